What follows belongs to an exercise in optimizing a design on an open flow for small area; a production flow would make more cautious choices.
Where RTL was checked, it was by simulation tests only, not by an equivalence proof against the original.
Order is by start time. A run may have started before the one above it ended, and the first run may already hold edits.
The series may have gaps, and a smaller design here may also do less where the tests do not look.
For runs 2 to 6, 8 to 11, 13 to 18 and 20 to 22, only the layout was checked, not whether the RTL still works.
Power is estimated from default activity; no workload was simulated.

===== flow/design.v =====
module add_32(
    input  [31:0] a,
    input  [31:0] b,
    output [31:0] c
);
    assign c = a + b;
endmodule
module REG32(
    input             clk,
    input             rst,
    input             CE,
    input      [31:0] D,
    output reg [31:0] Q
);
    always @(posedge clk or posedge rst) begin
        if (rst) Q <= 32'b0;
        else if (CE) Q <= D;
    end
endmodule
module Pipeline_IF(
    input wire clk_IF,
    input wire rst_IF,
    input wire en_IF,
    input wire [31:0] PC_in_IF,
    input wire PCSrc,
    output wire[31:0] PC_out_IF
);
    wire [31:0] Four_dout;
    assign Four_dout = 32'd4;
    wire [31:0] add_32_c;
    wire [31:0] MUX_o;
    wire [31:0] PC_out_Q; 
    add_32 add_32_0(
        .a(Four_dout),
        .b(PC_out_Q),
        .c(add_32_c)
    );
    REG32 PC(
        .clk(clk_IF),
        .rst(rst_IF),
        .CE(en_IF),
        .D(MUX_o),
        .Q(PC_out_Q)
    );
    assign MUX_o = (PCSrc == 1'b0) ? add_32_c : PC_in_IF;
    assign PC_out_IF = PC_out_Q;
endmodule
module IF_reg_ID(
    input wire clk_IFID,
    input wire rst_IFID,
    input wire en_IFID,
    input wire[31:0] PC_in_IFID,
    input wire[31:0] inst_in_IFID,
    output reg [31:0] PC_out_IFID,
    output reg [31:0] inst_out_IFID
);
always @(posedge clk_IFID or posedge rst_IFID) begin
    if (rst_IFID == 1'b1) begin 
        PC_out_IFID <= 32'b0;
        inst_out_IFID <= 32'b0;
    end
    else if (en_IFID == 1'b1) begin
        PC_out_IFID <= PC_in_IFID;
        inst_out_IFID <= inst_in_IFID;
    end
end
endmodule
module Regs(    input clk,
				input rst,
				input [4:0] Rs1_addr, 
				input [4:0] Rs2_addr, 
				input [4:0] Wt_addr, 
				input [31:0]Wt_data, 
				input RegWrite, 
				output [31:0] Rs1_data, 
				output [31:0] Rs2_data
    );
    reg [31:0] register [1:31];
        integer i;
    assign Rs1_data = (Rs1_addr == 0 )? 0 : register[Rs1_addr];
    assign Rs2_data = (Rs2_addr == 0 )? 0 : register[Rs2_addr];
    always @(posedge  clk or posedge rst)begin
        if(rst == 1) for(i = 1; i < 32; i=i+1) register[i] <= 0;
        else if ((Wt_addr != 0) && (RegWrite == 1)) register[Wt_addr] <= Wt_data;
    end 
endmodule
module ImmGen(
  input [2:0]   ImmSel,
  input [31:0]  inst_field,
  output reg [31:0] Imm_out
);
    always @(*) begin
        case(ImmSel) 
        3'b001: Imm_out <= {{20{inst_field[31]}}, inst_field[31:20]};
        3'b010: Imm_out <= {{20{inst_field[31]}}, inst_field[31:25] , inst_field[11:7]};
        3'b011: Imm_out <= {{20{inst_field[31]}}, inst_field[7],inst_field[30:25],inst_field[11:8],1'b0};
        3'b100: Imm_out <= {{12{inst_field[31]}}, inst_field[19:12],inst_field[20],inst_field[30:21],1'b0};
        3'b000: Imm_out <= {inst_field[31:12], 12'h000};
        default: Imm_out <= 32'b0;
        endcase
    end
endmodule
module SCPU_ctrl(
  input [4:0]       OPcode, 
  input [2:0]       Fun3,
  input             Fun7,
  input             MIO_ready,
  output reg [2:0]  ImmSel,
  output reg        ALUSrc_B,
  output reg [1:0]  MemtoReg,
  output reg [1:0]  Jump,
  output reg        Branch,
  output reg        BranchN,
  output reg        RegWrite,
  output reg        MemRW,
  output reg [3:0]  ALU_Control,
  output reg        CPU_MIO
);
  wire [3:0] Fun;
  assign Fun = {Fun3, Fun7};
  always @* begin
    {ALUSrc_B, MemtoReg, RegWrite, MemRW, Branch, BranchN, Jump, ALU_Control, ImmSel} = 16'b0;
    case(OPcode)
    5'b01100:  
        case(Fun)
            4'b0000: begin {ALUSrc_B, MemtoReg, RegWrite, MemRW, Branch, BranchN, Jump, ALU_Control, ImmSel} = {1'b0, 2'b0, 1'b1, 1'b0, 1'b0, 1'b0, 2'b0, 4'b0010, 3'b0}; end  
            4'b0001: begin {ALUSrc_B, MemtoReg, RegWrite, MemRW, Branch, BranchN, Jump, ALU_Control, ImmSel} = {1'b0, 2'b0, 1'b1, 1'b0, 1'b0, 1'b0, 2'b0, 4'b0110, 3'b0}; end  
            4'b0010: begin {ALUSrc_B, MemtoReg, RegWrite, MemRW, Branch, BranchN, Jump, ALU_Control, ImmSel} = {1'b0, 2'b0, 1'b1, 1'b0, 1'b0, 1'b0, 2'b0, 4'b1110, 3'b0}; end  
            4'b0100: begin {ALUSrc_B, MemtoReg, RegWrite, MemRW, Branch, BranchN, Jump, ALU_Control, ImmSel} = {1'b0, 2'b0, 1'b1, 1'b0, 1'b0, 1'b0, 2'b0, 4'b0111, 3'b0}; end  
            4'b0110: begin {ALUSrc_B, MemtoReg, RegWrite, MemRW, Branch, BranchN, Jump, ALU_Control, ImmSel} = {1'b0, 2'b0, 1'b1, 1'b0, 1'b0, 1'b0, 2'b0, 4'b1001, 3'b0}; end  
            4'b1000: begin {ALUSrc_B, MemtoReg, RegWrite, MemRW, Branch, BranchN, Jump, ALU_Control, ImmSel} = {1'b0, 2'b0, 1'b1, 1'b0, 1'b0, 1'b0, 2'b0, 4'b1100, 3'b0}; end  
            4'b1010: begin {ALUSrc_B, MemtoReg, RegWrite, MemRW, Branch, BranchN, Jump, ALU_Control, ImmSel} = {1'b0, 2'b0, 1'b1, 1'b0, 1'b0, 1'b0, 2'b0, 4'b1101, 3'b0}; end  
            4'b1011: begin {ALUSrc_B, MemtoReg, RegWrite, MemRW, Branch, BranchN, Jump, ALU_Control, ImmSel} = {1'b0, 2'b0, 1'b1, 1'b0, 1'b0, 1'b0, 2'b0, 4'b1111, 3'b0}; end  
            4'b1100: begin {ALUSrc_B, MemtoReg, RegWrite, MemRW, Branch, BranchN, Jump, ALU_Control, ImmSel} = {1'b0, 2'b0, 1'b1, 1'b0, 1'b0, 1'b0, 2'b0, 4'b0001, 3'b0}; end  
            4'b1110: begin {ALUSrc_B, MemtoReg, RegWrite, MemRW, Branch, BranchN, Jump, ALU_Control, ImmSel} = {1'b0, 2'b0, 1'b1, 1'b0, 1'b0, 1'b0, 2'b0, 4'b0000, 3'b0}; end  
        endcase
    5'b00000: begin {ALUSrc_B, MemtoReg, RegWrite, MemRW, Branch, BranchN, Jump, ALU_Control, ImmSel} = {1'b1, 2'b1, 1'b1, 1'b0, 1'b0, 1'b0, 2'b0, 4'b0010, 3'b001}; end  
    5'b01000: begin {ALUSrc_B, MemtoReg, RegWrite, MemRW, Branch, BranchN, Jump, ALU_Control, ImmSel} = {1'b1, 2'b0, 1'b0, 1'b1, 1'b0, 1'b0, 2'b0, 4'b0010, 3'b010}; end  
    5'b00100:   
        case(Fun3)
            3'b000: begin {ALUSrc_B, MemtoReg, RegWrite, MemRW, Branch, BranchN, Jump, ALU_Control, ImmSel} = {1'b1, 2'b0, 1'b1, 1'b0, 1'b0, 1'b0, 2'b0, 4'b0010, 3'b001}; end  
            3'b010: begin {ALUSrc_B, MemtoReg, RegWrite, MemRW, Branch, BranchN, Jump, ALU_Control, ImmSel} = {1'b1, 2'b0, 1'b1, 1'b0, 1'b0, 1'b0, 2'b0, 4'b0111, 3'b001}; end  
            3'b011: begin {ALUSrc_B, MemtoReg, RegWrite, MemRW, Branch, BranchN, Jump, ALU_Control, ImmSel} = {1'b1, 2'b0, 1'b1, 1'b0, 1'b0, 1'b0, 2'b0, 4'b1001, 3'b001}; end  
            3'b100: begin {ALUSrc_B, MemtoReg, RegWrite, MemRW, Branch, BranchN, Jump, ALU_Control, ImmSel} = {1'b1, 2'b0, 1'b1, 1'b0, 1'b0, 1'b0, 2'b0, 4'b1100, 3'b001}; end  
            3'b110: begin {ALUSrc_B, MemtoReg, RegWrite, MemRW, Branch, BranchN, Jump, ALU_Control, ImmSel} = {1'b1, 2'b0, 1'b1, 1'b0, 1'b0, 1'b0, 2'b0, 4'b0001, 3'b001}; end  
            3'b111: begin {ALUSrc_B, MemtoReg, RegWrite, MemRW, Branch, BranchN, Jump, ALU_Control, ImmSel} = {1'b1, 2'b0, 1'b1, 1'b0, 1'b0, 1'b0, 2'b0, 4'b0000, 3'b001}; end  
            3'b001: begin {ALUSrc_B, MemtoReg, RegWrite, MemRW, Branch, BranchN, Jump, ALU_Control, ImmSel} = {1'b1, 2'b0, 1'b1, 1'b0, 1'b0, 1'b0, 2'b0, 4'b1110, 3'b001}; end  
            3'b101: 
            begin 
                if (Fun7 == 1'b0) begin {ALUSrc_B, MemtoReg, RegWrite, MemRW, Branch, BranchN, Jump, ALU_Control, ImmSel} = {1'b1, 2'b0, 1'b1, 1'b0, 1'b0, 1'b0, 2'b0, 4'b1101, 3'b001}; end  
                else if (Fun7 == 1'b1) begin {ALUSrc_B, MemtoReg, RegWrite, MemRW, Branch, BranchN, Jump, ALU_Control, ImmSel} = {1'b1, 2'b0, 1'b1, 1'b0, 1'b0, 1'b0, 2'b0, 4'b1111, 3'b001}; end  
            end
        endcase
    5'b11000:  
        case(Fun3) 
        3'b000: begin {ALUSrc_B, MemtoReg, RegWrite, MemRW, Branch, BranchN, Jump, ALU_Control, ImmSel} = {1'b0, 2'b0, 1'b0, 1'b0, 1'b1, 1'b0, 2'b0, 4'b0110, 3'b011}; end  
        3'b001: begin {ALUSrc_B, MemtoReg, RegWrite, MemRW, Branch, BranchN, Jump, ALU_Control, ImmSel} = {1'b0, 2'b0, 1'b0, 1'b0, 1'b0, 1'b1, 2'b0, 4'b0110, 3'b011}; end  
        endcase
    5'b11011: begin {ALUSrc_B, MemtoReg, RegWrite, MemRW, Branch, BranchN, Jump, ALU_Control, ImmSel} = {1'b0, 2'b10, 1'b1, 1'b0, 1'b0, 1'b0, 2'b1, 4'b0, 3'b100}; end  
    5'b11001: begin {ALUSrc_B, MemtoReg, RegWrite, MemRW, Branch, BranchN, Jump, ALU_Control, ImmSel} = {1'b1, 2'b10, 1'b1, 1'b0, 1'b0, 1'b0, 2'b10, 4'b0010, 3'b001}; end  
    5'b01101: begin {ALUSrc_B, MemtoReg, RegWrite, MemRW, Branch, BranchN, Jump, ALU_Control, ImmSel} = {1'b0, 2'b11, 1'b1, 1'b0, 1'b0, 1'b0, 2'b0, 4'b0, 3'b000}; end  
    default: begin {ALUSrc_B, MemtoReg, RegWrite, MemRW, Branch, BranchN, Jump, ALU_Control, ImmSel} = {1'b0, 2'b00, 1'b0, 1'b0, 1'b0, 1'b0, 2'b0, 4'b0, 3'b000}; end 
        endcase 
        CPU_MIO = MIO_ready;
  end
endmodule
module Pipeline_ID (
    clk_ID, rst_ID, RegWrite_in_ID, Rd_addr_ID, 
  Wt_data_ID, Inst_in_ID, Rd_addr_out_ID, Rs1_out_ID, Rs2_out_ID, Imm_out_ID, ALUSrc_B_ID, 
  ALU_control_ID, Branch_ID, BranchN_ID, MemRW_ID, Jump_ID, MemtoReg_ID, RegWrite_out_ID)
 ;
  input clk_ID;
  input rst_ID;
  input RegWrite_in_ID;
  input [4:0]Rd_addr_ID;
  input [31:0]Wt_data_ID;
  input [31:0]Inst_in_ID;
  output [4:0]Rd_addr_out_ID;
  output [31:0]Rs1_out_ID;
  output [31:0]Rs2_out_ID;
  output [31:0]Imm_out_ID;
  output ALUSrc_B_ID;
  output [3:0]ALU_control_ID;
  output Branch_ID;
  output BranchN_ID;
  output MemRW_ID;
  output [1:0] Jump_ID;
  output [1:0]MemtoReg_ID;
  output RegWrite_out_ID;
    wire [2:0] SCPU_ctrl_ImmSel;
    Regs Regs_0(
        .clk(clk_ID),
        .rst(rst_ID),
        .RegWrite(RegWrite_in_ID),
        .Wt_data(Wt_data_ID),
        .Wt_addr(Rd_addr_ID),
        .Rs1_addr(Inst_in_ID[19:15]),
        .Rs2_addr(Inst_in_ID[24:20]),
        .Rs1_data(Rs1_out_ID),
        .Rs2_data(Rs2_out_ID)
    );
    ImmGen ImmGen_0(
        .ImmSel(SCPU_ctrl_ImmSel),
        .inst_field(Inst_in_ID),
        .Imm_out(Imm_out_ID)
    );
    SCPU_ctrl SCPU_ctrl_0(
        .OPcode(Inst_in_ID[6:2]),
        .Fun3(Inst_in_ID[14:12]),
        .Fun7(Inst_in_ID[30]),
        .MIO_ready(1'b0),
        .ImmSel(SCPU_ctrl_ImmSel),
        .ALUSrc_B(ALUSrc_B_ID),
        .ALU_Control(ALU_control_ID),
        .Branch(Branch_ID),
        .BranchN(BranchN_ID),
        .MemRW(MemRW_ID),
        .Jump(Jump_ID),
        .MemtoReg(MemtoReg_ID),
        .RegWrite(RegWrite_out_ID)
    );
    assign Rd_addr_out_ID = Inst_in_ID[11:7];
endmodule
module ID_reg_Ex(
    input clk_IDEX,
    input rst_IDEX,
    input en_IDEX,
    input [31:0] PC_in_IDEX,
    input [4:0] Rd_addr_IDEX,
    input [31:0] Rs1_in_IDEX,
    input [31:0] Rs2_in_IDEX,
    input [31:0] Imm_in_IDEX,
    input ALUSrc_B_in_IDEX,
    input [3:0] ALU_control_in_IDEX,
    input Branch_in_IDEX,
    input BranchN_in_IDEX,
    input MemRW_in_IDEX,
    input [1:0] Jump_in_IDEX,
    input [1:0] MemtoReg_in_IDEX,
    input RegWrite_in_IDEX,
    output reg [31:0] PC_out_IDEX,
    output reg [4:0] Rd_addr_out_IDEX,
    output reg [31:0] Rs1_out_IDEX,
    output reg [31:0] Rs2_out_IDEX,
    output reg [31:0] Imm_out_IDEX,
    output reg ALUSrc_B_out_IDEX,
    output reg [3:0] ALU_control_out_IDEX,
    output reg Branch_out_IDEX,
    output reg BranchN_out_IDEX,
    output reg MemRW_out_IDEX,
    output reg [1:0] Jump_out_IDEX,
    output reg [1:0] MemtoReg_out_IDEX,
    output reg RegWrite_out_IDEX
);  
    always @ (posedge clk_IDEX or posedge rst_IDEX) begin
        if (rst_IDEX) begin
            PC_out_IDEX <= 32'b0;
            Rd_addr_out_IDEX <= 5'b0;
            Rs1_out_IDEX <= 32'b0;
            Rs2_out_IDEX <= 32'b0;
            Imm_out_IDEX <= 32'b0;
            ALUSrc_B_out_IDEX <= 1'b0;
            ALU_control_out_IDEX <= 4'b0;
            Branch_out_IDEX <= 1'b0;
            BranchN_out_IDEX <= 1'b0;
            MemRW_out_IDEX <= 1'b0;
            Jump_out_IDEX <= 2'b0;
            MemtoReg_out_IDEX <= 2'b0;
            RegWrite_out_IDEX <= 1'b0;
        end
        else if (en_IDEX == 1'b1) begin
            PC_out_IDEX <= PC_in_IDEX;
            Rd_addr_out_IDEX <= Rd_addr_IDEX;
            Rs1_out_IDEX <= Rs1_in_IDEX;
            Rs2_out_IDEX <= Rs2_in_IDEX;
            Imm_out_IDEX <= Imm_in_IDEX;
            ALUSrc_B_out_IDEX <= ALUSrc_B_in_IDEX;
            ALU_control_out_IDEX <= ALU_control_in_IDEX;
            Branch_out_IDEX <= Branch_in_IDEX;
            BranchN_out_IDEX <= BranchN_in_IDEX;
            MemRW_out_IDEX <= MemRW_in_IDEX;
            Jump_out_IDEX <= Jump_in_IDEX;
            MemtoReg_out_IDEX <= MemtoReg_in_IDEX;
            RegWrite_out_IDEX <= RegWrite_in_IDEX;
        end
    end
endmodule
module ALU (
  input [31:0]  A,
  input [31:0]  B,
  input [3:0]   ALU_operation,
  output [31:0]  res,
  output        zero
);
reg [31:0] temp;
always @(*) begin
case (ALU_operation)
            4'b0000: temp <= A&B;  
            4'b0001: temp <= A|B;  
            4'b0010: temp <= A+B;  
            4'b1100: temp <= A^B;  
            4'b0110: temp <= A-B;  
            4'b1101: temp <= A >> B[4:0];  
            4'b0111: temp <= $signed(A) < $signed(B) ? 1:0;  
            4'b1110: temp <= A << B[4:0];  
            4'b1111: temp <= A >>> B[4:0];  
            4'b1001: temp <= $unsigned(A) < $unsigned(B) ? 1:0;  
  default : temp <= 0;
endcase
end
assign zero = temp == 0 ? 1 : 0 ;
assign res = temp;
endmodule
module Pipeline_Ex(
    input [31:0] PC_in_EX,
    input [31:0] Rs1_in_EX,
    input [31:0] Rs2_in_EX,
    input [31:0] Imm_in_EX,
    input ALUSrc_B_in_EX,
    input [3:0] ALU_control_in_EX,
    output [31:0] PC_out_EX,
    output [31:0] PC4_out_EX,
    output zero_out_EX,
    output [31:0] ALU_out_EX,
    output [31:0] Rs2_out_EX
);
assign PC_out_EX = PC_in_EX + Imm_in_EX;
assign PC4_out_EX = PC_in_EX + 4;
assign Rs2_out_EX = Rs2_in_EX;
wire [31:0] B;
assign B = ALUSrc_B_in_EX ? Imm_in_EX : Rs2_in_EX;
ALU alu_inst(
    .A(Rs1_in_EX),
    .B(B),
    .ALU_operation(ALU_control_in_EX),
    .res(ALU_out_EX),
    .zero(zero_out_EX)
);
endmodule
module Ex_reg_Mem(clk_EXMem, rst_EXMem, en_EXMem, PC_in_EXMem, 
  PC4_in_EXMem, Rd_addr_EXMem, zero_in_EXMem, ALU_in_EXMem, Rs2_in_EXMem, Branch_in_EXMem, 
  BranchN_in_EXMem, MemRW_in_EXMem, Junp_in_EXMem, MemtoReg_in_EXMem, RegWrite_in_EXMem, 
  PC_out_EXMem, PC4_out_EXMem, Rd_addr_out_EXMem, zero_out_EXMem, ALU_out_EXMem, 
  Rs2_out_EXMem, Branch_out_EXMem, BranchN_out_EXMem, MemRW_out_EXMem, Jump_out_EXMem, 
  MemtoReg_out_EXMem, RegWrite_out_EXMem)
 ;
  input clk_EXMem;
  input rst_EXMem;
  input en_EXMem;
  input [31:0]PC_in_EXMem;
  input [31:0]PC4_in_EXMem;
  input [4:0]Rd_addr_EXMem;
  input zero_in_EXMem;
  input [31:0]ALU_in_EXMem;
  input [31:0]Rs2_in_EXMem;
  input Branch_in_EXMem;
  input BranchN_in_EXMem;
  input MemRW_in_EXMem;
  input [1:0] Junp_in_EXMem;
  input [1:0]MemtoReg_in_EXMem;
  input RegWrite_in_EXMem;
  output reg [31:0]PC_out_EXMem;
  output reg [31:0]PC4_out_EXMem;
  output reg [4:0]Rd_addr_out_EXMem;
  output reg zero_out_EXMem;
  output reg [31:0]ALU_out_EXMem;
  output reg [31:0]Rs2_out_EXMem;
  output reg Branch_out_EXMem;
  output reg BranchN_out_EXMem;
  output reg MemRW_out_EXMem;
  output reg [1:0] Jump_out_EXMem;
  output reg [1:0]MemtoReg_out_EXMem;
  output reg RegWrite_out_EXMem;
  always @(posedge clk_EXMem or posedge rst_EXMem) begin
    if(rst_EXMem) begin 
        PC_out_EXMem <= 32'b0;
        PC4_out_EXMem <= 32'b0;
        Rd_addr_out_EXMem <= 5'b0;
        zero_out_EXMem <= 1'b0;
        ALU_out_EXMem <= 32'b0;
        Rs2_out_EXMem <= 32'b0;
        Branch_out_EXMem <= 1'b0;
        BranchN_out_EXMem <= 1'b0;
        MemRW_out_EXMem <= 1'b0;
        Jump_out_EXMem <= 2'b0;
        MemtoReg_out_EXMem <= 2'b0;
        RegWrite_out_EXMem <= 1'b0;
        end
        else if(en_EXMem == 1'b1) begin
        PC_out_EXMem <= PC_in_EXMem;
        PC4_out_EXMem <= PC4_in_EXMem;
        Rd_addr_out_EXMem <= Rd_addr_EXMem;
        zero_out_EXMem <= zero_in_EXMem;
        ALU_out_EXMem <= ALU_in_EXMem;
        Rs2_out_EXMem <= Rs2_in_EXMem;
        Branch_out_EXMem <= Branch_in_EXMem;
        BranchN_out_EXMem <= BranchN_in_EXMem;
        MemRW_out_EXMem <= MemRW_in_EXMem;
        Jump_out_EXMem <= Junp_in_EXMem;
        MemtoReg_out_EXMem <= MemtoReg_in_EXMem;
        RegWrite_out_EXMem <= RegWrite_in_EXMem;
    end
  end
endmodule
module Pipeline_Mem(
    input Branch_in_Mem,
    input zero_in_Mem,
    input BranchN_in_Mem,
    input [1:0] Jump_in_Mem,
    output PCSrc
);
assign PCSrc = (Branch_in_Mem & zero_in_Mem) | (BranchN_in_Mem & ~zero_in_Mem) | Jump_in_Mem[0] | Jump_in_Mem[1];
endmodule
module Mem_reg_WB(clk_MemWB, rst_MemWB, en_MemWB, PC4_in_MemWB, 
  Rd_addr_MemWB, ALU_in_MemWB, DMem_data_MemWB, MemtoReg_in_MemWB, RegWrite_in_MemWB, 
  PC4_out_MemWB, Rd_addr_out_MemWB, ALU_out_MemWB, DMem_data_out_MemWB, MemtoReg_out_MemWB, 
  RegWrite_out_MemWB)
 ;
  input clk_MemWB;
  input rst_MemWB;
  input en_MemWB;
  input [31:0]PC4_in_MemWB;
  input [4:0]Rd_addr_MemWB;
  input [31:0]ALU_in_MemWB;
  input [31:0]DMem_data_MemWB;
  input [1:0]MemtoReg_in_MemWB;
  input RegWrite_in_MemWB;
  output reg [31:0]PC4_out_MemWB;
  output reg [4:0]Rd_addr_out_MemWB;
  output reg [31:0]ALU_out_MemWB;
  output reg [31:0]DMem_data_out_MemWB;
  output reg [1:0]MemtoReg_out_MemWB;
  output reg RegWrite_out_MemWB;
always @(posedge clk_MemWB or posedge rst_MemWB) begin
    if(rst_MemWB) begin 
        PC4_out_MemWB <= 32'b0;
        Rd_addr_out_MemWB <= 5'b0;
        ALU_out_MemWB <= 32'b0;
        DMem_data_out_MemWB <= 32'b0;
        MemtoReg_out_MemWB <= 2'b0;
        RegWrite_out_MemWB <= 1'b0;
    end
    else if(en_MemWB == 1'b1) begin
        PC4_out_MemWB <= PC4_in_MemWB;
        Rd_addr_out_MemWB <= Rd_addr_MemWB;
        ALU_out_MemWB <= ALU_in_MemWB;
        DMem_data_out_MemWB <= DMem_data_MemWB;
        MemtoReg_out_MemWB <= MemtoReg_in_MemWB;
        RegWrite_out_MemWB <= RegWrite_in_MemWB;
    end
end
endmodule
module Pipeline_WB(
    input [1:0] MemtoReg_in_WB,
    input [31:0] ALU_in_WB,
    input [31:0] DMem_data_WB,
    input [31:0] PC4_in_WB,
    output reg [31:0] Data_out_WB   
);
always @(*) begin
    case(MemtoReg_in_WB)
        2'b00: Data_out_WB <= ALU_in_WB;
        2'b01: Data_out_WB <= DMem_data_WB;
        2'b10: Data_out_WB <= PC4_in_WB;
        2'b11: Data_out_WB <= PC4_in_WB;
    endcase
end
endmodule
module Pipeline_CPU(
    input clk,
    input rst,
    input[31:0] Data_in,
    input[31:0] inst_IF,
    output[31:0] PC_out_IF,
    output[31:0] PC_out_ID,
    output[31:0] inst_ID,
    output[31:0] PC_out_EX,
    output       MemRW_Ex,
    output       MemRW_Mem,
    output[31:0] Addr_out,
    output[31:0] Data_out,
    output[31:0] Data_out_WB
);
    wire b1_dout;
    assign b1_dout = 1'b1;
    wire [31:0] Instruction_Fetch_PC_out_IF;
    wire [31:0] IF_reg_ID_PC_out_IFID;
    wire [31:0] IF_reg_ID_inst_out_IFID;
    wire [4:0] Instruction_Decoder_Rd_addr_out_ID;
    wire [31:0] Instruction_Decoder_Rs1_out_ID;
    wire [31:0] Instruction_Decoder_Rs2_out_ID;
    wire [31:0] Instruction_Decoder_Imm_out_ID;
    wire Instruction_Decoder_ALUSrc_B_ID;
    wire [3:0] Instruction_Decoder_ALU_control_ID;
    wire  Instruction_Decoder_Branch_ID;
    wire  Instruction_Decoder_BranchN_ID;
    wire  Instruction_Decoder_MemRW_ID;
    wire  [1:0] Instruction_Decoder_Jump_ID;
    wire [1:0] Instruction_Decoder_MemtoReg_ID;
    wire  Instruction_Decoder_RegWrite_out_ID;
    wire [31:0] ID_reg_EX_PC_out_IDEX;
    wire [4:0] ID_reg_EX_Rd_addr_out_IDEX;
    wire [31:0] ID_reg_EX_Rs1_out_IDEX;
    wire [31:0] ID_reg_EX_Rs2_out_IDEX;
    wire [31:0] ID_reg_EX_Imm_out_IDEX;
    wire ID_reg_EX_ALUSrc_B_out_IDEX;
    wire [3:0] ID_reg_EX_ALU_control_out_IDEX;
    wire ID_reg_EX_Branch_out_IDEX;
    wire ID_reg_EX_BranchN_out_IDEX;
    wire ID_reg_EX_MemRW_out_IDEX;
    wire [1:0] ID_reg_EX_Jump_out_IDEX;
    wire [1:0] ID_reg_EX_MemtoReg_out_IDEX;
    wire ID_reg_EX_RegWrite_out_IDEX;
    wire [31:0] Execute_PC_out_EX;
    wire [31:0] Execute_PC4_out_EX;
    wire Execute_zero_out_EX;
    wire [31:0] Execute_ALU_out_EX;
    wire [31:0] Execute_Rs2_out_EX;
    wire [31:0] Ex_reg_Mem_PC_out_EXMem;
    wire [31:0] Ex_reg_Mem_PC4_out_EXMem;
    wire [4:0] Ex_reg_Mem_Rd_addr_out_EXMem;
    wire Ex_reg_Mem_zero_out_EXMem;
    wire [31:0] Ex_reg_Mem_ALU_out_EXMem;
    wire [31:0] Ex_reg_Mem_Rs2_out_EXMem;
    wire Ex_reg_Mem_Branch_out_EXMem;
    wire Ex_reg_Mem_BranchN_out_EXMem;
    wire Ex_reg_Mem_MemRW_out_EXMem;
    wire [1:0] Ex_reg_Mem_Jump_out_EXMem;
    wire [1:0] Ex_reg_Mem_MemtoReg_out_EXMem;
    wire Ex_reg_Mem_RegWrite_out_EXMem;
    wire Memory_Access_PCSrc;
    wire [31:0] Mem_reg_WB_PC4_out_MemWB;
    wire [4:0] Mem_reg_WB_Rd_addr_out_MemWB;
    wire [31:0] Mem_reg_WB_ALU_out_MemWB;
    wire [31:0] Mem_reg_WB_DMem_data_out_MemWB;
    wire [1:0] Mem_reg_WB_MemtoReg_out_MemWB;
    wire Mem_reg_WB_RegWrite_out_MemWB;
    wire [31:0] Write_Back_Data_out_WB;
    Pipeline_IF Instruction_Fetch (
        .clk_IF(clk),
        .rst_IF(rst),
        .en_IF(b1_dout),
        .PC_in_IF(Ex_reg_Mem_PC_out_EXMem),
        .PCSrc(Memory_Access_PCSrc),
        .PC_out_IF(Instruction_Fetch_PC_out_IF)
    );
    IF_reg_ID IF_reg_ID (
        .clk_IFID(clk),
        .rst_IFID(rst),
        .en_IFID(b1_dout),
        .PC_in_IFID(Instruction_Fetch_PC_out_IF),
        .inst_in_IFID(inst_IF),
        .PC_out_IFID(IF_reg_ID_PC_out_IFID),
        .inst_out_IFID(IF_reg_ID_inst_out_IFID)  
    );
    Pipeline_ID Instruction_Decoder (
        .clk_ID(clk),
        .rst_ID(rst),
        .RegWrite_in_ID(Mem_reg_WB_RegWrite_out_MemWB),
        .Rd_addr_ID(Mem_reg_WB_Rd_addr_out_MemWB),
        .Wt_data_ID(Write_Back_Data_out_WB),
        .Inst_in_ID(IF_reg_ID_inst_out_IFID),
        .Rd_addr_out_ID(Instruction_Decoder_Rd_addr_out_ID),
        .Rs1_out_ID(Instruction_Decoder_Rs1_out_ID),
        .Rs2_out_ID(Instruction_Decoder_Rs2_out_ID),
        .Imm_out_ID(Instruction_Decoder_Imm_out_ID),
        .ALUSrc_B_ID(Instruction_Decoder_ALUSrc_B_ID),
        .ALU_control_ID(Instruction_Decoder_ALU_control_ID),
        .Branch_ID(Instruction_Decoder_Branch_ID),
        .BranchN_ID(Instruction_Decoder_BranchN_ID),
        .MemRW_ID(Instruction_Decoder_MemRW_ID),
        .Jump_ID(Instruction_Decoder_Jump_ID),
        .MemtoReg_ID(Instruction_Decoder_MemtoReg_ID),
        .RegWrite_out_ID(Instruction_Decoder_RegWrite_out_ID)
    );
    ID_reg_Ex ID_reg_Ex(
        .clk_IDEX(clk),
        .rst_IDEX(rst),
        .en_IDEX(b1_dout),
        .PC_in_IDEX(IF_reg_ID_PC_out_IFID),
        .Rd_addr_IDEX(Instruction_Decoder_Rd_addr_out_ID),
        .Rs1_in_IDEX(Instruction_Decoder_Rs1_out_ID),
        .Rs2_in_IDEX(Instruction_Decoder_Rs2_out_ID),
        .Imm_in_IDEX(Instruction_Decoder_Imm_out_ID),
        .ALUSrc_B_in_IDEX(Instruction_Decoder_ALUSrc_B_ID),
        .ALU_control_in_IDEX(Instruction_Decoder_ALU_control_ID),
        .Branch_in_IDEX(Instruction_Decoder_Branch_ID),
        .BranchN_in_IDEX(Instruction_Decoder_BranchN_ID),
        .MemRW_in_IDEX(Instruction_Decoder_MemRW_ID),
        .Jump_in_IDEX(Instruction_Decoder_Jump_ID),
        .MemtoReg_in_IDEX(Instruction_Decoder_MemtoReg_ID),
        .RegWrite_in_IDEX(Instruction_Decoder_RegWrite_out_ID),
        .PC_out_IDEX(ID_reg_EX_PC_out_IDEX),
        .Rd_addr_out_IDEX(ID_reg_EX_Rd_addr_out_IDEX),
        .Rs1_out_IDEX(ID_reg_EX_Rs1_out_IDEX),
        .Rs2_out_IDEX(ID_reg_EX_Rs2_out_IDEX),
        .Imm_out_IDEX(ID_reg_EX_Imm_out_IDEX),
        .ALUSrc_B_out_IDEX(ID_reg_EX_ALUSrc_B_out_IDEX),
        .ALU_control_out_IDEX(ID_reg_EX_ALU_control_out_IDEX),
        .Branch_out_IDEX(ID_reg_EX_Branch_out_IDEX),
        .BranchN_out_IDEX(ID_reg_EX_BranchN_out_IDEX),
        .MemRW_out_IDEX(ID_reg_EX_MemRW_out_IDEX),
        .Jump_out_IDEX(ID_reg_EX_Jump_out_IDEX),
        .MemtoReg_out_IDEX(ID_reg_EX_MemtoReg_out_IDEX),
        .RegWrite_out_IDEX(ID_reg_EX_RegWrite_out_IDEX)
    );
    Pipeline_Ex Execute (
        .PC_in_EX(ID_reg_EX_PC_out_IDEX),
        .Rs1_in_EX(ID_reg_EX_Rs1_out_IDEX),
        .Rs2_in_EX(ID_reg_EX_Rs2_out_IDEX),
        .Imm_in_EX(ID_reg_EX_Imm_out_IDEX),
        .ALUSrc_B_in_EX(ID_reg_EX_ALUSrc_B_out_IDEX),
        .ALU_control_in_EX(ID_reg_EX_ALU_control_out_IDEX),
        .PC_out_EX(Execute_PC_out_EX),
        .PC4_out_EX(Execute_PC4_out_EX),
        .zero_out_EX(Execute_zero_out_EX),
        .ALU_out_EX(Execute_ALU_out_EX),
        .Rs2_out_EX(Execute_Rs2_out_EX)
    );
    Ex_reg_Mem Ex_reg_Mem(
        .clk_EXMem(clk),
        .rst_EXMem(rst),
        .en_EXMem(b1_dout),
        .Rd_addr_EXMem(ID_reg_EX_Rd_addr_out_IDEX),
        .PC_in_EXMem(Execute_PC_out_EX),
        .PC4_in_EXMem(Execute_PC4_out_EX),
        .zero_in_EXMem(Execute_zero_out_EX),
        .ALU_in_EXMem(Execute_ALU_out_EX),
        .Rs2_in_EXMem(Execute_Rs2_out_EX),
        .Branch_in_EXMem(ID_reg_EX_Branch_out_IDEX),
        .BranchN_in_EXMem(ID_reg_EX_BranchN_out_IDEX),
        .MemRW_in_EXMem(ID_reg_EX_MemRW_out_IDEX),
        .Junp_in_EXMem(ID_reg_EX_Jump_out_IDEX),
        .MemtoReg_in_EXMem(ID_reg_EX_MemtoReg_out_IDEX),
        .RegWrite_in_EXMem(ID_reg_EX_RegWrite_out_IDEX),
        .PC_out_EXMem(Ex_reg_Mem_PC_out_EXMem),
        .PC4_out_EXMem(Ex_reg_Mem_PC4_out_EXMem),
        .Rd_addr_out_EXMem(Ex_reg_Mem_Rd_addr_out_EXMem),
        .zero_out_EXMem(Ex_reg_Mem_zero_out_EXMem),
        .ALU_out_EXMem(Ex_reg_Mem_ALU_out_EXMem),
        .Rs2_out_EXMem(Ex_reg_Mem_Rs2_out_EXMem),
        .Branch_out_EXMem(Ex_reg_Mem_Branch_out_EXMem),
        .BranchN_out_EXMem(Ex_reg_Mem_BranchN_out_EXMem),
        .MemRW_out_EXMem(Ex_reg_Mem_MemRW_out_EXMem),
        .Jump_out_EXMem(Ex_reg_Mem_Jump_out_EXMem),
        .MemtoReg_out_EXMem(Ex_reg_Mem_MemtoReg_out_EXMem),
        .RegWrite_out_EXMem(Ex_reg_Mem_RegWrite_out_EXMem)
    );
    Pipeline_Mem Memory_Access (
        .zero_in_Mem(Ex_reg_Mem_zero_out_EXMem),
        .Branch_in_Mem(Ex_reg_Mem_Branch_out_EXMem),
        .BranchN_in_Mem(Ex_reg_Mem_BranchN_out_EXMem),
        .Jump_in_Mem(Ex_reg_Mem_Jump_out_EXMem),
        .PCSrc(Memory_Access_PCSrc)
    );
    Mem_reg_WB Mem_reg_WB(
        .clk_MemWB(clk),
        .rst_MemWB(rst),
        .en_MemWB(b1_dout),
        .DMem_data_MemWB(Data_in),
        .PC4_in_MemWB(Ex_reg_Mem_PC4_out_EXMem), 
        .Rd_addr_MemWB(Ex_reg_Mem_Rd_addr_out_EXMem),
        .ALU_in_MemWB(Ex_reg_Mem_ALU_out_EXMem),
        .MemtoReg_in_MemWB(Ex_reg_Mem_MemtoReg_out_EXMem),
        .RegWrite_in_MemWB(Ex_reg_Mem_RegWrite_out_EXMem),
        .PC4_out_MemWB(Mem_reg_WB_PC4_out_MemWB),
        .Rd_addr_out_MemWB(Mem_reg_WB_Rd_addr_out_MemWB),
        .ALU_out_MemWB(Mem_reg_WB_ALU_out_MemWB),
        .DMem_data_out_MemWB(Mem_reg_WB_DMem_data_out_MemWB),
        .MemtoReg_out_MemWB(Mem_reg_WB_MemtoReg_out_MemWB),
        .RegWrite_out_MemWB(Mem_reg_WB_RegWrite_out_MemWB)
    );
    Pipeline_WB Write_Back(
        .PC4_in_WB(Mem_reg_WB_PC4_out_MemWB),
        .ALU_in_WB(Mem_reg_WB_ALU_out_MemWB),
        .DMem_data_WB(Mem_reg_WB_DMem_data_out_MemWB),
        .MemtoReg_in_WB(Mem_reg_WB_MemtoReg_out_MemWB),
        .Data_out_WB(Write_Back_Data_out_WB)
    );
    assign Data_out_WB = Write_Back_Data_out_WB;
    assign MemRW_Mem = Ex_reg_Mem_MemRW_out_EXMem;
    assign MemRW_Ex = ID_reg_EX_MemRW_out_IDEX;
    assign Data_out = Ex_reg_Mem_Rs2_out_EXMem;
    assign Addr_out = Ex_reg_Mem_ALU_out_EXMem;
    assign PC_out_IF = Instruction_Fetch_PC_out_IF;
    assign PC_out_ID = IF_reg_ID_PC_out_IFID;
    assign PC_out_EX = Execute_PC_out_EX;
    assign inst_ID = IF_reg_ID_inst_out_IFID;
endmodule

===== flow/run.sh =====
#!/bin/bash
# synth_recipe.tcl (not shown) runs the flow's synth.tcl, then flattens the netlist and writes it again
# the make line also repeats each setting of config.mk as NAME=value (left out here)
make -C /OpenROAD-flow-scripts/flow DESIGN_CONFIG=/design/flow/config.mk WORK_HOME=/design/flow/orfs CLKGATE_MAP_FILE= SYNTH_SCRIPT=/design/flow/synth_recipe.tcl finish

===== flow/config.mk =====
export PLATFORM = sky130hd
export DESIGN_NAME = Pipeline_CPU
export DESIGN_NICKNAME = Pipeline_CPU
export VERILOG_FILES = /design/flow/design.v
export SDC_FILE = /design/flow/constraint.sdc
export NUM_CORES = 8
export LEC_CHECK = 0
export CAP_MARGIN = 20
export CORE_MARGIN = 2
export CORE_UTILIZATION = 30
export SLEW_MARGIN = 20

===== flow/constraint.sdc =====
create_clock -name core_clock -period 6.3 [get_ports {clk}]
set_input_delay 1.2600 -clock core_clock [delete_from_list [all_inputs] [get_ports {clk}]]
set_output_delay 1.2600 -clock core_clock [all_outputs]
set_load 0.01 [all_outputs]

==> flow_summary_export.csv, run 1 <==
group,metric,value,unit
pwr,p_sw_share,31.8,%
flow_run,maxCapViolCount,0,
detailed_routing,postRouteAntennaNets,0,
synth,syn-cell-area,72000,um2
setup_path,cpPeakStageDelay,0.44,ns
pwr,leakage,35.8,nW
detailed_routing,vias,69000,
grt,grt-ovfl-total,0,
floorplanning,fp.dieW,494,um
setup_path,worstSetupStartpoint,"ID_reg_Ex.Imm_out_IDEX[1]",
synth,synthCells,7502,
pwr,seqPwrFrac,44.3,%
floorplanning,die_h,494,um
grt,grt_pass1_wl,524,mm
cts,clk_latency,0.88,ns
setup_path,end_kind,"output port",
floorplanning,num_rows,179,
layout,drive_gt1_share,9.80,%
place,dp_hpwl,241,mm
setup_path,r2r_slack,0.49,ns
synth,synthArstFlopShare,100,%
sta,slew_headroom,2.37,%
floorplanning,dieArea,244000,um2
grt,grt_pass1_vias,65800,
pwr,power.internal,17.8,mW
grt,grt_max_degree,175,
pwr,p_comb_share,18.6,%
sta,grt_setup_unrepaired,"no",
grt,grt_use_total,30.1,%
cts,cts_buffers,157,
synth,synth_cell_types,98,
setup_path,arrival,4.85,ns
detailed_routing,drt_iter0_markers,12300,
pwr,p_per_area,307,nW/um2
sta,period_share,97.1,%
setup_path,critPathKind,"reg2out",
pwr,clkPwrFrac,37.1,%
cts,cts-hold-fix-buffers,0,
layout,instances_no_fill,10900,
detailed_routing,dr.pass1.iters,12,
floorplanning,io-pin-count,292,
setup_path,worstPathCellList,"ha_1 > a21o_1 > a21oi_2 > o211ai_1 > a221o_1 > a211oi_4 > o21ai_2 > a221o_1 > a311o_1 > o31ai_2 > o21ai_1 > a21oi_1 > xnor2_1 > dlygate4sd2_1",
detailed_routing,drcViolationCount,0,
cts,htreeDepth,4,
detailed_routing,via_per_inst,6.32,
place,gp_congestion,1.01,
cts,clock_sink_count,1480,
synth,synth-seq-cells,1480,
cts,clk_path_buf_depth,3,
sta,worst_slew_pin_slew,1.45,ns
setup_path,r2r_start,"ID_reg_Ex.ALUSrc_B_out_IDEX",
sta,setup_tns,0,ns
synth,synth_warnings,11,
floorplanning,core,238000,um2
grt,grt_antenna_before_repair,19,
detailed_routing,drt_wl_total,377,mm
pwr,peakVddDrop,323,uV
setup_path,crit_top_cell,"a221o_1",
sta,fmax,164,MHz
layout,fillers,23900,
outcome,outcome,"complete, no violations",
place,dp.cells,10600,
synth,ys.flop_type,"dfrtp_1",
worst_hold_path,hp-start,"Ex_reg_Mem.PC4_out_EXMem[10]",
setup_path,path_max_fanout,3,
detailed_routing,wl_per_cell,34.6,um
synth,avgSynthCellArea,9.60,um2
sta,period_minus_slack,6.11,ns
sta,hold_viol,0,
synth,synth_edf_count,0,
setup_path,worstSetupStartpointType,"register",
cts,cts_root_buffer,"clkbuf_16",
pwr,p_switching,8.31,mW
setup_path,slowest_stage,"a221o_1",
layout,area_growth,18.1,%
layout,layout.nets,7818,
sta,drv_slew,0,
floorplanning,initial_utilization,30.2,%
cts,clkSlewWorstSetupHoldPaths,0.06,ns
place,io_buffers,291,
sta,skew,0.0779,ns
setup_path,crit_required,5.04,ns
synth,synth_seq_area_share,51.4,%
sta,setup_viol,0,
cts,tritoncts,"yes",
worst_hold_path,worstHoldPathType,"reg2reg",
-- per-stage QoR --
| step | cell area [um2] | hold WS (ns) | power [mW] | util [%] | worst slack (ns) |
|---|---|---|---|---|---|
| 6_report | 85000 | 0.317 | 26.1 | 35.7 | 0.186 |
| 3_5_place_dp | 79600 | 0.335 | 16.4 | 33.4 | 0.314 |
| 3_3_place_gp | 79600 | 0.331 | 16.4 | 33.4 | 0.261 |
| 5_1_grt | 85000 | 0.319 | 26.9 | 35.7 | 0.00577 |
| 2_1_floorplan | 72000 | 0.331 | 13.7 | - | -15.45 |
| 4_1_cts | 84900 | 0.318 | 26.1 | 35.6 | 0.0418 |
-- cell families (layout without fill, tap and decap cells) --
kind of cell	Yosys count	after routing	share of synthesized area [%]
flops	1480	1480	51.4
simple gates	2144	2144	12.9
compound gates	2660	2660	24.2
mux	177	177	3.31
xor+xnor	100	100	1.22
fa+ha+maj	150	150	2.64
other cells	0	21	0
buf+inv	791	1020	4.26
-- power groups by stage --
stage,combinational (mW),sequential [mW],clock [mW]
6_report,4.86,11.6,9.68
2_1_floorplan,2.33,11.4,0
5_1_grt,5.15,11.7,10.1
4_1_cts,4.77,11.5,9.75
3_5_place_dp,4.75,11.7,0
3_3_place_gp,4.74,11.7,0
-- metal layers --
layer  part of all wire, %  global-route usage (%)  wire length, um  vias to the layer above
met5                 0.037                   0.294              138                        -
met2                    40                    41.8           153000                     5602
met4                   8.5                    20.6            32000                       15
met1                    38                    39.0           144000                    34000
li1                      -                       -                -                    27700
met3                    13                    10.5            48900                     1723
-- placed cells by master (no fill, tap or decap), types with 22 or more instances in the layout --
master           Yosys  layout
a211oi_1            25      24
a21o_1              49      49
a21oi_1            282     247
a21oi_2              0      33
a221oi_1           266     266
a222oi_1            65      65
a22o_1             259     259
a22oi_1            347     347
a31oi_1             25      25
and3_1              26      25
buf_12               0      24
buf_4                5     252
clkbuf_1           558      34
clkbuf_16            0     159
clkbuf_8             0      22
clkdlybuf4s50_1      0     288
clkinv_2             0      36
dfrtp_1           1480    1475
ha_1               147     147
inv_1              158     157
mux2i_1            122     122
mux4_2              39      39
nand2_1           1280    1261
nand2b_1            23      23
nand3_1            147     137
nand4_1            154     154
nor2_1             266     206
nor2_4               0      60
nor2b_1             29      29
nor3_1             119     114
o21ai_0           1108    1104
o22ai_1             42      42
xnor2_1             63      63
xor2_1              37      37
-- state kept, by name (all words and copies together), names as in the netlist, 32 cells and up --
| register | cells |
|---|---|
| IF_reg_ID.inst_out_IFID | 32 |
| Ex_reg_Mem.PC4_out_EXMem | 32 |
| ID_reg_Ex.Imm_out_IDEX | 32 |
| Ex_reg_Mem.ALU_out_EXMem | 32 |
| Mem_reg_WB.PC4_out_MemWB | 32 |
| Instruction_Fetch.PC.Q | 32 |
| Mem_reg_WB.DMem_data_out_MemWB | 32 |
| Mem_reg_WB.ALU_out_MemWB | 32 |
| Instruction_Decoder.Regs_0.register | 992 |
| ID_reg_Ex.Rs1_out_IDEX | 32 |
| ID_reg_Ex.Rs2_out_IDEX | 32 |
| Ex_reg_Mem.PC_out_EXMem | 32 |
| IF_reg_ID.PC_out_IFID | 32 |
| ID_reg_Ex.PC_out_IDEX | 32 |
| Ex_reg_Mem.Rs2_out_EXMem | 32 |
-- layout make-up --
class | count | area [um2] | share of cell area, %
antenna | 21 | 52.6 | 0.0618
clock buffer | 215 | 4410 | 5.18
clock inverter | 73 | 908 | 1.07
inverter | 164 | 622 | 0.731
multi-input combinational | 5231 | 32800 | 38.5
sequential | 1480 | 37000 | 43.6
tap | 3167 | 3960 | 4.66
timing repair buffer | 568 | 5290 | 6.21
-- timing repair --
action	CTS	global route
setup endpoints to repair	5	4
resized for setup	13	7
pin swaps	1	2
setup buffers	0	1
-- cell usage after synthesis (11+ instances only) --
library cell	count	area, um2
a211oi_1	25	188
mux4_2	39	878
o21a_1	11	82.6
inv_1	158	593
buf_2	18	90.1
xor2_1	37	324
nor2b_1	29	181
nand2b_1	23	144
o211ai_1	20	150
nand3_1	147	736
nand4_1	154	963
nor3_1	119	596
o221ai_1	15	131
o22ai_1	42	263
nor2_1	266	998
dfrtp_1	1480	37000
and2_1	13	81.3
buf_1	39	146
a22o_1	259	2270
a21oi_1	282	1410
o21ai_0	1108	5550
nor4_1	20	125
and3_1	26	163
a22oi_1	347	2610
xnor2_1	63	552
a31oi_1	25	156
or3_1	14	87.6
a21o_1	49	368
o21bai_1	18	135
a32oi_1	11	96.3
a222oi_1	65	651
a221oi_1	266	2330
clkbuf_1	558	2090
nand2_1	1280	4800
ha_1	147	1840
mux2i_1	122	1220
-- path summary, 6_finish.rpt --
path                                                                    end  cells after the start
worst min register to register                 Mem_reg_WB.PC4_out_MemWB[10]                      0
worst min-delay path                           Mem_reg_WB.PC4_out_MemWB[10]                      0
min in group asynchronous       Instruction_Decoder.Regs_0.register[18][20]                      2
max in group asynchronous                          IF_reg_ID.PC_out_IFID[7]                      4
worst max-delay path                                          PC_out_EX[31]                     14
worst max register to register                    Ex_reg_Mem.zero_out_EXMem                     15
-- worst max-delay path, delay by kind of cell (launching register included) --
family,cells,cell delay (ns)
fa+ha+maj,1,0.31
compound gates,11,2.79
xor+xnor,1,0.16
flops,1,0.42
buf+inv,1,0.31
==> run 2: changes to the inputs <==
==> flow/design.v (replaced) <==
module add_32(
    input  [31:0] a,
    input  [31:0] b,
    output [31:0] c
);
    assign c = a + b;
endmodule
module REG32(
    input             clk,
    input             rst,
    input             CE,
    input      [31:0] D,
    output reg [31:0] Q
);
    always @(posedge clk or posedge rst) begin
        if (rst) Q <= 32'b0;
        else if (CE) Q <= D;
    end
endmodule
module Pipeline_IF(
    input wire clk_IF,
    input wire rst_IF,
    input wire [31:0] PC_in_IF,
    input wire PCSrc,
    output wire [31:0] PC_out_IF
);
    wire [31:0] PC_q;
    wire [31:0] PC_next = PCSrc ? PC_in_IF : {PC_q[31:2] + 30'd1, PC_q[1:0]};
    REG32 PC(
        .clk(clk_IF),
        .rst(rst_IF),
        .CE(1'b1),
        .D(PC_next),
        .Q(PC_q)
    );
    assign PC_out_IF = PC_q;
endmodule
module IF_reg_ID(
    input wire clk_IFID,
    input wire rst_IFID,
    input wire[31:0] PC_in_IFID,
    input wire[31:0] inst_in_IFID,
    output reg [31:0] PC_out_IFID,
    output reg [31:0] inst_out_IFID
);
always @(posedge clk_IFID or posedge rst_IFID) begin
    if (rst_IFID) begin
        PC_out_IFID <= 32'b0;
        inst_out_IFID <= 32'b0;
    end
    else begin
        PC_out_IFID <= PC_in_IFID;
        inst_out_IFID <= inst_in_IFID;
    end
end
endmodule
module Regs(
    input clk,
    input rst,
    input [4:0] Rs1_addr,
    input [4:0] Rs2_addr,
    input [4:0] Wt_addr,
    input [31:0] Wt_data,
    input RegWrite,
    output reg [31:0] Rs1_data,
    output reg [31:0] Rs2_data
);
    reg [32*32-1:32] register;
    reg [31:1] valid;
    wire [31:1] we;
    wire [31:1] sel1, sel2;
    genvar i;
    generate
        for (i = 1; i < 32; i = i + 1) begin : dec
            assign we[i] = RegWrite && (Wt_addr == i);
            assign sel1[i] = valid[i] && (Rs1_addr == i);
            assign sel2[i] = valid[i] && (Rs2_addr == i);
        end
    endgenerate
    integer k;
    always @(posedge clk) begin
        for (k = 1; k < 32; k = k + 1)
            if (we[k]) register[k*32 +: 32] <= Wt_data;
    end
    always @(posedge clk or posedge rst) begin
        if (rst) valid <= 31'b0;
        else valid <= valid | we;
    end
    always @(*) begin
        Rs1_data = 32'b0;
        Rs2_data = 32'b0;
        for (k = 1; k < 32; k = k + 1) begin
            Rs1_data = Rs1_data | ({32{sel1[k]}} & register[k*32 +: 32]);
            Rs2_data = Rs2_data | ({32{sel2[k]}} & register[k*32 +: 32]);
        end
    end
endmodule
module ImmGen(
  input [2:0]   ImmSel,
  input [31:2]  inst_field,
  output reg [31:0] Imm_out
);
    always @(*) begin
        case(ImmSel)
        3'b001: Imm_out = {{20{inst_field[31]}}, inst_field[31:20]};
        3'b010: Imm_out = {{20{inst_field[31]}}, inst_field[31:25], inst_field[11:7]};
        3'b011: Imm_out = {{20{inst_field[31]}}, inst_field[7], inst_field[30:25], inst_field[11:8], 1'b0};
        3'b100: Imm_out = {{12{inst_field[31]}}, inst_field[19:12], inst_field[20], inst_field[30:21], 1'b0};
        default: Imm_out = {inst_field[31:12], 12'h000};
        endcase
    end
endmodule
module SCPU_ctrl(
  input [4:0]       OPcode,
  input [2:0]       Fun3,
  input             Fun7,
  output reg [2:0]  ImmSel,
  output reg        ALUSrc_B,
  output reg        MemtoReg,    
  output reg        PCtoReg,     
  output reg [1:0]  Br,
  output reg        RegWrite,
  output reg        MemRW,
  output reg [3:0]  ALU_Control
);
  localparam AND = 4'b0000, OR = 4'b0001, XOR = 4'b0010,
             ADD = 4'b0100, SUB = 4'b0101,
             SLL = 4'b1000, SRL = 4'b1001,
             SLT = 4'b1100, SLTU = 4'b1101;
  always @* begin
    ImmSel = 3'b000; ALUSrc_B = 1'b0; MemtoReg = 1'b0; PCtoReg = 1'b0;
    Br = 2'b00; RegWrite = 1'b0; MemRW = 1'b0; ALU_Control = AND;
    case (OPcode)
    5'b01100: begin  
        RegWrite = 1'b1;
        case ({Fun3, Fun7})
            4'b0000: ALU_Control = ADD;
            4'b0001: ALU_Control = SUB;
            4'b0010: ALU_Control = SLL;
            4'b0100: ALU_Control = SLT;
            4'b0110: ALU_Control = SLTU;
            4'b1000: ALU_Control = XOR;
            4'b1010: ALU_Control = SRL;
            4'b1011: ALU_Control = SRL;    
            4'b1100: ALU_Control = OR;
            4'b1110: ALU_Control = AND;
            default: RegWrite = 1'b0;
        endcase
    end
    5'b00000: begin  
        ALUSrc_B = 1'b1; MemtoReg = 1'b1; RegWrite = 1'b1; ALU_Control = ADD; ImmSel = 3'b001;
    end
    5'b01000: begin  
        ALUSrc_B = 1'b1; MemRW = 1'b1; ALU_Control = ADD; ImmSel = 3'b010;
    end
    5'b00100: begin  
        ALUSrc_B = 1'b1; RegWrite = 1'b1; ImmSel = 3'b001;
        case (Fun3)
            3'b000: ALU_Control = ADD;
            3'b010: ALU_Control = SLT;
            3'b011: ALU_Control = SLTU;
            3'b100: ALU_Control = XOR;
            3'b110: ALU_Control = OR;
            3'b111: ALU_Control = AND;
            3'b001: ALU_Control = SLL;
            3'b101: ALU_Control = SRL;
        endcase
    end
    5'b11000: begin  
        case (Fun3)
            3'b000: begin Br = 2'b01; ALU_Control = SUB; ImmSel = 3'b011; end
            3'b001: begin Br = 2'b10; ALU_Control = SUB; ImmSel = 3'b011; end
            default: ;
        endcase
    end
    5'b11011: begin  
        PCtoReg = 1'b1; RegWrite = 1'b1; Br = 2'b11; ImmSel = 3'b100;
    end
    5'b11001: begin  
        ALUSrc_B = 1'b1; PCtoReg = 1'b1; RegWrite = 1'b1; Br = 2'b11; ALU_Control = ADD; ImmSel = 3'b001;
    end
    5'b01101: begin  
        PCtoReg = 1'b1; RegWrite = 1'b1;
    end
    default: ;
    endcase
  end
endmodule
module Pipeline_ID (
    input clk_ID,
    input rst_ID,
    input RegWrite_in_ID,
    input [4:0] Rd_addr_ID,
    input [31:0] Wt_data_ID,
    input [31:2] Inst_in_ID,
    output [4:0] Rd_addr_out_ID,
    output [31:0] Rs1_out_ID,
    output [31:0] Rs2_out_ID,
    output [31:0] Imm_out_ID,
    output ALUSrc_B_ID,
    output [3:0] ALU_control_ID,
    output [1:0] Br_ID,
    output MemRW_ID,
    output MemtoReg_ID,
    output PCtoReg_ID,
    output RegWrite_out_ID
);
    wire [2:0] ImmSel;
    Regs Regs_0(
        .clk(clk_ID),
        .rst(rst_ID),
        .RegWrite(RegWrite_in_ID),
        .Wt_data(Wt_data_ID),
        .Wt_addr(Rd_addr_ID),
        .Rs1_addr(Inst_in_ID[19:15]),
        .Rs2_addr(Inst_in_ID[24:20]),
        .Rs1_data(Rs1_out_ID),
        .Rs2_data(Rs2_out_ID)
    );
    ImmGen ImmGen_0(
        .ImmSel(ImmSel),
        .inst_field(Inst_in_ID),
        .Imm_out(Imm_out_ID)
    );
    SCPU_ctrl SCPU_ctrl_0(
        .OPcode(Inst_in_ID[6:2]),
        .Fun3(Inst_in_ID[14:12]),
        .Fun7(Inst_in_ID[30]),
        .ImmSel(ImmSel),
        .ALUSrc_B(ALUSrc_B_ID),
        .MemtoReg(MemtoReg_ID),
        .PCtoReg(PCtoReg_ID),
        .Br(Br_ID),
        .RegWrite(RegWrite_out_ID),
        .MemRW(MemRW_ID),
        .ALU_Control(ALU_control_ID)
    );
    assign Rd_addr_out_ID = Inst_in_ID[11:7];
endmodule
module ID_reg_Ex(
    input clk_IDEX,
    input rst_IDEX,
    input [31:0] PC_in_IDEX,
    input [31:0] inst_in_IDEX,
    output reg [31:0] PC_out_IDEX,
    output [31:2] inst_out_IDEX
);
    reg [31:2] ir;
    always @ (posedge clk_IDEX or posedge rst_IDEX) begin
        if (rst_IDEX) begin
            PC_out_IDEX <= 32'b0;
            ir <= 30'b0;
        end
        else begin
            PC_out_IDEX <= PC_in_IDEX;
            ir <= {inst_in_IDEX[31:3], ~inst_in_IDEX[2]};
        end
    end
    assign inst_out_IDEX = {ir[31:3], ~ir[2]};
endmodule
module ALU (
  input [31:0]  A,
  input [31:0]  B,
  input [3:0]   ALU_operation,
  output reg [31:0] res
);
  wire sub = ALU_operation[3] | ALU_operation[0];
  wire [31:0] Bx = B ^ {32{sub}};
  wire [32:0] sum = {1'b0, A} + {1'b0, Bx} + {32'b0, sub};
  wire ltu = ~sum[32];
  wire lt = (A[31] ^ B[31]) ? A[31] : sum[31];
  wire left = ~ALU_operation[0];
  function [31:0] rev(input [31:0] x);
    integer j;
    for (j = 0; j < 32; j = j + 1) rev[j] = x[31-j];
  endfunction
  wire [31:0] sh_in = left ? rev(A) : A;
  wire [31:0] sh = sh_in >> B[4:0];
  wire [31:0] sh_out = left ? rev(sh) : sh;
  always @(*) begin
    case (ALU_operation[3:2])
      2'b00: case (ALU_operation[1:0])
               2'b00: res = A & B;
               2'b01: res = A | B;
               default: res = A ^ B;
             endcase
      2'b01: res = sum[31:0];
      2'b10: res = sh_out;
      default: res = {31'b0, ALU_operation[0] ? ltu : lt};
    endcase
  end
endmodule
module Pipeline_Ex(
    input [31:0] PC_in_EX,
    input [31:0] Rs1_in_EX,
    input [31:0] Rs2_in_EX,
    input [31:0] Imm_in_EX,
    input ALUSrc_B_in_EX,
    input [3:0] ALU_control_in_EX,
    output [31:0] PC_out_EX,
    output [31:0] PC4_out_EX,
    output [31:0] ALU_out_EX
);
add_32 target(
    .a(PC_in_EX),
    .b(Imm_in_EX),
    .c(PC_out_EX)
);
assign PC4_out_EX = {PC_in_EX[31:2] + 30'd1, PC_in_EX[1:0]};
ALU alu_inst(
    .A(Rs1_in_EX),
    .B(ALUSrc_B_in_EX ? Imm_in_EX : Rs2_in_EX),
    .ALU_operation(ALU_control_in_EX),
    .res(ALU_out_EX)
);
endmodule
module Ex_reg_Mem(
  input clk_EXMem,
  input rst_EXMem,
  input [31:0] PC_in_EXMem,
  input [31:0] PC4_in_EXMem,
  input [4:0] Rd_addr_EXMem,
  input [31:0] ALU_in_EXMem,
  input [31:0] Rs2_in_EXMem,
  input [1:0] Br_in_EXMem,
  input MemRW_in_EXMem,
  input MemtoReg_in_EXMem,
  input PCtoReg_in_EXMem,
  input RegWrite_in_EXMem,
  output reg [31:0] PC_out_EXMem,
  output reg [31:0] PC4_out_EXMem,
  output reg [4:0] Rd_addr_out_EXMem,
  output reg [31:0] ALU_out_EXMem,
  output reg [31:0] Rs2_out_EXMem,
  output reg [1:0] Br_out_EXMem,
  output reg MemRW_out_EXMem,
  output reg MemtoReg_out_EXMem,
  output reg PCtoReg_out_EXMem,
  output reg RegWrite_out_EXMem
);
  always @(posedge clk_EXMem) begin
    PC_out_EXMem <= PC_in_EXMem;
    PC4_out_EXMem <= PC4_in_EXMem;
    Rd_addr_out_EXMem <= Rd_addr_EXMem;
  end
  always @(posedge clk_EXMem or posedge rst_EXMem) begin
    if (rst_EXMem) begin
      ALU_out_EXMem <= 32'b0;
      Rs2_out_EXMem <= 32'b0;
      Br_out_EXMem <= 2'b0;
      MemRW_out_EXMem <= 1'b0;
      MemtoReg_out_EXMem <= 1'b0;
      PCtoReg_out_EXMem <= 1'b0;
      RegWrite_out_EXMem <= 1'b0;
    end
    else begin
      ALU_out_EXMem <= ALU_in_EXMem;
      Rs2_out_EXMem <= Rs2_in_EXMem;
      Br_out_EXMem <= Br_in_EXMem;
      MemRW_out_EXMem <= MemRW_in_EXMem;
      MemtoReg_out_EXMem <= MemtoReg_in_EXMem;
      PCtoReg_out_EXMem <= PCtoReg_in_EXMem;
      RegWrite_out_EXMem <= RegWrite_in_EXMem;
    end
  end
endmodule
module Pipeline_Mem(
    input [1:0] Br_in_Mem,
    input [31:0] ALU_in_Mem,
    output PCSrc
);
wire zero = ~|ALU_in_Mem;
assign PCSrc = (Br_in_Mem == 2'b11) | (Br_in_Mem == 2'b01 & zero) | (Br_in_Mem == 2'b10 & ~zero);
endmodule
module Mem_reg_WB(
  input clk_MemWB,
  input rst_MemWB,
  input [31:0] Data_in_MemWB,
  input [4:0] Rd_addr_MemWB,
  input RegWrite_in_MemWB,
  output reg [31:0] Data_out_MemWB,
  output reg [31:0] Wt_data_MemWB,
  output reg [4:0] Wt_addr_MemWB,
  output reg RegWrite_out_MemWB
);
  reg [4:0] Rd_addr_q;
  reg RegWrite_q;
  always @(posedge clk_MemWB) begin
    Rd_addr_q <= Rd_addr_MemWB;
    Wt_data_MemWB <= Data_out_MemWB;
    Wt_addr_MemWB <= Rd_addr_q;
  end
  always @(posedge clk_MemWB or posedge rst_MemWB) begin
    if (rst_MemWB) begin
      Data_out_MemWB <= 32'b0;
      RegWrite_q <= 1'b0;
      RegWrite_out_MemWB <= 1'b0;
    end
    else begin
      Data_out_MemWB <= Data_in_MemWB;
      RegWrite_q <= RegWrite_in_MemWB;
      RegWrite_out_MemWB <= RegWrite_q;
    end
  end
endmodule
module Pipeline_WB(
    input MemtoReg_in_WB,
    input PCtoReg_in_WB,
    input [31:0] ALU_in_WB,
    input [31:0] DMem_data_WB,
    input [31:0] PC4_in_WB,
    output [31:0] Data_out_WB
);
assign Data_out_WB = MemtoReg_in_WB ? DMem_data_WB : PCtoReg_in_WB ? PC4_in_WB : ALU_in_WB;
endmodule
module Pipeline_CPU(
    input clk,
    input rst,
    input[31:0] Data_in,
    input[31:0] inst_IF,
    output[31:0] PC_out_IF,
    output[31:0] PC_out_ID,
    output[31:0] inst_ID,
    output[31:0] PC_out_EX,
    output       MemRW_Ex,
    output       MemRW_Mem,
    output[31:0] Addr_out,
    output[31:0] Data_out,
    output[31:0] Data_out_WB
);
    wire [31:0] pc_if;
    wire [31:0] pc_id, inst_id;
    wire [31:0] pc_ex;
    wire [31:2] ir_ex;
    wire [4:0]  rd_ex;
    wire [31:0] rs1_ex, rs2_ex, imm_ex;
    wire        alusrc_ex, memrw_ex, memtoreg_ex, pctoreg_ex, regwrite_ex;
    wire [3:0]  aluctl_ex;
    wire [1:0]  br_ex;
    wire [31:0] target_ex, pc4_ex, alu_ex;
    wire [31:0] target_mem, pc4_mem, alu_mem, rs2_mem;
    wire [4:0]  rd_mem;
    wire [1:0]  br_mem;
    wire        memrw_mem, memtoreg_mem, pctoreg_mem, regwrite_mem;
    wire        pcsrc;
    wire [31:0] wb_next, wb_data, wt_data;
    wire [4:0]  wt_addr;
    wire        wt_en;
    Pipeline_IF Instruction_Fetch (
        .clk_IF(clk),
        .rst_IF(rst),
        .PC_in_IF(target_mem),
        .PCSrc(pcsrc),
        .PC_out_IF(pc_if)
    );
    IF_reg_ID IF_reg_ID (
        .clk_IFID(clk),
        .rst_IFID(rst),
        .PC_in_IFID(pc_if),
        .inst_in_IFID(inst_IF),
        .PC_out_IFID(pc_id),
        .inst_out_IFID(inst_id)
    );
    ID_reg_Ex ID_reg_Ex (
        .clk_IDEX(clk),
        .rst_IDEX(rst),
        .PC_in_IDEX(pc_id),
        .inst_in_IDEX(inst_id),
        .PC_out_IDEX(pc_ex),
        .inst_out_IDEX(ir_ex)
    );
    Pipeline_ID Instruction_Decoder (
        .clk_ID(clk),
        .rst_ID(rst),
        .RegWrite_in_ID(wt_en),
        .Rd_addr_ID(wt_addr),
        .Wt_data_ID(wt_data),
        .Inst_in_ID(ir_ex),
        .Rd_addr_out_ID(rd_ex),
        .Rs1_out_ID(rs1_ex),
        .Rs2_out_ID(rs2_ex),
        .Imm_out_ID(imm_ex),
        .ALUSrc_B_ID(alusrc_ex),
        .ALU_control_ID(aluctl_ex),
        .Br_ID(br_ex),
        .MemRW_ID(memrw_ex),
        .MemtoReg_ID(memtoreg_ex),
        .PCtoReg_ID(pctoreg_ex),
        .RegWrite_out_ID(regwrite_ex)
    );
    Pipeline_Ex Execute (
        .PC_in_EX(pc_ex),
        .Rs1_in_EX(rs1_ex),
        .Rs2_in_EX(rs2_ex),
        .Imm_in_EX(imm_ex),
        .ALUSrc_B_in_EX(alusrc_ex),
        .ALU_control_in_EX(aluctl_ex),
        .PC_out_EX(target_ex),
        .PC4_out_EX(pc4_ex),
        .ALU_out_EX(alu_ex)
    );
    Ex_reg_Mem Ex_reg_Mem (
        .clk_EXMem(clk),
        .rst_EXMem(rst),
        .PC_in_EXMem(target_ex),
        .PC4_in_EXMem(pc4_ex),
        .Rd_addr_EXMem(rd_ex),
        .ALU_in_EXMem(alu_ex),
        .Rs2_in_EXMem(rs2_ex),
        .Br_in_EXMem(br_ex),
        .MemRW_in_EXMem(memrw_ex),
        .MemtoReg_in_EXMem(memtoreg_ex),
        .PCtoReg_in_EXMem(pctoreg_ex),
        .RegWrite_in_EXMem(regwrite_ex),
        .PC_out_EXMem(target_mem),
        .PC4_out_EXMem(pc4_mem),
        .Rd_addr_out_EXMem(rd_mem),
        .ALU_out_EXMem(alu_mem),
        .Rs2_out_EXMem(rs2_mem),
        .Br_out_EXMem(br_mem),
        .MemRW_out_EXMem(memrw_mem),
        .MemtoReg_out_EXMem(memtoreg_mem),
        .PCtoReg_out_EXMem(pctoreg_mem),
        .RegWrite_out_EXMem(regwrite_mem)
    );
    Pipeline_Mem Memory_Access (
        .Br_in_Mem(br_mem),
        .ALU_in_Mem(alu_mem),
        .PCSrc(pcsrc)
    );
    Pipeline_WB Write_Back (
        .MemtoReg_in_WB(memtoreg_mem),
        .PCtoReg_in_WB(pctoreg_mem),
        .ALU_in_WB(alu_mem),
        .DMem_data_WB(Data_in),
        .PC4_in_WB(pc4_mem),
        .Data_out_WB(wb_next)
    );
    Mem_reg_WB Mem_reg_WB (
        .clk_MemWB(clk),
        .rst_MemWB(rst),
        .Data_in_MemWB(wb_next),
        .Rd_addr_MemWB(rd_mem),
        .RegWrite_in_MemWB(regwrite_mem),
        .Data_out_MemWB(wb_data),
        .Wt_data_MemWB(wt_data),
        .Wt_addr_MemWB(wt_addr),
        .RegWrite_out_MemWB(wt_en)
    );
    assign PC_out_IF = pc_if;
    assign PC_out_ID = pc_id;
    assign inst_ID = inst_id;
    assign PC_out_EX = target_ex;
    assign MemRW_Ex = memrw_ex;
    assign MemRW_Mem = memrw_mem;
    assign Addr_out = alu_mem;
    assign Data_out = rs2_mem;
    assign Data_out_WB = wb_data;
endmodule
==> flow_summary_export.csv, run 2 <==
group,metric,value,unit
pwr,leakage,29.8,nW
floorplanning,die_h,468,um
synth,synthArstFlopShare,21.0,%
cts,cts_buffers,149,
setup_path,worstSetupStartpointType,"register",
setup_path,arrival,5.41,ns
cts,clock_sink_count,1396,
pwr,p_per_area,327,nW/um2
place,io_buffers,291,
flow_run,maxCapViolCount,0,
place,dp_hpwl,221,mm
floorplanning,fp.dieW,468,um
synth,synth_common_cells,"992 x edfxtp_1, 693 x nand3_1, 423 x a22oi_1",
cts,clkSlewWorstSetupHoldPaths,0.06,ns
floorplanning,io-pin-count,292,
grt,grt_max_degree,151,
detailed_routing,met1_length,126,mm
detailed_routing,dr.pass1.iters,12,
sta,period_minus_slack,6.67,ns
layout,instances_no_fill,9009,
setup_path,critPathKind,"reg2out",
detailed_routing,highest-signal-layer,"met5",
detailed_routing,postRouteAntennaNets,0,
cts,htreeDepth,4,
sta,hold_viol,0,
floorplanning,num_rows,170,
layout,largest_register_ffs,992,
detailed_routing,dr_wl_met2,135,mm
sta,setup_viol,3,
sta,layout_setup_ws,-0.372,ns
detailed_routing,wl_met3,56.6,mm
synth,syn-cell-area,64500,um2
synth,synth_seq_area_share,61.0,%
grt,grt_antenna_before_repair,21,
cts,cts_root_buffer,"clkbuf_16",
synth,avgSynthCellArea,12.0,um2
place,gp_congestion,1.00,
pwr,peakVddDrop,291,uV
layout,area_growth,24.2,%
detailed_routing,vias,58700,
grt,grt-ovfl-total,0,
outcome,check.faults,"negative setup slack",
synth,synth_cell_types,91,
synth,netlist_top_cells_area,"edfxtp_1 46%, dfrtp_1 11%, nand3_1 5.4%",
synth,ys.flop_type,"edfxtp_1",
worst_hold_path,hp-start,"Mem_reg_WB.Rd_addr_q[2]",
layout,mostFrequentLayoutCells,"992 x edfxtp_1, 693 x nand3_1, 528 x buf_4, 421 x a22oi_1, 287 x dfrtp_1",
place,dp.cells,8643,
detailed_routing,via_per_inst,6.51,
layout,layout_commonest_cell,"edfxtp_1",
setup_path,end_kind,"output port",
cts,tritoncts,"yes",
grt,grt_use_total,30.4,%
grt,grt_pass1_wl,461,mm
synth,synth_top_cell_area_share,46.2,%
synth,synth-seq-cells,1396,
layout,drive_gt1_share,17.6,%
synth,synth_warnings,9,
setup_path,r2r_slack,0.13,ns
setup_path,crit_required,5.04,ns
sta,grt_setup_unrepaired,"yes",
layout,fin_util,37.4,%
detailed_routing,drcViolationCount,0,
sta,worst_slew_pin_slew,1.38,ns
outcome,outcome,"failed layout checks",
sta,setup_tns,-0.740,ns
floorplanning,dieArea,219000,um2
worst_hold_path,hold_depth,0,
layout,layout.nets,6182,
layout,top_register,"Instruction_Decoder.Regs_0.register",
sta,slew_headroom,7.60,%
setup_path,reg2reg_depth,18,
synth,synthCells,5361,
synth,yosysMostFrequentCell,"edfxtp_1",
detailed_routing,drt_iter0_markers,11400,
worst_hold_path,holdPathEnd,"Mem_reg_WB.Wt_addr_MemWB[2]",
synth,synth_edf_count,992,
cts,clk_path_buf_depth,3,
cts,clk_latency,0.83,ns
layout,fillers,20600,
sta,drv_slew,0,
sta,fmax,150,MHz
floorplanning,initial_utilization,30.1,%
floorplanning,core,214000,um2
setup_path,r2r-end,"Ex_reg_Mem.ALU_out_EXMem[0]",
synth,synth_area_leader_cell,"edfxtp_1",
sta,period_share,106,%
grt,grt_pass1_vias,55300,
detailed_routing,wl_per_cell,38.2,um
setup_path,r2r_start,"ID_reg_Ex.ir[17]",
worst_hold_path,worstHoldPathType,"reg2reg",
detailed_routing,drt_wl_total,344,mm
sta,skew,0.0427,ns
setup_path,path_max_fanout,2,
run 2: cell types whose count changed after synthesis, sizes merged, moves of 338 or more:
cell	before	now
clkbuf	558	220
dfrtp	1480	293
edfxtp	0	992
nand2	1280	274
nand3	147	693
o21ai	1115	115
run 2: final cells by class:
cell class	count	area (um2)	share of cell area, %
antenna	62	155	0.194
clock buffer	200	4250	5.31
clock inverter	77	736	0.919
inverter	96	364	0.455
multi-input combinational	3478	24000	30.0
sequential	1396	39400	49.1
tap	2838	3550	4.43
timing repair buffer	862	7680	9.59
run 2: where the power goes:
part / internal (mW) / leakage, nW / switching (mW)
Combinational: 2.24 / 13.8 / 2.98
Sequential: 10.8 / 13.6 / 1.06
Clock: 5.12 / 2.44 / 4.01
run 2: worst max path at each step:
stage,from,end
after floorplan,ID_reg_Ex.ir[3],PC_out_EX[31]
after global placement,ID_reg_Ex.ir[4],PC_out_EX[31]
after detailed placement,ID_reg_Ex.ir[4],PC_out_EX[31]
after CTS,ID_reg_Ex.ir[4],PC_out_EX[31]
after global routing,ID_reg_Ex.ir[4],PC_out_EX[31]
final,ID_reg_Ex.ir[4],PC_out_EX[31]
run 2: logic make-up after synthesis:
kind of cell / count (synthesis) / share of synthesized area [%]
adders and majority gates: 133 / 2.60
DFF: 1396 / 61.0
and+or+nand+nor: 1864 / 15.3
AOI/OAI and AO/OA: 1133 / 12.8
buffers and inverters: 487 / 3.08
xor gates and xnor gates: 137 / 1.86
muxes: 211 / 3.36
run 2: worst max-delay path, stage by stage, from the launching register on:
cell and delay, ns:
dfrtp_1 0.37, nand3b_1 0.20, nor4b_2 0.23, buf_4 0.15, o21a_1 0.13, or2_1 0.13, a22o_1 0.19, ha_1 0.24
a21o_1 0.18, a21oi_2 0.18, o21ai_2 0.10, a2111oi_4 0.31, buf_4 0.18, o21ai_4 0.07, a21oi_2 0.21, a311oi_2 0.17
o31ai_2 0.33, o21ai_2 0.10, or4_4 0.42, a31o_2 0.25, a21oi_2 0.17, xnor2_2 0.14, buf_2 0.16
run 2: layer usage:
layer | vias to the layer above | track usage, %
met2 | 5874 | 41.0
met5 | - | 0.395
met1 | 28900 | 39.6
li1 | 22300 | -
met3 | 1547 | 13.7
met4 | 32 | 18.2
run 2: timing repair:
item / in CTS / in global routing
buffers inserted: 20 / 5
endpoints found under the setup margin: 25 / 27
hold buffers: 0 / 0
pin swaps: 30 / 26
resized for setup: 85 / 53
hold endpoints to repair: 0 / 0
run 2: metrics by stage:
step                      total power [mW]  setup WS, ns  area [um2]  hold WS, ns
after global routing                  26.9        -0.591       80000        0.325
after global placement                16.9        -0.850       74200        0.311
after floorplan                       13.7        0.0298       64500        0.310
after detailed placement              16.9        -0.610       74300        0.312
final                                 26.2        -0.372       80100        0.313
after CTS                             26.0        -0.309       79600        0.319
==> run 3: changes to the inputs <==
--- a/flow/design.v
+++ b/flow/design.v
@@ -1,20 +1,53 @@
 module add_32(
     input  [31:0] a,
     input  [31:0] b,
-    output [31:0] c
+    input         ci,
+    output [31:0] c,
+    output        co
+);
+    reg [31:0] p, g;
+    integer i, j;
+    always @* begin
+        p = a ^ b;
+        g = a & b;
+        g[0] = g[0] | (p[0] & ci);
+        for (i = 1; i <= 5; i = i + 1)
+            for (j = 2**i - 1; j < 32; j = j + 2**i) begin
+                g[j] = g[j] | (p[j] & g[j - 2**(i-1)]);
+                p[j] = p[j] & p[j - 2**(i-1)];
+            end
+        for (i = 5; i > 0; i = i - 1)
+            for (j = 2**i + 2**(i-1) - 1; j < 32; j = j + 2**i) begin
+                g[j] = g[j] | (p[j] & g[j - 2**(i-1)]);
+                p[j] = p[j] & p[j - 2**(i-1)];
+            end
+    end
+    assign c = a ^ b ^ {g[30:0], ci};
+    assign co = g[31];
+endmodule
+module inc30(
+    input  [31:0] a,
+    output [31:0] y
 );
-    assign c = a + b;
+    wire [32:2] cy;
+    assign cy[2] = 1'b1;
+    genvar i;
+    generate
+        for (i = 2; i < 32; i = i + 1) begin : carry
+            assign cy[i+1] = cy[i] & a[i];
+        end
+    endgenerate
+    assign y = {a[31:2] ^ cy[31:2], a[1:0]};
 endmodule
 module REG32(
     input             clk,
     input             rst,
-    input             CE,
     input      [31:0] D,
     output reg [31:0] Q
 );
     always @(posedge clk or posedge rst) begin
         if (rst) Q <= 32'b0;
-        else if (CE) Q <= D;
+        else Q <= D;
     end
 endmodule
 module Pipeline_IF(
@@ -25,11 +58,12 @@
     output wire [31:0] PC_out_IF
 );
     wire [31:0] PC_q;
-    wire [31:0] PC_next = PCSrc ? PC_in_IF : {PC_q[31:2] + 30'd1, PC_q[1:0]};
+    wire [31:0] PC_4;
+    inc30 pc4(.a(PC_q), .y(PC_4));
+    wire [31:0] PC_next = PCSrc ? PC_in_IF : PC_4;
     REG32 PC(
         .clk(clk_IF),
         .rst(rst_IF),
-        .CE(1'b1),
         .D(PC_next),
         .Q(PC_q)
     );
@@ -57,24 +91,26 @@
 module Regs(
     input clk,
     input rst,
-    input [4:0] Rs1_addr,
-    input [4:0] Rs2_addr,
+    input [3:0] Rs1_lo,      
+    input [7:0] Rs1_hi,      
+    input [3:0] Rs2_lo,
+    input [7:0] Rs2_hi,
     input [4:0] Wt_addr,
     input [31:0] Wt_data,
     input RegWrite,
-    output reg [31:0] Rs1_data,
-    output reg [31:0] Rs2_data
+    output [31:0] Rs1_data,
+    output [31:0] Rs2_data
 );
     reg [32*32-1:32] register;
     reg [31:1] valid;
     wire [31:1] we;
     wire [31:1] sel1, sel2;
-    genvar i;
+    genvar i, b;
     generate
         for (i = 1; i < 32; i = i + 1) begin : dec
             assign we[i] = RegWrite && (Wt_addr == i);
-            assign sel1[i] = valid[i] && (Rs1_addr == i);
-            assign sel2[i] = valid[i] && (Rs2_addr == i);
+            assign sel1[i] = valid[i] & Rs1_lo[i % 4] & Rs1_hi[i / 4];
+            assign sel2[i] = valid[i] & Rs2_lo[i % 4] & Rs2_hi[i / 4];
         end
     endgenerate
     integer k;
@@ -86,35 +122,39 @@
         if (rst) valid <= 31'b0;
         else valid <= valid | we;
     end
-    always @(*) begin
-        Rs1_data = 32'b0;
-        Rs2_data = 32'b0;
-        for (k = 1; k < 32; k = k + 1) begin
-            Rs1_data = Rs1_data | ({32{sel1[k]}} & register[k*32 +: 32]);
-            Rs2_data = Rs2_data | ({32{sel2[k]}} & register[k*32 +: 32]);
+    generate
+        for (b = 0; b < 32; b = b + 1) begin : rd
+            wire [31:1] col;
+            for (i = 1; i < 32; i = i + 1) begin : c
+                assign col[i] = register[i*32 + b];
+            end
+            rf_rbit r1(.d(col), .s(sel1), .y(Rs1_data[b]));
+            rf_rbit r2(.d(col), .s(sel2), .y(Rs2_data[b]));
         end
-    end
+    endgenerate
+endmodule
+module rf_rbit(input [31:1] d, input [31:1] s, output y);
+    assign y = |(d & s);
 endmodule
 module ImmGen(
-  input [2:0]   ImmSel,
+  input [3:0]   ImmType,      
   input [31:2]  inst_field,
-  output reg [31:0] Imm_out
+  output [31:0] Imm_out
 );
-    always @(*) begin
-        case(ImmSel)
-        3'b001: Imm_out = {{20{inst_field[31]}}, inst_field[31:20]};
-        3'b010: Imm_out = {{20{inst_field[31]}}, inst_field[31:25], inst_field[11:7]};
-        3'b011: Imm_out = {{20{inst_field[31]}}, inst_field[7], inst_field[30:25], inst_field[11:8], 1'b0};
-        3'b100: Imm_out = {{12{inst_field[31]}}, inst_field[19:12], inst_field[20], inst_field[30:21], 1'b0};
-        default: Imm_out = {inst_field[31:12], 12'h000};
-        endcase
-    end
+    wire [31:0] i_imm = {{20{inst_field[31]}}, inst_field[31:20]};
+    wire [31:0] s_imm = {{20{inst_field[31]}}, inst_field[31:25], inst_field[11:7]};
+    wire [31:0] b_imm = {{20{inst_field[31]}}, inst_field[7], inst_field[30:25], inst_field[11:8], 1'b0};
+    wire [31:0] j_imm = {{12{inst_field[31]}}, inst_field[19:12], inst_field[20], inst_field[30:21], 1'b0};
+    wire [31:0] u_imm = {inst_field[31:12], 12'h000};
+    wire u = ~|ImmType;
+    assign Imm_out = ({32{ImmType[0]}} & i_imm) | ({32{ImmType[1]}} & s_imm)
+                   | ({32{ImmType[2]}} & b_imm) | ({32{ImmType[3]}} & j_imm)
+                   | ({32{u}} & u_imm);
 endmodule
 module SCPU_ctrl(
   input [4:0]       OPcode,
   input [2:0]       Fun3,
   input             Fun7,
-  output reg [2:0]  ImmSel,
   output reg        ALUSrc_B,
   output reg        MemtoReg,    
   output reg        PCtoReg,     
@@ -128,7 +168,7 @@
              SLL = 4'b1000, SRL = 4'b1001,
              SLT = 4'b1100, SLTU = 4'b1101;
   always @* begin
-    ImmSel = 3'b000; ALUSrc_B = 1'b0; MemtoReg = 1'b0; PCtoReg = 1'b0;
+    ALUSrc_B = 1'b0; MemtoReg = 1'b0; PCtoReg = 1'b0;
     Br = 2'b00; RegWrite = 1'b0; MemRW = 1'b0; ALU_Control = AND;
     case (OPcode)
     5'b01100: begin  
@@ -148,13 +188,13 @@
         endcase
     end
     5'b00000: begin  
-        ALUSrc_B = 1'b1; MemtoReg = 1'b1; RegWrite = 1'b1; ALU_Control = ADD; ImmSel = 3'b001;
+        ALUSrc_B = 1'b1; MemtoReg = 1'b1; RegWrite = 1'b1; ALU_Control = ADD;
     end
     5'b01000: begin  
-        ALUSrc_B = 1'b1; MemRW = 1'b1; ALU_Control = ADD; ImmSel = 3'b010;
+        ALUSrc_B = 1'b1; MemRW = 1'b1; ALU_Control = ADD;
     end
     5'b00100: begin  
-        ALUSrc_B = 1'b1; RegWrite = 1'b1; ImmSel = 3'b001;
+        ALUSrc_B = 1'b1; RegWrite = 1'b1;
         case (Fun3)
             3'b000: ALU_Control = ADD;
             3'b010: ALU_Control = SLT;
@@ -168,16 +208,16 @@
     end
     5'b11000: begin  
         case (Fun3)
-            3'b000: begin Br = 2'b01; ALU_Control = SUB; ImmSel = 3'b011; end
-            3'b001: begin Br = 2'b10; ALU_Control = SUB; ImmSel = 3'b011; end
+            3'b000: begin Br = 2'b01; ALU_Control = SUB; end
+            3'b001: begin Br = 2'b10; ALU_Control = SUB; end
             default: ;
         endcase
     end
     5'b11011: begin  
-        PCtoReg = 1'b1; RegWrite = 1'b1; Br = 2'b11; ImmSel = 3'b100;
+        PCtoReg = 1'b1; RegWrite = 1'b1; Br = 2'b11;
     end
     5'b11001: begin  
-        ALUSrc_B = 1'b1; PCtoReg = 1'b1; RegWrite = 1'b1; Br = 2'b11; ALU_Control = ADD; ImmSel = 3'b001;
+        ALUSrc_B = 1'b1; PCtoReg = 1'b1; RegWrite = 1'b1; Br = 2'b11; ALU_Control = ADD;
     end
     5'b01101: begin  
         PCtoReg = 1'b1; RegWrite = 1'b1;
@@ -193,6 +233,11 @@
     input [4:0] Rd_addr_ID,
     input [31:0] Wt_data_ID,
     input [31:2] Inst_in_ID,
+    input [3:0] ImmType_ID,
+    input [3:0] Rs1_lo_ID,
+    input [7:0] Rs1_hi_ID,
+    input [3:0] Rs2_lo_ID,
+    input [7:0] Rs2_hi_ID,
     output [4:0] Rd_addr_out_ID,
     output [31:0] Rs1_out_ID,
     output [31:0] Rs2_out_ID,
@@ -205,20 +250,21 @@
     output PCtoReg_ID,
     output RegWrite_out_ID
 );
-    wire [2:0] ImmSel;
     Regs Regs_0(
         .clk(clk_ID),
         .rst(rst_ID),
         .RegWrite(RegWrite_in_ID),
         .Wt_data(Wt_data_ID),
         .Wt_addr(Rd_addr_ID),
-        .Rs1_addr(Inst_in_ID[19:15]),
-        .Rs2_addr(Inst_in_ID[24:20]),
+        .Rs1_lo(Rs1_lo_ID),
+        .Rs1_hi(Rs1_hi_ID),
+        .Rs2_lo(Rs2_lo_ID),
+        .Rs2_hi(Rs2_hi_ID),
         .Rs1_data(Rs1_out_ID),
         .Rs2_data(Rs2_out_ID)
     );
     ImmGen ImmGen_0(
-        .ImmSel(ImmSel),
+        .ImmType(ImmType_ID),
         .inst_field(Inst_in_ID),
         .Imm_out(Imm_out_ID)
     );
@@ -226,7 +272,6 @@
         .OPcode(Inst_in_ID[6:2]),
         .Fun3(Inst_in_ID[14:12]),
         .Fun7(Inst_in_ID[30]),
-        .ImmSel(ImmSel),
         .ALUSrc_B(ALUSrc_B_ID),
         .MemtoReg(MemtoReg_ID),
         .PCtoReg(PCtoReg_ID),
@@ -243,17 +288,38 @@
     input [31:0] PC_in_IDEX,
     input [31:0] inst_in_IDEX,
     output reg [31:0] PC_out_IDEX,
-    output [31:2] inst_out_IDEX
+    output [31:2] inst_out_IDEX,
+    output reg [3:0] ImmType_out_IDEX,   
+    output reg [3:0] Rs1_lo_IDEX,
+    output reg [7:0] Rs1_hi_IDEX,
+    output reg [3:0] Rs2_lo_IDEX,
+    output reg [7:0] Rs2_hi_IDEX
 );
     reg [31:2] ir;
+    wire [4:0] op = inst_in_IDEX[6:2];
+    wire [3:0] imm_type;
+    assign imm_type[0] = op == 5'b00000 || op == 5'b00100 || op == 5'b11001;
+    assign imm_type[1] = op == 5'b01000;
+    assign imm_type[2] = op == 5'b11000 && inst_in_IDEX[14:13] == 2'b00;
+    assign imm_type[3] = op == 5'b11011;
     always @ (posedge clk_IDEX or posedge rst_IDEX) begin
         if (rst_IDEX) begin
             PC_out_IDEX <= 32'b0;
             ir <= 30'b0;
+            ImmType_out_IDEX <= 4'b0;
+            Rs1_lo_IDEX <= 4'b0;
+            Rs1_hi_IDEX <= 8'b0;
+            Rs2_lo_IDEX <= 4'b0;
+            Rs2_hi_IDEX <= 8'b0;
         end
         else begin
             PC_out_IDEX <= PC_in_IDEX;
             ir <= {inst_in_IDEX[31:3], ~inst_in_IDEX[2]};
+            ImmType_out_IDEX <= imm_type;
+            Rs1_lo_IDEX <= 4'b1 << inst_in_IDEX[16:15];
+            Rs1_hi_IDEX <= 8'b1 << inst_in_IDEX[19:17];
+            Rs2_lo_IDEX <= 4'b1 << inst_in_IDEX[21:20];
+            Rs2_hi_IDEX <= 8'b1 << inst_in_IDEX[24:22];
         end
     end
     assign inst_out_IDEX = {ir[31:3], ~ir[2]};
@@ -266,8 +332,10 @@
 );
   wire sub = ALU_operation[3] | ALU_operation[0];
   wire [31:0] Bx = B ^ {32{sub}};
-  wire [32:0] sum = {1'b0, A} + {1'b0, Bx} + {32'b0, sub};
-  wire ltu = ~sum[32];
+  wire [31:0] sum;
+  wire co;
+  add_32 adder(.a(A), .b(Bx), .ci(sub), .c(sum), .co(co));
+  wire ltu = ~co;
   wire lt = (A[31] ^ B[31]) ? A[31] : sum[31];
   wire left = ~ALU_operation[0];
   function [31:0] rev(input [31:0] x);
@@ -284,7 +352,7 @@
                2'b01: res = A | B;
                default: res = A ^ B;
              endcase
-      2'b01: res = sum[31:0];
+      2'b01: res = sum;
       2'b10: res = sh_out;
       default: res = {31'b0, ALU_operation[0] ? ltu : lt};
     endcase
@@ -304,9 +372,11 @@
 add_32 target(
     .a(PC_in_EX),
     .b(Imm_in_EX),
+    .ci(1'b0),
+    .co(),
     .c(PC_out_EX)
 );
-assign PC4_out_EX = {PC_in_EX[31:2] + 30'd1, PC_in_EX[1:0]};
+inc30 pc4(.a(PC_in_EX), .y(PC4_out_EX));
 ALU alu_inst(
     .A(Rs1_in_EX),
     .B(ALUSrc_B_in_EX ? Imm_in_EX : Rs2_in_EX),
@@ -432,6 +502,9 @@
     wire [31:0] pc_id, inst_id;
     wire [31:0] pc_ex;
     wire [31:2] ir_ex;
+    wire [3:0]  immtype_ex;
+    wire [3:0]  rs1lo_ex, rs2lo_ex;
+    wire [7:0]  rs1hi_ex, rs2hi_ex;
     wire [4:0]  rd_ex;
     wire [31:0] rs1_ex, rs2_ex, imm_ex;
     wire        alusrc_ex, memrw_ex, memtoreg_ex, pctoreg_ex, regwrite_ex;
@@ -467,7 +540,12 @@
         .PC_in_IDEX(pc_id),
         .inst_in_IDEX(inst_id),
         .PC_out_IDEX(pc_ex),
-        .inst_out_IDEX(ir_ex)
+        .inst_out_IDEX(ir_ex),
+        .ImmType_out_IDEX(immtype_ex),
+        .Rs1_lo_IDEX(rs1lo_ex),
+        .Rs1_hi_IDEX(rs1hi_ex),
+        .Rs2_lo_IDEX(rs2lo_ex),
+        .Rs2_hi_IDEX(rs2hi_ex)
     );
     Pipeline_ID Instruction_Decoder (
         .clk_ID(clk),
@@ -476,6 +554,11 @@
         .Rd_addr_ID(wt_addr),
         .Wt_data_ID(wt_data),
         .Inst_in_ID(ir_ex),
+        .ImmType_ID(immtype_ex),
+        .Rs1_lo_ID(rs1lo_ex),
+        .Rs1_hi_ID(rs1hi_ex),
+        .Rs2_lo_ID(rs2lo_ex),
+        .Rs2_hi_ID(rs2hi_ex),
         .Rd_addr_out_ID(rd_ex),
         .Rs1_out_ID(rs1_ex),
         .Rs2_out_ID(rs2_ex),
==> flow/flow/run.sh (new file) <==
#!/bin/bash
# Layout flow: the standard flow (standard.sh), with the port buffers
# made from the smallest buffer cell and the clock tree built without
# dummy loads.  Each step's full log is under orfs/logs; the output of
# standard.sh itself goes to standard.log.
set -e
export BUFFER_PORTS_ARGS="-buffer_cell sky130_fd_sc_hd__buf_1"
export CTS_ARGS="-sink_clustering_enable -repair_clock_nets -buf_list "sky130_fd_sc_hd__clkbuf_8" -sink_clustering_size 16 -sink_clustering_max_diameter 50 -dont_use_dummy_load"
bash standard.sh > standard.log 2>&1
==> flow/standard.sh (new file) <==
#!/bin/bash
# synth_recipe.tcl (not shown) runs the flow's synth.tcl, then flattens the netlist and writes it again
# the make line also repeats each setting of config.mk as NAME=value (left out here)
make -C /OpenROAD-flow-scripts/flow DESIGN_CONFIG=/design/flow/config.mk WORK_HOME=/design/flow/orfs CLKGATE_MAP_FILE= SYNTH_SCRIPT=/design/flow/synth_recipe.tcl "${@:-finish}"
--- a/flow/config.mk
+++ b/flow/config.mk
@@ -7,5 +7,10 @@
 export LEC_CHECK = 0
 export CAP_MARGIN = 20
 export CORE_MARGIN = 2
-export CORE_UTILIZATION = 30
+export CORE_UTILIZATION = 60
+export CTS_BUF_LIST = sky130_fd_sc_hd__clkbuf_8
+export CTS_CLUSTER_DIAMETER = 100
+export CTS_CLUSTER_SIZE = 30
+export GPL_TIMING_DRIVEN = 0
 export SLEW_MARGIN = 20
+export SYNTH_HIERARCHICAL = 1
removed: flow/run.sh
==> flow_summary_export.csv, run 3 <==
group,metric,value,unit
sta,grt_setup_unrepaired,"yes",
floorplanning,initial_utilization,60.7,%
layout,mostFrequentLayoutCells,"992 x edfxtp_1, 783 x a22oi_1, 317 x dfrtp_1, 291 x buf_1, 163 x ha_1",
cts,clock_sink_count,1424,
setup_path,crit_required,5.04,ns
detailed_routing,vias,47300,
sta,worst_slew_pin_slew,1.19,ns
detailed_routing,via_per_inst,7.53,
pwr,p_per_area,283,nW/um2
cts,cts_buffers,119,
sta,fmax,159,MHz
cts,htreeDepth,3,
synth,synth_warnings,15,
setup_path,worstSetupStartpointType,"register",
setup_path,path_max_fanout,10,
worst_hold_path,worstHoldPathType,"reg2reg",
synth,avgSynthCellArea,14.4,um2
setup_path,cpPeakStageDelay,0.47,ns
setup_path,crit_buf_inv,4,
setup_path,cp.depth,13,
layout,largest_register_ffs,992,
cts,cts_root_buffer,"clkbuf_8",
sta,holdWs,0.331,ns
floorplanning,die_h,328,um
outcome,outcome,"failed layout checks",
sta,hold_viol,0,
setup_path,end_kind,"output port",
sta,period_share,100,%
layout,drive_gt1_share,15.2,%
layout,fillers,7246,
worst_hold_path,hold_depth,0,
detailed_routing,wl_per_cell,37.8,um
detailed_routing,drt_wl_total,237,mm
detailed_routing,dr.pass1.iters,8,
floorplanning,fp.dieW,328,um
sta,drv_slew,0,
synth,synthCells,4360,
grt,grt_pass1_vias,44500,
sta,slew_headroom,20.9,%
pwr,total_power,20.0,mW
pwr,peakVddDrop,317,uV
detailed_routing,postRouteAntennaNets,0,
layout,fin_util,68.1,%
detailed_routing,drt_iter0_markers,8133,
layout,layout_commonest_cell,"edfxtp_1",
floorplanning,num_rows,118,
cts,clkSlewWorstSetupHoldPaths,0.09,ns
place,io_buffers,291,
pwr,leakage,25.4,nW
synth,syn-cell-area,63000,um2
layout,area_growth,12.3,%
sta,skew,0.125,ns
grt,grt_antenna_before_repair,21,
setup_path,worstPathCellList,"buf_2 > o31ai_4 > buf_12 > nand3_1 > ha_1 > a21oi_1 > o21ai_0 > a221oi_2 > nor2b_2 > inv_1 > fa_1 > xor2_1 > buf_1",
setup_path,path_delay_family,"compound AO/OA/AOI/OAI gates",
cts,tritoncts,"yes",
layout,top_register,"Instruction_Decoder.Regs_0.register",
floorplanning,dieArea,108000,um2
outcome,check.faults,"negative setup slack",
cts,clk_path_buf_depth,3,
floorplanning,io-pin-count,292,
detailed_routing,drcViolationCount,0,
grt,grt_max_degree,67,
flow_run,maxCapViolCount,0,
sta,setup_viol,1,
layout,layout.nets,5174,
place,gp_congestion,1.08,
grt,grt_use_total,43.4,%
cts,cts-hold-fix-buffers,0,
sta,layout_setup_ws,-0.00877,ns
sta,period_minus_slack,6.31,ns
grt,grt_pass1_wl,329,mm
setup_path,critPathKind,"reg2out",
place,dp_hpwl,174,mm
cts,clk_latency,0.87,ns
setup_path,slowest_stage,"dfrtp_1",
setup_path,arrival,5.05,ns
floorplanning,core,104000,um2
setup_path,reg2reg_depth,23,
grt,grt-ovfl-total,0,
==> run 3: worst reg2reg max path, cell delays in order (launching register included) <==
cell and delay (ns):
dfrtp_2 0.52, and3_4 0.25, buf_4 0.17, clkbuf_16 0.19, a22o_1 0.23, a221oi_2 0.19, nand3_1 0.26, or4_1 0.76
mux2_4 0.40, xnor2_1 0.18, ha_1 0.30, nand2_1 0.06, a21oi_1 0.31, nand4b_4 0.18, a2111oi_4 0.45, nor2_2 0.09
nor2_2 0.12, fa_2 0.21, xor2_1 0.09, mux2_4 0.30, o2111ai_4 0.25, o21ai_2 0.11, a211oi_2 0.20, o211ai_1 0.21
==> run 3: final timing paths <==
path / start / endpoint / slack [ns]
worst max-delay path: ID_reg_Ex.ImmType_out_IDEX[2] / PC_out_EX[25] / -0.009
worst min-delay path: Mem_reg_WB.Rd_addr_q[4] / Mem_reg_WB.Wt_addr_MemWB[4] / 0.33
worst max register to register: ID_reg_Ex.Rs2_lo_IDEX[1] / Ex_reg_Mem.ALU_out_EXMem[0] / 0
worst min register to register: Mem_reg_WB.Rd_addr_q[4] / Mem_reg_WB.Wt_addr_MemWB[4] / 0.33
max in group asynchronous: rst / ID_reg_Ex.PC_out_IDEX[7] / 4.69
min in group asynchronous: rst / Instruction_Fetch.PC.Q[26] / 0.70
==> run 3: cell type report <==
| class | instances | area, um2 | share of cell area [%] |
|---|---|---|---|
| antenna | 10 | 25.0 | 0.0354 |
| buffer | 123 | 947 | 1.34 |
| clock buffer | 119 | 1640 | 2.32 |
| inverter | 137 | 524 | 0.741 |
| multi-input combinational | 2662 | 22200 | 31.4 |
| sequential | 1424 | 40100 | 56.7 |
| tap | 1380 | 1730 | 2.44 |
| timing repair buffer | 424 | 3610 | 5.10 |
==> run 3: power by group <==
group / internal, mW / switching, mW / total (mW)
Combinational: 1.32 / 2.33 / 3.65
Clock: 1.67 / 2.90 / 4.57
Sequential: 10.9 / 0.854 / 11.8
==> run 3: repair_timing <==
action                                  CTS  global route
gates resized for setup                  57            68
pin swaps                                16            29
endpoints found under the hold margin     0             0
setup buffers                             9            22
endpoints found under the setup margin   47            26
gates cloned                              2             3
==> run 3: metal layers <==
metal  GRT usage [%]  up-vias  share of wire (%)
li1                -    18900                  -
met1            60.9    23500                 37
met2            60.7     4106                 42
met3            13.0      733                 14
met4            24.0       16                7.1
met5           0.577        -              0.069
==> run 3: stage by stage <==
stage                     instances  TNS [ns]  setup slack [ns]  cell area [um2]
after global placement         6031    -57.40             -2.62            65800
after CTS                      6248         0           0.00268            70200
after global routing           6271   -0.0570           -0.0509            70700
after floorplan                4360         0             0.259            63000
final                          6279  -0.00877          -0.00877            70700
after detailed placement       6130    -25.05             -1.56            68300
==> run 4: changes to the inputs <==
--- a/flow/config.mk
+++ b/flow/config.mk
@@ -8,9 +8,7 @@
 export CAP_MARGIN = 20
 export CORE_MARGIN = 2
 export CORE_UTILIZATION = 60
-export CTS_BUF_LIST = sky130_fd_sc_hd__clkbuf_8
-export CTS_CLUSTER_DIAMETER = 100
-export CTS_CLUSTER_SIZE = 30
 export GPL_TIMING_DRIVEN = 0
+export SETUP_SLACK_MARGIN = 0.15
 export SLEW_MARGIN = 20
 export SYNTH_HIERARCHICAL = 1
==> flow_summary_export.csv, run 4 <==
group,metric,value,unit
sta,fmax,155,MHz
setup_path,cpPeakStageDelay,0.56,ns
grt,grt_use_total,43.9,%
place,io_buffers,291,
sta,drv_slew,0,
detailed_routing,via_per_inst,7.52,
grt,grt_antenna_before_repair,27,
cts,htreeDepth,3,
worst_hold_path,hp-start,"Mem_reg_WB.Rd_addr_q[4]",
floorplanning,initial_utilization,60.7,%
setup_path,worstSetupStartpoint,"ID_reg_Ex.Rs2_lo_IDEX[1]",
pwr,power.internal,14.0,mW
setup_path,r2r_start,"ID_reg_Ex.Rs2_lo_IDEX[1]",
sta,period_share,102,%
sta,worst_slew_pin_slew,1.19,ns
pwr,p_switching,6.12,mW
setup_path,r2r_slack,-0.15,ns
pwr,p_sw_share,30.5,%
pwr,p_per_area,282,nW/um2
floorplanning,dieArea,108000,um2
pwr,seqPwrFrac,58.8,%
setup_path,end_kind,"register",
outcome,outcome,"failed layout checks",
sta,setup_tns,-0.260,ns
setup_path,crit_required,6.90,ns
grt,grt_pass1_vias,44800,
worst_hold_path,worstHoldPathType,"reg2reg",
pwr,p_comb_share,18.5,%
setup_path,path_max_fanout,9,
worst_hold_path,holdPathEnd,"Mem_reg_WB.Wt_addr_MemWB[4]",
detailed_routing,drt_iter0_markers,8564,
cts,tritoncts,"yes",
synth,syn-cell-area,63000,um2
sta,holdWs,0.332,ns
cts,clock_sink_count,1424,
floorplanning,core,104000,um2
detailed_routing,vias,47500,
floorplanning,io-pin-count,292,
cts,clkSlewWorstSetupHoldPaths,0.09,ns
synth,synthCells,4360,
cts,cts_buffers,119,
detailed_routing,postRouteAntennaNets,0,
worst_hold_path,hold_depth,0,
layout,mostFrequentLayoutCells,"992 x edfxtp_1, 779 x a22oi_1, 315 x dfrtp_1, 289 x buf_1, 151 x ha_1",
place,dp_hpwl,174,mm
detailed_routing,drt_wl_total,240,mm
pwr,leakage,25.7,nW
layout,fin_util,68.7,%
setup_path,cp.depth,28,
place,gp_congestion,1.08,
setup_path,worstSetupStartpointType,"register",
cts,cts_root_buffer,"clkbuf_8",
grt,grt-ovfl-total,0,
cts,clk_latency,0.87,ns
floorplanning,fp.dieW,328,um
flow_run,maxCapViolCount,0,
sta,hold_viol,0,
floorplanning,num_rows,118,
layout,layout.nets,5209,
grt,grt_max_degree,67,
setup_path,r2r-end,"Ex_reg_Mem.ALU_out_EXMem[0]",
sta,period_minus_slack,6.45,ns
detailed_routing,drcViolationCount,0,
place,place_worst_setup_slack,-1.56,ns
setup_path,path_delay_family,"compound AO/OA/AOI/OAI gates",
setup_path,arrival,7.05,ns
setup_path,slowest_stage,"or4_4",
setup_path,crit_buf_inv,6,
layout,largest_register_ffs,992,
grt,grt_pass1_wl,332,mm
pwr,peakVddDrop,320,uV
sta,slew_headroom,20.7,%
synth,avgSynthCellArea,14.4,um2
sta,layout_setup_ws,-0.152,ns
sta,skew,0.124,ns
layout,drive_gt1_share,16.3,%
setup_path,crit_top_cell,"fa_2",
cts,cts-hold-fix-buffers,0,
cts,clk_path_buf_depth,3,
layout,top_register,"Instruction_Decoder.Regs_0.register",
synth,synth_warnings,15,
detailed_routing,dr.pass1.iters,10,
pwr,clkPwrFrac,22.8,%
setup_path,critPathKind,"reg2reg",
outcome,check.faults,"negative setup slack",
floorplanning,die_h,328,um
sta,setup_viol,4,
pwr,total_power,20.1,mW
layout,area_growth,13.2,%
sta,grt_setup_unrepaired,"yes",
setup_path,reg2reg_depth,28,
layout,layout_commonest_cell,"edfxtp_1",
detailed_routing,wl_per_cell,38.0,um
## run 4: how the worst max path moves through the flow
stage | end | slack [ns]
2_1_floorplan | Ex_reg_Mem.ALU_out_EXMem[0] | 0.26
3_5_place_dp | Ex_reg_Mem.ALU_out_EXMem[0] | -1.56
4_1_cts | Ex_reg_Mem.ALU_out_EXMem[0] | 0.02
5_1_grt | Ex_reg_Mem.ALU_out_EXMem[0] | -0.23
6_report | Ex_reg_Mem.ALU_out_EXMem[0] | -0.15
3_3_place_gp | Ex_reg_Mem.ALU_out_EXMem[0] | -2.62
## run 4: final cells by class
cell class,instances,area [um2]
plain buffers,135,1100
flip-flops and latches,1424,40100
fillers,7182,32500
diodes,11,27.5
inverters,137,524
multi-input cells,2661,22400
well taps,1380,1730
clock buffers,119,1640
repair buffers,448,3840
## run 4: power groups by stage
stage                     logic, mW  clock network [mW]  registers [mW]
after CTS                      3.53                4.53            11.8
after global routing           3.91                4.84            11.9
final                          3.71                4.57            11.8
after global placement         3.36                   0            11.9
after detailed placement       3.43                   0            11.9
after floorplan                1.90                   0            11.7
## run 4: metrics by stage
stage	cells	instance area [um2]
3_5_place_dp	6130	68300
2_1_floorplan	4360	63000
4_1_cts	6279	70700
5_1_grt	6308	71300
6_report	6315	71300
3_3_place_gp	6031	65800
## run 4: routing by layer
layer / vias to the layer above / wire length (um) / track usage (%)
met3: 741 / 36300 / 14.2
met5: - / 205 / 0.577
met1: 23600 / 87200 / 60.9
met4: 20 / 16700 / 24.8
li1: 19000 / - / -
met2: 4128 / 99800 / 61.0
## run 4: worst register-to-register path, delay by kind of cell (launching register included)
kind | cells | cell delay [ns]
multiplexers | 2 | 0.61
flip-flops | 1 | 0.52
adder cells (fa/ha/maj) | 3 | 0.82
XOR/XNOR | 2 | 0.18
buffers and inverters | 6 | 0.66
AO/OA/AOI/OAI | 9 | 2.01
AND/OR/NAND/NOR | 6 | 1.36
## run 4: repair_timing
item	4_1_cts	5_1_grt
cloned	2	3
setup buffers	32	22
endpoints found under the setup margin	53	35
resized for setup	117	84
pin swaps	32	36
endpoints found under the hold margin	0	0
==> run 5: changes to the inputs <==
--- a/flow/config.mk
+++ b/flow/config.mk
@@ -5,10 +5,10 @@
 export SDC_FILE = /design/flow/constraint.sdc
 export NUM_CORES = 8
 export LEC_CHECK = 0
-export CAP_MARGIN = 20
+export CAP_MARGIN = 0
 export CORE_MARGIN = 2
 export CORE_UTILIZATION = 60
 export GPL_TIMING_DRIVEN = 0
 export SETUP_SLACK_MARGIN = 0.15
-export SLEW_MARGIN = 20
+export SLEW_MARGIN = 0
 export SYNTH_HIERARCHICAL = 1
==> flow_summary_export.csv, run 5 <==
group,metric,value,unit
pwr,p_per_area,284,nW/um2
setup_path,worstSetupStartpointType,"register",
sta,slew_headroom,7.29,%
pwr,leakage,25.4,nW
detailed_routing,drt_iter0_markers,8235,
floorplanning,die_h,328,um
layout,top_register,"Instruction_Decoder.Regs_0.register",
layout,mostFrequentLayoutCells,"992 x edfxtp_1, 781 x a22oi_1, 314 x dfrtp_1, 290 x buf_1, 154 x ha_1",
place,io_buffers,291,
pwr,total_power,20.1,mW
floorplanning,initial_utilization,60.7,%
place,place_worst_setup_slack,-1.58,ns
grt,grt-ovfl-total,0,
setup_path,arrival,7.00,ns
sta,setup_viol,2,
detailed_routing,dr.pass1.iters,7,
sta,layout_setup_ws,-0.108,ns
setup_path,slowest_stage,"or4_1",
sta,period_minus_slack,6.41,ns
detailed_routing,drt_wl_total,239,mm
sta,grt_setup_unrepaired,"yes",
place,gp_congestion,1.08,
layout,largest_register_ffs,992,
grt,gr-max-usage-layer,"met2",
grt,met3_usage,14.9,%
sta,fmax,156,MHz
sta,hold_viol,0,
outcome,check.faults,"negative setup slack",
cts,clk_path_buf_depth,3,
pwr,peakVddDrop,324,uV
synth,synth_warnings,15,
floorplanning,dieArea,108000,um2
grt,grtUsageMet2,60.6,%
sta,worst_slew_pin_slew,1.38,ns
grt,grt_antenna_before_repair,28,
detailed_routing,vias,47100,
worst_hold_path,worstHoldPathType,"reg2reg",
floorplanning,num_rows,118,
cts,cts_buffers,119,
synth,synthCells,4360,
floorplanning,core,104000,um2
worst_hold_path,hold_depth,0,
layout,multi_input_area,22300,um2
layout,drive_gt1_share,15.5,%
detailed_routing,via_per_inst,7.48,
sta,skew,0.109,ns
floorplanning,io-pin-count,292,
synth,avgSynthCellArea,14.4,um2
cts,cts_root_buffer,"clkbuf_8",
sta,period_share,102,%
layout,area_growth,12.1,%
grt,grt_use_total,43.6,%
cts,clock_sink_count,1424,
synth,syn-cell-area,63000,um2
layout,seq_area,40100,um2
grt,grt_pass1_vias,44400,
grt,grt_max_degree,65,
layout,layout.nets,5183,
cts,tritoncts,"yes",
setup_path,r2r_slack,-0.11,ns
detailed_routing,wl_per_cell,37.9,um
setup_path,path_max_fanout,16,
setup_path,cpPeakStageDelay,0.77,ns
setup_path,crit_required,6.89,ns
cts,cts-hold-fix-buffers,0,
setup_path,worstPathCellList,"buf_6 > buf_4 > and3_4 > a22o_1 > a221oi_2 > nand3_1 > or4_1 > mux2_4 > xnor2_1 > ha_1 > nand2_1 > a21oi_1 > nand4b_4 > a2111oi_4 > nor2_2 > nor2_2 > fa_2 > xor2_2 > mux2_4 > o2111ai_4 > o21ai_2 > a211oi_2 > o211ai_1",
place,dp_hpwl,168,mm
sta,drv_slew,0,
cts,clkSlewWorstSetupHoldPaths,0.09,ns
outcome,outcome,"failed layout checks",
flow_run,maxCapViolCount,0,
grt,grt_pass1_wl,330,mm
grt,grtUsageMet1,60.1,%
floorplanning,fp.dieW,328,um
setup_path,end_kind,"register",
detailed_routing,drcViolationCount,0,
layout,layout_commonest_cell,"edfxtp_1",
cts,clk_latency,0.86,ns
layout,fillers,7233,
detailed_routing,postRouteAntennaNets,0,
cts,htreeDepth,3,
setup_path,critPathKind,"reg2reg",
setup_path,reg2reg_depth,23,
run 5: path summary, 6_finish.rpt:
kind                                                 end                startpoint
max                          Ex_reg_Mem.ALU_out_EXMem[0]  ID_reg_Ex.Rs2_lo_IDEX[1]
min                          Mem_reg_WB.Wt_addr_MemWB[4]   Mem_reg_WB.Rd_addr_q[4]
max reg2reg                  Ex_reg_Mem.ALU_out_EXMem[0]  ID_reg_Ex.Rs2_lo_IDEX[1]
min reg2reg                  Mem_reg_WB.Wt_addr_MemWB[4]   Mem_reg_WB.Rd_addr_q[4]
max in group asynchronous  Mem_reg_WB.Data_out_MemWB[10]                       rst
min in group asynchronous   Ex_reg_Mem.Rs2_out_EXMem[22]                       rst
run 5: cell type report:
| class | count | area share [%] |
|---|---|---|
| Antenna cell | 15 | 0.0532 |
| Tap cell | 1380 | 2.45 |
| Buffer | 134 | 1.60 |
| Inverter | 137 | 0.739 |
| Multi-Input combinational cell | 2663 | 31.6 |
| Sequential cell | 1424 | 56.7 |
| Timing Repair Buffer | 421 | 4.46 |
| Clock buffer | 119 | 2.32 |
run 5: through the flow:
stage                     TNS (ns)  std cells  hold slack [ns]  util [%]  area, um2
after floorplan                  0       4360            0.310         -      63000
after global placement      -57.40       6031            0.311      63.4      65800
after detailed placement    -25.88       6104            0.312      65.2      67600
after CTS                 -0.00311       6257            0.330      67.6      70100
after global routing        -0.250       6279            0.335      68.0      70600
final                       -0.188       6293            0.331      68.0      70600
run 5: routing by layer:
layer  routed length, um  up-vias
li1                    -    18900
met4               17100       30
met3               34500      749
met5                 181        -
met1               87600    23300
met2               99200     4062
run 5: critical path, delay by kind of cell, from the launching register on:
family	cells	cell delay (ns)
AOI/OAI and AO/OA	8	1.95
xor gates and xnor gates	2	0.25
adders and majority gates	2	0.52
buffers and inverters	2	0.37
DFF	1	0.55
muxes	2	0.70
and+or+nand+nor	7	1.79
run 5: where the power goes:
part           internal (mW)  leakage, nW  switching [mW]
clock                   1.67        0.856            2.89
sequential              10.9         14.1           0.858
combinational           1.34         10.4            2.36
total                   14.0         25.4            6.11
run 5: what timing repair did:
| action | CTS | global route |
|---|---|---|
| setup buffers | 35 | 20 |
| hold endpoints to repair | 0 | 0 |
| endpoints found under the setup margin | 52 | 35 |
| resized for setup | 134 | 76 |
| pin swaps | 31 | 27 |
| gates cloned | 3 | 2 |
==> run 6: changes to the inputs <==
--- a/flow/design.v
+++ b/flow/design.v
@@ -91,10 +91,8 @@
 module Regs(
     input clk,
     input rst,
-    input [3:0] Rs1_lo,      
-    input [7:0] Rs1_hi,      
-    input [3:0] Rs2_lo,
-    input [7:0] Rs2_hi,
+    input [4:0] Rs1_addr,
+    input [4:0] Rs2_addr,
     input [4:0] Wt_addr,
     input [31:0] Wt_data,
     input RegWrite,
@@ -109,8 +107,8 @@
     generate
         for (i = 1; i < 32; i = i + 1) begin : dec
             assign we[i] = RegWrite && (Wt_addr == i);
-            assign sel1[i] = valid[i] & Rs1_lo[i % 4] & Rs1_hi[i / 4];
-            assign sel2[i] = valid[i] & Rs2_lo[i % 4] & Rs2_hi[i / 4];
+            assign sel1[i] = valid[i] & (Rs1_addr == i);
+            assign sel2[i] = valid[i] & (Rs2_addr == i);
         end
     endgenerate
     integer k;
@@ -134,7 +132,54 @@
     endgenerate
 endmodule
 module rf_rbit(input [31:1] d, input [31:1] s, output y);
-    assign y = |(d & s);
+    wire [10:0] t;
+    genvar i;
+    generate
+        for (i = 0; i < 10; i = i + 1) begin : g
+            cell_aoi222 u(.a1(d[3*i+1]), .a2(s[3*i+1]), .b1(d[3*i+2]), .b2(s[3*i+2]),
+                          .c1(d[3*i+3]), .c2(s[3*i+3]), .y(t[i]));
+        end
+    endgenerate
+    cell_nand2 u10(.a(d[31]), .b(s[31]), .y(t[10]));
+    wire u0, u1, u2;
+    cell_nand4 n0(.a(t[0]), .b(t[1]), .c(t[2]), .d(t[3]), .y(u0));
+    cell_nand4 n1(.a(t[4]), .b(t[5]), .c(t[6]), .d(t[7]), .y(u1));
+    cell_nand3 n2(.a(t[8]), .b(t[9]), .c(t[10]), .y(u2));
+    cell_or3 o(.a(u0), .b(u1), .c(u2), .y(y));
+endmodule
+module cell_aoi222(input a1, a2, b1, b2, c1, c2, output y);
+    assign y = ~((a1 & a2) | (b1 & b2) | (c1 & c2));
+endmodule
+module cell_nand2(input a, b, output y);
+    assign y = ~(a & b);
+endmodule
+module cell_nand3(input a, b, c, output y);
+    assign y = ~(a & b & c);
+endmodule
+module cell_nand4(input a, b, c, d, output y);
+    assign y = ~(a & b & c & d);
+endmodule
+module cell_or3(input a, b, c, output y);
+    assign y = a | b | c;
+endmodule
+module cell_inv(input a, output y);
+    assign y = ~a;
+endmodule
+module cell_nor2(input a, b, output y);
+    assign y = ~(a | b);
+endmodule
+module cell_xor2(input a, b, output y);
+    assign y = a ^ b;
+endmodule
+module cell_aoi22(input a1, a2, b1, b2, output y);
+    assign y = ~((a1 & a2) | (b1 & b2));
+endmodule
+module cell_mux2i(input a0, a1, s, output y);
+    assign y = ~(s ? a1 : a0);
+endmodule
+module cell_ha(input a, b, output c, output s);
+    assign c = a & b;
+    assign s = a ^ b;
 endmodule
 module ImmGen(
   input [3:0]   ImmType,      
@@ -232,23 +277,10 @@
     input RegWrite_in_ID,
     input [4:0] Rd_addr_ID,
     input [31:0] Wt_data_ID,
-    input [31:2] Inst_in_ID,
-    input [3:0] ImmType_ID,
-    input [3:0] Rs1_lo_ID,
-    input [7:0] Rs1_hi_ID,
-    input [3:0] Rs2_lo_ID,
-    input [7:0] Rs2_hi_ID,
-    output [4:0] Rd_addr_out_ID,
+    input [31:0] Inst_in_ID,
     output [31:0] Rs1_out_ID,
     output [31:0] Rs2_out_ID,
-    output [31:0] Imm_out_ID,
-    output ALUSrc_B_ID,
-    output [3:0] ALU_control_ID,
-    output [1:0] Br_ID,
-    output MemRW_ID,
-    output MemtoReg_ID,
-    output PCtoReg_ID,
-    output RegWrite_out_ID
+    output [3:0] ImmType_ID     
 );
     Regs Regs_0(
         .clk(clk_ID),
@@ -256,122 +288,187 @@
         .RegWrite(RegWrite_in_ID),
         .Wt_data(Wt_data_ID),
         .Wt_addr(Rd_addr_ID),
-        .Rs1_lo(Rs1_lo_ID),
-        .Rs1_hi(Rs1_hi_ID),
-        .Rs2_lo(Rs2_lo_ID),
-        .Rs2_hi(Rs2_hi_ID),
+        .Rs1_addr(Inst_in_ID[19:15]),
+        .Rs2_addr(Inst_in_ID[24:20]),
         .Rs1_data(Rs1_out_ID),
         .Rs2_data(Rs2_out_ID)
     );
-    ImmGen ImmGen_0(
-        .ImmType(ImmType_ID),
-        .inst_field(Inst_in_ID),
-        .Imm_out(Imm_out_ID)
-    );
-    SCPU_ctrl SCPU_ctrl_0(
-        .OPcode(Inst_in_ID[6:2]),
-        .Fun3(Inst_in_ID[14:12]),
-        .Fun7(Inst_in_ID[30]),
-        .ALUSrc_B(ALUSrc_B_ID),
-        .MemtoReg(MemtoReg_ID),
-        .PCtoReg(PCtoReg_ID),
-        .Br(Br_ID),
-        .RegWrite(RegWrite_out_ID),
-        .MemRW(MemRW_ID),
-        .ALU_Control(ALU_control_ID)
-    );
-    assign Rd_addr_out_ID = Inst_in_ID[11:7];
+    wire [4:0] op = Inst_in_ID[6:2];
+    assign ImmType_ID[0] = op == 5'b00000 || op == 5'b00100 || op == 5'b11001;
+    assign ImmType_ID[1] = op == 5'b01000;
+    assign ImmType_ID[2] = op == 5'b11000 && Inst_in_ID[14:13] == 2'b00;
+    assign ImmType_ID[3] = op == 5'b11011;
 endmodule
 module ID_reg_Ex(
     input clk_IDEX,
     input rst_IDEX,
     input [31:0] PC_in_IDEX,
     input [31:0] inst_in_IDEX,
+    input [3:0] ImmType_in_IDEX,
+    input [31:0] Rs1_in_IDEX,
+    input [31:0] Rs2_in_IDEX,
     output reg [31:0] PC_out_IDEX,
     output [31:2] inst_out_IDEX,
-    output reg [3:0] ImmType_out_IDEX,   
-    output reg [3:0] Rs1_lo_IDEX,
-    output reg [7:0] Rs1_hi_IDEX,
-    output reg [3:0] Rs2_lo_IDEX,
-    output reg [7:0] Rs2_hi_IDEX
+    output [3:0] ImmType_out_IDEX,     
+    output reg [31:0] Rs1_out_IDEX,
+    output reg [31:0] Rs2_out_IDEX
 );
+    localparam [31:2] INV = 30'b0 | (30'b1 << (4 - 2)) | (30'b111 << (12 - 2));
     reg [31:2] ir;
-    wire [4:0] op = inst_in_IDEX[6:2];
-    wire [3:0] imm_type;
-    assign imm_type[0] = op == 5'b00000 || op == 5'b00100 || op == 5'b11001;
-    assign imm_type[1] = op == 5'b01000;
-    assign imm_type[2] = op == 5'b11000 && inst_in_IDEX[14:13] == 2'b00;
-    assign imm_type[3] = op == 5'b11011;
+    reg [3:0] it;    
+    always @ (posedge clk_IDEX) begin
+        Rs1_out_IDEX <= Rs1_in_IDEX;
+    end
     always @ (posedge clk_IDEX or posedge rst_IDEX) begin
         if (rst_IDEX) begin
             PC_out_IDEX <= 32'b0;
             ir <= 30'b0;
-            ImmType_out_IDEX <= 4'b0;
-            Rs1_lo_IDEX <= 4'b0;
-            Rs1_hi_IDEX <= 8'b0;
-            Rs2_lo_IDEX <= 4'b0;
-            Rs2_hi_IDEX <= 8'b0;
+            it <= 4'b0;
+            Rs2_out_IDEX <= 32'b0;
         end
         else begin
             PC_out_IDEX <= PC_in_IDEX;
-            ir <= {inst_in_IDEX[31:3], ~inst_in_IDEX[2]};
-            ImmType_out_IDEX <= imm_type;
-            Rs1_lo_IDEX <= 4'b1 << inst_in_IDEX[16:15];
-            Rs1_hi_IDEX <= 8'b1 << inst_in_IDEX[19:17];
-            Rs2_lo_IDEX <= 4'b1 << inst_in_IDEX[21:20];
-            Rs2_hi_IDEX <= 8'b1 << inst_in_IDEX[24:22];
+            ir <= inst_in_IDEX[31:2] ^ INV;
+            it <= ImmType_in_IDEX ^ 4'b0001;
+            Rs2_out_IDEX <= Rs2_in_IDEX;
         end
     end
-    assign inst_out_IDEX = {ir[31:3], ~ir[2]};
+    assign inst_out_IDEX = ir ^ INV;
+    assign ImmType_out_IDEX = it ^ 4'b0001;
 endmodule
 module ALU (
   input [31:0]  A,
   input [31:0]  B,
   input [3:0]   ALU_operation,
-  output reg [31:0] res
+  output [31:0] res
 );
-  wire sub = ALU_operation[3] | ALU_operation[0];
-  wire [31:0] Bx = B ^ {32{sub}};
-  wire [31:0] sum;
+  wire [3:0] op = ALU_operation;
+  wire sub = op[2] & (op[3] | op[0]);
+  wire c_and = op[3:1] == 3'b000;                    
+  wire c_xor = op[3:2] == 2'b00 & (op[1] | op[0]);   
+  wire s_sum = op[3:2] == 2'b01;
+  wire s_sr  = op[3:2] == 2'b10 & op[0];
+  wire s_sl  = op[3:2] == 2'b10 & ~op[0];
+  wire s_lt  = op[3:2] == 2'b11;
+  wire [31:0] g, p, sum;
   wire co;
-  add_32 adder(.a(A), .b(Bx), .ci(sub), .c(sum), .co(co));
-  wire ltu = ~co;
-  wire lt = (A[31] ^ B[31]) ? A[31] : sum[31];
-  wire left = ~ALU_operation[0];
-  function [31:0] rev(input [31:0] x);
-    integer j;
-    for (j = 0; j < 32; j = j + 1) rev[j] = x[31-j];
-  endfunction
-  wire [31:0] sh_in = left ? rev(A) : A;
-  wire [31:0] sh = sh_in >> B[4:0];
-  wire [31:0] sh_out = left ? rev(sh) : sh;
-  always @(*) begin
-    case (ALU_operation[3:2])
-      2'b00: case (ALU_operation[1:0])
-               2'b00: res = A & B;
-               2'b01: res = A | B;
-               default: res = A ^ B;
-             endcase
-      2'b01: res = sum;
-      2'b10: res = sh_out;
-      default: res = {31'b0, ALU_operation[0] ? ltu : lt};
-    endcase
+  genvar i;
+  generate
+    for (i = 0; i < 32; i = i + 1) begin : pg
+      wire bx;
+      cell_xor2 x(.a(B[i]), .b(sub), .y(bx));
+      cell_ha h(.a(A[i]), .b(bx), .c(g[i]), .s(p[i]));
+    end
+  endgenerate
+  alu_carry carry(.p(p), .g(g), .ci(sub), .s(sum), .co(co));
+  wire lt = op[0] ? ~co : (p[31] ? sum[31] : A[31]);
+  wire lt_n;
+  cell_nand2 ltn(.a(s_lt), .b(lt), .y(lt_n));
+  wire [31:0] sr;
+  alu_shift shifter(.A(A), .s(B[4:0]), .left(~op[0]), .sr(sr));
+  generate
+    for (i = 0; i < 32; i = i + 1) begin : rb
+      wire n1, n2;
+      cell_aoi22 l(.a1(c_and), .a2(g[i]), .b1(c_xor), .b2(p[i]), .y(n1));
+      cell_aoi222 m(.a1(s_sum), .a2(sum[i]), .b1(s_sr), .b2(sr[i]), .c1(s_sl), .c2(sr[31-i]), .y(n2));
+      if (i == 0) begin : b0
+        cell_nand3 o(.a(n1), .b(n2), .c(lt_n), .y(res[i]));
+      end else begin : bn
+        cell_nand2 o(.a(n1), .b(n2), .y(res[i]));
+      end
+    end
+  endgenerate
+endmodule
+module alu_carry(
+  input  [31:0] p,
+  input  [31:0] g,
+  input         ci,
+  output [31:0] s,
+  output        co
+);
+  reg [31:0] pp, gg;
+  integer i, j;
+  always @* begin
+    pp = p;
+    gg = g;
+    gg[0] = gg[0] | (pp[0] & ci);
+    for (i = 1; i <= 5; i = i + 1)
+      for (j = 2**i - 1; j < 32; j = j + 2**i) begin
+        gg[j] = gg[j] | (pp[j] & gg[j - 2**(i-1)]);
+        pp[j] = pp[j] & pp[j - 2**(i-1)];
+      end
+    for (i = 5; i > 0; i = i - 1)
+      for (j = 2**i + 2**(i-1) - 1; j < 32; j = j + 2**i) begin
+        gg[j] = gg[j] | (pp[j] & gg[j - 2**(i-1)]);
+        pp[j] = pp[j] & pp[j - 2**(i-1)];
+      end
   end
+  assign s = p ^ {gg[30:0], ci};
+  assign co = gg[31];
+endmodule
+module alu_shift(input [31:0] A, input [4:0] s, input left, output [31:0] sr);
+  wire [31:0] v [0:5];
+  wire [4:0] sn;
+  genvar i, k;
+  generate
+    for (i = 0; i < 32; i = i + 1) begin : r
+      cell_mux2i m(.a0(A[i]), .a1(A[31-i]), .s(left), .y(v[0][i]));   
+    end
+    for (k = 0; k < 5; k = k + 1) begin : st
+      cell_inv si(.a(s[k]), .y(sn[k]));
+      for (i = 0; i < 32; i = i + 1) begin : b
+        if (i + 2**k < 32) begin : m
+          cell_mux2i m(.a0(v[k][i]), .a1(v[k][i + 2**k]), .s(s[k]), .y(v[k+1][i]));
+        end else if (k % 2 == 0) begin : z
+          cell_nor2 z(.a(s[k]), .b(v[k][i]), .y(v[k+1][i]));
+        end else begin : z
+          cell_nand2 z(.a(sn[k]), .b(v[k][i]), .y(v[k+1][i]));
+        end
+      end
+    end
+  endgenerate
+  assign sr = v[5];
 endmodule
 module Pipeline_Ex(
     input [31:0] PC_in_EX,
+    input [31:2] Inst_in_EX,
+    input [3:0] ImmType_in_EX,
     input [31:0] Rs1_in_EX,
     input [31:0] Rs2_in_EX,
-    input [31:0] Imm_in_EX,
-    input ALUSrc_B_in_EX,
-    input [3:0] ALU_control_in_EX,
     output [31:0] PC_out_EX,
     output [31:0] PC4_out_EX,
-    output [31:0] ALU_out_EX
+    output [31:0] ALU_out_EX,
+    output [4:0] Rd_addr_EX,
+    output [1:0] Br_EX,
+    output MemRW_EX,
+    output MemtoReg_EX,
+    output PCtoReg_EX,
+    output RegWrite_EX
+);
+wire [31:0] imm;
+wire alusrc;
+wire [3:0] aluctl;
+ImmGen ImmGen_0(
+    .ImmType(ImmType_in_EX),
+    .inst_field(Inst_in_EX),
+    .Imm_out(imm)
+);
+SCPU_ctrl SCPU_ctrl_0(
+    .OPcode(Inst_in_EX[6:2]),
+    .Fun3(Inst_in_EX[14:12]),
+    .Fun7(Inst_in_EX[30]),
+    .ALUSrc_B(alusrc),
+    .MemtoReg(MemtoReg_EX),
+    .PCtoReg(PCtoReg_EX),
+    .Br(Br_EX),
+    .RegWrite(RegWrite_EX),
+    .MemRW(MemRW_EX),
+    .ALU_Control(aluctl)
 );
+assign Rd_addr_EX = Inst_in_EX[11:7];
 add_32 target(
     .a(PC_in_EX),
-    .b(Imm_in_EX),
+    .b(imm),
     .ci(1'b0),
     .co(),
     .c(PC_out_EX)
@@ -379,8 +476,8 @@
 inc30 pc4(.a(PC_in_EX), .y(PC4_out_EX));
 ALU alu_inst(
     .A(Rs1_in_EX),
-    .B(ALUSrc_B_in_EX ? Imm_in_EX : Rs2_in_EX),
-    .ALU_operation(ALU_control_in_EX),
+    .B(alusrc ? imm : Rs2_in_EX),
+    .ALU_operation(aluctl),
     .res(ALU_out_EX)
 );
 endmodule
@@ -449,27 +546,20 @@
   input [4:0] Rd_addr_MemWB,
   input RegWrite_in_MemWB,
   output reg [31:0] Data_out_MemWB,
-  output reg [31:0] Wt_data_MemWB,
-  output reg [4:0] Wt_addr_MemWB,
+  output reg [4:0] Rd_addr_out_MemWB,
   output reg RegWrite_out_MemWB
 );
-  reg [4:0] Rd_addr_q;
-  reg RegWrite_q;
   always @(posedge clk_MemWB) begin
-    Rd_addr_q <= Rd_addr_MemWB;
-    Wt_data_MemWB <= Data_out_MemWB;
-    Wt_addr_MemWB <= Rd_addr_q;
+    Rd_addr_out_MemWB <= Rd_addr_MemWB;
   end
   always @(posedge clk_MemWB or posedge rst_MemWB) begin
     if (rst_MemWB) begin
       Data_out_MemWB <= 32'b0;
-      RegWrite_q <= 1'b0;
       RegWrite_out_MemWB <= 1'b0;
     end
     else begin
       Data_out_MemWB <= Data_in_MemWB;
-      RegWrite_q <= RegWrite_in_MemWB;
-      RegWrite_out_MemWB <= RegWrite_q;
+      RegWrite_out_MemWB <= RegWrite_in_MemWB;
     end
   end
 endmodule
@@ -481,7 +571,18 @@
     input [31:0] PC4_in_WB,
     output [31:0] Data_out_WB
 );
-assign Data_out_WB = MemtoReg_in_WB ? DMem_data_WB : PCtoReg_in_WB ? PC4_in_WB : ALU_in_WB;
+wire s_mem = MemtoReg_in_WB;
+wire s_pc = ~MemtoReg_in_WB & PCtoReg_in_WB;
+wire s_alu = ~MemtoReg_in_WB & ~PCtoReg_in_WB;
+genvar i;
+generate
+    for (i = 0; i < 32; i = i + 1) begin : m
+        wire n;
+        cell_aoi222 u(.a1(s_mem), .a2(DMem_data_WB[i]), .b1(s_pc), .b2(PC4_in_WB[i]),
+                      .c1(s_alu), .c2(ALU_in_WB[i]), .y(n));
+        cell_inv v(.a(n), .y(Data_out_WB[i]));
+    end
+endgenerate
 endmodule
 module Pipeline_CPU(
     input clk,
@@ -499,16 +600,13 @@
     output[31:0] Data_out_WB
 );
     wire [31:0] pc_if;
-    wire [31:0] pc_id, inst_id;
-    wire [31:0] pc_ex;
+    wire [31:0] pc_id, inst_id, rs1_id, rs2_id;
+    wire [3:0]  immtype_id;
+    wire [31:0] pc_ex, rs1_ex, rs2_ex;
     wire [31:2] ir_ex;
     wire [3:0]  immtype_ex;
-    wire [3:0]  rs1lo_ex, rs2lo_ex;
-    wire [7:0]  rs1hi_ex, rs2hi_ex;
     wire [4:0]  rd_ex;
-    wire [31:0] rs1_ex, rs2_ex, imm_ex;
-    wire        alusrc_ex, memrw_ex, memtoreg_ex, pctoreg_ex, regwrite_ex;
-    wire [3:0]  aluctl_ex;
+    wire        memrw_ex, memtoreg_ex, pctoreg_ex, regwrite_ex;
     wire [1:0]  br_ex;
     wire [31:0] target_ex, pc4_ex, alu_ex;
     wire [31:0] target_mem, pc4_mem, alu_mem, rs2_mem;
@@ -516,9 +614,9 @@
     wire [1:0]  br_mem;
     wire        memrw_mem, memtoreg_mem, pctoreg_mem, regwrite_mem;
     wire        pcsrc;
-    wire [31:0] wb_next, wb_data, wt_data;
-    wire [4:0]  wt_addr;
-    wire        wt_en;
+    wire [31:0] wb_next, wb_data;
+    wire [4:0]  rd_wb;
+    wire        regwrite_wb;
     Pipeline_IF Instruction_Fetch (
         .clk_IF(clk),
         .rst_IF(rst),
@@ -534,53 +632,46 @@
         .PC_out_IFID(pc_id),
         .inst_out_IFID(inst_id)
     );
+    Pipeline_ID Instruction_Decoder (
+        .clk_ID(clk),
+        .rst_ID(rst),
+        .RegWrite_in_ID(regwrite_wb),
+        .Rd_addr_ID(rd_wb),
+        .Wt_data_ID(wb_data),
+        .Inst_in_ID(inst_id),
+        .Rs1_out_ID(rs1_id),
+        .Rs2_out_ID(rs2_id),
+        .ImmType_ID(immtype_id)
+    );
     ID_reg_Ex ID_reg_Ex (
         .clk_IDEX(clk),
         .rst_IDEX(rst),
         .PC_in_IDEX(pc_id),
         .inst_in_IDEX(inst_id),
+        .ImmType_in_IDEX(immtype_id),
+        .Rs1_in_IDEX(rs1_id),
+        .Rs2_in_IDEX(rs2_id),
         .PC_out_IDEX(pc_ex),
         .inst_out_IDEX(ir_ex),
         .ImmType_out_IDEX(immtype_ex),
-        .Rs1_lo_IDEX(rs1lo_ex),
-        .Rs1_hi_IDEX(rs1hi_ex),
-        .Rs2_lo_IDEX(rs2lo_ex),
-        .Rs2_hi_IDEX(rs2hi_ex)
-    );
-    Pipeline_ID Instruction_Decoder (
-        .clk_ID(clk),
-        .rst_ID(rst),
-        .RegWrite_in_ID(wt_en),
-        .Rd_addr_ID(wt_addr),
-        .Wt_data_ID(wt_data),
-        .Inst_in_ID(ir_ex),
-        .ImmType_ID(immtype_ex),
-        .Rs1_lo_ID(rs1lo_ex),
-        .Rs1_hi_ID(rs1hi_ex),
-        .Rs2_lo_ID(rs2lo_ex),
-        .Rs2_hi_ID(rs2hi_ex),
-        .Rd_addr_out_ID(rd_ex),
-        .Rs1_out_ID(rs1_ex),
-        .Rs2_out_ID(rs2_ex),
-        .Imm_out_ID(imm_ex),
-        .ALUSrc_B_ID(alusrc_ex),
-        .ALU_control_ID(aluctl_ex),
-        .Br_ID(br_ex),
-        .MemRW_ID(memrw_ex),
-        .MemtoReg_ID(memtoreg_ex),
-        .PCtoReg_ID(pctoreg_ex),
-        .RegWrite_out_ID(regwrite_ex)
+        .Rs1_out_IDEX(rs1_ex),
+        .Rs2_out_IDEX(rs2_ex)
     );
     Pipeline_Ex Execute (
         .PC_in_EX(pc_ex),
+        .Inst_in_EX(ir_ex),
+        .ImmType_in_EX(immtype_ex),
         .Rs1_in_EX(rs1_ex),
         .Rs2_in_EX(rs2_ex),
-        .Imm_in_EX(imm_ex),
-        .ALUSrc_B_in_EX(alusrc_ex),
-        .ALU_control_in_EX(aluctl_ex),
         .PC_out_EX(target_ex),
         .PC4_out_EX(pc4_ex),
-        .ALU_out_EX(alu_ex)
+        .ALU_out_EX(alu_ex),
+        .Rd_addr_EX(rd_ex),
+        .Br_EX(br_ex),
+        .MemRW_EX(memrw_ex),
+        .MemtoReg_EX(memtoreg_ex),
+        .PCtoReg_EX(pctoreg_ex),
+        .RegWrite_EX(regwrite_ex)
     );
     Ex_reg_Mem Ex_reg_Mem (
         .clk_EXMem(clk),
@@ -626,9 +717,8 @@
         .Rd_addr_MemWB(rd_mem),
         .RegWrite_in_MemWB(regwrite_mem),
         .Data_out_MemWB(wb_data),
-        .Wt_data_MemWB(wt_data),
-        .Wt_addr_MemWB(wt_addr),
-        .RegWrite_out_MemWB(wt_en)
+        .Rd_addr_out_MemWB(rd_wb),
+        .RegWrite_out_MemWB(regwrite_wb)
     );
     assign PC_out_IF = pc_if;
     assign PC_out_ID = pc_id;
==> flow/config.mk (replaced) <==
export PLATFORM = sky130hd
export DESIGN_NAME = Pipeline_CPU
export DESIGN_NICKNAME = Pipeline_CPU
export VERILOG_FILES = /design/flow/design.v
export SDC_FILE = /design/flow/constraint.sdc
export NUM_CORES = 8
export LEC_CHECK = 0
export CAP_MARGIN = 20
export CORE_MARGIN = 2
export CORE_UTILIZATION = 60
export GPL_TIMING_DRIVEN = 0
export SLEW_MARGIN = 20
export SYNTH_HIERARCHICAL = 1
==> flow_summary_export.csv, run 6 <==
group,metric,value,unit
setup_path,r2r_slack,0.22,ns
sta,hold_viol,0,
layout,fillers,6507,
floorplanning,io-pin-count,292,
layout,drive_gt1_share,14.9,%
layout,largest_register_ffs,992,
sta,worst_slew_pin_slew,1.21,ns
grt,grt-ovfl-total,0,
pwr,total_power,20.0,mW
cts,clkSlewWorstSetupHoldPaths,0.10,ns
floorplanning,dieArea,100000,um2
layout,layout_commonest_cell,"edfxtp_1",
floorplanning,die_h,316,um
cts,cts_buffers,133,
layout,mostFrequentLayoutCells,"992 x edfxtp_1, 704 x a222oi_1, 298 x dfrtp_1, 291 x buf_1, 164 x mux2i_1",
layout,top_register,"Instruction_Decoder.Regs_0.register",
grt,grt_max_degree,63,
setup_path,end_kind,"output port",
setup_path,critPathKind,"reg2out",
grt,grt_use_total,43.7,%
detailed_routing,dr.pass1.iters,14,
detailed_routing,via_per_inst,7.96,
layout,multi_input_area,17900,um2
pwr,peakVddDrop,221,uV
place,io_buffers,291,
grt,grt_antenna_before_repair,20,
detailed_routing,drcViolationCount,0,
synth,syn-cell-area,58500,um2
worst_hold_path,hp-start,"Ex_reg_Mem.RegWrite_out_EXMem",
sta,setup_viol,0,
place,gp_congestion,1.02,
pwr,leakage,24.7,nW
setup_path,worstSetupStartpointType,"register",
sta,skew,0.107,ns
floorplanning,core,96700,um2
setup_path,r2r-end,"Instruction_Fetch.PC.Q[31]",
cts,cts_root_buffer,"clkbuf_8",
worst_hold_path,hold_depth,0,
grt,grt_pass1_vias,41800,
detailed_routing,drt_iter0_markers,11000,
sta,period_share,98.2,%
layout,layout.nets,4363,
worst_hold_path,worstHoldPathType,"reg2reg",
sta,period_minus_slack,6.19,ns
outcome,outcome,"complete, no violations",
setup_path,reg2reg_depth,30,
flow_run,maxCapViolCount,0,
floorplanning,num_rows,114,
place,dp_hpwl,154,mm
layout,seq_area,40200,um2
worst_hold_path,holdPathEnd,"Mem_reg_WB.RegWrite_out_MemWB",
sta,drv_slew,0,
setup_path,r2r_start,"Instruction_Fetch.PC.Q[3]",
floorplanning,initial_utilization,60.5,%
sta,fmax,162,MHz
detailed_routing,vias,43200,
cts,tritoncts,"yes",
cts,htreeDepth,4,
cts,clk_latency,0.88,ns
detailed_routing,drt_wl_total,222,mm
grt,grt_pass1_wl,305,mm
detailed_routing,postRouteAntennaNets,0,
cts,clk_path_buf_depth,3,
floorplanning,fp.dieW,316,um
setup_path,path_max_fanout,10,
setup_path,arrival,4.93,ns
cts,clock_sink_count,1426,
sta,setup_tns,0,ns
cts,cts-hold-fix-buffers,0,
synth,synth_warnings,16,
setup_path,crit_required,5.04,ns
layout,area_growth,13.4,%
detailed_routing,wl_per_cell,41.0,um
synth,synthCells,3573,
sta,slew_headroom,19.3,%
pwr,p_per_area,302,nW/um2
synth,avgSynthCellArea,16.4,um2
==> run 6: how the worst max path moves through the flow <==
| stage | slack, ns | from | depth (start not counted) | endpoint |
|---|---|---|---|---|
| finish | 0.11 | ID_reg_Ex.it[2] | 13 | PC_out_EX[23] |
| global route | -0.006 | Instruction_Fetch.PC.Q[2] | 30 | Instruction_Fetch.PC.Q[31] |
| CTS | 0.004 | Instruction_Fetch.PC.Q[2] | 30 | Instruction_Fetch.PC.Q[31] |
| detailed placement | -0.09 | ID_reg_Ex.ir[2] | 23 | Ex_reg_Mem.ALU_out_EXMem[21] |
| global placement | -1.97 | IF_reg_ID.inst_out_IFID[15] | 6 | ID_reg_Ex.Rs1_out_IDEX[14] |
| floorplan | 0.35 | ID_reg_Ex.ir[2] | 23 | Ex_reg_Mem.ALU_out_EXMem[21] |
==> run 6: worst max-delay path: stages (launching register included) <==
cell,delay (ns)
dfrtp_1,0.39
buf_4,0.16
buf_2,0.18
o31ai_4,0.33
nand3_1,0.48
ha_1,0.54
nand4_1,0.15
or3_1,0.36
o22a_4,0.26
and3_1,0.22
o31ai_2,0.25
fa_1,0.24
xor2_1,0.31
buf_1,0.20
==> run 6: timing repair <==
item	in CTS	in global routing
gates cloned	0	1
pin swaps	0	3
buffers inserted	1	5
resized for setup	3	14
setup endpoints to repair	15	16
==> run 6: stage by stage <==
stage	util (%)	setup slack, ns	hold slack (ns)	cells	instance area, um2
after floorplan	-	0.355	0.310	3573	58500
after global placement	63.3	-1.97	0.320	5140	61200
after detailed placement	66.5	-0.0944	0.312	5276	64300
after CTS	68.4	0.00377	0.343	5410	66100
after global routing	68.6	-0.00565	0.347	5417	66300
final	68.6	0.112	0.333	5427	66300
==> run 6: power breakdown <==
| group | total, mW | internal (mW) | leakage (nW) | switching, mW |
|---|---|---|---|---|
| clock | 4.82 | 1.88 | 0.956 | 2.94 |
| sequential | 12.0 | 11.0 | 14.2 | 0.987 |
| combinational | 3.24 | 1.25 | 9.58 | 2.00 |
| total | 20.0 | 14.1 | 24.7 | 5.93 |
==> run 6: layer usage <==
layer	vias up	track usage [%]	part of all wire, %
li1	16800	-	-
met1	21100	53.7	32
met2	4248	65.0	43
met3	982	14.8	15
met4	14	31.8	9.2
met5	-	0.900	0.083
==> run 6: area by class of cell <==
| cell class | instances | area share [%] |
|---|---|---|
| Sequential cell | 1426 | 60.5 |
| Multi-Input combinational cell | 1986 | 27.0 |
| Timing Repair Buffer | 433 | 5.83 |
| Clock buffer | 133 | 2.76 |
| Tap cell | 1276 | 2.41 |
| Buffer | 76 | 0.902 |
| Inverter | 86 | 0.502 |
| Antenna cell | 11 | 0.0415 |
==> run 7: changes to the inputs <==
--- a/flow/design.v
+++ b/flow/design.v
@@ -91,8 +91,10 @@
 module Regs(
     input clk,
     input rst,
-    input [4:0] Rs1_addr,
-    input [4:0] Rs2_addr,
+    input [3:0] Rs1_lo,      
+    input [7:0] Rs1_hi,      
+    input [3:0] Rs2_lo,
+    input [7:0] Rs2_hi,
     input [4:0] Wt_addr,
     input [31:0] Wt_data,
     input RegWrite,
@@ -107,8 +109,8 @@
     generate
         for (i = 1; i < 32; i = i + 1) begin : dec
             assign we[i] = RegWrite && (Wt_addr == i);
-            assign sel1[i] = valid[i] & (Rs1_addr == i);
-            assign sel2[i] = valid[i] & (Rs2_addr == i);
+            assign sel1[i] = valid[i] & Rs1_lo[i % 4] & Rs1_hi[i / 4];
+            assign sel2[i] = valid[i] & Rs2_lo[i % 4] & Rs2_hi[i / 4];
         end
     endgenerate
     integer k;
@@ -277,10 +279,23 @@
     input RegWrite_in_ID,
     input [4:0] Rd_addr_ID,
     input [31:0] Wt_data_ID,
-    input [31:0] Inst_in_ID,
+    input [31:2] Inst_in_ID,
+    input [3:0] ImmType_ID,
+    input [3:0] Rs1_lo_ID,
+    input [7:0] Rs1_hi_ID,
+    input [3:0] Rs2_lo_ID,
+    input [7:0] Rs2_hi_ID,
+    output [4:0] Rd_addr_out_ID,
     output [31:0] Rs1_out_ID,
     output [31:0] Rs2_out_ID,
-    output [3:0] ImmType_ID     
+    output [31:0] Imm_out_ID,
+    output ALUSrc_B_ID,
+    output [3:0] ALU_control_ID,
+    output [1:0] Br_ID,
+    output MemRW_ID,
+    output MemtoReg_ID,
+    output PCtoReg_ID,
+    output RegWrite_out_ID
 );
     Regs Regs_0(
         .clk(clk_ID),
@@ -288,53 +303,73 @@
         .RegWrite(RegWrite_in_ID),
         .Wt_data(Wt_data_ID),
         .Wt_addr(Rd_addr_ID),
-        .Rs1_addr(Inst_in_ID[19:15]),
-        .Rs2_addr(Inst_in_ID[24:20]),
+        .Rs1_lo(Rs1_lo_ID),
+        .Rs1_hi(Rs1_hi_ID),
+        .Rs2_lo(Rs2_lo_ID),
+        .Rs2_hi(Rs2_hi_ID),
         .Rs1_data(Rs1_out_ID),
         .Rs2_data(Rs2_out_ID)
     );
-    wire [4:0] op = Inst_in_ID[6:2];
-    assign ImmType_ID[0] = op == 5'b00000 || op == 5'b00100 || op == 5'b11001;
-    assign ImmType_ID[1] = op == 5'b01000;
-    assign ImmType_ID[2] = op == 5'b11000 && Inst_in_ID[14:13] == 2'b00;
-    assign ImmType_ID[3] = op == 5'b11011;
+    ImmGen ImmGen_0(
+        .ImmType(ImmType_ID),
+        .inst_field(Inst_in_ID),
+        .Imm_out(Imm_out_ID)
+    );
+    SCPU_ctrl SCPU_ctrl_0(
+        .OPcode(Inst_in_ID[6:2]),
+        .Fun3(Inst_in_ID[14:12]),
+        .Fun7(Inst_in_ID[30]),
+        .ALUSrc_B(ALUSrc_B_ID),
+        .MemtoReg(MemtoReg_ID),
+        .PCtoReg(PCtoReg_ID),
+        .Br(Br_ID),
+        .RegWrite(RegWrite_out_ID),
+        .MemRW(MemRW_ID),
+        .ALU_Control(ALU_control_ID)
+    );
+    assign Rd_addr_out_ID = Inst_in_ID[11:7];
 endmodule
 module ID_reg_Ex(
     input clk_IDEX,
     input rst_IDEX,
     input [31:0] PC_in_IDEX,
     input [31:0] inst_in_IDEX,
-    input [3:0] ImmType_in_IDEX,
-    input [31:0] Rs1_in_IDEX,
-    input [31:0] Rs2_in_IDEX,
     output reg [31:0] PC_out_IDEX,
     output [31:2] inst_out_IDEX,
-    output [3:0] ImmType_out_IDEX,     
-    output reg [31:0] Rs1_out_IDEX,
-    output reg [31:0] Rs2_out_IDEX
+    output reg [3:0] ImmType_out_IDEX,   
+    output reg [3:0] Rs1_lo_IDEX,
+    output reg [7:0] Rs1_hi_IDEX,
+    output reg [3:0] Rs2_lo_IDEX,
+    output reg [7:0] Rs2_hi_IDEX
 );
-    localparam [31:2] INV = 30'b0 | (30'b1 << (4 - 2)) | (30'b111 << (12 - 2));
     reg [31:2] ir;
-    reg [3:0] it;    
-    always @ (posedge clk_IDEX) begin
-        Rs1_out_IDEX <= Rs1_in_IDEX;
-    end
+    wire [4:0] op = inst_in_IDEX[6:2];
+    wire [3:0] imm_type;
+    assign imm_type[0] = op == 5'b00000 || op == 5'b00100 || op == 5'b11001;
+    assign imm_type[1] = op == 5'b01000;
+    assign imm_type[2] = op == 5'b11000 && inst_in_IDEX[14:13] == 2'b00;
+    assign imm_type[3] = op == 5'b11011;
     always @ (posedge clk_IDEX or posedge rst_IDEX) begin
         if (rst_IDEX) begin
             PC_out_IDEX <= 32'b0;
             ir <= 30'b0;
-            it <= 4'b0;
-            Rs2_out_IDEX <= 32'b0;
+            ImmType_out_IDEX <= 4'b0;
+            Rs1_lo_IDEX <= 4'b0;
+            Rs1_hi_IDEX <= 8'b0;
+            Rs2_lo_IDEX <= 4'b0;
+            Rs2_hi_IDEX <= 8'b0;
         end
         else begin
             PC_out_IDEX <= PC_in_IDEX;
-            ir <= inst_in_IDEX[31:2] ^ INV;
-            it <= ImmType_in_IDEX ^ 4'b0001;
-            Rs2_out_IDEX <= Rs2_in_IDEX;
+            ir <= {inst_in_IDEX[31:3], ~inst_in_IDEX[2]};
+            ImmType_out_IDEX <= imm_type;
+            Rs1_lo_IDEX <= 4'b1 << inst_in_IDEX[16:15];
+            Rs1_hi_IDEX <= 8'b1 << inst_in_IDEX[19:17];
+            Rs2_lo_IDEX <= 4'b1 << inst_in_IDEX[21:20];
+            Rs2_hi_IDEX <= 8'b1 << inst_in_IDEX[24:22];
         end
     end
-    assign inst_out_IDEX = ir ^ INV;
-    assign ImmType_out_IDEX = it ^ 4'b0001;
+    assign inst_out_IDEX = {ir[31:3], ~ir[2]};
 endmodule
 module ALU (
   input [31:0]  A,
@@ -431,44 +466,18 @@
 endmodule
 module Pipeline_Ex(
     input [31:0] PC_in_EX,
-    input [31:2] Inst_in_EX,
-    input [3:0] ImmType_in_EX,
     input [31:0] Rs1_in_EX,
     input [31:0] Rs2_in_EX,
+    input [31:0] Imm_in_EX,
+    input ALUSrc_B_in_EX,
+    input [3:0] ALU_control_in_EX,
     output [31:0] PC_out_EX,
     output [31:0] PC4_out_EX,
-    output [31:0] ALU_out_EX,
-    output [4:0] Rd_addr_EX,
-    output [1:0] Br_EX,
-    output MemRW_EX,
-    output MemtoReg_EX,
-    output PCtoReg_EX,
-    output RegWrite_EX
-);
-wire [31:0] imm;
-wire alusrc;
-wire [3:0] aluctl;
-ImmGen ImmGen_0(
-    .ImmType(ImmType_in_EX),
-    .inst_field(Inst_in_EX),
-    .Imm_out(imm)
-);
-SCPU_ctrl SCPU_ctrl_0(
-    .OPcode(Inst_in_EX[6:2]),
-    .Fun3(Inst_in_EX[14:12]),
-    .Fun7(Inst_in_EX[30]),
-    .ALUSrc_B(alusrc),
-    .MemtoReg(MemtoReg_EX),
-    .PCtoReg(PCtoReg_EX),
-    .Br(Br_EX),
-    .RegWrite(RegWrite_EX),
-    .MemRW(MemRW_EX),
-    .ALU_Control(aluctl)
+    output [31:0] ALU_out_EX
 );
-assign Rd_addr_EX = Inst_in_EX[11:7];
 add_32 target(
     .a(PC_in_EX),
-    .b(imm),
+    .b(Imm_in_EX),
     .ci(1'b0),
     .co(),
     .c(PC_out_EX)
@@ -476,8 +485,8 @@
 inc30 pc4(.a(PC_in_EX), .y(PC4_out_EX));
 ALU alu_inst(
     .A(Rs1_in_EX),
-    .B(alusrc ? imm : Rs2_in_EX),
-    .ALU_operation(aluctl),
+    .B(ALUSrc_B_in_EX ? Imm_in_EX : Rs2_in_EX),
+    .ALU_operation(ALU_control_in_EX),
     .res(ALU_out_EX)
 );
 endmodule
@@ -546,20 +555,27 @@
   input [4:0] Rd_addr_MemWB,
   input RegWrite_in_MemWB,
   output reg [31:0] Data_out_MemWB,
-  output reg [4:0] Rd_addr_out_MemWB,
+  output reg [31:0] Wt_data_MemWB,
+  output reg [4:0] Wt_addr_MemWB,
   output reg RegWrite_out_MemWB
 );
+  reg [4:0] Rd_addr_q;
+  reg RegWrite_q;
   always @(posedge clk_MemWB) begin
-    Rd_addr_out_MemWB <= Rd_addr_MemWB;
+    Rd_addr_q <= Rd_addr_MemWB;
+    Wt_data_MemWB <= Data_out_MemWB;
+    Wt_addr_MemWB <= Rd_addr_q;
   end
   always @(posedge clk_MemWB or posedge rst_MemWB) begin
     if (rst_MemWB) begin
       Data_out_MemWB <= 32'b0;
+      RegWrite_q <= 1'b0;
       RegWrite_out_MemWB <= 1'b0;
     end
     else begin
       Data_out_MemWB <= Data_in_MemWB;
-      RegWrite_out_MemWB <= RegWrite_in_MemWB;
+      RegWrite_q <= RegWrite_in_MemWB;
+      RegWrite_out_MemWB <= RegWrite_q;
     end
   end
 endmodule
@@ -600,13 +616,16 @@
     output[31:0] Data_out_WB
 );
     wire [31:0] pc_if;
-    wire [31:0] pc_id, inst_id, rs1_id, rs2_id;
-    wire [3:0]  immtype_id;
-    wire [31:0] pc_ex, rs1_ex, rs2_ex;
+    wire [31:0] pc_id, inst_id;
+    wire [31:0] pc_ex;
     wire [31:2] ir_ex;
     wire [3:0]  immtype_ex;
+    wire [3:0]  rs1lo_ex, rs2lo_ex;
+    wire [7:0]  rs1hi_ex, rs2hi_ex;
     wire [4:0]  rd_ex;
-    wire        memrw_ex, memtoreg_ex, pctoreg_ex, regwrite_ex;
+    wire [31:0] rs1_ex, rs2_ex, imm_ex;
+    wire        alusrc_ex, memrw_ex, memtoreg_ex, pctoreg_ex, regwrite_ex;
+    wire [3:0]  aluctl_ex;
     wire [1:0]  br_ex;
     wire [31:0] target_ex, pc4_ex, alu_ex;
     wire [31:0] target_mem, pc4_mem, alu_mem, rs2_mem;
@@ -614,9 +633,9 @@
     wire [1:0]  br_mem;
     wire        memrw_mem, memtoreg_mem, pctoreg_mem, regwrite_mem;
     wire        pcsrc;
-    wire [31:0] wb_next, wb_data;
-    wire [4:0]  rd_wb;
-    wire        regwrite_wb;
+    wire [31:0] wb_next, wb_data, wt_data;
+    wire [4:0]  wt_addr;
+    wire        wt_en;
     Pipeline_IF Instruction_Fetch (
         .clk_IF(clk),
         .rst_IF(rst),
@@ -632,46 +651,53 @@
         .PC_out_IFID(pc_id),
         .inst_out_IFID(inst_id)
     );
-    Pipeline_ID Instruction_Decoder (
-        .clk_ID(clk),
-        .rst_ID(rst),
-        .RegWrite_in_ID(regwrite_wb),
-        .Rd_addr_ID(rd_wb),
-        .Wt_data_ID(wb_data),
-        .Inst_in_ID(inst_id),
-        .Rs1_out_ID(rs1_id),
-        .Rs2_out_ID(rs2_id),
-        .ImmType_ID(immtype_id)
-    );
     ID_reg_Ex ID_reg_Ex (
         .clk_IDEX(clk),
         .rst_IDEX(rst),
         .PC_in_IDEX(pc_id),
         .inst_in_IDEX(inst_id),
-        .ImmType_in_IDEX(immtype_id),
-        .Rs1_in_IDEX(rs1_id),
-        .Rs2_in_IDEX(rs2_id),
         .PC_out_IDEX(pc_ex),
         .inst_out_IDEX(ir_ex),
         .ImmType_out_IDEX(immtype_ex),
-        .Rs1_out_IDEX(rs1_ex),
-        .Rs2_out_IDEX(rs2_ex)
+        .Rs1_lo_IDEX(rs1lo_ex),
+        .Rs1_hi_IDEX(rs1hi_ex),
+        .Rs2_lo_IDEX(rs2lo_ex),
+        .Rs2_hi_IDEX(rs2hi_ex)
+    );
+    Pipeline_ID Instruction_Decoder (
+        .clk_ID(clk),
+        .rst_ID(rst),
+        .RegWrite_in_ID(wt_en),
+        .Rd_addr_ID(wt_addr),
+        .Wt_data_ID(wt_data),
+        .Inst_in_ID(ir_ex),
+        .ImmType_ID(immtype_ex),
+        .Rs1_lo_ID(rs1lo_ex),
+        .Rs1_hi_ID(rs1hi_ex),
+        .Rs2_lo_ID(rs2lo_ex),
+        .Rs2_hi_ID(rs2hi_ex),
+        .Rd_addr_out_ID(rd_ex),
+        .Rs1_out_ID(rs1_ex),
+        .Rs2_out_ID(rs2_ex),
+        .Imm_out_ID(imm_ex),
+        .ALUSrc_B_ID(alusrc_ex),
+        .ALU_control_ID(aluctl_ex),
+        .Br_ID(br_ex),
+        .MemRW_ID(memrw_ex),
+        .MemtoReg_ID(memtoreg_ex),
+        .PCtoReg_ID(pctoreg_ex),
+        .RegWrite_out_ID(regwrite_ex)
     );
     Pipeline_Ex Execute (
         .PC_in_EX(pc_ex),
-        .Inst_in_EX(ir_ex),
-        .ImmType_in_EX(immtype_ex),
         .Rs1_in_EX(rs1_ex),
         .Rs2_in_EX(rs2_ex),
+        .Imm_in_EX(imm_ex),
+        .ALUSrc_B_in_EX(alusrc_ex),
+        .ALU_control_in_EX(aluctl_ex),
         .PC_out_EX(target_ex),
         .PC4_out_EX(pc4_ex),
-        .ALU_out_EX(alu_ex),
-        .Rd_addr_EX(rd_ex),
-        .Br_EX(br_ex),
-        .MemRW_EX(memrw_ex),
-        .MemtoReg_EX(memtoreg_ex),
-        .PCtoReg_EX(pctoreg_ex),
-        .RegWrite_EX(regwrite_ex)
+        .ALU_out_EX(alu_ex)
     );
     Ex_reg_Mem Ex_reg_Mem (
         .clk_EXMem(clk),
@@ -717,8 +743,9 @@
         .Rd_addr_MemWB(rd_mem),
         .RegWrite_in_MemWB(regwrite_mem),
         .Data_out_MemWB(wb_data),
-        .Rd_addr_out_MemWB(rd_wb),
-        .RegWrite_out_MemWB(regwrite_wb)
+        .Wt_data_MemWB(wt_data),
+        .Wt_addr_MemWB(wt_addr),
+        .RegWrite_out_MemWB(wt_en)
     );
     assign PC_out_IF = pc_if;
     assign PC_out_ID = pc_id;
--- a/flow/config.mk
+++ b/flow/config.mk
@@ -9,5 +9,6 @@
 export CORE_MARGIN = 2
 export CORE_UTILIZATION = 60
 export GPL_TIMING_DRIVEN = 0
+export SETUP_SLACK_MARGIN = 0.1
 export SLEW_MARGIN = 20
 export SYNTH_HIERARCHICAL = 1
==> flow_summary_export.csv, run 7 <==
group,metric,value,unit
setup_path,path_delay_family,"simple AND/OR/NAND/NOR gates",
setup_path,end_kind,"register",
synth,avgSynthCellArea,16.4,um2
floorplanning,io-pin-count,292,
cts,cts-hold-fix-buffers,0,
layout,layout.nets,4354,
layout,area_growth,14.1,%
detailed_routing,drt_wl_total,221,mm
place,io_buffers,291,
layout,top_register,"Instruction_Decoder.Regs_0.register",
floorplanning,dieArea,99800,um2
worst_hold_path,holdPathEnd,"Mem_reg_WB.Rd_addr_q[3]",
sta,hold_viol,0,
setup_path,cpPeakStageDelay,0.52,ns
pwr,seqPwrFrac,59.7,%
worst_hold_path,worstHoldPathType,"reg2reg",
setup_path,critPathKind,"reg2reg",
cts,clk_path_buf_depth,3,
sta,period_share,97.5,%
cts,htreeDepth,4,
layout,final_area,66600,um2
cts,clk_latency,0.88,ns
outcome,outcome,"complete, no violations",
pwr,clkPwrFrac,24.2,%
setup_path,slowest_stage,"dfrtp_2",
pwr,leakage,24.7,nW
setup_path,crit_required,7.02,ns
detailed_routing,dr_wl_met2,95.8,mm
sta,drv_slew,0,
sta,grt_setup_unrepaired,"yes",
setup_path,reg2reg_depth,23,
synth,synthCells,3559,
setup_path,worstPathCellList,"and3_4 > a222oi_1 > nand4_1 > or3_4 > mux2_8 > xor2_1 > ha_1 > ha_2 > or2_4 > ha_4 > o211ai_1 > buf_4 > a211oi_2 > nor3_2 > o31ai_4 > a41oi_4 > o211a_1 > nor2_1 > ha_2 > nor2_4 > xnor2_2 > a222oi_1 > nand2_1",
layout,mostFrequentLayoutCells,"992 x edfxtp_1, 704 x a222oi_1, 314 x dfrtp_1, 291 x buf_1, 164 x mux2i_1",
place,post_dp_cell_area,64200,um2
setup_path,r2r_slack,0.16,ns
setup_path,crit_buf_inv,1,
cts,tritoncts,"yes",
pwr,power.internal,14.0,mW
setup_path,r2r-end,"Ex_reg_Mem.ALU_out_EXMem[31]",
pwr,p_sw_share,28.7,%
detailed_routing,postRouteAntennaNets,0,
grt,grt_pass1_wl,306,mm
pwr,p_comb_share,16.1,%
sta,slew_headroom,18.9,%
setup_path,r2r_start,"ID_reg_Ex.Rs2_lo_IDEX[3]",
cts,cts_root_buffer,"clkbuf_8",
setup_path,path_max_fanout,8,
detailed_routing,drcViolationCount,0,
layout,drive_gt1_share,15.5,%
detailed_routing,met1_length,70.5,mm
synth,syn-cell-area,58400,um2
floorplanning,initial_utilization,60.4,%
grt,grt_pass1_vias,42300,
setup_path,arrival,6.86,ns
detailed_routing,wl_met3,34.9,mm
sta,setup_viol,0,
place,dp_hpwl,154,mm
layout,layout_commonest_cell,"edfxtp_1",
pwr,total_power,19.6,mW
grt,grt-ovfl-total,0,
floorplanning,core,96600,um2
sta,setup_tns,0,ns
worst_hold_path,hp-start,"Ex_reg_Mem.Rd_addr_out_EXMem[3]",
setup_path,worstSetupStartpointType,"register",
cts,clkSlewWorstSetupHoldPaths,0.10,ns
floorplanning,num_rows,114,
pwr,p_per_area,295,nW/um2
grt,grt_use_total,44.0,%
sta,skew,0.0952,ns
place,gp_congestion,0.976,
pwr,peakVddDrop,354,uV
floorplanning,fp.dieW,316,um
sta,fmax,163,MHz
detailed_routing,highest-signal-layer,"met5",
grt,grt_antenna_before_repair,18,
worst_hold_path,hold_depth,0,
detailed_routing,drt_iter0_markers,10700,
flow_run,maxCapViolCount,0,
sta,worst_slew_pin_slew,1.22,ns
floorplanning,die_h,316,um
layout,largest_register_ffs,992,
pwr,p_switching,5.64,mW
synth,synth_warnings,16,
cts,clock_sink_count,1424,
detailed_routing,dr.pass1.iters,17,
grt,grt_max_degree,58,
detailed_routing,via_per_inst,7.94,
detailed_routing,wl_per_cell,40.7,um
detailed_routing,vias,43000,
sta,period_minus_slack,6.14,ns
cts,cts_buffers,131,
-- run 7: power by group through the flow --
stage                     registers (mW)  logic (mW)  clock network, mW
after floorplan                     11.7        1.70                  0
after global placement              11.8        2.90                  0
after detailed placement            11.9        3.00                  0
after CTS                           11.7        3.06               4.72
after global routing                11.8        3.37               5.07
final                               11.7        3.15               4.75
-- run 7: timing repair --
item / 4_1_cts / 5_1_grt
pin swaps: 9 / 26
gates cloned: 1 / 1
setup endpoints to repair: 31 / 19
gates resized for setup: 23 / 49
setup buffers: 5 / 19
-- run 7: worst reg2reg max path, cell delays in order (launching register included) --
cell and delay, ns:
dfrtp_2 0.52, and3_4 0.24, a222oi_1 0.50, nand4_1 0.38, or3_4 0.52, mux2_8 0.36
xor2_1 0.16, ha_1 0.32, ha_2 0.18, or2_4 0.24, ha_4 0.17, o211ai_1 0.17
buf_4 0.18, a211oi_2 0.07, nor3_2 0.29, o31ai_4 0.14, a41oi_4 0.34, o211a_1 0.24
nor2_1 0.06, ha_2 0.19, nor2_4 0.13, xnor2_2 0.09, a222oi_1 0.41, nand2_1 0.11
-- run 7: worst max-delay path by stage --
stage,startpoint,end,cells past startpoint
2_1_floorplan,ID_reg_Ex.ir[3],Ex_reg_Mem.ALU_out_EXMem[21],22
3_3_place_gp,ID_reg_Ex.Rs2_lo_IDEX[2],Ex_reg_Mem.ALU_out_EXMem[27],22
3_5_place_dp,ID_reg_Ex.Rs2_lo_IDEX[2],Ex_reg_Mem.ALU_out_EXMem[27],22
4_1_cts,ID_reg_Ex.Rs2_lo_IDEX[1],Ex_reg_Mem.ALU_out_EXMem[23],23
5_1_grt,ID_reg_Ex.Rs2_lo_IDEX[3],Ex_reg_Mem.ALU_out_EXMem[31],23
6_report,ID_reg_Ex.Rs2_lo_IDEX[3],Ex_reg_Mem.ALU_out_EXMem[31],23
-- run 7: stage by stage --
stage | hold slack (ns) | utilization, % | worst slack [ns] | cells
2_1_floorplan | 0.310 | - | 0.491 | 3559
3_3_place_gp | 0.314 | 63.2 | -1.31 | 5126
3_5_place_dp | 0.312 | 66.5 | -0.466 | 5250
4_1_cts | 0.330 | 68.5 | 0.100 | 5387
5_1_grt | 0.347 | 68.9 | 0.0231 | 5409
6_report | 0.323 | 68.9 | 0.157 | 5416
-- run 7: final cells by class --
cell class | count | area (um2)
Sequential cell | 1424 | 40100
Antenna cell | 9 | 22.5
Tap cell | 1276 | 1600
Timing Repair Buffer | 439 | 4100
Buffer | 70 | 558
Multi-Input combinational cell | 1987 | 18100
Clock buffer | 131 | 1800
Inverter | 80 | 308
Fill cell | 6360 | 30000
-- run 7: per-layer routing --
| layer | vias to the layer above | GRT usage, % |
|---|---|---|
| li1 | 16800 | - |
| met1 | 20900 | 53.5 |
| met2 | 4346 | 64.7 |
| met3 | 935 | 17.3 |
| met4 | 18 | 30.6 |
| met5 | - | 0.663 |
==> run 8: changes to the inputs <==
==> flow/design.v: back to that of run 6 <==
==> flow/flow/run.sh (replaced) <==
#!/bin/bash
# Layout flow: the standard flow (standard.sh) with three changes:
#  - the port buffers are the smallest buffer cell (buf_1);
#  - the clock tree is built from clkbuf_8 in clusters of at most 16
#    sinks, without dummy loads;
#  - the largest buffers (buf_8 and up) are not used, so that repair
#    buffers the high-fanout nets with small buffers.
# Each step's full log is under orfs/logs; standard.sh's own output goes
# to standard.log.
set -e
PLATFORM_DONT_USE="$(sed -n '/^export DONT_USE_CELLS += /,/^#/p' $FLOW_HOME/platforms/sky130hd/config.mk | grep -o 'sky130_fd_sc_hd__[a-z0-9_]*' | tr '\n' ' ')"
EXTRA_DONT_USE="sky130_fd_sc_hd__buf_8 sky130_fd_sc_hd__buf_12 sky130_fd_sc_hd__buf_16 sky130_fd_sc_hd__bufbuf_8 sky130_fd_sc_hd__bufbuf_16"
export BUFFER_PORTS_ARGS="-buffer_cell sky130_fd_sc_hd__buf_1"
export CTS_ARGS="-sink_clustering_enable -repair_clock_nets -buf_list sky130_fd_sc_hd__clkbuf_8 -sink_clustering_size 16 -sink_clustering_max_diameter 50 -dont_use_dummy_load"
bash standard.sh "DONT_USE_CELLS=$PLATFORM_DONT_USE $EXTRA_DONT_USE" finish > standard.log 2>&1
--- a/flow/config.mk
+++ b/flow/config.mk
@@ -9,6 +9,5 @@
 export CORE_MARGIN = 2
 export CORE_UTILIZATION = 60
 export GPL_TIMING_DRIVEN = 0
-export SETUP_SLACK_MARGIN = 0.1
 export SLEW_MARGIN = 20
 export SYNTH_HIERARCHICAL = 1
==> flow_summary_export.csv, run 8 <==
group,metric,value,unit
place,dp.cells,5276,
cts,clk_path_buf_depth,3,
cts,cts_root_buffer,"clkbuf_8",
place,dp_hpwl,155,mm
floorplanning,io-pin-count,292,
floorplanning,initial_utilization,60.5,%
setup_path,path_max_fanout,10,
pwr,peakVddDrop,245,uV
detailed_routing,drcViolationCount,0,
sta,layout_setup_ws,0.129,ns
synth,avgSynthCellArea,16.4,um2
pwr,p_sw_share,29.5,%
pwr,clkPwrFrac,23.8,%
pwr,seqPwrFrac,59.6,%
floorplanning,num_rows,114,
place,io_buffers,291,
layout,drive_gt1_share,15.0,%
setup_path,r2r_slack,0.22,ns
sta,drv_slew,0,
flow_run,maxCapViolCount,0,
pwr,p_switching,5.88,mW
pwr,power.internal,14.1,mW
grt,grt_pass1_wl,308,mm
sta,hold_viol,0,
layout,area_growth,11.3,%
layout,largest_register_ffs,992,
synth,syn-cell-area,58400,um2
sta,period_share,97.9,%
cts,cts_buffers,131,
floorplanning,core,96600,um2
setup_path,arrival,4.91,ns
cts,tritoncts,"yes",
layout,fillers,6645,
setup_path,critPathKind,"reg2out",
layout,mostFrequentLayoutCells,"992 x edfxtp_1, 704 x a222oi_1, 303 x dfrtp_1, 291 x buf_1, 164 x mux2i_1",
layout,top_register,"Instruction_Decoder.Regs_0.register",
cts,clkSlewWorstSetupHoldPaths,0.08,ns
pwr,leakage,24.4,nW
grt,grt_use_total,44.4,%
grt,grt_pass1_vias,41800,
sta,setup_tns,0,ns
detailed_routing,postRouteAntennaNets,0,
layout,multi_input_area,17900,um2
setup_path,r2r-end,"Instruction_Fetch.PC.Q[31]",
sta,fmax,162,MHz
layout,seq_area,40100,um2
detailed_routing,wl_per_cell,41.1,um
pwr,total_power,19.9,mW
floorplanning,fp.dieW,316,um
layout,fin_util,67.3,%
synth,synth_warnings,16,
pwr,p_comb_share,16.6,%
setup_path,worstPathCellList,"buf_4 > buf_6 > o31ai_4 > nand3_1 > ha_1 > a21oi_1 > o21ai_1 > a221oi_2 > o21a_1 > o31ai_4 > a31o_1 > fa_1 > xor2_1 > buf_1",
layout,layout_commonest_cell,"edfxtp_1",
detailed_routing,via_per_inst,7.93,
layout,final_area,65000,um2
setup_path,cp-endpoint,"PC_out_EX[31]",
setup_path,cpPeakStageDelay,0.52,ns
detailed_routing,drt_iter0_markers,10700,
detailed_routing,dr.pass1.iters,14,
floorplanning,die_h,316,um
sta,period_minus_slack,6.17,ns
sta,worst_slew_pin_slew,1.36,ns
sta,skew,0.101,ns
sta,holdWs,0.315,ns
detailed_routing,vias,43100,
synth,synthCells,3573,
place,place_worst_setup_slack,-0.358,ns
grt,grt-ovfl-total,0,
layout,instances_no_fill,5435,
setup_path,worstSetupStartpointType,"register",
layout,layout.nets,4367,
outcome,outcome,"complete, no violations",
setup_path,worstSetupStartpoint,"ID_reg_Ex.it[1]",
cts,htreeDepth,4,
setup_path,crit_top_cell,"o31ai_4",
pwr,p_per_area,307,nW/um2
setup_path,r2r_start,"Instruction_Fetch.PC.Q[2]",
setup_path,reg2reg_depth,30,
worst_hold_path,worstHoldPathType,"reg2reg",
floorplanning,dieArea,99900,um2
place,post_dp_cell_area,62900,um2
detailed_routing,drt_wl_total,223,mm
sta,slew_headroom,9.30,%
sta,setup_viol,0,
setup_path,crit_required,5.04,ns
grt,grt_max_degree,71,
cts,clock_sink_count,1426,
grt,grt_antenna_before_repair,18,
setup_path,slowest_stage,"nand3_1",
setup_path,end_kind,"output port",
place,gp_congestion,1.03,
cts,clk_latency,0.90,ns
==> run 8: what timing repair did <==
| item | CTS | global route |
|---|---|---|
| buffers inserted | 3 | 5 |
| cloned | 1 | 0 |
| setup endpoints to repair | 15 | 12 |
| hold buffers | 0 | 0 |
| pin swaps | 3 | 4 |
| gates resized for setup | 5 | 21 |
| hold endpoints to repair | 0 | 0 |
==> run 8: power groups by stage <==
stage	Clock [mW]	Combinational, mW	Sequential, mW
2_1_floorplan	0	1.74	11.7
3_3_place_gp	0	3.09	12.0
3_5_place_dp	0	3.19	12.1
4_1_cts	4.74	3.22	11.9
5_1_grt	5.09	3.48	11.9
6_report	4.75	3.30	11.9
==> run 8: critical path: cells and delay by family, from the launching register on <==
family	cells	cell delay, ns
AO/OA/AOI/OAI	7	1.65
AND/OR/NAND/NOR	1	0.52
adder cells (fa/ha/maj)	2	0.75
XOR/XNOR	1	0.26
flip-flops	1	0.38
buffers and inverters	3	0.49
==> run 8: worst min-delay path by stage <==
stage,start,to,slack [ns],cells past startpoint
floorplan,Ex_reg_Mem.Rd_addr_out_EXMem[0],Mem_reg_WB.Rd_addr_out_MemWB[0],0.31,0
global placement,Ex_reg_Mem.Rd_addr_out_EXMem[3],Mem_reg_WB.Rd_addr_out_MemWB[3],0.32,0
detailed placement,Ex_reg_Mem.Rd_addr_out_EXMem[0],Mem_reg_WB.Rd_addr_out_MemWB[0],0.32,0
CTS,Ex_reg_Mem.Rd_addr_out_EXMem[2],Mem_reg_WB.Rd_addr_out_MemWB[2],0.32,0
global route,Ex_reg_Mem.Rd_addr_out_EXMem[2],Mem_reg_WB.Rd_addr_out_MemWB[2],0.31,0
finish,Ex_reg_Mem.Rd_addr_out_EXMem[2],Mem_reg_WB.Rd_addr_out_MemWB[2],0.32,0
==> run 8: layout make-up <==
| cell class | count | area share, % |
|---|---|---|
| timing repair buffer | 439 | 3.98 |
| sequential | 1426 | 61.8 |
| tap | 1276 | 2.46 |
| buffer | 76 | 0.858 |
| multi-input combinational | 1986 | 27.6 |
| antenna | 15 | 0.0577 |
| clock buffer | 131 | 2.77 |
| inverter | 86 | 0.512 |
==> run 8: metal layers <==
metal / track usage (%) / wire [um]
met5: 0.284 / 54
met4: 32.7 / 21100
met3: 16.5 / 34600
met2: 65.8 / 96600
met1: 53.3 / 71100
==> run 9: changes to the inputs <==
--- a/flow/design.v
+++ b/flow/design.v
@@ -338,12 +338,12 @@
 endmodule
 module ALU (
   input [31:0]  A,
-  input [31:0]  B,
+  input [31:0]  B_n,          
   input [3:0]   ALU_operation,
   output [31:0] res
 );
   wire [3:0] op = ALU_operation;
-  wire sub = op[2] & (op[3] | op[0]);
+  wire sub_n = ~(op[2] & (op[3] | op[0]));
   wire c_and = op[3:1] == 3'b000;                    
   wire c_xor = op[3:2] == 2'b00 & (op[1] | op[0]);   
   wire s_sum = op[3:2] == 2'b01;
@@ -356,20 +356,20 @@
   generate
     for (i = 0; i < 32; i = i + 1) begin : pg
       wire bx;
-      cell_xor2 x(.a(B[i]), .b(sub), .y(bx));
+      cell_xor2 x(.a(B_n[i]), .b(sub_n), .y(bx));    
       cell_ha h(.a(A[i]), .b(bx), .c(g[i]), .s(p[i]));
     end
   endgenerate
-  alu_carry carry(.p(p), .g(g), .ci(sub), .s(sum), .co(co));
+  alu_carry carry(.p(p), .g(g), .ci(~sub_n), .s(sum), .co(co));
   wire lt = op[0] ? ~co : (p[31] ? sum[31] : A[31]);
   wire lt_n;
   cell_nand2 ltn(.a(s_lt), .b(lt), .y(lt_n));
   wire [31:0] sr;
-  alu_shift shifter(.A(A), .s(B[4:0]), .left(~op[0]), .sr(sr));
+  alu_shift shifter(.A(A), .s_n(B_n[4:0]), .left(~op[0]), .sr(sr));
   generate
     for (i = 0; i < 32; i = i + 1) begin : rb
       wire n1, n2;
-      cell_aoi22 l(.a1(c_and), .a2(g[i]), .b1(c_xor), .b2(p[i]), .y(n1));
+      cell_aoi222 l(.a1(c_and), .a2(g[i]), .b1(c_xor), .b2(p[i]), .c1(1'b0), .c2(1'b0), .y(n1));
       cell_aoi222 m(.a1(s_sum), .a2(sum[i]), .b1(s_sr), .b2(sr[i]), .c1(s_sl), .c2(sr[31-i]), .y(n2));
       if (i == 0) begin : b0
         cell_nand3 o(.a(n1), .b(n2), .c(lt_n), .y(res[i]));
@@ -406,23 +406,23 @@
   assign s = p ^ {gg[30:0], ci};
   assign co = gg[31];
 endmodule
-module alu_shift(input [31:0] A, input [4:0] s, input left, output [31:0] sr);
+module alu_shift(input [31:0] A, input [4:0] s_n, input left, output [31:0] sr);
   wire [31:0] v [0:5];
-  wire [4:0] sn;
+  wire [4:0] s;
   genvar i, k;
   generate
     for (i = 0; i < 32; i = i + 1) begin : r
       cell_mux2i m(.a0(A[i]), .a1(A[31-i]), .s(left), .y(v[0][i]));   
     end
     for (k = 0; k < 5; k = k + 1) begin : st
-      cell_inv si(.a(s[k]), .y(sn[k]));
+      cell_inv si(.a(s_n[k]), .y(s[k]));
       for (i = 0; i < 32; i = i + 1) begin : b
         if (i + 2**k < 32) begin : m
-          cell_mux2i m(.a0(v[k][i]), .a1(v[k][i + 2**k]), .s(s[k]), .y(v[k+1][i]));
+          cell_mux2i m(.a0(v[k][i + 2**k]), .a1(v[k][i]), .s(s_n[k]), .y(v[k+1][i]));
         end else if (k % 2 == 0) begin : z
           cell_nor2 z(.a(s[k]), .b(v[k][i]), .y(v[k+1][i]));
         end else begin : z
-          cell_nand2 z(.a(sn[k]), .b(v[k][i]), .y(v[k+1][i]));
+          cell_nand2 z(.a(s_n[k]), .b(v[k][i]), .y(v[k+1][i]));
         end
       end
     end
@@ -474,9 +474,16 @@
     .c(PC_out_EX)
 );
 inc30 pc4(.a(PC_in_EX), .y(PC4_out_EX));
+wire [31:0] b_n;
+genvar i;
+generate
+    for (i = 0; i < 32; i = i + 1) begin : bsel
+        cell_mux2i m(.a0(Rs2_in_EX[i]), .a1(imm[i]), .s(alusrc), .y(b_n[i]));
+    end
+endgenerate
 ALU alu_inst(
     .A(Rs1_in_EX),
-    .B(alusrc ? imm : Rs2_in_EX),
+    .B_n(b_n),
     .ALU_operation(aluctl),
     .res(ALU_out_EX)
 );
==> flow_summary_export.csv, run 9 <==
group,metric,value,unit
outcome,outcome,"complete, no violations",
layout,layout_commonest_cell,"edfxtp_1",
setup_path,cp-endpoint,"PC_out_EX[31]",
cts,cts_root_buffer,"clkbuf_8",
floorplanning,die_h,315,um
setup_path,r2r_slack,0.22,ns
detailed_routing,via_per_inst,7.91,
sta,drv_slew,0,
detailed_routing,dr.pass1.iters,15,
pwr,peakVddDrop,234,uV
synth,avgSynthCellArea,16.3,um2
grt,grt_pass1_wl,306,mm
detailed_routing,drt_wl_total,222,mm
sta,slew_headroom,23.4,%
place,dp_hpwl,155,mm
sta,layout_setup_ws,0.182,ns
cts,clk_path_buf_depth,3,
place,io_buffers,291,
detailed_routing,postRouteAntennaNets,0,
floorplanning,core,96400,um2
layout,fin_util,67.4,%
setup_path,arrival,4.86,ns
layout,top_register,"Instruction_Decoder.Regs_0.register",
cts,htreeDepth,3,
detailed_routing,drt_iter0_markers,10500,
detailed_routing,drcViolationCount,0,
setup_path,worstSetupStartpointType,"register",
floorplanning,initial_utilization,60.3,%
floorplanning,fp.dieW,315,um
cts,clock_sink_count,1426,
floorplanning,io-pin-count,292,
sta,period_minus_slack,6.12,ns
sta,worst_slew_pin_slew,1.15,ns
layout,largest_register_ffs,992,
setup_path,reg2reg_depth,25,
cts,cts-hold-fix-buffers,0,
sta,grt_setup_unrepaired,"yes",
layout,mostFrequentLayoutCells,"992 x edfxtp_1, 736 x a222oi_1, 307 x dfrtp_1, 291 x buf_1, 191 x mux2i_1",
setup_path,path_max_fanout,10,
cts,clk_latency,0.90,ns
layout,layout.nets,4428,
synth,synth_warnings,16,
sta,holdWs,0.345,ns
cts,cts_buffers,120,
setup_path,cpPeakStageDelay,0.43,ns
setup_path,end_kind,"output port",
grt,grt_use_total,44.0,%
sta,period_share,97.1,%
synth,syn-cell-area,58200,um2
sta,hold_viol,0,
setup_path,r2r-end,"Ex_reg_Mem.ALU_out_EXMem[27]",
pwr,p_per_area,303,nW/um2
layout,instances_no_fill,5494,
grt,grt-ovfl-total,0,
sta,fmax,163,MHz
setup_path,worstSetupStartpoint,"ID_reg_Ex.it[2]",
detailed_routing,vias,43400,
grt,grt_pass1_vias,42200,
flow_run,maxCapViolCount,0,
setup_path,crit_top_cell,"o21ai_1",
pwr,leakage,24.8,nW
layout,drive_gt1_share,13.1,%
place,gp_congestion,1.03,
setup_path,critPathKind,"reg2out",
detailed_routing,wl_per_cell,40.4,um
worst_hold_path,worstHoldPathType,"reg2reg",
place,dp.cells,5355,
grt,grt_max_degree,65,
sta,skew,0.122,ns
floorplanning,dieArea,99500,um2
setup_path,worstPathCellList,"buf_4 > buf_2 > o31ai_4 > nand3_1 > ha_1 > nand2_1 > o21ai_1 > a221oi_2 > o21ai_1 > a21o_2 > a31o_1 > fa_1 > xor2_2 > buf_1",
cts,tritoncts,"yes",
place,place_worst_setup_slack,-0.366,ns
layout,fillers,6641,
cts,clkSlewWorstSetupHoldPaths,0.08,ns
synth,synthCells,3579,
sta,setup_viol,0,
setup_path,crit_required,5.04,ns
setup_path,r2r_start,"ID_reg_Ex.ir[2]",
layout,area_growth,11.6,%
floorplanning,num_rows,114,
grt,grt_antenna_before_repair,33,
setup_path,slowest_stage,"nand3_1",
==> run 9: final cells by class <==
class	count	area (um2)	area share, %
repair buffers	443	2640	4.06
plain buffers	72	499	0.769
clock buffers	120	1650	2.54
multi-input cells	2053	18000	27.8
diodes	13	32.5	0.0501
flip-flops and latches	1426	40100	61.8
well taps	1276	1600	2.46
inverters	91	354	0.545
==> run 9: metrics by stage <==
| stage | TNS (ns) | power (mW) | area [um2] |
|---|---|---|---|
| 6_report | 0 | 19.6 | 64900 |
| 3_3_place_gp | -77.82 | 15.0 | 61200 |
| 3_5_place_dp | -2.33 | 15.2 | 63100 |
| 4_1_cts | 0 | 19.5 | 64800 |
| 5_1_grt | -0.0287 | 20.2 | 64900 |
| 2_1_floorplan | 0 | 13.4 | 58500 |
==> run 9: metal layers <==
metal / wire length [um] / share of wire, % / up-vias / global-route usage [%]
met5: 257 / 0.12 / - / 0
met4: 19200 / 8.6 / 34 / 28.9
met3: 34200 / 15 / 1065 / 16.4
met2: 97300 / 44 / 4234 / 66.8
met1: 70900 / 32 / 21100 / 53.0
li1: - / - / 17000 / -
==> run 9: timing repair <==
item / 4_1_cts / 5_1_grt
buffers inserted: 2 / 0
pin swaps: 0 / 0
resized for setup: 7 / 15
setup endpoints to repair: 17 / 9
==> run 9: report_power, final <==
part | total (mW) | switching (mW) | internal [mW]
logic | 3.23 | 2.04 | 1.19
registers | 11.9 | 0.926 | 11.0
clock network | 4.53 | 2.85 | 1.68
total | 19.6 | 5.81 | 13.8
==> run 9: worst min path at each step <==
stage	from	to	slack, ns	depth (start not counted)
6_report	Ex_reg_Mem.Rd_addr_out_EXMem[3]	Mem_reg_WB.Rd_addr_out_MemWB[3]	0.35	0
5_1_grt	Ex_reg_Mem.Rd_addr_out_EXMem[4]	Mem_reg_WB.Rd_addr_out_MemWB[4]	0.36	0
4_1_cts	Ex_reg_Mem.Rd_addr_out_EXMem[3]	Mem_reg_WB.Rd_addr_out_MemWB[3]	0.35	0
3_5_place_dp	Ex_reg_Mem.Rd_addr_out_EXMem[2]	Mem_reg_WB.Rd_addr_out_MemWB[2]	0.31	0
3_3_place_gp	Ex_reg_Mem.Rd_addr_out_EXMem[3]	Mem_reg_WB.Rd_addr_out_MemWB[3]	0.32	0
2_1_floorplan	Ex_reg_Mem.Rd_addr_out_EXMem[0]	Mem_reg_WB.Rd_addr_out_MemWB[0]	0.31	0
==> run 9: worst max-delay path: cells and delay by family (launching register included) <==
| kind | cells | cell delay [ns] |
|---|---|---|
| compound gates | 6 | 1.45 |
| fa+ha+maj | 2 | 0.85 |
| simple gates | 2 | 0.59 |
| buf+inv | 3 | 0.52 |
| flops | 1 | 0.38 |
| xor+xnor | 1 | 0.26 |
==> run 10: changes to the inputs <==
--- a/flow/flow/run.sh
+++ b/flow/flow/run.sh
@@ -3,6 +3,8 @@
 #  - the port buffers are the smallest buffer cell (buf_1);
 #  - the clock tree is built from clkbuf_8 in clusters of at most 16
 #    sinks, without dummy loads;
+#  - after global routing, gates off the critical paths are downsized
+#    (RECOVER_POWER);
 #  - the largest buffers (buf_8 and up) are not used, so that repair
 #    buffers the high-fanout nets with small buffers.
 # Each step's full log is under orfs/logs; standard.sh's own output goes
@@ -12,4 +14,4 @@
 EXTRA_DONT_USE="sky130_fd_sc_hd__buf_8 sky130_fd_sc_hd__buf_12 sky130_fd_sc_hd__buf_16 sky130_fd_sc_hd__bufbuf_8 sky130_fd_sc_hd__bufbuf_16"
 export BUFFER_PORTS_ARGS="-buffer_cell sky130_fd_sc_hd__buf_1"
 export CTS_ARGS="-sink_clustering_enable -repair_clock_nets -buf_list sky130_fd_sc_hd__clkbuf_8 -sink_clustering_size 16 -sink_clustering_max_diameter 50 -dont_use_dummy_load"
-bash standard.sh "DONT_USE_CELLS=$PLATFORM_DONT_USE $EXTRA_DONT_USE" finish > standard.log 2>&1
+bash standard.sh "DONT_USE_CELLS=$PLATFORM_DONT_USE $EXTRA_DONT_USE" RECOVER_POWER=100 finish > standard.log 2>&1
==> flow_summary_export.csv, run 10 <==
group,metric,value,unit
outcome,outcome,"failed layout checks",
outcome,check.faults,"max-capacitance violations, max-slew violations",
cts,clkSlewWorstSetupHoldPaths,0.09,ns
cts,clk_path_buf_depth,3,
pwr,p_sw_share,29.5,%
layout,top_register,"Instruction_Decoder.Regs_0.register",
cts,cts_root_buffer,"clkbuf_8",
floorplanning,io-pin-count,292,
worst_hold_path,worstHoldPathType,"reg2reg",
cts,htreeDepth,3,
synth,synth_warnings,16,
setup_path,end_kind,"output port",
detailed_routing,dr.pass1.iters,14,
grt,grt_pass1_wl,306,mm
floorplanning,num_rows,114,
cts,cts_buffers,120,
pwr,peakVddDrop,235,uV
layout,drive_gt1_share,12.2,%
place,post_dp_cell_area,63100,um2
floorplanning,initial_utilization,60.3,%
cts,clock_sink_count,1426,
setup_path,r2r-end,"Instruction_Fetch.PC.Q[31]",
layout,multi_input_area,18000,um2
detailed_routing,dr_wl_met2,97.7,mm
sta,slew_headroom,-113,%
detailed_routing,highest-signal-layer,"met5",
detailed_routing,via_per_inst,7.88,
layout,largest_register_ffs,992,
pwr,p_comb_share,16.4,%
layout,mostFrequentLayoutCells,"992 x edfxtp_1, 736 x a222oi_1, 327 x dfrtp_1, 290 x buf_1, 191 x mux2i_1",
pwr,total_power,19.6,mW
setup_path,path_max_fanout,10,
setup_path,slowest_stage,"ha_1",
sta,setup_viol,0,
grt,grt-ovfl-total,0,
setup_path,worstSetupStartpointType,"register",
worst_hold_path,hp-start,"Ex_reg_Mem.Rd_addr_out_EXMem[1]",
synth,syn-cell-area,58200,um2
worst_hold_path,holdPathEnd,"Mem_reg_WB.Rd_addr_out_MemWB[1]",
layout,fillers,6681,
pwr,clkPwrFrac,23.0,%
setup_path,worstPathCellList,"buf_4 > buf_2 > o31ai_4 > nand3_2 > ha_1 > a21oi_1 > o21ai_0 > a32oi_1 > o41ai_4 > a21o_2 > a31o_1 > fa_1 > xor2_2 > buf_1",
pwr,power.internal,13.8,mW
floorplanning,dieArea,99500,um2
setup_path,crit_required,5.04,ns
place,io_buffers,291,
synth,avgSynthCellArea,16.3,um2
layout,layout_commonest_cell,"edfxtp_1",
floorplanning,fp.dieW,315,um
setup_path,reg2reg_depth,30,
detailed_routing,met1_length,70.4,mm
detailed_routing,drcViolationCount,0,
sta,worst_slew_pin_slew,3.19,ns
layout,area_growth,11.4,%
sta,fmax,163,MHz
flow_run,maxCapViolCount,7,
pwr,leakage,24.7,nW
grt,grt_pass1_vias,42200,
detailed_routing,postRouteAntennaNets,0,
worst_hold_path,hold_depth,0,
layout,final_area,64900,um2
pwr,p_switching,5.79,mW
cts,clk_latency,0.90,ns
setup_path,r2r_slack,0.24,ns
grt,grt_use_total,44.0,%
detailed_routing,wl_per_cell,40.3,um
cts,tritoncts,"yes",
layout,layout.nets,4428,
pwr,seqPwrFrac,60.6,%
sta,drv_slew,268,
sta,hold_viol,0,
setup_path,r2r_start,"Instruction_Fetch.PC.Q[2]",
synth,synthCells,3579,
detailed_routing,wl_met3,34.3,mm
sta,period_minus_slack,6.14,ns
sta,period_share,97.5,%
detailed_routing,drt_iter0_markers,10300,
place,gp_congestion,1.03,
sta,skew,0.121,ns
place,dp_hpwl,155,mm
setup_path,arrival,4.88,ns
setup_path,critPathKind,"reg2out",
sta,holdWs,0.345,ns
grt,grt_max_degree,65,
detailed_routing,vias,43300,
sta,grt_setup_unrepaired,"yes",
floorplanning,die_h,315,um
layout,seq_area,40100,um2
pwr,p_per_area,303,nW/um2
setup_path,cpPeakStageDelay,0.43,ns
detailed_routing,drt_wl_total,221,mm
grt,grt_antenna_before_repair,33,
floorplanning,core,96400,um2
run 10: changes by cell type in the layout (fill, tap and decap cells not counted), sizes merged:
cell,previous run,this run
buf,498,482
clkbuf,137,153
clkinvlp,0,3
diode,13,15
inv,91,88
run 10: what timing repair did:
action	CTS	global route
hold buffers	0	0
resized for setup	7	15
setup endpoints to repair	17	9
setup buffers	2	0
run 10: how the worst max path moves through the flow:
stage               startpoint                      endpoint  slack, ns  cells after the start
6_report       ID_reg_Ex.it[2]                 PC_out_EX[31]       0.16                     14
5_1_grt        ID_reg_Ex.ir[2]  Ex_reg_Mem.ALU_out_EXMem[31]      -0.02                     25
4_1_cts        ID_reg_Ex.it[2]                 PC_out_EX[31]       0.02                     14
3_5_place_dp   ID_reg_Ex.ir[2]  Ex_reg_Mem.ALU_out_EXMem[31]      -0.37                     24
3_3_place_gp   ID_reg_Ex.ir[2]  Ex_reg_Mem.ALU_out_EXMem[31]      -1.75                     20
2_1_floorplan  ID_reg_Ex.ir[2]  Ex_reg_Mem.ALU_out_EXMem[21]      0.001                     23
run 10: per-stage QoR:
| step | cells | util, % | worst slack (ns) | TNS, ns |
|---|---|---|---|---|
| 2_1_floorplan | 3642 | - | 0.00140 | 0 |
| 3_3_place_gp | 5209 | 63.4 | -1.75 | -77.82 |
| 3_5_place_dp | 5355 | 65.4 | -0.366 | -2.33 |
| 4_1_cts | 5477 | 67.2 | 0.0152 | 0 |
| 5_1_grt | 5487 | 67.2 | -0.0248 | -0.0287 |
| 6_report | 5496 | 67.3 | 0.156 | 0 |
run 10: power by group through the flow:
| stage | sequential, mW | combinational, mW | clock (mW) |
|---|---|---|---|
| floorplan | 11.8 | 1.70 | 0 |
| global placement | 12.0 | 3.02 | 0 |
| detailed placement | 12.1 | 3.11 | 0 |
| CTS | 11.9 | 3.14 | 4.50 |
| global route | 11.9 | 3.42 | 4.82 |
| finish | 11.9 | 3.22 | 4.51 |
run 10: final cells by class:
cell class	instances	area share (%)
sequential	1426	61.9
multi-input combinational	2053	27.8
timing repair buffer	443	4.00
clock buffer	120	2.55
tap	1276	2.46
buffer	72	0.722
inverter	91	0.536
antenna	15	0.0579
run 10: worst max-delay path, delay by kind of cell, from the launching register on:
family | cells | cell delay, ns
compound gates | 7 | 1.77
xor+xnor | 1 | 0.26
fa+ha+maj | 2 | 0.84
buf+inv | 3 | 0.52
flops | 1 | 0.38
simple gates | 1 | 0.30
run 10: layer usage:
| metal | global-route usage [%] | up-vias |
|---|---|---|
| met3 | 16.4 | 1034 |
| met4 | 28.9 | 34 |
| li1 | - | 16900 |
| met5 | 0 | - |
| met2 | 66.8 | 4332 |
| met1 | 53.0 | 21000 |
==> run 11: changes to the inputs <==
==> flow/flow/run.sh (replaced) <==
#!/bin/bash
# Layout flow: the standard flow (standard.sh) with these changes:
#  - the port buffers are the smallest buffer cell (buf_1);
#  - the clock tree is built from clkbuf_8 in clusters of at most 16
#    sinks, without dummy loads;
#  - the larger buffers (buf_6 and up) are not used, so that repair
#    buffers the high-fanout nets with small buffers;
#  - the buffers synthesis made are removed before placement
#    (REMOVE_ABC_BUFFERS), as the standard flow's timing-driven
#    placement would.
# Each step's full log is under orfs/logs; standard.sh's own output goes
# to standard.log.
set -e
PLATFORM_DONT_USE="$(sed -n '/^export DONT_USE_CELLS += /,/^#/p' $FLOW_HOME/platforms/sky130hd/config.mk | grep -o 'sky130_fd_sc_hd__[a-z0-9_]*' | tr '\n' ' ')"
EXTRA_DONT_USE="sky130_fd_sc_hd__buf_6 sky130_fd_sc_hd__buf_8 sky130_fd_sc_hd__buf_12 sky130_fd_sc_hd__buf_16 sky130_fd_sc_hd__bufbuf_8 sky130_fd_sc_hd__bufbuf_16"
export BUFFER_PORTS_ARGS="-buffer_cell sky130_fd_sc_hd__buf_1"
export CTS_ARGS="-sink_clustering_enable -repair_clock_nets -buf_list sky130_fd_sc_hd__clkbuf_8 -sink_clustering_size 16 -sink_clustering_max_diameter 50 -dont_use_dummy_load"
bash standard.sh "DONT_USE_CELLS=$PLATFORM_DONT_USE $EXTRA_DONT_USE" REMOVE_ABC_BUFFERS=1 finish > standard.log 2>&1
==> flow_summary_export.csv, run 11 <==
group,metric,value,unit
floorplanning,core,96400,um2
setup_path,crit_top_cell,"buf_1",
sta,hold_viol,0,
detailed_routing,wl_met3,32.7,mm
detailed_routing,vias,42200,
setup_path,path_delay_family,"compound AO/OA/AOI/OAI gates",
setup_path,critPathKind,"reg2out",
floorplanning,die_h,315,um
sta,fmax,160,MHz
cts,cts_buffers,134,
outcome,outcome,"complete, no violations",
layout,drive_gt1_share,12.5,%
grt,grt_max_degree,58,
detailed_routing,postRouteAntennaNets,0,
layout,instances_no_fill,5436,
setup_path,path_max_fanout,14,
detailed_routing,drcViolationCount,0,
cts,tritoncts,"yes",
sta,worst_slew_pin_slew,1.09,ns
setup_path,end_kind,"output port",
sta,slew_headroom,27.4,%
detailed_routing,wl_per_cell,39.6,um
setup_path,slowest_stage,"dfrtp_1",
setup_path,crit_required,5.04,ns
floorplanning,num_rows,114,
detailed_routing,drt_wl_total,215,mm
layout,multi_input_area,18000,um2
sta,skew,0.0996,ns
detailed_routing,dr.pass1.iters,15,
cts,clkSlewWorstSetupHoldPaths,0.10,ns
cts,cts-hold-fix-buffers,0,
place,io_buffers,291,
pwr,p_per_area,310,nW/um2
detailed_routing,drt_iter0_markers,9879,
detailed_routing,dr_wl_met2,95.0,mm
grt,grt_pass1_wl,296,mm
layout,seq_area,40200,um2
cts,cts_root_buffer,"clkbuf_8",
place,gp_congestion,1.04,
layout,layout_commonest_cell,"edfxtp_1",
sta,setup_viol,0,
place,post_dp_cell_area,62000,um2
grt,grt_pass1_vias,40400,
detailed_routing,met1_length,71.3,mm
layout,largest_register_ffs,992,
cts,clk_latency,0.87,ns
layout,final_area,64100,um2
cts,htreeDepth,4,
place,dp_hpwl,150,mm
cts,clock_sink_count,1426,
floorplanning,dieArea,99500,um2
floorplanning,initial_utilization,60.3,%
floorplanning,io-pin-count,292,
layout,fillers,6825,
sta,holdWs,0.322,ns
synth,syn-cell-area,58200,um2
flow_run,maxCapViolCount,0,
setup_path,arrival,5.00,ns
layout,top_register,"Instruction_Decoder.Regs_0.register",
layout,area_growth,10.2,%
detailed_routing,highest-signal-layer,"met5",
sta,period_share,99.4,%
synth,synth_warnings,16,
layout,mostFrequentLayoutCells,"992 x edfxtp_1, 736 x a222oi_1, 302 x buf_1, 295 x dfrtp_1, 191 x mux2i_1",
layout,layout.nets,4371,
grt,grt-ovfl-total,0,
floorplanning,fp.dieW,315,um
place,dp.cells,5270,
detailed_routing,via_per_inst,7.77,
setup_path,worstSetupStartpointType,"register",
sta,period_minus_slack,6.26,ns
pwr,leakage,24.4,nW
setup_path,crit_buf_inv,3,
grt,grt_antenna_before_repair,21,
sta,drv_slew,0,
cts,clk_path_buf_depth,3,
synth,synthCells,3579,
pwr,peakVddDrop,231,uV
grt,grt_use_total,42.6,%
synth,avgSynthCellArea,16.3,um2
worst_hold_path,worstHoldPathType,"reg2reg",
setup_path,worstPathCellList,"o31ai_4 > buf_1 > buf_1 > nand3_1 > ha_1 > a21oi_2 > o21ai_1 > a221oi_2 > o21ai_1 > a21o_2 > a31o_1 > fa_1 > xor2_2 > buf_1",
setup_path,cpPeakStageDelay,0.58,ns
run 11: final timing paths:
check                                           startpoint                              end  slack [ns]  depth (start not counted)
setup / recovery                           ID_reg_Ex.it[1]                    PC_out_EX[31]        0.04                         14
hold / removal             Ex_reg_Mem.Rd_addr_out_EXMem[3]  Mem_reg_WB.Rd_addr_out_MemWB[3]        0.32                          0
setup reg to reg                 Instruction_Fetch.PC.Q[2]       Instruction_Fetch.PC.Q[31]        0.19                         30
hold reg to reg            Ex_reg_Mem.Rd_addr_out_EXMem[3]  Mem_reg_WB.Rd_addr_out_MemWB[3]        0.32                          0
max in group asynchronous                              rst         ID_reg_Ex.PC_out_IDEX[5]        4.34                          3
min in group asynchronous                              rst     Ex_reg_Mem.Rs2_out_EXMem[25]        0.65                          2
run 11: power breakdown:
group | internal [mW] | total (mW) | switching (mW)
registers | 11.0 | 11.9 | 0.983
clock network | 1.90 | 4.83 | 2.94
logic | 1.14 | 3.13 | 1.99
total | 14.0 | 19.9 | 5.91
run 11: worst reg2reg max path, delay by kind of cell (launching register included):
family	cells	cell delay (ns)
adder cells (fa/ha/maj)	28	5.18
flip-flops	1	0.40
multiplexers	1	0.26
XOR/XNOR	1	0.16
run 11: timing repair:
action                     4_1_cts  5_1_grt
gates resized for setup          4       26
cloned                           0        1
pin swaps                        2        2
buffers inserted                 8       11
setup endpoints to repair       27       29
run 11: metal layers:
metal  up-vias  global-route usage (%)
met5         -                   0.900
met4        14                    25.2
met3       673                    14.2
met2      3843                    64.3
met1     20900                    53.9
li1      16800                       -
run 11: layout make-up:
cell class              count  share of cell area, %
clock buffers             134                   2.88
multi-input cells        2053                   28.1
inverters                  91                  0.558
repair inverters            1                0.00781
diodes                     12                 0.0468
well taps                1276                   2.49
flip-flops and latches   1426                   62.6
repair buffers            443                   3.30
run 11: through the flow:
step	total power [mW]	setup WS [ns]	util (%)	TNS (ns)
floorplan	13.4	-4.26	-	-122.56
global placement	15.0	-8.06	62.9	-282.15
detailed placement	15.1	-0.630	64.3	-7.00
CTS	19.8	0.00683	66.3	0
global route	20.5	-0.0397	66.5	-0.0397
finish	19.9	0.0361	66.5	0
==> run 12: changes to the inputs <==
--- a/flow/design.v
+++ b/flow/design.v
@@ -366,18 +366,8 @@
   cell_nand2 ltn(.a(s_lt), .b(lt), .y(lt_n));
   wire [31:0] sr;
   alu_shift shifter(.A(A), .s_n(B_n[4:0]), .left(~op[0]), .sr(sr));
-  generate
-    for (i = 0; i < 32; i = i + 1) begin : rb
-      wire n1, n2;
-      cell_aoi222 l(.a1(c_and), .a2(g[i]), .b1(c_xor), .b2(p[i]), .c1(1'b0), .c2(1'b0), .y(n1));
-      cell_aoi222 m(.a1(s_sum), .a2(sum[i]), .b1(s_sr), .b2(sr[i]), .c1(s_sl), .c2(sr[31-i]), .y(n2));
-      if (i == 0) begin : b0
-        cell_nand3 o(.a(n1), .b(n2), .c(lt_n), .y(res[i]));
-      end else begin : bn
-        cell_nand2 o(.a(n1), .b(n2), .y(res[i]));
-      end
-    end
-  endgenerate
+  alu_result result(.g(g), .p(p), .sum(sum), .sr(sr), .lt_n(lt_n),
+                    .c_and(c_and), .c_xor(c_xor), .s_sum(s_sum), .s_sr(s_sr), .s_sl(s_sl), .res(res));
 endmodule
 module alu_carry(
   input  [31:0] p,
@@ -407,27 +397,61 @@
   assign co = gg[31];
 endmodule
 module alu_shift(input [31:0] A, input [4:0] s_n, input left, output [31:0] sr);
-  wire [31:0] v [0:5];
+  wire [31:0] v0, v1, v2, v3, v4, v5;
   wire [4:0] s;
-  genvar i, k;
+  genvar k;
+  generate
+    for (k = 0; k < 5; k = k + 1) begin : si
+      cell_inv i(.a(s_n[k]), .y(s[k]));
+    end
+  endgenerate
+  alu_shift_rev r(.a(A), .left(left), .left_n(~left), .y(v0));
+  alu_shift_stage #(.K(0), .INV(1)) s0(.v(v0), .s(s[0]), .s_n(s_n[0]), .y(v1));
+  alu_shift_stage #(.K(1), .INV(0)) s1(.v(v1), .s(s[1]), .s_n(s_n[1]), .y(v2));
+  alu_shift_stage #(.K(2), .INV(1)) s2(.v(v2), .s(s[2]), .s_n(s_n[2]), .y(v3));
+  alu_shift_stage #(.K(3), .INV(0)) s3(.v(v3), .s(s[3]), .s_n(s_n[3]), .y(v4));
+  alu_shift_stage #(.K(4), .INV(1)) s4(.v(v4), .s(s[4]), .s_n(s_n[4]), .y(v5));
+  assign sr = v5;
+endmodule
+module alu_shift_rev(input [31:0] a, input left, input left_n, output [31:0] y);
+  genvar i;
+  generate
+    for (i = 0; i < 32; i = i + 1) begin : b
+      assign y[i] = ~((left & a[31-i]) | (left_n & a[i]));
+    end
+  endgenerate
+endmodule
+module alu_shift_stage #(parameter K = 0, parameter INV = 0) (
+  input [31:0] v, input s, input s_n, output [31:0] y);    
+  genvar i;
   generate
-    for (i = 0; i < 32; i = i + 1) begin : r
-      cell_mux2i m(.a0(A[i]), .a1(A[31-i]), .s(left), .y(v[0][i]));   
+    for (i = 0; i < 32; i = i + 1) begin : b
+      if (i + 2**K < 32) begin : m
+        assign y[i] = ~((s & v[i + 2**K]) | (s_n & v[i]));
+      end else if (INV) begin : z
+        assign y[i] = ~(s | (s_n & v[i]));
+      end else begin : z
+        assign y[i] = ~(s_n & v[i]);
+      end
     end
-    for (k = 0; k < 5; k = k + 1) begin : st
-      cell_inv si(.a(s_n[k]), .y(s[k]));
-      for (i = 0; i < 32; i = i + 1) begin : b
-        if (i + 2**k < 32) begin : m
-          cell_mux2i m(.a0(v[k][i + 2**k]), .a1(v[k][i]), .s(s_n[k]), .y(v[k+1][i]));
-        end else if (k % 2 == 0) begin : z
-          cell_nor2 z(.a(s[k]), .b(v[k][i]), .y(v[k+1][i]));
-        end else begin : z
-          cell_nand2 z(.a(s_n[k]), .b(v[k][i]), .y(v[k+1][i]));
-        end
+  endgenerate
+endmodule
+module alu_result(
+  input [31:0] g, p, sum, sr, input lt_n,
+  input c_and, c_xor, s_sum, s_sr, s_sl,
+  output [31:0] res);
+  genvar i;
+  generate
+    for (i = 0; i < 32; i = i + 1) begin : b
+      wire n1 = ~((c_and & g[i]) | (c_xor & p[i]));
+      wire n2 = ~((s_sum & sum[i]) | (s_sr & sr[i]) | (s_sl & sr[31-i]));
+      if (i == 0) begin : b0
+        assign res[i] = ~(n1 & n2 & lt_n);
+      end else begin : bn
+        assign res[i] = ~(n1 & n2);
       end
     end
   endgenerate
-  assign sr = v[5];
 endmodule
 module Pipeline_Ex(
     input [31:0] PC_in_EX,
@@ -475,12 +499,7 @@
 );
 inc30 pc4(.a(PC_in_EX), .y(PC4_out_EX));
 wire [31:0] b_n;
-genvar i;
-generate
-    for (i = 0; i < 32; i = i + 1) begin : bsel
-        cell_mux2i m(.a0(Rs2_in_EX[i]), .a1(imm[i]), .s(alusrc), .y(b_n[i]));
-    end
-endgenerate
+bmux bsel(.rs2(Rs2_in_EX), .imm(imm), .s(alusrc), .s_n(~alusrc), .y_n(b_n));
 ALU alu_inst(
     .A(Rs1_in_EX),
     .B_n(b_n),
@@ -488,6 +507,9 @@
     .res(ALU_out_EX)
 );
 endmodule
+module bmux(input [31:0] rs2, imm, input s, input s_n, output [31:0] y_n);    
+    assign y_n = ~((imm & {32{s}}) | (rs2 & {32{s_n}}));
+endmodule
 module Ex_reg_Mem(
   input clk_EXMem,
   input rst_EXMem,
==> flow_summary_export.csv, run 12 <==
group,metric,value,unit
floorplanning,io-pin-count,292,
detailed_routing,drcViolationCount,0,
pwr,leakage,23.4,nW
setup_path,arrival,4.85,ns
detailed_routing,via_per_inst,8.00,
sta,layout_setup_ws,0.186,ns
setup_path,path_delay_family,"simple AND/OR/NAND/NOR gates",
pwr,clkPwrFrac,22.8,%
setup_path,worstPathCellList,"inv_1 > nor4_4 > buf_4 > nor2b_1 > ha_1 > a21o_2 > a211oi_4 > nor4_4 > o21ai_1 > a31oi_1 > fa_1 > xor2_1 > buf_1",
layout,drive_gt1_share,13.4,%
setup_path,worstSetupStartpointType,"register",
sta,setup_tns,0,ns
sta,setup_viol,0,
sta,worst_slew_pin_slew,1.28,ns
floorplanning,num_rows,114,
sta,hold_viol,0,
setup_path,path_max_fanout,14,
place,io_buffers,291,
setup_path,crit_required,5.04,ns
place,gp_congestion,0.987,
synth,syn-cell-area,58400,um2
floorplanning,fp.dieW,316,um
floorplanning,dieArea,99800,um2
synth,synthCells,3648,
grt,grt_antenna_before_repair,21,
floorplanning,initial_utilization,60.4,%
sta,fmax,164,MHz
place,post_dp_cell_area,61600,um2
setup_path,crit_top_cell,"nor4_4",
floorplanning,core,96600,um2
flow_run,maxCapViolCount,0,
pwr,seqPwrFrac,60.3,%
setup_path,crit_buf_inv,3,
sta,slew_headroom,14.4,%
cts,clk_latency,0.85,ns
setup_path,cpPeakStageDelay,0.71,ns
outcome,outcome,"complete, no violations",
layout,top_register,"Instruction_Decoder.Regs_0.register",
cts,clkSlewWorstSetupHoldPaths,0.10,ns
setup_path,end_kind,"output port",
sta,skew,0.128,ns
pwr,p_sw_share,30.2,%
pwr,p_per_area,313,nW/um2
detailed_routing,postRouteAntennaNets,0,
pwr,power.internal,13.9,mW
detailed_routing,vias,43100,
cts,tritoncts,"yes",
worst_hold_path,worstHoldPathType,"reg2reg",
layout,layout_commonest_cell,"edfxtp_1",
detailed_routing,drt_iter0_markers,10700,
setup_path,slowest_stage,"nor2b_1",
cts,cts_buffers,120,
layout,area_growth,8.85,%
pwr,p_comb_share,16.9,%
cts,htreeDepth,3,
cts,clock_sink_count,1426,
layout,mostFrequentLayoutCells,"992 x edfxtp_1, 703 x a222oi_1, 308 x dfrtp_1, 304 x buf_1, 177 x a22oi_1",
cts,clk_path_buf_depth,3,
pwr,peakVddDrop,246,uV
place,dp_hpwl,155,mm
pwr,p_switching,6.00,mW
layout,layout.nets,4328,
sta,drv_slew,0,
sta,period_share,97.0,%
floorplanning,die_h,316,um
grt,grt_use_total,43.3,%
layout,largest_register_ffs,992,
synth,avgSynthCellArea,16.0,um2
setup_path,critPathKind,"reg2out",
grt,grt_pass1_wl,303,mm
grt,grt_max_degree,57,
grt,grt_pass1_vias,41400,
grt,grt-ovfl-total,0,
cts,cts_root_buffer,"clkbuf_8",
detailed_routing,drt_wl_total,218,mm
place,place_worst_setup_slack,-0.513,ns
synth,synth_warnings,15,
sta,period_minus_slack,6.11,ns
layout,final_area,63500,um2
detailed_routing,wl_per_cell,40.4,um
detailed_routing,dr.pass1.iters,15,
pwr,total_power,19.9,mW
## run 12: cell count changes in the layout (fill, tap and decap cells not counted), moves of 8 or more
| cell | previous run | this run |
|---|---|---|
| a22oi_2 | 0 | 50 |
| clkbuf_8 | 134 | 120 |
| nand3_1 | 71 | 79 |
| buf_4 | 110 | 123 |
| mux2i_1 | 191 | 3 |
| dfrtp_2 | 33 | 20 |
| a22oi_1 | 1 | 177 |
| a21oi_1 | 22 | 45 |
| conb_1 | 65 | 1 |
| nor2_1 | 52 | 36 |
| a222oi_1 | 736 | 703 |
| dfrtp_1 | 295 | 308 |
## run 12: path summary, 6_finish.rpt
kind | start | endpoint | slack (ns) | cells after the start
max | ID_reg_Ex.it[0] | PC_out_EX[31] | 0.19 | 13
min | Ex_reg_Mem.Rd_addr_out_EXMem[4] | Mem_reg_WB.Rd_addr_out_MemWB[4] | 0.34 | 0
max reg2reg | ID_reg_Ex.ir[12] | Ex_reg_Mem.ALU_out_EXMem[0] | 0.26 | 27
min reg2reg | Ex_reg_Mem.Rd_addr_out_EXMem[4] | Mem_reg_WB.Rd_addr_out_MemWB[4] | 0.34 | 0
max in group asynchronous | rst | ID_reg_Ex.ir[25] | 4.28 | 3
min in group asynchronous | rst | Mem_reg_WB.Data_out_MemWB[1] | 0.64 | 2
## run 12: metal layers
metal,vias to the layer above,part of all wire (%),GRT usage [%]
li1,17000,-,-
met1,21100,32,53.5
met2,4139,44,64.6
met3,892,15,15.4
met4,22,8.5,28.9
met5,-,0.067,0
## run 12: per-stage QoR
stage | std cells | utilization, % | hold WS, ns
floorplan | 3520 | - | 0.310
global placement | 5087 | 62.3 | 0.320
global route | 5382 | 65.8 | 0.348
finish | 5390 | 65.8 | 0.342
CTS | 5365 | 65.6 | 0.341
detailed placement | 5238 | 63.8 | 0.314
## run 12: final cells by class
type,instances,area [um2]
fillers,6832,33000
diodes,9,22.5
inverters,92,368
clock buffers,120,1650
flip-flops and latches,1426,40100
well taps,1276,1600
multi-input cells,2002,17500
repair buffers,465,2270
## run 12: power groups by stage
stage | combinational (mW) | clock [mW] | sequential [mW]
after floorplan | 1.83 | 0 | 11.8
after global placement | 3.16 | 0 | 12.1
after detailed placement | 3.24 | 0 | 12.2
after CTS | 3.27 | 4.52 | 12.0
after global routing | 3.61 | 4.83 | 12.1
final | 3.37 | 4.53 | 12.0
## run 12: what timing repair did
action | CTS | global route
endpoints found under the setup margin | 32 | 24
buffers inserted | 7 | 11
hold buffers | 0 | 0
pin swaps | 1 | 3
resized for setup | 7 | 17
==> run 13: changes to the inputs <==
--- a/flow/design.v
+++ b/flow/design.v
@@ -55,12 +55,14 @@
     input wire rst_IF,
     input wire [31:0] PC_in_IF,
     input wire PCSrc,
+    input wire PCSrc_n,      
     output wire [31:0] PC_out_IF
 );
     wire [31:0] PC_q;
     wire [31:0] PC_4;
     inc30 pc4(.a(PC_q), .y(PC_4));
-    wire [31:0] PC_next = PCSrc ? PC_in_IF : PC_4;
+    wire [31:0] PC_next;
+    pc_mux m(.target(PC_in_IF), .pc4(PC_4), .s(PCSrc), .s_n(PCSrc_n), .y(PC_next));
     REG32 PC(
         .clk(clk_IF),
         .rst(rst_IF),
@@ -69,6 +71,9 @@
     );
     assign PC_out_IF = PC_q;
 endmodule
+module pc_mux(input [31:0] target, pc4, input s, input s_n, output [31:0] y);
+    assign y = (target & {32{s}}) | (pc4 & {32{s_n}});
+endmodule
 module IF_reg_ID(
     input wire clk_IFID,
     input wire rst_IFID,
@@ -200,7 +205,6 @@
   input [4:0]       OPcode,
   input [2:0]       Fun3,
   input             Fun7,
-  output reg        ALUSrc_B,
   output reg        MemtoReg,    
   output reg        PCtoReg,     
   output reg [1:0]  Br,
@@ -213,7 +217,7 @@
              SLL = 4'b1000, SRL = 4'b1001,
              SLT = 4'b1100, SLTU = 4'b1101;
   always @* begin
-    ALUSrc_B = 1'b0; MemtoReg = 1'b0; PCtoReg = 1'b0;
+    MemtoReg = 1'b0; PCtoReg = 1'b0;
     Br = 2'b00; RegWrite = 1'b0; MemRW = 1'b0; ALU_Control = AND;
     case (OPcode)
     5'b01100: begin  
@@ -233,13 +237,13 @@
         endcase
     end
     5'b00000: begin  
-        ALUSrc_B = 1'b1; MemtoReg = 1'b1; RegWrite = 1'b1; ALU_Control = ADD;
+        MemtoReg = 1'b1; RegWrite = 1'b1; ALU_Control = ADD;
     end
     5'b01000: begin  
-        ALUSrc_B = 1'b1; MemRW = 1'b1; ALU_Control = ADD;
+        MemRW = 1'b1; ALU_Control = ADD;
     end
     5'b00100: begin  
-        ALUSrc_B = 1'b1; RegWrite = 1'b1;
+        RegWrite = 1'b1;
         case (Fun3)
             3'b000: ALU_Control = ADD;
             3'b010: ALU_Control = SLT;
@@ -262,7 +266,7 @@
         PCtoReg = 1'b1; RegWrite = 1'b1; Br = 2'b11;
     end
     5'b11001: begin  
-        ALUSrc_B = 1'b1; PCtoReg = 1'b1; RegWrite = 1'b1; Br = 2'b11; ALU_Control = ADD;
+        PCtoReg = 1'b1; RegWrite = 1'b1; Br = 2'b11; ALU_Control = ADD;
     end
     5'b01101: begin  
         PCtoReg = 1'b1; RegWrite = 1'b1;
@@ -280,7 +284,9 @@
     input [31:0] Inst_in_ID,
     output [31:0] Rs1_out_ID,
     output [31:0] Rs2_out_ID,
-    output [3:0] ImmType_ID     
+    output [3:0] ImmType_ID,    
+    output ALUSrc_B_ID,         
+    output Sub_ID               
 );
     Regs Regs_0(
         .clk(clk_ID),
@@ -298,6 +304,11 @@
     assign ImmType_ID[1] = op == 5'b01000;
     assign ImmType_ID[2] = op == 5'b11000 && Inst_in_ID[14:13] == 2'b00;
     assign ImmType_ID[3] = op == 5'b11011;
+    wire [2:0] f3 = Inst_in_ID[14:12];
+    assign ALUSrc_B_ID = op == 5'b00000 || op == 5'b01000 || op == 5'b00100 || op == 5'b11001;
+    assign Sub_ID = (op == 5'b01100 && (f3 == 3'b000 && Inst_in_ID[30] || f3 == 3'b010 && !Inst_in_ID[30] || f3 == 3'b011 && !Inst_in_ID[30]))
+                 || (op == 5'b00100 && (f3 == 3'b010 || f3 == 3'b011))
+                 || (op == 5'b11000 && (f3 == 3'b000 || f3 == 3'b001));
 endmodule
 module ID_reg_Ex(
     input clk_IDEX,
@@ -307,11 +318,15 @@
     input [3:0] ImmType_in_IDEX,
     input [31:0] Rs1_in_IDEX,
     input [31:0] Rs2_in_IDEX,
+    input ALUSrc_B_in_IDEX,
+    input Sub_in_IDEX,
     output reg [31:0] PC_out_IDEX,
     output [31:2] inst_out_IDEX,
     output [3:0] ImmType_out_IDEX,     
     output reg [31:0] Rs1_out_IDEX,
-    output reg [31:0] Rs2_out_IDEX
+    output reg [31:0] Rs2_out_IDEX,
+    output reg ALUSrc_B_n_out_IDEX,      
+    output reg Sub_out_IDEX
 );
     localparam [31:2] INV = 30'b0 | (30'b1 << (4 - 2)) | (30'b111 << (12 - 2));
     reg [31:2] ir;
@@ -325,12 +340,16 @@
             ir <= 30'b0;
             it <= 4'b0;
             Rs2_out_IDEX <= 32'b0;
+            ALUSrc_B_n_out_IDEX <= 1'b0;
+            Sub_out_IDEX <= 1'b0;
         end
         else begin
             PC_out_IDEX <= PC_in_IDEX;
             ir <= inst_in_IDEX[31:2] ^ INV;
             it <= ImmType_in_IDEX ^ 4'b0001;
             Rs2_out_IDEX <= Rs2_in_IDEX;
+            ALUSrc_B_n_out_IDEX <= ~ALUSrc_B_in_IDEX;
+            Sub_out_IDEX <= Sub_in_IDEX;
         end
     end
     assign inst_out_IDEX = ir ^ INV;
@@ -340,10 +359,11 @@
   input [31:0]  A,
   input [31:0]  B_n,          
   input [3:0]   ALU_operation,
+  input         sub,           
   output [31:0] res
 );
   wire [3:0] op = ALU_operation;
-  wire sub_n = ~(op[2] & (op[3] | op[0]));
+  wire sub_n = ~sub;
   wire c_and = op[3:1] == 3'b000;                    
   wire c_xor = op[3:2] == 2'b00 & (op[1] | op[0]);   
   wire s_sum = op[3:2] == 2'b01;
@@ -459,6 +479,8 @@
     input [3:0] ImmType_in_EX,
     input [31:0] Rs1_in_EX,
     input [31:0] Rs2_in_EX,
+    input ALUSrc_B_n_in_EX,
+    input Sub_in_EX,
     output [31:0] PC_out_EX,
     output [31:0] PC4_out_EX,
     output [31:0] ALU_out_EX,
@@ -470,7 +492,6 @@
     output RegWrite_EX
 );
 wire [31:0] imm;
-wire alusrc;
 wire [3:0] aluctl;
 ImmGen ImmGen_0(
     .ImmType(ImmType_in_EX),
@@ -481,7 +502,6 @@
     .OPcode(Inst_in_EX[6:2]),
     .Fun3(Inst_in_EX[14:12]),
     .Fun7(Inst_in_EX[30]),
-    .ALUSrc_B(alusrc),
     .MemtoReg(MemtoReg_EX),
     .PCtoReg(PCtoReg_EX),
     .Br(Br_EX),
@@ -499,11 +519,12 @@
 );
 inc30 pc4(.a(PC_in_EX), .y(PC4_out_EX));
 wire [31:0] b_n;
-bmux bsel(.rs2(Rs2_in_EX), .imm(imm), .s(alusrc), .s_n(~alusrc), .y_n(b_n));
+bmux bsel(.rs2(Rs2_in_EX), .imm(imm), .s(~ALUSrc_B_n_in_EX), .s_n(ALUSrc_B_n_in_EX), .y_n(b_n));
 ALU alu_inst(
     .A(Rs1_in_EX),
     .B_n(b_n),
     .ALU_operation(aluctl),
+    .sub(Sub_in_EX),
     .res(ALU_out_EX)
 );
 endmodule
@@ -563,10 +584,12 @@
 module Pipeline_Mem(
     input [1:0] Br_in_Mem,
     input [31:0] ALU_in_Mem,
-    output PCSrc
+    output PCSrc,
+    output PCSrc_n
 );
 wire zero = ~|ALU_in_Mem;
 assign PCSrc = (Br_in_Mem == 2'b11) | (Br_in_Mem == 2'b01 & zero) | (Br_in_Mem == 2'b10 & ~zero);
+assign PCSrc_n = ~PCSrc;
 endmodule
 module Mem_reg_WB(
   input clk_MemWB,
@@ -631,6 +654,7 @@
     wire [31:0] pc_if;
     wire [31:0] pc_id, inst_id, rs1_id, rs2_id;
     wire [3:0]  immtype_id;
+    wire        alusrc_id, sub_id, alusrc_n_ex, sub_ex;
     wire [31:0] pc_ex, rs1_ex, rs2_ex;
     wire [31:2] ir_ex;
     wire [3:0]  immtype_ex;
@@ -642,7 +666,7 @@
     wire [4:0]  rd_mem;
     wire [1:0]  br_mem;
     wire        memrw_mem, memtoreg_mem, pctoreg_mem, regwrite_mem;
-    wire        pcsrc;
+    wire        pcsrc, pcsrc_n;
     wire [31:0] wb_next, wb_data;
     wire [4:0]  rd_wb;
     wire        regwrite_wb;
@@ -651,6 +675,7 @@
         .rst_IF(rst),
         .PC_in_IF(target_mem),
         .PCSrc(pcsrc),
+        .PCSrc_n(pcsrc_n),
         .PC_out_IF(pc_if)
     );
     IF_reg_ID IF_reg_ID (
@@ -670,7 +695,9 @@
         .Inst_in_ID(inst_id),
         .Rs1_out_ID(rs1_id),
         .Rs2_out_ID(rs2_id),
-        .ImmType_ID(immtype_id)
+        .ImmType_ID(immtype_id),
+        .ALUSrc_B_ID(alusrc_id),
+        .Sub_ID(sub_id)
     );
     ID_reg_Ex ID_reg_Ex (
         .clk_IDEX(clk),
@@ -680,11 +707,15 @@
         .ImmType_in_IDEX(immtype_id),
         .Rs1_in_IDEX(rs1_id),
         .Rs2_in_IDEX(rs2_id),
+        .ALUSrc_B_in_IDEX(alusrc_id),
+        .Sub_in_IDEX(sub_id),
         .PC_out_IDEX(pc_ex),
         .inst_out_IDEX(ir_ex),
         .ImmType_out_IDEX(immtype_ex),
         .Rs1_out_IDEX(rs1_ex),
-        .Rs2_out_IDEX(rs2_ex)
+        .Rs2_out_IDEX(rs2_ex),
+        .ALUSrc_B_n_out_IDEX(alusrc_n_ex),
+        .Sub_out_IDEX(sub_ex)
     );
     Pipeline_Ex Execute (
         .PC_in_EX(pc_ex),
@@ -692,6 +723,8 @@
         .ImmType_in_EX(immtype_ex),
         .Rs1_in_EX(rs1_ex),
         .Rs2_in_EX(rs2_ex),
+        .ALUSrc_B_n_in_EX(alusrc_n_ex),
+        .Sub_in_EX(sub_ex),
         .PC_out_EX(target_ex),
         .PC4_out_EX(pc4_ex),
         .ALU_out_EX(alu_ex),
@@ -729,7 +762,8 @@
     Pipeline_Mem Memory_Access (
         .Br_in_Mem(br_mem),
         .ALU_in_Mem(alu_mem),
-        .PCSrc(pcsrc)
+        .PCSrc(pcsrc),
+        .PCSrc_n(pcsrc_n)
     );
     Pipeline_WB Write_Back (
         .MemtoReg_in_WB(memtoreg_mem),
==> flow/flow/run.sh (replaced) <==
#!/bin/bash
# Layout flow: the standard flow (standard.sh) with these changes:
#  - the port buffers are the smallest buffer cell (buf_1);
#  - the clock tree is built from clkbuf_16 in clusters of at most 30
#    sinks, without dummy loads;
#  - the larger buffers (buf_6 and up) are not used, so that repair
#    buffers the high-fanout nets with small buffers;
#  - the buffers synthesis made are removed before placement
#    (REMOVE_ABC_BUFFERS), as the standard flow's timing-driven
#    placement would.
# Each step's full log is under orfs/logs; standard.sh's own output goes
# to standard.log.
set -e
PLATFORM_DONT_USE="$(sed -n '/^export DONT_USE_CELLS += /,/^#/p' $FLOW_HOME/platforms/sky130hd/config.mk | grep -o 'sky130_fd_sc_hd__[a-z0-9_]*' | tr '\n' ' ')"
EXTRA_DONT_USE="sky130_fd_sc_hd__buf_6 sky130_fd_sc_hd__buf_8 sky130_fd_sc_hd__buf_12 sky130_fd_sc_hd__buf_16 sky130_fd_sc_hd__bufbuf_8 sky130_fd_sc_hd__bufbuf_16"
export BUFFER_PORTS_ARGS="-buffer_cell sky130_fd_sc_hd__buf_1"
export CTS_ARGS="-sink_clustering_enable -repair_clock_nets -buf_list sky130_fd_sc_hd__clkbuf_16 -sink_clustering_size 30 -sink_clustering_max_diameter 60 -dont_use_dummy_load"
bash standard.sh "DONT_USE_CELLS=$PLATFORM_DONT_USE $EXTRA_DONT_USE" REMOVE_ABC_BUFFERS=1 finish > standard.log 2>&1
==> flow_summary_export.csv, run 13 <==
group,metric,value,unit
floorplanning,dieArea,99400,um2
grt,grt_pass1_wl,296,mm
setup_path,slowest_stage,"nor2b_1",
place,io_buffers,291,
floorplanning,num_rows,114,
sta,fmax,160,MHz
setup_path,worstPathCellList,"inv_1 > nor4_4 > buf_4 > nor2b_1 > ha_1 > a21oi_1 > o211ai_2 > nand4b_2 > a21o_1 > nand3_1 > and2_1 > fa_1 > xor2_1 > buf_1",
setup_path,reg2reg_depth,30,
detailed_routing,wl_per_cell,39.9,um
floorplanning,fp.dieW,315,um
synth,synthCells,3652,
outcome,outcome,"complete, no violations",
sta,grt_setup_unrepaired,"no",
layout,largest_register_ffs,992,
cts,htreeDepth,3,
sta,period_share,98.9,%
synth,avgSynthCellArea,15.9,um2
sta,setup_viol,0,
cts,clock_sink_count,1428,
sta,setup_tns,0,ns
floorplanning,die_h,315,um
setup_path,crit_buf_inv,3,
setup_path,worstSetupStartpoint,"ID_reg_Ex.it[0]",
layout,top_register,"Instruction_Decoder.Regs_0.register",
cts,cts_root_buffer,"clkbuf_16",
place,dp_hpwl,151,mm
sta,drv_slew,0,
detailed_routing,drt_iter0_markers,10600,
setup_path,crit_required,5.04,ns
layout,area_growth,9.96,%
layout,layout_commonest_cell,"edfxtp_1",
synth,syn-cell-area,58100,um2
floorplanning,core,96300,um2
setup_path,arrival,4.97,ns
detailed_routing,postRouteAntennaNets,0,
flow_run,maxCapViolCount,0,
sta,slew_headroom,27.0,%
layout,multi_input_area,17200,um2
place,post_dp_cell_area,61300,um2
setup_path,path_max_fanout,14,
setup_path,cp.depth,14,
layout,mostFrequentLayoutCells,"992 x edfxtp_1, 703 x a222oi_1, 296 x dfrtp_1, 295 x buf_1, 177 x a22oi_1",
detailed_routing,via_per_inst,7.99,
cts,clkSlewWorstSetupHoldPaths,0.09,ns
worst_hold_path,hp-start,"Ex_reg_Mem.Rd_addr_out_EXMem[3]",
detailed_routing,drcViolationCount,0,
layout,seq_area,40200,um2
setup_path,worstSetupStartpointType,"register",
grt,grt_max_degree,73,
floorplanning,io-pin-count,292,
layout,instances_no_fill,5341,
setup_path,path_delay_family,"simple AND/OR/NAND/NOR gates",
layout,layout.nets,4276,
detailed_routing,dr.pass1.iters,17,
grt,grt_antenna_before_repair,27,
cts,clk_path_buf_depth,3,
sta,period_minus_slack,6.23,ns
pwr,peakVddDrop,279,uV
setup_path,r2r_start,"Instruction_Fetch.PC.Q[2]",
layout,fillers,6784,
detailed_routing,drt_wl_total,213,mm
synth,synth_warnings,15,
cts,cts_buffers,99,
grt,grt-ovfl-total,0,
place,dp.cells,5222,
setup_path,cpPeakStageDelay,0.78,ns
worst_hold_path,hold_depth,0,
detailed_routing,vias,42700,
layout,final_area,63900,um2
cts,clk_latency,0.74,ns
sta,worst_slew_pin_slew,1.09,ns
grt,grt_pass1_vias,40600,
sta,skew,0.0753,ns
worst_hold_path,worstHoldPathType,"reg2reg",
place,gp_congestion,1.08,
sta,hold_viol,0,
setup_path,critPathKind,"reg2out",
floorplanning,initial_utilization,60.4,%
cts,tritoncts,"yes",
pwr,p_per_area,322,nW/um2
pwr,leakage,23.7,nW
grt,grt_use_total,42.4,%
layout,drive_gt1_share,11.7,%
setup_path,end_kind,"output port",
[run 13: area by class of cell]
class | count | area share (%)
diodes | 12 | 0.0470
inverters | 93 | 0.562
flip-flops and latches | 1428 | 62.9
repair buffers | 430 | 3.22
multi-input cells | 2003 | 26.9
clock buffers | 99 | 3.88
well taps | 1276 | 2.50
[run 13: path summary, 6_finish.rpt]
| kind | end | slack (ns) |
|---|---|---|
| setup / recovery | PC_out_EX[21] | 0.07 |
| hold / removal | Mem_reg_WB.Rd_addr_out_MemWB[3] | 0.34 |
| setup reg to reg | Instruction_Fetch.PC.Q[31] | 0.20 |
| hold reg to reg | Mem_reg_WB.Rd_addr_out_MemWB[3] | 0.34 |
| max in group asynchronous | ID_reg_Ex.ALUSrc_B_n_out_IDEX | 4.19 |
| min in group asynchronous | IF_reg_ID.inst_out_IFID[18] | 0.73 |
[run 13: per-stage QoR]
stage	setup WS [ns]	util (%)	total power, mW	hold slack (ns)
detailed placement	0.0635	63.7	14.9	0.313
global route	0.00420	66.4	21.2	0.341
floorplan	-0.374	-	13.3	0.310
global placement	-2.60	62.3	14.8	0.318
finish	0.0678	66.4	20.6	0.336
CTS	0.0467	66.3	20.5	0.341
[run 13: repair_timing]
item / CTS / global route
hold buffers: 0 / 0
pin swaps: 1 / 0
buffers inserted: 6 / 2
setup endpoints to repair: 5 / 6
resized for setup: 1 / 7
[run 13: routing by layer]
metal	part of all wire (%)	track usage, %	up-vias	wire (um)
met3	15	11.6	717	31300
met4	8.0	27.3	16	17100
li1	-	-	16900	-
met1	33	53.9	21100	70100
met2	44	64.8	3940	94600
met5	0.044	0	-	93
[run 13: where the power goes]
| group | switching [mW] | internal (mW) | total, mW |
|---|---|---|---|
| combinational | 1.97 | 1.03 | 3.00 |
| sequential | 0.914 | 10.9 | 11.8 |
| clock | 2.97 | 2.76 | 5.73 |
==> run 14: changes to the inputs <==
==> flow/flow/run.sh (replaced) <==
#!/bin/bash
# Layout flow: the standard flow (standard.sh) with these changes:
#  - the port buffers are the smallest buffer cell (buf_1);
#  - the clock tree is built from clkbuf_8 in clusters of at most 16
#    sinks, without dummy loads;
#  - the larger buffers (buf_6 and up) are not used, so that repair
#    buffers the high-fanout nets with small buffers;
#  - the buffers synthesis made are removed before placement
#    (REMOVE_ABC_BUFFERS), as the standard flow's timing-driven
#    placement would.
# Each step's full log is under orfs/logs; standard.sh's own output goes
# to standard.log.
set -e
PLATFORM_DONT_USE="$(sed -n '/^export DONT_USE_CELLS += /,/^#/p' $FLOW_HOME/platforms/sky130hd/config.mk | grep -o 'sky130_fd_sc_hd__[a-z0-9_]*' | tr '\n' ' ')"
EXTRA_DONT_USE="sky130_fd_sc_hd__buf_6 sky130_fd_sc_hd__buf_8 sky130_fd_sc_hd__buf_12 sky130_fd_sc_hd__buf_16 sky130_fd_sc_hd__bufbuf_8 sky130_fd_sc_hd__bufbuf_16"
export BUFFER_PORTS_ARGS="-buffer_cell sky130_fd_sc_hd__buf_1"
export CTS_ARGS="-sink_clustering_enable -repair_clock_nets -buf_list sky130_fd_sc_hd__clkbuf_8 -sink_clustering_size 16 -sink_clustering_max_diameter 50 -dont_use_dummy_load"
bash standard.sh "DONT_USE_CELLS=$PLATFORM_DONT_USE $EXTRA_DONT_USE" REMOVE_ABC_BUFFERS=1 finish > standard.log 2>&1
==> flow_summary_export.csv, run 14 <==
group,metric,value,unit
pwr,total_power,19.7,mW
synth,avgSynthCellArea,15.9,um2
setup_path,worstSetupStartpointType,"register",
floorplanning,fp.dieW,315,um
pwr,p_sw_share,29.5,%
cts,clkSlewWorstSetupHoldPaths,0.09,ns
floorplanning,dieArea,99400,um2
place,post_dp_cell_area,61300,um2
setup_path,crit_buf_inv,1,
sta,slew_headroom,24.1,%
layout,layout.nets,4313,
pwr,power.internal,13.9,mW
detailed_routing,vias,42800,
sta,fmax,164,MHz
layout,layout_commonest_cell,"edfxtp_1",
setup_path,slowest_stage,"dfrtp_1",
sta,setup_viol,0,
cts,clock_sink_count,1428,
detailed_routing,drt_wl_total,214,mm
pwr,peakVddDrop,205,uV
detailed_routing,drt_iter0_markers,10800,
setup_path,cp.depth,12,
grt,grt_antenna_before_repair,31,
floorplanning,die_h,315,um
sta,skew,0.0913,ns
setup_path,path_max_fanout,13,
cts,cts_root_buffer,"clkbuf_8",
setup_path,crit_top_cell,"fa_1",
cts,clk_path_buf_depth,3,
grt,grt_max_degree,73,
layout,final_area,63400,um2
sta,worst_slew_pin_slew,1.14,ns
detailed_routing,wl_per_cell,39.8,um
outcome,outcome,"complete, no violations",
grt,grt_pass1_vias,40700,
setup_path,r2r_slack,0.23,ns
setup_path,worstPathCellList,"or2_1 > a22o_1 > fa_1 > a211oi_1 > o211ai_2 > nand4b_2 > a21o_1 > nand3_1 > and2_1 > fa_1 > xor2_1 > buf_1",
detailed_routing,postRouteAntennaNets,0,
detailed_routing,via_per_inst,7.95,
worst_hold_path,hp-start,"Ex_reg_Mem.Rd_addr_out_EXMem[2]",
cts,clk_latency,0.88,ns
cts,htreeDepth,4,
grt,grt-ovfl-total,0,
setup_path,arrival,4.85,ns
setup_path,worstSetupStartpoint,"ID_reg_Ex.it[2]",
detailed_routing,drcViolationCount,0,
place,dp_hpwl,151,mm
pwr,leakage,23.5,nW
layout,top_register,"Instruction_Decoder.Regs_0.register",
layout,area_growth,9.03,%
sta,period_minus_slack,6.11,ns
pwr,clkPwrFrac,24.5,%
layout,drive_gt1_share,12.8,%
setup_path,r2r_start,"Instruction_Fetch.PC.Q[2]",
place,io_buffers,291,
sta,holdWs,0.340,ns
pwr,p_per_area,310,nW/um2
sta,hold_viol,0,
grt,grt_use_total,42.6,%
setup_path,cpPeakStageDelay,0.59,ns
setup_path,end_kind,"output port",
worst_hold_path,worstHoldPathType,"reg2reg",
synth,synth_warnings,15,
flow_run,maxCapViolCount,0,
setup_path,path_delay_family,"compound AO/OA/AOI/OAI gates",
detailed_routing,dr.pass1.iters,12,
sta,drv_slew,0,
setup_path,reg2reg_depth,30,
pwr,seqPwrFrac,60.2,%
setup_path,critPathKind,"reg2out",
place,gp_congestion,1.08,
worst_hold_path,hold_depth,0,
synth,synthCells,3652,
floorplanning,io-pin-count,292,
layout,mostFrequentLayoutCells,"992 x edfxtp_1, 703 x a222oi_1, 296 x dfrtp_1, 295 x buf_1, 177 x a22oi_1",
cts,cts_buffers,134,
synth,syn-cell-area,58100,um2
pwr,p_switching,5.80,mW
sta,period_share,96.9,%
cts,tritoncts,"yes",
grt,grt_pass1_wl,297,mm
floorplanning,initial_utilization,60.4,%
layout,largest_register_ffs,992,
floorplanning,num_rows,114,
pwr,p_comb_share,15.3,%
cts,cts-hold-fix-buffers,0,
setup_path,crit_required,5.04,ns
floorplanning,core,96300,um2
run 14: metal layers:
layer / wire [um] / part of all wire (%) / vias up / global-route usage [%]
met3: 31500 / 15 / 781 / 12.1
met1: 71100 / 33 / 21100 / 54.1
met4: 17800 / 8.3 / 20 / 28.2
met2: 93900 / 44 / 3982 / 64.4
li1: - / - / 17000 / -
met5: 124 / 0.058 / - / 0
run 14: per-stage QoR:
step	worst slack, ns	instances	TNS, ns	util, %
floorplan	-0.374	3524	-3.40	-
global placement	-2.60	5091	-113.44	62.3
detailed placement	0.0635	5222	0	63.7
CTS	-0.00977	5362	-0.00977	65.7
global route	-0.0201	5370	-0.0201	65.8
finish	0.194	5384	0	65.8
run 14: area by class of cell:
class | instances | area, um2
Sequential cell | 1428 | 40200
Fill cell | 6869 | 32900
Multi-Input combinational cell | 2003 | 17200
Timing Repair Buffer | 432 | 2070
Clock buffer | 134 | 1840
Tap cell | 1276 | 1600
Inverter | 93 | 359
Antenna cell | 18 | 45.0
run 14: final timing paths:
check | to
setup / recovery | PC_out_EX[21]
hold / removal | Mem_reg_WB.Rd_addr_out_MemWB[2]
setup reg to reg | Instruction_Fetch.PC.Q[31]
hold reg to reg | Mem_reg_WB.Rd_addr_out_MemWB[2]
max in group asynchronous | ID_reg_Ex.Rs2_out_IDEX[26]
min in group asynchronous | IF_reg_ID.inst_out_IFID[15]
run 14: timing repair:
item / CTS / global route
pin swaps: 1 / 1
gates resized for setup: 3 / 20
setup endpoints to repair: 13 / 15
buffers inserted: 6 / 4
run 14: power groups by stage:
stage / Sequential (mW) / Combinational (mW) / Clock, mW
after CTS: 11.8 / 2.92 / 4.81
after floorplan: 11.7 / 1.59 / 0
after global routing: 11.9 / 3.20 / 5.13
after global placement: 12.0 / 2.82 / 0
after detailed placement: 12.0 / 2.90 / 0
final: 11.8 / 3.00 / 4.82
run 14: worst register-to-register path: cells and delay by family (launching register included):
family,cells,cell delay [ns]
AO/OA/AOI/OAI,1,0.21
flip-flops,1,0.41
XOR/XNOR,1,0.17
adder cells (fa/ha/maj),28,5.18
==> run 15: changes to the inputs <==
--- a/flow/design.v
+++ b/flow/design.v
@@ -5,25 +5,13 @@
     output [31:0] c,
     output        co
 );
-    reg [31:0] p, g;
-    integer i, j;
-    always @* begin
-        p = a ^ b;
-        g = a & b;
-        g[0] = g[0] | (p[0] & ci);
-        for (i = 1; i <= 5; i = i + 1)
-            for (j = 2**i - 1; j < 32; j = j + 2**i) begin
-                g[j] = g[j] | (p[j] & g[j - 2**(i-1)]);
-                p[j] = p[j] & p[j - 2**(i-1)];
-            end
-        for (i = 5; i > 0; i = i - 1)
-            for (j = 2**i + 2**(i-1) - 1; j < 32; j = j + 2**i) begin
-                g[j] = g[j] | (p[j] & g[j - 2**(i-1)]);
-                p[j] = p[j] & p[j - 2**(i-1)];
-            end
-    end
-    assign c = a ^ b ^ {g[30:0], ci};
-    assign co = g[31];
+    wire [31:0] p, g;
+    add_pg pg(.a(a), .b(b), .p(p), .g(g));
+    alu_carry carry(.p(p), .g(g), .ci(ci), .s(c), .co(co));
+endmodule
+module add_pg(input [31:0] a, input [31:0] b, output [31:0] p, output [31:0] g);
+    assign p = a ^ b;
+    assign g = a & b;
 endmodule
 module inc30(
     input  [31:0] a,
@@ -106,20 +94,23 @@
 );
     reg [32*32-1:32] register;
     reg [31:1] valid;
-    wire [31:1] we;
+    wire [31:1] we, we_n;
     wire [31:1] sel1, sel2;
+    wire [32*32-1:32] next;
     genvar i, b;
     generate
         for (i = 1; i < 32; i = i + 1) begin : dec
             assign we[i] = RegWrite && (Wt_addr == i);
+            assign we_n[i] = ~we[i];
+            rf_wmux wm(.d(Wt_data), .q(register[i*32 +: 32]), .we(we[i]), .we_n(we_n[i]),
+                       .y(next[i*32 +: 32]));
             assign sel1[i] = valid[i] & (Rs1_addr == i);
             assign sel2[i] = valid[i] & (Rs2_addr == i);
         end
     endgenerate
     integer k;
     always @(posedge clk) begin
-        for (k = 1; k < 32; k = k + 1)
-            if (we[k]) register[k*32 +: 32] <= Wt_data;
+        register <= next;
     end
     always @(posedge clk or posedge rst) begin
         if (rst) valid <= 31'b0;
@@ -136,6 +127,9 @@
         end
     endgenerate
 endmodule
+module rf_wmux(input [31:0] d, input [31:0] q, input we, input we_n, output [31:0] y);
+    assign y = (d & {32{we}}) | (q & {32{we_n}});
+endmodule
 module rf_rbit(input [31:1] d, input [31:1] s, output y);
     wire [10:0] t;
     genvar i;
==> flow_summary_export.csv, run 15 <==
group,metric,value,unit
setup_path,crit_required,5.04,ns
outcome,outcome,"complete, no violations",
floorplanning,dieArea,100000,um2
sta,holdWs,0.327,ns
floorplanning,die_h,316,um
detailed_routing,postRouteAntennaNets,0,
cts,clkSlewWorstSetupHoldPaths,0.10,ns
setup_path,critPathKind,"reg2out",
setup_path,reg2reg_depth,30,
cts,clk_latency,0.89,ns
cts,htreeDepth,4,
sta,period_share,97.4,%
layout,drive_gt1_share,13.1,%
layout,fillers,7687,
layout,seq_area,30300,um2
floorplanning,io-pin-count,292,
grt,grt_pass1_vias,48700,
detailed_routing,vias,53300,
layout,largest_register_ffs,992,
sta,setup_viol,0,
sta,fmax,163,MHz
pwr,leakage,25.6,nW
pwr,peakVddDrop,198,uV
place,io_buffers,291,
detailed_routing,wl_per_cell,39.1,um
synth,avgSynthCellArea,12.0,um2
layout,top_register,"Instruction_Decoder.Regs_0.register",
place,post_dp_cell_area,60800,um2
layout,layout.nets,5405,
sta,hold_viol,0,
grt,grt_antenna_before_repair,27,
cts,cts_buffers,136,
sta,drv_slew,0,
place,gp_congestion,1.02,
sta,worst_slew_pin_slew,1.13,ns
grt,grt_use_total,48.7,%
layout,mostFrequentLayoutCells,"1098 x dfxtp_1, 964 x a22o_1, 703 x a222oi_1, 299 x buf_1, 294 x dfrtp_1",
worst_hold_path,worstHoldPathType,"reg2reg",
sta,period_minus_slack,6.14,ns
setup_path,arrival,4.88,ns
floorplanning,num_rows,114,
floorplanning,core,96700,um2
layout,multi_input_area,26300,um2
detailed_routing,drt_wl_total,253,mm
cts,clock_sink_count,1428,
synth,syn-cell-area,58600,um2
grt,grt_max_degree,60,
cts,cts-hold-fix-buffers,0,
grt,grt_pass1_wl,354,mm
grt,grt-ovfl-total,0,
cts,cts_root_buffer,"clkbuf_8",
detailed_routing,drcViolationCount,0,
synth,synth_warnings,14,
layout,area_growth,7.36,%
floorplanning,fp.dieW,316,um
detailed_routing,via_per_inst,8.24,
setup_path,path_max_fanout,11,
cts,tritoncts,"yes",
layout,final_area,62900,um2
flow_run,maxCapViolCount,0,
floorplanning,initial_utilization,60.6,%
setup_path,worstSetupStartpointType,"register",
synth,synthCells,4876,
sta,skew,0.120,ns
cts,clk_path_buf_depth,3,
layout,layout_commonest_cell,"dfxtp_1",
worst_hold_path,hold_depth,0,
detailed_routing,drt_iter0_markers,12700,
sta,slew_headroom,24.4,%
detailed_routing,dr.pass1.iters,14,
pwr,p_per_area,282,nW/um2
setup_path,end_kind,"output port",
place,dp_hpwl,172,mm
==> run 15: what timing repair did <==
action | in CTS | in global routing
pin swaps | 1 | 1
setup buffers | 5 | 10
gates resized for setup | 5 | 15
setup endpoints to repair | 17 | 7
==> run 15: cell type report <==
cell class	instances	area share [%]
clock buffer	136	2.98
timing repair buffer	488	3.93
tap	1276	2.54
multi-input combinational	3052	41.9
inverter	75	0.470
sequential	1428	48.2
antenna	14	0.0557
==> run 15: layer usage <==
layer	share of wire, %	GRT usage [%]	routed length [um]
met4	8.6	33.1	21700
met5	0.052	0	132
met3	16	18.3	40600
met1	35	62.8	89200
met2	40	67.6	101000
==> run 15: through the flow <==
step	total power, mW	setup slack [ns]	util, %	setup TNS (ns)	cells
6_report	17.8	0.165	65.0	0	6469
5_1_grt	18.2	-0.0200	65.0	-0.0241	6457
4_1_cts	17.6	0.0369	64.9	0	6445
3_5_place_dp	12.9	0.0797	62.9	0	6304
3_3_place_gp	12.8	-2.97	61.0	-155.64	6122
2_1_floorplan	11.7	-0.374	-	-3.40	4555
==> run 15: path summary, 6_finish.rpt <==
path	start	end	slack, ns
min in group asynchronous	rst	Instruction_Fetch.PC.Q[17]	0.68
setup reg to reg	Instruction_Fetch.PC.Q[2]	Instruction_Fetch.PC.Q[31]	0.26
hold reg to reg	Ex_reg_Mem.Rd_addr_out_EXMem[1]	Mem_reg_WB.Rd_addr_out_MemWB[1]	0.33
setup / recovery	ID_reg_Ex.it[0]	PC_out_EX[27]	0.16
max in group asynchronous	rst	ID_reg_Ex.Rs2_out_IDEX[5]	4.18
hold / removal	Ex_reg_Mem.Rd_addr_out_EXMem[1]	Mem_reg_WB.Rd_addr_out_MemWB[1]	0.33
==> run 15: worst max-delay path: stages (launching register included) <==
cell and delay [ns]:
dfrtp_1 0.38, clkinvlp_4 0.21, o41a_1 0.73, a21o_4 0.33, ha_1 0.34, a21o_1 0.21, a21o_1 0.17, a21oi_1 0.16
o21ai_0 0.18, a41oi_4 0.30, inv_1 0.10, a31o_1 0.23, ha_1 0.17, nor2_1 0.11, xnor2_1 0.21, buf_1 0.19
==> run 15: where the power goes <==
group / internal, mW / total, mW / switching [mW]
registers: 9.80 / 10.5 / 0.680
logic: 0.848 / 2.30 / 1.46
clock network: 1.93 / 4.98 / 3.05
==> run 16: changes to the inputs <==
==> flow/flow/run.sh (replaced) <==
#!/bin/bash
# Layout flow: the standard flow (standard.sh) with these changes:
#  - the port buffers are the smallest buffer cell (buf_1);
#  - the clock tree is built from clkbuf_8, with clkbuf_4 driving
#    clusters of at most 10
#    sinks, without dummy loads;
#  - the larger buffers (buf_6 and up) are not used, so that repair
#    buffers the high-fanout nets with small buffers;
#  - the buffers synthesis made are removed before placement
#    (REMOVE_ABC_BUFFERS), as the standard flow's timing-driven
#    placement would.
# Each step's full log is under orfs/logs; standard.sh's own output goes
# to standard.log.
set -e
PLATFORM_DONT_USE="$(sed -n '/^export DONT_USE_CELLS += /,/^#/p' $FLOW_HOME/platforms/sky130hd/config.mk | grep -o 'sky130_fd_sc_hd__[a-z0-9_]*' | tr '\n' ' ')"
EXTRA_DONT_USE="sky130_fd_sc_hd__buf_6 sky130_fd_sc_hd__buf_8 sky130_fd_sc_hd__buf_12 sky130_fd_sc_hd__buf_16 sky130_fd_sc_hd__bufbuf_8 sky130_fd_sc_hd__bufbuf_16"
export BUFFER_PORTS_ARGS="-buffer_cell sky130_fd_sc_hd__buf_1"
export CTS_ARGS="-sink_clustering_enable -repair_clock_nets -buf_list sky130_fd_sc_hd__clkbuf_8 -sink_clustering_buffer sky130_fd_sc_hd__clkbuf_4 -sink_clustering_size 10 -sink_clustering_max_diameter 40 -dont_use_dummy_load"
bash standard.sh "DONT_USE_CELLS=$PLATFORM_DONT_USE $EXTRA_DONT_USE" REMOVE_ABC_BUFFERS=1 finish > standard.log 2>&1
==> flow_summary_export.csv, run 16 <==
group,metric,value,unit
cts,clock_sink_count,1428,
floorplanning,fp.dieW,316,um
setup_path,cp.depth,15,
floorplanning,num_rows,114,
detailed_routing,drt_wl_total,254,mm
setup_path,path_delay_family,"compound AO/OA/AOI/OAI gates",
cts,htreeDepth,4,
pwr,peakVddDrop,202,uV
setup_path,cpPeakStageDelay,0.72,ns
outcome,outcome,"complete, no violations",
place,gp_congestion,1.02,
floorplanning,initial_utilization,60.6,%
floorplanning,core,96700,um2
synth,syn-cell-area,58600,um2
sta,hold_viol,0,
synth,avgSynthCellArea,12.0,um2
pwr,leakage,25.5,nW
grt,grt_pass1_vias,48900,
grt,grt_use_total,48.7,%
cts,clk_path_buf_depth,3,
layout,mostFrequentLayoutCells,"1098 x dfxtp_1, 964 x a22o_1, 703 x a222oi_1, 298 x buf_1, 294 x dfrtp_1",
sta,setup_viol,0,
layout,layout.nets,5451,
worst_hold_path,hp-start,"Ex_reg_Mem.Rd_addr_out_EXMem[3]",
layout,layout_commonest_cell,"dfxtp_1",
sta,drv_slew,0,
setup_path,crit_required,5.04,ns
sta,worst_slew_pin_slew,1.28,ns
grt,grt_max_degree,60,
setup_path,worstPathCellList,"clkinvlp_4 > o41a_2 > a21o_1 > ha_1 > a21o_1 > a21o_1 > a21oi_1 > o21ai_0 > a41oi_4 > inv_1 > a31o_1 > ha_1 > nor2_1 > xnor2_1 > buf_1",
worst_hold_path,hold_depth,0,
cts,cts_buffers,184,
detailed_routing,vias,53800,
setup_path,worstSetupStartpointType,"register",
detailed_routing,wl_per_cell,38.9,um
sta,slew_headroom,14.7,%
setup_path,r2r_start,"Instruction_Fetch.PC.Q[2]",
detailed_routing,via_per_inst,8.27,
floorplanning,dieArea,100000,um2
sta,period_minus_slack,6.17,ns
floorplanning,die_h,316,um
cts,clkSlewWorstSetupHoldPaths,0.11,ns
setup_path,reg2reg_depth,30,
layout,drive_gt1_share,13.9,%
setup_path,crit_buf_inv,3,
setup_path,crit_top_cell,"a21o_1",
layout,area_growth,6.67,%
cts,tritoncts,"yes",
setup_path,worstSetupStartpoint,"ID_reg_Ex.it[0]",
detailed_routing,drt_iter0_markers,12400,
sta,fmax,162,MHz
setup_path,slowest_stage,"o41a_2",
detailed_routing,postRouteAntennaNets,0,
pwr,p_per_area,277,nW/um2
detailed_routing,drcViolationCount,0,
grt,grt-ovfl-total,0,
cts,cts-hold-fix-buffers,0,
grt,grt_pass1_wl,354,mm
place,dp.cells,6304,
setup_path,arrival,4.91,ns
layout,largest_register_ffs,992,
synth,synthCells,4876,
flow_run,maxCapViolCount,0,
place,dp_hpwl,172,mm
worst_hold_path,worstHoldPathType,"reg2reg",
grt,grt_antenna_before_repair,25,
layout,instances_no_fill,6513,
setup_path,path_max_fanout,11,
sta,skew,0.107,ns
detailed_routing,dr.pass1.iters,14,
cts,cts_root_buffer,"clkbuf_8",
cts,clk_latency,0.90,ns
place,io_buffers,291,
synth,synth_warnings,14,
setup_path,critPathKind,"reg2out",
floorplanning,io-pin-count,292,
sta,setup_tns,0,ns
setup_path,end_kind,"output port",
sta,holdWs,0.326,ns
sta,period_share,98.0,%
layout,top_register,"Instruction_Decoder.Regs_0.register",
## run 16: what timing repair did
| action | 4_1_cts | 5_1_grt |
|---|---|---|
| gates cloned | 0 | 0 |
| setup buffers | 5 | 8 |
| gates resized for setup | 3 | 16 |
| pin swaps | 1 | 1 |
| setup endpoints to repair | 17 | 11 |
## run 16: final timing paths
kind / end / slack, ns
setup / recovery: PC_out_EX[27] / 0.13
hold / removal: Mem_reg_WB.Rd_addr_out_MemWB[3] / 0.33
setup reg to reg: Instruction_Fetch.PC.Q[31] / 0.25
hold reg to reg: Mem_reg_WB.Rd_addr_out_MemWB[3] / 0.33
max in group asynchronous: ID_reg_Ex.Rs2_out_IDEX[7] / 4.19
min in group asynchronous: Instruction_Fetch.PC.Q[18] / 0.71
## run 16: report_power, final
part	switching, mW	internal, mW
registers	0.682	9.80
clock network	3.02	1.47
logic	1.46	0.845
## run 16: layer usage
layer	GRT usage (%)	up-vias	routed length, um	part of all wire (%)
met2	67.9	5076	102000	40
met3	18.1	1149	41200	16
li1	-	21500	-	-
met4	32.8	24	21400	8.4
met1	63.0	26100	89000	35
met5	0	-	161	0.063
## run 16: through the flow
step | instance area, um2 | worst slack (ns) | power (mW) | utilization (%)
floorplan | 56300 | -0.374 | 11.7 | -
global placement | 59000 | -2.97 | 12.8 | 61.0
detailed placement | 60800 | 0.0797 | 12.9 | 62.9
CTS | 62400 | 0.0147 | 17.1 | 64.5
global route | 62500 | -0.0277 | 17.8 | 64.6
finish | 62500 | 0.128 | 17.3 | 64.6
## run 16: worst register-to-register path: cells and delay by family (launching register included)
kind | cells | cell delay [ns]
xor+xnor | 1 | 0.16
flops | 1 | 0.41
fa+ha+maj | 28 | 5.16
compound gates | 1 | 0.20
## run 16: final cells by class
cell class              count  area [um2]
flip-flops and latches   1428       30300
inverters                  75         295
fillers                  7751       34200
multi-input cells        3052       26300
well taps                1276        1600
diodes                     12        30.0
clock buffers             184        1490
repair buffers            486        2460
==> run 17: changes to the inputs <==
--- a/flow/design.v
+++ b/flow/design.v
@@ -183,17 +183,25 @@
 module ImmGen(
   input [3:0]   ImmType,      
   input [31:2]  inst_field,
-  output [31:0] Imm_out
+  output [30:0] Imm_out
 );
-    wire [31:0] i_imm = {{20{inst_field[31]}}, inst_field[31:20]};
-    wire [31:0] s_imm = {{20{inst_field[31]}}, inst_field[31:25], inst_field[11:7]};
-    wire [31:0] b_imm = {{20{inst_field[31]}}, inst_field[7], inst_field[30:25], inst_field[11:8], 1'b0};
-    wire [31:0] j_imm = {{12{inst_field[31]}}, inst_field[19:12], inst_field[20], inst_field[30:21], 1'b0};
-    wire [31:0] u_imm = {inst_field[31:12], 12'h000};
-    wire u = ~|ImmType;
-    assign Imm_out = ({32{ImmType[0]}} & i_imm) | ({32{ImmType[1]}} & s_imm)
-                   | ({32{ImmType[2]}} & b_imm) | ({32{ImmType[3]}} & j_imm)
-                   | ({32{u}} & u_imm);
+    wire I = ImmType[0], S = ImmType[1], B = ImmType[2], J = ImmType[3];
+    wire nU = I | S | B | J;
+    imm_bits m(.ir(inst_field), .I(I), .S(S), .B(B), .J(J),
+               .IJ(I | J), .SB(S | B), .IS(I | S), .ISB(I | S | B), .JU(~(I | S | B)),
+               .U(~nU), .nU(nU), .y(Imm_out));
+endmodule
+module imm_bits(
+  input [31:2] ir,
+  input I, S, B, J, IJ, SB, IS, ISB, JU, U, nU,
+  output [30:0] y
+);
+    assign y[0]     = (I & ir[20]) | (S & ir[7]);
+    assign y[4:1]   = ({4{IJ}} & ir[24:21]) | ({4{SB}} & ir[11:8]);
+    assign y[10:5]  = {6{nU}} & ir[30:25];
+    assign y[11]    = (IS & ir[31]) | (B & ir[7]) | (J & ir[20]);
+    assign y[19:12] = ({8{ISB}} & {8{ir[31]}}) | ({8{JU}} & ir[19:12]);
+    assign y[30:20] = ({11{nU}} & {11{ir[31]}}) | ({11{U}} & ir[30:20]);
 endmodule
 module SCPU_ctrl(
   input [4:0]       OPcode,
@@ -316,15 +324,15 @@
     input Sub_in_IDEX,
     output reg [31:0] PC_out_IDEX,
     output [31:2] inst_out_IDEX,
-    output [3:0] ImmType_out_IDEX,     
+    output reg [3:0] ImmType_out_IDEX,   
     output reg [31:0] Rs1_out_IDEX,
     output reg [31:0] Rs2_out_IDEX,
+    output reg ALUSrc_B_out_IDEX,
     output reg ALUSrc_B_n_out_IDEX,      
     output reg Sub_out_IDEX
 );
-    localparam [31:2] INV = 30'b0 | (30'b1 << (4 - 2)) | (30'b111 << (12 - 2));
+    localparam [31:2] INV = 30'b1;
     reg [31:2] ir;
-    reg [3:0] it;    
     always @ (posedge clk_IDEX) begin
         Rs1_out_IDEX <= Rs1_in_IDEX;
     end
@@ -332,22 +340,23 @@
         if (rst_IDEX) begin
             PC_out_IDEX <= 32'b0;
             ir <= 30'b0;
-            it <= 4'b0;
+            ImmType_out_IDEX <= 4'b0;
             Rs2_out_IDEX <= 32'b0;
-            ALUSrc_B_n_out_IDEX <= 1'b0;
+            ALUSrc_B_out_IDEX <= 1'b0;
+            ALUSrc_B_n_out_IDEX <= 1'b1;
             Sub_out_IDEX <= 1'b0;
         end
         else begin
             PC_out_IDEX <= PC_in_IDEX;
             ir <= inst_in_IDEX[31:2] ^ INV;
-            it <= ImmType_in_IDEX ^ 4'b0001;
+            ImmType_out_IDEX <= ImmType_in_IDEX;
             Rs2_out_IDEX <= Rs2_in_IDEX;
+            ALUSrc_B_out_IDEX <= ALUSrc_B_in_IDEX;
             ALUSrc_B_n_out_IDEX <= ~ALUSrc_B_in_IDEX;
             Sub_out_IDEX <= Sub_in_IDEX;
         end
     end
     assign inst_out_IDEX = ir ^ INV;
-    assign ImmType_out_IDEX = it ^ 4'b0001;
 endmodule
 module ALU (
   input [31:0]  A,
@@ -473,6 +482,7 @@
     input [3:0] ImmType_in_EX,
     input [31:0] Rs1_in_EX,
     input [31:0] Rs2_in_EX,
+    input ALUSrc_B_in_EX,
     input ALUSrc_B_n_in_EX,
     input Sub_in_EX,
     output [31:0] PC_out_EX,
@@ -486,11 +496,13 @@
     output RegWrite_EX
 );
 wire [31:0] imm;
+wire [30:0] imm30;
+assign imm = {Inst_in_EX[31], imm30};
 wire [3:0] aluctl;
 ImmGen ImmGen_0(
     .ImmType(ImmType_in_EX),
     .inst_field(Inst_in_EX),
-    .Imm_out(imm)
+    .Imm_out(imm30)
 );
 SCPU_ctrl SCPU_ctrl_0(
     .OPcode(Inst_in_EX[6:2]),
@@ -513,7 +525,7 @@
 );
 inc30 pc4(.a(PC_in_EX), .y(PC4_out_EX));
 wire [31:0] b_n;
-bmux bsel(.rs2(Rs2_in_EX), .imm(imm), .s(~ALUSrc_B_n_in_EX), .s_n(ALUSrc_B_n_in_EX), .y_n(b_n));
+bmux bsel(.rs2(Rs2_in_EX), .imm(imm), .s(ALUSrc_B_in_EX), .s_n(ALUSrc_B_n_in_EX), .y_n(b_n));
 ALU alu_inst(
     .A(Rs1_in_EX),
     .B_n(b_n),
@@ -648,7 +660,7 @@
     wire [31:0] pc_if;
     wire [31:0] pc_id, inst_id, rs1_id, rs2_id;
     wire [3:0]  immtype_id;
-    wire        alusrc_id, sub_id, alusrc_n_ex, sub_ex;
+    wire        alusrc_id, sub_id, alusrc_ex, alusrc_n_ex, sub_ex;
     wire [31:0] pc_ex, rs1_ex, rs2_ex;
     wire [31:2] ir_ex;
     wire [3:0]  immtype_ex;
@@ -708,6 +720,7 @@
         .ImmType_out_IDEX(immtype_ex),
         .Rs1_out_IDEX(rs1_ex),
         .Rs2_out_IDEX(rs2_ex),
+        .ALUSrc_B_out_IDEX(alusrc_ex),
         .ALUSrc_B_n_out_IDEX(alusrc_n_ex),
         .Sub_out_IDEX(sub_ex)
     );
@@ -717,6 +730,7 @@
         .ImmType_in_EX(immtype_ex),
         .Rs1_in_EX(rs1_ex),
         .Rs2_in_EX(rs2_ex),
+        .ALUSrc_B_in_EX(alusrc_ex),
         .ALUSrc_B_n_in_EX(alusrc_n_ex),
         .Sub_in_EX(sub_ex),
         .PC_out_EX(target_ex),
==> flow/flow/run.sh (replaced) <==
#!/bin/bash
# Layout flow: the standard flow (standard.sh) with these changes:
#  - the port buffers are the smallest buffer cell (buf_1);
#  - the clock tree is built from clkbuf_8, with clkbuf_4 driving
#    clusters of at most 8
#    sinks, without dummy loads;
#  - the larger buffers (buf_6 and up) are not used, so that repair
#    buffers the high-fanout nets with small buffers;
#  - the buffers synthesis made are removed before placement
#    (REMOVE_ABC_BUFFERS), as the standard flow's timing-driven
#    placement would.
# Each step's full log is under orfs/logs; standard.sh's own output goes
# to standard.log.
set -e
PLATFORM_DONT_USE="$(sed -n '/^export DONT_USE_CELLS += /,/^#/p' $FLOW_HOME/platforms/sky130hd/config.mk | grep -o 'sky130_fd_sc_hd__[a-z0-9_]*' | tr '\n' ' ')"
EXTRA_DONT_USE="sky130_fd_sc_hd__buf_6 sky130_fd_sc_hd__buf_8 sky130_fd_sc_hd__buf_12 sky130_fd_sc_hd__buf_16 sky130_fd_sc_hd__bufbuf_8 sky130_fd_sc_hd__bufbuf_16"
export BUFFER_PORTS_ARGS="-buffer_cell sky130_fd_sc_hd__buf_1"
export CTS_ARGS="-sink_clustering_enable -repair_clock_nets -buf_list sky130_fd_sc_hd__clkbuf_8 -sink_clustering_buffer sky130_fd_sc_hd__clkbuf_4 -sink_clustering_size 8 -sink_clustering_max_diameter 35 -dont_use_dummy_load"
bash standard.sh "DONT_USE_CELLS=$PLATFORM_DONT_USE $EXTRA_DONT_USE" REMOVE_ABC_BUFFERS=1 finish > standard.log 2>&1
--- a/flow/config.mk
+++ b/flow/config.mk
@@ -9,5 +9,6 @@
 export CORE_MARGIN = 2
 export CORE_UTILIZATION = 60
 export GPL_TIMING_DRIVEN = 0
+export SETUP_SLACK_MARGIN = 0.05
 export SLEW_MARGIN = 20
 export SYNTH_HIERARCHICAL = 1
==> flow_summary_export.csv, run 17 <==
group,metric,value,unit
outcome,outcome,"complete, no violations",
grt,grt_max_degree,73,
sta,period_minus_slack,6.05,ns
setup_path,crit_buf_inv,0,
cts,cts_buffers,221,
detailed_routing,drt_iter0_markers,11400,
cts,tritoncts,"yes",
grt,grtUsageMet2,67.7,%
setup_path,r2r_start,"Instruction_Fetch.PC.Q[2]",
detailed_routing,vias,53300,
sta,grt_setup_unrepaired,"no",
grt,grt_pass1_vias,48600,
floorplanning,io-pin-count,292,
setup_path,path_delay_family,"adder cells",
setup_path,reg2reg_depth,30,
cts,clock_sink_count,1429,
sta,fmax,165,MHz
pwr,p_per_area,279,nW/um2
synth,synthCells,4871,
pwr,peakVddDrop,204,uV
setup_path,cp.depth,30,
place,io_buffers,291,
detailed_routing,drt_wl_total,249,mm
grt,grt_use_total,48.2,%
synth,avgSynthCellArea,12.0,um2
place,gp_congestion,1.02,
synth,synth_warnings,14,
layout,drive_gt1_share,14.1,%
place,dp_hpwl,171,mm
floorplanning,num_rows,114,
setup_path,critPathKind,"reg2reg",
pwr,leakage,25.6,nW
detailed_routing,postRouteAntennaNets,0,
setup_path,arrival,6.82,ns
grt,grt_pass1_wl,350,mm
setup_path,path_max_fanout,3,
sta,hold_viol,0,
sta,setup_tns,0,ns
worst_hold_path,worstHoldPathType,"reg2reg",
layout,layout_commonest_cell,"dfxtp_1",
layout,layout.nets,5477,
detailed_routing,wl_per_cell,38.1,um
setup_path,worstSetupStartpointType,"register",
detailed_routing,dr.pass1.iters,13,
flow_run,maxCapViolCount,0,
grt,met3_usage,17.9,%
detailed_routing,drcViolationCount,0,
grt,grt_antenna_before_repair,43,
setup_path,slowest_stage,"dfrtp_2",
setup_path,r2r-end,"Instruction_Fetch.PC.Q[31]",
cts,clkSlewWorstSetupHoldPaths,0.09,ns
setup_path,crit_top_cell,"ha_1",
sta,setup_viol,0,
cts,htreeDepth,4,
floorplanning,core,96600,um2
sta,worst_slew_pin_slew,1.20,ns
setup_path,cpPeakStageDelay,0.42,ns
layout,largest_register_ffs,992,
worst_hold_path,hp-start,"Ex_reg_Mem.Rd_addr_out_EXMem[2]",
layout,mostFrequentLayoutCells,"1098 x dfxtp_1, 965 x a22o_1, 704 x a222oi_1, 295 x dfrtp_1, 294 x buf_1",
floorplanning,fp.dieW,316,um
cts,clk_path_buf_depth,3,
layout,area_growth,7.09,%
grt,gr-max-usage-layer,"met2",
worst_hold_path,hold_depth,0,
detailed_routing,via_per_inst,8.13,
floorplanning,die_h,316,um
setup_path,crit_required,7.07,ns
grt,grtUsageMet1,61.6,%
layout,final_area,62600,um2
floorplanning,initial_utilization,60.5,%
place,post_dp_cell_area,60700,um2
setup_path,r2r_slack,0.25,ns
sta,drv_slew,0,
synth,syn-cell-area,58400,um2
sta,period_share,96.0,%
cts,cts_root_buffer,"clkbuf_8",
layout,top_register,"Instruction_Decoder.Regs_0.register",
setup_path,end_kind,"register",
grt,grt-ovfl-total,0,
floorplanning,dieArea,99900,um2
sta,slew_headroom,19.9,%
sta,skew,0.116,ns
cts,clk_latency,0.91,ns
worst_hold_path,holdPathEnd,"Mem_reg_WB.Rd_addr_out_MemWB[2]",
-- run 17: final cells by class --
| type | instances | area, um2 |
|---|---|---|
| timing repair buffer | 475 | 2420 |
| fill | 7677 | 34000 |
| antenna | 21 | 52.6 |
| sequential | 1429 | 30300 |
| multi-input combinational | 3060 | 26200 |
| clock buffer | 221 | 1770 |
| inverter | 66 | 258 |
| tap | 1276 | 1600 |
-- run 17: repair_timing --
item / 4_1_cts / 5_1_grt
setup endpoints to repair: 1 / 3
setup buffers: 0 / 3
gates cloned: 0 / 0
gates resized for setup: 1 / 5
hold buffers: 0 / 0
-- run 17: how the worst max path moves through the flow --
stage                                           start                    endpoint  slack (ns)
after floorplan             Instruction_Fetch.PC.Q[2]  Instruction_Fetch.PC.Q[31]        0.57
after global placement    IF_reg_ID.inst_out_IFID[15]  ID_reg_Ex.Rs1_out_IDEX[11]       -1.96
after detailed placement    Instruction_Fetch.PC.Q[2]  Instruction_Fetch.PC.Q[31]        0.14
after CTS                   Instruction_Fetch.PC.Q[2]  Instruction_Fetch.PC.Q[31]        0.11
after global routing        Instruction_Fetch.PC.Q[2]  Instruction_Fetch.PC.Q[31]        0.06
final                       Instruction_Fetch.PC.Q[2]  Instruction_Fetch.PC.Q[31]        0.25
-- run 17: report_power, final --
group,internal (mW),leakage (nW),total (mW),switching (mW)
Combinational,0.817,11.4,2.20,1.38
Clock,1.73,1.06,4.81,3.08
Sequential,9.79,13.1,10.5,0.659
Total,12.3,25.6,17.5,5.12
-- run 17: per-layer routing --
layer	vias up	part of all wire, %
li1	21500	-
met1	25600	35
met2	5002	41
met3	1105	16
met4	28	8.2
met5	-	0.10
-- run 17: metrics by stage --
| step | worst slack, ns | util, % | power [mW] | hold WS (ns) | instances |
|---|---|---|---|---|---|
| finish | 0.250 | 64.8 | 17.5 | 0.333 | 6548 |
| global route | 0.0579 | 64.8 | 18.0 | 0.334 | 6530 |
| CTS | 0.106 | 64.7 | 17.4 | 0.330 | 6523 |
| detailed placement | 0.138 | 62.9 | 12.8 | 0.322 | 6302 |
| global placement | -1.96 | 61.0 | 12.7 | 0.317 | 6122 |
| floorplan | 0.569 | - | 11.7 | 0.310 | 4555 |
==> run 18: changes to the inputs <==
--- a/flow/config.mk
+++ b/flow/config.mk
@@ -9,6 +9,5 @@
 export CORE_MARGIN = 2
 export CORE_UTILIZATION = 60
 export GPL_TIMING_DRIVEN = 0
-export SETUP_SLACK_MARGIN = 0.05
 export SLEW_MARGIN = 20
 export SYNTH_HIERARCHICAL = 1
==> flow_summary_export.csv, run 18 <==
group,metric,value,unit
outcome,outcome,"complete, no violations",
layout,drive_gt1_share,14.1,%
cts,cts_root_buffer,"clkbuf_8",
worst_hold_path,worstHoldPathType,"reg2reg",
cts,clock_sink_count,1429,
pwr,clkPwrFrac,27.5,%
cts,clk_path_buf_depth,3,
pwr,p_sw_share,29.3,%
grt,grt_antenna_before_repair,43,
floorplanning,num_rows,114,
place,gp_congestion,1.02,
cts,clk_latency,0.91,ns
detailed_routing,drt_iter0_markers,11500,
floorplanning,initial_utilization,60.5,%
detailed_routing,via_per_inst,8.15,
pwr,power.internal,12.3,mW
flow_run,maxCapViolCount,0,
sta,grt_setup_unrepaired,"no",
floorplanning,dieArea,99900,um2
pwr,p_per_area,279,nW/um2
grt,grt_max_degree,73,
grt,grt-ovfl-total,0,
cts,tritoncts,"yes",
sta,fmax,164,MHz
floorplanning,io-pin-count,292,
detailed_routing,vias,53400,
place,dp_hpwl,171,mm
layout,area_growth,7.08,%
setup_path,r2r_start,"Instruction_Fetch.PC.Q[2]",
sta,period_minus_slack,6.10,ns
detailed_routing,wl_per_cell,38.1,um
setup_path,worstSetupStartpoint,"ID_reg_Ex.ImmType_out_IDEX[1]",
sta,skew,0.113,ns
layout,layout.nets,5477,
pwr,total_power,17.5,mW
cts,cts-hold-fix-buffers,0,
synth,synth_warnings,14,
cts,clkSlewWorstSetupHoldPaths,0.09,ns
pwr,peakVddDrop,204,uV
setup_path,end_kind,"output port",
worst_hold_path,hold_depth,0,
detailed_routing,drcViolationCount,0,
sta,period_share,96.8,%
setup_path,arrival,4.84,ns
grt,grt_pass1_vias,48600,
pwr,leakage,25.6,nW
pwr,seqPwrFrac,59.9,%
setup_path,worstSetupStartpointType,"register",
synth,avgSynthCellArea,12.0,um2
sta,slew_headroom,16.1,%
setup_path,reg2reg_depth,30,
setup_path,critPathKind,"reg2out",
sta,setup_viol,0,
cts,htreeDepth,4,
layout,seq_area,30300,um2
synth,synthCells,4871,
sta,holdWs,0.333,ns
sta,hold_viol,0,
floorplanning,die_h,316,um
pwr,p_comb_share,12.6,%
pwr,p_switching,5.11,mW
detailed_routing,drt_wl_total,249,mm
place,io_buffers,291,
layout,multi_input_area,26200,um2
floorplanning,fp.dieW,316,um
sta,drv_slew,0,
grt,grt_use_total,48.2,%
detailed_routing,postRouteAntennaNets,0,
sta,worst_slew_pin_slew,1.26,ns
layout,mostFrequentLayoutCells,"1098 x dfxtp_1, 965 x a22o_1, 704 x a222oi_1, 295 x dfrtp_1, 294 x buf_1",
detailed_routing,dr.pass1.iters,14,
floorplanning,core,96600,um2
grt,grt_pass1_wl,350,mm
worst_hold_path,hp-start,"Ex_reg_Mem.Rd_addr_out_EXMem[2]",
cts,cts_buffers,221,
layout,top_register,"Instruction_Decoder.Regs_0.register",
synth,syn-cell-area,58400,um2
layout,layout_commonest_cell,"dfxtp_1",
setup_path,path_max_fanout,11,
layout,largest_register_ffs,992,
setup_path,crit_required,5.04,ns
layout,fillers,7685,
run 18: worst paths after layout:
kind	slack, ns	endpoint
max	0.20	PC_out_EX[27]
min	0.33	Mem_reg_WB.Rd_addr_out_MemWB[2]
max reg2reg	0.21	Instruction_Fetch.PC.Q[31]
min reg2reg	0.33	Mem_reg_WB.Rd_addr_out_MemWB[2]
max in group asynchronous	4.49	ID_reg_Ex.PC_out_IDEX[5]
min in group asynchronous	0.63	Ex_reg_Mem.ALU_out_EXMem[9]
run 18: power by group through the flow:
| stage | clock, mW | combinational, mW | sequential, mW |
|---|---|---|---|
| finish | 4.81 | 2.19 | 10.5 |
| floorplan | 0 | 1.15 | 10.5 |
| global route | 5.16 | 2.35 | 10.5 |
| global placement | 0 | 1.98 | 10.7 |
| detailed placement | 0 | 2.14 | 10.6 |
| CTS | 4.80 | 2.15 | 10.4 |
run 18: area by class of cell:
cell class | count | share of cell area (%)
antenna | 21 | 0.0840
tap | 1276 | 2.55
clock buffer | 221 | 2.82
timing repair buffer | 475 | 3.86
sequential | 1429 | 48.4
inverter | 66 | 0.412
multi-input combinational | 3060 | 41.8
run 18: timing repair:
action                                  CTS  global route
hold endpoints to repair                  0             0
gates cloned                              0             0
pin swaps                                 0             0
resized for setup                         1             2
endpoints found under the setup margin    1             3
setup buffers                             0             3
run 18: critical path, stage by stage, from the launching register on:
cell	delay, ns
dfrtp_1	0.46
or4_1	0.69
nand2_2	0.31
nand2_2	0.22
ha_1	0.39
a21o_1	0.22
a21o_1	0.17
a21oi_1	0.14
o21ai_0	0.13
a41oi_2	0.27
inv_1	0.11
a31o_1	0.23
ha_1	0.18
nor2_1	0.11
xnor2_1	0.17
buf_1	0.19
run 18: per-layer routing:
metal	share of wire [%]	global-route usage, %	vias to the layer above
met3	16	17.9	1076
li1	-	-	21500
met1	35	61.6	25800
met2	41	67.7	4978
met5	0.10	1.18	-
met4	8.2	32.8	26
run 18: metrics by stage:
step | instances | area, um2 | setup slack, ns | util, % | setup TNS, ns
final | 6548 | 62600 | 0.204 | 64.8 | 0
after global routing | 6530 | 62500 | 0.00230 | 64.7 | 0
after CTS | 6523 | 62500 | 0.106 | 64.7 | 0
after detailed placement | 6302 | 60700 | 0.138 | 62.9 | 0
after global placement | 6122 | 58900 | -1.96 | 61.0 | -70.48
after floorplan | 4555 | 56200 | 0.569 | - | 0
==> run 19: changes to the inputs <==
--- a/flow/design.v
+++ b/flow/design.v
@@ -324,15 +324,15 @@
     input Sub_in_IDEX,
     output reg [31:0] PC_out_IDEX,
     output [31:2] inst_out_IDEX,
-    output reg [3:0] ImmType_out_IDEX,   
+    output [3:0] ImmType_out_IDEX,     
     output reg [31:0] Rs1_out_IDEX,
     output reg [31:0] Rs2_out_IDEX,
-    output reg ALUSrc_B_out_IDEX,
     output reg ALUSrc_B_n_out_IDEX,      
     output reg Sub_out_IDEX
 );
-    localparam [31:2] INV = 30'b1;
+    localparam [31:2] INV = 30'b0 | (30'b1 << (4 - 2)) | (30'b111 << (12 - 2));
     reg [31:2] ir;
+    reg [3:0] it;    
     always @ (posedge clk_IDEX) begin
         Rs1_out_IDEX <= Rs1_in_IDEX;
     end
@@ -340,23 +340,22 @@
         if (rst_IDEX) begin
             PC_out_IDEX <= 32'b0;
             ir <= 30'b0;
-            ImmType_out_IDEX <= 4'b0;
+            it <= 4'b0;
             Rs2_out_IDEX <= 32'b0;
-            ALUSrc_B_out_IDEX <= 1'b0;
-            ALUSrc_B_n_out_IDEX <= 1'b1;
+            ALUSrc_B_n_out_IDEX <= 1'b0;
             Sub_out_IDEX <= 1'b0;
         end
         else begin
             PC_out_IDEX <= PC_in_IDEX;
             ir <= inst_in_IDEX[31:2] ^ INV;
-            ImmType_out_IDEX <= ImmType_in_IDEX;
+            it <= ImmType_in_IDEX ^ 4'b0001;
             Rs2_out_IDEX <= Rs2_in_IDEX;
-            ALUSrc_B_out_IDEX <= ALUSrc_B_in_IDEX;
             ALUSrc_B_n_out_IDEX <= ~ALUSrc_B_in_IDEX;
             Sub_out_IDEX <= Sub_in_IDEX;
         end
     end
     assign inst_out_IDEX = ir ^ INV;
+    assign ImmType_out_IDEX = it ^ 4'b0001;
 endmodule
 module ALU (
   input [31:0]  A,
@@ -482,7 +481,6 @@
     input [3:0] ImmType_in_EX,
     input [31:0] Rs1_in_EX,
     input [31:0] Rs2_in_EX,
-    input ALUSrc_B_in_EX,
     input ALUSrc_B_n_in_EX,
     input Sub_in_EX,
     output [31:0] PC_out_EX,
@@ -525,7 +523,7 @@
 );
 inc30 pc4(.a(PC_in_EX), .y(PC4_out_EX));
 wire [31:0] b_n;
-bmux bsel(.rs2(Rs2_in_EX), .imm(imm), .s(ALUSrc_B_in_EX), .s_n(ALUSrc_B_n_in_EX), .y_n(b_n));
+bmux bsel(.rs2(Rs2_in_EX), .imm(imm), .s(~ALUSrc_B_n_in_EX), .s_n(ALUSrc_B_n_in_EX), .y_n(b_n));
 ALU alu_inst(
     .A(Rs1_in_EX),
     .B_n(b_n),
@@ -660,7 +658,7 @@
     wire [31:0] pc_if;
     wire [31:0] pc_id, inst_id, rs1_id, rs2_id;
     wire [3:0]  immtype_id;
-    wire        alusrc_id, sub_id, alusrc_ex, alusrc_n_ex, sub_ex;
+    wire        alusrc_id, sub_id, alusrc_n_ex, sub_ex;
     wire [31:0] pc_ex, rs1_ex, rs2_ex;
     wire [31:2] ir_ex;
     wire [3:0]  immtype_ex;
@@ -720,7 +718,6 @@
         .ImmType_out_IDEX(immtype_ex),
         .Rs1_out_IDEX(rs1_ex),
         .Rs2_out_IDEX(rs2_ex),
-        .ALUSrc_B_out_IDEX(alusrc_ex),
         .ALUSrc_B_n_out_IDEX(alusrc_n_ex),
         .Sub_out_IDEX(sub_ex)
     );
@@ -730,7 +727,6 @@
         .ImmType_in_EX(immtype_ex),
         .Rs1_in_EX(rs1_ex),
         .Rs2_in_EX(rs2_ex),
-        .ALUSrc_B_in_EX(alusrc_ex),
         .ALUSrc_B_n_in_EX(alusrc_n_ex),
         .Sub_in_EX(sub_ex),
         .PC_out_EX(target_ex),
==> flow_summary_export.csv, run 19 <==
group,metric,value,unit
cts,clock_sink_count,1428,
sta,grt_setup_unrepaired,"yes",
cts,cts-hold-fix-buffers,0,
layout,drive_gt1_share,14.0,%
place,post_dp_cell_area,60700,um2
layout,final_area,62500,um2
place,io_buffers,291,
cts,htreeDepth,4,
grt,grt-ovfl-total,0,
detailed_routing,drt_wl_total,257,mm
sta,slew_headroom,20.0,%
layout,multi_input_area,26200,um2
grt,grt_use_total,49.8,%
sta,fmax,161,MHz
pwr,power.internal,12.3,mW
layout,fin_util,64.7,%
synth,syn-cell-area,58400,um2
layout,fillers,7730,
sta,holdWs,0.325,ns
setup_path,critPathKind,"reg2reg",
layout,layout.nets,5480,
sta,period_minus_slack,6.19,ns
grt,met3_usage,22.3,%
pwr,p_comb_share,12.6,%
layout,mostFrequentLayoutCells,"1098 x dfxtp_1, 965 x a22o_1, 704 x a222oi_1, 296 x dfrtp_1, 292 x buf_1",
place,dp_hpwl,175,mm
sta,setup_viol,0,
worst_hold_path,worstHoldPathType,"reg2reg",
setup_path,path_max_fanout,26,
floorplanning,core,96600,um2
synth,synthCells,4879,
sta,skew,0.0912,ns
pwr,p_switching,5.20,mW
cts,tritoncts,"yes",
setup_path,crit_buf_inv,4,
floorplanning,initial_utilization,60.5,%
pwr,leakage,25.6,nW
grt,gr-max-usage-layer,"met2",
floorplanning,fp.dieW,316,um
cts,cts_root_buffer,"clkbuf_8",
setup_path,cpPeakStageDelay,0.62,ns
cts,clk_latency,0.93,ns
synth,synth_warnings,14,
setup_path,crit_required,7.10,ns
pwr,p_per_area,280,nW/um2
pwr,p_sw_share,29.7,%
setup_path,r2r_slack,0.11,ns
layout,top_register,"Instruction_Decoder.Regs_0.register",
sta,period_share,98.3,%
sta,setup_tns,0,ns
outcome,outcome,"complete, no violations",
setup_path,path_delay_family,"compound AO/OA/AOI/OAI gates",
grt,grt_antenna_before_repair,32,
grt,grtUsageMet1,61.2,%
floorplanning,num_rows,114,
layout,layout_commonest_cell,"dfxtp_1",
detailed_routing,drt_iter0_markers,11300,
sta,hold_viol,0,
detailed_routing,dr.pass1.iters,14,
grt,grtUsageMet2,68.9,%
detailed_routing,via_per_inst,8.18,
detailed_routing,postRouteAntennaNets,0,
pwr,seqPwrFrac,59.6,%
setup_path,end_kind,"register",
sta,worst_slew_pin_slew,1.20,ns
setup_path,worstSetupStartpointType,"register",
layout,seq_area,30300,um2
pwr,clkPwrFrac,27.8,%
pwr,total_power,17.5,mW
floorplanning,dieArea,99900,um2
cts,clkSlewWorstSetupHoldPaths,0.09,ns
flow_run,maxCapViolCount,0,
pwr,peakVddDrop,170,uV
sta,layout_setup_ws,0.108,ns
detailed_routing,vias,53600,
place,place_worst_setup_slack,0.0511,ns
floorplanning,die_h,316,um
cts,cts_buffers,219,
setup_path,worstPathCellList,"buf_4 > inv_2 > buf_4 > a22oi_2 > buf_4 > xor2_1 > ha_1 > ha_1 > o211ai_1 > a211oi_2 > nor3_2 > o31ai_4 > a41oi_2 > o211a_1 > nor2_1 > ha_1 > nor2_1 > xnor2_1 > mux2i_1 > mux2i_1 > nand2_1 > nand4_1",
detailed_routing,wl_per_cell,39.2,um
layout,instances_no_fill,6548,
floorplanning,io-pin-count,292,
place,dp.cells,6304,
place,gp_congestion,1.04,
detailed_routing,drcViolationCount,0,
layout,largest_register_ffs,992,
sta,drv_slew,0,
grt,grt_max_degree,57,
cts,clk_path_buf_depth,3,
grt,grt_pass1_wl,357,mm
synth,avgSynthCellArea,12.0,um2
setup_path,slowest_stage,"a22oi_2",
setup_path,arrival,6.99,ns
grt,grt_pass1_vias,49400,
layout,area_growth,6.99,%
## run 19: cell count changes in the layout (fill, tap and decap cells not counted), moves of 2 or more
cell and change:
buf_1 -2, buf_2 +11, buf_4 -11, clkbuf_4 -2
diode_2 -3, inv_1 +8, nand2_2 -3, nand2_4 +3
## run 19: area by class of cell
type / instances / area share (%)
antenna: 18 / 0.0720
multi-input combinational: 3060 / 41.9
clock buffer: 219 / 2.80
tap: 1276 / 2.55
inverter: 75 / 0.470
sequential: 1428 / 48.4
timing repair buffer: 472 / 3.79
## run 19: path summary, 6_finish.rpt
path                                              endpoint                             from  depth (start not counted)
min reg2reg                Mem_reg_WB.Rd_addr_out_MemWB[0]  Ex_reg_Mem.Rd_addr_out_EXMem[0]                          0
min in group asynchronous      IF_reg_ID.inst_out_IFID[24]                              rst                          2
max                            Ex_reg_Mem.ALU_out_EXMem[0]    ID_reg_Ex.ALUSrc_B_n_out_IDEX                         22
max in group asynchronous    ID_reg_Ex.ALUSrc_B_n_out_IDEX                              rst                          3
min                        Mem_reg_WB.Rd_addr_out_MemWB[0]  Ex_reg_Mem.Rd_addr_out_EXMem[0]                          0
max reg2reg                    Ex_reg_Mem.ALU_out_EXMem[0]    ID_reg_Ex.ALUSrc_B_n_out_IDEX                         22
## run 19: power groups by stage
| stage | logic, mW | clock network, mW | registers, mW |
|---|---|---|---|
| 2_1_floorplan | 1.16 | 0 | 10.5 |
| 4_1_cts | 2.18 | 4.81 | 10.4 |
| 3_3_place_gp | 2.01 | 0 | 10.6 |
| 5_1_grt | 2.37 | 5.19 | 10.5 |
| 6_report | 2.21 | 4.86 | 10.4 |
| 3_5_place_dp | 2.16 | 0 | 10.6 |
## run 19: repair_timing
action,in CTS,in global routing
endpoints found under the setup margin,1,7
pin swaps,0,2
gates resized for setup,1,5
gates cloned,0,0
setup buffers,0,3
## run 19: metal layers
layer | routed length, um | part of all wire, %
met5 | 671 | 0.26
met4 | 22700 | 8.8
met3 | 42100 | 16
met2 | 103000 | 40
met1 | 88800 | 35
==> run 20: changes to the inputs <==
--- a/flow/design.v
+++ b/flow/design.v
@@ -2,12 +2,11 @@
     input  [31:0] a,
     input  [31:0] b,
     input         ci,
-    output [31:0] c,
-    output        co
+    output [31:0] c
 );
     wire [31:0] p, g;
     add_pg pg(.a(a), .b(b), .p(p), .g(g));
-    alu_carry carry(.p(p), .g(g), .ci(ci), .s(c), .co(co));
+    alu_carry carry(.p(p), .g(g), .ci(ci), .s(c), .c31());
 endmodule
 module add_pg(input [31:0] a, input [31:0] b, output [31:0] p, output [31:0] g);
     assign p = a ^ b;
@@ -324,38 +323,43 @@
     input Sub_in_IDEX,
     output reg [31:0] PC_out_IDEX,
     output [31:2] inst_out_IDEX,
-    output [3:0] ImmType_out_IDEX,     
+    output reg [3:0] ImmType_out_IDEX,   
     output reg [31:0] Rs1_out_IDEX,
     output reg [31:0] Rs2_out_IDEX,
+    output reg ALUSrc_B_out_IDEX,
     output reg ALUSrc_B_n_out_IDEX,      
     output reg Sub_out_IDEX
 );
-    localparam [31:2] INV = 30'b0 | (30'b1 << (4 - 2)) | (30'b111 << (12 - 2));
-    reg [31:2] ir;
-    reg [3:0] it;    
+    reg [31:12] ir_hi;
+    reg [11:7] ir_rd;
+    reg [6:2] ir_op;
     always @ (posedge clk_IDEX) begin
         Rs1_out_IDEX <= Rs1_in_IDEX;
+        ir_rd <= inst_in_IDEX[11:7];
     end
     always @ (posedge clk_IDEX or posedge rst_IDEX) begin
         if (rst_IDEX) begin
             PC_out_IDEX <= 32'b0;
-            ir <= 30'b0;
-            it <= 4'b0;
+            ir_hi <= 20'b0;
+            ir_op <= 5'b0;
+            ImmType_out_IDEX <= 4'b0;
             Rs2_out_IDEX <= 32'b0;
-            ALUSrc_B_n_out_IDEX <= 1'b0;
+            ALUSrc_B_out_IDEX <= 1'b0;
+            ALUSrc_B_n_out_IDEX <= 1'b1;
             Sub_out_IDEX <= 1'b0;
         end
         else begin
             PC_out_IDEX <= PC_in_IDEX;
-            ir <= inst_in_IDEX[31:2] ^ INV;
-            it <= ImmType_in_IDEX ^ 4'b0001;
+            ir_hi <= inst_in_IDEX[31:12];
+            ir_op <= inst_in_IDEX[6:2] ^ 5'b00001;
+            ImmType_out_IDEX <= ImmType_in_IDEX;
             Rs2_out_IDEX <= Rs2_in_IDEX;
+            ALUSrc_B_out_IDEX <= ALUSrc_B_in_IDEX;
             ALUSrc_B_n_out_IDEX <= ~ALUSrc_B_in_IDEX;
             Sub_out_IDEX <= Sub_in_IDEX;
         end
     end
-    assign inst_out_IDEX = ir ^ INV;
-    assign ImmType_out_IDEX = it ^ 4'b0001;
+    assign inst_out_IDEX = {ir_hi, ir_rd, ir_op ^ 5'b00001};
 endmodule
 module ALU (
   input [31:0]  A,
@@ -373,7 +377,7 @@
   wire s_sl  = op[3:2] == 2'b10 & ~op[0];
   wire s_lt  = op[3:2] == 2'b11;
   wire [31:0] g, p, sum;
-  wire co;
+  wire c31;
   genvar i;
   generate
     for (i = 0; i < 32; i = i + 1) begin : pg
@@ -382,10 +386,9 @@
       cell_ha h(.a(A[i]), .b(bx), .c(g[i]), .s(p[i]));
     end
   endgenerate
-  alu_carry carry(.p(p), .g(g), .ci(~sub_n), .s(sum), .co(co));
-  wire lt = op[0] ? ~co : (p[31] ? sum[31] : A[31]);
-  wire lt_n;
-  cell_nand2 ltn(.a(s_lt), .b(lt), .y(lt_n));
+  alu_carry carry(.p(p), .g(g), .ci(~sub_n), .s(sum), .c31(c31));
+  wire lt_early = op[0] ? ~g[31] : A[31];
+  wire lt_n = ~(s_lt & (p[31] ? ~c31 : lt_early));
   wire [31:0] sr;
   alu_shift shifter(.A(A), .s_n(B_n[4:0]), .left(~op[0]), .sr(sr));
   alu_result result(.g(g), .p(p), .sum(sum), .sr(sr), .lt_n(lt_n),
@@ -396,7 +399,7 @@
   input  [31:0] g,
   input         ci,
   output [31:0] s,
-  output        co
+  output        c31          
 );
   reg [31:0] pp, gg;
   integer i, j;
@@ -416,7 +419,7 @@
       end
   end
   assign s = p ^ {gg[30:0], ci};
-  assign co = gg[31];
+  assign c31 = gg[30];
 endmodule
 module alu_shift(input [31:0] A, input [4:0] s_n, input left, output [31:0] sr);
   wire [31:0] v0, v1, v2, v3, v4, v5;
@@ -481,6 +484,7 @@
     input [3:0] ImmType_in_EX,
     input [31:0] Rs1_in_EX,
     input [31:0] Rs2_in_EX,
+    input ALUSrc_B_in_EX,
     input ALUSrc_B_n_in_EX,
     input Sub_in_EX,
     output [31:0] PC_out_EX,
@@ -518,12 +522,11 @@
     .a(PC_in_EX),
     .b(imm),
     .ci(1'b0),
-    .co(),
     .c(PC_out_EX)
 );
 inc30 pc4(.a(PC_in_EX), .y(PC4_out_EX));
 wire [31:0] b_n;
-bmux bsel(.rs2(Rs2_in_EX), .imm(imm), .s(~ALUSrc_B_n_in_EX), .s_n(ALUSrc_B_n_in_EX), .y_n(b_n));
+bmux bsel(.rs2(Rs2_in_EX), .imm(imm), .s(ALUSrc_B_in_EX), .s_n(ALUSrc_B_n_in_EX), .y_n(b_n));
 ALU alu_inst(
     .A(Rs1_in_EX),
     .B_n(b_n),
@@ -658,7 +661,7 @@
     wire [31:0] pc_if;
     wire [31:0] pc_id, inst_id, rs1_id, rs2_id;
     wire [3:0]  immtype_id;
-    wire        alusrc_id, sub_id, alusrc_n_ex, sub_ex;
+    wire        alusrc_id, sub_id, alusrc_ex, alusrc_n_ex, sub_ex;
     wire [31:0] pc_ex, rs1_ex, rs2_ex;
     wire [31:2] ir_ex;
     wire [3:0]  immtype_ex;
@@ -718,6 +721,7 @@
         .ImmType_out_IDEX(immtype_ex),
         .Rs1_out_IDEX(rs1_ex),
         .Rs2_out_IDEX(rs2_ex),
+        .ALUSrc_B_out_IDEX(alusrc_ex),
         .ALUSrc_B_n_out_IDEX(alusrc_n_ex),
         .Sub_out_IDEX(sub_ex)
     );
@@ -727,6 +731,7 @@
         .ImmType_in_EX(immtype_ex),
         .Rs1_in_EX(rs1_ex),
         .Rs2_in_EX(rs2_ex),
+        .ALUSrc_B_in_EX(alusrc_ex),
         .ALUSrc_B_n_in_EX(alusrc_n_ex),
         .Sub_in_EX(sub_ex),
         .PC_out_EX(target_ex),
==> flow_summary_export.csv, run 20 <==
group,metric,value,unit
floorplanning,fp.dieW,315,um
sta,worst_slew_pin_slew,1.26,ns
pwr,peakVddDrop,232,uV
worst_hold_path,worstHoldPathType,"reg2reg",
grt,grt_max_degree,62,
layout,top_register,"Instruction_Decoder.Regs_0.register",
sta,drv_slew,0,
sta,period_share,98.9,%
place,gp_congestion,1.02,
layout,fillers,7651,
grt,grt_pass1_wl,358,mm
setup_path,crit_required,5.04,ns
sta,holdWs,0.309,ns
detailed_routing,drcViolationCount,0,
detailed_routing,postRouteAntennaNets,0,
synth,yosys.area_share.adder,3.40,%
floorplanning,io-pin-count,292,
detailed_routing,wl_per_cell,39.2,um
synth,synth_area_leader_cell,"dfxtp_1",
setup_path,worstPathCellList,"or4_4 > and2_2 > ha_1 > a21oi_1 > o21ai_0 > a221oi_2 > o41ai_4 > a221o_2 > a41oi_2 > a21oi_1 > ha_1 > or2_2 > xor2_2 > clkbuf_2",
synth,muxShareOfSynthArea,0.0883,%
place,place_worst_setup_slack,0.199,ns
setup_path,r2r_slack,0.28,ns
setup_path,critPathKind,"reg2out",
setup_path,arrival,4.97,ns
floorplanning,num_rows,114,
worst_hold_path,holdPathEnd,"Mem_reg_WB.Rd_addr_out_MemWB[3]",
detailed_routing,drt_wl_total,256,mm
detailed_routing,via_per_inst,8.21,
floorplanning,die_h,315,um
synth,synth_top_family_by_area,"compound AO/OA/AOI/OAI gates",
synth,yosys.area_share.xor_xnor,0.980,%
setup_path,end_kind,"output port",
cts,cts_buffers,223,
synth,synth-seq-cells,1429,
detailed_routing,drt_iter0_markers,11900,
setup_path,r2r_start,"Instruction_Fetch.PC.Q[2]",
setup_path,cpPeakStageDelay,0.59,ns
synth,ys.flop_type,"dfxtp_1",
synth,synth_common_cells,"1103 x dfxtp_1, 967 x a22o_1, 704 x a222oi_1",
worst_hold_path,hold_depth,0,
synth,synth_edf_count,0,
setup_path,reg2reg_depth,30,
cts,htreeDepth,4,
grt,grt_pass1_vias,50200,
place,post_dp_cell_area,60600,um2
pwr,p_per_area,281,nW/um2
setup_path,path_max_fanout,6,
place,io_buffers,291,
sta,setup_tns,0,ns
worst_hold_path,hp-start,"Ex_reg_Mem.Rd_addr_out_EXMem[3]",
cts,clkSlewWorstSetupHoldPaths,0.09,ns
sta,layout_setup_ws,0.0689,ns
synth,netlist_top_cells_area,"dfxtp_1 38%, a22o_1 15%, dfrtp_1 14%",
synth,synth_cell_types,70,
cts,tritoncts,"yes",
layout,final_area,62600,um2
cts,clk_path_buf_depth,3,
grt,grt-ovfl-total,0,
sta,fmax,160,MHz
place,dp_hpwl,175,mm
synth,synth_warnings,14,
layout,mostFrequentLayoutCells,"1103 x dfxtp_1, 966 x a22o_1, 704 x a222oi_1, 295 x buf_1, 288 x dfrtp_1",
layout,layout.nets,5473,
layout,area_growth,7.74,%
layout,layout_commonest_cell,"dfxtp_1",
sta,skew,0.0973,ns
cts,cts_root_buffer,"clkbuf_8",
layout,drive_gt1_share,14.5,%
setup_path,worstSetupStartpointType,"register",
synth,synth_top_cell_area_share,38.0,%
pwr,total_power,17.6,mW
layout,largest_register_ffs,992,
outcome,outcome,"complete, no violations",
floorplanning,dieArea,99300,um2
sta,hold_viol,0,
detailed_routing,dr.pass1.iters,15,
pwr,leakage,25.7,nW
setup_path,slowest_stage,"or4_4",
detailed_routing,vias,53800,
synth,synthCells,4828,
synth,avgSynthCellArea,12.0,um2
cts,clock_sink_count,1429,
sta,slew_headroom,15.7,%
floorplanning,core,96300,um2
floorplanning,initial_utilization,60.3,%
synth,synthArstFlopShare,22.8,%
cts,clk_latency,0.93,ns
sta,period_minus_slack,6.23,ns
synth,synth-simple-area-share,6.62,%
synth,synth_seq_area_share,52.1,%
synth,synth-compound-area-share,32.9,%
grt,grt_use_total,49.8,%
flow_run,maxCapViolCount,0,
grt,grt_antenna_before_repair,34,
sta,setup_viol,0,
setup_path,r2r-end,"Instruction_Fetch.PC.Q[31]",
synth,syn-cell-area,58100,um2
synth,yosysMostFrequentCell,"dfxtp_1",
## run 20: worst max-delay path, delay by kind of cell (launching register included)
family / cells / cell delay (ns)
AOI/OAI and AO/OA: 7 / 1.53
xor gates and xnor gates: 1 / 0.20
adders and majority gates: 2 / 0.53
buffers and inverters: 1 / 0.17
DFF: 1 / 0.43
and+or+nand+nor: 3 / 1.18
## run 20: cell families (layout without fill, tap and decap cells)
family	count (synthesis)	count (layout)
multiplexers	5	5
other	1	26
AO/OA/AOI/OAI	2105	2105
flip-flops	1429	1429
adder cells (fa/ha/maj)	158	158
AND/OR/NAND/NOR	712	712
XOR/XNOR	65	65
buffers and inverters	353	772
## run 20: metrics by stage
stage / std cells / utilization, %
after floorplan: 4537 / -
after global placement: 6104 / 61.0
after detailed placement: 6292 / 62.9
after CTS: 6515 / 64.8
after global routing: 6530 / 65.0
final: 6548 / 65.0
## run 20: final cells by class
| class | instances | area [um2] | area share (%) |
|---|---|---|---|
| flip-flops and latches | 1429 | 30300 | 48.4 |
| diodes | 25 | 62.6 | 0.100 |
| repair buffers | 487 | 2460 | 3.94 |
| well taps | 1276 | 1600 | 2.55 |
| inverters | 62 | 243 | 0.388 |
| multi-input cells | 3046 | 26200 | 41.8 |
| clock buffers | 223 | 1780 | 2.84 |
## run 20: worst max-delay path by stage
stage | from | endpoint | cells past startpoint
6_report | ID_reg_Ex.ImmType_out_IDEX[3] | PC_out_EX[31] | 14
5_1_grt | ID_reg_Ex.ImmType_out_IDEX[3] | PC_out_EX[31] | 14
4_1_cts | ID_reg_Ex.ImmType_out_IDEX[1] | PC_out_EX[31] | 14
3_5_place_dp | Instruction_Fetch.PC.Q[2] | Instruction_Fetch.PC.Q[31] | 30
3_3_place_gp | IF_reg_ID.inst_out_IFID[19] | ID_reg_Ex.Rs1_out_IDEX[3] | 5
2_1_floorplan | Instruction_Fetch.PC.Q[2] | Instruction_Fetch.PC.Q[31] | 30
## run 20: where the power goes
part,internal (mW),switching (mW),total (mW)
combinational,0.831,1.37,2.20
sequential,9.79,0.669,10.5
clock,1.75,3.16,4.90
total,12.4,5.19,17.6
## run 20: metal layers
layer,wire length (um),global-route usage [%],vias to the layer above
met2,104000,69.8,5007
li1,-,-,21500
met1,87500,60.0,25900
met5,550,1.40,-
met4,23600,37.3,33
met3,41200,21.7,1333
## run 20: repair_timing
action / 4_1_cts / 5_1_grt
setup buffers: 0 / 6
pin swaps: 0 / 3
setup endpoints to repair: 2 / 4
hold endpoints to repair: 0 / 0
hold buffers: 0 / 0
resized for setup: 12 / 11
gates cloned: 0 / 0
## run 20: Yosys stat by module (local to each module, per instance), a selection
module | cell area, um2 | flops+latches | cells
Ex_reg_Mem | 3140 | 139 | 140
alu_result | 774 | 0 | 112
SCPU_ctrl | 347 | 0 | 55
alu_shift_rev | 285 | 0 | 38
imm_bits | 263 | 0 | 56
Pipeline_ID | 123 | 0 | 17
ImmGen | 43.8 | 0 | 7
Pipeline_WB | 17.5 | 0 | 2
cell_ha | 12.5 | 0 | 1
cell_or3 | 6.26 | 0 | 1
==> run 21: changes to the inputs <==
--- a/flow/config.mk
+++ b/flow/config.mk
@@ -7,7 +7,7 @@
 export LEC_CHECK = 0
 export CAP_MARGIN = 20
 export CORE_MARGIN = 2
-export CORE_UTILIZATION = 60
+export CORE_UTILIZATION = 65
 export GPL_TIMING_DRIVEN = 0
 export SLEW_MARGIN = 20
 export SYNTH_HIERARCHICAL = 1
==> flow_summary_export.csv, run 21 <==
group,metric,value,unit
grt,grt_antenna_before_repair,40,
grt,grt-ovfl-total,0,
setup_path,crit_required,5.04,ns
layout,top_register,"Instruction_Decoder.Regs_0.register",
cts,htreeDepth,4,
synth,yosysMostFrequentCell,"dfxtp_1",
floorplanning,die_h,303,um
setup_path,worstSetupStartpointType,"register",
cts,clock_sink_count,1429,
sta,period_minus_slack,6.24,ns
detailed_routing,vias,54100,
detailed_routing,via_per_inst,8.44,
synth,syn-cell-area,58100,um2
worst_hold_path,hp-start,"IF_reg_ID.PC_out_IFID[1]",
sta,fmax,160,MHz
layout,mostFrequentLayoutCells,"1103 x dfxtp_1, 966 x a22o_1, 704 x a222oi_1, 292 x buf_1, 289 x dfrtp_1",
grt,grt_use_total,52.2,%
synth,netlist_top_cells_area,"dfxtp_1 38%, a22o_1 15%, dfrtp_1 14%",
setup_path,end_kind,"output port",
sta,hold_viol,0,
worst_hold_path,hold_depth,0,
setup_path,arrival,4.98,ns
detailed_routing,drcViolationCount,0,
layout,instances_no_fill,6412,
grt,grt_pass1_wl,348,mm
floorplanning,fp.dieW,303,um
cts,clk_path_buf_depth,3,
detailed_routing,dr.pass1.iters,32,
worst_hold_path,worstHoldPathType,"reg2reg",
sta,skew,0.0988,ns
pwr,peakVddDrop,222,uV
synth,synth_warnings,14,
sta,worst_slew_pin_slew,1.11,ns
synth,ys.flop_type,"dfxtp_1",
detailed_routing,wl_per_cell,38.7,um
synth,synth_edf_count,0,
place,post_dp_cell_area,60400,um2
floorplanning,core,88500,um2
synth,synth_top_cell_area_share,38.0,%
layout,layout.nets,5454,
floorplanning,num_rows,109,
pwr,p_per_area,280,nW/um2
setup_path,critPathKind,"reg2out",
cts,tritoncts,"yes",
synth,avgSynthCellArea,12.0,um2
place,dp.cells,6171,
sta,period_share,99.0,%
synth,synth_cell_types,70,
place,dp_hpwl,169,mm
grt,grt_pass1_vias,49800,
cts,cts_root_buffer,"clkbuf_8",
grt,grt_max_degree,53,
synth,synth_seq_area_share,52.1,%
floorplanning,initial_utilization,65.6,%
flow_run,maxCapViolCount,0,
detailed_routing,postRouteAntennaNets,0,
sta,drv_slew,0,
setup_path,r2r-end,"Instruction_Fetch.PC.Q[31]",
synth,synth_area_leader_cell,"dfxtp_1",
layout,drive_gt1_share,14.1,%
sta,setup_tns,0,ns
place,io_buffers,291,
setup_path,r2r_start,"Instruction_Fetch.PC.Q[2]",
outcome,outcome,"complete, no violations",
place,gp_congestion,1.05,
setup_path,path_max_fanout,8,
floorplanning,io-pin-count,292,
cts,clk_latency,0.88,ns
pwr,leakage,25.6,nW
layout,area_growth,7.19,%
synth,synthCells,4828,
synth,synthArstFlopShare,22.8,%
sta,setup_viol,0,
setup_path,r2r_slack,0.29,ns
detailed_routing,drt_iter0_markers,13100,
setup_path,reg2reg_depth,30,
cts,cts_buffers,215,
layout,final_area,62300,um2
cts,clkSlewWorstSetupHoldPaths,0.10,ns
detailed_routing,drt_wl_total,248,mm
synth,synth_common_cells,"1103 x dfxtp_1, 967 x a22o_1, 704 x a222oi_1",
worst_hold_path,holdPathEnd,"ID_reg_Ex.PC_out_IDEX[1]",
cts,cts-hold-fix-buffers,0,
layout,largest_register_ffs,992,
layout,layout_commonest_cell,"dfxtp_1",
sta,slew_headroom,26.2,%
floorplanning,dieArea,91800,um2
synth,synth-seq-cells,1429,
==> run 21: cell counts after synthesis <==
No cell type changed its count.
==> run 21: power breakdown <==
group	total, mW	switching (mW)	leakage, nW	internal, mW
clock network	4.77	3.08	1.03	1.69
logic	2.22	1.40	11.5	0.821
registers	10.5	0.672	13.1	9.79
==> run 21: area by class of cell <==
cell class / count / area (um2)
sequential: 1429 / 30300
inverter: 62 / 243
tap: 1165 / 1460
clock buffer: 215 / 1720
multi-input combinational: 3046 / 26100
fill: 6598 / 26200
antenna: 19 / 47.5
timing repair buffer: 476 / 2410
==> run 21: kinds of logic (layout without fill, tap and decap cells) <==
logic type	count (synthesis)	in the layout	share of synthesized area [%]
AOI/OAI and AO/OA	2105	2105	32.9
xor gates and xnor gates	65	65	0.980
adders and majority gates	158	158	3.40
buffers and inverters	353	753	3.94
DFF	1429	1429	52.1
muxes	5	5	0.0883
other	1	20	0.00646
and+or+nand+nor	712	712	6.62
==> run 21: metrics by stage <==
step / hold WS [ns] / power (mW) / utilization (%) / setup WS (ns)
after floorplan: 0.310 / 11.6 / - / 0.569
after global placement: 0.357 / 12.6 / 66.2 / -2.31
after detailed placement: 0.347 / 12.8 / 68.2 / 0.205
after CTS: 0.376 / 17.3 / 70.2 / 0.0354
after global routing: 0.391 / 17.9 / 70.3 / -0.0109
final: 0.378 / 17.5 / 70.3 / 0.0638
==> run 21: Yosys stat by module (local to each module, per instance), excerpt <==
module,cells inside,area [um2]
Mem_reg_WB,39,930
cell_ha,1,12.5
REG32,33,805
inc30,32,378
ID_reg_Ex,141,3190
alu_result,112,774
==> run 21: critical path, stage by stage, from the launching register on <==
cell      delay, ns
dfrtp_2        0.45
or3_1          0.42
nand2_4        0.22
nand2_2        0.16
ha_1           0.37
a21o_1         0.21
a21o_1         0.18
a221oi_2       0.33
o41ai_4        0.17
a221o_2        0.41
a41oi_2        0.20
a21oi_1        0.12
ha_1           0.18
or2_2          0.30
xor2_1         0.20
clkbuf_2       0.18
==> run 21: repair_timing <==
| item | in CTS | in global routing |
|---|---|---|
| gates resized for setup | 7 | 11 |
| gates cloned | 0 | 0 |
| pin swaps | 0 | 2 |
| setup endpoints to repair | 8 | 3 |
| setup buffers | 0 | 3 |
==> run 21: per-layer routing <==
layer  global-route usage, %  wire [um]  up-vias
li1                        -          -    21400
met1                    65.7      83300    25700
met2                    71.8      97900     5565
met3                    20.4      42900     1380
met4                    39.5      23600       30
met5                   0.880        309        -
==> run 21: worst max-delay path by stage <==
stage / start / cells past startpoint / to
floorplan: Instruction_Fetch.PC.Q[2] / 30 / Instruction_Fetch.PC.Q[31]
global placement: IF_reg_ID.inst_out_IFID[19] / 5 / ID_reg_Ex.Rs1_out_IDEX[3]
detailed placement: Instruction_Fetch.PC.Q[2] / 30 / Instruction_Fetch.PC.Q[31]
CTS: ID_reg_Ex.ImmType_out_IDEX[1] / 14 / PC_out_EX[31]
global route: ID_reg_Ex.ImmType_out_IDEX[1] / 14 / PC_out_EX[31]
finish: ID_reg_Ex.ImmType_out_IDEX[1] / 15 / PC_out_EX[31]
==> run 22: changes to the inputs <==
==> flow/flow/run.sh (replaced) <==
#!/bin/bash
# Layout flow: the standard flow (standard.sh) with these changes:
#  - the port buffers are the smallest buffer cell (buf_1);
#  - the clock tree is built from clkbuf_8, with clkbuf_8 driving
#    clusters of at most 18
#    sinks, without dummy loads;
#  - the larger buffers (buf_6 and up) are not used, so that repair
#    buffers the high-fanout nets with small buffers;
#  - the buffers synthesis made are removed before placement
#    (REMOVE_ABC_BUFFERS), as the standard flow's timing-driven
#    placement would.
# Each step's full log is under orfs/logs; standard.sh's own output goes
# to standard.log.
set -e
PLATFORM_DONT_USE="$(sed -n '/^export DONT_USE_CELLS += /,/^#/p' $FLOW_HOME/platforms/sky130hd/config.mk | grep -o 'sky130_fd_sc_hd__[a-z0-9_]*' | tr '\n' ' ')"
EXTRA_DONT_USE="sky130_fd_sc_hd__buf_6 sky130_fd_sc_hd__buf_8 sky130_fd_sc_hd__buf_12 sky130_fd_sc_hd__buf_16 sky130_fd_sc_hd__bufbuf_8 sky130_fd_sc_hd__bufbuf_16"
export BUFFER_PORTS_ARGS="-buffer_cell sky130_fd_sc_hd__buf_1"
export CTS_ARGS="-sink_clustering_enable -repair_clock_nets -buf_list sky130_fd_sc_hd__clkbuf_8 -sink_clustering_buffer sky130_fd_sc_hd__clkbuf_8 -sink_clustering_size 18 -sink_clustering_max_diameter 45 -dont_use_dummy_load"
bash standard.sh "DONT_USE_CELLS=$PLATFORM_DONT_USE $EXTRA_DONT_USE" REMOVE_ABC_BUFFERS=1 finish > standard.log 2>&1
--- a/flow/config.mk
+++ b/flow/config.mk
@@ -7,7 +7,7 @@
 export LEC_CHECK = 0
 export CAP_MARGIN = 20
 export CORE_MARGIN = 2
-export CORE_UTILIZATION = 65
+export CORE_UTILIZATION = 60
 export GPL_TIMING_DRIVEN = 0
 export SLEW_MARGIN = 20
 export SYNTH_HIERARCHICAL = 1
==> flow_summary_export.csv, run 22 <==
group,metric,value,unit
worst_hold_path,worstHoldPathType,"reg2reg",
detailed_routing,drcViolationCount,0,
sta,slew_headroom,19.6,%
cts,clkSlewWorstSetupHoldPaths,0.10,ns
pwr,total_power,17.7,mW
detailed_routing,drt_wl_total,255,mm
grt,grtUsageMet2,69.8,%
sta,worst_slew_pin_slew,1.20,ns
floorplanning,dieArea,99300,um2
synth,synth_warnings,14,
synth,synth_seq_area_share,52.1,%
synth,avgSynthCellArea,12.0,um2
sta,hold_viol,0,
grt,grt_pass1_wl,356,mm
layout,drive_gt1_share,13.1,%
synth,synth_cell_types,70,
floorplanning,io-pin-count,292,
synth,syn-cell-area,58100,um2
cts,clk_latency,0.88,ns
sta,period_share,98.9,%
setup_path,slowest_stage,"or4_4",
outcome,outcome,"complete, no violations",
synth,synth_edf_count,0,
setup_path,critPathKind,"reg2out",
floorplanning,fp.dieW,315,um
synth,synth_area_leader_cell,"dfxtp_1",
synth,netlist_top_cells_area,"dfxtp_1 38%, a22o_1 15%, dfrtp_1 14%",
detailed_routing,via_per_inst,8.25,
sta,fmax,161,MHz
layout,layout.nets,5388,
pwr,power.internal,12.6,mW
grt,grt_antenna_before_repair,38,
synth,synthCells,4828,
setup_path,path_delay_family,"compound AO/OA/AOI/OAI gates",
floorplanning,num_rows,114,
synth,synthArstFlopShare,22.8,%
setup_path,end_kind,"output port",
sta,setup_viol,0,
cts,htreeDepth,4,
place,post_dp_cell_area,60600,um2
pwr,p_switching,5.07,mW
layout,final_area,62700,um2
setup_path,cpPeakStageDelay,0.60,ns
grt,grtUsageMet1,59.9,%
layout,mostFrequentLayoutCells,"1103 x dfxtp_1, 966 x a22o_1, 704 x a222oi_1, 295 x buf_1, 288 x dfrtp_1",
setup_path,crit_buf_inv,1,
sta,drv_slew,0,
detailed_routing,vias,53300,
layout,layout_commonest_cell,"dfxtp_1",
layout,largest_register_ffs,992,
pwr,seqPwrFrac,59.2,%
floorplanning,initial_utilization,60.3,%
grt,grt-ovfl-total,0,
detailed_routing,drt_iter0_markers,12000,
grt,grt_max_degree,62,
cts,clk_path_buf_depth,3,
grt,grt_use_total,49.5,%
pwr,p_sw_share,28.7,%
cts,tritoncts,"yes",
pwr,clkPwrFrac,28.4,%
cts,clock_sink_count,1429,
place,dp_hpwl,175,mm
setup_path,arrival,4.97,ns
detailed_routing,wl_per_cell,39.5,um
synth,yosysMostFrequentCell,"dfxtp_1",
pwr,p_comb_share,12.4,%
place,io_buffers,291,
cts,cts_root_buffer,"clkbuf_8",
cts,cts_buffers,139,
place,gp_congestion,1.02,
synth,synth_common_cells,"1103 x dfxtp_1, 967 x a22o_1, 704 x a222oi_1",
sta,period_minus_slack,6.23,ns
detailed_routing,postRouteAntennaNets,0,
sta,skew,0.101,ns
synth,synth-seq-cells,1429,
pwr,leakage,25.6,nW
detailed_routing,dr.pass1.iters,15,
setup_path,path_max_fanout,6,
grt,grt_pass1_vias,49300,
pwr,p_per_area,282,nW/um2
floorplanning,die_h,315,um
setup_path,worstSetupStartpointType,"register",
grt,gr-max-usage-layer,"met2",
pwr,peakVddDrop,243,uV
synth,ys.flop_type,"dfxtp_1",
layout,area_growth,7.93,%
floorplanning,core,96300,um2
layout,top_register,"Instruction_Decoder.Regs_0.register",
synth,synth_top_cell_area_share,38.0,%
setup_path,crit_required,5.04,ns
sta,setup_tns,0,ns
setup_path,worstPathCellList,"or4_4 > and2_2 > ha_1 > a21oi_1 > o21ai_0 > a221oi_2 > o41ai_4 > a221o_2 > a41oi_2 > a21oi_1 > ha_1 > or2_2 > xor2_2 > clkbuf_2",
grt,met3_usage,21.0,%
flow_run,maxCapViolCount,0,
run 22: routing by layer:
| metal | vias to the layer above | share of wire (%) | routed length (um) |
|---|---|---|---|
| met2 | 5021 | 40 | 103000 |
| met3 | 1288 | 16 | 40900 |
| li1 | 21200 | - | - |
| met5 | - | 0.13 | 327 |
| met4 | 36 | 9.3 | 23600 |
| met1 | 25700 | 34 | 87000 |
run 22: Yosys stat by module (local to each module, per instance), a selection:
module,area (um2),cells,flops+latches,copies in the design
alu_shift,3.75,1,0,1
cell_xor2,8.76,1,0,32
Regs,22000,1258,1023,1
alu_carry,771,100,0,2
Ex_reg_Mem,3140,140,139,1
SCPU_ctrl,347,55,0,1
IF_reg_ID,1610,65,64,1
add_pg,400,32,0,1
Pipeline_Mem,90.1,13,0,1
run 22: cell families (layout without fill, tap and decap cells):
| kind of cell | Yosys count | in the layout | synth area share (%) |
|---|---|---|---|
| flops | 1429 | 1429 | 52.1 |
| simple gates | 712 | 712 | 6.62 |
| mux | 5 | 5 | 0.0883 |
| xor+xnor | 65 | 65 | 0.980 |
| other cells | 1 | 26 | 0.00646 |
| compound gates | 2105 | 2105 | 32.9 |
| buf+inv | 353 | 687 | 3.94 |
| fa+ha+maj | 158 | 158 | 3.40 |
run 22: power by group through the flow:
stage / clock (mW) / combinational (mW) / sequential (mW)
after floorplan: 0 / 1.13 / 10.5
after global placement: 0 / 1.95 / 10.7
after detailed placement: 0 / 2.10 / 10.6
after CTS: 4.97 / 2.12 / 10.4
after global routing: 5.31 / 2.34 / 10.5
final: 5.01 / 2.19 / 10.5
run 22: final cells by class:
type / count / area, um2
diodes: 25 / 62.6
fillers: 7616 / 33600
clock buffers: 139 / 1910
multi-input cells: 3046 / 26100
flip-flops and latches: 1429 / 30300
repair buffers: 486 / 2460
inverters: 62 / 243
well taps: 1276 / 1600
run 22: metrics by stage:
stage | utilization [%] | std cells | hold slack (ns) | setup slack [ns]
after detailed placement | 62.9 | 6292 | 0.315 | 0.199
after CTS | 65.0 | 6431 | 0.309 | 0.00415
after global placement | 61.0 | 6104 | 0.311 | -1.58
final | 65.1 | 6463 | 0.307 | 0.0714
after global routing | 65.1 | 6445 | 0.319 | -0.0654
after floorplan | - | 4537 | 0.310 | 0.569
run 22: worst paths after layout:
kind	startpoint	endpoint	slack (ns)	depth (start not counted)
worst min register to register	Ex_reg_Mem.Rd_addr_out_EXMem[2]	Mem_reg_WB.Rd_addr_out_MemWB[2]	0.31	0
max in group asynchronous	rst	ID_reg_Ex.ImmType_out_IDEX[0]	4.05	3
worst max register to register	Instruction_Fetch.PC.Q[2]	Instruction_Fetch.PC.Q[31]	0.28	30
min in group asynchronous	rst	IF_reg_ID.inst_out_IFID[22]	0.80	2
worst min-delay path	Ex_reg_Mem.Rd_addr_out_EXMem[2]	Mem_reg_WB.Rd_addr_out_MemWB[2]	0.31	0
worst max-delay path	ID_reg_Ex.ImmType_out_IDEX[3]	PC_out_EX[31]	0.07	14
run 22: what timing repair did:
| action | in CTS | in global routing |
|---|---|---|
| pin swaps | 0 | 3 |
| setup endpoints to repair | 2 | 4 |
| setup buffers | 0 | 5 |
| hold buffers | 0 | 0 |
| gates resized for setup | 11 | 11 |
==> run 23: changes to the inputs <==
--- a/flow/design.v
+++ b/flow/design.v
@@ -107,7 +107,6 @@
             assign sel2[i] = valid[i] & (Rs2_addr == i);
         end
     endgenerate
-    integer k;
     always @(posedge clk) begin
         register <= next;
     end
@@ -163,18 +162,9 @@
 module cell_inv(input a, output y);
     assign y = ~a;
 endmodule
-module cell_nor2(input a, b, output y);
-    assign y = ~(a | b);
-endmodule
 module cell_xor2(input a, b, output y);
     assign y = a ^ b;
 endmodule
-module cell_aoi22(input a1, a2, b1, b2, output y);
-    assign y = ~((a1 & a2) | (b1 & b2));
-endmodule
-module cell_mux2i(input a0, a1, s, output y);
-    assign y = ~(s ? a1 : a0);
-endmodule
 module cell_ha(input a, b, output c, output s);
     assign c = a & b;
     assign s = a ^ b;
==> flow/flow/run.sh (replaced) <==
#!/bin/bash
# Layout flow: the standard flow (standard.sh) with these changes:
#  - the port buffers are the smallest buffer cell (buf_1);
#  - the clock tree is built from clkbuf_8, with clkbuf_4 driving
#    clusters of at most 8 sinks, without dummy loads;
#  - the larger buffers (buf_6 and up) are not used, so that repair
#    buffers the high-fanout nets with small buffers;
#  - the buffers synthesis made are removed before placement
#    (REMOVE_ABC_BUFFERS), as the standard flow's timing-driven
#    placement would.
# Each step's full log is under orfs/logs; standard.sh's own output goes
# to standard.log.
set -e
PLATFORM_DONT_USE="$(sed -n '/^export DONT_USE_CELLS += /,/^#/p' $FLOW_HOME/platforms/sky130hd/config.mk | grep -o 'sky130_fd_sc_hd__[a-z0-9_]*' | tr '\n' ' ')"
EXTRA_DONT_USE="sky130_fd_sc_hd__buf_6 sky130_fd_sc_hd__buf_8 sky130_fd_sc_hd__buf_12 sky130_fd_sc_hd__buf_16 sky130_fd_sc_hd__bufbuf_8 sky130_fd_sc_hd__bufbuf_16"
export BUFFER_PORTS_ARGS="-buffer_cell sky130_fd_sc_hd__buf_1"
export CTS_ARGS="-sink_clustering_enable -repair_clock_nets -buf_list sky130_fd_sc_hd__clkbuf_8 -sink_clustering_buffer sky130_fd_sc_hd__clkbuf_4 -sink_clustering_size 8 -sink_clustering_max_diameter 35 -dont_use_dummy_load"
bash standard.sh "DONT_USE_CELLS=$PLATFORM_DONT_USE $EXTRA_DONT_USE" REMOVE_ABC_BUFFERS=1 finish > standard.log 2>&1
--- a/flow/config.mk
+++ b/flow/config.mk
@@ -7,7 +7,7 @@
 export LEC_CHECK = 0
 export CAP_MARGIN = 20
 export CORE_MARGIN = 2
-export CORE_UTILIZATION = 60
+export CORE_UTILIZATION = 65
 export GPL_TIMING_DRIVEN = 0
 export SLEW_MARGIN = 20
 export SYNTH_HIERARCHICAL = 1
==> flow_summary_export.csv, run 23 <==
group,metric,value,unit
outcome,outcome,"complete, no violations",
setup_path,worstSetupStartpointType,"register",
setup_path,arrival,4.98,ns
layout,drive_gt1_share,14.1,%
cts,clock_sink_count,1429,
detailed_routing,dr.pass1.iters,32,
grt,grt_pass1_wl,348,mm
setup_path,r2r_start,"Instruction_Fetch.PC.Q[2]",
detailed_routing,via_per_inst,8.44,
synth,synth-seq-cells,1429,
flow_run,maxCapViolCount,0,
layout,fillers,6598,
floorplanning,die_h,303,um
setup_path,crit_required,5.04,ns
sta,fmax,160,MHz
layout,layout_commonest_cell,"dfxtp_1",
floorplanning,initial_utilization,65.6,%
synth,synthCells,4828,
setup_path,critPathKind,"reg2out",
pwr,power.internal,12.3,mW
pwr,peakVddDrop,222,uV
cts,cts_buffers,215,
sta,setup_tns,0,ns
synth,synth_warnings,14,
setup_path,path_max_fanout,8,
place,io_buffers,291,
place,place_worst_setup_slack,0.205,ns
synth,avgSynthCellArea,12.0,um2
detailed_routing,wl_per_cell,38.7,um
sta,worst_slew_pin_slew,1.11,ns
sta,hold_viol,0,
synth,netlist_top_cells_area,"dfxtp_1 38%, a22o_1 15%, dfrtp_1 14%",
floorplanning,dieArea,91800,um2
floorplanning,core,88500,um2
floorplanning,io-pin-count,292,
floorplanning,fp.dieW,303,um
sta,layout_setup_ws,0.0638,ns
grt,grt_use_total,52.2,%
sta,skew,0.0988,ns
floorplanning,num_rows,109,
sta,setup_viol,0,
cts,tritoncts,"yes",
worst_hold_path,hp-start,"IF_reg_ID.PC_out_IFID[1]",
grt,grt_pass1_vias,49800,
synth,synth_seq_area_share,52.1,%
synth,synth_cell_types,70,
sta,period_share,99.0,%
worst_hold_path,worstHoldPathType,"reg2reg",
cts,cts_root_buffer,"clkbuf_8",
pwr,seqPwrFrac,59.9,%
place,gp_congestion,1.05,
cts,clk_latency,0.88,ns
detailed_routing,drt_wl_total,248,mm
layout,final_area,62300,um2
detailed_routing,postRouteAntennaNets,0,
synth,synth_edf_count,0,
cts,cts-hold-fix-buffers,0,
pwr,p_per_area,280,nW/um2
detailed_routing,vias,54100,
pwr,p_sw_share,29.5,%
synth,synth_top_cell_area_share,38.0,%
pwr,p_switching,5.15,mW
detailed_routing,drt_iter0_markers,13100,
grt,grt-ovfl-total,0,
cts,clk_path_buf_depth,3,
place,post_dp_cell_area,60400,um2
synth,synth_common_cells,"1103 x dfxtp_1, 967 x a22o_1, 704 x a222oi_1",
sta,drv_slew,0,
layout,largest_register_ffs,992,
synth,synth_area_leader_cell,"dfxtp_1",
place,dp_hpwl,169,mm
pwr,clkPwrFrac,27.3,%
layout,layout.nets,5454,
synth,synthArstFlopShare,22.8,%
synth,syn-cell-area,58100,um2
cts,htreeDepth,4,
grt,grt_max_degree,53,
sta,slew_headroom,26.2,%
setup_path,worstSetupStartpoint,"ID_reg_Ex.ImmType_out_IDEX[1]",
layout,top_register,"Instruction_Decoder.Regs_0.register",
cts,clkSlewWorstSetupHoldPaths,0.10,ns
grt,grt_antenna_before_repair,40,
synth,ys.flop_type,"dfxtp_1",
synth,yosysMostFrequentCell,"dfxtp_1",
pwr,p_comb_share,12.7,%
layout,area_growth,7.19,%
setup_path,end_kind,"output port",
layout,mostFrequentLayoutCells,"1103 x dfxtp_1, 966 x a22o_1, 704 x a222oi_1, 292 x buf_1, 289 x dfrtp_1",
sta,period_minus_slack,6.24,ns
pwr,leakage,25.6,nW
detailed_routing,drcViolationCount,0,
run 23: cell counts after synthesis:
Identical to the previous run, type by type.
run 23: final cells by class:
class | count | area [um2] | area share (%)
antenna | 19 | 47.5 | 0.0764
clock buffer | 215 | 1720 | 2.76
inverter | 62 | 243 | 0.390
multi-input combinational | 3046 | 26100 | 41.9
sequential | 1429 | 30300 | 48.6
tap | 1165 | 1460 | 2.34
timing repair buffer | 476 | 2410 | 3.86
run 23: metrics by stage:
step	util, %	power (mW)	hold slack (ns)	cells
after floorplan	-	11.6	0.310	4537
after global placement	66.2	12.6	0.357	5993
after detailed placement	68.2	12.8	0.347	6171
after CTS	70.2	17.3	0.376	6386
after global routing	70.3	17.9	0.391	6399
final	70.3	17.5	0.378	6412
run 23: what timing repair did:
item	in CTS	in global routing
pin swaps	0	2
setup endpoints to repair	8	3
resized for setup	7	11
setup buffers	0	3
run 23: final timing paths:
kind / slack [ns] / cells past startpoint / endpoint
setup / recovery: 0.06 / 15 / PC_out_EX[31]
hold / removal: 0.38 / 0 / ID_reg_Ex.PC_out_IDEX[1]
setup reg to reg: 0.29 / 30 / Instruction_Fetch.PC.Q[31]
hold reg to reg: 0.38 / 0 / ID_reg_Ex.PC_out_IDEX[1]
max in group asynchronous: 4.18 / 3 / ID_reg_Ex.ir_hi[17]
min in group asynchronous: 0.77 / 2 / Ex_reg_Mem.Br_out_EXMem[0]
run 23: per-layer routing:
metal | vias to the layer above | GRT usage (%) | part of all wire [%]
met5 | - | 0.880 | 0.12
met4 | 30 | 39.5 | 9.5
met3 | 1380 | 20.4 | 17
met2 | 5565 | 71.8 | 39
met1 | 25700 | 65.7 | 34
li1 | 21400 | - | -
run 23: cells by family (layout without fill, tap and decap cells):
family | after synthesis | in the layout | share of synthesized area, %
flip-flops | 1429 | 1429 | 52.1
AO/OA/AOI/OAI | 2105 | 2105 | 32.9
adder cells (fa/ha/maj) | 158 | 158 | 3.40
buffers and inverters | 353 | 753 | 3.94
other | 1 | 20 | 0.00646
multiplexers | 5 | 5 | 0.0883
XOR/XNOR | 65 | 65 | 0.980
AND/OR/NAND/NOR | 712 | 712 | 6.62
run 23: power by group through the flow:
| stage | Clock [mW] | Sequential [mW] | Combinational (mW) |
|---|---|---|---|
| 5_1_grt | 5.08 | 10.5 | 2.35 |
| 3_3_place_gp | 0 | 10.7 | 1.97 |
| 6_report | 4.77 | 10.5 | 2.22 |
| 3_5_place_dp | 0 | 10.6 | 2.13 |
| 2_1_floorplan | 0 | 10.5 | 1.13 |
| 4_1_cts | 4.73 | 10.4 | 2.15 |
run 23: modules after synthesis, one instance, submodules excluded, excerpt:
module	copies in the design	flops+latches
ID_reg_Ex	1	133
alu_carry	2	0
bmux	1	0
SCPU_ctrl	1	0
rf_wmux	31	0
pc_mux	1	0
alu_shift_rev	1	0
Pipeline_Mem	1	0
ImmGen	1	0
Pipeline_WB	1	0
cell_ha	32	0
run 23: critical path, cell delays in order, from the launching register on:
cell,delay (ns)
dfrtp_2,0.45
or3_1,0.42
nand2_4,0.22
nand2_2,0.16
ha_1,0.37
a21o_1,0.21
a21o_1,0.18
a221oi_2,0.33
o41ai_4,0.17
a221o_2,0.41
a41oi_2,0.20
a21oi_1,0.12
ha_1,0.18
or2_2,0.30
xor2_1,0.20
clkbuf_2,0.18
==> run 24: changes to the inputs <==
--- a/flow/config.mk
+++ b/flow/config.mk
@@ -7,7 +7,7 @@
 export LEC_CHECK = 0
 export CAP_MARGIN = 20
 export CORE_MARGIN = 2
-export CORE_UTILIZATION = 65
-export GPL_TIMING_DRIVEN = 0
+export CORE_UTILIZATION = 60
+export GPL_TIMING_DRIVEN = 1
 export SLEW_MARGIN = 20
 export SYNTH_HIERARCHICAL = 1
==> flow_summary_export.csv, run 24 <==
group,metric,value,unit
place,dp_hpwl,169,mm
sta,period_minus_slack,6.14,ns
floorplanning,fp.dieW,315,um
synth,synth-seq-cells,1429,
layout,drive_gt1_share,10.9,%
outcome,outcome,"complete, no violations",
grt,met3_usage,20.0,%
synth,synth_cell_types,70,
setup_path,arrival,4.88,ns
synth,synth_top_cell_area_share,38.0,%
grt,grtUsageMet1,63.6,%
cts,clock_sink_count,1429,
cts,htreeDepth,4,
sta,hold_viol,0,
synth,synth_edf_count,0,
detailed_routing,dr.pass1.iters,14,
setup_path,worstPathCellList,"or2_2 > a22o_1 > ha_1 > ha_1 > o211ai_1 > nand2_1 > a31oi_2 > o41ai_2 > a221o_2 > a41oi_2 > a21oi_1 > ha_1 > or2_2 > xor2_1 > buf_1",
layout,mostFrequentLayoutCells,"1103 x dfxtp_1, 967 x a22o_1, 704 x a222oi_1, 376 x buf_1, 324 x dfrtp_1",
grt,grt_antenna_before_repair,35,
sta,setup_viol,0,
layout,area_growth,6.45,%
worst_hold_path,worstHoldPathType,"reg2reg",
detailed_routing,wl_per_cell,39.9,um
setup_path,slowest_stage,"dfrtp_1",
setup_path,cpPeakStageDelay,0.45,ns
place,io_buffers,291,
sta,fmax,163,MHz
layout,largest_register_ffs,992,
synth,synthCells,4828,
grt,grt_max_degree,61,
floorplanning,initial_utilization,60.3,%
layout,top_register,"Instruction_Decoder.Regs_0.register",
sta,drv_slew,0,
floorplanning,die_h,315,um
detailed_routing,drcViolationCount,0,
setup_path,end_kind,"output port",
sta,slew_headroom,9.20,%
detailed_routing,drt_iter0_markers,12200,
synth,ys.flop_type,"dfxtp_1",
floorplanning,dieArea,99300,um2
sta,period_share,97.5,%
grt,grt-ovfl-total,0,
cts,clk_latency,0.94,ns
setup_path,critPathKind,"reg2out",
cts,clk_path_buf_depth,3,
detailed_routing,vias,53900,
synth,synth_area_leader_cell,"dfxtp_1",
synth,netlist_top_cells_area,"dfxtp_1 38%, a22o_1 15%, dfrtp_1 14%",
floorplanning,num_rows,114,
place,gp_congestion,1.05,
sta,skew,0.136,ns
synth,avgSynthCellArea,12.0,um2
detailed_routing,via_per_inst,8.24,
setup_path,worstSetupStartpointType,"register",
setup_path,crit_required,5.04,ns
cts,clkSlewWorstSetupHoldPaths,0.09,ns
grt,grt_pass1_vias,49400,
place,dp.cells,6290,
floorplanning,io-pin-count,292,
pwr,total_power,17.6,mW
cts,cts_buffers,223,
setup_path,crit_top_cell,"ha_1",
grt,grt_use_total,50.8,%
cts,cts-hold-fix-buffers,0,
grt,grt_pass1_wl,363,mm
synth,synthArstFlopShare,22.8,%
grt,gr-max-usage-layer,"met2",
floorplanning,core,96300,um2
pwr,p_per_area,285,nW/um2
synth,synth_warnings,14,
flow_run,maxCapViolCount,0,
cts,cts_root_buffer,"clkbuf_8",
detailed_routing,postRouteAntennaNets,0,
pwr,peakVddDrop,196,uV
synth,yosysMostFrequentCell,"dfxtp_1",
layout,instances_no_fill,6534,
layout,layout.nets,5468,
synth,synth_common_cells,"1103 x dfxtp_1, 967 x a22o_1, 704 x a222oi_1",
synth,syn-cell-area,58100,um2
setup_path,r2r_slack,0.23,ns
sta,setup_tns,0,ns
synth,synth_seq_area_share,52.1,%
cts,tritoncts,"yes",
layout,layout_commonest_cell,"dfxtp_1",
setup_path,path_max_fanout,7,
detailed_routing,drt_wl_total,261,mm
pwr,leakage,25.4,nW
sta,worst_slew_pin_slew,1.36,ns
grt,grtUsageMet2,70.2,%
==> run 24: cell counts after synthesis <==
No cell type changed its count.
==> run 24: cells by family (layout without fill, tap and decap cells) <==
kind of cell / count (synthesis) / count (layout) / share of synthesized area (%)
flip-flops: 1429 / 1429 / 52.1
adder cells (fa/ha/maj): 158 / 158 / 3.40
buffers and inverters: 353 / 767 / 3.94
AO/OA/AOI/OAI: 2105 / 2105 / 32.9
AND/OR/NAND/NOR: 712 / 712 / 6.62
other: 1 / 17 / 0.00646
multiplexers: 5 / 5 / 0.0883
XOR/XNOR: 65 / 65 / 0.980
==> run 24: worst paths after layout <==
kind / start / to / cells after the start
max: ID_reg_Ex.ImmType_out_IDEX[0] / PC_out_EX[31] / 15
min: Ex_reg_Mem.Rd_addr_out_EXMem[4] / Mem_reg_WB.Rd_addr_out_MemWB[4] / 0
max reg2reg: Instruction_Fetch.PC.Q[2] / Instruction_Fetch.PC.Q[31] / 30
min reg2reg: Ex_reg_Mem.Rd_addr_out_EXMem[4] / Mem_reg_WB.Rd_addr_out_MemWB[4] / 0
max in group asynchronous: rst / Instruction_Decoder.Regs_0.valid[8] / 3
min in group asynchronous: rst / Mem_reg_WB.Data_out_MemWB[22] / 2
==> run 24: worst max-delay path: cells and delay by family, from the launching register on <==
kind / cells / cell delay [ns]
xor gates and xnor gates: 1 / 0.18
buffers and inverters: 1 / 0.18
DFF: 1 / 0.45
and+or+nand+nor: 3 / 0.76
AOI/OAI and AO/OA: 7 / 1.71
adders and majority gates: 3 / 0.68
==> run 24: repair_timing <==
item / in CTS / in global routing
resized for setup: 0 / 4
hold endpoints to repair: 0 / 0
setup endpoints to repair: 0 / 3
buffers inserted: 0 / 2
==> run 24: stage by stage <==
stage	area [um2]	hold WS, ns	setup WS (ns)	util [%]
after global placement	59900	0.312	0.301	62.2
after global routing	61800	0.352	-0.0248	64.2
after CTS	61700	0.346	0.00904	64.1
after detailed placement	59900	0.315	0.265	62.2
after floorplan	56000	0.310	0.569	-
final	61800	0.355	0.160	64.2
==> run 24: power breakdown <==
part           internal, mW  leakage, nW  switching (mW)  total, mW
registers              9.79         13.2           0.617       10.4
logic                 0.812         11.2            1.49       2.30
clock network          1.74         1.07            3.15       4.90
==> run 24: per-module statistics from Yosys, one instance, submodules excluded, a selection <==
module       times used  cells inside
IF_reg_ID             1            65
cell_nand3           64             1
ImmGen                1             7
alu_carry             2           100
Pipeline_Ex           1             6
Ex_reg_Mem            1           140
cell_ha              32             1
pc_mux                1            38
bmux                  1            38
SCPU_ctrl             1            55
Pipeline_ID           1            17
cell_or3             64             1
cell_nand4          128             1
==> run 24: metal layers <==
metal / routed length [um] / share of wire, %
met2: 105000 / 40
met3: 42800 / 16
met5: 323 / 0.12
met1: 89000 / 34
met4: 23900 / 9.2
==> run 24: final cells by class <==
cell class | instances | area, um2
Fill cell | 7841 | 34400
Inverter | 62 | 236
Timing Repair Buffer | 482 | 2020
Clock buffer | 223 | 1780
Tap cell | 1276 | 1600
Antenna cell | 16 | 40.0
Sequential cell | 1429 | 30200
Multi-Input combinational cell | 3046 | 25900
==> run 25: changes to the inputs <==
--- a/flow/config.mk
+++ b/flow/config.mk
@@ -7,7 +7,7 @@
 export LEC_CHECK = 0
 export CAP_MARGIN = 20
 export CORE_MARGIN = 2
-export CORE_UTILIZATION = 60
+export CORE_UTILIZATION = 65
 export GPL_TIMING_DRIVEN = 1
 export SLEW_MARGIN = 20
 export SYNTH_HIERARCHICAL = 1
==> flow_summary_export.csv, run 25 <==
group,metric,value,unit
outcome,outcome,"complete, no violations",
pwr,p_per_area,285,nW/um2
pwr,leakage,25.4,nW
synth,synthArstFlopShare,22.8,%
floorplanning,dieArea,91800,um2
pwr,p_sw_share,29.8,%
synth,synthCells,4828,
synth,synth_cell_types,70,
grt,grt_antenna_before_repair,37,
cts,cts-hold-fix-buffers,0,
worst_hold_path,holdPathEnd,"Ex_reg_Mem.Rd_addr_out_EXMem[0]",
flow_run,maxCapViolCount,0,
pwr,p_switching,5.22,mW
worst_hold_path,worstHoldPathType,"reg2reg",
setup_path,r2r-end,"Instruction_Fetch.PC.Q[31]",
pwr,power.internal,12.3,mW
layout,area_growth,6.14,%
sta,period_minus_slack,6.17,ns
cts,clk_latency,0.91,ns
synth,synth-seq-cells,1429,
sta,hold_viol,0,
setup_path,r2r_slack,0.16,ns
place,gp_congestion,1.07,
setup_path,r2r_start,"Instruction_Fetch.PC.Q[2]",
sta,fmax,162,MHz
grt,grt_pass1_vias,49900,
floorplanning,io-pin-count,292,
grt,grt-ovfl-total,0,
detailed_routing,drcViolationCount,0,
layout,layout_commonest_cell,"dfxtp_1",
sta,grt_setup_unrepaired,"no",
synth,syn-cell-area,58100,um2
pwr,seqPwrFrac,59.4,%
floorplanning,initial_utilization,65.6,%
detailed_routing,vias,54900,
synth,synth_warnings,14,
floorplanning,num_rows,109,
place,dp_hpwl,169,mm
sta,drv_slew,0,
sta,period_share,97.9,%
synth,netlist_top_cells_area,"dfxtp_1 38%, a22o_1 15%, dfrtp_1 14%",
layout,mostFrequentLayoutCells,"1103 x dfxtp_1, 967 x a22o_1, 704 x a222oi_1, 376 x buf_1, 324 x dfrtp_1",
place,io_buffers,291,
synth,synth_seq_area_share,52.1,%
setup_path,end_kind,"output port",
cts,clock_sink_count,1429,
cts,clk_path_buf_depth,3,
floorplanning,die_h,303,um
floorplanning,core,88500,um2
pwr,peakVddDrop,223,uV
layout,fillers,6731,
detailed_routing,wl_per_cell,40.0,um
pwr,clkPwrFrac,27.5,%
detailed_routing,postRouteAntennaNets,0,
synth,synth_top_cell_area_share,38.0,%
synth,yosysMostFrequentCell,"dfxtp_1",
detailed_routing,via_per_inst,8.54,
detailed_routing,dr.pass1.iters,30,
cts,clkSlewWorstSetupHoldPaths,0.08,ns
floorplanning,fp.dieW,303,um
worst_hold_path,hp-start,"ID_reg_Ex.ir_rd[7]",
layout,drive_gt1_share,10.4,%
setup_path,critPathKind,"reg2out",
setup_path,reg2reg_depth,30,
place,post_dp_cell_area,59700,um2
sta,skew,0.102,ns
synth,synth_area_leader_cell,"dfxtp_1",
setup_path,crit_required,5.04,ns
cts,tritoncts,"yes",
detailed_routing,drt_wl_total,257,mm
pwr,p_comb_share,13.2,%
sta,setup_tns,0,ns
cts,htreeDepth,4,
sta,slew_headroom,12.2,%
detailed_routing,drt_iter0_markers,14400,
setup_path,worstSetupStartpointType,"register",
layout,final_area,61700,um2
worst_hold_path,hold_depth,0,
synth,synth_edf_count,0,
setup_path,path_max_fanout,7,
grt,grt_pass1_wl,359,mm
grt,grt_use_total,54.2,%
layout,layout.nets,5464,
setup_path,arrival,4.91,ns
layout,top_register,"Instruction_Decoder.Regs_0.register",
grt,grt_max_degree,58,
sta,setup_viol,0,
sta,worst_slew_pin_slew,1.32,ns
cts,cts_buffers,218,
synth,avgSynthCellArea,12.0,um2
layout,largest_register_ffs,992,
synth,ys.flop_type,"dfxtp_1",
cts,cts_root_buffer,"clkbuf_8",
synth,synth_common_cells,"1103 x dfxtp_1, 967 x a22o_1, 704 x a222oi_1",
-- run 25: cell counts after synthesis --
Identical to the previous run, type by type.
-- run 25: through the flow --
stage	setup WS (ns)	std cells	total power, mW	hold WS (ns)	util (%)
5_1_grt	0.00107	6406	18.0	0.346	69.6
4_1_cts	0.0726	6396	17.4	0.334	69.4
6_report	0.131	6428	17.5	0.340	69.7
3_3_place_gp	0.295	6176	12.7	0.322	67.4
2_1_floorplan	0.569	4537	11.6	0.310	-
3_5_place_dp	0.103	6178	12.8	0.326	67.5
-- run 25: cell type report --
class / instances / area [um2] / share of cell area, %
sequential: 1429 / 30200 / 49.0
multi-input combinational: 3046 / 25900 / 42.0
tap: 1165 / 1460 / 2.36
antenna: 25 / 62.6 / 0.101
clock buffer: 218 / 1740 / 2.83
inverter: 62 / 236 / 0.384
timing repair buffer: 483 / 2030 / 3.29
-- run 25: how the worst max path moves through the flow --
stage	from	end	slack [ns]
6_report	ID_reg_Ex.ImmType_out_IDEX[1]	PC_out_EX[31]	0.13
2_1_floorplan	Instruction_Fetch.PC.Q[2]	Instruction_Fetch.PC.Q[31]	0.57
5_1_grt	ID_reg_Ex.ImmType_out_IDEX[1]	PC_out_EX[31]	0.001
3_5_place_dp	Instruction_Fetch.PC.Q[2]	Instruction_Fetch.PC.Q[31]	0.10
3_3_place_gp	Instruction_Fetch.PC.Q[2]	Instruction_Fetch.PC.Q[31]	0.29
4_1_cts	ID_reg_Ex.ImmType_out_IDEX[1]	PC_out_EX[31]	0.07
-- run 25: critical path, stage by stage, from the launching register on --
cell and delay (ns):
dfrtp_2 0.44, or4_4 0.59, and2_1 0.24, ha_1 0.36, a21oi_1 0.17, o21ai_0 0.15, a221oi_2 0.28, o41ai_2 0.17
a221o_2 0.41, a41oi_2 0.27, a21oi_1 0.11, ha_1 0.18, or2_2 0.29, xor2_1 0.19, clkbuf_2 0.17
-- run 25: what timing repair did --
item                       in CTS  in global routing
setup endpoints to repair       1                  3
gates resized for setup         1                 10
pin swaps                       0                  0
setup buffers                   0                  2
-- run 25: kinds of logic (layout without fill, tap and decap cells) --
logic type               count (synthesis)  after routing  share of synthesized area [%]
XOR/XNOR                                65             65                          0.980
AO/OA/AOI/OAI                         2105           2105                           32.9
flip-flops                            1429           1429                           52.1
other                                    1             26                        0.00646
AND/OR/NAND/NOR                        712            712                           6.62
multiplexers                             5              5                         0.0883
adder cells (fa/ha/maj)                158            158                           3.40
buffers and inverters                  353            763                           3.94
-- run 25: modules after synthesis (local to each module, per instance), a selection --
module | flip-flops and latches | area (um2) | cells
cell_inv | 0 | 3.75 | 1
Regs | 1023 | 22000 | 1258
rf_wmux | 0 | 328 | 38
SCPU_ctrl | 0 | 347 | 55
cell_nand3 | 0 | 5.00 | 1
cell_xor2 | 0 | 8.76 | 1
bmux | 0 | 435 | 38
ALU | 0 | 77.6 | 13
cell_ha | 0 | 12.5 | 1
ID_reg_Ex | 133 | 3190 | 141
IF_reg_ID | 64 | 1610 | 65
cell_nand2 | 0 | 3.75 | 1
-- run 25: power groups by stage --
stage,clock network (mW),registers [mW],logic [mW]
4_1_cts,4.75,10.4,2.23
5_1_grt,5.12,10.5,2.44
6_report,4.82,10.4,2.31
3_5_place_dp,0,10.6,2.22
2_1_floorplan,0,10.5,1.13
3_3_place_gp,0,10.6,2.15
-- run 25: routing by layer --
layer | GRT usage (%) | routed length (um) | up-vias
met1 | 66.3 | 85000 | 26200
met5 | 0.880 | 257 | -
met4 | 42.5 | 26700 | 26
li1 | - | - | 21500
met3 | 23.7 | 44500 | 1474
met2 | 74.5 | 101000 | 5770
==> run 26: changes to the inputs <==
==> flow/flow/run.sh (replaced) <==
#!/bin/bash
# Layout flow: the standard flow (standard.sh) with these changes:
#  - the port buffers are the smallest buffer cell (buf_1);
#  - the clock tree is built from clkbuf_8, with clkbuf_4 driving
#    clusters of at most 9 sinks, without dummy loads;
#  - the larger buffers (buf_6 and up) are not used, so that repair
#    buffers the high-fanout nets with small buffers;
#  - the buffers synthesis made are removed before placement
#    (REMOVE_ABC_BUFFERS), as the standard flow's timing-driven
#    placement would.
# Each step's full log is under orfs/logs; standard.sh's own output goes
# to standard.log.
set -e
PLATFORM_DONT_USE="$(sed -n '/^export DONT_USE_CELLS += /,/^#/p' $FLOW_HOME/platforms/sky130hd/config.mk | grep -o 'sky130_fd_sc_hd__[a-z0-9_]*' | tr '\n' ' ')"
EXTRA_DONT_USE="sky130_fd_sc_hd__buf_6 sky130_fd_sc_hd__buf_8 sky130_fd_sc_hd__buf_12 sky130_fd_sc_hd__buf_16 sky130_fd_sc_hd__bufbuf_8 sky130_fd_sc_hd__bufbuf_16"
export BUFFER_PORTS_ARGS="-buffer_cell sky130_fd_sc_hd__buf_1"
export CTS_ARGS="-sink_clustering_enable -repair_clock_nets -buf_list sky130_fd_sc_hd__clkbuf_8 -sink_clustering_buffer sky130_fd_sc_hd__clkbuf_4 -sink_clustering_size 9 -sink_clustering_max_diameter 35 -dont_use_dummy_load"
bash standard.sh "DONT_USE_CELLS=$PLATFORM_DONT_USE $EXTRA_DONT_USE" REMOVE_ABC_BUFFERS=1 finish > standard.log 2>&1
--- a/flow/config.mk
+++ b/flow/config.mk
@@ -7,7 +7,7 @@
 export LEC_CHECK = 0
 export CAP_MARGIN = 20
 export CORE_MARGIN = 2
-export CORE_UTILIZATION = 65
+export CORE_UTILIZATION = 60
 export GPL_TIMING_DRIVEN = 1
 export SLEW_MARGIN = 20
 export SYNTH_HIERARCHICAL = 1
==> flow_summary_export.csv, run 26 <==
group,metric,value,unit
outcome,outcome,"complete, no violations",
synth,synthArstFlopShare,22.8,%
sta,setup_tns,0,ns
worst_hold_path,worstHoldPathType,"reg2reg",
grt,grt_antenna_before_repair,43,
cts,cts_root_buffer,"clkbuf_8",
sta,worst_slew_pin_slew,1.30,ns
pwr,p_per_area,284,nW/um2
setup_path,r2r_start,"Instruction_Fetch.PC.Q[2]",
layout,drive_gt1_share,10.7,%
layout,area_growth,6.37,%
synth,synthCells,4828,
synth,ys.flop_type,"dfxtp_1",
detailed_routing,vias,54100,
cts,cts_buffers,214,
setup_path,worstSetupStartpointType,"register",
synth,synth_warnings,14,
layout,top_register,"Instruction_Decoder.Regs_0.register",
detailed_routing,wl_per_cell,40.0,um
setup_path,crit_required,5.04,ns
synth,synth_area_leader_cell,"dfxtp_1",
cts,clk_latency,0.95,ns
setup_path,r2r_slack,0.25,ns
synth,synth_cell_types,70,
floorplanning,initial_utilization,60.3,%
cts,clkSlewWorstSetupHoldPaths,0.10,ns
sta,setup_viol,0,
grt,grt_pass1_vias,49200,
place,gp_congestion,1.05,
floorplanning,num_rows,114,
grt,grt_pass1_wl,363,mm
cts,clock_sink_count,1429,
sta,period_share,96.8,%
setup_path,r2r-end,"Instruction_Fetch.PC.Q[31]",
setup_path,critPathKind,"reg2out",
setup_path,end_kind,"output port",
floorplanning,fp.dieW,315,um
grt,grt-ovfl-total,0,
sta,fmax,164,MHz
pwr,peakVddDrop,184,uV
layout,layout_commonest_cell,"dfxtp_1",
detailed_routing,dr.pass1.iters,13,
synth,synth_common_cells,"1103 x dfxtp_1, 967 x a22o_1, 704 x a222oi_1",
detailed_routing,drt_wl_total,261,mm
synth,netlist_top_cells_area,"dfxtp_1 38%, a22o_1 15%, dfrtp_1 14%",
pwr,total_power,17.5,mW
setup_path,worstSetupStartpoint,"ID_reg_Ex.ImmType_out_IDEX[1]",
sta,skew,0.142,ns
synth,synth_top_cell_area_share,38.0,%
setup_path,path_max_fanout,7,
cts,tritoncts,"yes",
cts,clk_path_buf_depth,3,
synth,synth-seq-cells,1429,
detailed_routing,postRouteAntennaNets,0,
cts,cts-hold-fix-buffers,0,
setup_path,cp-endpoint,"PC_out_EX[31]",
setup_path,arrival,4.84,ns
setup_path,reg2reg_depth,30,
detailed_routing,drcViolationCount,0,
cts,htreeDepth,4,
synth,syn-cell-area,58100,um2
detailed_routing,drt_iter0_markers,12200,
detailed_routing,via_per_inst,8.29,
layout,mostFrequentLayoutCells,"1103 x dfxtp_1, 967 x a22o_1, 704 x a222oi_1, 376 x buf_1, 325 x dfrtp_1",
layout,largest_register_ffs,992,
pwr,leakage,25.4,nW
sta,hold_viol,0,
flow_run,maxCapViolCount,0,
floorplanning,io-pin-count,292,
place,io_buffers,291,
synth,avgSynthCellArea,12.0,um2
floorplanning,core,96300,um2
grt,grt_max_degree,61,
synth,yosysMostFrequentCell,"dfxtp_1",
sta,slew_headroom,12.7,%
grt,grt_use_total,50.9,%
floorplanning,dieArea,99300,um2
sta,drv_slew,0,
place,dp_hpwl,169,mm
synth,synth_edf_count,0,
layout,layout.nets,5459,
sta,period_minus_slack,6.10,ns
synth,synth_seq_area_share,52.1,%
floorplanning,die_h,315,um
[run 26: cell count changes in the layout (fill, tap and decap cells not counted), sizes merged]
cell    change
clkbuf      -4
buf         -1
diode       -2
clkinv      +1
inv         -1
[run 26: cell families after synthesis]
group / synth area share, %
flip-flops: 52.1
buffers and inverters: 3.94
adder cells (fa/ha/maj): 3.40
multiplexers: 0.0883
AND/OR/NAND/NOR: 6.62
other: 0.00646
XOR/XNOR: 0.980
AO/OA/AOI/OAI: 32.9
[run 26: final cells by class]
| cell class | count | area, um2 |
|---|---|---|
| well taps | 1276 | 1600 |
| flip-flops and latches | 1429 | 30200 |
| repair buffers | 482 | 2020 |
| clock buffers | 214 | 1710 |
| diodes | 23 | 57.6 |
| inverters | 62 | 236 |
| multi-input cells | 3046 | 25900 |
| fillers | 7842 | 34500 |
[run 26: Yosys stat by module, one instance, submodules excluded, a selection]
module / flops+latches / copies in the design
Ex_reg_Mem: 139 / 1
IF_reg_ID: 64 / 1
Mem_reg_WB: 38 / 1
add_pg: 0 / 1
SCPU_ctrl: 0 / 1
pc_mux: 0 / 1
Pipeline_Mem: 0 / 1
cell_ha: 0 / 32
cell_aoi222: 0 / 672
cell_xor2: 0 / 32
cell_or3: 0 / 64
cell_nand4: 0 / 128
[run 26: worst min path at each step]
stage / startpoint / end / slack, ns / cells after the start
after global routing: Ex_reg_Mem.Rd_addr_out_EXMem[4] / Mem_reg_WB.Rd_addr_out_MemWB[4] / 0.34 / 0
after floorplan: Ex_reg_Mem.Rd_addr_out_EXMem[0] / Mem_reg_WB.Rd_addr_out_MemWB[0] / 0.31 / 0
after CTS: Ex_reg_Mem.Rd_addr_out_EXMem[4] / Mem_reg_WB.Rd_addr_out_MemWB[4] / 0.34 / 0
after global placement: Ex_reg_Mem.Rd_addr_out_EXMem[4] / Mem_reg_WB.Rd_addr_out_MemWB[4] / 0.31 / 0
final: Ex_reg_Mem.Rd_addr_out_EXMem[4] / Mem_reg_WB.Rd_addr_out_MemWB[4] / 0.34 / 0
after detailed placement: Ex_reg_Mem.Rd_addr_out_EXMem[4] / Mem_reg_WB.Rd_addr_out_MemWB[4] / 0.31 / 0
[run 26: worst max-delay path, cell delays in order (launching register included)]
cell,delay (ns)
dfrtp_1,0.46
or4_4,0.60
and2_1,0.20
ha_1,0.34
a21oi_1,0.15
o21ai_0,0.15
a221oi_2,0.28
o41ai_2,0.14
a221o_2,0.41
a41oi_2,0.28
a21oi_1,0.11
ha_1,0.18
or2_2,0.29
xor2_1,0.18
buf_1,0.18
[run 26: report_power, final]
group	switching [mW]	internal (mW)
Clock	3.14	1.68
Combinational	1.49	0.811
Sequential	0.617	9.79
Total	5.24	12.3
[run 26: layer usage]
metal	vias up	part of all wire, %	wire length [um]	global-route usage, %
li1	21400	-	-	-
met1	26000	34	88500	63.2
met2	5329	40	103000	70.0
met3	1321	17	44000	20.8
met4	36	9.5	24800	38.7
met5	-	0.12	322	0.532
[run 26: through the flow]
stage | hold WS [ns] | area [um2] | util, % | setup WS (ns) | std cells
floorplan | 0.310 | 56000 | - | 0.569 | 4537
global placement | 0.312 | 59900 | 62.2 | 0.301 | 6285
detailed placement | 0.315 | 59900 | 62.2 | 0.265 | 6290
CTS | 0.340 | 61600 | 64.0 | 0.0190 | 6504
global route | 0.339 | 61700 | 64.1 | -0.00612 | 6511
finish | 0.343 | 61800 | 64.2 | 0.201 | 6532
[run 26: what timing repair did]
item                                    in CTS  in global routing
setup buffers                                0                  2
endpoints found under the setup margin       0                  3
resized for setup                            0                  4
==> run 27: changes to the inputs <==
--- a/flow/design.v
+++ b/flow/design.v
@@ -59,7 +59,12 @@
     assign PC_out_IF = PC_q;
 endmodule
 module pc_mux(input [31:0] target, pc4, input s, input s_n, output [31:0] y);
-    assign y = (target & {32{s}}) | (pc4 & {32{s_n}});
+    genvar b;
+    generate
+        for (b = 0; b < 32; b = b + 1) begin : m
+            cell_ao22 c(.a1(target[b]), .a2(s), .b1(pc4[b]), .b2(s_n), .y(y[b]));
+        end
+    endgenerate
 endmodule
 module IF_reg_ID(
     input wire clk_IFID,
@@ -126,7 +131,12 @@
     endgenerate
 endmodule
 module rf_wmux(input [31:0] d, input [31:0] q, input we, input we_n, output [31:0] y);
-    assign y = (d & {32{we}}) | (q & {32{we_n}});
+    genvar b;
+    generate
+        for (b = 0; b < 32; b = b + 1) begin : m
+            cell_ao22 c(.a1(d[b]), .a2(we), .b1(q[b]), .b2(we_n), .y(y[b]));
+        end
+    endgenerate
 endmodule
 module rf_rbit(input [31:1] d, input [31:1] s, output y);
     wire [10:0] t;
@@ -159,6 +169,9 @@
 module cell_or3(input a, b, c, output y);
     assign y = a | b | c;
 endmodule
+module cell_ao22(input a1, a2, b1, b2, output y);
+    assign y = (a1 & a2) | (b1 & b2);
+endmodule
 module cell_inv(input a, output y);
     assign y = ~a;
 endmodule
==> flow/flow/run.sh (replaced) <==
#!/bin/bash
# Layout flow: the standard flow (standard.sh) with these changes:
#  - the port buffers are the smallest buffer cell (buf_1);
#  - the clock tree is built from clkbuf_8, with clkbuf_4 driving
#    clusters of at most 8 sinks, without dummy loads;
#  - the larger buffers (buf_6 and up) are not used, so that repair
#    buffers the high-fanout nets with small buffers;
#  - the buffers synthesis made are removed before placement
#    (REMOVE_ABC_BUFFERS), as the standard flow's timing-driven
#    placement would.
# Each step's full log is under orfs/logs; standard.sh's own output goes
# to standard.log.
set -e
PLATFORM_DONT_USE="$(sed -n '/^export DONT_USE_CELLS += /,/^#/p' $FLOW_HOME/platforms/sky130hd/config.mk | grep -o 'sky130_fd_sc_hd__[a-z0-9_]*' | tr '\n' ' ')"
EXTRA_DONT_USE="sky130_fd_sc_hd__buf_6 sky130_fd_sc_hd__buf_8 sky130_fd_sc_hd__buf_12 sky130_fd_sc_hd__buf_16 sky130_fd_sc_hd__bufbuf_8 sky130_fd_sc_hd__bufbuf_16"
export BUFFER_PORTS_ARGS="-buffer_cell sky130_fd_sc_hd__buf_1"
export CTS_ARGS="-sink_clustering_enable -repair_clock_nets -buf_list sky130_fd_sc_hd__clkbuf_8 -sink_clustering_buffer sky130_fd_sc_hd__clkbuf_4 -sink_clustering_size 8 -sink_clustering_max_diameter 35 -dont_use_dummy_load"
bash standard.sh "DONT_USE_CELLS=$PLATFORM_DONT_USE $EXTRA_DONT_USE" REMOVE_ABC_BUFFERS=1 finish > standard.log 2>&1
==> flow_summary_export.csv, run 27 <==
group,metric,value,unit
outcome,outcome,"complete, no violations",
grt,grt-ovfl-total,0,
synth,synthCells,4636,
layout,top_register,"Instruction_Decoder.Regs_0.register",
pwr,total_power,17.6,mW
floorplanning,core,93300,um2
place,io_buffers,291,
setup_path,path_delay_family,"compound AO/OA/AOI/OAI gates",
synth,synth-seq-cells,1429,
detailed_routing,vias,54100,
layout,drive_gt1_share,9.23,%
synth,avgSynthCellArea,12.2,um2
setup_path,slowest_stage,"or4_4",
place,gp_congestion,1.04,
floorplanning,num_rows,112,
layout,layout_commonest_cell,"dfxtp_1",
synth,synth_seq_area_share,53.5,%
pwr,power.internal,12.4,mW
layout,fin_util,66.1,%
setup_path,critPathKind,"reg2out",
floorplanning,die_h,311,um
sta,fmax,165,MHz
floorplanning,io-pin-count,292,
layout,fillers,7339,
sta,period_minus_slack,6.06,ns
synth,synth_cell_types,69,
setup_path,crit_required,5.04,ns
pwr,p_comb_share,13.1,%
grt,grt_pass1_vias,49600,
setup_path,worstSetupStartpointType,"register",
setup_path,path_max_fanout,7,
sta,setup_viol,0,
cts,tritoncts,"yes",
setup_path,worstPathCellList,"or4_4 > and2_1 > ha_1 > a21oi_1 > o21ai_0 > a221oi_2 > o41ai_2 > a221o_2 > a41oi_2 > a21oi_1 > ha_1 > or2_2 > xor2_1 > clkbuf_2",
detailed_routing,dr.pass1.iters,15,
pwr,seqPwrFrac,59.2,%
synth,yosysMostFrequentCell,"dfxtp_1",
grt,grt_use_total,50.4,%
detailed_routing,via_per_inst,8.29,
pwr,p_per_area,286,nW/um2
layout,layout.nets,5458,
cts,clk_path_buf_depth,3,
detailed_routing,drcViolationCount,0,
sta,period_share,96.2,%
synth,synth_top_cell_area_share,39.0,%
grt,grt_antenna_before_repair,46,
sta,worst_slew_pin_slew,1.32,ns
layout,area_growth,9.10,%
synth,synth_area_leader_cell,"dfxtp_1",
setup_path,cpPeakStageDelay,0.58,ns
cts,cts_buffers,222,
detailed_routing,wl_per_cell,39.1,um
grt,grt_pass1_wl,358,mm
cts,cts-hold-fix-buffers,0,
layout,seq_area,30200,um2
flow_run,maxCapViolCount,0,
synth,netlist_top_cells_area,"dfxtp_1 39%, a22o_1 16%, dfrtp_1 14%",
cts,clock_sink_count,1429,
pwr,leakage,25.3,nW
layout,multi_input_area,25800,um2
place,dp_hpwl,168,mm
sta,slew_headroom,11.8,%
sta,skew,0.108,ns
floorplanning,initial_utilization,60.6,%
synth,synth_common_cells,"1103 x dfxtp_1, 1031 x a22o_1, 704 x a222oi_1",
pwr,peakVddDrop,204,uV
detailed_routing,postRouteAntennaNets,0,
synth,synth_edf_count,0,
pwr,p_switching,5.27,mW
synth,ys.flop_type,"dfxtp_1",
sta,hold_viol,0,
cts,cts_root_buffer,"clkbuf_8",
grt,grt_max_degree,74,
cts,clkSlewWorstSetupHoldPaths,0.08,ns
sta,drv_slew,0,
worst_hold_path,worstHoldPathType,"reg2reg",
layout,largest_register_ffs,992,
synth,synthArstFlopShare,22.8,%
setup_path,crit_buf_inv,1,
worst_hold_path,hold_depth,0,
detailed_routing,drt_wl_total,255,mm
cts,htreeDepth,4,
setup_path,arrival,4.80,ns
setup_path,end_kind,"output port",
pwr,clkPwrFrac,27.7,%
floorplanning,dieArea,96800,um2
floorplanning,fp.dieW,311,um
cts,clk_latency,0.93,ns
pwr,p_sw_share,29.9,%
synth,syn-cell-area,56600,um2
setup_path,cp.depth,14,
setup_path,reg2reg_depth,30,
layout,mostFrequentLayoutCells,"1103 x dfxtp_1, 1031 x a22o_1, 704 x a222oi_1, 352 x buf_1, 324 x dfrtp_1",
detailed_routing,drt_iter0_markers,13700,
synth,synth_warnings,14,
## run 27: changes by cell type after synthesis, sizes merged
cell / previous run / this run
buf: 275 / 83
## run 27: final cells by class
cell class	count	share of cell area (%)
timing repair buffer	473	3.29
clock buffer	222	2.87
tap	1254	2.54
multi-input combinational	3046	41.8
sequential	1429	49.0
inverter	62	0.381
antenna	37	0.150
## run 27: routing by layer
layer	share of wire, %	track usage, %	wire [um]
met1	33	63.2	85200
met2	40	70.5	103000
met5	0.053	0	135
met4	8.9	35.5	22700
met3	17	20.2	43900
## run 27: stage by stage
stage               setup TNS, ns  cells  cell area, um2  hold slack (ns)  setup slack (ns)
floorplan                       0   4537           56000            0.310             0.575
global placement                0   6256           59700            0.338             0.342
detailed placement              0   6259           59700            0.344             0.327
CTS                             0   6481           61500            0.366            0.0494
global route            -0.000322   6502           61700            0.368         -0.000322
finish                          0   6523           61700            0.377             0.241
## run 27: path summary, 6_finish.rpt
path / start / to / slack, ns
worst max-delay path: ID_reg_Ex.ImmType_out_IDEX[1] / PC_out_EX[31] / 0.24
worst min-delay path: IF_reg_ID.PC_out_IFID[30] / ID_reg_Ex.PC_out_IDEX[30] / 0.38
worst max register to register: Instruction_Fetch.PC.Q[2] / Instruction_Fetch.PC.Q[31] / 0.31
worst min register to register: IF_reg_ID.PC_out_IFID[30] / ID_reg_Ex.PC_out_IDEX[30] / 0.38
max in group asynchronous: rst / Instruction_Decoder.Regs_0.valid[29] / 4.09
min in group asynchronous: rst / Ex_reg_Mem.RegWrite_out_EXMem / 0.63
## run 27: power groups by stage
stage               Sequential (mW)  Combinational, mW  Clock [mW]
finish                         10.4               2.30        4.88
floorplan                      10.5               1.14           0
global route                   10.5               2.42        5.17
CTS                            10.4               2.25        4.81
global placement               10.6               2.20           0
detailed placement             10.6               2.24           0
## run 27: cell families after synthesis
kind of cell | Yosys count | share of synthesized area, %
compound gates | 2105 | 33.6
xor+xnor | 65 | 1.01
fa+ha+maj | 158 | 3.49
buf+inv | 161 | 1.50
flops | 1429 | 53.5
mux | 5 | 0.0907
other cells | 1 | 0.00663
simple gates | 712 | 6.80
## run 27: Yosys stat by module (local to each module, per instance), a selection
module	cells	copies in the design	cell area [um2]
imm_bits	56	1	263
cell_inv	1	37	3.75
cell_or3	1	64	6.26
IF_reg_ID	65	1	1610
cell_nand3	1	64	5.00
cell_nand2	1	64	3.75
add_pg	32	1	400
Pipeline_ID	17	1	123
cell_aoi222	1	672	10.0
Regs	1258	1	22000
inc30	32	2	378
## run 27: timing repair
item / in CTS / in global routing
setup buffers: 0 / 1
setup endpoints to repair: 0 / 3
gates resized for setup: 0 / 5
==> run 28: changes to the inputs <==
==> flow/flow/run.sh (replaced) <==
#!/bin/bash
# Layout flow: the standard flow (standard.sh) with these changes:
#  - the port buffers are the smallest buffer cell (buf_1);
#  - the clock tree is built from clkbuf_8, with clkbuf_4 driving
#    clusters of at most 9 sinks, without dummy loads;
#  - the larger buffers (buf_6 and up) are not used, so that repair
#    buffers the high-fanout nets with small buffers;
#  - the buffers synthesis made are removed before placement
#    (REMOVE_ABC_BUFFERS), as the standard flow's timing-driven
#    placement would.
# Each step's full log is under orfs/logs; standard.sh's own output goes
# to standard.log.
set -e
PLATFORM_DONT_USE="$(sed -n '/^export DONT_USE_CELLS += /,/^#/p' $FLOW_HOME/platforms/sky130hd/config.mk | grep -o 'sky130_fd_sc_hd__[a-z0-9_]*' | tr '\n' ' ')"
EXTRA_DONT_USE="sky130_fd_sc_hd__buf_6 sky130_fd_sc_hd__buf_8 sky130_fd_sc_hd__buf_12 sky130_fd_sc_hd__buf_16 sky130_fd_sc_hd__bufbuf_8 sky130_fd_sc_hd__bufbuf_16"
export BUFFER_PORTS_ARGS="-buffer_cell sky130_fd_sc_hd__buf_1"
export CTS_ARGS="-sink_clustering_enable -repair_clock_nets -buf_list sky130_fd_sc_hd__clkbuf_8 -sink_clustering_buffer sky130_fd_sc_hd__clkbuf_4 -sink_clustering_size 9 -sink_clustering_max_diameter 35 -dont_use_dummy_load"
bash standard.sh "DONT_USE_CELLS=$PLATFORM_DONT_USE $EXTRA_DONT_USE" REMOVE_ABC_BUFFERS=1 finish > standard.log 2>&1
==> flow_summary_export.csv, run 28 <==
group,metric,value,unit
floorplanning,die_h,311,um
grt,grt_pass1_vias,49600,
setup_path,worstPathCellList,"or4_4 > and2_1 > ha_1 > a21oi_1 > o21ai_0 > a221oi_2 > o41ai_2 > a221o_2 > a41oi_2 > a21oi_1 > ha_1 > or2_2 > xor2_1 > buf_1",
detailed_routing,dr.pass1.iters,17,
grt,grt_use_total,50.4,%
synth,ys.flop_type,"dfxtp_1",
sta,fmax,165,MHz
setup_path,path_max_fanout,7,
detailed_routing,dr_wl_met2,104,mm
setup_path,end_kind,"output port",
detailed_routing,met1_length,86.1,mm
setup_path,cpPeakStageDelay,0.58,ns
synth,synth_cell_types,69,
grt,grt_antenna_before_repair,49,
sta,hold_viol,0,
setup_path,arrival,4.81,ns
flow_run,maxCapViolCount,0,
cts,clock_sink_count,1429,
grt,grt-ovfl-total,0,
floorplanning,fp.dieW,311,um
sta,slew_headroom,12.2,%
synth,syn-cell-area,56600,um2
layout,top_register,"Instruction_Decoder.Regs_0.register",
synth,synth_area_leader_cell,"dfxtp_1",
detailed_routing,drt_wl_total,255,mm
pwr,peakVddDrop,205,uV
synth,netlist_top_cells_area,"dfxtp_1 39%, a22o_1 16%, dfrtp_1 14%",
layout,final_area,61600,um2
setup_path,crit_required,5.04,ns
sta,period_minus_slack,6.07,ns
floorplanning,dieArea,96800,um2
detailed_routing,drcViolationCount,0,
cts,clk_path_buf_depth,3,
synth,synth-seq-cells,1429,
layout,largest_register_ffs,992,
pwr,leakage,25.3,nW
sta,drv_slew,0,
layout,multi_input_area,25800,um2
sta,setup_viol,0,
cts,clkSlewWorstSetupHoldPaths,0.09,ns
setup_path,critPathKind,"reg2out",
layout,drive_gt1_share,9.04,%
synth,synth_common_cells,"1103 x dfxtp_1, 1031 x a22o_1, 704 x a222oi_1",
synth,synthArstFlopShare,22.8,%
place,dp_hpwl,168,mm
layout,seq_area,30200,um2
worst_hold_path,worstHoldPathType,"reg2reg",
synth,yosysMostFrequentCell,"dfxtp_1",
floorplanning,num_rows,112,
place,post_dp_cell_area,59700,um2
cts,cts_root_buffer,"clkbuf_8",
setup_path,worstSetupStartpointType,"register",
detailed_routing,drt_iter0_markers,13600,
layout,area_growth,8.88,%
place,io_buffers,291,
detailed_routing,highest-signal-layer,"met5",
floorplanning,core,93300,um2
synth,synthCells,4636,
synth,synth_warnings,14,
setup_path,reg2reg_depth,30,
cts,cts_buffers,209,
setup_path,slowest_stage,"or4_4",
layout,mostFrequentLayoutCells,"1103 x dfxtp_1, 1031 x a22o_1, 704 x a222oi_1, 352 x buf_1, 323 x dfrtp_1",
detailed_routing,postRouteAntennaNets,0,
cts,htreeDepth,4,
sta,worst_slew_pin_slew,1.32,ns
sta,skew,0.0877,ns
layout,layout_commonest_cell,"dfxtp_1",
grt,grt_max_degree,74,
detailed_routing,wl_per_cell,39.3,um
cts,clk_latency,0.92,ns
layout,layout.nets,5445,
synth,synth_seq_area_share,53.5,%
layout,fillers,7347,
synth,synth_top_cell_area_share,39.0,%
detailed_routing,via_per_inst,8.31,
sta,setup_tns,0,ns
synth,avgSynthCellArea,12.2,um2
pwr,p_per_area,284,nW/um2
cts,tritoncts,"yes",
detailed_routing,wl_met3,43.3,mm
synth,synth_edf_count,0,
floorplanning,initial_utilization,60.6,%
sta,period_share,96.4,%
floorplanning,io-pin-count,292,
grt,grt_pass1_wl,358,mm
worst_hold_path,hold_depth,0,
place,gp_congestion,1.04,
outcome,outcome,"complete, no violations",
detailed_routing,vias,54000,
## run 28: cell counts after synthesis
Identical to the previous run, type by type.
## run 28: stage by stage
stage	std cells	hold slack, ns	power, mW	utilization [%]	worst slack, ns
after detailed placement	6259	0.344	12.8	64.0	0.327
after CTS	6468	0.364	17.3	65.8	0.0613
after global placement	6256	0.338	12.8	64.0	0.342
after floorplan	4537	0.310	11.7	-	0.575
after global routing	6482	0.373	18.0	65.9	-0.000343
final	6500	0.361	17.5	66.0	0.229
## run 28: per-module statistics from Yosys (local to each module, per instance), excerpt
module / copies in the design / cells inside / flops+latches / area [um2]
IF_reg_ID: 1 / 65 / 64 / 1610
Pipeline_WB: 1 / 2 / 0 / 17.5
cell_ao22: 1024 / 1 / 0 / 8.76
cell_aoi222: 672 / 1 / 0 / 10.0
Pipeline_Mem: 1 / 13 / 0 / 90.1
add_pg: 1 / 32 / 0 / 400
inc30: 2 / 32 / 0 / 378
cell_nand3: 64 / 1 / 0 / 5.00
Regs: 1 / 1258 / 1023 / 22000
cell_nand2: 64 / 1 / 0 / 3.75
Ex_reg_Mem: 1 / 140 / 139 / 3140
cell_ha: 32 / 1 / 0 / 12.5
cell_inv: 37 / 1 / 0 / 3.75
SCPU_ctrl: 1 / 55 / 0 / 347
Pipeline_Ex: 1 / 6 / 0 / 41.3
## run 28: layer usage
| metal | global-route usage (%) | vias to the layer above |
|---|---|---|
| met5 | 0 | - |
| met4 | 34.7 | 40 |
| met3 | 20.2 | 1216 |
| met2 | 71.0 | 5363 |
| met1 | 63.3 | 26000 |
| li1 | - | 21400 |
## run 28: final timing paths
kind / start / to / slack (ns)
min in group asynchronous: rst / Ex_reg_Mem.Br_out_EXMem[1] / 0.62
hold / removal: IF_reg_ID.PC_out_IFID[30] / ID_reg_Ex.PC_out_IDEX[30] / 0.36
hold reg to reg: IF_reg_ID.PC_out_IFID[30] / ID_reg_Ex.PC_out_IDEX[30] / 0.36
setup / recovery: ID_reg_Ex.ImmType_out_IDEX[1] / PC_out_EX[31] / 0.23
setup reg to reg: Instruction_Fetch.PC.Q[2] / Instruction_Fetch.PC.Q[31] / 0.28
max in group asynchronous: rst / Instruction_Decoder.Regs_0.valid[29] / 4.09
## run 28: area by class of cell
cell class | count | share of cell area [%]
inverter | 62 | 0.382
antenna | 27 | 0.110
multi-input combinational | 3046 | 41.8
tap | 1254 | 2.55
timing repair buffer | 473 | 3.29
sequential | 1429 | 49.1
clock buffer | 209 | 2.72
## run 28: timing repair
item | CTS | global route
gates resized for setup | 0 | 4
setup buffers | 0 | 1
endpoints found under the setup margin | 0 | 2
hold buffers | 0 | 0
## run 28: power breakdown
group          total [mW]  internal [mW]  switching, mW
registers            10.4           9.79          0.655
clock network        4.76           1.65           3.11
logic                2.31          0.823           1.48
## run 28: cells by family (layout without fill, tap and decap cells)
family / Yosys count / in the layout / share of synthesized area, %
XOR/XNOR: 65 / 65 / 1.01
flip-flops: 1429 / 1429 / 53.5
multiplexers: 5 / 5 / 0.0907
AO/OA/AOI/OAI: 2105 / 2105 / 33.6
adder cells (fa/ha/maj): 158 / 158 / 3.49
other: 1 / 28 / 0.00663
AND/OR/NAND/NOR: 712 / 712 / 6.80
buffers and inverters: 161 / 744 / 1.50
## run 28: worst max-delay path, delay by kind of cell, from the launching register on
kind	cells	cell delay [ns]
AOI/OAI and AO/OA	7	1.50
xor gates and xnor gates	1	0.16
adders and majority gates	2	0.53
buffers and inverters	1	0.17
DFF	1	0.45
and+or+nand+nor	3	1.09
==> run 29: changes to the inputs <==
--- a/flow/config.mk
+++ b/flow/config.mk
@@ -7,7 +7,7 @@
 export LEC_CHECK = 0
 export CAP_MARGIN = 20
 export CORE_MARGIN = 2
-export CORE_UTILIZATION = 60
+export CORE_UTILIZATION = 65
 export GPL_TIMING_DRIVEN = 1
 export SLEW_MARGIN = 20
 export SYNTH_HIERARCHICAL = 1
==> flow_summary_export.csv, run 29 <==
group,metric,value,unit
synth,synth_common_cells,"1103 x dfxtp_1, 1031 x a22o_1, 704 x a222oi_1",
synth,synth-seq-cells,1429,
setup_path,end_kind,"output port",
synth,ys.flop_type,"dfxtp_1",
setup_path,crit_required,5.04,ns
setup_path,crit_top_cell,"ha_1",
synth,synth_warnings,14,
place,io_buffers,291,
layout,drive_gt1_share,8.88,%
setup_path,worstSetupStartpointType,"register",
floorplanning,die_h,299,um
synth,synth_seq_area_share,53.5,%
cts,clock_sink_count,1429,
layout,top_register,"Instruction_Decoder.Regs_0.register",
layout,area_growth,8.46,%
setup_path,critPathKind,"reg2out",
synth,synth-compound-area-share,33.6,%
synth,synthArstFlopShare,22.8,%
synth,synth_area_leader_cell,"dfxtp_1",
synth,synth_top_cell_area_share,39.0,%
setup_path,worstPathCellList,"or2_2 > a22o_1 > ha_1 > ha_1 > o211ai_1 > nand2_1 > a31oi_2 > o41ai_2 > a221o_2 > a41oi_2 > a21oi_1 > ha_1 > or2_2 > xor2_1 > buf_1",
layout,layout_commonest_cell,"dfxtp_1",
sta,worst_slew_pin_slew,1.28,ns
sta,setup_tns,0,ns
synth,avgSynthCellArea,12.2,um2
place,place_worst_setup_slack,0.245,ns
layout,largest_register_ffs,992,
cts,cts_buffers,200,
flow_run,maxCapViolCount,0,
synth,synth_edf_count,0,
worst_hold_path,worstHoldPathType,"reg2reg",
sta,hold_viol,0,
setup_path,r2r_slack,0.27,ns
detailed_routing,vias,54700,
detailed_routing,drcViolationCount,0,
floorplanning,initial_utilization,65.4,%
grt,grt_antenna_before_repair,42,
cts,tritoncts,"yes",
cts,cts-hold-fix-buffers,0,
synth,yosys.area_share.xor_xnor,1.01,%
floorplanning,fp.dieW,299,um
sta,slew_headroom,14.4,%
sta,drv_slew,0,
grt,grt_pass1_vias,50800,
cts,htreeDepth,4,
synth,yosys.area_share.adder,3.49,%
synth,synthCells,4636,
setup_path,cpPeakStageDelay,0.45,ns
sta,skew,0.112,ns
synth,muxShareOfSynthArea,0.0907,%
grt,grt_max_degree,66,
sta,fmax,164,MHz
detailed_routing,postRouteAntennaNets,0,
grt,grt-ovfl-total,0,
floorplanning,num_rows,108,
grt,grt_pass1_wl,358,mm
layout,mostFrequentLayoutCells,"1103 x dfxtp_1, 1031 x a22o_1, 704 x a222oi_1, 366 x buf_1, 325 x dfrtp_1",
outcome,outcome,"complete, no violations",
detailed_routing,via_per_inst,8.54,
detailed_routing,dr.pass1.iters,14,
sta,setup_viol,0,
cts,clkSlewWorstSetupHoldPaths,0.09,ns
grt,grt_use_total,54.5,%
layout,fin_util,70.9,%
setup_path,arrival,4.85,ns
synth,synth_top_family_by_area,"compound AO/OA/AOI/OAI gates",
synth,synth-simple-area-share,6.80,%
detailed_routing,drt_wl_total,252,mm
pwr,leakage,25.2,nW
sta,period_share,97.0,%
synth,syn-cell-area,56600,um2
detailed_routing,wl_per_cell,39.4,um
layout,layout.nets,5452,
pwr,peakVddDrop,291,uV
cts,clk_path_buf_depth,3,
synth,synth_cell_types,69,
place,gp_congestion,1.06,
floorplanning,core,86500,um2
sta,period_minus_slack,6.11,ns
setup_path,slowest_stage,"dfrtp_1",
floorplanning,dieArea,89400,um2
setup_path,path_max_fanout,7,
synth,netlist_top_cells_area,"dfxtp_1 39%, a22o_1 16%, dfrtp_1 14%",
place,dp_hpwl,166,mm
floorplanning,io-pin-count,292,
cts,cts_root_buffer,"clkbuf_8",
pwr,p_per_area,284,nW/um2
synth,yosysMostFrequentCell,"dfxtp_1",
detailed_routing,drt_iter0_markers,13700,
cts,clk_latency,0.92,ns
sta,layout_setup_ws,0.189,ns
## run 29: cell count changes in the layout (fill, tap and decap cells not counted), sizes merged
cell,delta
buf,+18
clkbuf,-11
clkinv,-1
diode,-4
inv,+1
## run 29: final timing paths
check,startpoint,to,depth (start not counted)
worst max-delay path,ID_reg_Ex.ImmType_out_IDEX[0],PC_out_EX[31],15
worst min-delay path,Ex_reg_Mem.Rd_addr_out_EXMem[4],Mem_reg_WB.Rd_addr_out_MemWB[4],0
worst max register to register,Instruction_Fetch.PC.Q[2],Instruction_Fetch.PC.Q[31],30
worst min register to register,Ex_reg_Mem.Rd_addr_out_EXMem[4],Mem_reg_WB.Rd_addr_out_MemWB[4],0
max in group asynchronous,rst,Instruction_Decoder.Regs_0.valid[10],3
min in group asynchronous,rst,ID_reg_Ex.ir_hi[31],2
## run 29: layout make-up
cell class,count,area [um2]
sequential,1429,30200
multi-input combinational,3046,25700
fill,6442,25100
timing repair buffer,489,2040
clock buffer,200,1610
tap,1155,1450
inverter,62,235
antenna,23,57.6
## run 29: worst max-delay path, delay by kind of cell, from the launching register on
kind / cells / cell delay (ns)
adders and majority gates: 3 / 0.70
buffers and inverters: 1 / 0.17
and+or+nand+nor: 3 / 0.77
AOI/OAI and AO/OA: 7 / 1.68
xor gates and xnor gates: 1 / 0.20
DFF: 1 / 0.45
## run 29: timing repair
item,in CTS,in global routing
gates resized for setup,0,6
endpoints found under the setup margin,0,3
buffers inserted,0,2
## run 29: logic make-up after synthesis
group                    Yosys count
buffers and inverters            161
XOR/XNOR                          65
AND/OR/NAND/NOR                  712
flip-flops                      1429
multiplexers                       5
adder cells (fa/ha/maj)          158
other                              1
AO/OA/AOI/OAI                   2105
## run 29: metrics by stage
| step | power, mW | area, um2 | instances | hold slack, ns |
|---|---|---|---|---|
| 2_1_floorplan | 11.7 | 56000 | 4537 | 0.310 |
| 3_5_place_dp | 12.8 | 59600 | 6177 | 0.319 |
| 6_report | 17.4 | 61400 | 6404 | 0.349 |
| 3_3_place_gp | 12.8 | 59600 | 6176 | 0.319 |
| 5_1_grt | 17.8 | 61300 | 6383 | 0.353 |
| 4_1_cts | 17.2 | 61200 | 6377 | 0.345 |
## run 29: per-module statistics from Yosys, one instance, submodules excluded, a selection
module | times used | flip-flops and latches | cell area [um2]
Pipeline_WB | 1 | 0 | 17.5
Pipeline_ID | 1 | 0 | 123
add_pg | 1 | 0 | 400
Pipeline_Mem | 1 | 0 | 90.1
cell_nand2 | 64 | 0 | 3.75
inc30 | 2 | 0 | 378
bmux | 1 | 0 | 435
IF_reg_ID | 1 | 64 | 1610
cell_xor2 | 32 | 0 | 8.76
## run 29: where the power goes
part	internal, mW	switching (mW)
Combinational	0.826	1.52
Clock	1.58	3.07
Sequential	9.79	0.627
Total	12.2	5.22
## run 29: routing by layer
metal / vias to the layer above / global-route usage, % / wire, um
li1: 21400 / - / -
met1: 25800 / 67.5 / 83100
met5: - / 0.370 / 244
met3: 1513 / 23.4 / 44800
met4: 30 / 40.1 / 24600
met2: 5925 / 75.3 / 99700
==> run 30: changes to the inputs <==
--- a/flow/config.mk
+++ b/flow/config.mk
@@ -9,5 +9,6 @@
 export CORE_MARGIN = 2
 export CORE_UTILIZATION = 65
 export GPL_TIMING_DRIVEN = 1
+export PLACE_DENSITY = 0.75
 export SLEW_MARGIN = 20
 export SYNTH_HIERARCHICAL = 1
==> flow_summary_export.csv, run 30 <==
group,metric,value,unit
synth,synth-seq-cells,1429,
cts,clk_path_buf_depth,3,
setup_path,arrival,4.83,ns
sta,setup_viol,0,
detailed_routing,dr.pass1.iters,17,
floorplanning,num_rows,108,
layout,top_register,"Instruction_Decoder.Regs_0.register",
sta,worst_slew_pin_slew,1.30,ns
grt,grt_antenna_before_repair,43,
setup_path,crit_required,5.04,ns
sta,slew_headroom,13.2,%
cts,clkSlewWorstSetupHoldPaths,0.10,ns
synth,synth_edf_count,0,
place,io_buffers,291,
sta,layout_setup_ws,0.211,ns
synth,netlist_top_cells_area,"dfxtp_1 39%, a22o_1 16%, dfrtp_1 14%",
worst_hold_path,worstHoldPathType,"reg2reg",
setup_path,path_max_fanout,7,
synth,synth_area_leader_cell,"dfxtp_1",
cts,cts_buffers,202,
grt,grt_use_total,54.6,%
layout,largest_register_ffs,992,
floorplanning,fp.dieW,299,um
floorplanning,dieArea,89400,um2
outcome,outcome,"complete, no violations",
grt,grt-ovfl-total,0,
cts,tritoncts,"yes",
layout,layout.nets,5451,
cts,clk_latency,0.93,ns
synth,syn-cell-area,56600,um2
detailed_routing,postRouteAntennaNets,0,
detailed_routing,wl_per_cell,39.4,um
floorplanning,die_h,299,um
place,gp_congestion,1.11,
synth,synth_warnings,14,
detailed_routing,drt_iter0_markers,13500,
pwr,p_per_area,284,nW/um2
grt,grt_max_degree,73,
sta,fmax,164,MHz
layout,layout_commonest_cell,"dfxtp_1",
layout,drive_gt1_share,9.15,%
synth,yosysMostFrequentCell,"dfxtp_1",
cts,htreeDepth,4,
grt,grt_pass1_wl,357,mm
place,place_worst_setup_slack,0.220,ns
synth,synth_top_cell_area_share,39.0,%
floorplanning,initial_utilization,65.4,%
detailed_routing,vias,54500,
synth,ys.flop_type,"dfxtp_1",
floorplanning,io-pin-count,292,
sta,setup_tns,0,ns
synth,synth_seq_area_share,53.5,%
synth,synth_common_cells,"1103 x dfxtp_1, 1031 x a22o_1, 704 x a222oi_1",
synth,avgSynthCellArea,12.2,um2
layout,mostFrequentLayoutCells,"1103 x dfxtp_1, 1031 x a22o_1, 704 x a222oi_1, 363 x buf_1, 323 x dfrtp_1",
place,dp_hpwl,166,mm
synth,synthArstFlopShare,22.8,%
cts,cts-hold-fix-buffers,0,
synth,synthCells,4636,
grt,grt_pass1_vias,50600,
sta,period_minus_slack,6.09,ns
sta,grt_setup_unrepaired,"no",
detailed_routing,drt_wl_total,253,mm
sta,period_share,96.7,%
cts,cts_root_buffer,"clkbuf_8",
cts,clock_sink_count,1429,
layout,area_growth,8.52,%
pwr,peakVddDrop,319,uV
setup_path,end_kind,"output port",
setup_path,r2r_slack,0.26,ns
synth,synth_cell_types,69,
detailed_routing,via_per_inst,8.51,
flow_run,maxCapViolCount,0,
pwr,leakage,25.2,nW
floorplanning,core,86500,um2
setup_path,critPathKind,"reg2out",
setup_path,worstSetupStartpointType,"register",
sta,hold_viol,0,
sta,skew,0.107,ns
sta,drv_slew,0,
detailed_routing,drcViolationCount,0,
==> run 30: power by group <==
| part | internal (mW) | total [mW] | switching, mW |
|---|---|---|---|
| registers | 9.79 | 10.4 | 0.650 |
| logic | 0.827 | 2.34 | 1.51 |
| clock network | 1.60 | 4.67 | 3.07 |
| total | 12.2 | 17.4 | 5.23 |
==> run 30: path summary, 6_finish.rpt <==
kind | cells after the start | end | start
worst max-delay path | 14 | PC_out_EX[31] | ID_reg_Ex.ImmType_out_IDEX[1]
worst min-delay path | 0 | Mem_reg_WB.Rd_addr_out_MemWB[2] | Ex_reg_Mem.Rd_addr_out_EXMem[2]
min in group asynchronous | 2 | IF_reg_ID.PC_out_IFID[29] | rst
worst min register to register | 0 | Mem_reg_WB.Rd_addr_out_MemWB[2] | Ex_reg_Mem.Rd_addr_out_EXMem[2]
max in group asynchronous | 3 | Instruction_Decoder.Regs_0.valid[5] | rst
worst max register to register | 30 | Instruction_Fetch.PC.Q[31] | Instruction_Fetch.PC.Q[2]
==> run 30: final cells by class <==
type / instances / area, um2
multi-input combinational: 3046 / 25800
antenna: 25 / 62.6
inverter: 62 / 235
sequential: 1429 / 30200
fill: 6411 / 25100
tap: 1155 / 1450
clock buffer: 202 / 1620
timing repair buffer: 486 / 2030
==> run 30: per-stage QoR <==
step                instances  area (um2)  utilization, %  power (mW)  hold slack [ns]
global route             6383       61300            70.9        17.9            0.351
floorplan                4537       56000               -        11.7            0.310
detailed placement       6176       59600            69.0        12.8            0.312
CTS                      6378       61300            70.8        17.2            0.341
finish                   6405       61400            71.0        17.4            0.342
global placement         6172       59600            68.9        12.8            0.313
==> run 30: modules after synthesis (local to each module, per instance), a selection <==
module | cell area (um2) | times used | flops+latches
ID_reg_Ex | 3190 | 1 | 133
Ex_reg_Mem | 3140 | 1 | 139
alu_result | 774 | 1 | 0
bmux | 435 | 1 | 0
inc30 | 378 | 2 | 0
SCPU_ctrl | 347 | 1 | 0
alu_shift_rev | 285 | 1 | 0
Pipeline_ID | 123 | 1 | 0
Pipeline_Mem | 90.1 | 1 | 0
cell_ha | 12.5 | 32 | 0
cell_or3 | 6.26 | 64 | 0
cell_nand3 | 5.00 | 64 | 0
==> run 30: worst max-delay path, stage by stage, from the launching register on <==
cell and delay (ns):
dfrtp_2 0.45, or4_4 0.58, and2_1 0.21, ha_1 0.35
a21oi_1 0.18, o21ai_0 0.16, a221oi_2 0.29, o41ai_2 0.16
a221o_2 0.40, a41oi_2 0.19, a21oi_1 0.11, ha_1 0.19
or2_2 0.31, xor2_2 0.18, buf_1 0.17
==> run 30: logic make-up after synthesis <==
group / Yosys count / synth area share [%]
mux: 5 / 0.0907
xor+xnor: 65 / 1.01
simple gates: 712 / 6.80
other cells: 1 / 0.00663
fa+ha+maj: 158 / 3.49
buf+inv: 161 / 1.50
flops: 1429 / 53.5
compound gates: 2105 / 33.6
==> run 30: per-layer routing <==
layer  up-vias  track usage, %  wire length, um
li1      21400               -                -
met1     25800            67.4            82700
met2      5835            73.7            98100
met3      1476            24.3            45400
met4        36            43.1            26100
met5         -           0.476              239
==> run 30: repair_timing <==
action / in CTS / in global routing
setup buffers: 0 / 1
pin swaps: 0 / 1
gates cloned: 0 / 0
resized for setup: 1 / 8
setup endpoints to repair: 1 / 2
==> run 31: changes to the inputs <==
--- a/flow/config.mk
+++ b/flow/config.mk
@@ -7,8 +7,7 @@
 export LEC_CHECK = 0
 export CAP_MARGIN = 20
 export CORE_MARGIN = 2
-export CORE_UTILIZATION = 65
+export CORE_UTILIZATION = 67
 export GPL_TIMING_DRIVEN = 1
-export PLACE_DENSITY = 0.75
 export SLEW_MARGIN = 20
 export SYNTH_HIERARCHICAL = 1
==> flow_summary_export.csv, run 31 <==
group,metric,value,unit
grt,grt_pass1_wl,366,mm
place,io_buffers,291,
layout,top_register,"Instruction_Decoder.Regs_0.register",
place,gp_congestion,1.07,
synth,avgSynthCellArea,12.2,um2
layout,fillers,5900,
detailed_routing,wl_met3,48.3,mm
setup_path,arrival,4.89,ns
synth,synth_seq_area_share,53.5,%
floorplanning,dieArea,86800,um2
layout,multi_input_area,25800,um2
sta,slew_headroom,12.3,%
setup_path,critPathKind,"reg2out",
sta,fmax,163,MHz
grt,grt-ovfl-total,0,
sta,hold_viol,0,
setup_path,crit_required,5.04,ns
sta,skew,0.102,ns
synth,synth_edf_count,0,
floorplanning,core,83700,um2
synth,syn-cell-area,56600,um2
setup_path,end_kind,"output port",
detailed_routing,drcViolationCount,0,
detailed_routing,drt_iter0_markers,14800,
layout,instances_no_fill,6378,
detailed_routing,dr.pass1.iters,23,
detailed_routing,postRouteAntennaNets,0,
cts,cts_buffers,198,
synth,synth_area_leader_cell,"dfxtp_1",
layout,drive_gt1_share,9.22,%
cts,cts_root_buffer,"clkbuf_8",
pwr,leakage,25.3,nW
detailed_routing,highest-signal-layer,"met5",
layout,mostFrequentLayoutCells,"1103 x dfxtp_1, 1031 x a22o_1, 704 x a222oi_1, 349 x buf_1, 322 x dfrtp_1",
worst_hold_path,worstHoldPathType,"reg2reg",
synth,synth_warnings,14,
sta,worst_slew_pin_slew,1.32,ns
detailed_routing,via_per_inst,8.78,
layout,seq_area,30200,um2
sta,setup_tns,0,ns
layout,layout.nets,5443,
floorplanning,num_rows,106,
layout,fin_util,73.3,%
place,dp_hpwl,170,mm
cts,cts-hold-fix-buffers,0,
detailed_routing,dr_wl_met2,100,mm
synth,synth-seq-cells,1429,
layout,largest_register_ffs,992,
detailed_routing,wl_per_cell,40.8,um
sta,period_share,97.6,%
setup_path,worstSetupStartpointType,"register",
pwr,peakVddDrop,297,uV
floorplanning,initial_utilization,67.6,%
floorplanning,io-pin-count,292,
synth,synth_cell_types,69,
grt,grt_max_degree,56,
detailed_routing,drt_wl_total,260,mm
synth,netlist_top_cells_area,"dfxtp_1 39%, a22o_1 16%, dfrtp_1 14%",
synth,synth_common_cells,"1103 x dfxtp_1, 1031 x a22o_1, 704 x a222oi_1",
place,post_dp_cell_area,59600,um2
floorplanning,die_h,295,um
setup_path,path_max_fanout,7,
layout,area_growth,8.51,%
synth,synthCells,4636,
cts,htreeDepth,4,
floorplanning,fp.dieW,295,um
outcome,outcome,"complete, no violations",
detailed_routing,met1_length,81.1,mm
synth,yosysMostFrequentCell,"dfxtp_1",
layout,layout_commonest_cell,"dfxtp_1",
synth,synthArstFlopShare,22.8,%
flow_run,maxCapViolCount,0,
sta,setup_viol,0,
sta,grt_setup_unrepaired,"yes",
detailed_routing,vias,56000,
cts,clk_path_buf_depth,3,
place,dp.cells,6146,
grt,grt_antenna_before_repair,36,
synth,ys.flop_type,"dfxtp_1",
sta,period_minus_slack,6.15,ns
cts,clk_latency,0.91,ns
synth,synth_top_cell_area_share,39.0,%
cts,clkSlewWorstSetupHoldPaths,0.10,ns
grt,grt_use_total,58.1,%
layout,final_area,61400,um2
cts,clock_sink_count,1429,
grt,grt_pass1_vias,51800,
sta,drv_slew,0,
pwr,p_per_area,285,nW/um2
cts,tritoncts,"yes",
[run 31: cell counts after synthesis]
Identical to the previous run, type by type.
[run 31: cells by family after synthesis]
family,share of synthesized area [%]
muxes,0.0907
adders and majority gates,3.49
and+or+nand+nor,6.80
buffers and inverters,1.50
AOI/OAI and AO/OA,33.6
xor gates and xnor gates,1.01
other,0.00663
DFF,53.5
[run 31: critical path, cell delays in order, from the launching register on]
cell and delay (ns):
dfrtp_2 0.46, or4_4 0.59, and2_1 0.22, ha_1 0.35
a21oi_1 0.16, o21ai_0 0.17, a221oi_2 0.31, o41ai_2 0.17
a221o_2 0.41, a41oi_2 0.24, a21oi_1 0.10, ha_1 0.17
or2_2 0.30, xor2_1 0.17, clkbuf_2 0.18
[run 31: layout make-up]
type	count	area share (%)
repair buffers	482	3.34
multi-input cells	3046	42.0
well taps	1134	2.31
inverters	62	0.383
diodes	27	0.110
clock buffers	198	2.59
flip-flops and latches	1429	49.3
[run 31: path summary, 6_finish.rpt]
kind	to	startpoint	slack, ns	cells after the start
min reg2reg	Ex_reg_Mem.Rd_addr_out_EXMem[2]	ID_reg_Ex.ir_rd[9]	0.31	0
max reg2reg	Instruction_Fetch.PC.Q[31]	Instruction_Fetch.PC.Q[3]	0.22	30
max	PC_out_EX[31]	ID_reg_Ex.ImmType_out_IDEX[1]	0.15	14
max in group asynchronous	Instruction_Decoder.Regs_0.valid[11]	rst	4.06	3
min in group asynchronous	Mem_reg_WB.Data_out_MemWB[25]	rst	0.79	2
min	Ex_reg_Mem.Rd_addr_out_EXMem[2]	ID_reg_Ex.ir_rd[9]	0.31	0
[run 31: metal layers]
metal	GRT usage [%]	up-vias
met5	0	-
met4	50.0	32
met3	28.1	1994
met2	78.4	6532
met1	68.6	26100
li1	-	21400
[run 31: power breakdown]
group / internal, mW / leakage, nW / switching (mW)
clock: 1.57 / 0.955 / 3.08
sequential: 9.79 / 13.2 / 0.664
combinational: 0.829 / 11.2 / 1.53
[run 31: modules after synthesis (local to each module, per instance), a selection]
module | flops+latches | cell area (um2)
bmux | 0 | 435
add_pg | 0 | 400
cell_nand3 | 0 | 5.00
REG32 | 32 | 805
ID_reg_Ex | 133 | 3190
ImmGen | 0 | 43.8
SCPU_ctrl | 0 | 347
Pipeline_Mem | 0 | 90.1
cell_xor2 | 0 | 8.76
ALU | 0 | 77.6
IF_reg_ID | 64 | 1610
Regs | 1023 | 22000
[run 31: metrics by stage]
step / hold slack (ns) / total power [mW] / worst slack (ns)
4_1_cts: 0.311 / 17.2 / 0.0588
3_5_place_dp: 0.319 / 12.8 / 0.178
5_1_grt: 0.317 / 17.8 / -0.00509
2_1_floorplan: 0.310 / 11.7 / 0.575
6_report: 0.314 / 17.5 / 0.149
3_3_place_gp: 0.320 / 12.7 / 0.313
[run 31: repair_timing]
item | 4_1_cts | 5_1_grt
resized for setup | 0 | 9
buffers inserted | 0 | 2
hold endpoints to repair | 0 | 0
endpoints found under the setup margin | 0 | 4

-- separate check: timing with driven ports --
The results above use ideal ports. As a check the final layouts listed here were re-extracted and re-timed, cells and wires unchanged. Step 1, drivers: a clkbuf_16 drives clk and a buf_2 each remaining input, both assumed. Step 2, shift: input delay + t, output delay - t, t = (earliest + latest rising clock arrival at the registers) / 2. This alone moves slack from input paths to output paths. Slacks: no drivers / after step 1 / after step 2; pairs: no drivers / after step 1.
| run | t, ns | setup slack, ns | worst setup path after step 2 | clock arrival spread, ns |
|---|---|---|---|---|
| run 1 | 0.935 | 0.186 / 0.093 / 0.493 | register to register | 0.079 / 0.078 |
| run 2 | 0.897 | -0.372 / -0.462 / 0.129 | register to register | 0.044 / 0.044 |
| run 3 | 0.889 | -0.009 / -0.089 / 0.001 | register to register | 0.125 / 0.125 |
| run 4 | 0.891 | -0.152 / -0.152 / -0.152 | register to register | 0.124 / 0.125 |
| run 5 | 0.886 | -0.108 / -0.108 / -0.108 | register to register | 0.109 / 0.109 |
| run 6 | 0.906 | 0.112 / 0.038 / 0.219 | register to register | 0.110 / 0.111 |
| run 7 | 0.901 | 0.157 / 0.157 / 0.157 | register to register | 0.104 / 0.103 |
| run 8 | 0.917 | 0.129 / 0.066 / 0.225 | register to register | 0.101 / 0.101 |
| run 9 | 0.910 | 0.182 / 0.108 / 0.215 | register to register | 0.125 / 0.124 |
| run 10 | 0.911 | 0.156 / 0.081 / 0.240 | register to register | 0.125 / 0.126 |
| run 11 | 0.902 | 0.036 / -0.045 / 0.190 | register to register | 0.106 / 0.107 |
| run 12 | 0.854 | 0.186 / 0.122 / 0.264 | register to register | 0.127 / 0.128 |
| run 13 | 0.773 | 0.068 / -0.007 / 0.201 | register to register | 0.090 / 0.090 |
| run 14 | 0.906 | 0.194 / 0.129 / 0.232 | register to register | 0.101 / 0.101 |
| run 15 | 0.908 | 0.165 / 0.093 / 0.261 | register to register | 0.128 / 0.128 |
| run 16 | 0.922 | 0.128 / 0.052 / 0.253 | register to register | 0.110 / 0.110 |
| run 17 | 0.934 | 0.250 / 0.186 / 0.250 | register to register | 0.121 / 0.120 |
| run 18 | 0.929 | 0.204 / 0.129 / 0.209 | register to register | 0.119 / 0.118 |
| run 19 | 0.960 | 0.108 / 0.108 / 0.108 | register to register | 0.098 / 0.098 |
| run 20 | 0.957 | 0.069 / -0.007 / 0.281 | register to register | 0.116 / 0.116 |
| run 21 | 0.910 | 0.064 / -0.006 / 0.292 | register to register | 0.113 / 0.113 |
| run 22 | 0.917 | 0.071 / -0.005 / 0.275 | register to register | 0.117 / 0.118 |
| run 23 | 0.910 | 0.064 / -0.006 / 0.292 | register to register | 0.113 / 0.113 |
| run 24 | 0.944 | 0.160 / 0.082 / 0.232 | register to register | 0.151 / 0.151 |
| run 25 | 0.935 | 0.131 / 0.058 / 0.159 | register to register | 0.110 / 0.109 |
| run 26 | 0.955 | 0.201 / 0.122 / 0.249 | register to register | 0.144 / 0.144 |
| run 27 | 0.945 | 0.241 / 0.168 / 0.313 | register to register | 0.113 / 0.114 |
| run 28 | 0.947 | 0.229 / 0.154 / 0.276 | register to register | 0.099 / 0.098 |
| run 29 | 0.935 | 0.189 / 0.109 / 0.268 | register to register | 0.135 / 0.135 |
| run 30 | 0.957 | 0.211 / 0.136 / 0.256 | register to register | 0.112 / 0.112 |
| run 31 | 0.938 | 0.149 / 0.070 / 0.222 | register to register | 0.102 / 0.102 |
